What follows belongs to an exercise in optimizing a design on an open flow for small area and a short achievable clock period; a production flow would make more cautious choices.
At most, simulation tests tie the RTL to the original design; equivalence was not proved.
The runs stand in the order in which they began. Some may have run side by side, so a run need not build on the results above it, and the first need not be the original design.
Some runs may be left out. An edit can pass the tests and still lose a function that they never use.
The RTL of runs 17, 24, 29, 30, 33, 34 and 38 was laid out without a check of its function.
No activity file was given, so power comes from the tool's default toggle rates.

[design.v]
module fp32_mul (
    input wire          clk         ,
    input wire          rst_n       ,
    input wire [31:0]   a           ,        
    input wire [31:0]   b           ,        
    input wire          in_valid    ,        
    output reg          out_valid   ,        
    output reg [31:0]   result               
);
    localparam TOT_BITS = 32;
    localparam EXP_BITS = 8;
    localparam MAN_BITS = 23;
    localparam MAN_STT = 0;
    localparam MAN_END = MAN_BITS-1;
    localparam EXP_STT = MAN_BITS;
    localparam EXP_END = TOT_BITS - 2;
    localparam SGN_BIT = TOT_BITS -1;
    localparam FP_BIAS = 127;
    localparam [EXP_BITS-1:0] EXP_ZERO    = {EXP_BITS{1'b0}};  
    localparam [EXP_BITS-1:0] EXP_INF_NAN = {EXP_BITS{1'b1}};  
    localparam [MAN_BITS-1:0] MAN_ZERO    = {MAN_BITS{1'b0}};
    wire a_sign, b_sign;
    wire [EXP_BITS-1:0] a_exp, b_exp;
    wire [MAN_BITS-1:0] a_mant, b_mant;
    wire a_is_zero, b_is_zero;
    wire a_is_inf, b_is_inf;
    wire a_is_nan, b_is_nan;    
    assign a_sign = a[SGN_BIT];
    assign b_sign = b[SGN_BIT];
    assign a_exp  = a[EXP_END:EXP_STT];
    assign b_exp  = b[EXP_END:EXP_STT];
    assign a_mant = a[MAN_END:MAN_STT];
    assign b_mant = b[MAN_END:MAN_STT];
    assign a_is_zero = (a_exp == 8'h00) && (a_mant == 23'h000000);   
    assign b_is_zero = (b_exp == 8'h00) && (b_mant == 23'h000000);   
    assign a_is_inf  = (a_exp == 8'hff && a_mant == 23'h0);          
    assign b_is_inf  = (b_exp == 8'hff && b_mant == 23'h0);          
    assign a_is_nan  = (a_exp == 8'hff && a_mant != 23'h0);          
    assign b_is_nan  = (b_exp == 8'hff && b_mant != 23'h0);          
    wire a_is_subnormal, b_is_subnormal;
    assign a_is_subnormal = (a_exp == 8'h00 && a_mant != 23'h0);  
    assign b_is_subnormal = (b_exp == 8'h00 && b_mant != 23'h0);  
    wire [23:0] a_mant_std, b_mant_std;
    wire a_std_leading_bit, b_std_leading_bit;
    assign a_std_leading_bit = (a_exp == 8'h00) ? 1'b0 : 1'b1;
    assign b_std_leading_bit = (b_exp == 8'h00) ? 1'b0 : 1'b1;
    assign a_mant_std = {a_std_leading_bit, a_mant};
    assign b_mant_std = {b_std_leading_bit, b_mant};
    reg s1_in_valid_reg;
    reg s1_a_sign_reg, s1_b_sign_reg;
    reg [EXP_BITS-1:0] s1_a_exp_reg, s1_b_exp_reg;
    reg [MAN_BITS:0] s1_a_mant_std_reg, s1_b_mant_std_reg;  
    reg s1_a_is_zero_reg, s1_b_is_zero_reg;
    reg s1_a_is_inf_reg,  s1_b_is_inf_reg;
    reg s1_a_is_nan_reg,  s1_b_is_nan_reg;
    reg s1_a_is_subnormal_reg, s1_b_is_subnormal_reg;
    reg s2_in_valid_reg;
    reg s2_res_sign_reg;
    reg signed [EXP_BITS+3:0] s2_res_exp_provisional_reg;   
    reg [2*MAN_BITS+1:0] s2_prod_mant_reg;
    reg s2_is_special_case_reg;
    reg [TOT_BITS-1:0] s2_special_result_word_reg;
    always @(posedge clk or negedge rst_n) begin
        if (!rst_n) begin
            s1_in_valid_reg <= 1'b0;
            s1_a_sign_reg <= 1'b0; s1_b_sign_reg <= 1'b0;
            s1_a_exp_reg <= {EXP_BITS{1'b0}}; s1_b_exp_reg <= {EXP_BITS{1'b0}};
            s1_a_mant_std_reg <= {(MAN_BITS+1){1'b0}}; s1_b_mant_std_reg <= {(MAN_BITS+1){1'b0}};
            s1_a_is_zero_reg <= 1'b0; s1_b_is_zero_reg <= 1'b0;
            s1_a_is_inf_reg <= 1'b0;  s1_b_is_inf_reg <= 1'b0;
            s1_a_is_nan_reg <= 1'b0;  s1_b_is_nan_reg <= 1'b0;
            s1_a_is_subnormal_reg <= 1'b0; s1_b_is_subnormal_reg <= 1'b0;
        end else begin
            s1_in_valid_reg <= in_valid;
            if (in_valid) begin
                s1_a_sign_reg <= a_sign; s1_b_sign_reg <= b_sign;
                s1_a_exp_reg <= a_exp; s1_b_exp_reg <= b_exp;
                s1_a_mant_std_reg <= a_mant_std; s1_b_mant_std_reg <= b_mant_std;
                s1_a_is_zero_reg <= a_is_zero; s1_b_is_zero_reg <= b_is_zero;
                s1_a_is_inf_reg <= a_is_inf;  s1_b_is_inf_reg <= b_is_inf;
                s1_a_is_nan_reg <= a_is_nan;  s1_b_is_nan_reg <= b_is_nan;
                s1_a_is_subnormal_reg <= a_is_subnormal; s1_b_is_subnormal_reg <= b_is_subnormal;
            end
        end
    end
    wire s2_res_sign_comb;
    wire signed [EXP_BITS+3:0] s2_res_exp_provisional_comb;   
    wire [2*MAN_BITS+1:0] s2_prod_mant_comb;
    wire s2_is_special_case_comb;
    wire [TOT_BITS-1:0] s2_special_result_word_comb;
    wire [EXP_BITS-1:0] eff_a_exp_s1, eff_b_exp_s1;
    assign eff_a_exp_s1 = s1_a_is_subnormal_reg ? 8'd1 : s1_a_exp_reg;
    assign eff_b_exp_s1 = s1_b_is_subnormal_reg ? 8'd1 : s1_b_exp_reg;
    assign s2_res_sign_comb = s1_a_sign_reg ^ s1_b_sign_reg;
    assign s2_res_exp_provisional_comb = $signed({3'b000, eff_a_exp_s1}) + $signed({3'b000, eff_b_exp_s1}) - $signed({3'b000, FP_BIAS});
    assign s2_prod_mant_comb = s1_a_mant_std_reg * s1_b_mant_std_reg;  
    wire s2_res_is_nan, s2_res_is_inf, s2_res_is_zero;
    wire s2_res_is_overflow;
    wire s2_res_is_underflow;
    assign s2_res_is_overflow = (s2_res_exp_provisional_comb > $signed({3'b000, EXP_INF_NAN}));
    assign s2_res_is_underflow = (s2_res_exp_provisional_comb <= -126) || 
                                ((s2_res_exp_provisional_comb == -125) && 
                                 (s1_a_exp_reg == 8'd1) && (s1_b_exp_reg == 8'd1));
    assign s2_res_is_zero = (s1_a_is_zero_reg || s1_b_is_zero_reg || 
                            (s1_a_is_subnormal_reg && s1_b_is_subnormal_reg)) && 
                            !s2_res_is_nan && !s2_res_is_inf;
    assign s2_res_is_nan = s1_a_is_nan_reg || s1_b_is_nan_reg ||
                           (s1_a_is_inf_reg && s1_b_is_zero_reg) ||
                           (s1_b_is_inf_reg && s1_a_is_zero_reg);
    assign s2_res_is_inf = ((s1_a_is_inf_reg || s1_b_is_inf_reg) && !s2_res_is_nan) || s2_res_is_overflow;
    assign s2_is_special_case_comb = s2_res_is_nan || s2_res_is_inf || s2_res_is_zero || s2_res_is_underflow;
    localparam [MAN_END:MAN_STT] QNAN_MANTISSA = (1'b1 << (MAN_BITS-1));
    assign s2_special_result_word_comb =
        s2_res_is_nan  ? {1'b0, EXP_INF_NAN, QNAN_MANTISSA} :  
        s2_res_is_inf  ? {s2_res_sign_comb, EXP_INF_NAN, MAN_ZERO} :
        (s2_res_is_zero || s2_res_is_underflow) ? {s2_res_sign_comb, EXP_ZERO, MAN_ZERO} :
                         32'b0;  
    always @(posedge clk or negedge rst_n) begin
        if (!rst_n) begin
            s2_in_valid_reg <= 1'b0;
            s2_res_sign_reg <= 1'b0;
            s2_res_exp_provisional_reg <= {(EXP_BITS+4){1'b0}};
            s2_prod_mant_reg <= {(2*MAN_BITS+2){1'b0}};
            s2_is_special_case_reg <= 1'b0;
            s2_special_result_word_reg <= {TOT_BITS{1'b0}};
        end else begin
            s2_in_valid_reg <= s1_in_valid_reg;
            if (s1_in_valid_reg) begin
                s2_res_sign_reg <= s2_res_sign_comb;
                s2_res_exp_provisional_reg <= s2_res_exp_provisional_comb;
                s2_prod_mant_reg <= s2_prod_mant_comb;
                s2_is_special_case_reg <= s2_is_special_case_comb;
                s2_special_result_word_reg <= s2_special_result_word_comb;
            end
        end
    end
    wire [TOT_BITS-1:0] result_comb;
    reg signed [EXP_BITS+3:0] norm_exp;  
    reg [2*MAN_BITS+1:0]      norm_mant_shifted;  
    reg [MAN_BITS-1:0]        final_mant;
    reg [EXP_BITS-1:0]        final_exp;
    reg                       norm_prod_is_zero;
    reg signed [EXP_BITS+3:0] exp_after_norm_shift;  
    reg [2*MAN_BITS+1:0]      mant_after_norm_shift;
    reg [5:0]                 left_shift_amount;  
    always @(*) begin
        {exp_after_norm_shift, mant_after_norm_shift, left_shift_amount} = '0;
        norm_exp = s2_res_exp_provisional_reg;
        norm_mant_shifted = s2_prod_mant_reg;
        norm_prod_is_zero = (s2_prod_mant_reg == 0);  
        if (norm_mant_shifted[2*MAN_BITS+1]) begin  
            exp_after_norm_shift = norm_exp + 1;
            mant_after_norm_shift = norm_mant_shifted >> 1;
        end else begin
            exp_after_norm_shift = norm_exp;
            mant_after_norm_shift = norm_mant_shifted;
        end
        if (!norm_prod_is_zero) begin  
            if (mant_after_norm_shift[2*MAN_BITS]) begin  
                left_shift_amount = 6'd0;
            end else if (mant_after_norm_shift[2*MAN_BITS-1]) begin  
                left_shift_amount = 6'd1;
            end else if (mant_after_norm_shift[2*MAN_BITS-2]) begin  
                left_shift_amount = 6'd2;
            end else if (mant_after_norm_shift[2*MAN_BITS-3]) begin  
                left_shift_amount = 6'd3;
            end else if (mant_after_norm_shift[2*MAN_BITS-4]) begin  
                left_shift_amount = 6'd4;
            end else if (mant_after_norm_shift[2*MAN_BITS-5]) begin  
                left_shift_amount = 6'd5;
            end else if (mant_after_norm_shift[2*MAN_BITS-6]) begin  
                left_shift_amount = 6'd6;
            end else if (mant_after_norm_shift[2*MAN_BITS-7]) begin  
                left_shift_amount = 6'd7;
            end else if (mant_after_norm_shift[2*MAN_BITS-8]) begin  
                left_shift_amount = 6'd8;
            end else if (mant_after_norm_shift[2*MAN_BITS-9]) begin  
                left_shift_amount = 6'd9;
            end else if (mant_after_norm_shift[2*MAN_BITS-10]) begin  
                left_shift_amount = 6'd10;
            end else if (mant_after_norm_shift[2*MAN_BITS-11]) begin  
                left_shift_amount = 6'd11;
            end else if (mant_after_norm_shift[2*MAN_BITS-12]) begin  
                left_shift_amount = 6'd12;
            end else if (mant_after_norm_shift[2*MAN_BITS-13]) begin  
                left_shift_amount = 6'd13;
            end else if (mant_after_norm_shift[2*MAN_BITS-14]) begin  
                left_shift_amount = 6'd14;
            end else if (mant_after_norm_shift[2*MAN_BITS-15]) begin  
                left_shift_amount = 6'd15;
            end else if (mant_after_norm_shift[2*MAN_BITS-16]) begin  
                left_shift_amount = 6'd16;
            end else if (mant_after_norm_shift[2*MAN_BITS-17]) begin  
                left_shift_amount = 6'd17;
            end else if (mant_after_norm_shift[2*MAN_BITS-18]) begin  
                left_shift_amount = 6'd18;
            end else if (mant_after_norm_shift[2*MAN_BITS-19]) begin  
                left_shift_amount = 6'd19;
            end else if (mant_after_norm_shift[2*MAN_BITS-20]) begin  
                left_shift_amount = 6'd20;
            end else if (mant_after_norm_shift[2*MAN_BITS-21]) begin  
                left_shift_amount = 6'd21;
            end else if (mant_after_norm_shift[2*MAN_BITS-22]) begin  
                left_shift_amount = 6'd22;
            end else if (mant_after_norm_shift[2*MAN_BITS-23]) begin  
                left_shift_amount = 6'd23;
            end else if (mant_after_norm_shift[2*MAN_BITS-24]) begin  
                left_shift_amount = 6'd24;
            end else if (mant_after_norm_shift[2*MAN_BITS-25]) begin  
                left_shift_amount = 6'd25;
            end else if (mant_after_norm_shift[2*MAN_BITS-26]) begin  
                left_shift_amount = 6'd26;
            end else if (mant_after_norm_shift[2*MAN_BITS-27]) begin  
                left_shift_amount = 6'd27;
            end else if (mant_after_norm_shift[2*MAN_BITS-28]) begin  
                left_shift_amount = 6'd28;
            end else if (mant_after_norm_shift[2*MAN_BITS-29]) begin  
                left_shift_amount = 6'd29;
            end else if (mant_after_norm_shift[2*MAN_BITS-30]) begin  
                left_shift_amount = 6'd30;
            end else if (mant_after_norm_shift[2*MAN_BITS-31]) begin  
                left_shift_amount = 6'd31;
            end else if (mant_after_norm_shift[2*MAN_BITS-32]) begin  
                left_shift_amount = 6'd32;
            end else if (mant_after_norm_shift[2*MAN_BITS-33]) begin  
                left_shift_amount = 6'd33;
            end else if (mant_after_norm_shift[2*MAN_BITS-34]) begin  
                left_shift_amount = 6'd34;
            end else if (mant_after_norm_shift[2*MAN_BITS-35]) begin  
                left_shift_amount = 6'd35;
            end else if (mant_after_norm_shift[2*MAN_BITS-36]) begin  
                left_shift_amount = 6'd36;
            end else if (mant_after_norm_shift[2*MAN_BITS-37]) begin  
                left_shift_amount = 6'd37;
            end else if (mant_after_norm_shift[2*MAN_BITS-38]) begin  
                left_shift_amount = 6'd38;
            end else if (mant_after_norm_shift[2*MAN_BITS-39]) begin  
                left_shift_amount = 6'd39;
            end else if (mant_after_norm_shift[2*MAN_BITS-40]) begin  
                left_shift_amount = 6'd40;
            end else if (mant_after_norm_shift[2*MAN_BITS-41]) begin  
                left_shift_amount = 6'd41;
            end else if (mant_after_norm_shift[2*MAN_BITS-42]) begin  
                left_shift_amount = 6'd42;
            end else if (mant_after_norm_shift[2*MAN_BITS-43]) begin  
                left_shift_amount = 6'd43;
            end else if (mant_after_norm_shift[2*MAN_BITS-44]) begin  
                left_shift_amount = 6'd44;
            end else if (mant_after_norm_shift[2*MAN_BITS-45]) begin  
                left_shift_amount = 6'd45;
            end else if (mant_after_norm_shift[2*MAN_BITS-46]) begin  
                left_shift_amount = 6'd46;
            end else begin  
                left_shift_amount = (2*MAN_BITS)+1;  
            end
        end
        if (left_shift_amount > 0 && left_shift_amount <= (2*MAN_BITS)+1) begin
            exp_after_norm_shift = exp_after_norm_shift - left_shift_amount;
            mant_after_norm_shift = mant_after_norm_shift << left_shift_amount;
        end
    end
    wire [MAN_BITS-1:0] unrounded_fraction = mant_after_norm_shift[(2*MAN_BITS)-1 : (2*MAN_BITS)-MAN_BITS];  
    wire guard_bit  = mant_after_norm_shift[(2*MAN_BITS)-MAN_BITS-1];  
    wire round_bit  = mant_after_norm_shift[(2*MAN_BITS)-MAN_BITS-2];  
    wire sticky_bit = |(mant_after_norm_shift[(2*MAN_BITS)-MAN_BITS-3 : 0]);  
    wire lsb_of_unrounded = unrounded_fraction[0];
    wire round_increment = guard_bit && ( (round_bit || sticky_bit) || (!(round_bit || sticky_bit) && lsb_of_unrounded) );
    wire [MAN_BITS:0] rounded_fraction_sum = {1'b0, unrounded_fraction} + round_increment;
    always @(*) begin
        final_exp = exp_after_norm_shift[EXP_BITS-1:0];  
        final_mant = rounded_fraction_sum[MAN_BITS-1:0];  
        if (exp_after_norm_shift <= 0) begin  
            final_exp = EXP_ZERO;
            final_mant = MAN_ZERO;
        end
        else if (norm_prod_is_zero || (left_shift_amount > (2*MAN_BITS))) begin
            final_exp = EXP_ZERO;
            final_mant = MAN_ZERO;
        end
        else if (exp_after_norm_shift >= $signed({4'b0000, EXP_INF_NAN})) begin  
            final_exp = EXP_INF_NAN;
            final_mant = MAN_ZERO;
        end
        else begin
            if (rounded_fraction_sum[MAN_BITS]) begin  
                final_exp = final_exp + 1;
                if (final_exp >= EXP_INF_NAN) begin
                    final_exp = EXP_INF_NAN;
                    final_mant = MAN_ZERO;
                end
            end
        end
    end
    assign result_comb = s2_is_special_case_reg ? s2_special_result_word_reg :
                         {s2_res_sign_reg, final_exp, final_mant};
    always @(posedge clk or negedge rst_n) begin
        if (!rst_n) begin
            out_valid <= 1'b0;
            result <= {TOT_BITS{1'b0}};
        end else begin
            out_valid <= s2_in_valid_reg;  
            if (s2_in_valid_reg) begin
                result <= result_comb;
            end
        end
    end
endmodule
[run.sh]
#!/bin/bash
# synth_recipe.tcl (not shown) runs the flow's synth.tcl, then flattens the netlist and writes it again
# the make line also repeats each setting of config.mk as NAME=value (left out here)
make -C /OpenROAD-flow-scripts/flow DESIGN_CONFIG=/design/flow/config.mk WORK_HOME=/design/flow/orfs CLKGATE_MAP_FILE= SYNTH_SCRIPT=/design/flow/synth_recipe.tcl finish
[config.mk]
export PLATFORM = sky130hd
export DESIGN_NAME = fp32_mul
export DESIGN_NICKNAME = fp32_mul
export VERILOG_FILES = /design/flow/design.v
export SDC_FILE = /design/flow/constraint.sdc
export NUM_CORES = 4
export LEC_CHECK = 0
export CAP_MARGIN = 20
export CORE_MARGIN = 2
export CORE_UTILIZATION = 40
export SLEW_MARGIN = 20
[constraint.sdc]
create_clock -name core_clock -period 10.0 [get_ports {clk}]
set_input_delay 2.0000 -clock core_clock [delete_from_list [all_inputs] [get_ports {clk}]]
set_output_delay 2.0000 -clock core_clock [all_outputs]
set_load 0.01 [all_outputs]
==> flow_summary.toml, run 1 <==
[synthesis]
synth_cells = 3760
synth_ff_type = "dfrtp_1"
ys_seq_elements = 172
yosysWarnings = 1
async_flop_share = 1.00
ys_seq_area_frac = 0.131
synth_cell_types = 109
synth-edff-count = 0
synthesis.area_sq_um = 32900
avgSynthCellArea_sq_um = 8.75

[timing]
grt_setup_unrepaired = "false"
fin_crit_ns = 9.05
hold_violations = 0
skew_ns = 0.0133
fin_tns_setup_ns = 0
slew_headroom = 0.241
fmax_mhz = 111
setup_violations = 0
finalCritPeriodShare = 0.905
slew_violations = 0
tightest_slew_ns = 1.14

[global_routing]
antenna_found_initial = 2
grt_pass1_vias = 27500
grt-ovfl-total = 0
grt_max_degree = 143
grtUsageTotal = 0.247
grt_pass1_wl_microns = 164000

[setup_path]
cp_slowest_stage_delay_ns = 0.98
reg2reg_depth = 29
required_ns = 10.37
crit_fanout = 25
cp_top_family = "adder cells"
r2r_start = "s1_b_mant_std_reg[9]"
critPathBufInv = 5
timing.rr.end = "s2_prod_mant_reg[47]"
cp_slowest_cell = "dfrtp_1"
worst_path_most_repeated_cell = "fa_1"
worstPathArrival_ns = 9.41
startpoint_type = "flip-flop"
reg2reg_slack_ns = 0.95
critical_path_class = "flip-flop to flip-flop"
critPathCaptureType = "flip-flop"

[place]
placed_area_sq_um = 34700
hpwlAfterDp_microns = 80400
io_buffer_count = 99
routabilityCongestion = 0.971

[clocking]
cts_made_buffers = 17
post_cts_buffers = 0
cts_max_level = 4
cts_buffer_depth = 2
cts_sinks = 172
root_buffer = "clkbuf_16"
cts_resized = 0
clkTransAtPathRegs_ns = 0.08
cts_tree = "done"
holdBufCountCts = 0
clk_latency_ns = 0.49

[detailed_routing]
drtIter0Drc = 2547
wl_per_cell_microns = 21.3
via_per_inst = 5.64
ant_nets = 0
wl_microns = 102000
drc_errors = 0
first_pass_iters = 6
vias = 27100

[layout]
drive_above_1_share = 0.0825
largest_reg_flops = 48
layout_commonest_cell = "inv_1"
fin_nets = 4470
final_cell_mix = "566 x inv_1, 539 x nand2_1, 484 x fa_1"
fin_area_sq_um = 35300
diodes = 0
nFillCells = 8105
synthToLayoutAreaGrowth_pct = 7.46

[floorplanning]
num_rows = 105
pin_count = 100
die-height_microns = 291
coreArea_sq_um = 81700
die_area_sq_um = 84500
die_w_microns = 291
start_util = 0.402

[hold_path]
worstHoldPathCells = 2
holdCritStartpoint = "s2_special_result_word_reg[31]"
hold_end = "s2_special_result_word_reg[31]"
hold_path_class = "flip-flop to flip-flop"

[run]
drv_cap = 0

[outcome]
outcome = "finished clean"
[layout make-up]
| type | count | area, sq um | share of cell area |
|---|---|---|---|
| multi-input combinational | 2792 | 25400 | 0.719 |
| sequential | 172 | 4310 | 0.122 |
| inverter | 568 | 2140 | 0.0605 |
| timing repair buffer | 168 | 1520 | 0.0431 |
| tap | 1070 | 1340 | 0.0379 |
| clock buffer | 17 | 425 | 0.0120 |
| clock inverter | 15 | 196 | 0.00556 |
[worst reg2reg max path, delay by kind of cell, from the launching register on]
kind | cells | cell delay [ns]
mux | 1 | 0.26
compound gates | 10 | 2.32
flops | 1 | 0.98
buf+inv | 5 | 0.26
simple gates | 4 | 1.12
fa+ha+maj | 8 | 3.87
xor+xnor | 1 | 0.12
[cell usage after synthesis, drive strengths merged, types with 89 or more instances]
cell    count  area share
inv       568       0.065
nand2     541       0.062
fa        484        0.29
and2      202       0.038
ha        200       0.076
dfrtp     172        0.13
clkbuf    162       0.018
nor2      150       0.017
mux2      134       0.046
a21oi     127       0.020
mux2i      92       0.028
nor3       89       0.015
[logic make-up (layout without fill, tap and decap cells)]
| family | after synthesis | count (layout) | synth area share |
|---|---|---|---|
| buffers and inverters | 796 | 768 | 0.0974 |
| AO/OA/AOI/OAI | 556 | 556 | 0.118 |
| multiplexers | 227 | 227 | 0.0756 |
| flip-flops | 172 | 172 | 0.131 |
| adder cells (fa/ha/maj) | 684 | 684 | 0.371 |
| XOR/XNOR | 84 | 84 | 0.0224 |
| AND/OR/NAND/NOR | 1241 | 1241 | 0.185 |
[stage by stage]
step | hold slack (ns) | utilization | setup WS [ns] | cells
after floorplan | 0.365 | - | 2.03 | 3760
final | 0.488 | 0.432 | 0.953 | 4802
after global placement | 0.473 | 0.425 | 1.17 | 4770
after CTS | 0.496 | 0.432 | 1.00 | 4802
after detailed placement | 0.477 | 0.425 | 1.03 | 4770
after global routing | 0.533 | 0.432 | 0.522 | 4802
[per-layer routing]
layer / global-route usage / routed length, microns / vias to the layer above
li1: - / - / 12300
met1: 0.354 / 47300 / 13700
met2: 0.388 / 45800 / 1032
met3: 0.0361 / 6800 / 143
met4: 0.0689 / 2440 / 0
met5: 0 / 0 / -
[how the worst max path moves through the flow]
stage	startpoint	depth (start not counted)	to	slack, ns
after floorplan	s1_b_mant_std_reg[9]	30	s2_prod_mant_reg[47]	2.03
after global placement	s1_b_mant_std_reg[9]	29	s2_prod_mant_reg[47]	1.17
after detailed placement	s1_b_mant_std_reg[9]	29	s2_prod_mant_reg[47]	1.03
after CTS	s1_b_mant_std_reg[9]	29	s2_prod_mant_reg[47]	1.00
after global routing	s1_b_mant_std_reg[12]	29	s2_prod_mant_reg[47]	0.52
final	s1_b_mant_std_reg[9]	29	s2_prod_mant_reg[47]	0.95
Power of run 1 is not shown: default switching activity piles up to over one toggle a cycle in this logic, so the estimate is an artifact.
==> inputs of run 2 (changes only) <==
==> design.v (replaced) <==
module fp32_mul (
    input wire          clk         ,
    input wire          rst_n       ,
    input wire [31:0]   a           ,        
    input wire [31:0]   b           ,        
    input wire          in_valid    ,        
    output reg          out_valid   ,        
    output reg [31:0]   result               
);
    wire [7:0]  ea = a[30:23];
    wire [7:0]  eb = b[30:23];
    wire [22:0] fa = a[22:0];
    wire [22:0] fb = b[22:0];
    wire a_e0 = (ea == 8'h00);
    wire b_e0 = (eb == 8'h00);
    wire a_e1 = (ea == 8'hff);
    wire b_e1 = (eb == 8'hff);
    wire a_f0 = (fa == 23'h0);
    wire b_f0 = (fb == 23'h0);
    wire a_zero = a_e0 & a_f0;
    wire b_zero = b_e0 & b_f0;
    wire a_inf  = a_e1 & a_f0;
    wire b_inf  = b_e1 & b_f0;
    wire a_nan  = a_e1 & ~a_f0;
    wire b_nan  = b_e1 & ~b_f0;
    wire c_nan  = a_nan | b_nan | (a_inf & b_zero) | (b_inf & a_zero);
    wire c_inf  = a_inf | b_inf;
    wire c_zero = a_zero | b_zero | (a_e0 & b_e0);
    function [4:0] lzc24;
        input [23:0] v;
        integer k;
        begin
            lzc24 = 5'd0;
            for (k = 0; k < 24; k = k + 1)
                if (v[k]) lzc24 = 5'd23 - k[4:0];
        end
    endfunction
    wire        swap = b_e0;
    wire [22:0] xf   = swap ? fb : fa;
    wire [22:0] yf   = swap ? fa : fb;
    wire [4:0]  lza  = lzc24({~a_e0, fa});
    wire [4:0]  lzb  = lzc24({~b_e0, fb});
    wire [4:0]  xsh  = swap ? lzb : lza;
    wire [8:0]  esum = {1'b0, ea[7:1], ea[0] | a_e0} + {1'b0, eb[7:1], eb[0] | b_e0};
    reg         s1_valid;
    reg [22:0]  s1_xf, s1_yf;
    reg [4:0]   s1_xsh;
    reg [8:0]   s1_esum;
    reg         s1_sign, s1_nan, s1_inf, s1_zero;
    always @(posedge clk or negedge rst_n) begin
        if (!rst_n) s1_valid <= 1'b0;
        else        s1_valid <= in_valid;
    end
    always @(posedge clk) begin
        s1_xf   <= xf;
        s1_yf   <= yf;
        s1_xsh  <= xsh;
        s1_esum <= esum;
        s1_sign <= a[31] ^ b[31];
        s1_nan  <= c_nan;
        s1_inf  <= c_inf;
        s1_zero <= c_zero;
    end
    wire [22:0] xsf = s1_xf << s1_xsh;
    wire [23:0] xn  = {1'b1, xsf};
    wire [23:0] yn  = {1'b1, s1_yf};
    wire [9:0]  e1 = {1'b0, s1_esum} - 10'd127 - {5'd0, s1_xsh};
    wire [24:0] yx = {yn, 1'b0};
    wire [11:0] one, two, neg;
    genvar gi;
    generate
        for (gi = 0; gi < 12; gi = gi + 1) begin : g_booth
            assign one[gi] = yx[2*gi+1] ^ yx[2*gi];
            assign two[gi] = (yx[2*gi+2] & ~yx[2*gi+1] & ~yx[2*gi]) |
                             (~yx[2*gi+2] & yx[2*gi+1] & yx[2*gi]);
            assign neg[gi] = yx[2*gi+2];
        end
    endgenerate
    wire [24:0] pp0 = (({25{one[0]}} & {1'b0, xn}) | ({25{two[0]}} & {xn, 1'b0})) ^ {25{neg[0]}};
    wire [24:0] pp1 = (({25{one[1]}} & {1'b0, xn}) | ({25{two[1]}} & {xn, 1'b0})) ^ {25{neg[1]}};
    wire [24:0] pp2 = (({25{one[2]}} & {1'b0, xn}) | ({25{two[2]}} & {xn, 1'b0})) ^ {25{neg[2]}};
    wire [24:0] pp3 = (({25{one[3]}} & {1'b0, xn}) | ({25{two[3]}} & {xn, 1'b0})) ^ {25{neg[3]}};
    wire [24:0] pp4 = (({25{one[4]}} & {1'b0, xn}) | ({25{two[4]}} & {xn, 1'b0})) ^ {25{neg[4]}};
    wire [24:0] pp5 = (({25{one[5]}} & {1'b0, xn}) | ({25{two[5]}} & {xn, 1'b0})) ^ {25{neg[5]}};
    wire [24:0] pp6 = (({25{one[6]}} & {1'b0, xn}) | ({25{two[6]}} & {xn, 1'b0})) ^ {25{neg[6]}};
    wire [24:0] pp7 = (({25{one[7]}} & {1'b0, xn}) | ({25{two[7]}} & {xn, 1'b0})) ^ {25{neg[7]}};
    wire [24:0] pp8 = (({25{one[8]}} & {1'b0, xn}) | ({25{two[8]}} & {xn, 1'b0})) ^ {25{neg[8]}};
    wire [24:0] pp9 = (({25{one[9]}} & {1'b0, xn}) | ({25{two[9]}} & {xn, 1'b0})) ^ {25{neg[9]}};
    wire [24:0] pp10 = (({25{one[10]}} & {1'b0, xn}) | ({25{two[10]}} & {xn, 1'b0})) ^ {25{neg[10]}};
    wire [24:0] pp11 = (({25{one[11]}} & {1'b0, xn}) | ({25{two[11]}} & {xn, 1'b0})) ^ {25{neg[11]}};
    wire hs0, hc0;
    assign hs0 = neg[8] ^ pp0[16];
    assign hc0 = neg[8] & pp0[16];
    wire hs1, hc1;
    assign hs1 = pp0[17] ^ pp1[15];
    assign hc1 = pp0[17] & pp1[15];
    wire fs0, fc0;
    assign fs0 = neg[9] ^ pp0[18] ^ pp1[16];
    assign fc0 = (neg[9] & pp0[18]) | (neg[9] & pp1[16]) | (pp0[18] & pp1[16]);
    wire hs2, hc2;
    assign hs2 = pp2[14] ^ pp3[12];
    assign hc2 = pp2[14] & pp3[12];
    wire fs1, fc1;
    assign fs1 = pp0[19] ^ pp1[17] ^ pp2[15];
    assign fc1 = (pp0[19] & pp1[17]) | (pp0[19] & pp2[15]) | (pp1[17] & pp2[15]);
    wire hs3, hc3;
    assign hs3 = pp3[13] ^ pp4[11];
    assign hc3 = pp3[13] & pp4[11];
    wire fs2, fc2;
    assign fs2 = neg[10] ^ pp0[20] ^ pp10[0];
    assign fc2 = (neg[10] & pp0[20]) | (neg[10] & pp10[0]) | (pp0[20] & pp10[0]);
    wire fs3, fc3;
    assign fs3 = pp1[18] ^ pp2[16] ^ pp3[14];
    assign fc3 = (pp1[18] & pp2[16]) | (pp1[18] & pp3[14]) | (pp2[16] & pp3[14]);
    wire hs4, hc4;
    assign hs4 = pp4[12] ^ pp5[10];
    assign hc4 = pp4[12] & pp5[10];
    wire fs4, fc4;
    assign fs4 = pp0[21] ^ pp10[1] ^ pp1[19];
    assign fc4 = (pp0[21] & pp10[1]) | (pp0[21] & pp1[19]) | (pp10[1] & pp1[19]);
    wire fs5, fc5;
    assign fs5 = pp2[17] ^ pp3[15] ^ pp4[13];
    assign fc5 = (pp2[17] & pp3[15]) | (pp2[17] & pp4[13]) | (pp3[15] & pp4[13]);
    wire hs5, hc5;
    assign hs5 = pp5[11] ^ pp6[9];
    assign hc5 = pp5[11] & pp6[9];
    wire fs6, fc6;
    assign fs6 = neg[11] ^ pp0[22] ^ pp10[2];
    assign fc6 = (neg[11] & pp0[22]) | (neg[11] & pp10[2]) | (pp0[22] & pp10[2]);
    wire fs7, fc7;
    assign fs7 = pp11[0] ^ pp1[20] ^ pp2[18];
    assign fc7 = (pp11[0] & pp1[20]) | (pp11[0] & pp2[18]) | (pp1[20] & pp2[18]);
    wire fs8, fc8;
    assign fs8 = pp3[16] ^ pp4[14] ^ pp5[12];
    assign fc8 = (pp3[16] & pp4[14]) | (pp3[16] & pp5[12]) | (pp4[14] & pp5[12]);
    wire hs6, hc6;
    assign hs6 = pp6[10] ^ pp7[8];
    assign hc6 = pp6[10] & pp7[8];
    wire fs9, fc9;
    assign fs9 = pp0[23] ^ pp10[3] ^ pp11[1];
    assign fc9 = (pp0[23] & pp10[3]) | (pp0[23] & pp11[1]) | (pp10[3] & pp11[1]);
    wire fs10, fc10;
    assign fs10 = pp1[21] ^ pp2[19] ^ pp3[17];
    assign fc10 = (pp1[21] & pp2[19]) | (pp1[21] & pp3[17]) | (pp2[19] & pp3[17]);
    wire fs11, fc11;
    assign fs11 = pp4[15] ^ pp5[13] ^ pp6[11];
    assign fc11 = (pp4[15] & pp5[13]) | (pp4[15] & pp6[11]) | (pp5[13] & pp6[11]);
    wire hs7, hc7;
    assign hs7 = pp7[9] ^ pp8[7];
    assign hc7 = pp7[9] & pp8[7];
    wire fs12, fc12;
    assign fs12 = xn[0] ^ pp0[24] ^ pp10[4];
    assign fc12 = (xn[0] & pp0[24]) | (xn[0] & pp10[4]) | (pp0[24] & pp10[4]);
    wire fs13, fc13;
    assign fs13 = pp11[2] ^ pp1[22] ^ pp2[20];
    assign fc13 = (pp11[2] & pp1[22]) | (pp11[2] & pp2[20]) | (pp1[22] & pp2[20]);
    wire fs14, fc14;
    assign fs14 = pp3[18] ^ pp4[16] ^ pp5[14];
    assign fc14 = (pp3[18] & pp4[16]) | (pp3[18] & pp5[14]) | (pp4[16] & pp5[14]);
    wire fs15, fc15;
    assign fs15 = pp6[12] ^ pp7[10] ^ pp8[8];
    assign fc15 = (pp6[12] & pp7[10]) | (pp6[12] & pp8[8]) | (pp7[10] & pp8[8]);
    wire fs16, fc16;
    assign fs16 = xn[1] ^ neg[0] ^ pp10[5];
    assign fc16 = (xn[1] & neg[0]) | (xn[1] & pp10[5]) | (neg[0] & pp10[5]);
    wire fs17, fc17;
    assign fs17 = pp11[3] ^ pp1[23] ^ pp2[21];
    assign fc17 = (pp11[3] & pp1[23]) | (pp11[3] & pp2[21]) | (pp1[23] & pp2[21]);
    wire fs18, fc18;
    assign fs18 = pp3[19] ^ pp4[17] ^ pp5[15];
    assign fc18 = (pp3[19] & pp4[17]) | (pp3[19] & pp5[15]) | (pp4[17] & pp5[15]);
    wire fs19, fc19;
    assign fs19 = pp6[13] ^ pp7[11] ^ pp8[9];
    assign fc19 = (pp6[13] & pp7[11]) | (pp6[13] & pp8[9]) | (pp7[11] & pp8[9]);
    wire fs20, fc20;
    assign fs20 = xn[2] ^ neg[0] ^ pp10[6];
    assign fc20 = (xn[2] & neg[0]) | (xn[2] & pp10[6]) | (neg[0] & pp10[6]);
    wire fs21, fc21;
    assign fs21 = pp11[4] ^ pp1[24] ^ pp2[22];
    assign fc21 = (pp11[4] & pp1[24]) | (pp11[4] & pp2[22]) | (pp1[24] & pp2[22]);
    wire fs22, fc22;
    assign fs22 = pp3[20] ^ pp4[18] ^ pp5[16];
    assign fc22 = (pp3[20] & pp4[18]) | (pp3[20] & pp5[16]) | (pp4[18] & pp5[16]);
    wire fs23, fc23;
    assign fs23 = pp6[14] ^ pp7[12] ^ pp8[10];
    assign fc23 = (pp6[14] & pp7[12]) | (pp6[14] & pp8[10]) | (pp7[12] & pp8[10]);
    wire fs24, fc24;
    assign fs24 = xn[3] ^ ~neg[0] ^ ~neg[1];
    assign fc24 = (xn[3] & ~neg[0]) | (xn[3] & ~neg[1]) | (~neg[0] & ~neg[1]);
    wire fs25, fc25;
    assign fs25 = pp10[7] ^ pp11[5] ^ pp2[23];
    assign fc25 = (pp10[7] & pp11[5]) | (pp10[7] & pp2[23]) | (pp11[5] & pp2[23]);
    wire fs26, fc26;
    assign fs26 = pp3[21] ^ pp4[19] ^ pp5[17];
    assign fc26 = (pp3[21] & pp4[19]) | (pp3[21] & pp5[17]) | (pp4[19] & pp5[17]);
    wire fs27, fc27;
    assign fs27 = pp6[15] ^ pp7[13] ^ pp8[11];
    assign fc27 = (pp6[15] & pp7[13]) | (pp6[15] & pp8[11]) | (pp7[13] & pp8[11]);
    wire fs28, fc28;
    assign fs28 = 1'b1 ^ xn[4] ^ pp10[8];
    assign fc28 = (1'b1 & xn[4]) | (1'b1 & pp10[8]) | (xn[4] & pp10[8]);
    wire fs29, fc29;
    assign fs29 = pp11[6] ^ pp2[24] ^ pp3[22];
    assign fc29 = (pp11[6] & pp2[24]) | (pp11[6] & pp3[22]) | (pp2[24] & pp3[22]);
    wire fs30, fc30;
    assign fs30 = pp4[20] ^ pp5[18] ^ pp6[16];
    assign fc30 = (pp4[20] & pp5[18]) | (pp4[20] & pp6[16]) | (pp5[18] & pp6[16]);
    wire hs8, hc8;
    assign hs8 = pp7[14] ^ pp8[12];
    assign hc8 = pp7[14] & pp8[12];
    wire fs31, fc31;
    assign fs31 = xn[5] ^ ~neg[2] ^ pp10[9];
    assign fc31 = (xn[5] & ~neg[2]) | (xn[5] & pp10[9]) | (~neg[2] & pp10[9]);
    wire fs32, fc32;
    assign fs32 = pp11[7] ^ pp3[23] ^ pp4[21];
    assign fc32 = (pp11[7] & pp3[23]) | (pp11[7] & pp4[21]) | (pp3[23] & pp4[21]);
    wire fs33, fc33;
    assign fs33 = pp5[19] ^ pp6[17] ^ pp7[15];
    assign fc33 = (pp5[19] & pp6[17]) | (pp5[19] & pp7[15]) | (pp6[17] & pp7[15]);
    wire fs34, fc34;
    assign fs34 = 1'b1 ^ xn[6] ^ pp10[10];
    assign fc34 = (1'b1 & xn[6]) | (1'b1 & pp10[10]) | (xn[6] & pp10[10]);
    wire fs35, fc35;
    assign fs35 = pp11[8] ^ pp3[24] ^ pp4[22];
    assign fc35 = (pp11[8] & pp3[24]) | (pp11[8] & pp4[22]) | (pp3[24] & pp4[22]);
    wire hs9, hc9;
    assign hs9 = pp5[20] ^ pp6[18];
    assign hc9 = pp5[20] & pp6[18];
    wire fs36, fc36;
    assign fs36 = xn[7] ^ ~neg[3] ^ pp10[11];
    assign fc36 = (xn[7] & ~neg[3]) | (xn[7] & pp10[11]) | (~neg[3] & pp10[11]);
    wire fs37, fc37;
    assign fs37 = pp11[9] ^ pp4[23] ^ pp5[21];
    assign fc37 = (pp11[9] & pp4[23]) | (pp11[9] & pp5[21]) | (pp4[23] & pp5[21]);
    wire fs38, fc38;
    assign fs38 = 1'b1 ^ xn[8] ^ pp10[12];
    assign fc38 = (1'b1 & xn[8]) | (1'b1 & pp10[12]) | (xn[8] & pp10[12]);
    wire hs10, hc10;
    assign hs10 = pp11[10] ^ pp4[24];
    assign hc10 = pp11[10] & pp4[24];
    wire fs39, fc39;
    assign fs39 = xn[9] ^ ~neg[4] ^ pp10[13];
    assign fc39 = (xn[9] & ~neg[4]) | (xn[9] & pp10[13]) | (~neg[4] & pp10[13]);
    wire hs11, hc11;
    assign hs11 = 1'b1 ^ xn[10];
    assign hc11 = 1'b1 & xn[10];
    wire hs12, hc12;
    assign hs12 = neg[5] ^ pp0[10];
    assign hc12 = neg[5] & pp0[10];
    wire hs13, hc13;
    assign hs13 = pp0[11] ^ pp1[9];
    assign hc13 = pp0[11] & pp1[9];
    wire fs40, fc40;
    assign fs40 = neg[6] ^ pp0[12] ^ pp1[10];
    assign fc40 = (neg[6] & pp0[12]) | (neg[6] & pp1[10]) | (pp0[12] & pp1[10]);
    wire hs14, hc14;
    assign hs14 = pp2[8] ^ pp3[6];
    assign hc14 = pp2[8] & pp3[6];
    wire fs41, fc41;
    assign fs41 = pp0[13] ^ pp1[11] ^ pp2[9];
    assign fc41 = (pp0[13] & pp1[11]) | (pp0[13] & pp2[9]) | (pp1[11] & pp2[9]);
    wire hs15, hc15;
    assign hs15 = pp3[7] ^ pp4[5];
    assign hc15 = pp3[7] & pp4[5];
    wire fs42, fc42;
    assign fs42 = neg[7] ^ pp0[14] ^ pp1[12];
    assign fc42 = (neg[7] & pp0[14]) | (neg[7] & pp1[12]) | (pp0[14] & pp1[12]);
    wire fs43, fc43;
    assign fs43 = pp2[10] ^ pp3[8] ^ pp4[6];
    assign fc43 = (pp2[10] & pp3[8]) | (pp2[10] & pp4[6]) | (pp3[8] & pp4[6]);
    wire hs16, hc16;
    assign hs16 = pp5[4] ^ pp6[2];
    assign hc16 = pp5[4] & pp6[2];
    wire fs44, fc44;
    assign fs44 = pp0[15] ^ pp1[13] ^ pp2[11];
    assign fc44 = (pp0[15] & pp1[13]) | (pp0[15] & pp2[11]) | (pp1[13] & pp2[11]);
    wire fs45, fc45;
    assign fs45 = pp3[9] ^ pp4[7] ^ pp5[5];
    assign fc45 = (pp3[9] & pp4[7]) | (pp3[9] & pp5[5]) | (pp4[7] & pp5[5]);
    wire hs17, hc17;
    assign hs17 = pp6[3] ^ pp7[1];
    assign hc17 = pp6[3] & pp7[1];
    wire fs46, fc46;
    assign fs46 = pp1[14] ^ pp2[12] ^ pp3[10];
    assign fc46 = (pp1[14] & pp2[12]) | (pp1[14] & pp3[10]) | (pp2[12] & pp3[10]);
    wire fs47, fc47;
    assign fs47 = pp4[8] ^ pp5[6] ^ pp6[4];
    assign fc47 = (pp4[8] & pp5[6]) | (pp4[8] & pp6[4]) | (pp5[6] & pp6[4]);
    wire fs48, fc48;
    assign fs48 = pp7[2] ^ pp8[0] ^ hs0;
    assign fc48 = (pp7[2] & pp8[0]) | (pp7[2] & hs0) | (pp8[0] & hs0);
    wire fs49, fc49;
    assign fs49 = pp2[13] ^ pp3[11] ^ pp4[9];
    assign fc49 = (pp2[13] & pp3[11]) | (pp2[13] & pp4[9]) | (pp3[11] & pp4[9]);
    wire fs50, fc50;
    assign fs50 = pp5[7] ^ pp6[5] ^ pp7[3];
    assign fc50 = (pp5[7] & pp6[5]) | (pp5[7] & pp7[3]) | (pp6[5] & pp7[3]);
    wire fs51, fc51;
    assign fs51 = pp8[1] ^ hc0 ^ hs1;
    assign fc51 = (pp8[1] & hc0) | (pp8[1] & hs1) | (hc0 & hs1);
    wire fs52, fc52;
    assign fs52 = pp4[10] ^ pp5[8] ^ pp6[6];
    assign fc52 = (pp4[10] & pp5[8]) | (pp4[10] & pp6[6]) | (pp5[8] & pp6[6]);
    wire fs53, fc53;
    assign fs53 = pp7[4] ^ pp8[2] ^ pp9[0];
    assign fc53 = (pp7[4] & pp8[2]) | (pp7[4] & pp9[0]) | (pp8[2] & pp9[0]);
    wire fs54, fc54;
    assign fs54 = hc1 ^ hs2 ^ fs0;
    assign fc54 = (hc1 & hs2) | (hc1 & fs0) | (hs2 & fs0);
    wire fs55, fc55;
    assign fs55 = pp5[9] ^ pp6[7] ^ pp7[5];
    assign fc55 = (pp5[9] & pp6[7]) | (pp5[9] & pp7[5]) | (pp6[7] & pp7[5]);
    wire fs56, fc56;
    assign fs56 = pp8[3] ^ pp9[1] ^ hc2;
    assign fc56 = (pp8[3] & pp9[1]) | (pp8[3] & hc2) | (pp9[1] & hc2);
    wire fs57, fc57;
    assign fs57 = hs3 ^ fc0 ^ fs1;
    assign fc57 = (hs3 & fc0) | (hs3 & fs1) | (fc0 & fs1);
    wire fs58, fc58;
    assign fs58 = pp6[8] ^ pp7[6] ^ pp8[4];
    assign fc58 = (pp6[8] & pp7[6]) | (pp6[8] & pp8[4]) | (pp7[6] & pp8[4]);
    wire fs59, fc59;
    assign fs59 = pp9[2] ^ hc3 ^ hs4;
    assign fc59 = (pp9[2] & hc3) | (pp9[2] & hs4) | (hc3 & hs4);
    wire fs60, fc60;
    assign fs60 = fc1 ^ fs2 ^ fs3;
    assign fc60 = (fc1 & fs2) | (fc1 & fs3) | (fs2 & fs3);
    wire fs61, fc61;
    assign fs61 = pp7[7] ^ pp8[5] ^ pp9[3];
    assign fc61 = (pp7[7] & pp8[5]) | (pp7[7] & pp9[3]) | (pp8[5] & pp9[3]);
    wire fs62, fc62;
    assign fs62 = hc4 ^ hs5 ^ fc2;
    assign fc62 = (hc4 & hs5) | (hc4 & fc2) | (hs5 & fc2);
    wire fs63, fc63;
    assign fs63 = fc3 ^ fs4 ^ fs5;
    assign fc63 = (fc3 & fs4) | (fc3 & fs5) | (fs4 & fs5);
    wire fs64, fc64;
    assign fs64 = pp8[6] ^ pp9[4] ^ hc5;
    assign fc64 = (pp8[6] & pp9[4]) | (pp8[6] & hc5) | (pp9[4] & hc5);
    wire fs65, fc65;
    assign fs65 = hs6 ^ fc4 ^ fc5;
    assign fc65 = (hs6 & fc4) | (hs6 & fc5) | (fc4 & fc5);
    wire fs66, fc66;
    assign fs66 = fs6 ^ fs7 ^ fs8;
    assign fc66 = (fs6 & fs7) | (fs6 & fs8) | (fs7 & fs8);
    wire fs67, fc67;
    assign fs67 = pp9[5] ^ hc6 ^ hs7;
    assign fc67 = (pp9[5] & hc6) | (pp9[5] & hs7) | (hc6 & hs7);
    wire fs68, fc68;
    assign fs68 = fc6 ^ fc7 ^ fc8;
    assign fc68 = (fc6 & fc7) | (fc6 & fc8) | (fc7 & fc8);
    wire fs69, fc69;
    assign fs69 = fs10 ^ fs11 ^ fs9;
    assign fc69 = (fs10 & fs11) | (fs10 & fs9) | (fs11 & fs9);
    wire fs70, fc70;
    assign fs70 = pp9[6] ^ hc7 ^ fc10;
    assign fc70 = (pp9[6] & hc7) | (pp9[6] & fc10) | (hc7 & fc10);
    wire fs71, fc71;
    assign fs71 = fc11 ^ fc9 ^ fs12;
    assign fc71 = (fc11 & fc9) | (fc11 & fs12) | (fc9 & fs12);
    wire fs72, fc72;
    assign fs72 = fs13 ^ fs14 ^ fs15;
    assign fc72 = (fs13 & fs14) | (fs13 & fs15) | (fs14 & fs15);
    wire fs73, fc73;
    assign fs73 = pp9[7] ^ fc12 ^ fc13;
    assign fc73 = (pp9[7] & fc12) | (pp9[7] & fc13) | (fc12 & fc13);
    wire fs74, fc74;
    assign fs74 = fc14 ^ fc15 ^ fs16;
    assign fc74 = (fc14 & fc15) | (fc14 & fs16) | (fc15 & fs16);
    wire fs75, fc75;
    assign fs75 = fs17 ^ fs18 ^ fs19;
    assign fc75 = (fs17 & fs18) | (fs17 & fs19) | (fs18 & fs19);
    wire fs76, fc76;
    assign fs76 = pp9[8] ^ fc16 ^ fc17;
    assign fc76 = (pp9[8] & fc16) | (pp9[8] & fc17) | (fc16 & fc17);
    wire fs77, fc77;
    assign fs77 = fc18 ^ fc19 ^ fs20;
    assign fc77 = (fc18 & fc19) | (fc18 & fs20) | (fc19 & fs20);
    wire fs78, fc78;
    assign fs78 = fs21 ^ fs22 ^ fs23;
    assign fc78 = (fs21 & fs22) | (fs21 & fs23) | (fs22 & fs23);
    wire fs79, fc79;
    assign fs79 = pp9[9] ^ fs24 ^ fc20;
    assign fc79 = (pp9[9] & fs24) | (pp9[9] & fc20) | (fs24 & fc20);
    wire fs80, fc80;
    assign fs80 = fc21 ^ fc22 ^ fc23;
    assign fc80 = (fc21 & fc22) | (fc21 & fc23) | (fc22 & fc23);
    wire fs81, fc81;
    assign fs81 = fs25 ^ fs26 ^ fs27;
    assign fc81 = (fs25 & fs26) | (fs25 & fs27) | (fs26 & fs27);
    wire fs82, fc82;
    assign fs82 = pp9[10] ^ fc24 ^ hs8;
    assign fc82 = (pp9[10] & fc24) | (pp9[10] & hs8) | (fc24 & hs8);
    wire fs83, fc83;
    assign fs83 = fc25 ^ fc26 ^ fc27;
    assign fc83 = (fc25 & fc26) | (fc25 & fc27) | (fc26 & fc27);
    wire fs84, fc84;
    assign fs84 = fs28 ^ fs29 ^ fs30;
    assign fc84 = (fs28 & fs29) | (fs28 & fs30) | (fs29 & fs30);
    wire fs85, fc85;
    assign fs85 = pp8[13] ^ pp9[11] ^ hc8;
    assign fc85 = (pp8[13] & pp9[11]) | (pp8[13] & hc8) | (pp9[11] & hc8);
    wire fs86, fc86;
    assign fs86 = fc28 ^ fc29 ^ fc30;
    assign fc86 = (fc28 & fc29) | (fc28 & fc30) | (fc29 & fc30);
    wire fs87, fc87;
    assign fs87 = fs31 ^ fs32 ^ fs33;
    assign fc87 = (fs31 & fs32) | (fs31 & fs33) | (fs32 & fs33);
    wire fs88, fc88;
    assign fs88 = pp7[16] ^ pp8[14] ^ pp9[12];
    assign fc88 = (pp7[16] & pp8[14]) | (pp7[16] & pp9[12]) | (pp8[14] & pp9[12]);
    wire fs89, fc89;
    assign fs89 = hs9 ^ fc31 ^ fc32;
    assign fc89 = (hs9 & fc31) | (hs9 & fc32) | (fc31 & fc32);
    wire fs90, fc90;
    assign fs90 = fc33 ^ fs34 ^ fs35;
    assign fc90 = (fc33 & fs34) | (fc33 & fs35) | (fs34 & fs35);
    wire fs91, fc91;
    assign fs91 = pp6[19] ^ pp7[17] ^ pp8[15];
    assign fc91 = (pp6[19] & pp7[17]) | (pp6[19] & pp8[15]) | (pp7[17] & pp8[15]);
    wire fs92, fc92;
    assign fs92 = pp9[13] ^ hc9 ^ fc34;
    assign fc92 = (pp9[13] & hc9) | (pp9[13] & fc34) | (hc9 & fc34);
    wire fs93, fc93;
    assign fs93 = fc35 ^ fs36 ^ fs37;
    assign fc93 = (fc35 & fs36) | (fc35 & fs37) | (fs36 & fs37);
    wire fs94, fc94;
    assign fs94 = pp5[22] ^ pp6[20] ^ pp7[18];
    assign fc94 = (pp5[22] & pp6[20]) | (pp5[22] & pp7[18]) | (pp6[20] & pp7[18]);
    wire fs95, fc95;
    assign fs95 = pp8[16] ^ pp9[14] ^ hs10;
    assign fc95 = (pp8[16] & pp9[14]) | (pp8[16] & hs10) | (pp9[14] & hs10);
    wire fs96, fc96;
    assign fs96 = fc36 ^ fc37 ^ fs38;
    assign fc96 = (fc36 & fc37) | (fc36 & fs38) | (fc37 & fs38);
    wire fs97, fc97;
    assign fs97 = pp11[11] ^ pp5[23] ^ pp6[21];
    assign fc97 = (pp11[11] & pp5[23]) | (pp11[11] & pp6[21]) | (pp5[23] & pp6[21]);
    wire fs98, fc98;
    assign fs98 = pp7[19] ^ pp8[17] ^ pp9[15];
    assign fc98 = (pp7[19] & pp8[17]) | (pp7[19] & pp9[15]) | (pp8[17] & pp9[15]);
    wire fs99, fc99;
    assign fs99 = hc10 ^ fc38 ^ fs39;
    assign fc99 = (hc10 & fc38) | (hc10 & fs39) | (fc38 & fs39);
    wire fs100, fc100;
    assign fs100 = hs11 ^ pp10[14] ^ pp11[12];
    assign fc100 = (hs11 & pp10[14]) | (hs11 & pp11[12]) | (pp10[14] & pp11[12]);
    wire fs101, fc101;
    assign fs101 = pp5[24] ^ pp6[22] ^ pp7[20];
    assign fc101 = (pp5[24] & pp6[22]) | (pp5[24] & pp7[20]) | (pp6[22] & pp7[20]);
    wire fs102, fc102;
    assign fs102 = pp8[18] ^ pp9[16] ^ fc39;
    assign fc102 = (pp8[18] & pp9[16]) | (pp8[18] & fc39) | (pp9[16] & fc39);
    wire fs103, fc103;
    assign fs103 = xn[11] ^ ~neg[5] ^ hc11;
    assign fc103 = (xn[11] & ~neg[5]) | (xn[11] & hc11) | (~neg[5] & hc11);
    wire fs104, fc104;
    assign fs104 = pp10[15] ^ pp11[13] ^ pp6[23];
    assign fc104 = (pp10[15] & pp11[13]) | (pp10[15] & pp6[23]) | (pp11[13] & pp6[23]);
    wire fs105, fc105;
    assign fs105 = pp7[21] ^ pp8[19] ^ pp9[17];
    assign fc105 = (pp7[21] & pp8[19]) | (pp7[21] & pp9[17]) | (pp8[19] & pp9[17]);
    wire fs106, fc106;
    assign fs106 = 1'b1 ^ xn[12] ^ pp10[16];
    assign fc106 = (1'b1 & xn[12]) | (1'b1 & pp10[16]) | (xn[12] & pp10[16]);
    wire fs107, fc107;
    assign fs107 = pp11[14] ^ pp6[24] ^ pp7[22];
    assign fc107 = (pp11[14] & pp6[24]) | (pp11[14] & pp7[22]) | (pp6[24] & pp7[22]);
    wire hs18, hc18;
    assign hs18 = pp8[20] ^ pp9[18];
    assign hc18 = pp8[20] & pp9[18];
    wire fs108, fc108;
    assign fs108 = xn[13] ^ ~neg[6] ^ pp10[17];
    assign fc108 = (xn[13] & ~neg[6]) | (xn[13] & pp10[17]) | (~neg[6] & pp10[17]);
    wire fs109, fc109;
    assign fs109 = pp11[15] ^ pp7[23] ^ pp8[21];
    assign fc109 = (pp11[15] & pp7[23]) | (pp11[15] & pp8[21]) | (pp7[23] & pp8[21]);
    wire fs110, fc110;
    assign fs110 = 1'b1 ^ xn[14] ^ pp10[18];
    assign fc110 = (1'b1 & xn[14]) | (1'b1 & pp10[18]) | (xn[14] & pp10[18]);
    wire hs19, hc19;
    assign hs19 = pp11[16] ^ pp7[24];
    assign hc19 = pp11[16] & pp7[24];
    wire fs111, fc111;
    assign fs111 = xn[15] ^ ~neg[7] ^ pp10[19];
    assign fc111 = (xn[15] & ~neg[7]) | (xn[15] & pp10[19]) | (~neg[7] & pp10[19]);
    wire hs20, hc20;
    assign hs20 = 1'b1 ^ xn[16];
    assign hc20 = 1'b1 & xn[16];
    wire hs21, hc21;
    assign hs21 = neg[3] ^ pp0[6];
    assign hc21 = neg[3] & pp0[6];
    wire hs22, hc22;
    assign hs22 = pp0[7] ^ pp1[5];
    assign hc22 = pp0[7] & pp1[5];
    wire fs112, fc112;
    assign fs112 = neg[4] ^ pp0[8] ^ pp1[6];
    assign fc112 = (neg[4] & pp0[8]) | (neg[4] & pp1[6]) | (pp0[8] & pp1[6]);
    wire hs23, hc23;
    assign hs23 = pp2[4] ^ pp3[2];
    assign hc23 = pp2[4] & pp3[2];
    wire fs113, fc113;
    assign fs113 = pp0[9] ^ pp1[7] ^ pp2[5];
    assign fc113 = (pp0[9] & pp1[7]) | (pp0[9] & pp2[5]) | (pp1[7] & pp2[5]);
    wire hs24, hc24;
    assign hs24 = pp3[3] ^ pp4[1];
    assign hc24 = pp3[3] & pp4[1];
    wire fs114, fc114;
    assign fs114 = pp1[8] ^ pp2[6] ^ pp3[4];
    assign fc114 = (pp1[8] & pp2[6]) | (pp1[8] & pp3[4]) | (pp2[6] & pp3[4]);
    wire fs115, fc115;
    assign fs115 = pp4[2] ^ pp5[0] ^ hs12;
    assign fc115 = (pp4[2] & pp5[0]) | (pp4[2] & hs12) | (pp5[0] & hs12);
    wire fs116, fc116;
    assign fs116 = pp2[7] ^ pp3[5] ^ pp4[3];
    assign fc116 = (pp2[7] & pp3[5]) | (pp2[7] & pp4[3]) | (pp3[5] & pp4[3]);
    wire fs117, fc117;
    assign fs117 = pp5[1] ^ hc12 ^ hs13;
    assign fc117 = (pp5[1] & hc12) | (pp5[1] & hs13) | (hc12 & hs13);
    wire fs118, fc118;
    assign fs118 = pp4[4] ^ pp5[2] ^ pp6[0];
    assign fc118 = (pp4[4] & pp5[2]) | (pp4[4] & pp6[0]) | (pp5[2] & pp6[0]);
    wire fs119, fc119;
    assign fs119 = hc13 ^ hs14 ^ fs40;
    assign fc119 = (hc13 & hs14) | (hc13 & fs40) | (hs14 & fs40);
    wire fs120, fc120;
    assign fs120 = pp5[3] ^ pp6[1] ^ hc14;
    assign fc120 = (pp5[3] & pp6[1]) | (pp5[3] & hc14) | (pp6[1] & hc14);
    wire fs121, fc121;
    assign fs121 = hs15 ^ fc40 ^ fs41;
    assign fc121 = (hs15 & fc40) | (hs15 & fs41) | (fc40 & fs41);
    wire fs122, fc122;
    assign fs122 = pp7[0] ^ hc15 ^ hs16;
    assign fc122 = (pp7[0] & hc15) | (pp7[0] & hs16) | (hc15 & hs16);
    wire fs123, fc123;
    assign fs123 = fc41 ^ fs42 ^ fs43;
    assign fc123 = (fc41 & fs42) | (fc41 & fs43) | (fs42 & fs43);
    wire fs124, fc124;
    assign fs124 = hc16 ^ hs17 ^ fc42;
    assign fc124 = (hc16 & hs17) | (hc16 & fc42) | (hs17 & fc42);
    wire fs125, fc125;
    assign fs125 = fc43 ^ fs44 ^ fs45;
    assign fc125 = (fc43 & fs44) | (fc43 & fs45) | (fs44 & fs45);
    wire fs126, fc126;
    assign fs126 = hc17 ^ fc44 ^ fc45;
    assign fc126 = (hc17 & fc44) | (hc17 & fc45) | (fc44 & fc45);
    wire fs127, fc127;
    assign fs127 = fs46 ^ fs47 ^ fs48;
    assign fc127 = (fs46 & fs47) | (fs46 & fs48) | (fs47 & fs48);
    wire fs128, fc128;
    assign fs128 = fc46 ^ fc47 ^ fs49;
    assign fc128 = (fc46 & fc47) | (fc46 & fs49) | (fc47 & fs49);
    wire fs129, fc129;
    assign fs129 = fs50 ^ fc48 ^ fs51;
    assign fc129 = (fs50 & fc48) | (fs50 & fs51) | (fc48 & fs51);
    wire fs130, fc130;
    assign fs130 = fc49 ^ fc50 ^ fs52;
    assign fc130 = (fc49 & fc50) | (fc49 & fs52) | (fc50 & fs52);
    wire fs131, fc131;
    assign fs131 = fs53 ^ fc51 ^ fs54;
    assign fc131 = (fs53 & fc51) | (fs53 & fs54) | (fc51 & fs54);
    wire fs132, fc132;
    assign fs132 = fc52 ^ fc53 ^ fs55;
    assign fc132 = (fc52 & fc53) | (fc52 & fs55) | (fc53 & fs55);
    wire fs133, fc133;
    assign fs133 = fs56 ^ fc54 ^ fs57;
    assign fc133 = (fs56 & fc54) | (fs56 & fs57) | (fc54 & fs57);
    wire fs134, fc134;
    assign fs134 = fc55 ^ fs58 ^ fc56;
    assign fc134 = (fc55 & fs58) | (fc55 & fc56) | (fs58 & fc56);
    wire fs135, fc135;
    assign fs135 = fs59 ^ fc57 ^ fs60;
    assign fc135 = (fs59 & fc57) | (fs59 & fs60) | (fc57 & fs60);
    wire fs136, fc136;
    assign fs136 = fc58 ^ fs61 ^ fc59;
    assign fc136 = (fc58 & fs61) | (fc58 & fc59) | (fs61 & fc59);
    wire fs137, fc137;
    assign fs137 = fc60 ^ fs62 ^ fs63;
    assign fc137 = (fc60 & fs62) | (fc60 & fs63) | (fs62 & fs63);
    wire fs138, fc138;
    assign fs138 = fc61 ^ fs64 ^ fc62;
    assign fc138 = (fc61 & fs64) | (fc61 & fc62) | (fs64 & fc62);
    wire fs139, fc139;
    assign fs139 = fc63 ^ fs65 ^ fs66;
    assign fc139 = (fc63 & fs65) | (fc63 & fs66) | (fs65 & fs66);
    wire fs140, fc140;
    assign fs140 = fc64 ^ fc65 ^ fs67;
    assign fc140 = (fc64 & fc65) | (fc64 & fs67) | (fc65 & fs67);
    wire fs141, fc141;
    assign fs141 = fc66 ^ fs68 ^ fs69;
    assign fc141 = (fc66 & fs68) | (fc66 & fs69) | (fs68 & fs69);
    wire fs142, fc142;
    assign fs142 = fc67 ^ fc68 ^ fc69;
    assign fc142 = (fc67 & fc68) | (fc67 & fc69) | (fc68 & fc69);
    wire fs143, fc143;
    assign fs143 = fs70 ^ fs71 ^ fs72;
    assign fc143 = (fs70 & fs71) | (fs70 & fs72) | (fs71 & fs72);
    wire fs144, fc144;
    assign fs144 = fc70 ^ fc71 ^ fc72;
    assign fc144 = (fc70 & fc71) | (fc70 & fc72) | (fc71 & fc72);
    wire fs145, fc145;
    assign fs145 = fs73 ^ fs74 ^ fs75;
    assign fc145 = (fs73 & fs74) | (fs73 & fs75) | (fs74 & fs75);
    wire fs146, fc146;
    assign fs146 = fc73 ^ fc74 ^ fc75;
    assign fc146 = (fc73 & fc74) | (fc73 & fc75) | (fc74 & fc75);
    wire fs147, fc147;
    assign fs147 = fs76 ^ fs77 ^ fs78;
    assign fc147 = (fs76 & fs77) | (fs76 & fs78) | (fs77 & fs78);
    wire fs148, fc148;
    assign fs148 = fc76 ^ fc77 ^ fc78;
    assign fc148 = (fc76 & fc77) | (fc76 & fc78) | (fc77 & fc78);
    wire fs149, fc149;
    assign fs149 = fs79 ^ fs80 ^ fs81;
    assign fc149 = (fs79 & fs80) | (fs79 & fs81) | (fs80 & fs81);
    wire fs150, fc150;
    assign fs150 = fc79 ^ fc80 ^ fs82;
    assign fc150 = (fc79 & fc80) | (fc79 & fs82) | (fc80 & fs82);
    wire fs151, fc151;
    assign fs151 = fc81 ^ fs83 ^ fs84;
    assign fc151 = (fc81 & fs83) | (fc81 & fs84) | (fs83 & fs84);
    wire fs152, fc152;
    assign fs152 = fc82 ^ fs85 ^ fc83;
    assign fc152 = (fc82 & fs85) | (fc82 & fc83) | (fs85 & fc83);
    wire fs153, fc153;
    assign fs153 = fc84 ^ fs86 ^ fs87;
    assign fc153 = (fc84 & fs86) | (fc84 & fs87) | (fs86 & fs87);
    wire fs154, fc154;
    assign fs154 = fs88 ^ fc85 ^ fc86;
    assign fc154 = (fs88 & fc85) | (fs88 & fc86) | (fc85 & fc86);
    wire fs155, fc155;
    assign fs155 = fc87 ^ fs89 ^ fs90;
    assign fc155 = (fc87 & fs89) | (fc87 & fs90) | (fs89 & fs90);
    wire fs156, fc156;
    assign fs156 = fc88 ^ fs91 ^ fc89;
    assign fc156 = (fc88 & fs91) | (fc88 & fc89) | (fs91 & fc89);
    wire fs157, fc157;
    assign fs157 = fc90 ^ fs92 ^ fs93;
    assign fc157 = (fc90 & fs92) | (fc90 & fs93) | (fs92 & fs93);
    wire fs158, fc158;
    assign fs158 = fc91 ^ fs94 ^ fc92;
    assign fc158 = (fc91 & fs94) | (fc91 & fc92) | (fs94 & fc92);
    wire fs159, fc159;
    assign fs159 = fs95 ^ fc93 ^ fs96;
    assign fc159 = (fs95 & fc93) | (fs95 & fs96) | (fc93 & fs96);
    wire fs160, fc160;
    assign fs160 = fc94 ^ fs97 ^ fs98;
    assign fc160 = (fc94 & fs97) | (fc94 & fs98) | (fs97 & fs98);
    wire fs161, fc161;
    assign fs161 = fc95 ^ fc96 ^ fs99;
    assign fc161 = (fc95 & fc96) | (fc95 & fs99) | (fc96 & fs99);
    wire fs162, fc162;
    assign fs162 = fc97 ^ fc98 ^ fs100;
    assign fc162 = (fc97 & fc98) | (fc97 & fs100) | (fc98 & fs100);
    wire fs163, fc163;
    assign fs163 = fs101 ^ fc99 ^ fs102;
    assign fc163 = (fs101 & fc99) | (fs101 & fs102) | (fc99 & fs102);
    wire fs164, fc164;
    assign fs164 = fs103 ^ fc100 ^ fc101;
    assign fc164 = (fs103 & fc100) | (fs103 & fc101) | (fc100 & fc101);
    wire fs165, fc165;
    assign fs165 = fs104 ^ fs105 ^ fc102;
    assign fc165 = (fs104 & fs105) | (fs104 & fc102) | (fs105 & fc102);
    wire fs166, fc166;
    assign fs166 = fc103 ^ hs18 ^ fc104;
    assign fc166 = (fc103 & hs18) | (fc103 & fc104) | (hs18 & fc104);
    wire fs167, fc167;
    assign fs167 = fc105 ^ fs106 ^ fs107;
    assign fc167 = (fc105 & fs106) | (fc105 & fs107) | (fs106 & fs107);
    wire fs168, fc168;
    assign fs168 = pp9[19] ^ hc18 ^ fc106;
    assign fc168 = (pp9[19] & hc18) | (pp9[19] & fc106) | (hc18 & fc106);
    wire fs169, fc169;
    assign fs169 = fc107 ^ fs108 ^ fs109;
    assign fc169 = (fc107 & fs108) | (fc107 & fs109) | (fs108 & fs109);
    wire fs170, fc170;
    assign fs170 = pp8[22] ^ pp9[20] ^ hs19;
    assign fc170 = (pp8[22] & pp9[20]) | (pp8[22] & hs19) | (pp9[20] & hs19);
    wire fs171, fc171;
    assign fs171 = fc108 ^ fc109 ^ fs110;
    assign fc171 = (fc108 & fc109) | (fc108 & fs110) | (fc109 & fs110);
    wire fs172, fc172;
    assign fs172 = pp11[17] ^ pp8[23] ^ pp9[21];
    assign fc172 = (pp11[17] & pp8[23]) | (pp11[17] & pp9[21]) | (pp8[23] & pp9[21]);
    wire fs173, fc173;
    assign fs173 = hc19 ^ fc110 ^ fs111;
    assign fc173 = (hc19 & fc110) | (hc19 & fs111) | (fc110 & fs111);
    wire fs174, fc174;
    assign fs174 = hs20 ^ pp10[20] ^ pp11[18];
    assign fc174 = (hs20 & pp10[20]) | (hs20 & pp11[18]) | (pp10[20] & pp11[18]);
    wire fs175, fc175;
    assign fs175 = pp8[24] ^ pp9[22] ^ fc111;
    assign fc175 = (pp8[24] & pp9[22]) | (pp8[24] & fc111) | (pp9[22] & fc111);
    wire fs176, fc176;
    assign fs176 = xn[17] ^ ~neg[8] ^ hc20;
    assign fc176 = (xn[17] & ~neg[8]) | (xn[17] & hc20) | (~neg[8] & hc20);
    wire fs177, fc177;
    assign fs177 = pp10[21] ^ pp11[19] ^ pp9[23];
    assign fc177 = (pp10[21] & pp11[19]) | (pp10[21] & pp9[23]) | (pp11[19] & pp9[23]);
    wire fs178, fc178;
    assign fs178 = 1'b1 ^ xn[18] ^ pp10[22];
    assign fc178 = (1'b1 & xn[18]) | (1'b1 & pp10[22]) | (xn[18] & pp10[22]);
    wire hs25, hc25;
    assign hs25 = pp11[20] ^ pp9[24];
    assign hc25 = pp11[20] & pp9[24];
    wire fs179, fc179;
    assign fs179 = xn[19] ^ ~neg[9] ^ pp10[23];
    assign fc179 = (xn[19] & ~neg[9]) | (xn[19] & pp10[23]) | (~neg[9] & pp10[23]);
    wire hs26, hc26;
    assign hs26 = 1'b1 ^ xn[20];
    assign hc26 = 1'b1 & xn[20];
    wire hs27, hc27;
    assign hs27 = neg[2] ^ pp0[4];
    assign hc27 = neg[2] & pp0[4];
    wire hs28, hc28;
    assign hs28 = pp0[5] ^ pp1[3];
    assign hc28 = pp0[5] & pp1[3];
    wire fs180, fc180;
    assign fs180 = pp1[4] ^ pp2[2] ^ pp3[0];
    assign fc180 = (pp1[4] & pp2[2]) | (pp1[4] & pp3[0]) | (pp2[2] & pp3[0]);
    wire fs181, fc181;
    assign fs181 = pp2[3] ^ pp3[1] ^ hc21;
    assign fc181 = (pp2[3] & pp3[1]) | (pp2[3] & hc21) | (pp3[1] & hc21);
    wire fs182, fc182;
    assign fs182 = pp4[0] ^ hc22 ^ hs23;
    assign fc182 = (pp4[0] & hc22) | (pp4[0] & hs23) | (hc22 & hs23);
    wire fs183, fc183;
    assign fs183 = hc23 ^ hs24 ^ fc112;
    assign fc183 = (hc23 & hs24) | (hc23 & fc112) | (hs24 & fc112);
    wire fs184, fc184;
    assign fs184 = hc24 ^ fc113 ^ fs114;
    assign fc184 = (hc24 & fc113) | (hc24 & fs114) | (fc113 & fs114);
    wire fs185, fc185;
    assign fs185 = fc114 ^ fs116 ^ fc115;
    assign fc185 = (fc114 & fs116) | (fc114 & fc115) | (fs116 & fc115);
    wire fs186, fc186;
    assign fs186 = fc116 ^ fs118 ^ fc117;
    assign fc186 = (fc116 & fs118) | (fc116 & fc117) | (fs118 & fc117);
    wire fs187, fc187;
    assign fs187 = fc118 ^ fs120 ^ fc119;
    assign fc187 = (fc118 & fs120) | (fc118 & fc119) | (fs120 & fc119);
    wire fs188, fc188;
    assign fs188 = fc120 ^ fs122 ^ fc121;
    assign fc188 = (fc120 & fs122) | (fc120 & fc121) | (fs122 & fc121);
    wire fs189, fc189;
    assign fs189 = fc122 ^ fc123 ^ fs124;
    assign fc189 = (fc122 & fc123) | (fc122 & fs124) | (fc123 & fs124);
    wire fs190, fc190;
    assign fs190 = fc124 ^ fc125 ^ fs126;
    assign fc190 = (fc124 & fc125) | (fc124 & fs126) | (fc125 & fs126);
    wire fs191, fc191;
    assign fs191 = fc126 ^ fs128 ^ fc127;
    assign fc191 = (fc126 & fs128) | (fc126 & fc127) | (fs128 & fc127);
    wire fs192, fc192;
    assign fs192 = fc128 ^ fs130 ^ fc129;
    assign fc192 = (fc128 & fs130) | (fc128 & fc129) | (fs130 & fc129);
    wire fs193, fc193;
    assign fs193 = fc130 ^ fs132 ^ fc131;
    assign fc193 = (fc130 & fs132) | (fc130 & fc131) | (fs132 & fc131);
    wire fs194, fc194;
    assign fs194 = fc132 ^ fs134 ^ fc133;
    assign fc194 = (fc132 & fs134) | (fc132 & fc133) | (fs134 & fc133);
    wire fs195, fc195;
    assign fs195 = fc134 ^ fs136 ^ fc135;
    assign fc195 = (fc134 & fs136) | (fc134 & fc135) | (fs136 & fc135);
    wire fs196, fc196;
    assign fs196 = fc136 ^ fs138 ^ fc137;
    assign fc196 = (fc136 & fs138) | (fc136 & fc137) | (fs138 & fc137);
    wire fs197, fc197;
    assign fs197 = fc138 ^ fs140 ^ fc139;
    assign fc197 = (fc138 & fs140) | (fc138 & fc139) | (fs140 & fc139);
    wire fs198, fc198;
    assign fs198 = fc140 ^ fs142 ^ fc141;
    assign fc198 = (fc140 & fs142) | (fc140 & fc141) | (fs142 & fc141);
    wire fs199, fc199;
    assign fs199 = fc142 ^ fs144 ^ fc143;
    assign fc199 = (fc142 & fs144) | (fc142 & fc143) | (fs144 & fc143);
    wire fs200, fc200;
    assign fs200 = fc144 ^ fs146 ^ fc145;
    assign fc200 = (fc144 & fs146) | (fc144 & fc145) | (fs146 & fc145);
    wire fs201, fc201;
    assign fs201 = fc146 ^ fs148 ^ fc147;
    assign fc201 = (fc146 & fs148) | (fc146 & fc147) | (fs148 & fc147);
    wire fs202, fc202;
    assign fs202 = fc148 ^ fs150 ^ fc149;
    assign fc202 = (fc148 & fs150) | (fc148 & fc149) | (fs150 & fc149);
    wire fs203, fc203;
    assign fs203 = fc150 ^ fs152 ^ fc151;
    assign fc203 = (fc150 & fs152) | (fc150 & fc151) | (fs152 & fc151);
    wire fs204, fc204;
    assign fs204 = fc152 ^ fs154 ^ fc153;
    assign fc204 = (fc152 & fs154) | (fc152 & fc153) | (fs154 & fc153);
    wire fs205, fc205;
    assign fs205 = fc154 ^ fs156 ^ fc155;
    assign fc205 = (fc154 & fs156) | (fc154 & fc155) | (fs156 & fc155);
    wire fs206, fc206;
    assign fs206 = fc156 ^ fs158 ^ fc157;
    assign fc206 = (fc156 & fs158) | (fc156 & fc157) | (fs158 & fc157);
    wire fs207, fc207;
    assign fs207 = fs160 ^ fc158 ^ fc159;
    assign fc207 = (fs160 & fc158) | (fs160 & fc159) | (fc158 & fc159);
    wire fs208, fc208;
    assign fs208 = fc160 ^ fs162 ^ fs163;
    assign fc208 = (fc160 & fs162) | (fc160 & fs163) | (fs162 & fs163);
    wire fs209, fc209;
    assign fs209 = fc162 ^ fs164 ^ fs165;
    assign fc209 = (fc162 & fs164) | (fc162 & fs165) | (fs164 & fs165);
    wire fs210, fc210;
    assign fs210 = fc164 ^ fs166 ^ fs167;
    assign fc210 = (fc164 & fs166) | (fc164 & fs167) | (fs166 & fs167);
    wire fs211, fc211;
    assign fs211 = fc166 ^ fc167 ^ fs168;
    assign fc211 = (fc166 & fc167) | (fc166 & fs168) | (fc167 & fs168);
    wire fs212, fc212;
    assign fs212 = fc168 ^ fs170 ^ fc169;
    assign fc212 = (fc168 & fs170) | (fc168 & fc169) | (fs170 & fc169);
    wire fs213, fc213;
    assign fs213 = fs172 ^ fc170 ^ fc171;
    assign fc213 = (fs172 & fc170) | (fs172 & fc171) | (fc170 & fc171);
    wire fs214, fc214;
    assign fs214 = fc172 ^ fs174 ^ fc173;
    assign fc214 = (fc172 & fs174) | (fc172 & fc173) | (fs174 & fc173);
    wire fs215, fc215;
    assign fs215 = fs176 ^ fc174 ^ fs177;
    assign fc215 = (fs176 & fc174) | (fs176 & fs177) | (fc174 & fs177);
    wire fs216, fc216;
    assign fs216 = fc176 ^ hs25 ^ fc177;
    assign fc216 = (fc176 & hs25) | (fc176 & fc177) | (hs25 & fc177);
    wire fs217, fc217;
    assign fs217 = pp11[21] ^ hc25 ^ fc178;
    assign fc217 = (pp11[21] & hc25) | (pp11[21] & fc178) | (hc25 & fc178);
    wire fs218, fc218;
    assign fs218 = hs26 ^ pp10[24] ^ pp11[22];
    assign fc218 = (hs26 & pp10[24]) | (hs26 & pp11[22]) | (pp10[24] & pp11[22]);
    wire fs219, fc219;
    assign fs219 = xn[21] ^ ~neg[10] ^ hc26;
    assign fc219 = (xn[21] & ~neg[10]) | (xn[21] & hc26) | (~neg[10] & hc26);
    wire hs29, hc29;
    assign hs29 = 1'b1 ^ xn[22];
    assign hc29 = 1'b1 & xn[22];
    wire hs30, hc30;
    assign hs30 = neg[1] ^ pp0[2];
    assign hc30 = neg[1] & pp0[2];
    wire hs31, hc31;
    assign hs31 = pp0[3] ^ pp1[1];
    assign hc31 = pp0[3] & pp1[1];
    wire fs220, fc220;
    assign fs220 = pp1[2] ^ pp2[0] ^ hs27;
    assign fc220 = (pp1[2] & pp2[0]) | (pp1[2] & hs27) | (pp2[0] & hs27);
    wire fs221, fc221;
    assign fs221 = pp2[1] ^ hc27 ^ hs28;
    assign fc221 = (pp2[1] & hc27) | (pp2[1] & hs28) | (hc27 & hs28);
    wire fs222, fc222;
    assign fs222 = hc28 ^ hs21 ^ fs180;
    assign fc222 = (hc28 & hs21) | (hc28 & fs180) | (hs21 & fs180);
    wire fs223, fc223;
    assign fs223 = hs22 ^ fc180 ^ fs181;
    assign fc223 = (hs22 & fc180) | (hs22 & fs181) | (fc180 & fs181);
    wire fs224, fc224;
    assign fs224 = fs112 ^ fc181 ^ fs182;
    assign fc224 = (fs112 & fc181) | (fs112 & fs182) | (fc181 & fs182);
    wire fs225, fc225;
    assign fs225 = fs113 ^ fc182 ^ fs183;
    assign fc225 = (fs113 & fc182) | (fs113 & fs183) | (fc182 & fs183);
    wire fs226, fc226;
    assign fs226 = fc183 ^ fs115 ^ fs184;
    assign fc226 = (fc183 & fs115) | (fc183 & fs184) | (fs115 & fs184);
    wire fs227, fc227;
    assign fs227 = fs117 ^ fc184 ^ fs185;
    assign fc227 = (fs117 & fc184) | (fs117 & fs185) | (fc184 & fs185);
    wire fs228, fc228;
    assign fs228 = fs119 ^ fc185 ^ fs186;
    assign fc228 = (fs119 & fc185) | (fs119 & fs186) | (fc185 & fs186);
    wire fs229, fc229;
    assign fs229 = fs121 ^ fc186 ^ fs187;
    assign fc229 = (fs121 & fc186) | (fs121 & fs187) | (fc186 & fs187);
    wire fs230, fc230;
    assign fs230 = fs123 ^ fc187 ^ fs188;
    assign fc230 = (fs123 & fc187) | (fs123 & fs188) | (fc187 & fs188);
    wire fs231, fc231;
    assign fs231 = fs125 ^ fc188 ^ fs189;
    assign fc231 = (fs125 & fc188) | (fs125 & fs189) | (fc188 & fs189);
    wire fs232, fc232;
    assign fs232 = fc189 ^ fs127 ^ fs190;
    assign fc232 = (fc189 & fs127) | (fc189 & fs190) | (fs127 & fs190);
    wire fs233, fc233;
    assign fs233 = fc190 ^ fs129 ^ fs191;
    assign fc233 = (fc190 & fs129) | (fc190 & fs191) | (fs129 & fs191);
    wire fs234, fc234;
    assign fs234 = fs131 ^ fc191 ^ fs192;
    assign fc234 = (fs131 & fc191) | (fs131 & fs192) | (fc191 & fs192);
    wire fs235, fc235;
    assign fs235 = fs133 ^ fc192 ^ fs193;
    assign fc235 = (fs133 & fc192) | (fs133 & fs193) | (fc192 & fs193);
    wire fs236, fc236;
    assign fs236 = fs135 ^ fc193 ^ fs194;
    assign fc236 = (fs135 & fc193) | (fs135 & fs194) | (fc193 & fs194);
    wire fs237, fc237;
    assign fs237 = fs137 ^ fc194 ^ fs195;
    assign fc237 = (fs137 & fc194) | (fs137 & fs195) | (fc194 & fs195);
    wire fs238, fc238;
    assign fs238 = fs139 ^ fc195 ^ fs196;
    assign fc238 = (fs139 & fc195) | (fs139 & fs196) | (fc195 & fs196);
    wire fs239, fc239;
    assign fs239 = fs141 ^ fc196 ^ fs197;
    assign fc239 = (fs141 & fc196) | (fs141 & fs197) | (fc196 & fs197);
    wire fs240, fc240;
    assign fs240 = fs143 ^ fc197 ^ fs198;
    assign fc240 = (fs143 & fc197) | (fs143 & fs198) | (fc197 & fs198);
    wire fs241, fc241;
    assign fs241 = fs145 ^ fc198 ^ fs199;
    assign fc241 = (fs145 & fc198) | (fs145 & fs199) | (fc198 & fs199);
    wire fs242, fc242;
    assign fs242 = fs147 ^ fc199 ^ fs200;
    assign fc242 = (fs147 & fc199) | (fs147 & fs200) | (fc199 & fs200);
    wire fs243, fc243;
    assign fs243 = fs149 ^ fc200 ^ fs201;
    assign fc243 = (fs149 & fc200) | (fs149 & fs201) | (fc200 & fs201);
    wire fs244, fc244;
    assign fs244 = fs151 ^ fc201 ^ fs202;
    assign fc244 = (fs151 & fc201) | (fs151 & fs202) | (fc201 & fs202);
    wire fs245, fc245;
    assign fs245 = fs153 ^ fc202 ^ fs203;
    assign fc245 = (fs153 & fc202) | (fs153 & fs203) | (fc202 & fs203);
    wire fs246, fc246;
    assign fs246 = fs155 ^ fc203 ^ fs204;
    assign fc246 = (fs155 & fc203) | (fs155 & fs204) | (fc203 & fs204);
    wire fs247, fc247;
    assign fs247 = fs157 ^ fc204 ^ fs205;
    assign fc247 = (fs157 & fc204) | (fs157 & fs205) | (fc204 & fs205);
    wire fs248, fc248;
    assign fs248 = fs159 ^ fc205 ^ fs206;
    assign fc248 = (fs159 & fc205) | (fs159 & fs206) | (fc205 & fs206);
    wire fs249, fc249;
    assign fs249 = fs161 ^ fc206 ^ fs207;
    assign fc249 = (fs161 & fc206) | (fs161 & fs207) | (fc206 & fs207);
    wire fs250, fc250;
    assign fs250 = fc161 ^ fc207 ^ fs208;
    assign fc250 = (fc161 & fc207) | (fc161 & fs208) | (fc207 & fs208);
    wire fs251, fc251;
    assign fs251 = fc163 ^ fc208 ^ fs209;
    assign fc251 = (fc163 & fc208) | (fc163 & fs209) | (fc208 & fs209);
    wire fs252, fc252;
    assign fs252 = fc165 ^ fs210 ^ fc209;
    assign fc252 = (fc165 & fs210) | (fc165 & fc209) | (fs210 & fc209);
    wire fs253, fc253;
    assign fs253 = fs169 ^ fs211 ^ fc210;
    assign fc253 = (fs169 & fs211) | (fs169 & fc210) | (fs211 & fc210);
    wire fs254, fc254;
    assign fs254 = fs171 ^ fc211 ^ fs212;
    assign fc254 = (fs171 & fc211) | (fs171 & fs212) | (fc211 & fs212);
    wire fs255, fc255;
    assign fs255 = fs173 ^ fc212 ^ fs213;
    assign fc255 = (fs173 & fc212) | (fs173 & fs213) | (fc212 & fs213);
    wire fs256, fc256;
    assign fs256 = fs175 ^ fc213 ^ fs214;
    assign fc256 = (fs175 & fc213) | (fs175 & fs214) | (fc213 & fs214);
    wire fs257, fc257;
    assign fs257 = fc175 ^ fs215 ^ fc214;
    assign fc257 = (fc175 & fs215) | (fc175 & fc214) | (fs215 & fc214);
    wire fs258, fc258;
    assign fs258 = fs178 ^ fc215 ^ fs216;
    assign fc258 = (fs178 & fc215) | (fs178 & fs216) | (fc215 & fs216);
    wire fs259, fc259;
    assign fs259 = fs179 ^ fc216 ^ fs217;
    assign fc259 = (fs179 & fc216) | (fs179 & fs217) | (fc216 & fs217);
    wire fs260, fc260;
    assign fs260 = fc179 ^ fs218 ^ fc217;
    assign fc260 = (fc179 & fs218) | (fc179 & fc217) | (fs218 & fc217);
    wire fs261, fc261;
    assign fs261 = pp11[23] ^ fs219 ^ fc218;
    assign fc261 = (pp11[23] & fs219) | (pp11[23] & fc218) | (fs219 & fc218);
    wire fs262, fc262;
    assign fs262 = hs29 ^ pp11[24] ^ fc219;
    assign fc262 = (hs29 & pp11[24]) | (hs29 & fc219) | (pp11[24] & fc219);
    wire fs263, fc263;
    assign fs263 = xn[23] ^ ~neg[11] ^ hc29;
    assign fc263 = (xn[23] & ~neg[11]) | (xn[23] & hc29) | (~neg[11] & hc29);
    wire [47:0] rs, rc;
    assign rs[0] = neg[0];
    assign rc[0] = pp0[0];
    assign rs[1] = pp0[1];
    assign rc[1] = 1'b0;
    assign rs[2] = pp1[0];
    assign rc[2] = hs30;
    assign rs[3] = hc30;
    assign rc[3] = hs31;
    assign rs[4] = hc31;
    assign rc[4] = fs220;
    assign rs[5] = fc220;
    assign rc[5] = fs221;
    assign rs[6] = fc221;
    assign rc[6] = fs222;
    assign rs[7] = fc222;
    assign rc[7] = fs223;
    assign rs[8] = fc223;
    assign rc[8] = fs224;
    assign rs[9] = fc224;
    assign rc[9] = fs225;
    assign rs[10] = fc225;
    assign rc[10] = fs226;
    assign rs[11] = fc226;
    assign rc[11] = fs227;
    assign rs[12] = fc227;
    assign rc[12] = fs228;
    assign rs[13] = fc228;
    assign rc[13] = fs229;
    assign rs[14] = fc229;
    assign rc[14] = fs230;
    assign rs[15] = fc230;
    assign rc[15] = fs231;
    assign rs[16] = fc231;
    assign rc[16] = fs232;
    assign rs[17] = fc232;
    assign rc[17] = fs233;
    assign rs[18] = fc233;
    assign rc[18] = fs234;
    assign rs[19] = fc234;
    assign rc[19] = fs235;
    assign rs[20] = fc235;
    assign rc[20] = fs236;
    assign rs[21] = fc236;
    assign rc[21] = fs237;
    assign rs[22] = fc237;
    assign rc[22] = fs238;
    assign rs[23] = fc238;
    assign rc[23] = fs239;
    assign rs[24] = fc239;
    assign rc[24] = fs240;
    assign rs[25] = fc240;
    assign rc[25] = fs241;
    assign rs[26] = fc241;
    assign rc[26] = fs242;
    assign rs[27] = fc242;
    assign rc[27] = fs243;
    assign rs[28] = fc243;
    assign rc[28] = fs244;
    assign rs[29] = fc244;
    assign rc[29] = fs245;
    assign rs[30] = fc245;
    assign rc[30] = fs246;
    assign rs[31] = fc246;
    assign rc[31] = fs247;
    assign rs[32] = fc247;
    assign rc[32] = fs248;
    assign rs[33] = fc248;
    assign rc[33] = fs249;
    assign rs[34] = fc249;
    assign rc[34] = fs250;
    assign rs[35] = fc250;
    assign rc[35] = fs251;
    assign rs[36] = fc251;
    assign rc[36] = fs252;
    assign rs[37] = fs253;
    assign rc[37] = fc252;
    assign rs[38] = fc253;
    assign rc[38] = fs254;
    assign rs[39] = fc254;
    assign rc[39] = fs255;
    assign rs[40] = fc255;
    assign rc[40] = fs256;
    assign rs[41] = fc256;
    assign rc[41] = fs257;
    assign rs[42] = fs258;
    assign rc[42] = fc257;
    assign rs[43] = fc258;
    assign rc[43] = fs259;
    assign rs[44] = fs260;
    assign rc[44] = fc259;
    assign rs[45] = fs261;
    assign rc[45] = fc260;
    assign rs[46] = fs262;
    assign rc[46] = fc261;
    assign rs[47] = fs263;
    assign rc[47] = fc262;
    wire [22:0] lo = {1'b0, rs[21:0]} + {1'b0, rc[21:0]};
    reg         s2_valid;
    reg [25:0]  s2_hs, s2_hc;
    reg         s2_cin, s2_sticky;
    reg [9:0]   s2_e;
    reg         s2_sign, s2_nan, s2_inf, s2_zero;
    always @(posedge clk or negedge rst_n) begin
        if (!rst_n) s2_valid <= 1'b0;
        else        s2_valid <= s1_valid;
    end
    always @(posedge clk) begin
        s2_hs     <= rs[47:22];
        s2_hc     <= rc[47:22];
        s2_cin    <= lo[22];
        s2_sticky <= |lo[21:0];
        s2_e      <= e1;
        s2_sign   <= s1_sign;
        s2_nan    <= s1_nan;
        s2_inf    <= s1_inf;
        s2_zero   <= s1_zero;
    end
    wire [25:0] ph = s2_hs + s2_hc + {25'd0, s2_cin};
    wire        h  = ph[25];                        
    wire [22:0] mant = h ? ph[24:2] : ph[23:1];
    wire        gbit = h ? ph[1] : ph[0];
    wire        sbit = (h & ph[0]) | s2_sticky;
    wire        rinc = gbit & (sbit | mant[0]);
    wire [23:0] mr   = {1'b0, mant} + {23'd0, rinc};
    wire        rco  = mr[23];
    wire signed [9:0] ep = s2_e + {9'd0, h};
    wire signed [9:0] ef = ep + {9'd0, rco};
    wire        unf = (ep <= 0);
    wire        ovf = (ef >= 255);
    wire [31:0] res =
        s2_nan            ? 32'h7fc00000 :
        s2_inf            ? {s2_sign, 8'hff, 23'd0} :
        (s2_zero | unf)   ? {s2_sign, 8'h00, 23'd0} :
        ovf               ? {s2_sign, 8'hff, 23'd0} :
                            {s2_sign, ef[7:0], mr[22:0]};
    always @(posedge clk or negedge rst_n) begin
        if (!rst_n) out_valid <= 1'b0;
        else        out_valid <= s2_valid;
    end
    always @(posedge clk) begin
        result <= res;
    end
endmodule
--- a/config.mk
+++ b/config.mk
@@ -6,4 +6,5 @@
 export NUM_CORES = 4
 export LEC_CHECK = 0
+export ABC_AREA = 1
 export CAP_MARGIN = 20
 export CORE_MARGIN = 2
==> run 2 against run 1 <==
Compared with the run above:
- critical path depth decreased by 5
- sequential share of layout area rose by 1.4 points
- setup slack gained 1.6 ns
- highest routed layer unchanged
- synthesized cell count shrank 20%
- hold slack worse by 0.16 ns
- first-iteration DRC count down 23%
- global-route usage up 1.4 points
- area after synthesis is 32% lower
- critical endpoint is now s2_sticky
- fmax rose by 22%
==> flow_summary.toml, run 2 <==
[outcome]
outcome = "finished clean"

[timing]
hold_violations = 0
fmax_mhz = 135
slew_headroom = 0.241
tightest_slew_ns = 1.14
grt_setup_unrepaired = "false"
skew_ns = 0.0282
fin_crit_ns = 7.43
slew_violations = 0
setup_violations = 0
finalCritPeriodShare = 0.743
fin_tns_setup_ns = 0

[layout]
seq_area_sq_um = 3360
utilization = 0.446
final_cell_mix = "525 x inv_1, 515 x nand2_1, 282 x xor2_1"
diodes = 0
final_cells = 3774
multi_input_area_sq_um = 16400
synthToLayoutAreaGrowth_pct = 9.72
fin_nets = 3445
layout_commonest_cell = "inv_1"
drive_above_1_share = 0.0549
largest_reg_flops = 32
nFillCells = 5553

[synthesis]
synthTopCellsByCount = "525 x inv_1, 515 x nand2_1, 282 x xor2_1, 256 x fa_1, 251 x o22ai_1"
synth_cells = 3005
yosys.area.top_type = "fa_1"
synth_most_common_cell = "inv_1"
async_flop_share = 0.0180
avgSynthCellArea_sq_um = 7.49
synth_ff_type = "dfxtp_1"
ys_seq_area_frac = 0.149
yosys.area.top_type_share = 0.228
ys_seq_elements = 167
synth-edff-count = 0
netlist_top_cells_area = "fa_1 23%, dfxtp_1 15%, xor2_1 11%"
yosysWarnings = 1
synthesis.area_sq_um = 22500
synth_cell_types = 67

[setup_path]
critical_path_class = "flip-flop to flip-flop"
critPathCaptureType = "flip-flop"
cp_slowest_cell = "dfxtp_1"
startpoint_type = "flip-flop"
cp_cell_sequence = "clkinv_1 -> nand2_1 -> o21ai_0 -> a32o_1 -> inv_1 -> o22ai_1 -> xor2_1 -> fa_1 -> inv_1 -> fa_1 -> fa_1 -> inv_1 -> fa_1 -> fa_1 -> ha_1 -> inv_1 -> nor3_1 -> a21oi_1 -> nand2_1 -> a31oi_1 -> nand3_1 -> nand3b_1 -> nor2_1 -> nand4_1"
worstPathArrival_ns = 7.80
worst_path_most_repeated_cell = "fa_1"
cp_slowest_stage_delay_ns = 0.90
crit_fanout = 25
required_ns = 10.37

[clocking]
cts_sinks = 167
clk_latency_ns = 0.50
cts_max_level = 4
clkTransAtPathRegs_ns = 0.07
cts_resized = 0
cts_made_buffers = 17
root_buffer = "clkbuf_16"
holdBufCountCts = 0
cts_tree = "done"
post_cts_buffers = 0
cts_buffer_depth = 2

[place]
dp.cells = 3742
hpwlAfterDp_microns = 56000
routabilityCongestion = 0.964
io_buffer_count = 99

[floorplanning]
die_area_sq_um = 58200
coreArea_sq_um = 55400
die-height_microns = 241
die_w_microns = 241
num_rows = 86
start_util = 0.406
pin_count = 100

[global_routing]
grt-ovfl-total = 0
grt_max_degree = 89
grt_pass1_wl_microns = 115000
grtUsageTotal = 0.261
antenna_found_initial = 1
grt_pass1_vias = 20500

[detailed_routing]
wl_microns = 73600
drtIter0Drc = 1954
drc_errors = 0
wl_per_cell_microns = 19.5
via_per_inst = 5.45
first_pass_iters = 6
ant_nets = 0
vias = 20600

[run]
drv_cap = 0

[hold_path]
hold_path_class = "flip-flop to flip-flop"
==> run 2: path summary, 6_finish.rpt <==
| path | startpoint | endpoint | slack [ns] | cells after the start |
|---|---|---|---|---|
| setup / recovery | s1_xsh[2] | s2_sticky | 2.57 | 24 |
| hold / removal | s1_inf | s2_inf | 0.33 | 0 |
| setup reg to reg | s1_xsh[2] | s2_sticky | 2.57 | 24 |
| hold reg to reg | s1_inf | s2_inf | 0.33 | 0 |
| max in group asynchronous | rst_n | s2_valid | 8.17 | 1 |
| min in group asynchronous | rst_n | out_valid | 1.69 | 1 |
==> run 2: cell families (layout without fill, tap and decap cells) <==
| logic type | count (synthesis) | after routing | share of synthesized area |
|---|---|---|---|
| adders and majority gates | 365 | 365 | 0.288 |
| and+or+nand+nor | 895 | 895 | 0.171 |
| muxes | 2 | 2 | 0.000889 |
| xor gates and xnor gates | 307 | 307 | 0.120 |
| buffers and inverters | 707 | 728 | 0.121 |
| DFF | 167 | 167 | 0.149 |
| AOI/OAI and AO/OA | 562 | 562 | 0.149 |
==> run 2: layer usage <==
layer | wire length [microns] | global-route usage
met5 | 0 | 0
met2 | 32300 | 0.402
met1 | 31800 | 0.353
met4 | 2970 | 0.108
met3 | 6570 | 0.0582
==> run 2: through the flow <==
step / worst slack, ns / area (sq um) / hold WS (ns)
6_report: 2.57 / 24700 / 0.330
5_1_grt: 2.08 / 24700 / 0.342
4_1_cts: 2.68 / 24700 / 0.333
3_5_place_dp: 2.66 / 24100 / 0.318
3_3_place_gp: 2.74 / 24100 / 0.314
2_1_floorplan: 4.28 / 22500 / 0.310
==> run 2: critical path, delay by kind of cell, from the launching register on <==
family / cells / cell delay, ns
flip-flops: 1 / 0.90
AND/OR/NAND/NOR: 7 / 0.96
adder cells (fa/ha/maj): 6 / 2.74
buffers and inverters: 5 / 1.74
AO/OA/AOI/OAI: 5 / 0.75
XOR/XNOR: 1 / 0.21
==> run 2: final cells by class <==
class,count,share of cell area
Timing Repair Buffer,144,0.0538
Multi-Input combinational cell,2131,0.665
Inverter,552,0.0839
Sequential cell,167,0.136
Clock inverter,10,0.00380
Clock buffer,22,0.0192
Tap cell,748,0.0379
Power of run 2 is not shown: the default activity estimate is doubtful for this run.
==> inputs of run 3 (changes only) <==
--- a/design.v
+++ b/design.v
@@ -36,4 +36,13 @@
         end
     endfunction
+    function [4:0] tzc24;
+        input [23:0] v;
+        integer k;
+        begin
+            tzc24 = 5'd23;
+            for (k = 22; k >= 0; k = k - 1)
+                if (v[k]) tzc24 = k[4:0];
+        end
+    endfunction
     wire        swap = b_e0;
     wire [22:0] xf   = swap ? fb : fa;
@@ -42,9 +51,12 @@
     wire [4:0]  lzb  = lzc24({~b_e0, fb});
     wire [4:0]  xsh  = swap ? lzb : lza;
-    wire [8:0]  esum = {1'b0, ea[7:1], ea[0] | a_e0} + {1'b0, eb[7:1], eb[0] | b_e0};
+    wire [3:0]  xsh_r = 4'b0001 << xsh[1:0];
+    wire [5:0]  xsh_q = 6'b000001 << xsh[4:2];
     reg         s1_valid;
     reg [22:0]  s1_xf, s1_yf;
     reg [4:0]   s1_xsh;
-    reg [8:0]   s1_esum;
+    reg [3:0]   s1_xsh_r;
+    reg [5:0]   s1_xsh_q;
+    reg [7:0]   s1_ea, s1_eb;
     reg         s1_sign, s1_nan, s1_inf, s1_zero;
     always @(posedge clk or negedge rst_n) begin
@@ -53,17 +65,68 @@
     end
     always @(posedge clk) begin
-        s1_xf   <= xf;
-        s1_yf   <= yf;
-        s1_xsh  <= xsh;
-        s1_esum <= esum;
-        s1_sign <= a[31] ^ b[31];
-        s1_nan  <= c_nan;
-        s1_inf  <= c_inf;
-        s1_zero <= c_zero;
+        s1_xf    <= xf;
+        s1_yf    <= yf;
+        s1_xsh   <= xsh;
+        s1_xsh_r <= xsh_r;
+        s1_xsh_q <= xsh_q;
+        s1_ea    <= {ea[7:1], ea[0] | a_e0};
+        s1_eb    <= {eb[7:1], eb[0] | b_e0};
+        s1_sign  <= a[31] ^ b[31];
+        s1_nan   <= c_nan;
+        s1_inf   <= c_inf;
+        s1_zero  <= c_zero;
     end
-    wire [22:0] xsf = s1_xf << s1_xsh;
+    wire [22:0] xs4, xsf;
+    assign xs4[0] = (s1_xsh_r[0] & s1_xf[0]);
+    assign xs4[1] = (s1_xsh_r[0] & s1_xf[1]) | (s1_xsh_r[1] & s1_xf[0]);
+    assign xs4[2] = (s1_xsh_r[0] & s1_xf[2]) | (s1_xsh_r[1] & s1_xf[1]) | (s1_xsh_r[2] & s1_xf[0]);
+    assign xs4[3] = (s1_xsh_r[0] & s1_xf[3]) | (s1_xsh_r[1] & s1_xf[2]) | (s1_xsh_r[2] & s1_xf[1]) | (s1_xsh_r[3] & s1_xf[0]);
+    assign xs4[4] = (s1_xsh_r[0] & s1_xf[4]) | (s1_xsh_r[1] & s1_xf[3]) | (s1_xsh_r[2] & s1_xf[2]) | (s1_xsh_r[3] & s1_xf[1]);
+    assign xs4[5] = (s1_xsh_r[0] & s1_xf[5]) | (s1_xsh_r[1] & s1_xf[4]) | (s1_xsh_r[2] & s1_xf[3]) | (s1_xsh_r[3] & s1_xf[2]);
+    assign xs4[6] = (s1_xsh_r[0] & s1_xf[6]) | (s1_xsh_r[1] & s1_xf[5]) | (s1_xsh_r[2] & s1_xf[4]) | (s1_xsh_r[3] & s1_xf[3]);
+    assign xs4[7] = (s1_xsh_r[0] & s1_xf[7]) | (s1_xsh_r[1] & s1_xf[6]) | (s1_xsh_r[2] & s1_xf[5]) | (s1_xsh_r[3] & s1_xf[4]);
+    assign xs4[8] = (s1_xsh_r[0] & s1_xf[8]) | (s1_xsh_r[1] & s1_xf[7]) | (s1_xsh_r[2] & s1_xf[6]) | (s1_xsh_r[3] & s1_xf[5]);
+    assign xs4[9] = (s1_xsh_r[0] & s1_xf[9]) | (s1_xsh_r[1] & s1_xf[8]) | (s1_xsh_r[2] & s1_xf[7]) | (s1_xsh_r[3] & s1_xf[6]);
+    assign xs4[10] = (s1_xsh_r[0] & s1_xf[10]) | (s1_xsh_r[1] & s1_xf[9]) | (s1_xsh_r[2] & s1_xf[8]) | (s1_xsh_r[3] & s1_xf[7]);
+    assign xs4[11] = (s1_xsh_r[0] & s1_xf[11]) | (s1_xsh_r[1] & s1_xf[10]) | (s1_xsh_r[2] & s1_xf[9]) | (s1_xsh_r[3] & s1_xf[8]);
+    assign xs4[12] = (s1_xsh_r[0] & s1_xf[12]) | (s1_xsh_r[1] & s1_xf[11]) | (s1_xsh_r[2] & s1_xf[10]) | (s1_xsh_r[3] & s1_xf[9]);
+    assign xs4[13] = (s1_xsh_r[0] & s1_xf[13]) | (s1_xsh_r[1] & s1_xf[12]) | (s1_xsh_r[2] & s1_xf[11]) | (s1_xsh_r[3] & s1_xf[10]);
+    assign xs4[14] = (s1_xsh_r[0] & s1_xf[14]) | (s1_xsh_r[1] & s1_xf[13]) | (s1_xsh_r[2] & s1_xf[12]) | (s1_xsh_r[3] & s1_xf[11]);
+    assign xs4[15] = (s1_xsh_r[0] & s1_xf[15]) | (s1_xsh_r[1] & s1_xf[14]) | (s1_xsh_r[2] & s1_xf[13]) | (s1_xsh_r[3] & s1_xf[12]);
+    assign xs4[16] = (s1_xsh_r[0] & s1_xf[16]) | (s1_xsh_r[1] & s1_xf[15]) | (s1_xsh_r[2] & s1_xf[14]) | (s1_xsh_r[3] & s1_xf[13]);
+    assign xs4[17] = (s1_xsh_r[0] & s1_xf[17]) | (s1_xsh_r[1] & s1_xf[16]) | (s1_xsh_r[2] & s1_xf[15]) | (s1_xsh_r[3] & s1_xf[14]);
+    assign xs4[18] = (s1_xsh_r[0] & s1_xf[18]) | (s1_xsh_r[1] & s1_xf[17]) | (s1_xsh_r[2] & s1_xf[16]) | (s1_xsh_r[3] & s1_xf[15]);
+    assign xs4[19] = (s1_xsh_r[0] & s1_xf[19]) | (s1_xsh_r[1] & s1_xf[18]) | (s1_xsh_r[2] & s1_xf[17]) | (s1_xsh_r[3] & s1_xf[16]);
+    assign xs4[20] = (s1_xsh_r[0] & s1_xf[20]) | (s1_xsh_r[1] & s1_xf[19]) | (s1_xsh_r[2] & s1_xf[18]) | (s1_xsh_r[3] & s1_xf[17]);
+    assign xs4[21] = (s1_xsh_r[0] & s1_xf[21]) | (s1_xsh_r[1] & s1_xf[20]) | (s1_xsh_r[2] & s1_xf[19]) | (s1_xsh_r[3] & s1_xf[18]);
+    assign xs4[22] = (s1_xsh_r[0] & s1_xf[22]) | (s1_xsh_r[1] & s1_xf[21]) | (s1_xsh_r[2] & s1_xf[20]) | (s1_xsh_r[3] & s1_xf[19]);
+    assign xsf[0] = (s1_xsh_q[0] & xs4[0]);
+    assign xsf[1] = (s1_xsh_q[0] & xs4[1]);
+    assign xsf[2] = (s1_xsh_q[0] & xs4[2]);
+    assign xsf[3] = (s1_xsh_q[0] & xs4[3]);
+    assign xsf[4] = (s1_xsh_q[0] & xs4[4]) | (s1_xsh_q[1] & xs4[0]);
+    assign xsf[5] = (s1_xsh_q[0] & xs4[5]) | (s1_xsh_q[1] & xs4[1]);
+    assign xsf[6] = (s1_xsh_q[0] & xs4[6]) | (s1_xsh_q[1] & xs4[2]);
+    assign xsf[7] = (s1_xsh_q[0] & xs4[7]) | (s1_xsh_q[1] & xs4[3]);
+    assign xsf[8] = (s1_xsh_q[0] & xs4[8]) | (s1_xsh_q[1] & xs4[4]) | (s1_xsh_q[2] & xs4[0]);
+    assign xsf[9] = (s1_xsh_q[0] & xs4[9]) | (s1_xsh_q[1] & xs4[5]) | (s1_xsh_q[2] & xs4[1]);
+    assign xsf[10] = (s1_xsh_q[0] & xs4[10]) | (s1_xsh_q[1] & xs4[6]) | (s1_xsh_q[2] & xs4[2]);
+    assign xsf[11] = (s1_xsh_q[0] & xs4[11]) | (s1_xsh_q[1] & xs4[7]) | (s1_xsh_q[2] & xs4[3]);
+    assign xsf[12] = (s1_xsh_q[0] & xs4[12]) | (s1_xsh_q[1] & xs4[8]) | (s1_xsh_q[2] & xs4[4]) | (s1_xsh_q[3] & xs4[0]);
+    assign xsf[13] = (s1_xsh_q[0] & xs4[13]) | (s1_xsh_q[1] & xs4[9]) | (s1_xsh_q[2] & xs4[5]) | (s1_xsh_q[3] & xs4[1]);
+    assign xsf[14] = (s1_xsh_q[0] & xs4[14]) | (s1_xsh_q[1] & xs4[10]) | (s1_xsh_q[2] & xs4[6]) | (s1_xsh_q[3] & xs4[2]);
+    assign xsf[15] = (s1_xsh_q[0] & xs4[15]) | (s1_xsh_q[1] & xs4[11]) | (s1_xsh_q[2] & xs4[7]) | (s1_xsh_q[3] & xs4[3]);
+    assign xsf[16] = (s1_xsh_q[0] & xs4[16]) | (s1_xsh_q[1] & xs4[12]) | (s1_xsh_q[2] & xs4[8]) | (s1_xsh_q[3] & xs4[4]) | (s1_xsh_q[4] & xs4[0]);
+    assign xsf[17] = (s1_xsh_q[0] & xs4[17]) | (s1_xsh_q[1] & xs4[13]) | (s1_xsh_q[2] & xs4[9]) | (s1_xsh_q[3] & xs4[5]) | (s1_xsh_q[4] & xs4[1]);
+    assign xsf[18] = (s1_xsh_q[0] & xs4[18]) | (s1_xsh_q[1] & xs4[14]) | (s1_xsh_q[2] & xs4[10]) | (s1_xsh_q[3] & xs4[6]) | (s1_xsh_q[4] & xs4[2]);
+    assign xsf[19] = (s1_xsh_q[0] & xs4[19]) | (s1_xsh_q[1] & xs4[15]) | (s1_xsh_q[2] & xs4[11]) | (s1_xsh_q[3] & xs4[7]) | (s1_xsh_q[4] & xs4[3]);
+    assign xsf[20] = (s1_xsh_q[0] & xs4[20]) | (s1_xsh_q[1] & xs4[16]) | (s1_xsh_q[2] & xs4[12]) | (s1_xsh_q[3] & xs4[8]) | (s1_xsh_q[4] & xs4[4]) | (s1_xsh_q[5] & xs4[0]);
+    assign xsf[21] = (s1_xsh_q[0] & xs4[21]) | (s1_xsh_q[1] & xs4[17]) | (s1_xsh_q[2] & xs4[13]) | (s1_xsh_q[3] & xs4[9]) | (s1_xsh_q[4] & xs4[5]) | (s1_xsh_q[5] & xs4[1]);
+    assign xsf[22] = (s1_xsh_q[0] & xs4[22]) | (s1_xsh_q[1] & xs4[18]) | (s1_xsh_q[2] & xs4[14]) | (s1_xsh_q[3] & xs4[10]) | (s1_xsh_q[4] & xs4[6]) | (s1_xsh_q[5] & xs4[2]);
     wire [23:0] xn  = {1'b1, xsf};
     wire [23:0] yn  = {1'b1, s1_yf};
-    wire [9:0]  e1 = {1'b0, s1_esum} - 10'd127 - {5'd0, s1_xsh};
+    wire [9:0]  e1 = {2'b0, s1_ea} + {2'b0, s1_eb} - 10'd127 - {5'd0, s1_xsh};
+    wire [5:0]  tzs = {1'b0, tzc24(xn)} + {1'b0, tzc24(yn)};
+    wire        sticky = (tzs < 6'd22);
     wire [24:0] yx = {yn, 1'b0};
     wire [11:0] one, two, neg;
@@ -1074,8 +1137,27 @@
     assign rs[47] = fs263;
     assign rc[47] = fc262;
-    wire [22:0] lo = {1'b0, rs[21:0]} + {1'b0, rc[21:0]};
+    wire [6-1:0] lg, lp;
+    wire [4:0] lb0 = {1'b0, rs[3:0]} + {1'b0, rc[3:0]};
+    assign lg[0] = lb0[4];
+    assign lp[0] = &(rs[3:0] ^ rc[3:0]);
+    wire [4:0] lb1 = {1'b0, rs[7:4]} + {1'b0, rc[7:4]};
+    assign lg[1] = lb1[4];
+    assign lp[1] = &(rs[7:4] ^ rc[7:4]);
+    wire [4:0] lb2 = {1'b0, rs[11:8]} + {1'b0, rc[11:8]};
+    assign lg[2] = lb2[4];
+    assign lp[2] = &(rs[11:8] ^ rc[11:8]);
+    wire [4:0] lb3 = {1'b0, rs[15:12]} + {1'b0, rc[15:12]};
+    assign lg[3] = lb3[4];
+    assign lp[3] = &(rs[15:12] ^ rc[15:12]);
+    wire [4:0] lb4 = {1'b0, rs[19:16]} + {1'b0, rc[19:16]};
+    assign lg[4] = lb4[4];
+    assign lp[4] = &(rs[19:16] ^ rc[19:16]);
+    wire [2:0] lb5 = {1'b0, rs[21:20]} + {1'b0, rc[21:20]};
+    assign lg[5] = lb5[2];
+    assign lp[5] = &(rs[21:20] ^ rc[21:20]);
     reg         s2_valid;
     reg [25:0]  s2_hs, s2_hc;
-    reg         s2_cin, s2_sticky;
+    reg [6-1:0] s2_lg, s2_lp;
+    reg         s2_sticky;
     reg [9:0]   s2_e;
     reg         s2_sign, s2_nan, s2_inf, s2_zero;
@@ -1087,6 +1169,7 @@
         s2_hs     <= rs[47:22];
         s2_hc     <= rc[47:22];
-        s2_cin    <= lo[22];
-        s2_sticky <= |lo[21:0];
+        s2_lg     <= lg;
+        s2_lp     <= lp;
+        s2_sticky <= sticky;
         s2_e      <= e1;
         s2_sign   <= s1_sign;
@@ -1095,4 +1178,11 @@
         s2_zero   <= s1_zero;
     end
+    reg s2_cin;
+    integer kb;
+    always @(*) begin
+        s2_cin = 1'b0;
+        for (kb = 0; kb < 6; kb = kb + 1)
+            s2_cin = s2_lg[kb] | (s2_lp[kb] & s2_cin);
+    end
     wire [25:0] ph = s2_hs + s2_hc + {25'd0, s2_cin};
     wire        h  = ph[25];                        
--- a/config.mk
+++ b/config.mk
@@ -10,3 +10,4 @@
 export CORE_MARGIN = 2
 export CORE_UTILIZATION = 40
+export SETUP_SLACK_MARGIN = 5
 export SLEW_MARGIN = 20
==> run 3 against run 2 <==
Compared with the run above:
- cell area rose by 5.7%
- fmax up 31%
- still clean on timing, DRC and antenna
- hold slack got worse by 0.0048 ns
- register-to-register slack gained 1.8 ns
- synthesized cell count shrank 6.9%
- non-clock buffer count up 118
==> flow_summary.toml, run 3 <==
[outcome]
outcome = "finished clean"

[global_routing]
grtUsageTotal = 0.253
grt_max_degree = 76
grt_pass1_vias = 19700
grt_pass1_wl_microns = 112000
antenna_found_initial = 1
grt-ovfl-total = 0

[setup_path]
worstPathArrival_ns = 6.08
critPathCaptureType = "flip-flop"
critical_path_class = "flip-flop to flip-flop"
cp_slowest_stage_delay_ns = 0.40
startpoint_type = "flip-flop"
crit_fanout = 5
cp_slowest_cell = "fa_2"
required_ns = 10.42

[synthesis]
synth_ff_type = "dfxtp_1"
ys_seq_elements = 194
synthesis.area_sq_um = 22100
synth_most_common_cell = "inv_1"
avgSynthCellArea_sq_um = 7.90
synthTopCellsByCount = "511 x inv_1, 379 x nand2_1, 268 x xor2_1, 265 x fa_1, 246 x o22ai_1"
async_flop_share = 0.0155
yosys.area.top_type = "fa_1"
yosysWarnings = 1
synth-edff-count = 0
synth_cells = 2797
ys_seq_area_frac = 0.177
yosys.area.top_type_share = 0.240
synth_cell_types = 62
netlist_top_cells_area = "fa_1 24%, dfxtp_1 17%, xor2_1 11%"

[floorplanning]
die-height_microns = 239
num_rows = 86
die_w_microns = 239
coreArea_sq_um = 54900
pin_count = 100
die_area_sq_um = 57100
start_util = 0.402

[clocking]
holdBufCountCts = 0
cts_tree = "done"
cts_buffer_depth = 2
cts_made_buffers = 17
cts_sinks = 194
cts_max_level = 4
clkTransAtPathRegs_ns = 0.08
root_buffer = "clkbuf_16"
clk_latency_ns = 0.50

[place]
dp_slack_ns = 3.27
hpwlAfterDp_microns = 50500
routabilityCongestion = 0.904
io_buffer_count = 99
dp.cells = 3493

[power]
switching_share = 0.498
power.leakage_nw = 12.1
combPwrFrac = 0.771
p_int_mw = 4.01
seqPwrFrac = 0.143
power_frac_clock = 0.086
powerDensity_nw_per_um2 = 306
p_sw_mw = 3.98
max-vdd-ir-drop_uv = 205

[timing]
fin_tns_setup_ns = 0
worst_slack_ns = 4.34
hold_violations = 0
slew_headroom = 0.421
finalCritPeriodShare = 0.566
fin_crit_ns = 5.66
fmax_mhz = 177
grt_setup_unrepaired = "true"
setup_violations = 0
tightest_slew_ns = 0.868
slew_violations = 0
skew_ns = 0.0170

[detailed_routing]
drtIter0Drc = 2145
via_per_inst = 5.50
ant_nets = 0
wl_per_cell_microns = 19.9
first_pass_iters = 6
drc_errors = 0
wl_microns = 72700
vias = 20100

[layout]
synthToLayoutAreaGrowth_pct = 18.2
largest_reg_flops = 32
drive_above_1_share = 0.144
fin_nets = 3375
final_cells = 3656
final_cell_mix = "488 x inv_1, 365 x nand2_1, 266 x xor2_1"
layout_commonest_cell = "inv_1"

[run]
drv_cap = 0

[hold_path]
hold_path_class = "flip-flop to flip-flop"
## run 3: final timing paths
check,startpoint,end,slack (ns),cells after the start
max,s2_lp[1],result[11],4.34,34
min,s1_nan,s2_nan,0.33,0
max reg2reg,s2_lp[1],result[11],4.34,34
min reg2reg,s1_nan,s2_nan,0.33,0
max in group asynchronous,rst_n,s2_valid,8.16,1
min in group asynchronous,rst_n,out_valid,1.69,1
## run 3: layout make-up
cell class / instances / area [sq um]
Sequential cell: 194 / 3920
Timing Repair inverter: 5 / 30.0
Inverter: 531 / 2080
Multi-Input combinational cell: 1927 / 16200
Fill cell: 5259 / 28800
Antenna cell: 1 / 2.50
Tap cell: 704 / 881
Timing Repair Buffer: 262 / 2420
Clock buffer: 18 / 429
Clock inverter: 14 / 151
## run 3: timing repair
action	CTS	global route
cloned	12	5
setup endpoints to repair	75	66
buffers inserted	54	59
resized for setup	98	134
pin swaps	49	76
## run 3: worst max-delay path: cells and delay by family, from the launching register on
| kind | cells | cell delay [ns] |
|---|---|---|
| multiplexers | 1 | 0.22 |
| AND/OR/NAND/NOR | 12 | 1.73 |
| flip-flops | 1 | 0.32 |
| AO/OA/AOI/OAI | 13 | 1.54 |
| adder cells (fa/ha/maj) | 4 | 1.12 |
| buffers and inverters | 2 | 0.32 |
| XOR/XNOR | 2 | 0.32 |
## run 3: stage by stage
| stage | hold WS, ns | area [sq um] | power [mW] | util |
|---|---|---|---|---|
| after global routing | 0.335 | 26100 | 8.94 | 0.476 |
| after CTS | 0.322 | 25100 | 7.56 | 0.458 |
| final | 0.325 | 26100 | 7.99 | 0.476 |
| after detailed placement | 0.316 | 23700 | 6.42 | 0.433 |
| after global placement | 0.312 | 23700 | 6.32 | 0.433 |
| after floorplan | 0.310 | 22100 | 5.08 | - |
## run 3: kinds of logic after synthesis
| logic type | Yosys count | share of synthesized area |
|---|---|---|
| muxes | 5 | 0.00244 |
| buffers and inverters | 683 | 0.119 |
| xor gates and xnor gates | 284 | 0.113 |
| and+or+nand+nor | 692 | 0.136 |
| DFF | 194 | 0.177 |
| adders and majority gates | 370 | 0.300 |
| AOI/OAI and AO/OA | 569 | 0.154 |
## run 3: metal layers
layer | share of wire | vias up | routed length, microns | track usage
met2 | 0.44 | 1086 | 32300 | 0.393
met5 | 0 | - | 0 | 0
met1 | 0.42 | 9586 | 30700 | 0.345
li1 | - | 9203 | - | -
met4 | 0.043 | 0 | 3130 | 0.104
met3 | 0.091 | 222 | 6630 | 0.0477
## run 3: power by group through the flow
stage                     sequential (mW)  clock (mW)  combinational, mW
after floorplan                      1.16           0               3.92
final                                1.14       0.689               6.16
after global routing                 1.17       0.737               7.04
after CTS                            1.15       0.708               5.70
after detailed placement             1.16           0               5.26
after global placement               1.16           0               5.17
==> inputs of run 4 (changes only) <==
--- a/config.mk
+++ b/config.mk
@@ -9,5 +9,5 @@
 export CAP_MARGIN = 20
 export CORE_MARGIN = 2
-export CORE_UTILIZATION = 40
+export CORE_UTILIZATION = 55
 export SETUP_SLACK_MARGIN = 5
 export SLEW_MARGIN = 20
==> run 4 against run 3 <==
Compared with the run above:
- core utilization is 19 points higher
- clock power up 0.7%
- largest power group unchanged
- hold slack lost 0.0016 ns
- still clean
- area after synthesis unchanged
==> flow_summary.toml, run 4 <==
[synthesis]
async_flop_share = 0.0155
yosys.area.top_type_share = 0.240
yosysWarnings = 1
ys_seq_elements = 194
synthTopCellsByCount = "511 x inv_1, 379 x nand2_1, 268 x xor2_1, 265 x fa_1, 246 x o22ai_1"
synth-edff-count = 0
synthesis.area_sq_um = 22100
ys_seq_area_frac = 0.177
synth_cell_types = 62
synth_cells = 2797
synth_ff_type = "dfxtp_1"
synth_most_common_cell = "inv_1"
netlist_top_cells_area = "fa_1 24%, dfxtp_1 17%, xor2_1 11%"
avgSynthCellArea_sq_um = 7.90
yosys.area.top_type = "fa_1"

[timing]
skew_ns = 0.0156
hold_violations = 0
holdWs_ns = 0.324
tightest_slew_ns = 0.788
slew_headroom = 0.474
fmax_mhz = 167
grt_setup_unrepaired = "true"
setup_violations = 0
finalCritPeriodShare = 0.600
slew_violations = 0
fin_tns_setup_ns = 0
fin_crit_ns = 6.00

[place]
routabilityCongestion = 0.921
placed_area_sq_um = 23500
hpwlAfterDp_microns = 48600
io_buffer_count = 99
dp.cells = 3310

[layout]
largest_reg_flops = 32
fin_area_sq_um = 26200
fin_nets = 3396
synthToLayoutAreaGrowth_pct = 18.7
final_cell_mix = "483 x inv_1, 359 x nand2_1, 265 x xor2_1"
drive_above_1_share = 0.152
final_cells = 3497
diodes = 0
layout_commonest_cell = "inv_1"

[clocking]
holdBufCountCts = 0
cts_max_level = 4
cts_tree = "done"
cts_sinks = 194
clkTransAtPathRegs_ns = 0.08
cts_buffer_depth = 2
clk_latency_ns = 0.48
root_buffer = "clkbuf_16"
cts_made_buffers = 17

[global_routing]
grtUsageMet2 = 0.546
antenna_found_initial = 1
global_route.usage.met1 = 0.448
grt_pass1_vias = 20300
busiest_layer = "met2"
grt-ovfl-total = 0
grt_util_met3 = 0.0842
grt_pass1_wl_microns = 112000
grtUsageTotal = 0.349
grt_max_degree = 76

[detailed_routing]
ant_nets = 0
via_per_inst = 5.87
drc_errors = 0
wl_microns = 73500
first_pass_iters = 6
vias = 20500
wl_per_cell_microns = 21.0
drtIter0Drc = 2223

[power]
power.leakage_nw = 12.2
max-vdd-ir-drop_uv = 267
powerDensity_nw_per_um2 = 309

[setup_path]
startpoint_type = "flip-flop"
crit_fanout = 5
required_ns = 10.39
cp_slowest_cell = "fa_2"
worst_path_most_repeated_cell = "nand2_2"
cp_top_family = "simple AND/OR/NAND/NOR gates"
cp_slowest_stage_delay_ns = 0.39
critical_path_class = "flip-flop to flip-flop"
critPathBufInv = 4
critPathCaptureType = "flip-flop"
worstPathArrival_ns = 6.39

[floorplanning]
coreArea_sq_um = 39600
die-height_microns = 204
num_rows = 73
die_w_microns = 204
pin_count = 100
start_util = 0.557
die_area_sq_um = 41800

[run]
drv_cap = 0

[outcome]
outcome = "finished clean"

[hold_path]
hold_path_class = "flip-flop to flip-flop"
run 4: metrics by stage:
step	total power, mW	setup slack, ns	utilization
global placement	6.37	3.31	0.593
detailed placement	6.51	3.19	0.593
global route	8.97	3.67	0.661
floorplan	5.08	5.03	-
CTS	7.69	4.19	0.635
finish	8.09	4.00	0.661
run 4: report_power, final:
part | total, mW | internal, mW | switching, mW
registers | 1.14 | 1.06 | 0.0755
logic | 6.26 | 2.65 | 3.62
clock network | 0.694 | 0.342 | 0.352
total | 8.09 | 4.05 | 4.05
run 4: timing repair:
item	in CTS	in global routing
gates cloned	16	6
endpoints found under the setup margin	71	61
setup buffers	75	58
pin swaps	51	79
resized for setup	117	142
run 4: worst paths after layout:
path                                from   endpoint  slack (ns)  cells after the start
worst max-delay path            s2_lg[0]  result[4]        4.00                     36
worst min-delay path             s1_sign    s2_sign        0.32                      0
worst max register to register  s2_lg[0]  result[4]        4.00                     36
worst min register to register   s1_sign    s2_sign        0.32                      0
max in group asynchronous          rst_n   s2_valid        8.16                      1
min in group asynchronous          rst_n  out_valid        1.70                      1
run 4: layer usage:
layer	up-vias	routed length, microns
met5	-	55
met4	2	3990
met3	309	8050
met2	1240	32500
met1	9715	28900
li1	9249	-
run 4: final cells by class:
class / instances / area, sq um
well taps: 525 / 657
repair inverters: 9 / 57.6
flip-flops and latches: 194 / 3920
fillers: 3448 / 13400
clock inverters: 12 / 114
repair buffers: 279 / 2650
clock buffers: 20 / 457
inverters: 531 / 2090
multi-input cells: 1927 / 16300
run 4: logic make-up (layout without fill, tap and decap cells):
family                   count (synthesis)  after routing  share of synthesized area
flip-flops                             194            194                      0.177
AO/OA/AOI/OAI                          569            569                      0.154
adder cells (fa/ha/maj)                370            370                      0.300
AND/OR/NAND/NOR                        692            699                      0.136
multiplexers                             5              5                    0.00244
XOR/XNOR                               284            284                      0.113
buffers and inverters                  683            851                      0.119
## Run 5: large edit since run 4, in outline
design.v: 1212 -> 1568 lines; modules unchanged: 0
  fp32_mul: edited, 1212 -> 1568 lines, not shown
--- a/config.mk
+++ b/config.mk
@@ -9,5 +9,5 @@
 export CAP_MARGIN = 20
 export CORE_MARGIN = 2
-export CORE_UTILIZATION = 55
+export CORE_UTILIZATION = 40
 export SETUP_SLACK_MARGIN = 5
 export SLEW_MARGIN = 20
==> run 5 against run 4 <==
Compared with the run above:
- routed wire length fell by 3.6%
- register-to-register slack better by 1.1 ns
- cell count is 6.7% higher
- flip-flop and latch count did not move
- non-clock buffer count decreased by 46
- global-route usage fell by 11 points
- critical path depth fell by 17
- area after synthesis rose by 1.5%
- sequential share of layout area is essentially flat
- fmax rose by 22%
- critical endpoint is now s2_lg[5]
- highest routed layer is now met4
==> flow_summary.toml, run 5 <==
[timing]
fin_tns_setup_ns = 0
finalCritPeriodShare = 0.490
slew_headroom = 0.413
setup_violations = 0
tightest_slew_ns = 0.879
fin_crit_ns = 4.90
grt_setup_unrepaired = "true"
skew_ns = 0.0143
worst_slack_ns = 5.10
hold_violations = 0
slew_violations = 0
fmax_mhz = 204

[global_routing]
grt-ovfl-total = 0
grt_pass1_wl_microns = 108000
grt_max_degree = 75
grt_pass1_vias = 19800
grtUsageTotal = 0.242
antenna_found_initial = 1

[power]
max-vdd-ir-drop_uv = 258
total_power_mw = 7.81
power.leakage_nw = 12.1
powerDensity_nw_per_um2 = 298

[clocking]
clk_latency_ns = 0.50
holdBufCountCts = 0
cts_made_buffers = 17
root_buffer = "clkbuf_16"
cts_max_level = 4
cts_tree = "done"
cts_sinks = 194
cts_buffer_depth = 2
clkTransAtPathRegs_ns = 0.09

[detailed_routing]
ant_nets = 0
route.met2.wl_microns = 32100
vias = 20300
drc_errors = 0
dr.max_layer_used = "met4"
wl_met1_microns = 29100
route.met3.wl_microns = 6630
wl_per_cell_microns = 19.0
first_pass_iters = 8
wl_microns = 70800
drtIter0Drc = 1977
via_per_inst = 5.45

[floorplanning]
die_area_sq_um = 57900
coreArea_sq_um = 55200
num_rows = 86
start_util = 0.406
die-height_microns = 241
die_w_microns = 241
pin_count = 100

[synthesis]
synth_most_common_cell = "inv_1"
synthesis.area_sq_um = 22400
synth_ff_type = "dfxtp_1"
avgSynthCellArea_sq_um = 7.83
synth_cell_types = 69
ys_seq_elements = 194
yosys.area.top_type = "fa_1"
netlist_top_cells_area = "fa_1 24%, dfxtp_1 17%, xor2_1 10%"
yosys.area.top_type_share = 0.236
ys_seq_area_frac = 0.174
synthTopCellsByCount = "501 x inv_1, 403 x nand2_1, 264 x fa_1, 260 x xor2_1, 250 x o22ai_1"
async_flop_share = 0.0155
yosysWarnings = 1
synth_cells = 2864
synth-edff-count = 0

[layout]
layout_commonest_cell = "inv_1"
nFillCells = 5412
largest_reg_flops = 52
final_cell_mix = "475 x inv_1, 387 x nand2_1, 259 x fa_1"
drive_above_1_share = 0.124
synthToLayoutAreaGrowth_pct = 16.9
fin_nets = 3411

[setup_path]
timing.rr.end = "s2_lg[5]"
worstPathArrival_ns = 5.30
cp_top_family = "adder cells"
reg2reg_slack_ns = 5.10
cp_slowest_stage_delay_ns = 0.55
critical_path_class = "flip-flop to flip-flop"
reg2reg_depth = 19
critPathCaptureType = "flip-flop"
worst_path_most_repeated_cell = "fa_1"
crit_fanout = 7
cp_cell_sequence = "buf_4 -> inv_2 -> o22ai_1 -> o21a_1 -> nor4_4 -> buf_12 -> buf_4 -> o22ai_1 -> xor2_1 -> fa_1 -> fa_1 -> inv_1 -> fa_1 -> inv_2 -> fa_1 -> inv_1 -> fa_1 -> ha_4 -> a21o_1"
startpoint_type = "flip-flop"
required_ns = 10.40
critPathBufInv = 7
cp_slowest_cell = "fa_1"
r2r_start = "s1_xsh_r[2]"

[hold_path]
worstHoldPathCells = 0
holdCritStartpoint = "s1_zero"
hold_path_class = "flip-flop to flip-flop"
hold_end = "s2_zero"

[place]
routabilityCongestion = 0.958
hpwlAfterDp_microns = 51000
dp_slack_ns = 4.29
io_buffer_count = 99

[outcome]
outcome = "finished clean"

[run]
drv_cap = 0
[run 5: repair_timing]
action                                  4_1_cts  5_1_grt
gates cloned                                  5        6
gates resized for setup                      66      127
pin swaps                                    13       55
endpoints found under the setup margin       64       62
setup buffers                                27       60
[run 5: layout make-up]
type | instances | area, sq um | share of cell area
Timing Repair Buffer | 233 | 2190 | 0.0837
Multi-Input combinational cell | 1987 | 16400 | 0.624
Clock inverter | 15 | 225 | 0.00860
Timing Repair inverter | 6 | 41.3 | 0.00158
Inverter | 531 | 2090 | 0.0799
Tap cell | 748 | 936 | 0.0357
Antenna cell | 1 | 2.50 | 0.0000955
Sequential cell | 194 | 3920 | 0.150
Clock buffer | 17 | 425 | 0.0162
[run 5: layer usage]
layer | GRT usage | vias up
li1 | - | 9359
met1 | 0.316 | 9713
met2 | 0.382 | 1064
met3 | 0.0495 | 194
met4 | 0.115 | 0
met5 | 0.00168 | -
[run 5: worst max-delay path by stage]
stage | from | endpoint | slack (ns) | cells past startpoint
floorplan | s1_xsh_q[0] | s2_lg[5] | 5.04 | 18
global placement | s1_xsh_r[0] | s2_lg[4] | 4.35 | 18
detailed placement | s1_xsh_r[0] | s2_lg[4] | 4.29 | 18
CTS | s1_xsh_r[0] | s2_lg[4] | 4.97 | 19
global route | s1_xsh_r[0] | s2_lg[4] | 4.93 | 22
finish | s1_xsh_r[2] | s2_lg[5] | 5.10 | 19
[run 5: power by group]
group          switching (mW)  internal (mW)
sequential             0.0890           1.06
combinational            3.55           2.37
clock                   0.374          0.369
total                    4.01           3.81
[run 5: cells by family (layout without fill, tap and decap cells)]
| kind of cell | Yosys count | count (layout) | share of synthesized area |
|---|---|---|---|
| AND/OR/NAND/NOR | 790 | 791 | 0.154 |
| buffers and inverters | 684 | 802 | 0.118 |
| AO/OA/AOI/OAI | 549 | 549 | 0.149 |
| adder cells (fa/ha/maj) | 374 | 374 | 0.297 |
| XOR/XNOR | 272 | 272 | 0.107 |
| flip-flops | 194 | 194 | 0.174 |
| multiplexers | 1 | 1 | 0.000502 |
| other | 0 | 1 | 0 |
[run 5: through the flow]
step | cell area, sq um | hold WS (ns) | util | instances
final | 26200 | 0.332 | 0.474 | 3732
after global routing | 26200 | 0.340 | 0.474 | 3731
after CTS | 25200 | 0.334 | 0.457 | 3665
after detailed placement | 24100 | 0.318 | 0.436 | 3601
after global placement | 24100 | 0.314 | 0.436 | 3601
after floorplan | 22400 | 0.310 | - | 2864
## Run 6: large edit since run 5, in outline
design.v: 1568 -> 1674 lines; modules unchanged: 0
  fp32_mul: edited, 1568 -> 1674 lines, shown in part
==> module fp32_mul, changes in run 6, first 29 of 641 lines <==
@@ -938,107 +938,5 @@
     assign fs229 = fs121 ^ fc186 ^ fs187;
     assign fc229 = (fs121 & fc186) | (fs121 & fs187) | (fc186 & fs187);
-    wire fs230, fc230;
-    assign fs230 = fs123 ^ fc187 ^ fs188;
-    assign fc230 = (fs123 & fc187) | (fs123 & fs188) | (fc187 & fs188);
-    wire fs231, fc231;
-    assign fs231 = fs125 ^ fc188 ^ fs189;
-    assign fc231 = (fs125 & fc188) | (fs125 & fs189) | (fc188 & fs189);
-    wire fs232, fc232;
-    assign fs232 = fs127 ^ fc189 ^ fs190;
-    assign fc232 = (fs127 & fc189) | (fs127 & fs190) | (fc189 & fs190);
-    wire fs233, fc233;
-    assign fs233 = fs129 ^ fc190 ^ fs191;
-    assign fc233 = (fs129 & fc190) | (fs129 & fs191) | (fc190 & fs191);
-    wire fs234, fc234;
-    assign fs234 = fs131 ^ fc191 ^ fs192;
-    assign fc234 = (fs131 & fc191) | (fs131 & fs192) | (fc191 & fs192);
-    wire fs235, fc235;
-    assign fs235 = fs133 ^ fc192 ^ fs193;
-    assign fc235 = (fs133 & fc192) | (fs133 & fs193) | (fc192 & fs193);
-    wire fs236, fc236;
-    assign fs236 = fs135 ^ fc193 ^ fs194;
-    assign fc236 = (fs135 & fc193) | (fs135 & fs194) | (fc193 & fs194);
-    wire fs237, fc237;
-    assign fs237 = fs137 ^ fc194 ^ fs195;
-    assign fc237 = (fs137 & fc194) | (fs137 & fs195) | (fc194 & fs195);
-    wire fs238, fc238;
-    assign fs238 = fs139 ^ fc195 ^ fs196;
==> run 6 against run 5 <==
Compared with the run above:
- still clean
- cell count is 0.67% higher
- clock skew up 0.033 ns
- area after synthesis grew 3.0%
- setup slack got worse by 0.48 ns
- cell area up 2.1%
- critical path type unchanged
- largest cell class unchanged
==> flow_summary.toml, run 6 <==
[detailed_routing]
first_pass_iters = 5
drc_errors = 0
drtIter0Drc = 1737
wl_per_cell_microns = 19.3
route.met3.wl_microns = 6150
vias = 20200
dr.max_layer_used = "met4"
route.met2.wl_microns = 31800
wl_met1_microns = 30900
ant_nets = 0
wl_microns = 72500
via_per_inst = 5.39

[setup_path]
required_ns = 10.50
cp_top_family = "buffers and inverters"
cp_slowest_stage_delay_ns = 0.59
crit_fanout = 4
reg2reg_slack_ns = 4.63
cp_slowest_cell = "fa_1"
worst_path_most_repeated_cell = "buf_4"
critPathCaptureType = "flip-flop"
worstPathArrival_ns = 5.87
critical_path_class = "flip-flop to flip-flop"
critPathBufInv = 24
startpoint_type = "flip-flop"

[timing]
slew_headroom = 0.289
slew_violations = 0
fin_crit_ns = 5.37
finalCritPeriodShare = 0.537
setup_violations = 0
fin_tns_setup_ns = 0
fmax_mhz = 186
worst_slack_ns = 4.63
tightest_slew_ns = 1.06
hold_violations = 0
grt_setup_unrepaired = "true"
skew_ns = 0.0474

[clocking]
cts_max_level = 1
cts_sinks = 239
cts_tree = "done"
clkTransAtPathRegs_ns = 0.07
clk_latency_ns = 0.61
cts_made_buffers = 26
root_buffer = "clkbuf_16"
holdBufCountCts = 0
cts_buffer_depth = 3

[synthesis]
synth-edff-count = 0
yosysWarnings = 1
synth_most_common_cell = "inv_1"
yosys.area.top_type_share = 0.228
synthesis.area_sq_um = 23100
synth_ff_type = "dfxtp_1"
async_flop_share = 0.0126
avgSynthCellArea_sq_um = 8.04
synth_cell_types = 66
ys_seq_elements = 239
yosys.area.top_type = "fa_1"
synthTopCellsByCount = "458 x inv_1, 410 x nand2_1, 277 x xor2_1, 263 x fa_1, 251 x o22ai_1"
netlist_top_cells_area = "fa_1 23%, dfxtp_1 20%, xor2_1 11%"
synth_cells = 2874
ys_seq_area_frac = 0.208

[global_routing]
grt-ovfl-total = 0
grtUsageTotal = 0.238
grt_pass1_vias = 20200
grt_pass1_wl_microns = 112000
antenna_found_initial = 0
grt_max_degree = 76

[hold_path]
hold_path_class = "flip-flop to flip-flop"

[layout]
fin_nets = 3411
largest_reg_flops = 101
final_cell_mix = "448 x inv_1, 399 x nand2_1, 275 x xor2_1"
diodes = 0
drive_above_1_share = 0.106
final_cells = 3757
layout_commonest_cell = "inv_1"
synthToLayoutAreaGrowth_pct = 15.8

[floorplanning]
start_util = 0.403
die_area_sq_um = 59700
die-height_microns = 244
pin_count = 100
die_w_microns = 244
coreArea_sq_um = 57400
num_rows = 88

[place]
io_buffer_count = 99
routabilityCongestion = 0.928
hpwlAfterDp_microns = 51600
dp.cells = 3630
dp_slack_ns = 2.77

[outcome]
outcome = "finished clean"

[run]
drv_cap = 0
run 6: metrics by stage:
stage	area, sq um	hold WS (ns)	util
2_1_floorplan	23100	0.310	-
3_3_place_gp	24800	0.311	0.433
3_5_place_dp	24800	0.312	0.433
4_1_cts	26400	0.326	0.460
5_1_grt	26700	0.333	0.466
6_report	26700	0.325	0.466
run 6: what timing repair did:
action                     CTS  global route
cloned                       3             1
setup buffers               57            18
pin swaps                   38            33
gates resized for setup     50            45
setup endpoints to repair   59            61
run 6: path summary, 6_finish.rpt:
path,startpoint,to,depth (start not counted)
max,s2_hb[16],result[3],40
min,s1_nan,s2_nan,0
max reg2reg,s2_hb[16],result[3],40
min reg2reg,s1_nan,s2_nan,0
max in group asynchronous,rst_n,out_valid,1
min in group asynchronous,rst_n,s1_valid,1
run 6: cells by family (layout without fill, tap and decap cells):
kind of cell,after synthesis,count (layout),share of synthesized area
xor gates and xnor gates,285,286,0.109
buffers and inverters,633,750,0.104
muxes,1,1,0.000488
DFF,239,239,0.208
AOI/OAI and AO/OA,536,536,0.140
adders and majority gates,372,372,0.287
and+or+nand+nor,808,808,0.152
run 6: layout make-up:
class                      count  area [sq um]
multi-input combinational   2003         16300
timing repair inverter         2          10.0
clock inverter                12           118
tap                          765           957
inverter                     480          1830
fill                        5524         30600
sequential                   239          4810
timing repair buffer         220          1960
clock buffer                  36           748
run 6: routing by layer:
| layer | vias to the layer above | track usage |
|---|---|---|
| met2 | 994 | 0.380 |
| li1 | 9401 | - |
| met3 | 227 | 0.0369 |
| met5 | - | 0 |
| met4 | 0 | 0.108 |
| met1 | 9623 | 0.317 |
Power of run 6 is not shown: the default activity estimate is doubtful for this run.
==> run 7: too many edits to list; what changed since run 6 <==
design.v: 1674 -> 1287 lines; modules unchanged: 0
  fp32_mul: edited, 1674 -> 1273 lines, shown in part
  fp32_mul_fa: new, 7 lines
  fp32_mul_ha: new, 7 lines
==> module fp32_mul, changes in run 7, first 24 of 1686 lines <==
@@ -55,8 +55,7 @@
     reg         s1_valid;
     reg [22:0]  s1_xf, s1_yf;
-    reg [4:0]   s1_xsh;
     reg [3:0]   s1_xsh_r;
     reg [5:0]   s1_xsh_q;
-    reg [7:0]   s1_ea, s1_eb;
+    reg [8:0]   s1_esum;
     reg         s1_sign, s1_nan, s1_inf, s1_zero;
     always @(posedge clk or negedge rst_n) begin
@@ -67,9 +66,7 @@
         s1_xf    <= xf;
         s1_yf    <= yf;
-        s1_xsh   <= xsh;
         s1_xsh_r <= xsh_r;
         s1_xsh_q <= xsh_q;
-        s1_ea    <= {ea[7:1], ea[0] | a_e0};
-        s1_eb    <= {eb[7:1], eb[0] | b_e0};
+        s1_esum  <= {1'b0, ea[7:1], ea[0] | a_e0} + {1'b0, eb[7:1], eb[0] | b_e0};
         s1_sign  <= a[31] ^ b[31];
         s1_nan   <= c_nan;
@@ -126,5 +123,8 @@
     wire [23:0] xn  = {1'b1, xsf};
     wire [23:0] yn  = {1'b1, s1_yf};
==> module fp32_mul_fa as of run 7 <==
module fp32_mul_fa (
    input wire a, b, c,
    output wire s, co
);
    assign s  = a ^ b ^ c;
    assign co = (a & b) | (a & c) | (b & c);
endmodule
==> module fp32_mul_ha as of run 7 <==
module fp32_mul_ha (
    input wire a, b,
    output wire s, co
);
    assign s  = a ^ b;
    assign co = a & b;
endmodule
--- a/config.mk
+++ b/config.mk
@@ -12,2 +12,4 @@
 export SETUP_SLACK_MARGIN = 5
 export SLEW_MARGIN = 20
+export SYNTH_HIERARCHICAL = 1
+export SYNTH_MINIMUM_KEEP_SIZE = 0
==> run 7 against run 6 <==
Compared with the run above:
- still clean
- sequential share of layout area decreased by 3.2 points
- routed wire length shrank 2.5%
- critical path depth is 30 lower
- critical endpoint is now s2_lg[4]
==> flow_summary.toml, run 7 <==
[run]
drv_cap = 0

[setup_path]
worstPathArrival_ns = 5.31
r2r_start = "s1_yf[1]"
cp_cell_sequence = "nand2_1 -> o221ai_1 -> fa_1 -> fa_1 -> fa_1 -> fa_1 -> fa_1 -> ha_1 -> a21oi_1 -> o21ai_0"
reg2reg_slack_ns = 5.06
critPathCaptureType = "flip-flop"
worst_path_most_repeated_cell = "fa_1"
startpoint_type = "flip-flop"
cp-endpoint = "s2_lg[4]"
required_ns = 10.37
critPathBufInv = 0
worst-path-stages = 10
timing.rr.end = "s2_lg[4]"
reg2reg_depth = 10
critPathLaunch = "s1_yf[1]"
critical_path_class = "flip-flop to flip-flop"
crit_fanout = 22
cp_slowest_stage_delay_ns = 0.72
cp_slowest_cell = "dfxtp_1"
cp_top_family = "adder cells"

[global_routing]
grt_max_degree = 78
grtUsageTotal = 0.256
grt-ovfl-total = 0
grt_pass1_wl_microns = 108000
antenna_found_initial = 2
grt_pass1_vias = 19400

[timing]
fin_crit_ns = 4.94
skew_ns = 0.0134
setup_violations = 0
slew_headroom = 0.366
finalCritPeriodShare = 0.494
fmax_mhz = 202
slew_violations = 0
hold_violations = 0
fin_tns_setup_ns = 0
grt_setup_unrepaired = "true"
tightest_slew_ns = 0.949

[layout]
largest_reg_flops = 52
final_cell_mix = "418 x nand2_1, 266 x xor2_1, 266 x fa_1"
layout_commonest_cell = "nand2_1"
nFillCells = 5079
fin_nets = 3186
drive_above_1_share = 0.115
diodes = 0
synthToLayoutAreaGrowth_pct = 17.2

[detailed_routing]
wl_microns = 70600
drc_errors = 0
vias = 19600
first_pass_iters = 6
via_per_inst = 5.69
drtIter0Drc = 1642
ant_nets = 0
wl_per_cell_microns = 20.5

[floorplanning]
die_w_microns = 235
coreArea_sq_um = 52600
pin_count = 100
die-height_microns = 235
start_util = 0.405
num_rows = 84
die_area_sq_um = 55000

[synthesis]
synth_top_family_by_area = "adder cells"
synth_ff_type = "dfxtp_1"
synth_xor_area_frac = 0.118
synth-edff-count = 0
ys_seq_elements = 182
synth-simple-area-share = 0.157
synth_cell_types = 57
synthTopCellsByCount = "420 x nand2_1, 268 x fa_1, 268 x xor2_1, 259 x inv_1, 239 x o22ai_1"
synth_cells = 2624
yosys.area.top_type = "fa_1"
async_flop_share = 0.0165
avgSynthCellArea_sq_um = 8.10
yosys.area.top_type_share = 0.252
ys_seq_area_frac = 0.172
netlist_top_cells_area = "fa_1 25%, dfxtp_1 17%, xor2_1 11%"
synth_most_common_cell = "nand2_1"
synthesis.area_sq_um = 21300
synth-compound-area-share = 0.158
synth_fa_ha_area_frac = 0.318
yosysWarnings = 7
synthMuxAreaShare = 0

[place]
hpwlAfterDp_microns = 49500
io_buffer_count = 99
routabilityCongestion = 0.909

[power]
power.leakage_nw = 10.7
total_power_mw = 7.75
powerDensity_nw_per_um2 = 311
max-vdd-ir-drop_uv = 155

[clocking]
clk_latency_ns = 0.48
cts_sinks = 182
root_buffer = "clkbuf_16"
clkTransAtPathRegs_ns = 0.08
cts_max_level = 4
cts_tree = "done"
cts_buffer_depth = 2
cts_made_buffers = 17
holdBufCountCts = 0

[outcome]
outcome = "finished clean"

[hold_path]
hold_path_class = "flip-flop to flip-flop"
run 7: worst min-delay path by stage:
stage | startpoint | end | slack (ns) | cells past startpoint
3_3_place_gp | s1_sign | s2_sign | 0.31 | 0
5_1_grt | s1_zero | s2_zero | 0.33 | 0
6_report | s1_sign | s2_sign | 0.33 | 0
2_1_floorplan | s1_inf | s2_inf | 0.31 | 0
4_1_cts | s1_sign | s2_sign | 0.33 | 0
3_5_place_dp | s1_sign | s2_sign | 0.31 | 0
run 7: power breakdown:
part	switching (mW)	leakage [nW]	internal [mW]	total [mW]
clock network	0.311	0.301	0.401	0.713
logic	3.48	8.86	2.44	5.92
registers	0.0943	1.54	1.02	1.12
total	3.89	10.7	3.87	7.75
run 7: final cells by class:
class	count	area, sq um	area share
sequential	182	3680	0.148
clock buffer	18	439	0.0176
tap	688	861	0.0346
clock inverter	12	166	0.00668
multi-input combinational	2020	16400	0.659
timing repair inverter	14	95.1	0.00382
timing repair buffer	229	2090	0.0839
inverter	275	1150	0.0463
run 7: cells by family after synthesis:
| group | Yosys count |
|---|---|
| and+or+nand+nor | 788 |
| AOI/OAI and AO/OA | 556 |
| buffers and inverters | 434 |
| adders and majority gates | 380 |
| xor gates and xnor gates | 282 |
| DFF | 182 |
| other | 2 |
run 7: repair_timing:
| action | CTS | global route |
|---|---|---|
| resized for setup | 67 | 91 |
| setup buffers | 31 | 52 |
| endpoints found under the hold margin | 0 | 0 |
| pin swaps | 6 | 31 |
| cloned | 12 | 8 |
| setup endpoints to repair | 64 | 69 |
run 7: layer usage:
metal  wire, microns  vias up  global-route usage  part of all wire
met5              28        -                   0           0.00040
li1                -     8912                   -                 -
met2           31600     1057               0.405              0.45
met3            6760      251              0.0607             0.096
met1           28400     9355               0.325              0.40
met4            3850        4               0.133             0.055
run 7: per-stage QoR:
step,util,area [sq um],cells,worst slack [ns],hold WS [ns]
after floorplan,-,21300,2635,5.27,0.310
after global placement,0.436,22900,3305,4.14,0.311
after detailed placement,0.436,22900,3305,4.09,0.315
after CTS,0.458,24100,3378,5.00,0.331
after global routing,0.474,24900,3438,4.91,0.333
final,0.474,24900,3438,5.06,0.328
run 7: modules after synthesis (local to each module, per instance):
module	flip-flops and latches	cells	cell area, sq um	copies in the design
fp32_mul	182	2328	15600	1
fp32_mul_fa	0	1	20.0	264
fp32_mul_ha	0	1	12.5	32
==> run 8: too many edits to list; what changed since run 7 <==
design.v: 1287 -> 1459 lines; modules unchanged: 2
  fp32_mul: edited, 1273 -> 1445 lines, shown in part
==> module fp32_mul, changes in run 8, first 39 of 362 lines <==
@@ -27,35 +27,132 @@
     wire c_inf  = a_inf | b_inf;
     wire c_zero = a_zero | b_zero | (a_e0 & b_e0);
-    function [4:0] lzc24;
-        input [23:0] v;
-        integer k;
-        begin
-            lzc24 = 5'd0;
-            for (k = 0; k < 24; k = k + 1)
-                if (v[k]) lzc24 = 5'd23 - k[4:0];
-        end
-    endfunction
-    function [4:0] tzc24;
-        input [23:0] v;
-        integer k;
-        begin
-            tzc24 = 5'd23;
-            for (k = 22; k >= 0; k = k - 1)
-                if (v[k]) tzc24 = k[4:0];
-        end
-    endfunction
-    wire        swap = b_e0;
-    wire [22:0] xf   = swap ? fb : fa;
-    wire [22:0] yf   = swap ? fa : fb;
-    wire [4:0]  lza  = lzc24({~a_e0, fa});
-    wire [4:0]  lzb  = lzc24({~b_e0, fb});
-    wire [4:0]  xsh  = swap ? lzb : lza;
-    wire [3:0]  xsh_r = 4'b0001 << xsh[1:0];
-    wire [5:0]  xsh_q = 6'b000001 << xsh[4:2];
+    wire [23:0] ma = {~a_e0, fa};
+    wire [23:0] mb = {~b_e0, fb};
+    wire [5:0]  qsa, qsb;
+    wire [3:0]  rsa, rsb;
+    wire [23:0] ca, cb;
+    wire [22:0] asf, bsf;
+    assign qsa[0] = (|ma[23:20]);
+    assign qsa[1] = (|ma[19:16]) & ~(|ma[23:20]);
+    assign qsa[2] = (|ma[15:12]) & ~(|ma[23:20]) & ~(|ma[19:16]);
+    assign qsa[3] = (|ma[11:8]) & ~(|ma[23:20]) & ~(|ma[19:16]) & ~(|ma[15:12]);
==> run 8 against run 7 <==
Compared with the run above:
- still clean
- non-clock buffer count down 93
- die area up 3.4%
- global-route usage down 0.72 points
- power down 0.82%
- sequential share of layout area down 0.13 points
- hold slack about the same
- first-iteration DRC count up 27%
- register-to-register slack better by 0.09 ns
- combinational power down 0.7%
- critical path type is now primary input to flip-flop
- largest power group unchanged
==> flow_summary.toml, run 8 <==
[global_routing]
grt_pass1_wl_microns = 110000
grtUsageTotal = 0.249
grt-ovfl-total = 0
antenna_found_initial = 3
grt_max_degree = 32
grt_pass1_vias = 20100

[floorplanning]
die_area_sq_um = 56900
num_rows = 85
start_util = 0.406
coreArea_sq_um = 54100
pin_count = 100
die-height_microns = 238
die_w_microns = 238

[detailed_routing]
wl_per_cell_microns = 20.1
vias = 20100
drtIter0Drc = 2093
ant_nets = 0
drc_errors = 0
wl_microns = 70000
first_pass_iters = 6
via_per_inst = 5.78

[setup_path]
timing.rr.end = "s2_lg[5]"
required_ns = 10.37
critical_path_class = "primary input to flip-flop"
reg2reg_slack_ns = 5.15
reg2reg_depth = 14
critPathCaptureType = "flip-flop"
startpoint_type = "primary input"
critPathLaunch = "b[30]"
worstPathArrival_ns = 5.22
crit_fanout = 23
r2r_start = "s1_yf[5]"

[clocking]
cts_sinks = 177
cts_tree = "done"
clk_latency_ns = 0.51
holdBufCountCts = 0
clkTransAtPathRegs_ns = 0.08
root_buffer = "clkbuf_16"
cts_max_level = 4
cts_made_buffers = 17
cts_buffer_depth = 2

[layout]
diodes = 0
synthToLayoutAreaGrowth_pct = 10.5
drive_above_1_share = 0.0680
nFillCells = 5296
fin_area_sq_um = 24300
largest_reg_flops = 52
layout_commonest_cell = "nand2_1"
final_cell_mix = "496 x nand2_1, 288 x o22ai_1, 281 x xor2_1"
fin_nets = 3210

[power]
max-vdd-ir-drop_uv = 228
powerDensity_nw_per_um2 = 316
power.leakage_nw = 10.5

[place]
io_buffer_count = 99
placed_area_sq_um = 23500
hpwlAfterDp_microns = 50000
routabilityCongestion = 0.945

[hold_path]
hold_path_class = "flip-flop to flip-flop"
hold_end = "s2_zero"
holdCritStartpoint = "s1_zero"
worstHoldPathCells = 0

[timing]
finalCritPeriodShare = 0.485
setup_violations = 0
fmax_mhz = 206
skew_ns = 0.0305
fin_crit_ns = 4.85
slew_violations = 0
tightest_slew_ns = 1.18
fin_tns_setup_ns = 0
hold_violations = 0
grt_setup_unrepaired = "true"
holdWs_ns = 0.328
slew_headroom = 0.212

[synthesis]
synth_cells = 2756
synthesis.area_sq_um = 22000
synth_most_common_cell = "nand2_1"
yosys.area.top_type_share = 0.244
netlist_top_cells_area = "fa_1 24%, dfxtp_1 16%, xor2_1 11%"
synthTopCellsByCount = "506 x nand2_1, 288 x o22ai_1, 281 x xor2_1, 271 x inv_1, 268 x fa_1"
synth_cell_types = 51
ys_seq_elements = 177
avgSynthCellArea_sq_um = 7.98
yosysWarnings = 7
yosys.area.top_type = "fa_1"
async_flop_share = 0.0169
synth_ff_type = "dfxtp_1"
ys_seq_area_frac = 0.162
synth-edff-count = 0

[run]
drv_cap = 0

[outcome]
outcome = "finished clean"
==> run 8: Yosys stat by module, one instance, submodules excluded <==
module	cells	flops+latches	area [sq um]
fp32_mul_fa	1	0	20.0
fp32_mul_ha	1	0	12.5
fp32_mul	2460	177	16300
==> run 8: per-layer routing <==
layer  GRT usage  up-vias  part of all wire  wire length, microns
li1            -     9210                 -                     -
met1       0.316     9567              0.41                 28700
met2       0.396     1073              0.45                 31200
met3      0.0765      212              0.11                  7530
met4      0.0958        4             0.036                  2520
met5           0        -           0.00030                    21
==> run 8: worst max-delay path by stage <==
stage,end,slack (ns),depth (start not counted)
after floorplan,s2_lg[5],5.56,15
after global placement,s1_yf[1],3.81,14
after detailed placement,s1_yf[1],4.13,14
after CTS,s2_lg[5],4.92,14
after global routing,s1_lz[0],4.94,16
final,s1_yf[14],5.15,16
==> run 8: kinds of logic after synthesis <==
| kind of cell | share of synthesized area |
|---|---|
| compound gates | 0.144 |
| fa+ha+maj | 0.307 |
| simple gates | 0.193 |
| xor+xnor | 0.115 |
| flops | 0.162 |
| buf+inv | 0.0792 |
| other cells | 0.000342 |
==> run 8: timing repair <==
item                       in CTS  in global routing
setup buffers                   0                  4
cloned                          1                  1
setup endpoints to repair      61                 59
gates resized for setup        11                 18
pin swaps                       0                  1
==> run 8: through the flow <==
stage | power (mW) | instances | util | setup slack [ns]
after floorplan | 5.31 | 2767 | - | 5.56
after global placement | 6.81 | 3436 | 0.434 | 3.81
after detailed placement | 6.94 | 3436 | 0.434 | 4.13
after CTS | 7.70 | 3469 | 0.447 | 4.92
after global routing | 8.59 | 3474 | 0.449 | 4.94
final | 7.69 | 3474 | 0.449 | 5.15
==> run 8: worst max-delay path: stages <==
cell and delay, ns:
clkdlybuf4s50_1 0.47, nor2_1 0.11, nand2_1 0.07, nor2_1 0.24
inv_1 0.20, nor2_4 0.32, inv_1 0.20, nor2_1 0.30
nand3_1 0.22, o21ai_1 0.18, buf_4 0.29, inv_1 0.12
nand2_1 0.14, nor2_4 0.12, nand2_1 0.13, nand4_1 0.10
==> run 8: layout make-up <==
type	count	area, sq um	area share
Clock buffer	17	425	0.0175
Tap cell	696	871	0.0358
Multi-Input combinational cell	2136	16800	0.693
Sequential cell	177	3560	0.146
Timing Repair Buffer	136	1280	0.0527
Timing Repair inverter	1	5.00	0.000206
Clock inverter	15	213	0.00875
Inverter	296	1120	0.0460
==> run 8: power by group <==
part           total, mW  switching (mW)  leakage, nW  internal [mW]
Clock              0.721           0.356        0.305          0.365
Sequential          1.09          0.0952         1.49          0.992
Combinational       5.88            3.53         8.69           2.35
==> inputs of run 9 (changes only) <==
--- a/config.mk
+++ b/config.mk
@@ -9,5 +9,5 @@
 export CAP_MARGIN = 20
 export CORE_MARGIN = 2
-export CORE_UTILIZATION = 40
+export CORE_UTILIZATION = 60
 export SETUP_SLACK_MARGIN = 5
 export SLEW_MARGIN = 20
==> run 9 against run 8 <==
Compared with the run above:
- still clean
- setup slack worse by 0.025 ns
- die area is 33% lower
- cell count decreased by 6.2%
- hold slack better by 0.0018 ns
- critical path depth shrank 5
- critical path type is now flip-flop to flip-flop
==> flow_summary.toml, run 9 <==
[outcome]
outcome = "finished clean"

[floorplanning]
die_w_microns = 195
coreArea_sq_um = 36300
die-height_microns = 195
num_rows = 70
die_area_sq_um = 38200
start_util = 0.605
pin_count = 100

[clocking]
cts_max_level = 4
clk_latency_ns = 0.47
holdBufCountCts = 0
cts_made_buffers = 17
cts_buffer_depth = 2
clkTransAtPathRegs_ns = 0.08
root_buffer = "clkbuf_16"
cts_tree = "done"
cts_sinks = 177

[setup_path]
cp_slowest_stage_delay_ns = 0.64
worstPathArrival_ns = 5.22
timing.rr.end = "s2_hb[17]"
crit_fanout = 28
reg2reg_depth = 11
critPathLaunch = "s1_yf[21]"
reg2reg_slack_ns = 5.12
critical_path_class = "flip-flop to flip-flop"
cp_cell_sequence = "buf_4 -> inv_1 -> ha_1 -> inv_1 -> o22ai_1 -> inv_1 -> fa_1 -> fa_1 -> fa_1 -> fa_1 -> fa_1"
startpoint_type = "flip-flop"
critPathCaptureType = "flip-flop"
required_ns = 10.34
worst_path_most_repeated_cell = "fa_1"
cp_slowest_cell = "inv_1"
r2r_start = "s1_yf[21]"

[timing]
fin_crit_ns = 4.88
tightest_slew_ns = 1.11
setup_violations = 0
slew_headroom = 0.261
fmax_mhz = 205
grt_setup_unrepaired = "false"
fin_tns_setup_ns = 0
hold_violations = 0
slew_violations = 0
holdWs_ns = 0.330
finalCritPeriodShare = 0.488
worst_slack_ns = 5.12
skew_ns = 0.00804

[power]
power.leakage_nw = 10.5
powerDensity_nw_per_um2 = 308
max-vdd-ir-drop_uv = 165
total_power_mw = 7.42

[global_routing]
antenna_found_initial = 0
grtUsageTotal = 0.364
grt-ovfl-total = 0
grt_pass1_wl_microns = 109000
grt_pass1_vias = 20600
grt_max_degree = 32

[synthesis]
synth_cell_types = 51
synth_ff_type = "dfxtp_1"
synthTopCellsByCount = "506 x nand2_1, 288 x o22ai_1, 281 x xor2_1, 271 x inv_1, 268 x fa_1"
synth_cells = 2756
async_flop_share = 0.0169
synth_top_family_by_area = "adder cells"
ys_seq_elements = 177
synth-compound-area-share = 0.144
yosys.area.top_type_share = 0.244
synth-simple-area-share = 0.193
ys_seq_area_frac = 0.162
synthMuxAreaShare = 0
synth_most_common_cell = "nand2_1"
synthesis.area_sq_um = 22000
yosys.area.top_type = "fa_1"
synth-edff-count = 0
netlist_top_cells_area = "fa_1 24%, dfxtp_1 16%, xor2_1 11%"
yosysWarnings = 7
synth_xor_area_frac = 0.115
avgSynthCellArea_sq_um = 7.98
synth_fa_ha_area_frac = 0.307

[layout]
layout_commonest_cell = "nand2_1"
drive_above_1_share = 0.0731
synthToLayoutAreaGrowth_pct = 9.51
multi_input_area_sq_um = 16800
utilization = 0.662
diodes = 0
fin_area_sq_um = 24100
seq_area_sq_um = 3560
fin_nets = 3222
final_cell_mix = "497 x nand2_1, 288 x o22ai_1, 281 x xor2_1"
final_cells = 3258
largest_reg_flops = 52
nFillCells = 3049

[detailed_routing]
route.met3.wl_microns = 7100
drc_errors = 0
vias = 20500
route.met2.wl_microns = 32600
via_per_inst = 6.30
first_pass_iters = 6
wl_microns = 69000
dr.max_layer_used = "met4"
ant_nets = 0
drtIter0Drc = 2112
wl_per_cell_microns = 21.2
wl_met1_microns = 26200

[place]
hpwlAfterDp_microns = 50400
dp.cells = 3215
dp_slack_ns = 3.62
routabilityCongestion = 1.00
io_buffer_count = 99
placed_area_sq_um = 23300

[hold_path]
hold_path_class = "flip-flop to flip-flop"
holdCritStartpoint = "s1_inf"
hold_end = "s2_inf"
worstHoldPathCells = 0

[run]
drv_cap = 0
## run 9: changes by cell type in the layout (fill, tap and decap cells not counted), sizes merged
cell    change
buf        +13
clkinv      -4
inv         +3
bufinv      -1
clkbuf      +1
## run 9: how the worst max path moves through the flow
stage / end / depth (start not counted)
after floorplan: s2_lg[5] / 15
after global placement: s1_yf[1] / 14
after detailed placement: s1_yf[4] / 17
after CTS: s2_lg[5] / 13
after global routing: s2_lp[4] / 14
final: s2_hb[17] / 11
## run 9: cells by family after synthesis
group,after synthesis
xor+xnor,289
flops,177
simple gates,942
compound gates,513
other cells,2
buf+inv,455
fa+ha+maj,378
## run 9: modules after synthesis, one instance, submodules excluded
module,cells,flip-flops and latches
fp32_mul,2460,177
fp32_mul_fa,1,0
fp32_mul_ha,1,0
## run 9: critical path, delay by kind of cell (launching register included)
kind,cells,cell delay (ns)
flops,1,0.31
compound gates,1,0.15
buf+inv,4,1.51
fa+ha+maj,6,2.75
## run 9: report_power, final
group	switching [mW]	total, mW	internal [mW]
registers	0.0917	1.08	0.992
logic	3.41	5.67	2.25
clock network	0.330	0.672	0.343
total	3.83	7.42	3.59
## run 9: layer usage
layer  vias up  GRT usage
met3       251     0.0846
li1       9224          -
met2      1253      0.614
met1      9790      0.440
met4         0      0.177
met5         -          0
## run 9: cell type report
cell class,count,area share
sequential,177,0.148
multi-input combinational,2136,0.700
timing repair buffer,149,0.0571
clock buffer,18,0.0182
clock inverter,14,0.00665
tap,468,0.0243
inverter,296,0.0465
## run 9: timing repair
action,4_1_cts,5_1_grt
setup buffers,3,7
resized for setup,16,15
endpoints found under the setup margin,51,50
pin swaps,1,2
endpoints found under the hold margin,0,0
gates cloned,1,0
==> inputs of run 10 (changes only) <==
==> flow/run.sh (new file) <==
#!/bin/bash
# The standard layout (standard.sh), with the ports buffered by buf_2 cells
# instead of the default delay buffers. Synthesis is unchanged.
set -euo pipefail
bash standard.sh BUFFER_PORTS_ARGS="-buffer_cell sky130_fd_sc_hd__buf_2" finish > flow_make.log 2>&1
==> standard.sh (new file) <==
#!/bin/bash
# synth_recipe.tcl (not shown) runs the flow's synth.tcl, then flattens the netlist and writes it again
# the make line also repeats each setting of config.mk as NAME=value (left out here)
make -C /OpenROAD-flow-scripts/flow DESIGN_CONFIG=/design/flow/config.mk WORK_HOME=/design/flow/orfs CLKGATE_MAP_FILE= SYNTH_SCRIPT=/design/flow/synth_recipe.tcl "${@:-finish}"
--- a/config.mk
+++ b/config.mk
@@ -9,5 +9,5 @@
 export CAP_MARGIN = 20
 export CORE_MARGIN = 2
-export CORE_UTILIZATION = 60
+export CORE_UTILIZATION = 40
 export SETUP_SLACK_MARGIN = 5
 export SLEW_MARGIN = 20
removed: run.sh
==> run 10 against run 9 <==
Compared with the run above:
- area after synthesis stayed put
- cell count is 6.7% higher
- critical path depth is 4 higher
- combinational power is 3% higher
- sequential share of layout area is 0.24 points higher
- core utilization is 22 points lower
- via count is 1.8% lower
- cell area is 1.6% lower
- clock skew is 0.012 ns higher
==> flow_summary.toml, run 10 <==
[outcome]
outcome = "finished clean"

[hold_path]
hold_path_class = "flip-flop to flip-flop"

[layout]
fin_area_sq_um = 23700
synthToLayoutAreaGrowth_pct = 7.78
diodes = 0
final_cell_mix = "499 x nand2_1, 288 x o22ai_1, 281 x xor2_1"
largest_reg_flops = 52
fin_nets = 3211
final_cells = 3475
utilization = 0.438
drive_above_1_share = 0.101
layout_commonest_cell = "nand2_1"
nFillCells = 5316

[detailed_routing]
drc_errors = 0
wl_per_cell_microns = 20.3
ant_nets = 0
drtIter0Drc = 2117
first_pass_iters = 6
wl_microns = 70400
vias = 20100
via_per_inst = 5.80

[power]
total_power_mw = 7.61
power.leakage_nw = 10.5
max-vdd-ir-drop_uv = 218
powerDensity_nw_per_um2 = 321

[setup_path]
critPathBufInv = 3
crit_fanout = 29
worstPathArrival_ns = 5.30
cp_cell_sequence = "buf_4 -> inv_1 -> nand2_1 -> nand2_1 -> nand2_1 -> buf_4 -> o22ai_1 -> xor2_1 -> fa_1 -> fa_1 -> fa_1 -> fa_1 -> fa_1 -> ha_1 -> a21o_1"
critical_path_class = "flip-flop to flip-flop"
worst_path_most_repeated_cell = "fa_1"
cp_slowest_cell = "fa_1"
startpoint_type = "flip-flop"
critPathCaptureType = "flip-flop"
cp_top_family = "adder cells"
cp_slowest_stage_delay_ns = 0.52
required_ns = 10.40

[floorplanning]
coreArea_sq_um = 54100
pin_count = 100
die_area_sq_um = 56900
die_w_microns = 238
num_rows = 85
start_util = 0.406
die-height_microns = 238

[timing]
holdWs_ns = 0.330
tightest_slew_ns = 1.17
worst_slack_ns = 5.10
skew_ns = 0.0202
slew_headroom = 0.218
fin_crit_ns = 4.90
grt_setup_unrepaired = "true"
fin_tns_setup_ns = 0
hold_violations = 0
slew_violations = 0
fmax_mhz = 204
setup_violations = 0
finalCritPeriodShare = 0.490

[place]
io_buffer_count = 99
routabilityCongestion = 0.935
placed_area_sq_um = 23100
dp.cells = 3442
hpwlAfterDp_microns = 50400
dp_slack_ns = 4.81

[clocking]
cts_made_buffers = 17
cts_tree = "done"
cts_buffer_depth = 2
holdBufCountCts = 0
cts_sinks = 177
cts_max_level = 4
clk_latency_ns = 0.50
clkTransAtPathRegs_ns = 0.08
root_buffer = "clkbuf_16"

[synthesis]
synth-edff-count = 0
async_flop_share = 0.0169
synth_most_common_cell = "nand2_1"
synthesis.area_sq_um = 22000
synth_ff_type = "dfxtp_1"
yosys.area.top_type = "fa_1"
synth_cell_types = 51
netlist_top_cells_area = "fa_1 24%, dfxtp_1 16%, xor2_1 11%"
synthTopCellsByCount = "506 x nand2_1, 288 x o22ai_1, 281 x xor2_1, 271 x inv_1, 268 x fa_1"
ys_seq_area_frac = 0.162
synth_cells = 2756
ys_seq_elements = 177
yosysWarnings = 7
avgSynthCellArea_sq_um = 7.98
yosys.area.top_type_share = 0.244

[global_routing]
grt_max_degree = 32
global_route.usage.met1 = 0.329
busiest_layer = "met2"
grt_pass1_vias = 19700
grtUsageTotal = 0.248
grt_util_met3 = 0.0559
antenna_found_initial = 1
grt-ovfl-total = 0
grtUsageMet2 = 0.390
grt_pass1_wl_microns = 110000

[run]
drv_cap = 0
-- run 10: final cells by class --
class / instances / area (sq um) / area share
clock buffers: 18 / 429 / 0.0181
repair inverters: 1 / 5.00 / 0.000211
multi-input cells: 2135 / 16800 / 0.707
flip-flops and latches: 177 / 3560 / 0.150
repair buffers: 138 / 792 / 0.0334
inverters: 296 / 1110 / 0.0470
well taps: 696 / 871 / 0.0367
clock inverters: 14 / 163 / 0.00686
-- run 10: worst reg2reg max path: stages (launching register included) --
cell     delay (ns)
dfxtp_1        0.31
buf_4          0.42
inv_1          0.24
nand2_1        0.18
nand2_1        0.08
nand2_1        0.08
buf_4          0.33
o22ai_1        0.15
xor2_1         0.19
fa_1           0.52
fa_1           0.45
fa_1           0.40
fa_1           0.50
fa_1           0.45
ha_1           0.32
a21o_1         0.18
-- run 10: cell families (layout without fill, tap and decap cells) --
kind of cell / count (synthesis) / count (layout) / synth area share
simple gates: 942 / 942 / 0.193
compound gates: 513 / 513 / 0.144
buf+inv: 455 / 467 / 0.0792
fa+ha+maj: 378 / 378 / 0.307
xor+xnor: 289 / 289 / 0.115
flops: 177 / 177 / 0.162
other cells: 2 / 13 / 0.000342
-- run 10: modules after synthesis (local to each module, per instance) --
module | cells inside | times used | area, sq um | flops+latches
fp32_mul | 2460 | 1 | 16300 | 177
fp32_mul_fa | 1 | 264 | 20.0 | 0
fp32_mul_ha | 1 | 32 | 12.5 | 0
-- run 10: final timing paths --
kind / from / endpoint / slack [ns] / depth (start not counted)
setup / recovery: s1_yf[5] / s2_lg[5] / 5.10 / 15
hold / removal: s1_nan / s2_nan / 0.33 / 0
setup reg to reg: s1_yf[5] / s2_lg[5] / 5.10 / 15
hold reg to reg: s1_nan / s2_nan / 0.33 / 0
max in group asynchronous: rst_n / s1_valid / 8.62 / 1
min in group asynchronous: rst_n / out_valid / 1.28 / 1
-- run 10: what timing repair did --
item / in CTS / in global routing
buffers inserted: 0 / 0
gates resized for setup: 6 / 5
endpoints found under the setup margin: 3 / 5
gates cloned: 1 / 0
-- run 10: report_power, final --
group          internal (mW)  total (mW)  switching (mW)  leakage [nW]
registers              0.992        1.09          0.0956          1.49
logic                   2.28        5.83            3.55          8.72
clock network          0.335       0.688           0.353         0.282
total                   3.61        7.61            4.00          10.5
-- run 10: metal layers --
| layer | wire length [microns] | vias up |
|---|---|---|
| met5 | 0 | - |
| met4 | 2710 | 0 |
| met3 | 6440 | 239 |
| met2 | 31200 | 1100 |
| met1 | 30000 | 9596 |
| li1 | - | 9210 |
==> inputs of run 11 (changes only) <==
--- a/design.v
+++ b/design.v
@@ -33,10 +33,10 @@
     wire [23:0] ca, cb;
     wire [22:0] asf, bsf;
-    assign qsa[0] = (|ma[23:20]);
-    assign qsa[1] = (|ma[19:16]) & ~(|ma[23:20]);
-    assign qsa[2] = (|ma[15:12]) & ~(|ma[23:20]) & ~(|ma[19:16]);
-    assign qsa[3] = (|ma[11:8]) & ~(|ma[23:20]) & ~(|ma[19:16]) & ~(|ma[15:12]);
-    assign qsa[4] = (|ma[7:4]) & ~(|ma[23:20]) & ~(|ma[19:16]) & ~(|ma[15:12]) & ~(|ma[11:8]);
-    assign qsa[5] = (|ma[3:0]) & ~(|ma[23:20]) & ~(|ma[19:16]) & ~(|ma[15:12]) & ~(|ma[11:8]) & ~(|ma[7:4]);
+    assign qsa[0] = ~a_e0 | ((|ma[22:20]));
+    assign qsa[1] = a_e0 & (|ma[19:16]) & ~(|ma[22:20]);
+    assign qsa[2] = a_e0 & (|ma[15:12]) & ~(|ma[22:20]) & ~(|ma[19:16]);
+    assign qsa[3] = a_e0 & (|ma[11:8]) & ~(|ma[22:20]) & ~(|ma[19:16]) & ~(|ma[15:12]);
+    assign qsa[4] = a_e0 & (|ma[7:4]) & ~(|ma[22:20]) & ~(|ma[19:16]) & ~(|ma[15:12]) & ~(|ma[11:8]);
+    assign qsa[5] = a_e0 & (|ma[3:0]) & ~(|ma[22:20]) & ~(|ma[19:16]) & ~(|ma[15:12]) & ~(|ma[11:8]) & ~(|ma[7:4]);
     assign ca[0] = (qsa[0] & ma[0]);
     assign ca[1] = (qsa[0] & ma[1]);
@@ -90,10 +90,10 @@
     assign asf[21] = (rsa[0] & ca[21]) | (rsa[1] & ca[20]) | (rsa[2] & ca[19]) | (rsa[3] & ca[18]);
     assign asf[22] = (rsa[0] & ca[22]) | (rsa[1] & ca[21]) | (rsa[2] & ca[20]) | (rsa[3] & ca[19]);
-    assign qsb[0] = (|mb[23:20]);
-    assign qsb[1] = (|mb[19:16]) & ~(|mb[23:20]);
-    assign qsb[2] = (|mb[15:12]) & ~(|mb[23:20]) & ~(|mb[19:16]);
-    assign qsb[3] = (|mb[11:8]) & ~(|mb[23:20]) & ~(|mb[19:16]) & ~(|mb[15:12]);
-    assign qsb[4] = (|mb[7:4]) & ~(|mb[23:20]) & ~(|mb[19:16]) & ~(|mb[15:12]) & ~(|mb[11:8]);
-    assign qsb[5] = (|mb[3:0]) & ~(|mb[23:20]) & ~(|mb[19:16]) & ~(|mb[15:12]) & ~(|mb[11:8]) & ~(|mb[7:4]);
+    assign qsb[0] = ~b_e0 | ((|mb[22:20]));
+    assign qsb[1] = b_e0 & (|mb[19:16]) & ~(|mb[22:20]);
+    assign qsb[2] = b_e0 & (|mb[15:12]) & ~(|mb[22:20]) & ~(|mb[19:16]);
+    assign qsb[3] = b_e0 & (|mb[11:8]) & ~(|mb[22:20]) & ~(|mb[19:16]) & ~(|mb[15:12]);
+    assign qsb[4] = b_e0 & (|mb[7:4]) & ~(|mb[22:20]) & ~(|mb[19:16]) & ~(|mb[15:12]) & ~(|mb[11:8]);
+    assign qsb[5] = b_e0 & (|mb[3:0]) & ~(|mb[22:20]) & ~(|mb[19:16]) & ~(|mb[15:12]) & ~(|mb[11:8]) & ~(|mb[7:4]);
     assign cb[0] = (qsb[0] & mb[0]);
     assign cb[1] = (qsb[0] & mb[1]);
@@ -153,5 +153,5 @@
     reg         s1_valid;
     reg [22:0]  s1_xf, s1_yf;
-    reg [8:0]   s1_esum;
+    reg [7:0]   s1_ea, s1_eb;
     reg [4:0]   s1_lz;
     reg         s1_sign, s1_nan, s1_inf, s1_zero;
@@ -163,5 +163,6 @@
         s1_xf    <= asf;
         s1_yf    <= bsf;
-        s1_esum  <= {1'b0, ea[7:1], ea[0] | a_e0} + {1'b0, eb[7:1], eb[0] | b_e0};
+        s1_ea    <= {ea[7:1], ea[0] | a_e0};
+        s1_eb    <= {eb[7:1], eb[0] | b_e0};
         s1_lz    <= lza | lzb;
         s1_sign  <= a[31] ^ b[31];
@@ -172,5 +173,5 @@
     wire [23:0] xn  = {1'b1, s1_xf};
     wire [23:0] yn  = {1'b1, s1_yf};
-    wire [9:0]  e1  = {1'b0, s1_esum} - 10'd127 - {5'd0, s1_lz};
+    wire [9:0]  e1  = {2'b0, s1_ea} + {2'b0, s1_eb} - 10'd127 - {5'd0, s1_lz};
     wire [31:0] tzx_v = {8'hff, xn};
     wire tzx_a0_0 = tzx_v[0] | tzx_v[1];
@@ -916,5 +917,5 @@
     wire fs263, fc263;
     fp32_mul_fa u_fa263 (.a(~neg[11]), .b(xn[23]), .c(hc29), .s(fs263), .co(fc263));
-    wire [21:0] ls, lc;
+    wire [17:0] ls, lc;
     assign ls[0] = neg[0];
     assign lc[0] = pp0[0];
@@ -953,13 +954,5 @@
     assign ls[17] = fc232;
     assign lc[17] = fs233;
-    assign ls[18] = fc233;
-    assign lc[18] = fs234;
-    assign ls[19] = fc234;
-    assign lc[19] = fs235;
-    assign ls[20] = fc235;
-    assign lc[20] = fs236;
-    assign ls[21] = fc236;
-    assign lc[21] = fs237;
-    wire [5:0] lg, lp;
+    wire [4:0] lg, lp;
     wire [4:0] lb0 = {1'b0, ls[3:0]} + {1'b0, lc[3:0]};
     assign lg[0] = lb0[4];
@@ -974,66 +967,71 @@
     assign lg[3] = lb3[4];
     assign lp[3] = &(ls[15:12] ^ lc[15:12]);
-    wire [4:0] lb4 = {1'b0, ls[19:16]} + {1'b0, lc[19:16]};
-    assign lg[4] = lb4[4];
-    assign lp[4] = &(ls[19:16] ^ lc[19:16]);
-    wire [2:0] lb5 = {1'b0, ls[21:20]} + {1'b0, lc[21:20]};
-    assign lg[5] = lb5[2];
-    assign lp[5] = &(ls[21:20] ^ lc[21:20]);
-    wire [51:0] hb;
-    assign hb[0] = fc237;
-    assign hb[1] = fs238;
-    assign hb[2] = fc238;
-    assign hb[3] = fs239;
-    assign hb[4] = fc239;
-    assign hb[5] = fs240;
-    assign hb[6] = fc240;
-    assign hb[7] = fs241;
-    assign hb[8] = fc241;
-    assign hb[9] = fs242;
-    assign hb[10] = fc242;
-    assign hb[11] = fs243;
-    assign hb[12] = fc243;
-    assign hb[13] = fs244;
-    assign hb[14] = fc244;
-    assign hb[15] = fs245;
-    assign hb[16] = fc245;
-    assign hb[17] = fs246;
-    assign hb[18] = fc246;
-    assign hb[19] = fs247;
-    assign hb[20] = fc247;
-    assign hb[21] = fs248;
-    assign hb[22] = fc248;
-    assign hb[23] = fs249;
-    assign hb[24] = fc249;
-    assign hb[25] = fs250;
-    assign hb[26] = fc250;
-    assign hb[27] = fs251;
-    assign hb[28] = fc251;
-    assign hb[29] = fs252;
-    assign hb[30] = fc252;
-    assign hb[31] = fs253;
-    assign hb[32] = fc253;
-    assign hb[33] = fs254;
-    assign hb[34] = fc254;
-    assign hb[35] = fs255;
-    assign hb[36] = fc255;
-    assign hb[37] = fs256;
-    assign hb[38] = fc256;
-    assign hb[39] = fs257;
-    assign hb[40] = fc257;
-    assign hb[41] = fs258;
-    assign hb[42] = fc258;
-    assign hb[43] = fs259;
-    assign hb[44] = fc259;
-    assign hb[45] = fs260;
-    assign hb[46] = fc260;
-    assign hb[47] = fs261;
-    assign hb[48] = fc261;
-    assign hb[49] = fs262;
-    assign hb[50] = fc262;
-    assign hb[51] = fs263;
+    wire [2:0] lb4 = {1'b0, ls[17:16]} + {1'b0, lc[17:16]};
+    assign lg[4] = lb4[2];
+    assign lp[4] = &(ls[17:16] ^ lc[17:16]);
+    wire [59:0] hb;
+    assign hb[0] = fc233;
+    assign hb[1] = fs234;
+    assign hb[2] = fc234;
+    assign hb[3] = fs235;
+    assign hb[4] = fc235;
+    assign hb[5] = fs236;
+    assign hb[6] = fc236;
+    assign hb[7] = fs237;
+    assign hb[8] = fc237;
+    assign hb[9] = fs238;
+    assign hb[10] = fc238;
+    assign hb[11] = fs239;
+    assign hb[12] = fc239;
+    assign hb[13] = fs240;
+    assign hb[14] = fc240;
+    assign hb[15] = fs241;
+    assign hb[16] = fc241;
+    assign hb[17] = fs242;
+    assign hb[18] = fc242;
+    assign hb[19] = fs243;
+    assign hb[20] = fc243;
+    assign hb[21] = fs244;
+    assign hb[22] = fc244;
+    assign hb[23] = fs245;
+    assign hb[24] = fc245;
+    assign hb[25] = fs246;
+    assign hb[26] = fc246;
+    assign hb[27] = fs247;
+    assign hb[28] = fc247;
+    assign hb[29] = fs248;
+    assign hb[30] = fc248;
+    assign hb[31] = fs249;
+    assign hb[32] = fc249;
+    assign hb[33] = fs250;
+    assign hb[34] = fc250;
+    assign hb[35] = fs251;
+    assign hb[36] = fc251;
+    assign hb[37] = fs252;
+    assign hb[38] = fc252;
+    assign hb[39] = fs253;
+    assign hb[40] = fc253;
+    assign hb[41] = fs254;
+    assign hb[42] = fc254;
+    assign hb[43] = fs255;
+    assign hb[44] = fc255;
+    assign hb[45] = fs256;
+    assign hb[46] = fc256;
+    assign hb[47] = fs257;
+    assign hb[48] = fc257;
+    assign hb[49] = fs258;
+    assign hb[50] = fc258;
+    assign hb[51] = fs259;
+    assign hb[52] = fc259;
+    assign hb[53] = fs260;
+    assign hb[54] = fc260;
+    assign hb[55] = fs261;
+    assign hb[56] = fc261;
+    assign hb[57] = fs262;
+    assign hb[58] = fc262;
+    assign hb[59] = fs263;
     reg         s2_valid;
-    reg [51:0] s2_hb;
-    reg [5:0]  s2_lg, s2_lp;
+    reg [59:0] s2_hb;
+    reg [4:0]  s2_lg, s2_lp;
     reg         s2_sticky;
     reg [9:0]   s2_e;
@@ -1054,5 +1052,5 @@
         s2_zero   <= s1_zero;
     end
-    wire [25:0] ha_, hc_;
+    wire [29:0] ha_, hc_;
     assign ha_[0] = s2_hb[0];
     assign hc_[0] = s2_hb[1];
@@ -1107,7 +1105,15 @@
     assign ha_[25] = s2_hb[50];
     assign hc_[25] = s2_hb[51];
-    wire cin = ((s2_lg[5] | (s2_lp[5] & s2_lg[4])) | ((s2_lp[5] & s2_lp[4]) & ((s2_lg[3] | (s2_lp[3] & s2_lg[2])) | ((s2_lp[3] & s2_lp[2]) & (s2_lg[1] | (s2_lp[1] & s2_lg[0]))))));
-    wire [25:0] pg = ha_ & hc_;
-    wire [25:0] pp = ha_ ^ hc_;
+    assign ha_[26] = s2_hb[52];
+    assign hc_[26] = s2_hb[53];
+    assign ha_[27] = s2_hb[54];
+    assign hc_[27] = s2_hb[55];
+    assign ha_[28] = s2_hb[56];
+    assign hc_[28] = s2_hb[57];
+    assign ha_[29] = s2_hb[58];
+    assign hc_[29] = s2_hb[59];
+    wire cin = (s2_lg[4] | (s2_lp[4] & ((s2_lg[3] | (s2_lp[3] & s2_lg[2])) | ((s2_lp[3] & s2_lp[2]) & (s2_lg[1] | (s2_lp[1] & s2_lg[0]))))));
+    wire [29:0] pg = ha_ & hc_;
+    wire [29:0] pp = ha_ ^ hc_;
     wire sg0_1 = pg[1] | (pp[1] & pg[0]);
     wire sp0_1 = pp[1] & pp[0];
@@ -1136,4 +1142,8 @@
     wire sg0_25 = pg[25] | (pp[25] & pg[24]);
     wire sp0_25 = pp[25] & pp[24];
+    wire sg0_27 = pg[27] | (pp[27] & pg[26]);
+    wire sp0_27 = pp[27] & pp[26];
+    wire sg0_29 = pg[29] | (pp[29] & pg[28]);
+    wire sp0_29 = pp[29] & pp[28];
     wire sg1_2 = pg[2] | (pp[2] & sg0_1);
     wire sp1_2 = pp[2] & sp0_1;
@@ -1160,4 +1170,8 @@
     wire sg1_23 = sg0_23 | (sp0_23 & sg0_21);
     wire sp1_23 = sp0_23 & sp0_21;
+    wire sg1_26 = pg[26] | (pp[26] & sg0_25);
+    wire sp1_26 = pp[26] & sp0_25;
+    wire sg1_27 = sg0_27 | (sp0_27 & sg0_25);
+    wire sp1_27 = sp0_27 & sp0_25;
     wire sg2_4 = pg[4] | (pp[4] & sg1_3);
     wire sp2_4 = pp[4] & sp1_3;
@@ -1184,4 +1198,8 @@
     wire sg2_23 = sg1_23 | (sp1_23 & sg1_19);
     wire sp2_23 = sp1_23 & sp1_19;
+    wire sg2_28 = pg[28] | (pp[28] & sg1_27);
+    wire sp2_28 = pp[28] & sp1_27;
+    wire sg2_29 = sg0_29 | (sp0_29 & sg1_27);
+    wire sp2_29 = sp0_29 & sp1_27;
     wire sg3_8 = pg[8] | (pp[8] & sg2_7);
     wire sp3_8 = pp[8] & sp2_7;
@@ -1204,4 +1222,12 @@
     wire sg3_25 = sg0_25 | (sp0_25 & sg2_23);
     wire sp3_25 = sp0_25 & sp2_23;
+    wire sg3_26 = sg1_26 | (sp1_26 & sg2_23);
+    wire sp3_26 = sp1_26 & sp2_23;
+    wire sg3_27 = sg1_27 | (sp1_27 & sg2_23);
+    wire sp3_27 = sp1_27 & sp2_23;
+    wire sg3_28 = sg2_28 | (sp2_28 & sg2_23);
+    wire sp3_28 = sp2_28 & sp2_23;
+    wire sg3_29 = sg2_29 | (sp2_29 & sg2_23);
+    wire sp3_29 = sp2_29 & sp2_23;
     wire sg4_16 = pg[16] | (pp[16] & sg3_15);
     wire sp4_16 = pp[16] & sp3_15;
@@ -1224,5 +1250,13 @@
     wire sg4_25 = sg3_25 | (sp3_25 & sg3_15);
     wire sp4_25 = sp3_25 & sp3_15;
-    wire [26:0] cc;
+    wire sg4_26 = sg3_26 | (sp3_26 & sg3_15);
+    wire sp4_26 = sp3_26 & sp3_15;
+    wire sg4_27 = sg3_27 | (sp3_27 & sg3_15);
+    wire sp4_27 = sp3_27 & sp3_15;
+    wire sg4_28 = sg3_28 | (sp3_28 & sg3_15);
+    wire sp4_28 = sp3_28 & sp3_15;
+    wire sg4_29 = sg3_29 | (sp3_29 & sg3_15);
+    wire sp4_29 = sp3_29 & sp3_15;
+    wire [30:0] cc;
     assign cc[0] = cin;
     assign cc[1] = pg[0] | (pp[0] & cin);
@@ -1252,6 +1286,10 @@
     assign cc[25] = sg4_24 | (sp4_24 & cin);
     assign cc[26] = sg4_25 | (sp4_25 & cin);
-    wire [25:0] qa = pp ^ cc[25:0];
-    wire [25:0] q = qa[25:0];        
+    assign cc[27] = sg4_26 | (sp4_26 & cin);
+    assign cc[28] = sg4_27 | (sp4_27 & cin);
+    assign cc[29] = sg4_28 | (sp4_28 & cin);
+    assign cc[30] = sg4_29 | (sp4_29 & cin);
+    wire [29:0] qa = pp ^ cc[29:0];
+    wire [25:0] q = qa[29:4];        
     wire        h    = q[25];
     wire        inc0 = q[0] & (s2_sticky | q[1]);
==> flow/run.sh (replaced) <==
#!/bin/bash
# The standard layout (standard.sh) with two changes: the ports are buffered
# by buf_2 cells instead of the default delay buffers, and the setup repair
# aims for a slack of 5 ns. Synthesis is unchanged.
set -euo pipefail
sed "s/SETUP_SLACK_MARGIN=[0-9.]*/SETUP_SLACK_MARGIN=5/" standard.sh > standard_margin.sh
bash standard_margin.sh BUFFER_PORTS_ARGS="-buffer_cell sky130_fd_sc_hd__buf_2" finish > flow_make.log 2>&1
==> run 11 against run 10 <==
Compared with the run above:
- still clean on timing, DRC and antenna
- non-clock buffer count is 5 lower
- register-to-register slack gained 0.10 ns
- largest cell class unchanged
- count of clock-buffer cells in the layout is 1 lower
- cell count grew 1.6%
- first-iteration DRC count shrank 5.9%
- routed wire length grew 0.12%
==> flow_summary.toml, run 11 <==
[synthesis]
netlist_top_cells_area = "fa_1 24%, dfxtp_1 17%, xor2_1 11%"
synth_ff_type = "dfxtp_1"
yosys.area.top_type = "fa_1"
avgSynthCellArea_sq_um = 8.03
synth-edff-count = 0
async_flop_share = 0.0158
synthTopCellsByCount = "501 x nand2_1, 286 x o22ai_1, 277 x inv_1, 277 x xor2_1, 272 x fa_1"
yosysWarnings = 7
ys_seq_elements = 190
synth_cell_types = 55
synth_most_common_cell = "nand2_1"
synthesis.area_sq_um = 22200
ys_seq_area_frac = 0.172
yosys.area.top_type_share = 0.245
synth_cells = 2768

[layout]
fin_nets = 3214
fin_area_sq_um = 24000
final_cell_mix = "494 x nand2_1, 286 x o22ai_1, 277 x xor2_1"
synthToLayoutAreaGrowth_pct = 7.89
diodes = 0
utilization = 0.436
layout_commonest_cell = "nand2_1"
drive_above_1_share = 0.0973
multi_input_area_sq_um = 16700
nFillCells = 5481
final_cells = 3532
largest_reg_flops = 60
seq_area_sq_um = 3820

[global_routing]
grtUsageTotal = 0.250
grt_max_degree = 32
grt_pass1_vias = 20500
antenna_found_initial = 0
grt-ovfl-total = 0
grt_pass1_wl_microns = 112000

[detailed_routing]
ant_nets = 0
drc_errors = 0
wl_per_cell_microns = 20.0
drtIter0Drc = 1993
via_per_inst = 5.75
wl_microns = 70500
vias = 20300
first_pass_iters = 6

[setup_path]
critical_path_class = "flip-flop to flip-flop"
startpoint_type = "flip-flop"
worstPathArrival_ns = 5.18
critPathCaptureType = "flip-flop"
required_ns = 10.38
crit_fanout = 28

[timing]
slew_headroom = 0.256
finalCritPeriodShare = 0.480
hold_violations = 0
holdWs_ns = 0.318
fmax_mhz = 209
tightest_slew_ns = 1.11
slew_violations = 0
fin_tns_setup_ns = 0
skew_ns = 0.0230
setup_violations = 0
fin_crit_ns = 4.80
grt_setup_unrepaired = "false"

[place]
hpwlAfterDp_microns = 52000
placed_area_sq_um = 23300
dp.cells = 3499
io_buffer_count = 99
routabilityCongestion = 0.919

[floorplanning]
num_rows = 86
pin_count = 100
die_w_microns = 240
coreArea_sq_um = 55000
start_util = 0.404
die-height_microns = 240
die_area_sq_um = 57500

[outcome]
outcome = "finished clean"

[clocking]
root_buffer = "clkbuf_16"
clkTransAtPathRegs_ns = 0.09
cts_made_buffers = 17
cts_sinks = 190
cts_tree = "done"
cts_buffer_depth = 2
post_cts_buffers = 0
cts_max_level = 4
clk_latency_ns = 0.51

[power]
power.leakage_nw = 10.6
max-vdd-ir-drop_uv = 155
powerDensity_nw_per_um2 = 302

[hold_path]
hold_path_class = "flip-flop to flip-flop"

[run]
drv_cap = 0
[run 11: where the power goes]
group	internal, mW	switching, mW
combinational	2.07	3.33
clock	0.343	0.365
sequential	1.06	0.0835
total	3.48	3.78
[run 11: worst paths after layout]
| check | start | endpoint | slack, ns | cells after the start |
|---|---|---|---|---|
| worst min register to register | s1_zero | s2_zero | 0.32 | 0 |
| worst max register to register | s1_yf[21] | s2_hb[25] | 5.20 | 11 |
| worst max-delay path | s1_yf[21] | s2_hb[25] | 5.20 | 11 |
| worst min-delay path | s1_zero | s2_zero | 0.32 | 0 |
| min in group asynchronous | rst_n | s1_valid | 1.28 | 1 |
| max in group asynchronous | rst_n | out_valid | 8.62 | 1 |
[run 11: what timing repair did]
action | in CTS | in global routing
setup endpoints to repair | 0 | 55
resized for setup | 0 | 11
hold buffers | 0 | 0
[run 11: stage by stage]
| stage | setup slack, ns | power [mW] |
|---|---|---|
| global route | 5.02 | 8.11 |
| detailed placement | 4.51 | 6.56 |
| finish | 5.20 | 7.25 |
| floorplan | 5.91 | 5.17 |
| CTS | 5.06 | 7.30 |
| global placement | 4.45 | 6.41 |
[run 11: kinds of logic (layout without fill, tap and decap cells)]
| logic type | after synthesis | count (layout) | synth area share |
|---|---|---|---|
| AOI/OAI and AO/OA | 503 | 503 | 0.142 |
| xor gates and xnor gates | 283 | 283 | 0.111 |
| buffers and inverters | 460 | 465 | 0.0800 |
| adders and majority gates | 376 | 376 | 0.303 |
| and+or+nand+nor | 954 | 954 | 0.191 |
| other | 2 | 13 | 0.000338 |
| DFF | 190 | 190 | 0.172 |
[run 11: cell type report]
cell class | count | share of cell area
clock buffer | 17 | 0.0177
clock inverter | 15 | 0.00850
timing repair inverter | 1 | 0.000209
tap | 748 | 0.0390
sequential | 190 | 0.159
timing repair buffer | 133 | 0.0313
multi-input combinational | 2129 | 0.697
inverter | 299 | 0.0469
[run 11: metal layers]
layer	wire length [microns]	part of all wire	track usage	vias to the layer above
li1	-	-	-	9232
met1	29100	0.41	0.315	9842
met2	32200	0.46	0.403	1035
met3	6010	0.085	0.0519	193
met4	3210	0.045	0.134	0
met5	0	0	0	-
[run 11: per-module statistics from Yosys, one instance, submodules excluded]
module,cell area [sq um],cells
fp32_mul,16500,2472
fp32_mul_fa,20.0,1
fp32_mul_ha,12.5,1
[run 11: worst max-delay path, cell delays in order (launching register included)]
cell and delay [ns]:
dfxtp_1 0.33, buf_4 0.43, inv_1 0.23, ha_1 0.53, clkinvlp_4 0.36, o22ai_1 0.26
inv_1 0.10, fa_1 0.47, fa_1 0.51, fa_1 0.52, fa_1 0.53, fa_1 0.40
==> inputs of run 12 (changes only) <==
==> flow/run.sh (replaced) <==
#!/bin/bash
# The standard layout (standard.sh) with two changes: the ports are buffered
# by buf_2 cells instead of the default delay buffers, and the setup repair
# aims for a slack of 6.5 ns. Synthesis is unchanged.
set -euo pipefail
sed "s/SETUP_SLACK_MARGIN=[0-9.]*/SETUP_SLACK_MARGIN=6.5/" standard.sh > standard_margin.sh
bash standard_margin.sh BUFFER_PORTS_ARGS="-buffer_cell sky130_fd_sc_hd__buf_2" finish > flow_make.log 2>&1
==> run 12 against run 11 <==
Compared with the run above:
- synthesized cell count unchanged
- via count increased by 11%
- area after synthesis unchanged
- die area unchanged
- cell count increased by 6.4%
- non-clock buffer count increased by 189
- routed wire length increased by 20%
- critical path depth increased by 1
- count of clock-buffer cells in the layout unchanged
- first-iteration DRC count increased by 22%
- global-route usage increased by 3.5 points
==> flow_summary.toml, run 12 <==
[outcome]
outcome = "finished clean"

[layout]
drive_above_1_share = 0.315
seq_area_sq_um = 3900
final_cells = 3759
synthToLayoutAreaGrowth_pct = 32.0
largest_reg_flops = 60
nFillCells = 4827
fin_nets = 3440
final_cell_mix = "403 x nand2_1, 256 x xor2_1, 231 x inv_1"
multi_input_area_sq_um = 19500
fin_area_sq_um = 29300
layout_commonest_cell = "nand2_1"

[global_routing]
grt_max_degree = 30
grt_pass1_vias = 22100
grtUsageTotal = 0.285
grt-ovfl-total = 0
grt_util_met3 = 0.0725
grtUsageMet2 = 0.447
global_route.usage.met1 = 0.359
grt_pass1_wl_microns = 126000
antenna_found_initial = 1
busiest_layer = "met2"

[place]
placed_area_sq_um = 23700
io_buffer_count = 99
hpwlAfterDp_microns = 50400
dp_slack_ns = 4.65
routabilityCongestion = 0.902
dp.cells = 3494

[power]
power.leakage_nw = 12.4
switching_share = 0.517
combPwrFrac = 0.773
p_sw_mw = 4.22
p_int_mw = 3.94
seqPwrFrac = 0.141
powerDensity_nw_per_um2 = 278
power_frac_clock = 0.086
max-vdd-ir-drop_uv = 202

[synthesis]
avgSynthCellArea_sq_um = 8.03
synthTopCellsByCount = "501 x nand2_1, 286 x o22ai_1, 277 x inv_1, 277 x xor2_1, 272 x fa_1"
yosysWarnings = 7
synth-edff-count = 0
yosys.area.top_type_share = 0.245
synth_ff_type = "dfxtp_1"
yosys.area.top_type = "fa_1"
ys_seq_elements = 190
synth_cell_types = 55
synth_most_common_cell = "nand2_1"
synth_cells = 2768
async_flop_share = 0.0158
ys_seq_area_frac = 0.172
synthesis.area_sq_um = 22200
netlist_top_cells_area = "fa_1 24%, dfxtp_1 17%, xor2_1 11%"

[detailed_routing]
wl_microns = 84500
wl_per_cell_microns = 22.5
first_pass_iters = 12
vias = 22500
drtIter0Drc = 2435
via_per_inst = 5.97
drc_errors = 0
ant_nets = 0

[setup_path]
required_ns = 10.36
cp_slowest_cell = "fa_1"
critPathCaptureType = "flip-flop"
cp_cell_sequence = "buf_12 -> nor2_4 -> clkinv_4 -> nand2_8 -> nand2_8 -> o22ai_1 -> xor2_1 -> fa_1 -> fa_1 -> fa_2 -> fa_1 -> fa_2"
cp_slowest_stage_delay_ns = 0.51
critPathBufInv = 2
crit_fanout = 6
worstPathArrival_ns = 4.37
worst_path_most_repeated_cell = "fa_1"
cp_top_family = "adder cells"
startpoint_type = "flip-flop"
critical_path_class = "flip-flop to flip-flop"

[timing]
hold_violations = 0
grt_setup_unrepaired = "true"
holdWs_ns = 0.333
fin_tns_setup_ns = 0
setup_violations = 0
worst_slack_ns = 5.99
finalCritPeriodShare = 0.401
fmax_mhz = 250
fin_crit_ns = 4.01
tightest_slew_ns = 0.889
slew_headroom = 0.407
skew_ns = 0.0188
slew_violations = 0

[clocking]
cts_buffer_depth = 2
root_buffer = "clkbuf_16"
cts_max_level = 4
clk_latency_ns = 0.50
clkTransAtPathRegs_ns = 0.08
holdBufCountCts = 0
cts_made_buffers = 17
cts_tree = "done"
cts_sinks = 190

[floorplanning]
die-height_microns = 240
num_rows = 86
start_util = 0.404
pin_count = 100
die_area_sq_um = 57500
coreArea_sq_um = 55000
die_w_microns = 240

[hold_path]
hold_path_class = "flip-flop to flip-flop"

[run]
drv_cap = 0
-- run 12: what timing repair did --
action	4_1_cts	5_1_grt
resized for setup	354	321
buffers inserted	123	52
pin swaps	98	141
setup endpoints to repair	145	127
cloned	47	10
-- run 12: per-stage QoR --
step                power, mW  utilization
floorplan                5.30            -
global placement         6.52        0.431
detailed placement       6.66        0.431
CTS                      7.65        0.498
global route             9.02        0.534
finish                   8.15        0.534
-- run 12: per-layer routing --
metal,up-vias,part of all wire,wire (microns)
li1,9757,-,-
met1,10900,0.38,32500
met2,1447,0.45,38000
met3,384,0.11,9030
met4,0,0.059,4990
met5,-,0,0
-- run 12: worst paths after layout --
check	from	endpoint	slack [ns]	cells past startpoint
max	s1_yf[5]	s2_hb[15]	5.99	12
min	s1_zero	s2_zero	0.33	0
max reg2reg	s1_yf[5]	s2_hb[15]	5.99	12
min reg2reg	s1_zero	s2_zero	0.33	0
max in group asynchronous	rst_n	s2_valid	8.62	1
min in group asynchronous	rst_n	s1_valid	1.28	1
-- run 12: logic make-up (layout without fill, tap and decap cells) --
group,after synthesis,after routing,synth area share
XOR/XNOR,283,283,0.111
flip-flops,190,190,0.172
AO/OA/AOI/OAI,503,504,0.142
other,2,14,0.000338
AND/OR/NAND/NOR,954,984,0.191
buffers and inverters,460,660,0.0800
adder cells (fa/ha/maj),376,376,0.303
-- run 12: modules after synthesis (local to each module, per instance) --
module / flip-flops and latches / times used / cells inside / area, sq um
fp32_mul_ha: 0 / 32 / 1 / 12.5
fp32_mul_fa: 0 / 264 / 1 / 20.0
fp32_mul: 190 / 1 / 2472 / 16500
-- run 12: area by class of cell --
cell class / instances / area share
clock inverters: 15 / 0.00657
clock buffers: 17 / 0.0145
repair inverters: 7 / 0.00179
repair buffers: 322 / 0.106
multi-input cells: 2160 / 0.664
diodes: 1 / 0.0000853
inverters: 299 / 0.0417
well taps: 748 / 0.0319
flip-flops and latches: 190 / 0.133
-- run 12: power by group through the flow --
stage / clock, mW / sequential (mW) / combinational, mW
floorplan: 0 / 1.16 / 4.14
global placement: 0 / 1.17 / 5.35
detailed placement: 0 / 1.17 / 5.49
CTS: 0.726 / 1.15 / 5.77
global route: 0.755 / 1.17 / 7.10
finish: 0.705 / 1.15 / 6.30
==> inputs of run 13 (changes only) <==
==> flow/run.sh (replaced) <==
#!/bin/bash
# The standard layout (standard.sh) with two changes: the ports are buffered
# by buf_2 cells instead of the default delay buffers, and the setup repair
# aims for a slack of 7 ns. Synthesis is unchanged.
set -euo pipefail
sed "s/SETUP_SLACK_MARGIN=[0-9.]*/SETUP_SLACK_MARGIN=7/" standard.sh > standard_margin.sh
bash standard_margin.sh BUFFER_PORTS_ARGS="-buffer_cell sky130_fd_sc_hd__buf_2" finish > flow_make.log 2>&1
==> run 13 against run 12 <==
Compared with the run above:
- cell area rose by 8.3%
- critical path depth did not move
- first-iteration DRC count rose by 8.9%
- non-clock buffer count rose by 100
- power rose by 19%
- routed wire length rose by 7.4%
- sequential share of layout area fell by 0.92 points
- largest power group unchanged
==> flow_summary.toml, run 13 <==
[layout]
diodes = 0
synthToLayoutAreaGrowth_pct = 43.0
largest_reg_flops = 60
fin_nets = 3544
final_cells = 3862
drive_above_1_share = 0.408
fin_area_sq_um = 31800
final_cell_mix = "337 x nand2_1, 255 x xor2_1, 211 x inv_1"
nFillCells = 4581
layout_commonest_cell = "nand2_1"

[detailed_routing]
wl_microns = 90700
vias = 23400
drtIter0Drc = 2651
wl_per_cell_microns = 23.5
via_per_inst = 6.05
ant_nets = 0
first_pass_iters = 8
drc_errors = 0

[synthesis]
synth_top_family_by_area = "adder cells"
netlist_top_cells_area = "fa_1 24%, dfxtp_1 17%, xor2_1 11%"
synth_most_common_cell = "nand2_1"
synth_xor_area_frac = 0.111
synth-compound-area-share = 0.142
ys_seq_elements = 190
synth_cells = 2768
synth-edff-count = 0
ys_seq_area_frac = 0.172
async_flop_share = 0.0158
synthesis.area_sq_um = 22200
yosysWarnings = 7
yosys.area.top_type_share = 0.245
synthTopCellsByCount = "501 x nand2_1, 286 x o22ai_1, 277 x inv_1, 277 x xor2_1, 272 x fa_1"
synth_cell_types = 55
avgSynthCellArea_sq_um = 8.03
synthMuxAreaShare = 0
yosys.area.top_type = "fa_1"
synth-simple-area-share = 0.191
synth_ff_type = "dfxtp_1"
synth_fa_ha_area_frac = 0.303

[clocking]
clkTransAtPathRegs_ns = 0.09
cts_made_buffers = 17
clk_latency_ns = 0.51
cts_buffer_depth = 2
cts_tree = "done"
cts_sinks = 190
holdBufCountCts = 0
cts_max_level = 4
root_buffer = "clkbuf_16"

[setup_path]
critPathBufInv = 3
cp_slowest_cell = "fa_2"
cp_cell_sequence = "clkinvlp_4 -> buf_4 -> nand2_4 -> o21ai_4 -> buf_12 -> o22ai_1 -> xor2_1 -> fa_2 -> fa_2 -> fa_2 -> fa_2 -> fa_2"
crit_fanout = 12
critical_path_class = "flip-flop to flip-flop"
worstPathArrival_ns = 4.38
cp_slowest_stage_delay_ns = 0.58
worst_path_most_repeated_cell = "fa_2"
required_ns = 10.44
critPathCaptureType = "flip-flop"
startpoint_type = "flip-flop"
cp_top_family = "adder cells"

[timing]
slew_violations = 0
skew_ns = 0.0201
hold_violations = 0
setup_violations = 0
finalCritPeriodShare = 0.394
slew_headroom = 0.500
grt_setup_unrepaired = "true"
fmax_mhz = 254
tightest_slew_ns = 0.743
fin_tns_setup_ns = 0
worst_slack_ns = 6.06
fin_crit_ns = 3.94

[place]
dp_slack_ns = 4.72
placed_area_sq_um = 23800
routabilityCongestion = 0.901
io_buffer_count = 99
dp.cells = 3494
hpwlAfterDp_microns = 50900

[hold_path]
hold_path_class = "flip-flop to flip-flop"

[floorplanning]
die_area_sq_um = 57500
start_util = 0.404
coreArea_sq_um = 55000
num_rows = 86
pin_count = 100
die-height_microns = 240
die_w_microns = 240

[global_routing]
grt-ovfl-total = 0
grt_pass1_wl_microns = 134000
grt_pass1_vias = 23400
grt_max_degree = 30
antenna_found_initial = 1
grtUsageTotal = 0.306

[outcome]
outcome = "finished clean"

[power]
total_power_mw = 9.72
max-vdd-ir-drop_uv = 238
power.leakage_nw = 13.2
powerDensity_nw_per_um2 = 306

[run]
drv_cap = 0
-- run 13: changes by cell type in the layout (fill, tap and decap cells not counted), moves of 17 or more --
cell / delta
ha_4: +18
dfxtp_1: -18
nand3_2: +17
nand2_2: +34
ha_1: -21
nor2_1: -18
nand2_4: +28
fa_1: -24
nand3_1: -22
inv_1: -20
buf_4: +48
fa_2: +24
nand2_1: -66
buf_6: +47
-- run 13: power breakdown --
group / leakage (nW) / internal, mW / total (mW) / switching (mW)
clock: 0.315 / 0.355 / 0.757 / 0.402
combinational: 11.3 / 3.34 / 7.76 / 4.42
sequential: 1.61 / 1.07 / 1.20 / 0.131
total: 13.2 / 4.77 / 9.72 / 4.95
-- run 13: stage by stage --
| stage | hold slack (ns) | util |
|---|---|---|
| final | 0.335 | 0.578 |
| after floorplan | 0.310 | - |
| after global placement | 0.310 | 0.433 |
| after CTS | 0.336 | 0.535 |
| after detailed placement | 0.314 | 0.434 |
| after global routing | 0.344 | 0.578 |
-- run 13: logic make-up after synthesis --
| group | count (synthesis) |
|---|---|
| other cells | 2 |
| simple gates | 954 |
| flops | 190 |
| xor+xnor | 283 |
| fa+ha+maj | 376 |
| buf+inv | 460 |
| compound gates | 503 |
-- run 13: repair_timing --
item / 4_1_cts / 5_1_grt
gates resized for setup: 645 / 353
cloned: 55 / 6
pin swaps: 209 / 235
setup endpoints to repair: 153 / 150
setup buffers: 192 / 82
-- run 13: routing by layer --
layer / track usage / wire length (microns) / vias to the layer above
met4: 0.172 / 6020 / 2
met2: 0.469 / 40300 / 1631
met5: 0 / 13 / -
met3: 0.106 / 10600 / 465
met1: 0.373 / 33800 / 11300
li1: - / - / 9963
-- run 13: final timing paths --
check,from,slack [ns],depth (start not counted),to
worst max-delay path,s1_yf[21],6.06,12,s2_hb[17]
worst min-delay path,s1_sign,0.34,0,s2_sign
worst max register to register,s1_yf[21],6.06,12,s2_hb[17]
worst min register to register,s1_sign,0.34,0,s2_sign
max in group asynchronous,rst_n,8.61,1,out_valid
min in group asynchronous,rst_n,1.27,1,s2_valid
-- run 13: modules after synthesis, one instance, submodules excluded --
module / times used / cells / cell area (sq um)
fp32_mul: 1 / 2472 / 16500
fp32_mul_fa: 264 / 1 / 20.0
fp32_mul_ha: 32 / 1 / 12.5
-- run 13: final cells by class --
| type | count | area (sq um) | share of cell area |
|---|---|---|---|
| multi-input cells | 2163 | 20800 | 0.654 |
| repair buffers | 422 | 4180 | 0.131 |
| flip-flops and latches | 190 | 3930 | 0.124 |
| inverters | 299 | 1250 | 0.0392 |
| well taps | 748 | 936 | 0.0294 |
| clock buffers | 17 | 425 | 0.0134 |
| clock inverters | 15 | 229 | 0.00720 |
| repair inverters | 8 | 53.8 | 0.00169 |
==> inputs of run 14 (changes only) <==
==> flow/run.sh (replaced) <==
#!/bin/bash
# The standard layout (standard.sh) with two changes: the ports are buffered
# by buf_2 cells instead of the default delay buffers, and the setup repair
# aims for a slack of 6 ns. Synthesis is unchanged.
set -euo pipefail
sed "s/SETUP_SLACK_MARGIN=[0-9.]*/SETUP_SLACK_MARGIN=6/" standard.sh > standard_margin.sh
bash standard_margin.sh BUFFER_PORTS_ARGS="-buffer_cell sky130_fd_sc_hd__buf_2" finish > flow_make.log 2>&1
==> run 14 against run 13 <==
Compared with the run above:
- via count fell by 8.8%
- non-clock buffer count fell by 200
- combinational power fell by 28%
- synthesized cell count did not move
- largest cell class unchanged
==> flow_summary.toml, run 14 <==
[setup_path]
cp_slowest_cell = "fa_1"
timing.rr.end = "s2_hb[31]"
cp_slowest_stage_delay_ns = 0.53
crit_fanout = 6
critPathBufInv = 3
worstPathArrival_ns = 4.35
startpoint_type = "flip-flop"
worst_path_most_repeated_cell = "fa_1"
reg2reg_slack_ns = 6.01
cp_top_family = "adder cells"
r2r_start = "s1_yf[21]"
critPathCaptureType = "flip-flop"
critPathLaunch = "s1_yf[21]"
cp_cell_sequence = "buf_12 -> clkinvlp_4 -> o21ai_4 -> clkbuf_4 -> o22ai_1 -> xor2_1 -> fa_1 -> fa_1 -> fa_1 -> fa_1 -> fa_1"
reg2reg_depth = 11
critical_path_class = "flip-flop to flip-flop"
required_ns = 10.36

[synthesis]
async_flop_share = 0.0158
synthesis.area_sq_um = 22200
yosysWarnings = 7
netlist_top_cells_area = "fa_1 24%, dfxtp_1 17%, xor2_1 11%"
synth-edff-count = 0
synth_cell_types = 55
ys_seq_area_frac = 0.172
yosys.area.top_type_share = 0.245
synth_cells = 2768
ys_seq_elements = 190
synth_most_common_cell = "nand2_1"
avgSynthCellArea_sq_um = 8.03
synth_ff_type = "dfxtp_1"
yosys.area.top_type = "fa_1"
synthTopCellsByCount = "501 x nand2_1, 286 x o22ai_1, 277 x inv_1, 277 x xor2_1, 272 x fa_1"

[clocking]
clk_latency_ns = 0.49
cts_sinks = 190
clkTransAtPathRegs_ns = 0.09
cts_max_level = 4
cts_made_buffers = 17
cts_buffer_depth = 2
cts_tree = "done"
root_buffer = "clkbuf_16"
holdBufCountCts = 0

[place]
io_buffer_count = 99
dp.cells = 3501
routabilityCongestion = 0.925
hpwlAfterDp_microns = 52300
placed_area_sq_um = 23300

[outcome]
outcome = "finished clean"

[hold_path]
hold_end = "s2_sign"
holdCritStartpoint = "s1_sign"
worstHoldPathCells = 0
hold_path_class = "flip-flop to flip-flop"

[floorplanning]
pin_count = 100
num_rows = 86
coreArea_sq_um = 55000
die-height_microns = 240
die_w_microns = 240
start_util = 0.404
die_area_sq_um = 57500

[power]
powerDensity_nw_per_um2 = 287
max-vdd-ir-drop_uv = 162
total_power_mw = 7.47
power.leakage_nw = 11.4

[timing]
fmax_mhz = 251
tightest_slew_ns = 1.39
slew_headroom = 0.0729
grt_setup_unrepaired = "true"
setup_violations = 0
skew_ns = 0.0157
slew_violations = 0
hold_violations = 0
fin_tns_setup_ns = 0
finalCritPeriodShare = 0.399
fin_crit_ns = 3.99

[global_routing]
grt_util_met3 = 0.0554
grtUsageMet2 = 0.438
antenna_found_initial = 0
grt-ovfl-total = 0
global_route.usage.met1 = 0.335
busiest_layer = "met2"
grt_pass1_wl_microns = 119000
grtUsageTotal = 0.269
grt_max_degree = 31
grt_pass1_vias = 21100

[run]
drv_cap = 0

[detailed_routing]
via_per_inst = 5.84
ant_nets = 0
first_pass_iters = 5
drc_errors = 0
wl_microns = 79700
vias = 21300
drtIter0Drc = 2438
wl_per_cell_microns = 21.9

[layout]
diodes = 0
layout_commonest_cell = "nand2_1"
drive_above_1_share = 0.172
fin_area_sq_um = 26000
synthToLayoutAreaGrowth_pct = 17.1
fin_nets = 3330
final_cells = 3648
final_cell_mix = "471 x nand2_1, 279 x o22ai_1, 276 x xor2_1"
largest_reg_flops = 60
[run 14: cell counts after synthesis]
No cell type changed its count.
[run 14: stage by stage]
| step | utilization | hold WS (ns) | worst slack (ns) |
|---|---|---|---|
| after floorplan | - | 0.310 | 5.99 |
| after global placement | 0.424 | 0.314 | 4.22 |
| after detailed placement | 0.424 | 0.315 | 4.20 |
| after CTS | 0.456 | 0.342 | 6.00 |
| after global routing | 0.473 | 0.352 | 5.96 |
| final | 0.473 | 0.340 | 6.01 |
[run 14: cells by family (layout without fill, tap and decap cells)]
group	Yosys count	in the layout	synth area share
AND/OR/NAND/NOR	954	971	0.191
AO/OA/AOI/OAI	503	503	0.142
buffers and inverters	460	564	0.0800
adder cells (fa/ha/maj)	376	376	0.303
XOR/XNOR	283	283	0.111
flip-flops	190	190	0.172
other	2	13	0.000338
[run 14: area by class of cell]
| cell class | count | area (sq um) |
|---|---|---|
| tap | 748 | 936 |
| clock inverter | 15 | 201 |
| timing repair buffer | 222 | 1900 |
| timing repair inverter | 11 | 70.1 |
| clock buffer | 17 | 425 |
| multi-input combinational | 2146 | 17500 |
| fill | 5251 | 29000 |
| inverter | 299 | 1180 |
| sequential | 190 | 3850 |
[run 14: modules after synthesis, one instance, submodules excluded]
module	cells inside	flip-flops and latches
fp32_mul_fa	1	0
fp32_mul_ha	1	0
fp32_mul	2472	190
[run 14: timing repair]
action,4_1_cts,5_1_grt
resized for setup,140,122
gates cloned,24,18
pin swaps,11,48
buffers inserted,26,47
endpoints found under the setup margin,105,116
[run 14: how the worst max path moves through the flow]
stage / slack, ns / cells past startpoint / endpoint
final: 6.01 / 11 / s2_hb[31]
after CTS: 6.00 / 14 / s1_xf[16]
after detailed placement: 4.20 / 13 / s1_xf[2]
after floorplan: 5.99 / 11 / s2_hb[23]
after global placement: 4.22 / 12 / s1_xf[21]
after global routing: 5.96 / 12 / s2_hb[21]
[run 14: worst reg2reg max path: cells and delay by family, from the launching register on]
| family | cells | cell delay (ns) |
|---|---|---|
| buf+inv | 3 | 0.51 |
| fa+ha+maj | 5 | 2.39 |
| flops | 1 | 0.37 |
| xor+xnor | 1 | 0.23 |
| compound gates | 2 | 0.36 |
[run 14: power by group]
group | leakage, nW | switching (mW) | internal, mW
sequential | 1.60 | 0.0929 | 1.06
combinational | 9.46 | 3.42 | 2.19
clock | 0.301 | 0.368 | 0.343
total | 11.4 | 3.88 | 3.59
[run 14: layer usage]
metal  part of all wire  routed length, microns  vias up
li1                   -                       -     9504
met1               0.39                   31200    10200
met4              0.058                    4610        0
met3              0.098                    7810      302
met2               0.45                   36100     1313
met5                  0                       0        -
==> inputs of run 15 (changes only) <==
--- a/config.mk
+++ b/config.mk
@@ -9,5 +9,5 @@
 export CAP_MARGIN = 20
 export CORE_MARGIN = 2
-export CORE_UTILIZATION = 40
+export CORE_UTILIZATION = 60
 export SETUP_SLACK_MARGIN = 5
 export SLEW_MARGIN = 20
==> run 15 against run 14 <==
Compared with the run above:
- fmax fell by 2.3%
- flip-flop and latch count did not move
- area after synthesis unchanged
- cell count decreased by 7.1%
- highest routed layer is now met5
==> flow_summary.toml, run 15 <==
[clocking]
root_buffer = "clkbuf_16"
cts_buffer_depth = 2
holdBufCountCts = 0
cts_sinks = 190
cts_tree = "done"
clkTransAtPathRegs_ns = 0.08
cts_made_buffers = 17
cts_max_level = 4
clk_latency_ns = 0.48

[timing]
tightest_slew_ns = 0.708
skew_ns = 0.0116
holdWs_ns = 0.336
grt_setup_unrepaired = "true"
slew_headroom = 0.524
slew_violations = 0
fin_tns_setup_ns = 0
setup_violations = 0
fin_crit_ns = 4.08
finalCritPeriodShare = 0.408
fmax_mhz = 245
hold_violations = 0

[setup_path]
r2r_start = "s1_yf[5]"
critical_path_class = "flip-flop to flip-flop"
cp_top_family = "adder cells"
startpoint_type = "flip-flop"
crit_fanout = 15
timing.rr.end = "s2_hb[13]"
critPathCaptureType = "flip-flop"
worst_path_most_repeated_cell = "fa_1"
reg2reg_depth = 12
required_ns = 10.35
cp-endpoint = "s2_hb[13]"
critPathBufInv = 2
worstPathArrival_ns = 4.43
worst-path-stages = 12
critPathLaunch = "s1_yf[5]"
cp_cell_sequence = "buf_12 -> nor2_1 -> inv_2 -> nand2_4 -> nand2_8 -> o22ai_1 -> xor2_1 -> fa_1 -> fa_1 -> fa_1 -> fa_1 -> fa_1"
cp_slowest_cell = "fa_1"
cp_slowest_stage_delay_ns = 0.57
reg2reg_slack_ns = 5.92

[layout]
final_cell_mix = "470 x nand2_1, 276 x xor2_1, 273 x o22ai_1"
multi_input_area_sq_um = 17400
synthToLayoutAreaGrowth_pct = 16.2
largest_reg_flops = 60
seq_area_sq_um = 3850
layout_commonest_cell = "nand2_1"
final_cells = 3390
diodes = 0
fin_nets = 3352
nFillCells = 2830
drive_above_1_share = 0.176

[global_routing]
antenna_found_initial = 3
grt_pass1_wl_microns = 115000
busiest_layer = "met2"
grt_max_degree = 31
grt-ovfl-total = 0
global_route.usage.met1 = 0.473
grt_util_met3 = 0.0972
grtUsageMet2 = 0.615
grtUsageTotal = 0.384
grt_pass1_vias = 21500

[power]
power.leakage_nw = 11.5
powerDensity_nw_per_um2 = 292
max-vdd-ir-drop_uv = 255

[synthesis]
ys_seq_elements = 190
synth_cell_types = 55
synth_ff_type = "dfxtp_1"
synth-edff-count = 0
synthesis.area_sq_um = 22200
avgSynthCellArea_sq_um = 8.03
netlist_top_cells_area = "fa_1 24%, dfxtp_1 17%, xor2_1 11%"
synth_cells = 2768
yosys.area.top_type = "fa_1"
ys_seq_area_frac = 0.172
synth_most_common_cell = "nand2_1"
async_flop_share = 0.0158
yosysWarnings = 7
yosys.area.top_type_share = 0.245
synthTopCellsByCount = "501 x nand2_1, 286 x o22ai_1, 277 x inv_1, 277 x xor2_1, 272 x fa_1"

[detailed_routing]
first_pass_iters = 7
drc_errors = 0
vias = 22200
wl_microns = 78800
wl_per_cell_microns = 23.2
drtIter0Drc = 3156
ant_nets = 0
via_per_inst = 6.55

[floorplanning]
die-height_microns = 196
start_util = 0.609
coreArea_sq_um = 36500
pin_count = 100
die_area_sq_um = 38600
num_rows = 70
die_w_microns = 196

[place]
dp.cells = 3221
hpwlAfterDp_microns = 50200
routabilityCongestion = 0.970
io_buffer_count = 99

[run]
drv_cap = 0

[hold_path]
hold_path_class = "flip-flop to flip-flop"

[outcome]
outcome = "finished clean"
## run 15: cell counts after synthesis
Identical to the previous run, type by type.
## run 15: metal layers
| metal | part of all wire | vias to the layer above |
|---|---|---|
| li1 | - | 9555 |
| met1 | 0.36 | 10500 |
| met2 | 0.44 | 1720 |
| met3 | 0.13 | 484 |
| met4 | 0.071 | 2 |
| met5 | 0.00017 | - |
## run 15: cells by family (layout without fill, tap and decap cells)
logic type | after synthesis | count (layout) | synth area share
simple gates | 954 | 969 | 0.191
compound gates | 503 | 503 | 0.142
buf+inv | 460 | 588 | 0.0800
fa+ha+maj | 376 | 376 | 0.303
xor+xnor | 283 | 283 | 0.111
flops | 190 | 190 | 0.172
other cells | 2 | 13 | 0.000338
## run 15: modules after synthesis (local to each module, per instance)
module	area, sq um	cells inside
fp32_mul	16500	2472
fp32_mul_ha	12.5	1
fp32_mul_fa	20.0	1
## run 15: stage by stage
| step | util | instance area (sq um) | setup WS (ns) | power [mW] |
|---|---|---|---|---|
| finish | 0.707 | 25800 | 5.92 | 7.55 |
| global placement | 0.629 | 23000 | 4.38 | 6.34 |
| detailed placement | 0.629 | 23000 | 4.34 | 6.56 |
| CTS | 0.672 | 24500 | 5.92 | 7.35 |
| floorplan | - | 22300 | 5.99 | 5.17 |
| global route | 0.707 | 25800 | 5.88 | 8.29 |
## run 15: worst min-delay path by stage
stage / end / slack, ns / depth (start not counted) / start
after floorplan: s2_inf / 0.31 / 0 / s1_inf
after global placement: s2_nan / 0.32 / 0 / s1_nan
after detailed placement: s2_nan / 0.31 / 0 / s1_nan
after CTS: s2_nan / 0.34 / 0 / s1_nan
after global routing: s2_nan / 0.35 / 0 / s1_nan
final: s2_nan / 0.34 / 0 / s1_nan
## run 15: area by class of cell
type	count	share of cell area
clock buffers	17	0.0165
clock inverters	15	0.00789
inverters	299	0.0454
multi-input cells	2144	0.675
flip-flops and latches	190	0.149
well taps	468	0.0227
repair buffers	247	0.0809
repair inverters	10	0.00252
## run 15: what timing repair did
action	4_1_cts	5_1_grt
hold endpoints to repair	0	0
setup endpoints to repair	101	109
buffers inserted	29	69
gates cloned	18	21
pin swaps	9	50
resized for setup	113	137
## run 15: power by group
group          total [mW]  switching, mW  internal [mW]
clock network       0.718          0.374          0.344
logic                5.68           3.49           2.19
registers            1.15         0.0896           1.06
total                7.55           3.95           3.59
==> inputs of run 16 (changes only) <==
==> flow/run.sh (replaced) <==
#!/bin/bash
# The standard layout (standard.sh) with two changes: the ports are buffered
# by buf_2 cells instead of the default delay buffers, and the setup repair
# aims for a slack of 6.25 ns. Synthesis is unchanged.
set -euo pipefail
sed "s/SETUP_SLACK_MARGIN=[0-9.]*/SETUP_SLACK_MARGIN=6.25/" standard.sh > standard_margin.sh
bash standard_margin.sh BUFFER_PORTS_ARGS="-buffer_cell sky130_fd_sc_hd__buf_2" finish > flow_make.log 2>&1
--- a/config.mk
+++ b/config.mk
@@ -9,5 +9,5 @@
 export CAP_MARGIN = 20
 export CORE_MARGIN = 2
-export CORE_UTILIZATION = 60
+export CORE_UTILIZATION = 40
 export SETUP_SLACK_MARGIN = 5
 export SLEW_MARGIN = 20
==> run 16 against run 15 <==
Compared with the run above:
- power rose by 2.3%
- sequential power barely moved
- synthesized cell count did not move
- first-iteration DRC count fell by 17%
- routed wire length rose by 5.6%
- via count rose by 0.41%
- critical path depth rose by 1
- clock power rose by 4.5%
- register-to-register slack improved by 0.10 ns
- hold slack got worse by 0.0024 ns
- non-clock buffer count rose by 40
- clock skew rose by 0.0097 ns
- highest routed layer is now met4
==> flow_summary.toml, run 16 <==
[outcome]
outcome = "finished clean"

[timing]
fin_crit_ns = 3.98
skew_ns = 0.0214
fmax_mhz = 252
fin_tns_setup_ns = 0
grt_setup_unrepaired = "true"
slew_violations = 0
hold_violations = 0
slew_headroom = 0.402
tightest_slew_ns = 0.896
setup_violations = 0
finalCritPeriodShare = 0.398

[setup_path]
reg2reg_slack_ns = 6.02
cp_top_family = "adder cells"
startpoint_type = "flip-flop"
critPathBufInv = 3
timing.rr.end = "s2_hb[29]"
critPathLaunch = "s1_yf[9]"
required_ns = 10.38
critPathCaptureType = "flip-flop"
reg2reg_depth = 13
worst_path_most_repeated_cell = "fa_1"
r2r_start = "s1_yf[9]"
crit_fanout = 12
critical_path_class = "flip-flop to flip-flop"
worstPathArrival_ns = 4.36
cp_slowest_cell = "fa_2"
cp_cell_sequence = "buf_12 -> nor2_1 -> inv_1 -> nand2_2 -> nand2_4 -> buf_12 -> o22ai_1 -> xor2_1 -> fa_1 -> fa_1 -> fa_2 -> fa_2 -> fa_1"
cp_slowest_stage_delay_ns = 0.55

[power]
powerDensity_nw_per_um2 = 277
max-vdd-ir-drop_uv = 157
total_power_mw = 7.72
power.leakage_nw = 12.0

[layout]
layout_commonest_cell = "nand2_1"
final_cell_mix = "444 x nand2_1, 269 x xor2_1, 244 x inv_1"
largest_reg_flops = 60
fin_nets = 3409
drive_above_1_share = 0.251
utilization = 0.508
synthToLayoutAreaGrowth_pct = 25.6
final_cells = 3728
nFillCells = 4989

[synthesis]
synthesis.area_sq_um = 22200
synth_most_common_cell = "nand2_1"
avgSynthCellArea_sq_um = 8.03
ys_seq_area_frac = 0.172
netlist_top_cells_area = "fa_1 24%, dfxtp_1 17%, xor2_1 11%"
synth_cell_types = 55
synth_cells = 2768
async_flop_share = 0.0158
synth_ff_type = "dfxtp_1"
ys_seq_elements = 190
yosys.area.top_type = "fa_1"
synth-edff-count = 0
yosys.area.top_type_share = 0.245
yosysWarnings = 7
synthTopCellsByCount = "501 x nand2_1, 286 x o22ai_1, 277 x inv_1, 277 x xor2_1, 272 x fa_1"

[clocking]
clk_latency_ns = 0.52
holdBufCountCts = 0
cts_max_level = 4
cts_tree = "done"
cts_buffer_depth = 2
cts_sinks = 190
cts_made_buffers = 17
clkTransAtPathRegs_ns = 0.09
root_buffer = "clkbuf_16"

[detailed_routing]
wl_per_cell_microns = 22.3
drc_errors = 0
first_pass_iters = 7
wl_microns = 83200
drtIter0Drc = 2631
vias = 22300
ant_nets = 0
via_per_inst = 5.98

[hold_path]
worstHoldPathCells = 0
holdCritStartpoint = "s1_nan"
hold_path_class = "flip-flop to flip-flop"
hold_end = "s2_nan"

[global_routing]
grtUsageTotal = 0.282
grt_max_degree = 27
antenna_found_initial = 2
grt_pass1_wl_microns = 124000
grt-ovfl-total = 0
grt_pass1_vias = 21800

[place]
dp.cells = 3497
routabilityCongestion = 0.897
hpwlAfterDp_microns = 50400
io_buffer_count = 99

[floorplanning]
die_w_microns = 240
die_area_sq_um = 57500
num_rows = 86
start_util = 0.404
pin_count = 100
die-height_microns = 240
coreArea_sq_um = 55000

[run]
drv_cap = 0
==> run 16: changes by cell type in the layout (fill, tap and decap cells not counted), sizes merged <==
cell      delta
bufbuf       +6
clkbuf       -5
clkinvlp     +9
o21ai        +1
clkinv       -5
diode        +1
buf         +39
inv          -2
nand2       +10
nand3        +1
nor2         +3
==> run 16: per-layer routing <==
metal  part of all wire  vias up  track usage
met4              0.060        0        0.166
met3               0.12      361       0.0761
met2               0.44     1507        0.434
met1               0.38    10800        0.354
li1                   -     9671            -
met5                  0        -            0
==> run 16: per-module statistics from Yosys (local to each module, per instance) <==
| module | cells inside | area, sq um | copies in the design |
|---|---|---|---|
| fp32_mul_ha | 1 | 12.5 | 32 |
| fp32_mul_fa | 1 | 20.0 | 264 |
| fp32_mul | 2472 | 16500 | 1 |
==> run 16: cell families after synthesis <==
| kind of cell | after synthesis | synth area share |
|---|---|---|
| buffers and inverters | 460 | 0.0800 |
| other | 2 | 0.000338 |
| flip-flops | 190 | 0.172 |
| AND/OR/NAND/NOR | 954 | 0.191 |
| AO/OA/AOI/OAI | 503 | 0.142 |
| XOR/XNOR | 283 | 0.111 |
| adder cells (fa/ha/maj) | 376 | 0.303 |
==> run 16: repair_timing <==
action | 4_1_cts | 5_1_grt
gates resized for setup | 260 | 226
endpoints found under the setup margin | 135 | 119
setup buffers | 84 | 57
pin swaps | 67 | 127
cloned | 45 | 12
==> run 16: worst register-to-register path, cell delays in order (launching register included) <==
cell and delay [ns]:
dfxtp_4 0.38, buf_12 0.14, nor2_1 0.11, inv_1 0.08
nand2_2 0.09, nand2_4 0.11, buf_12 0.18, o22ai_1 0.16
xor2_1 0.28, fa_1 0.49, fa_1 0.49, fa_2 0.40
fa_2 0.55, fa_1 0.39
==> run 16: where the power goes <==
group	switching, mW	internal (mW)
clock	0.395	0.355
combinational	3.52	2.31
sequential	0.0923	1.06
total	4.00	3.72
==> run 16: area by class of cell <==
| cell class | count | area, sq um | area share |
|---|---|---|---|
| diodes | 1 | 2.50 | 0.0000896 |
| clock buffers | 17 | 425 | 0.0152 |
| clock inverters | 15 | 223 | 0.00797 |
| inverters | 299 | 1210 | 0.0435 |
| multi-input cells | 2159 | 18600 | 0.664 |
| flip-flops and latches | 190 | 3880 | 0.139 |
| well taps | 748 | 936 | 0.0335 |
| repair buffers | 287 | 2620 | 0.0937 |
| repair inverters | 12 | 82.6 | 0.00296 |
==> run 16: worst max-delay path by stage <==
stage,to,cells after the start
2_1_floorplan,s1_yf[22],15
3_3_place_gp,s1_yf[8],12
3_5_place_dp,s1_yf[13],14
4_1_cts,s2_hb[17],12
5_1_grt,s2_hb[29],13
6_report,s2_hb[29],13
==> run 16: per-stage QoR <==
stage	cell area (sq um)	hold WS, ns	worst slack [ns]
6_report	27900	0.334	6.02
5_1_grt	27900	0.339	5.96
4_1_cts	26300	0.336	6.17
3_5_place_dp	23400	0.313	4.64
3_3_place_gp	23400	0.311	4.40
2_1_floorplan	22500	0.310	6.03
==> inputs of run 17 (changes only) <==
--- a/design.v
+++ b/design.v
@@ -849,73 +849,5 @@
     wire fs229, fc229;
     fp32_mul_fa u_fa229 (.a(fs121), .b(fc186), .c(fs187), .s(fs229), .co(fc229));
-    wire fs230, fc230;
-    fp32_mul_fa u_fa230 (.a(fs123), .b(fc187), .c(fs188), .s(fs230), .co(fc230));
-    wire fs231, fc231;
-    fp32_mul_fa u_fa231 (.a(fs125), .b(fc188), .c(fs189), .s(fs231), .co(fc231));
-    wire fs232, fc232;
-    fp32_mul_fa u_fa232 (.a(fs127), .b(fc189), .c(fs190), .s(fs232), .co(fc232));
-    wire fs233, fc233;
-    fp32_mul_fa u_fa233 (.a(fs129), .b(fc190), .c(fs191), .s(fs233), .co(fc233));
-    wire fs234, fc234;
-    fp32_mul_fa u_fa234 (.a(fs131), .b(fc191), .c(fs192), .s(fs234), .co(fc234));
-    wire fs235, fc235;
-    fp32_mul_fa u_fa235 (.a(fs133), .b(fc192), .c(fs193), .s(fs235), .co(fc235));
-    wire fs236, fc236;
-    fp32_mul_fa u_fa236 (.a(fs135), .b(fc193), .c(fs194), .s(fs236), .co(fc236));
-    wire fs237, fc237;
-    fp32_mul_fa u_fa237 (.a(fs137), .b(fc194), .c(fs195), .s(fs237), .co(fc237));
-    wire fs238, fc238;
-    fp32_mul_fa u_fa238 (.a(fs139), .b(fc195), .c(fs196), .s(fs238), .co(fc238));
-    wire fs239, fc239;
-    fp32_mul_fa u_fa239 (.a(fs141), .b(fc196), .c(fs197), .s(fs239), .co(fc239));
-    wire fs240, fc240;
-    fp32_mul_fa u_fa240 (.a(fs143), .b(fc197), .c(fs198), .s(fs240), .co(fc240));
-    wire fs241, fc241;
-    fp32_mul_fa u_fa241 (.a(fs145), .b(fc198), .c(fs199), .s(fs241), .co(fc241));
-    wire fs242, fc242;
-    fp32_mul_fa u_fa242 (.a(fs147), .b(fc199), .c(fs200), .s(fs242), .co(fc242));
-    wire fs243, fc243;
-    fp32_mul_fa u_fa243 (.a(fs149), .b(fc200), .c(fs201), .s(fs243), .co(fc243));
-    wire fs244, fc244;
-    fp32_mul_fa u_fa244 (.a(fs151), .b(fc201), .c(fs202), .s(fs244), .co(fc244));
-    wire fs245, fc245;
-    fp32_mul_fa u_fa245 (.a(fs153), .b(fc202), .c(fs203), .s(fs245), .co(fc245));
-    wire fs246, fc246;
-    fp32_mul_fa u_fa246 (.a(fs155), .b(fc203), .c(fs204), .s(fs246), .co(fc246));
-    wire fs247, fc247;
-    fp32_mul_fa u_fa247 (.a(fs157), .b(fc204), .c(fs205), .s(fs247), .co(fc247));
-    wire fs248, fc248;
-    fp32_mul_fa u_fa248 (.a(fs159), .b(fc205), .c(fs206), .s(fs248), .co(fc248));
-    wire fs249, fc249;
-    fp32_mul_fa u_fa249 (.a(fs161), .b(fc206), .c(fs207), .s(fs249), .co(fc249));
-    wire fs250, fc250;
-    fp32_mul_fa u_fa250 (.a(fs163), .b(fc207), .c(fs208), .s(fs250), .co(fc250));
-    wire fs251, fc251;
-    fp32_mul_fa u_fa251 (.a(fs165), .b(fc208), .c(fs209), .s(fs251), .co(fc251));
-    wire fs252, fc252;
-    fp32_mul_fa u_fa252 (.a(fc165), .b(fs210), .c(fc209), .s(fs252), .co(fc252));
-    wire fs253, fc253;
-    fp32_mul_fa u_fa253 (.a(fs169), .b(fc210), .c(fs211), .s(fs253), .co(fc253));
-    wire fs254, fc254;
-    fp32_mul_fa u_fa254 (.a(fs171), .b(fc211), .c(fs212), .s(fs254), .co(fc254));
-    wire fs255, fc255;
-    fp32_mul_fa u_fa255 (.a(fs173), .b(fc212), .c(fs213), .s(fs255), .co(fc255));
-    wire fs256, fc256;
-    fp32_mul_fa u_fa256 (.a(fc173), .b(fc213), .c(fs214), .s(fs256), .co(fc256));
-    wire fs257, fc257;
-    fp32_mul_fa u_fa257 (.a(fc175), .b(fs215), .c(fc214), .s(fs257), .co(fc257));
-    wire fs258, fc258;
-    fp32_mul_fa u_fa258 (.a(fs178), .b(fs216), .c(fc215), .s(fs258), .co(fc258));
-    wire fs259, fc259;
-    fp32_mul_fa u_fa259 (.a(fs179), .b(fc216), .c(fs217), .s(fs259), .co(fc259));
-    wire fs260, fc260;
-    fp32_mul_fa u_fa260 (.a(fc179), .b(fs218), .c(fc217), .s(fs260), .co(fc260));
-    wire fs261, fc261;
-    fp32_mul_fa u_fa261 (.a(pp11[23]), .b(fs219), .c(fc218), .s(fs261), .co(fc261));
-    wire fs262, fc262;
-    fp32_mul_fa u_fa262 (.a(hs29), .b(pp11[24]), .c(fc219), .s(fs262), .co(fc262));
-    wire fs263, fc263;
-    fp32_mul_fa u_fa263 (.a(~neg[11]), .b(xn[23]), .c(hc29), .s(fs263), .co(fc263));
-    wire [17:0] ls, lc;
+    wire [13:0] ls, lc;
     assign ls[0] = neg[0];
     assign lc[0] = pp0[0];
@@ -946,13 +878,5 @@
     assign ls[13] = fc228;
     assign lc[13] = fs229;
-    assign ls[14] = fc229;
-    assign lc[14] = fs230;
-    assign ls[15] = fc230;
-    assign lc[15] = fs231;
-    assign ls[16] = fc231;
-    assign lc[16] = fs232;
-    assign ls[17] = fc232;
-    assign lc[17] = fs233;
-    wire [4:0] lg, lp;
+    wire [3:0] lg, lp;
     wire [4:0] lb0 = {1'b0, ls[3:0]} + {1'b0, lc[3:0]};
     assign lg[0] = lb0[4];
@@ -964,74 +888,114 @@
     assign lg[2] = lb2[4];
     assign lp[2] = &(ls[11:8] ^ lc[11:8]);
-    wire [4:0] lb3 = {1'b0, ls[15:12]} + {1'b0, lc[15:12]};
-    assign lg[3] = lb3[4];
-    assign lp[3] = &(ls[15:12] ^ lc[15:12]);
-    wire [2:0] lb4 = {1'b0, ls[17:16]} + {1'b0, lc[17:16]};
-    assign lg[4] = lb4[2];
-    assign lp[4] = &(ls[17:16] ^ lc[17:16]);
-    wire [59:0] hb;
-    assign hb[0] = fc233;
-    assign hb[1] = fs234;
-    assign hb[2] = fc234;
-    assign hb[3] = fs235;
-    assign hb[4] = fc235;
-    assign hb[5] = fs236;
-    assign hb[6] = fc236;
-    assign hb[7] = fs237;
-    assign hb[8] = fc237;
-    assign hb[9] = fs238;
-    assign hb[10] = fc238;
-    assign hb[11] = fs239;
-    assign hb[12] = fc239;
-    assign hb[13] = fs240;
-    assign hb[14] = fc240;
-    assign hb[15] = fs241;
-    assign hb[16] = fc241;
-    assign hb[17] = fs242;
-    assign hb[18] = fc242;
-    assign hb[19] = fs243;
-    assign hb[20] = fc243;
-    assign hb[21] = fs244;
-    assign hb[22] = fc244;
-    assign hb[23] = fs245;
-    assign hb[24] = fc245;
-    assign hb[25] = fs246;
-    assign hb[26] = fc246;
-    assign hb[27] = fs247;
-    assign hb[28] = fc247;
-    assign hb[29] = fs248;
-    assign hb[30] = fc248;
-    assign hb[31] = fs249;
-    assign hb[32] = fc249;
-    assign hb[33] = fs250;
-    assign hb[34] = fc250;
-    assign hb[35] = fs251;
-    assign hb[36] = fc251;
-    assign hb[37] = fs252;
-    assign hb[38] = fc252;
-    assign hb[39] = fs253;
-    assign hb[40] = fc253;
-    assign hb[41] = fs254;
-    assign hb[42] = fc254;
-    assign hb[43] = fs255;
-    assign hb[44] = fc255;
-    assign hb[45] = fs256;
-    assign hb[46] = fc256;
-    assign hb[47] = fs257;
-    assign hb[48] = fc257;
-    assign hb[49] = fs258;
-    assign hb[50] = fc258;
-    assign hb[51] = fs259;
-    assign hb[52] = fc259;
-    assign hb[53] = fs260;
-    assign hb[54] = fc260;
-    assign hb[55] = fs261;
-    assign hb[56] = fc261;
-    assign hb[57] = fs262;
-    assign hb[58] = fc262;
-    assign hb[59] = fs263;
+    wire [2:0] lb3 = {1'b0, ls[13:12]} + {1'b0, lc[13:12]};
+    assign lg[3] = lb3[2];
+    assign lp[3] = &(ls[13:12] ^ lc[13:12]);
+    wire [102:0] hb;
+    assign hb[0] = fc187;
+    assign hb[1] = fs188;
+    assign hb[2] = fs123;
+    assign hb[3] = fc229;
+    assign hb[4] = fc188;
+    assign hb[5] = fs189;
+    assign hb[6] = fs125;
+    assign hb[7] = fc189;
+    assign hb[8] = fs190;
+    assign hb[9] = fs127;
+    assign hb[10] = fc190;
+    assign hb[11] = fs191;
+    assign hb[12] = fs129;
+    assign hb[13] = fc191;
+    assign hb[14] = fs192;
+    assign hb[15] = fs131;
+    assign hb[16] = fc192;
+    assign hb[17] = fs193;
+    assign hb[18] = fs133;
+    assign hb[19] = fc193;
+    assign hb[20] = fs194;
+    assign hb[21] = fs135;
+    assign hb[22] = fc194;
+    assign hb[23] = fs195;
+    assign hb[24] = fs137;
+    assign hb[25] = fc195;
+    assign hb[26] = fs196;
+    assign hb[27] = fs139;
+    assign hb[28] = fc196;
+    assign hb[29] = fs197;
+    assign hb[30] = fs141;
+    assign hb[31] = fc197;
+    assign hb[32] = fs198;
+    assign hb[33] = fs143;
+    assign hb[34] = fc198;
+    assign hb[35] = fs199;
+    assign hb[36] = fs145;
+    assign hb[37] = fc199;
+    assign hb[38] = fs200;
+    assign hb[39] = fs147;
+    assign hb[40] = fc200;
+    assign hb[41] = fs201;
+    assign hb[42] = fs149;
+    assign hb[43] = fc201;
+    assign hb[44] = fs202;
+    assign hb[45] = fs151;
+    assign hb[46] = fc202;
+    assign hb[47] = fs203;
+    assign hb[48] = fs153;
+    assign hb[49] = fc203;
+    assign hb[50] = fs204;
+    assign hb[51] = fs155;
+    assign hb[52] = fc204;
+    assign hb[53] = fs205;
+    assign hb[54] = fs157;
+    assign hb[55] = fc205;
+    assign hb[56] = fs206;
+    assign hb[57] = fs159;
+    assign hb[58] = fc206;
+    assign hb[59] = fs207;
+    assign hb[60] = fs161;
+    assign hb[61] = fc207;
+    assign hb[62] = fs208;
+    assign hb[63] = fs163;
+    assign hb[64] = fc208;
+    assign hb[65] = fs209;
+    assign hb[66] = fs165;
+    assign hb[67] = fc209;
+    assign hb[68] = fs210;
+    assign hb[69] = fc165;
+    assign hb[70] = fc210;
+    assign hb[71] = fs211;
+    assign hb[72] = fs169;
+    assign hb[73] = fc211;
+    assign hb[74] = fs212;
+    assign hb[75] = fs171;
+    assign hb[76] = fc212;
+    assign hb[77] = fs213;
+    assign hb[78] = fs173;
+    assign hb[79] = fc213;
+    assign hb[80] = fs214;
+    assign hb[81] = fc173;
+    assign hb[82] = fc214;
+    assign hb[83] = fs215;
+    assign hb[84] = fc175;
+    assign hb[85] = fc215;
+    assign hb[86] = fs216;
+    assign hb[87] = fs178;
+    assign hb[88] = fc216;
+    assign hb[89] = fs217;
+    assign hb[90] = fs179;
+    assign hb[91] = fc217;
+    assign hb[92] = fs218;
+    assign hb[93] = fc179;
+    assign hb[94] = fc218;
+    assign hb[95] = fs219;
+    assign hb[96] = pp11[23];
+    assign hb[97] = fc219;
+    assign hb[98] = hs29;
+    assign hb[99] = pp11[24];
+    assign hb[100] = hc29;
+    assign hb[101] = ~neg[11];
+    assign hb[102] = xn[23];
     reg         s2_valid;
-    reg [59:0] s2_hb;
-    reg [4:0]  s2_lg, s2_lp;
+    reg [102:0] s2_hb;
+    reg [3:0]  s2_lg, s2_lp;
     reg         s2_sticky;
     reg [9:0]   s2_e;
@@ -1052,68 +1016,144 @@
         s2_zero   <= s1_zero;
     end
-    wire [29:0] ha_, hc_;
-    assign ha_[0] = s2_hb[0];
-    assign hc_[0] = s2_hb[1];
-    assign ha_[1] = s2_hb[2];
-    assign hc_[1] = s2_hb[3];
-    assign ha_[2] = s2_hb[4];
-    assign hc_[2] = s2_hb[5];
-    assign ha_[3] = s2_hb[6];
-    assign hc_[3] = s2_hb[7];
-    assign ha_[4] = s2_hb[8];
-    assign hc_[4] = s2_hb[9];
-    assign ha_[5] = s2_hb[10];
-    assign hc_[5] = s2_hb[11];
-    assign ha_[6] = s2_hb[12];
-    assign hc_[6] = s2_hb[13];
-    assign ha_[7] = s2_hb[14];
-    assign hc_[7] = s2_hb[15];
-    assign ha_[8] = s2_hb[16];
-    assign hc_[8] = s2_hb[17];
-    assign ha_[9] = s2_hb[18];
-    assign hc_[9] = s2_hb[19];
-    assign ha_[10] = s2_hb[20];
-    assign hc_[10] = s2_hb[21];
-    assign ha_[11] = s2_hb[22];
-    assign hc_[11] = s2_hb[23];
-    assign ha_[12] = s2_hb[24];
-    assign hc_[12] = s2_hb[25];
-    assign ha_[13] = s2_hb[26];
-    assign hc_[13] = s2_hb[27];
-    assign ha_[14] = s2_hb[28];
-    assign hc_[14] = s2_hb[29];
-    assign ha_[15] = s2_hb[30];
-    assign hc_[15] = s2_hb[31];
-    assign ha_[16] = s2_hb[32];
-    assign hc_[16] = s2_hb[33];
-    assign ha_[17] = s2_hb[34];
-    assign hc_[17] = s2_hb[35];
-    assign ha_[18] = s2_hb[36];
-    assign hc_[18] = s2_hb[37];
-    assign ha_[19] = s2_hb[38];
-    assign hc_[19] = s2_hb[39];
-    assign ha_[20] = s2_hb[40];
-    assign hc_[20] = s2_hb[41];
-    assign ha_[21] = s2_hb[42];
-    assign hc_[21] = s2_hb[43];
-    assign ha_[22] = s2_hb[44];
-    assign hc_[22] = s2_hb[45];
-    assign ha_[23] = s2_hb[46];
-    assign hc_[23] = s2_hb[47];
-    assign ha_[24] = s2_hb[48];
-    assign hc_[24] = s2_hb[49];
-    assign ha_[25] = s2_hb[50];
-    assign hc_[25] = s2_hb[51];
-    assign ha_[26] = s2_hb[52];
-    assign hc_[26] = s2_hb[53];
-    assign ha_[27] = s2_hb[54];
-    assign hc_[27] = s2_hb[55];
-    assign ha_[28] = s2_hb[56];
-    assign hc_[28] = s2_hb[57];
-    assign ha_[29] = s2_hb[58];
-    assign hc_[29] = s2_hb[59];
-    wire cin = (s2_lg[4] | (s2_lp[4] & ((s2_lg[3] | (s2_lp[3] & s2_lg[2])) | ((s2_lp[3] & s2_lp[2]) & (s2_lg[1] | (s2_lp[1] & s2_lg[0]))))));
-    wire [29:0] pg = ha_ & hc_;
-    wire [29:0] pp = ha_ ^ hc_;
+    wire fs230, fc230;
+    fp32_mul_fa u_fa230 (.a(s2_hb[0]), .b(s2_hb[1]), .c(s2_hb[2]), .s(fs230), .co(fc230));
+    wire fs231, fc231;
+    fp32_mul_fa u_fa231 (.a(s2_hb[4]), .b(s2_hb[5]), .c(s2_hb[6]), .s(fs231), .co(fc231));
+    wire fs232, fc232;
+    fp32_mul_fa u_fa232 (.a(s2_hb[7]), .b(s2_hb[8]), .c(s2_hb[9]), .s(fs232), .co(fc232));
+    wire fs233, fc233;
+    fp32_mul_fa u_fa233 (.a(s2_hb[10]), .b(s2_hb[11]), .c(s2_hb[12]), .s(fs233), .co(fc233));
+    wire fs234, fc234;
+    fp32_mul_fa u_fa234 (.a(s2_hb[13]), .b(s2_hb[14]), .c(s2_hb[15]), .s(fs234), .co(fc234));
+    wire fs235, fc235;
+    fp32_mul_fa u_fa235 (.a(s2_hb[16]), .b(s2_hb[17]), .c(s2_hb[18]), .s(fs235), .co(fc235));
+    wire fs236, fc236;
+    fp32_mul_fa u_fa236 (.a(s2_hb[19]), .b(s2_hb[20]), .c(s2_hb[21]), .s(fs236), .co(fc236));
+    wire fs237, fc237;
+    fp32_mul_fa u_fa237 (.a(s2_hb[22]), .b(s2_hb[23]), .c(s2_hb[24]), .s(fs237), .co(fc237));
+    wire fs238, fc238;
+    fp32_mul_fa u_fa238 (.a(s2_hb[25]), .b(s2_hb[26]), .c(s2_hb[27]), .s(fs238), .co(fc238));
+    wire fs239, fc239;
+    fp32_mul_fa u_fa239 (.a(s2_hb[28]), .b(s2_hb[29]), .c(s2_hb[30]), .s(fs239), .co(fc239));
+    wire fs240, fc240;
+    fp32_mul_fa u_fa240 (.a(s2_hb[31]), .b(s2_hb[32]), .c(s2_hb[33]), .s(fs240), .co(fc240));
+    wire fs241, fc241;
+    fp32_mul_fa u_fa241 (.a(s2_hb[34]), .b(s2_hb[35]), .c(s2_hb[36]), .s(fs241), .co(fc241));
+    wire fs242, fc242;
+    fp32_mul_fa u_fa242 (.a(s2_hb[37]), .b(s2_hb[38]), .c(s2_hb[39]), .s(fs242), .co(fc242));
+    wire fs243, fc243;
+    fp32_mul_fa u_fa243 (.a(s2_hb[40]), .b(s2_hb[41]), .c(s2_hb[42]), .s(fs243), .co(fc243));
+    wire fs244, fc244;
+    fp32_mul_fa u_fa244 (.a(s2_hb[43]), .b(s2_hb[44]), .c(s2_hb[45]), .s(fs244), .co(fc244));
+    wire fs245, fc245;
+    fp32_mul_fa u_fa245 (.a(s2_hb[46]), .b(s2_hb[47]), .c(s2_hb[48]), .s(fs245), .co(fc245));
+    wire fs246, fc246;
+    fp32_mul_fa u_fa246 (.a(s2_hb[49]), .b(s2_hb[50]), .c(s2_hb[51]), .s(fs246), .co(fc246));
+    wire fs247, fc247;
+    fp32_mul_fa u_fa247 (.a(s2_hb[52]), .b(s2_hb[53]), .c(s2_hb[54]), .s(fs247), .co(fc247));
+    wire fs248, fc248;
+    fp32_mul_fa u_fa248 (.a(s2_hb[55]), .b(s2_hb[56]), .c(s2_hb[57]), .s(fs248), .co(fc248));
+    wire fs249, fc249;
+    fp32_mul_fa u_fa249 (.a(s2_hb[58]), .b(s2_hb[59]), .c(s2_hb[60]), .s(fs249), .co(fc249));
+    wire fs250, fc250;
+    fp32_mul_fa u_fa250 (.a(s2_hb[61]), .b(s2_hb[62]), .c(s2_hb[63]), .s(fs250), .co(fc250));
+    wire fs251, fc251;
+    fp32_mul_fa u_fa251 (.a(s2_hb[64]), .b(s2_hb[65]), .c(s2_hb[66]), .s(fs251), .co(fc251));
+    wire fs252, fc252;
+    fp32_mul_fa u_fa252 (.a(s2_hb[67]), .b(s2_hb[68]), .c(s2_hb[69]), .s(fs252), .co(fc252));
+    wire fs253, fc253;
+    fp32_mul_fa u_fa253 (.a(s2_hb[70]), .b(s2_hb[71]), .c(s2_hb[72]), .s(fs253), .co(fc253));
+    wire fs254, fc254;
+    fp32_mul_fa u_fa254 (.a(s2_hb[73]), .b(s2_hb[74]), .c(s2_hb[75]), .s(fs254), .co(fc254));
+    wire fs255, fc255;
+    fp32_mul_fa u_fa255 (.a(s2_hb[76]), .b(s2_hb[77]), .c(s2_hb[78]), .s(fs255), .co(fc255));
+    wire fs256, fc256;
+    fp32_mul_fa u_fa256 (.a(s2_hb[79]), .b(s2_hb[80]), .c(s2_hb[81]), .s(fs256), .co(fc256));
+    wire fs257, fc257;
+    fp32_mul_fa u_fa257 (.a(s2_hb[82]), .b(s2_hb[83]), .c(s2_hb[84]), .s(fs257), .co(fc257));
+    wire fs258, fc258;
+    fp32_mul_fa u_fa258 (.a(s2_hb[85]), .b(s2_hb[86]), .c(s2_hb[87]), .s(fs258), .co(fc258));
+    wire fs259, fc259;
+    fp32_mul_fa u_fa259 (.a(s2_hb[88]), .b(s2_hb[89]), .c(s2_hb[90]), .s(fs259), .co(fc259));
+    wire fs260, fc260;
+    fp32_mul_fa u_fa260 (.a(s2_hb[91]), .b(s2_hb[92]), .c(s2_hb[93]), .s(fs260), .co(fc260));
+    wire fs261, fc261;
+    fp32_mul_fa u_fa261 (.a(s2_hb[94]), .b(s2_hb[95]), .c(s2_hb[96]), .s(fs261), .co(fc261));
+    wire fs262, fc262;
+    fp32_mul_fa u_fa262 (.a(s2_hb[97]), .b(s2_hb[98]), .c(s2_hb[99]), .s(fs262), .co(fc262));
+    wire fs263, fc263;
+    fp32_mul_fa u_fa263 (.a(s2_hb[100]), .b(s2_hb[101]), .c(s2_hb[102]), .s(fs263), .co(fc263));
+    wire [33:0] ha_, hc_;
+    assign ha_[0] = fs230;
+    assign hc_[0] = s2_hb[3];
+    assign ha_[1] = fc230;
+    assign hc_[1] = fs231;
+    assign ha_[2] = fc231;
+    assign hc_[2] = fs232;
+    assign ha_[3] = fc232;
+    assign hc_[3] = fs233;
+    assign ha_[4] = fc233;
+    assign hc_[4] = fs234;
+    assign ha_[5] = fc234;
+    assign hc_[5] = fs235;
+    assign ha_[6] = fc235;
+    assign hc_[6] = fs236;
+    assign ha_[7] = fc236;
+    assign hc_[7] = fs237;
+    assign ha_[8] = fc237;
+    assign hc_[8] = fs238;
+    assign ha_[9] = fc238;
+    assign hc_[9] = fs239;
+    assign ha_[10] = fc239;
+    assign hc_[10] = fs240;
+    assign ha_[11] = fc240;
+    assign hc_[11] = fs241;
+    assign ha_[12] = fc241;
+    assign hc_[12] = fs242;
+    assign ha_[13] = fc242;
+    assign hc_[13] = fs243;
+    assign ha_[14] = fc243;
+    assign hc_[14] = fs244;
+    assign ha_[15] = fc244;
+    assign hc_[15] = fs245;
+    assign ha_[16] = fc245;
+    assign hc_[16] = fs246;
+    assign ha_[17] = fc246;
+    assign hc_[17] = fs247;
+    assign ha_[18] = fc247;
+    assign hc_[18] = fs248;
+    assign ha_[19] = fc248;
+    assign hc_[19] = fs249;
+    assign ha_[20] = fc249;
+    assign hc_[20] = fs250;
+    assign ha_[21] = fc250;
+    assign hc_[21] = fs251;
+    assign ha_[22] = fc251;
+    assign hc_[22] = fs252;
+    assign ha_[23] = fc252;
+    assign hc_[23] = fs253;
+    assign ha_[24] = fc253;
+    assign hc_[24] = fs254;
+    assign ha_[25] = fc254;
+    assign hc_[25] = fs255;
+    assign ha_[26] = fc255;
+    assign hc_[26] = fs256;
+    assign ha_[27] = fc256;
+    assign hc_[27] = fs257;
+    assign ha_[28] = fc257;
+    assign hc_[28] = fs258;
+    assign ha_[29] = fc258;
+    assign hc_[29] = fs259;
+    assign ha_[30] = fc259;
+    assign hc_[30] = fs260;
+    assign ha_[31] = fc260;
+    assign hc_[31] = fs261;
+    assign ha_[32] = fc261;
+    assign hc_[32] = fs262;
+    assign ha_[33] = fc262;
+    assign hc_[33] = fs263;
+    wire cin = ((s2_lg[3] | (s2_lp[3] & s2_lg[2])) | ((s2_lp[3] & s2_lp[2]) & (s2_lg[1] | (s2_lp[1] & s2_lg[0]))));
+    wire [33:0] pg = ha_ & hc_;
+    wire [33:0] pp = ha_ ^ hc_;
     wire sg0_1 = pg[1] | (pp[1] & pg[0]);
     wire sp0_1 = pp[1] & pp[0];
@@ -1146,4 +1186,8 @@
     wire sg0_29 = pg[29] | (pp[29] & pg[28]);
     wire sp0_29 = pp[29] & pp[28];
+    wire sg0_31 = pg[31] | (pp[31] & pg[30]);
+    wire sp0_31 = pp[31] & pp[30];
+    wire sg0_33 = pg[33] | (pp[33] & pg[32]);
+    wire sp0_33 = pp[33] & pp[32];
     wire sg1_2 = pg[2] | (pp[2] & sg0_1);
     wire sp1_2 = pp[2] & sp0_1;
@@ -1174,4 +1218,8 @@
     wire sg1_27 = sg0_27 | (sp0_27 & sg0_25);
     wire sp1_27 = sp0_27 & sp0_25;
+    wire sg1_30 = pg[30] | (pp[30] & sg0_29);
+    wire sp1_30 = pp[30] & sp0_29;
+    wire sg1_31 = sg0_31 | (sp0_31 & sg0_29);
+    wire sp1_31 = sp0_31 & sp0_29;
     wire sg2_4 = pg[4] | (pp[4] & sg1_3);
     wire sp2_4 = pp[4] & sp1_3;
@@ -1202,4 +1250,8 @@
     wire sg2_29 = sg0_29 | (sp0_29 & sg1_27);
     wire sp2_29 = sp0_29 & sp1_27;
+    wire sg2_30 = sg1_30 | (sp1_30 & sg1_27);
+    wire sp2_30 = sp1_30 & sp1_27;
+    wire sg2_31 = sg1_31 | (sp1_31 & sg1_27);
+    wire sp2_31 = sp1_31 & sp1_27;
     wire sg3_8 = pg[8] | (pp[8] & sg2_7);
     wire sp3_8 = pp[8] & sp2_7;
@@ -1230,4 +1282,8 @@
     wire sg3_29 = sg2_29 | (sp2_29 & sg2_23);
     wire sp3_29 = sp2_29 & sp2_23;
+    wire sg3_30 = sg2_30 | (sp2_30 & sg2_23);
+    wire sp3_30 = sp2_30 & sp2_23;
+    wire sg3_31 = sg2_31 | (sp2_31 & sg2_23);
+    wire sp3_31 = sp2_31 & sp2_23;
     wire sg4_16 = pg[16] | (pp[16] & sg3_15);
     wire sp4_16 = pp[16] & sp3_15;
@@ -1258,5 +1314,13 @@
     wire sg4_29 = sg3_29 | (sp3_29 & sg3_15);
     wire sp4_29 = sp3_29 & sp3_15;
-    wire [30:0] cc;
+    wire sg4_30 = sg3_30 | (sp3_30 & sg3_15);
+    wire sp4_30 = sp3_30 & sp3_15;
+    wire sg4_31 = sg3_31 | (sp3_31 & sg3_15);
+    wire sp4_31 = sp3_31 & sp3_15;
+    wire sg5_32 = pg[32] | (pp[32] & sg4_31);
+    wire sp5_32 = pp[32] & sp4_31;
+    wire sg5_33 = sg0_33 | (sp0_33 & sg4_31);
+    wire sp5_33 = sp0_33 & sp4_31;
+    wire [34:0] cc;
     assign cc[0] = cin;
     assign cc[1] = pg[0] | (pp[0] & cin);
@@ -1290,6 +1354,10 @@
     assign cc[29] = sg4_28 | (sp4_28 & cin);
     assign cc[30] = sg4_29 | (sp4_29 & cin);
-    wire [29:0] qa = pp ^ cc[29:0];
-    wire [25:0] q = qa[29:4];        
+    assign cc[31] = sg4_30 | (sp4_30 & cin);
+    assign cc[32] = sg4_31 | (sp4_31 & cin);
+    assign cc[33] = sg5_32 | (sp5_32 & cin);
+    assign cc[34] = sg5_33 | (sp5_33 & cin);
+    wire [33:0] qa = pp ^ cc[33:0];
+    wire [25:0] q = qa[33:8];        
     wire        h    = q[25];
     wire        inc0 = q[0] & (s2_sticky | q[1]);
==> flow/run.sh (replaced) <==
#!/bin/bash
# The standard layout (standard.sh) with two changes: the ports are buffered
# by buf_2 cells instead of the default delay buffers, and the setup repair
# aims for a slack of 6 ns. Synthesis is unchanged.
set -euo pipefail
sed "s/SETUP_SLACK_MARGIN=[0-9.]*/SETUP_SLACK_MARGIN=6/" standard.sh > standard_margin.sh
bash standard_margin.sh BUFFER_PORTS_ARGS="-buffer_cell sky130_fd_sc_hd__buf_2" finish > flow_make.log 2>&1
==> run 17 against run 16 <==
Compared with the run above:
- largest cell class unchanged
- core utilization fell by 2.3 points
- setup slack improved by 0.014 ns
- flip-flop and latch count rose by 39
==> flow_summary.toml, run 17 <==
[clocking]
holdBufCountCts = 0
cts_tree = "done"
root_buffer = "clkbuf_16"
cts_buffer_depth = 3
cts_made_buffers = 28
clk_latency_ns = 0.59
cts_max_level = 1
cts_sinks = 229
clkTransAtPathRegs_ns = 0.06

[synthesis]
avgSynthCellArea_sq_um = 8.21
synthMuxAreaShare = 0.000872
synth-edff-count = 0
synth_most_common_cell = "nand2_1"
ys_seq_area_frac = 0.200
ys_seq_elements = 229
synthTopCellsByCount = "486 x nand2_1, 288 x xor2_1, 285 x o22ai_1, 283 x inv_1, 272 x fa_1"
synth_cell_types = 53
yosys.area.top_type_share = 0.237
yosysWarnings = 7
synth_xor_area_frac = 0.114
yosys.area.top_type = "fa_1"
async_flop_share = 0.0131
synth_top_family_by_area = "adder cells"
synthesis.area_sq_um = 23000
synth-simple-area-share = 0.177
synth_fa_ha_area_frac = 0.294
synth-compound-area-share = 0.136
synth_ff_type = "dfxtp_1"
synth_cells = 2795
netlist_top_cells_area = "fa_1 24%, dfxtp_1 20%, xor2_1 11%"

[setup_path]
required_ns = 10.48
critPathBufInv = 3
cp_cell_sequence = "buf_2 -> nor2_1 -> nand4_1 -> buf_4 -> a21oi_1 -> o21ai_1 -> a221oi_2 -> o21ai_4 -> inv_1 -> nand2_4 -> nor2_4 -> nand2_1 -> o2111ai_1"
cp_top_family = "compound AO/OA/AOI/OAI gates"
critical_path_class = "primary input to flip-flop"
cp_slowest_cell = "a221oi_2"
cp_slowest_stage_delay_ns = 0.44
critPathCaptureType = "flip-flop"
crit_fanout = 10
startpoint_type = "primary input"
worstPathArrival_ns = 4.44

[outcome]
outcome = "finished clean"

[run]
drv_cap = 0

[timing]
finalCritPeriodShare = 0.396
tightest_slew_ns = 1.05
fin_tns_setup_ns = 0
slew_violations = 0
grt_setup_unrepaired = "true"
slew_headroom = 0.301
setup_violations = 0
fmax_mhz = 252
skew_ns = 0.0349
hold_violations = 0
fin_crit_ns = 3.96

[global_routing]
grt-ovfl-total = 0
grt_pass1_vias = 21200
grt_pass1_wl_microns = 119000
antenna_found_initial = 0
grt_max_degree = 31
grtUsageTotal = 0.252

[place]
io_buffer_count = 99
hpwlAfterDp_microns = 52400
routabilityCongestion = 0.939

[detailed_routing]
vias = 21200
wl_per_cell_microns = 20.9
ant_nets = 0
route.met3.wl_microns = 6310
wl_met1_microns = 31700
wl_microns = 77200
drc_errors = 0
route.met2.wl_microns = 35500
first_pass_iters = 8
via_per_inst = 5.74
dr.max_layer_used = "met4"
drtIter0Drc = 2195

[hold_path]
hold_path_class = "flip-flop to flip-flop"

[floorplanning]
die-height_microns = 244
start_util = 0.406
pin_count = 100
die_w_microns = 244
num_rows = 87
die_area_sq_um = 59300
coreArea_sq_um = 56600

[layout]
layout_commonest_cell = "nand2_1"
diodes = 0
nFillCells = 5487
drive_above_1_share = 0.182
largest_reg_flops = 101
fin_nets = 3364
synthToLayoutAreaGrowth_pct = 19.6
final_cell_mix = "419 x nand2_1, 287 x xor2_1, 285 x o22ai_1"
-- run 17: area by class of cell --
type	count	area [sq um]	area share
clock buffer	40	827	0.0301
clock inverter	10	134	0.00488
inverter	299	1150	0.0419
multi-input combinational	2134	18000	0.656
sequential	229	4600	0.168
tap	756	946	0.0345
timing repair buffer	226	1780	0.0647
timing repair inverter	3	17.5	0.000638
-- run 17: logic make-up (layout without fill, tap and decap cells) --
group           Yosys count  in the layout
fa+ha+maj               376            376
flops                   229            229
simple gates            919            937
buf+inv                 462            578
compound gates          507            508
other cells               2             13
xor+xnor                298            298
mux                       2              2
-- run 17: final timing paths --
| path | from | to | slack [ns] | cells past startpoint |
|---|---|---|---|---|
| hold / removal | s1_sign | s2_sign | 0.33 | 0 |
| setup reg to reg | s2_hb[24] | result[10] | 6.04 | 22 |
| hold reg to reg | s1_sign | s2_sign | 0.33 | 0 |
| setup / recovery | b[30] | s1_yf[8] | 6.04 | 13 |
| min in group asynchronous | rst_n | out_valid | 1.20 | 1 |
| max in group asynchronous | rst_n | s2_valid | 8.70 | 1 |
-- run 17: layer usage --
layer | track usage | up-vias
li1 | - | 9582
met1 | 0.332 | 10400
met2 | 0.400 | 1090
met3 | 0.0400 | 198
met4 | 0.129 | 0
met5 | 0 | -
-- run 17: repair_timing --
item	in CTS	in global routing
gates resized for setup	152	148
cloned	16	10
setup buffers	42	51
setup endpoints to repair	123	98
pin swaps	41	66
-- run 17: modules after synthesis, one instance, submodules excluded --
module / flops+latches / times used
fp32_mul: 229 / 1
fp32_mul_fa: 0 / 264
fp32_mul_ha: 0 / 32
-- run 17: stage by stage --
| step | std cells | setup slack, ns | cell area, sq um | hold WS (ns) | utilization |
|---|---|---|---|---|---|
| after global routing | 3697 | 5.85 | 27500 | 0.345 | 0.485 |
| after CTS | 3636 | 6.00 | 26300 | 0.340 | 0.464 |
| after global placement | 3528 | 4.20 | 24100 | 0.311 | 0.425 |
| final | 3697 | 6.04 | 27500 | 0.333 | 0.485 |
| after detailed placement | 3528 | 4.01 | 24100 | 0.323 | 0.425 |
| after floorplan | 2806 | 5.99 | 23000 | 0.310 | - |
Power of run 17 is not shown: the default activity estimate is doubtful for this run.
==> inputs of run 18 (changes only) <==
==> design.v: back to that of run 11 <==
--- a/config.mk
+++ b/config.mk
@@ -14,2 +14,3 @@
 export SYNTH_HIERARCHICAL = 1
 export SYNTH_MINIMUM_KEEP_SIZE = 0
+export TNS_END_PERCENT = 10
==> run 18 against run 17 <==
Compared with the run above:
- area after synthesis shrank 3.2%
- largest cell class unchanged
- register-to-register slack lost 0.13 ns
- cell count shrank 2.5%
- flip-flop and latch count shrank 39
- critical path depth shrank 5
- die area shrank 3.1%
- global-route usage grew 1.1 points
- via count shrank 1.2%
==> flow_summary.toml, run 18 <==
[layout]
final_cells = 3606
largest_reg_flops = 60
nFillCells = 5312
synthToLayoutAreaGrowth_pct = 13.9
utilization = 0.461
layout_commonest_cell = "nand2_1"
final_cell_mix = "478 x nand2_1, 282 x o22ai_1, 277 x xor2_1"
drive_above_1_share = 0.141
fin_nets = 3287

[global_routing]
grt_max_degree = 32
grt-ovfl-total = 0
antenna_found_initial = 1
grtUsageTotal = 0.262
grt_pass1_wl_microns = 117000
grt_pass1_vias = 21000

[setup_path]
critical_path_class = "flip-flop to flip-flop"
critPathCaptureType = "flip-flop"
worstPathArrival_ns = 4.45
startpoint_type = "flip-flop"
reg2reg_slack_ns = 5.91
crit_fanout = 12
required_ns = 10.36

[synthesis]
yosys.area.top_type_share = 0.245
async_flop_share = 0.0158
synth_cells = 2768
synth_most_common_cell = "nand2_1"
synthesis.area_sq_um = 22200
synth-edff-count = 0
yosysWarnings = 7
ys_seq_elements = 190
netlist_top_cells_area = "fa_1 24%, dfxtp_1 17%, xor2_1 11%"
ys_seq_area_frac = 0.172
avgSynthCellArea_sq_um = 8.03
yosys.area.top_type = "fa_1"
synthTopCellsByCount = "501 x nand2_1, 286 x o22ai_1, 277 x inv_1, 277 x xor2_1, 272 x fa_1"
synth_ff_type = "dfxtp_1"
synth_cell_types = 55

[detailed_routing]
drc_errors = 0
wl_microns = 76100
first_pass_iters = 6
drtIter0Drc = 2182
wl_per_cell_microns = 21.1
ant_nets = 0
vias = 21000
via_per_inst = 5.82

[place]
routabilityCongestion = 0.917
dp.cells = 3503
io_buffer_count = 99
hpwlAfterDp_microns = 52200

[floorplanning]
die-height_microns = 240
die_area_sq_um = 57500
num_rows = 86
start_util = 0.404
pin_count = 100
coreArea_sq_um = 55000
die_w_microns = 240

[timing]
skew_ns = 0.0169
finalCritPeriodShare = 0.409
fin_tns_setup_ns = 0
fmax_mhz = 244
slew_violations = 0
grt_setup_unrepaired = "true"
holdWs_ns = 0.331
tightest_slew_ns = 1.09
slew_headroom = 0.269
fin_crit_ns = 4.09
setup_violations = 0
hold_violations = 0

[run]
drv_cap = 0

[hold_path]
hold_path_class = "flip-flop to flip-flop"

[power]
powerDensity_nw_per_um2 = 290
max-vdd-ir-drop_uv = 133
total_power_mw = 7.34
power.leakage_nw = 11.1

[outcome]
outcome = "finished clean"

[clocking]
holdBufCountCts = 0
cts_max_level = 4
cts_sinks = 190
clkTransAtPathRegs_ns = 0.09
cts_buffer_depth = 2
cts_tree = "done"
root_buffer = "clkbuf_16"
clk_latency_ns = 0.49
cts_made_buffers = 17
## run 18: changes by cell type after synthesis, sizes merged, moves of 10 or more
cell	delta
clkbuf	-10
nor2	-19
dfxtp	-39
nand2	+16
xor2	-11
a21oi	+11
nand3	+35
## run 18: cell type report
class | instances | area (sq um) | area share
antenna | 1 | 2.50 | 0.0000988
clock buffer | 17 | 425 | 0.0168
clock inverter | 15 | 201 | 0.00795
inverter | 299 | 1170 | 0.0462
multi-input combinational | 2135 | 17100 | 0.676
sequential | 190 | 3830 | 0.151
tap | 748 | 936 | 0.0370
timing repair buffer | 191 | 1570 | 0.0620
timing repair inverter | 10 | 62.6 | 0.00247
## run 18: cells by family after synthesis
group,after synthesis,share of synthesized area
AO/OA/AOI/OAI,503,0.142
buffers and inverters,460,0.0800
AND/OR/NAND/NOR,954,0.191
adder cells (fa/ha/maj),376,0.303
flip-flops,190,0.172
other,2,0.000338
XOR/XNOR,283,0.111
## run 18: per-layer routing
metal,share of wire,GRT usage,vias to the layer above,wire (microns)
met1,0.39,0.324,10100,29600
met4,0.057,0.143,0,4360
met2,0.46,0.427,1197,34700
met5,0,0,-,0
met3,0.096,0.0546,263,7340
li1,-,-,9409,-
## run 18: repair_timing
action                     4_1_cts  5_1_grt
resized for setup              110       54
buffers inserted                29       14
setup endpoints to repair      104      118
pin swaps                        7       10
cloned                          17       10
## run 18: power breakdown
part / switching, mW / internal (mW)
clock: 0.365 / 0.343
sequential: 0.0927 / 1.06
combinational: 3.36 / 2.12
total: 3.82 / 3.52
## run 18: path summary, 6_finish.rpt
check                          start        end  cells past startpoint
max reg2reg                s1_xf[13]   s2_hb[7]                      8
min                          s1_sign    s2_sign                      0
min in group asynchronous      rst_n   s2_valid                      1
max in group asynchronous      rst_n  out_valid                      1
max                        s1_xf[13]   s2_hb[7]                      8
min reg2reg                  s1_sign    s2_sign                      0
## run 18: worst max-delay path, stage by stage (launching register included)
cell,delay (ns)
dfxtp_1,0.65
clkinvlp_4,0.51
o22ai_1,0.27
xor2_1,0.22
fa_1,0.46
fa_1,0.53
fa_1,0.42
fa_1,0.51
fa_1,0.40
## run 18: modules after synthesis (local to each module, per instance)
module | cells inside | flip-flops and latches | area, sq um | times used
fp32_mul | 2472 | 190 | 16500 | 1
fp32_mul_fa | 1 | 0 | 20.0 | 264
fp32_mul_ha | 1 | 0 | 12.5 | 32
## run 18: metrics by stage
step	setup slack [ns]	instance area, sq um
floorplan	5.96	22300
global placement	4.68	23300
detailed placement	4.77	23400
CTS	5.96	24800
global route	5.86	25300
finish	5.91	25300
==> inputs of run 19 (changes only) <==
==> flow/run.sh (replaced) <==
#!/bin/bash
# The standard layout (standard.sh) with two changes: the ports are buffered
# by buf_2 cells instead of the default delay buffers, and the setup repair
# aims for a slack of 6.5 ns. Synthesis is unchanged.
set -euo pipefail
sed "s/SETUP_SLACK_MARGIN=[0-9.]*/SETUP_SLACK_MARGIN=6.5/" standard.sh > standard_margin.sh
bash standard_margin.sh BUFFER_PORTS_ARGS="-buffer_cell sky130_fd_sc_hd__buf_2" finish > flow_make.log 2>&1
==> run 19 against run 18 <==
Compared with the run above:
- still clean on timing, DRC and antenna
- critical path depth rose by 5
- clock power increased by 4.9%
- non-clock buffer count increased by 68
- combinational power rose by 5.1%
- clock skew increased by 0.0043 ns
- core utilization increased by 2.9 points
- register-to-register slack better by 0.18 ns
- critical path type unchanged
- largest cell class unchanged
==> flow_summary.toml, run 19 <==
[outcome]
outcome = "finished clean"

[setup_path]
critPathCaptureType = "flip-flop"
crit_fanout = 8
worstPathArrival_ns = 4.27
cp_top_family = "adder cells"
worst_path_most_repeated_cell = "fa_1"
cp_slowest_stage_delay_ns = 0.56
startpoint_type = "flip-flop"
worst-path-stages = 13
reg2reg_slack_ns = 6.09
timing.rr.end = "s2_hb[11]"
required_ns = 10.36
cp_slowest_cell = "fa_1"
r2r_start = "s1_yf[21]"
cp_cell_sequence = "buf_12 -> clkinvlp_4 -> nand2_2 -> o21ai_4 -> buf_8 -> buf_6 -> o22ai_1 -> xor2_1 -> fa_1 -> fa_1 -> fa_2 -> fa_1 -> fa_1"
critical_path_class = "flip-flop to flip-flop"
reg2reg_depth = 13
critPathBufInv = 4

[detailed_routing]
vias = 21900
first_pass_iters = 8
drc_errors = 0
wl_microns = 83200
wl_per_cell_microns = 22.5
via_per_inst = 5.92
drtIter0Drc = 2616
ant_nets = 0

[global_routing]
grt_pass1_vias = 21600
grt-ovfl-total = 0
antenna_found_initial = 1
grtUsageTotal = 0.284
grt_pass1_wl_microns = 125000
grt_max_degree = 30

[layout]
layout_commonest_cell = "nand2_1"
largest_reg_flops = 60
synthToLayoutAreaGrowth_pct = 21.2
final_cell_mix = "454 x nand2_1, 276 x xor2_1, 269 x o22ai_1"
fin_nets = 3374
diodes = 0
drive_above_1_share = 0.207

[clocking]
cts_max_level = 4
cts_made_buffers = 17
cts_tree = "done"
clk_latency_ns = 0.49
cts_buffer_depth = 2
holdBufCountCts = 0
cts_sinks = 190
clkTransAtPathRegs_ns = 0.08
root_buffer = "clkbuf_16"

[timing]
fin_crit_ns = 3.91
fmax_mhz = 256
setup_violations = 0
finalCritPeriodShare = 0.391
skew_ns = 0.0212
grt_setup_unrepaired = "true"
slew_headroom = 0.387
slew_violations = 0
hold_violations = 0
fin_tns_setup_ns = 0
tightest_slew_ns = 0.918
worst_slack_ns = 6.09

[hold_path]
hold_path_class = "flip-flop to flip-flop"
worstHoldPathCells = 0
hold_end = "s2_zero"
holdCritStartpoint = "s1_zero"

[floorplanning]
die_area_sq_um = 57500
pin_count = 100
num_rows = 86
start_util = 0.404
coreArea_sq_um = 55000
die_w_microns = 240
die-height_microns = 240

[power]
power_frac_clock = 0.097
max-vdd-ir-drop_uv = 153
powerDensity_nw_per_um2 = 284
switching_share = 0.520
power.leakage_nw = 11.7
p_int_mw = 3.67
combPwrFrac = 0.753
p_sw_mw = 3.98
seqPwrFrac = 0.150

[synthesis]
synthTopCellsByCount = "501 x nand2_1, 286 x o22ai_1, 277 x inv_1, 277 x xor2_1, 272 x fa_1"
avgSynthCellArea_sq_um = 8.03
yosysWarnings = 7
ys_seq_area_frac = 0.172
ys_seq_elements = 190
synth_cell_types = 55
yosys.area.top_type_share = 0.245
synth_ff_type = "dfxtp_1"
synth_most_common_cell = "nand2_1"
synth-edff-count = 0
synth_cells = 2768
yosys.area.top_type = "fa_1"
netlist_top_cells_area = "fa_1 24%, dfxtp_1 17%, xor2_1 11%"
async_flop_share = 0.0158
synthesis.area_sq_um = 22200

[place]
hpwlAfterDp_microns = 52700
io_buffer_count = 99
dp_slack_ns = 4.48
routabilityCongestion = 0.940

[run]
drv_cap = 0
[run 19: modules after synthesis, one instance, submodules excluded]
module       cell area (sq um)  flip-flops and latches  cells inside
fp32_mul                 16500                     190          2472
fp32_mul_ha               12.5                       0             1
fp32_mul_fa               20.0                       0             1
[run 19: logic make-up (layout without fill, tap and decap cells)]
group | count (synthesis) | count (layout) | share of synthesized area
buffers and inverters | 460 | 598 | 0.0800
DFF | 190 | 190 | 0.172
adders and majority gates | 376 | 376 | 0.303
AOI/OAI and AO/OA | 503 | 503 | 0.142
and+or+nand+nor | 954 | 981 | 0.191
xor gates and xnor gates | 283 | 283 | 0.111
other | 2 | 13 | 0.000338
[run 19: area by class of cell]
cell class | instances | area, sq um
clock inverter | 15 | 214
sequential | 190 | 3870
timing repair inverter | 8 | 52.6
multi-input combinational | 2156 | 17900
clock buffer | 17 | 425
inverter | 299 | 1210
fill | 5132 | 28000
timing repair buffer | 259 | 2320
tap | 748 | 936
[run 19: worst max path at each step]
stage               from         to  slack (ns)
2_1_floorplan      b[27]  s1_yf[22]        6.02
3_3_place_gp       b[27]  s1_yf[22]        4.35
3_5_place_dp        a[1]  s1_xf[19]        4.48
4_1_cts        s1_yf[21]  s2_hb[25]        6.17
5_1_grt         s1_yf[3]  s2_hb[19]        5.94
6_report       s1_yf[21]  s2_hb[11]        6.09
[run 19: timing repair]
item / CTS / global route
gates cloned: 41 / 12
setup buffers: 72 / 34
pin swaps: 51 / 60
endpoints found under the setup margin: 146 / 133
resized for setup: 254 / 120
endpoints found under the hold margin: 0 / 0
[run 19: layer usage]
metal,vias to the layer above,GRT usage,wire (microns)
met3,359,0.0641,8550
li1,9617,-,-
met4,2,0.166,5240
met1,10500,0.345,31000
met5,-,0,8
met2,1438,0.463,38400
[run 19: metrics by stage]
step	hold WS [ns]	instances	instance area (sq um)	utilization	total power, mW
6_report	0.336	3692	26900	0.490	7.65
5_1_grt	0.352	3692	26900	0.490	8.50
4_1_cts	0.336	3646	26000	0.474	7.55
3_5_place_dp	0.319	3501	23400	0.425	6.62
3_3_place_gp	0.313	3501	23400	0.425	6.47
2_1_floorplan	0.310	2779	22300	-	5.17
[run 19: power groups by stage]
stage	clock (mW)	sequential (mW)	combinational (mW)
floorplan	0	1.16	4.01
global placement	0	1.16	5.32
detailed placement	0	1.16	5.46
CTS	0.759	1.15	5.64
global route	0.787	1.17	6.54
finish	0.743	1.15	5.76
==> inputs of run 20 (changes only) <==
--- a/design.v
+++ b/design.v
@@ -153,5 +153,5 @@
     reg         s1_valid;
     reg [22:0]  s1_xf, s1_yf;
-    reg [7:0]   s1_ea, s1_eb;
+    reg [8:0]   s1_esum;
     reg [4:0]   s1_lz;
     reg         s1_sign, s1_nan, s1_inf, s1_zero;
@@ -163,6 +163,5 @@
         s1_xf    <= asf;
         s1_yf    <= bsf;
-        s1_ea    <= {ea[7:1], ea[0] | a_e0};
-        s1_eb    <= {eb[7:1], eb[0] | b_e0};
+        s1_esum  <= {1'b0, ea[7:1], ea[0] | a_e0} + {1'b0, eb[7:1], eb[0] | b_e0};
         s1_lz    <= lza | lzb;
         s1_sign  <= a[31] ^ b[31];
@@ -173,5 +172,5 @@
     wire [23:0] xn  = {1'b1, s1_xf};
     wire [23:0] yn  = {1'b1, s1_yf};
-    wire [9:0]  e1  = {2'b0, s1_ea} + {2'b0, s1_eb} - 10'd127 - {5'd0, s1_lz};
+    wire [9:0]  e1  = {1'b0, s1_esum} - 10'd127 - {5'd0, s1_lz};
     wire [31:0] tzx_v = {8'hff, xn};
     wire tzx_a0_0 = tzx_v[0] | tzx_v[1];
==> flow/run.sh (replaced) <==
#!/bin/bash
# The standard layout (standard.sh) with two changes: the ports are buffered
# by buf_2 cells instead of the default delay buffers, and the setup repair
# aims for a slack of 6 ns. Synthesis is unchanged.
set -euo pipefail
sed "s/SETUP_SLACK_MARGIN=[0-9.]*/SETUP_SLACK_MARGIN=6/" standard.sh > standard_margin.sh
bash standard_margin.sh BUFFER_PORTS_ARGS="-buffer_cell sky130_fd_sc_hd__buf_2" finish > flow_make.log 2>&1
--- a/config.mk
+++ b/config.mk
@@ -14,3 +14,2 @@
 export SYNTH_HIERARCHICAL = 1
 export SYNTH_MINIMUM_KEEP_SIZE = 0
-export TNS_END_PERCENT = 10
==> run 20 against run 19 <==
Compared with the run above:
- still clean
- combinational power fell by 3%
- hold slack worse by 0.0024 ns
- setup slack got worse by 0.11 ns
- sequential power about the same
- routed wire length decreased by 7.2%
- cell area decreased by 3.7%
- critical path type unchanged
- largest power group unchanged
- highest routed layer unchanged
==> flow_summary.toml, run 20 <==
[outcome]
outcome = "finished clean"

[detailed_routing]
drc_errors = 0
wl_per_cell_microns = 21.7
drtIter0Drc = 2377
wl_microns = 77200
ant_nets = 0
vias = 21200
first_pass_iters = 7
via_per_inst = 5.94

[timing]
skew_ns = 0.0145
slew_headroom = 0.253
grt_setup_unrepaired = "true"
setup_violations = 0
tightest_slew_ns = 1.12
worst_slack_ns = 5.98
slew_violations = 0
finalCritPeriodShare = 0.402
fin_tns_setup_ns = 0
fin_crit_ns = 4.02
fmax_mhz = 249
hold_violations = 0

[layout]
largest_reg_flops = 60
diodes = 0
synthToLayoutAreaGrowth_pct = 17.3
seq_area_sq_um = 3710
fin_nets = 3292
final_cell_mix = "459 x nand2_1, 287 x xor2_1, 264 x o22ai_1"
nFillCells = 5252
multi_input_area_sq_um = 17700
drive_above_1_share = 0.173
layout_commonest_cell = "nand2_1"

[clocking]
cts_tree = "done"
cts_made_buffers = 17
clkTransAtPathRegs_ns = 0.09
cts_buffer_depth = 2
cts_max_level = 4
root_buffer = "clkbuf_16"
clk_latency_ns = 0.51
cts_sinks = 183

[power]
total_power_mw = 7.46
powerDensity_nw_per_um2 = 288
power.leakage_nw = 11.2
max-vdd-ir-drop_uv = 157

[synthesis]
yosysWarnings = 7
ys_seq_elements = 183
synth_most_common_cell = "nand2_1"
synthMuxAreaShare = 0
synth_cell_types = 53
synth_fa_ha_area_frac = 0.304
async_flop_share = 0.0164
netlist_top_cells_area = "fa_1 24%, dfxtp_1 16%, xor2_1 11%"
synth_cells = 2749
synthTopCellsByCount = "491 x nand2_1, 287 x xor2_1, 285 x o22ai_1, 267 x fa_1, 254 x inv_1"
synth-compound-area-share = 0.146
ys_seq_area_frac = 0.166
synth_ff_type = "dfxtp_1"
synthesis.area_sq_um = 22100
synth_top_family_by_area = "adder cells"
avgSynthCellArea_sq_um = 8.04
synth-simple-area-share = 0.190
yosys.area.top_type = "fa_1"
synth-edff-count = 0
synth_xor_area_frac = 0.117
yosys.area.top_type_share = 0.242

[hold_path]
hold_end = "s2_sign"
worstHoldPathCells = 0
hold_path_class = "flip-flop to flip-flop"
holdCritStartpoint = "s1_sign"

[setup_path]
reg2reg_slack_ns = 5.98
critPathCaptureType = "flip-flop"
required_ns = 10.38
crit_fanout = 12
timing.rr.end = "s2_hb[23]"
r2r_start = "s1_yf[21]"
critical_path_class = "flip-flop to flip-flop"
critPathLaunch = "s1_yf[21]"
reg2reg_depth = 12
worstPathArrival_ns = 4.40
startpoint_type = "flip-flop"

[run]
drv_cap = 0

[place]
hpwlAfterDp_microns = 50300
dp_slack_ns = 4.28
io_buffer_count = 99
routabilityCongestion = 0.930

[global_routing]
grtUsageTotal = 0.259
grt_max_degree = 31
grt-ovfl-total = 0
grt_pass1_wl_microns = 115000
grt_pass1_vias = 20700
antenna_found_initial = 1

[floorplanning]
die_area_sq_um = 57100
die_w_microns = 239
num_rows = 86
die-height_microns = 239
start_util = 0.403
pin_count = 100
coreArea_sq_um = 54900
[run 20: cell families after synthesis]
logic type | Yosys count
buffers and inverters | 442
AOI/OAI and AO/OA | 517
other | 2
and+or+nand+nor | 933
DFF | 183
adders and majority gates | 377
xor gates and xnor gates | 295
[run 20: area by class of cell]
class / instances / area share
Clock buffer: 17 / 0.0164
Clock inverter: 15 / 0.00772
Inverter: 281 / 0.0426
Multi-Input combinational cell: 2154 / 0.684
Sequential cell: 183 / 0.143
Tap cell: 704 / 0.0340
Timing Repair Buffer: 203 / 0.0698
Timing Repair inverter: 8 / 0.00193
[run 20: worst max-delay path, stage by stage, from the launching register on]
cell	delay (ns)
dfxtp_4	0.37
buf_12	0.11
clkinvlp_4	0.11
buf_4	0.16
o21ai_2	0.18
buf_6	0.21
o22ai_1	0.10
xor2_1	0.25
fa_1	0.50
fa_2	0.53
fa_2	0.44
fa_1	0.53
fa_1	0.41
[run 20: Yosys stat by module, one instance, submodules excluded]
module | times used | area (sq um)
fp32_mul | 1 | 16400
fp32_mul_ha | 32 | 12.5
fp32_mul_fa | 264 | 20.0
[run 20: what timing repair did]
action,CTS,global route
gates resized for setup,123,153
hold buffers,0,0
endpoints found under the setup margin,124,115
pin swaps,10,43
cloned,22,19
setup buffers,20,38
[run 20: metal layers]
layer | share of wire | global-route usage | wire length, microns | vias to the layer above
li1 | - | - | - | 9457
met1 | 0.41 | 0.333 | 31500 | 10200
met2 | 0.45 | 0.409 | 34800 | 1223
met3 | 0.098 | 0.0627 | 7560 | 271
met4 | 0.044 | 0.125 | 3380 | 2
met5 | 0.00017 | 0 | 13 | -
[run 20: worst max path at each step]
| stage | endpoint | cells past startpoint | slack [ns] |
|---|---|---|---|
| after CTS | s2_lg[3] | 13 | 5.98 |
| after global placement | s1_yf[1] | 14 | 4.11 |
| after global routing | s2_lg[3] | 14 | 5.93 |
| final | s2_hb[23] | 12 | 5.98 |
| after detailed placement | s1_yf[22] | 16 | 4.28 |
| after floorplan | s2_lg[4] | 12 | 6.01 |
[run 20: per-stage QoR]
step / cells / util / hold WS, ns / area (sq um)
after global routing: 3565 / 0.473 / 0.339 / 25900
after floorplan: 2760 / - / 0.310 / 22200
after CTS: 3508 / 0.451 / 0.336 / 24700
final: 3565 / 0.473 / 0.333 / 25900
after global placement: 3433 / 0.421 / 0.310 / 23100
after detailed placement: 3434 / 0.422 / 0.315 / 23100
[run 20: report_power, final]
part,leakage [nW],total [mW],internal (mW),switching (mW)
Sequential,1.55,1.14,1.04,0.101
Clock,0.300,0.731,0.347,0.383
Combinational,9.36,5.59,2.22,3.38
==> inputs of run 21 (changes only) <==
--- a/design.v
+++ b/design.v
@@ -153,5 +153,5 @@
     reg         s1_valid;
     reg [22:0]  s1_xf, s1_yf;
-    reg [8:0]   s1_esum;
+    reg [7:0]   s1_ea, s1_eb;
     reg [4:0]   s1_lz;
     reg         s1_sign, s1_nan, s1_inf, s1_zero;
@@ -163,5 +163,6 @@
         s1_xf    <= asf;
         s1_yf    <= bsf;
-        s1_esum  <= {1'b0, ea[7:1], ea[0] | a_e0} + {1'b0, eb[7:1], eb[0] | b_e0};
+        s1_ea    <= {ea[7:1], ea[0] | a_e0};
+        s1_eb    <= {eb[7:1], eb[0] | b_e0};
         s1_lz    <= lza | lzb;
         s1_sign  <= a[31] ^ b[31];
@@ -172,5 +173,5 @@
     wire [23:0] xn  = {1'b1, s1_xf};
     wire [23:0] yn  = {1'b1, s1_yf};
-    wire [9:0]  e1  = {1'b0, s1_esum} - 10'd127 - {5'd0, s1_lz};
+    wire [9:0]  e1  = {2'b0, s1_ea} + {2'b0, s1_eb} - 10'd127 - {5'd0, s1_lz};
     wire [31:0] tzx_v = {8'hff, xn};
     wire tzx_a0_0 = tzx_v[0] | tzx_v[1];
--- a/config.mk
+++ b/config.mk
@@ -10,4 +10,5 @@
 export CORE_MARGIN = 2
 export CORE_UTILIZATION = 40
+export CTS_BUF_LIST = sky130_fd_sc_hd__clkbuf_8
 export SETUP_SLACK_MARGIN = 5
 export SLEW_MARGIN = 20
==> run 21 against run 20 <==
Compared with the run above:
- sequential share of layout area increased by 0.55 points
- flip-flop and latch count is 7 higher
- power fell by 1.9%
- cell area increased by 0.21%
- hold slack gained 0.016 ns
- cell count is 2.3% higher
- still clean on timing, DRC and antenna
- first-iteration DRC count rose by 6.2%
==> flow_summary.toml, run 21 <==
[timing]
finalCritPeriodShare = 0.404
fin_crit_ns = 4.04
grt_setup_unrepaired = "true"
worst_slack_ns = 5.96
skew_ns = 0.0254
slew_violations = 0
fmax_mhz = 247
holdWs_ns = 0.349
setup_violations = 0
slew_headroom = 0.132
tightest_slew_ns = 1.30
hold_violations = 0
fin_tns_setup_ns = 0

[synthesis]
synthesis.area_sq_um = 22200
yosysWarnings = 7
synthTopCellsByCount = "501 x nand2_1, 286 x o22ai_1, 277 x inv_1, 277 x xor2_1, 272 x fa_1"
synth_ff_type = "dfxtp_1"
synth-edff-count = 0
synth_most_common_cell = "nand2_1"
synth_cell_types = 55
yosys.area.top_type_share = 0.245
ys_seq_area_frac = 0.172
avgSynthCellArea_sq_um = 8.03
synth_cells = 2768
netlist_top_cells_area = "fa_1 24%, dfxtp_1 17%, xor2_1 11%"
async_flop_share = 0.0158
yosys.area.top_type = "fa_1"
ys_seq_elements = 190

[setup_path]
reg2reg_slack_ns = 5.96
reg2reg_depth = 11
cp_cell_sequence = "buf_12 -> clkinvlp_4 -> o21ai_4 -> buf_6 -> o22ai_1 -> xor2_1 -> fa_1 -> fa_1 -> fa_1 -> fa_1 -> fa_1"
critical_path_class = "flip-flop to flip-flop"
cp_slowest_cell = "fa_1"
cp_slowest_stage_delay_ns = 0.56
required_ns = 10.42
startpoint_type = "flip-flop"
critPathCaptureType = "flip-flop"
cp_top_family = "adder cells"
crit_fanout = 6
worst_path_most_repeated_cell = "fa_1"
r2r_start = "s1_yf[21]"
critPathBufInv = 3
worstPathArrival_ns = 4.46
timing.rr.end = "s2_hb[11]"

[layout]
synthToLayoutAreaGrowth_pct = 16.9
diodes = 0
layout_commonest_cell = "nand2_1"
fin_nets = 3329
utilization = 0.473
drive_above_1_share = 0.174
largest_reg_flops = 60
final_cell_mix = "470 x nand2_1, 276 x xor2_1, 274 x o22ai_1"

[power]
total_power_mw = 7.32
max-vdd-ir-drop_uv = 159
power.leakage_nw = 11.3
powerDensity_nw_per_um2 = 282

[detailed_routing]
ant_nets = 0
wl_per_cell_microns = 22.2
vias = 21500
via_per_inst = 5.88
first_pass_iters = 6
drtIter0Drc = 2525
wl_microns = 81000
drc_errors = 0

[clocking]
cts_buffer_depth = 2
cts_tree = "done"
clkTransAtPathRegs_ns = 0.12
cts_max_level = 4
cts_made_buffers = 17
clk_latency_ns = 0.55
cts_sinks = 190
holdBufCountCts = 0
root_buffer = "clkbuf_8"

[floorplanning]
die-height_microns = 240
die_w_microns = 240
start_util = 0.404
coreArea_sq_um = 55000
pin_count = 100
num_rows = 86
die_area_sq_um = 57500

[place]
hpwlAfterDp_microns = 52300
routabilityCongestion = 0.925
io_buffer_count = 99
dp_slack_ns = 4.20

[outcome]
outcome = "finished clean"

[global_routing]
grt-ovfl-total = 0
grt_pass1_wl_microns = 119000
grt_max_degree = 31
antenna_found_initial = 0
grtUsageTotal = 0.268
grt_pass1_vias = 21300

[hold_path]
worstHoldPathCells = 0
hold_end = "s2_sign"
holdCritStartpoint = "s1_sign"
hold_path_class = "flip-flop to flip-flop"

[run]
drv_cap = 0
## run 21: area by class of cell
class	count	area, sq um
Clock inverter	15	201
Tap cell	748	936
Fill cell	5266	29000
Sequential cell	190	3860
Timing Repair Buffer	222	2000
Multi-Input combinational cell	2145	17500
Inverter	299	1180
Clock buffer	17	234
Timing Repair inverter	11	70.1
## run 21: Yosys stat by module, one instance, submodules excluded
module,copies in the design,cells
fp32_mul_ha,32,1
fp32_mul_fa,264,1
fp32_mul,1,2472
## run 21: power breakdown
group	switching, mW	internal [mW]	total, mW
Combinational	3.43	2.19	5.63
Clock	0.343	0.197	0.540
Sequential	0.0946	1.06	1.15
## run 21: cell families (layout without fill, tap and decap cells)
| logic type | after synthesis | in the layout | synth area share |
|---|---|---|---|
| AOI/OAI and AO/OA | 503 | 503 | 0.142 |
| xor gates and xnor gates | 283 | 283 | 0.111 |
| adders and majority gates | 376 | 376 | 0.303 |
| buffers and inverters | 460 | 564 | 0.0800 |
| DFF | 190 | 190 | 0.172 |
| other | 2 | 13 | 0.000338 |
| and+or+nand+nor | 954 | 970 | 0.191 |
## run 21: through the flow
step | instance area [sq um] | instances
2_1_floorplan | 22300 | 2779
3_3_place_gp | 23300 | 3501
3_5_place_dp | 23300 | 3501
4_1_cts | 24800 | 3584
5_1_grt | 26000 | 3647
6_report | 26000 | 3647
## run 21: worst max path at each step
stage | slack, ns | startpoint | endpoint | cells after the start
6_report | 5.96 | s1_yf[21] | s2_hb[11] | 11
5_1_grt | 5.91 | s1_yf[7] | s2_hb[11] | 11
4_1_cts | 5.99 | s1_yf[5] | s2_hb[13] | 12
3_5_place_dp | 4.20 | a[25] | s1_xf[2] | 13
3_3_place_gp | 4.22 | a[21] | s1_xf[21] | 12
2_1_floorplan | 5.99 | s1_yf[19] | s2_hb[23] | 11
## run 21: what timing repair did
action	CTS	global route
pin swaps	9	48
endpoints found under the hold margin	0	0
gates cloned	24	19
setup buffers	27	44
endpoints found under the setup margin	103	116
gates resized for setup	131	141
## run 21: routing by layer
metal | global-route usage | up-vias | wire length (microns)
met2 | 0.436 | 1397 | 36600
met3 | 0.0552 | 345 | 8400
met1 | 0.332 | 10200 | 31200
li1 | - | 9507 | -
met5 | 0 | - | 0
met4 | 0.147 | 0 | 4880
==> inputs of run 22 (changes only) <==
--- a/config.mk
+++ b/config.mk
@@ -10,5 +10,5 @@
 export CORE_MARGIN = 2
 export CORE_UTILIZATION = 40
-export CTS_BUF_LIST = sky130_fd_sc_hd__clkbuf_8
+export GPL_ROUTABILITY_DRIVEN = 0
 export SETUP_SLACK_MARGIN = 5
 export SLEW_MARGIN = 20
==> run 22 against run 21 <==
Compared with the run above:
- fmax hardly changed
- power up 1.7%
- still clean on timing, DRC and antenna
- first-iteration DRC count increased by 5.7%
- flip-flop and latch count did not move
- critical endpoint is now s2_hb[27]
- critical path depth grew 1
- sequential share of layout area down 0.17 points
- cell area grew 1.1%
==> flow_summary.toml, run 22 <==
[outcome]
outcome = "finished clean"

[synthesis]
avgSynthCellArea_sq_um = 8.03
synth-edff-count = 0
async_flop_share = 0.0158
synthesis.area_sq_um = 22200
synth_cell_types = 55
ys_seq_elements = 190
netlist_top_cells_area = "fa_1 24%, dfxtp_1 17%, xor2_1 11%"
synth_ff_type = "dfxtp_1"
yosys.area.top_type = "fa_1"
synthTopCellsByCount = "501 x nand2_1, 286 x o22ai_1, 277 x inv_1, 277 x xor2_1, 272 x fa_1"
synth_cells = 2768
yosys.area.top_type_share = 0.245
ys_seq_area_frac = 0.172
yosysWarnings = 7
synth_most_common_cell = "nand2_1"

[layout]
largest_reg_flops = 60
fin_nets = 3358
synthToLayoutAreaGrowth_pct = 18.2
final_cells = 3675
layout_commonest_cell = "nand2_1"
diodes = 0
final_cell_mix = "470 x nand2_1, 276 x o22ai_1, 276 x xor2_1"
drive_above_1_share = 0.182

[clocking]
cts_sinks = 190
root_buffer = "clkbuf_16"
cts_buffer_depth = 2
cts_tree = "done"
cts_made_buffers = 17
clkTransAtPathRegs_ns = 0.08
clk_latency_ns = 0.51
cts_max_level = 4

[power]
combPwrFrac = 0.755
power.leakage_nw = 11.5
max-vdd-ir-drop_uv = 161
p_sw_mw = 3.86
p_int_mw = 3.58
power_frac_clock = 0.090
powerDensity_nw_per_um2 = 283
switching_share = 0.518
seqPwrFrac = 0.154

[timing]
finalCritPeriodShare = 0.404
fin_crit_ns = 4.04
slew_violations = 0
skew_ns = 0.0163
setup_violations = 0
tightest_slew_ns = 1.17
fin_tns_setup_ns = 0
hold_violations = 0
holdWs_ns = 0.324
fmax_mhz = 247
grt_setup_unrepaired = "true"
slew_headroom = 0.214

[global_routing]
grt_max_degree = 31
antenna_found_initial = 0
grtUsageTotal = 0.259
grt_pass1_wl_microns = 114000
grt_pass1_vias = 20600
grt-ovfl-total = 0

[setup_path]
cp_top_family = "adder cells"
cp_cell_sequence = "buf_12 -> clkinvlp_4 -> ha_4 -> buf_12 -> clkinvlp_4 -> o22ai_2 -> inv_2 -> fa_1 -> fa_1 -> fa_2 -> fa_2 -> fa_1"
critPathCaptureType = "flip-flop"
cp_slowest_stage_delay_ns = 0.58
critical_path_class = "flip-flop to flip-flop"
startpoint_type = "flip-flop"
worstPathArrival_ns = 4.43
required_ns = 10.38
worst_path_most_repeated_cell = "fa_1"
critPathBufInv = 5
cp_slowest_cell = "fa_1"
crit_fanout = 5

[hold_path]
hold_path_class = "flip-flop to flip-flop"

[floorplanning]
start_util = 0.404
die_w_microns = 240
die-height_microns = 240
num_rows = 86
coreArea_sq_um = 55000
die_area_sq_um = 57500
pin_count = 100

[detailed_routing]
ant_nets = 0
vias = 21600
wl_per_cell_microns = 21.3
first_pass_iters = 6
drc_errors = 0
via_per_inst = 5.87
drtIter0Drc = 2669
wl_microns = 78200

[place]
hpwlAfterDp_microns = 51000
io_buffer_count = 99
dp.cells = 3501

[run]
drv_cap = 0
## run 22: worst paths after layout
path / from / to / slack [ns] / cells after the start
setup / recovery: s1_yf[21] / s2_hb[27] / 5.96 / 12
hold / removal: s1_zero / s2_zero / 0.32 / 0
setup reg to reg: s1_yf[21] / s2_hb[27] / 5.96 / 12
hold reg to reg: s1_zero / s2_zero / 0.32 / 0
max in group asynchronous: rst_n / s1_valid / 8.62 / 1
min in group asynchronous: rst_n / out_valid / 1.27 / 1
## run 22: area by class of cell
class	instances	area, sq um
Clock buffer	17	425
Clock inverter	14	145
Tap cell	748	936
Multi-Input combinational cell	2143	17500
Timing Repair inverter	10	62.6
Timing Repair Buffer	254	2210
Sequential cell	190	3860
Fill cell	5198	28700
Inverter	299	1180
## run 22: power by group through the flow
stage	Clock (mW)	Sequential [mW]	Combinational, mW
after floorplan	0	1.16	4.01
after global placement	0	1.16	5.27
after detailed placement	0	1.16	5.41
after CTS	0.694	1.15	5.49
after global routing	0.715	1.17	6.39
final	0.670	1.15	5.62
## run 22: per-stage QoR
step                      power [mW]  area (sq um)  utilization  setup WS, ns
after detailed placement        6.57         23300        0.424          4.49
after CTS                       7.34         24900        0.453          5.99
after global routing            8.28         26300        0.478          5.92
after floorplan                 5.17         22300            -          5.99
final                           7.44         26300        0.478          5.96
after global placement          6.43         23300        0.424          4.37
## run 22: cell families (layout without fill, tap and decap cells)
| family | after synthesis | in the layout | synth area share |
|---|---|---|---|
| AO/OA/AOI/OAI | 503 | 503 | 0.142 |
| XOR/XNOR | 283 | 283 | 0.111 |
| adder cells (fa/ha/maj) | 376 | 376 | 0.303 |
| buffers and inverters | 460 | 594 | 0.0800 |
| flip-flops | 190 | 190 | 0.172 |
| other | 2 | 13 | 0.000338 |
| AND/OR/NAND/NOR | 954 | 968 | 0.191 |
## run 22: layer usage
metal  vias to the layer above  wire, microns  track usage
li1                       9538              -            -
met1                     10200          29800        0.328
met2                      1507          34300        0.404
met3                       337           9230       0.0644
met4                         0           4850        0.144
met5                         -              0            0
## run 22: per-module statistics from Yosys (local to each module, per instance)
module       cells inside  flops+latches
fp32_mul             2472            190
fp32_mul_ha             1              0
fp32_mul_fa             1              0
## run 22: worst register-to-register path, delay by kind of cell (launching register included)
kind	cells	cell delay, ns
flops	1	0.37
compound gates	1	0.20
fa+ha+maj	6	2.77
buf+inv	5	0.58
## run 22: what timing repair did
item / 4_1_cts / 5_1_grt
pin swaps: 8 / 33
hold endpoints to repair: 0 / 0
gates cloned: 21 / 19
setup endpoints to repair: 104 / 108
hold buffers: 0 / 0
setup buffers: 28 / 75
gates resized for setup: 125 / 135
==> inputs of run 23 (changes only) <==
--- a/config.mk
+++ b/config.mk
@@ -10,5 +10,5 @@
 export CORE_MARGIN = 2
 export CORE_UTILIZATION = 40
-export GPL_ROUTABILITY_DRIVEN = 0
+export PLACE_DENSITY = 0.7
 export SETUP_SLACK_MARGIN = 5
 export SLEW_MARGIN = 20
==> run 23 against run 22 <==
Compared with the run above:
- register-to-register slack is essentially flat
- synthesized cell count is the same
- combinational power is essentially flat
- flip-flop and latch count is the same
- die area is the same
- core utilization shrank 0.54 points
- sequential power is essentially flat
- first-iteration DRC count grew 9.8%
- largest power group unchanged
==> flow_summary.toml, run 23 <==
[power]
max-vdd-ir-drop_uv = 149
power.leakage_nw = 11.4
powerDensity_nw_per_um2 = 289
p_sw_mw = 3.86
combPwrFrac = 0.746
seqPwrFrac = 0.153
switching_share = 0.514
p_int_mw = 3.65
power_frac_clock = 0.100

[floorplanning]
num_rows = 86
die_w_microns = 240
die_area_sq_um = 57500
die-height_microns = 240
coreArea_sq_um = 55000
pin_count = 100
start_util = 0.404

[clocking]
clkTransAtPathRegs_ns = 0.08
root_buffer = "clkbuf_16"
clk_latency_ns = 0.51
cts_made_buffers = 17
cts_buffer_depth = 2
cts_tree = "done"
holdBufCountCts = 0
cts_sinks = 190
cts_max_level = 4

[setup_path]
startpoint_type = "flip-flop"
worstPathArrival_ns = 4.43
critical_path_class = "flip-flop to flip-flop"
critPathCaptureType = "flip-flop"
crit_fanout = 16
required_ns = 10.38

[timing]
fmax_mhz = 247
slew_violations = 0
tightest_slew_ns = 0.830
setup_violations = 0
finalCritPeriodShare = 0.405
slew_headroom = 0.442
skew_ns = 0.0203
holdWs_ns = 0.335
fin_crit_ns = 4.05
fin_tns_setup_ns = 0
grt_setup_unrepaired = "true"
hold_violations = 0

[synthesis]
yosysWarnings = 7
synth_cell_types = 55
synth_cells = 2768
synth_most_common_cell = "nand2_1"
synthesis.area_sq_um = 22200
netlist_top_cells_area = "fa_1 24%, dfxtp_1 17%, xor2_1 11%"
synth-edff-count = 0
ys_seq_area_frac = 0.172
synth_ff_type = "dfxtp_1"
yosys.area.top_type = "fa_1"
async_flop_share = 0.0158
avgSynthCellArea_sq_um = 8.03
yosys.area.top_type_share = 0.245
synthTopCellsByCount = "501 x nand2_1, 286 x o22ai_1, 277 x inv_1, 277 x xor2_1, 272 x fa_1"
ys_seq_elements = 190

[hold_path]
hold_path_class = "flip-flop to flip-flop"

[global_routing]
antenna_found_initial = 1
grt_pass1_vias = 19900
grt_pass1_wl_microns = 111000
grt_max_degree = 31
grt-ovfl-total = 0
grtUsageTotal = 0.249

[detailed_routing]
ant_nets = 0
wl_microns = 75500
drtIter0Drc = 2931
vias = 21200
wl_per_cell_microns = 20.7
via_per_inst = 5.84
drc_errors = 0
first_pass_iters = 8

[layout]
layout_commonest_cell = "nand2_1"
fin_nets = 3319
largest_reg_flops = 60
utilization = 0.472
synthToLayoutAreaGrowth_pct = 16.8
drive_above_1_share = 0.166
final_cell_mix = "466 x nand2_1, 277 x xor2_1, 276 x o22ai_1"

[place]
io_buffer_count = 99
hpwlAfterDp_microns = 48200
routabilityCongestion = 0.926

[run]
drv_cap = 0

[outcome]
outcome = "finished clean"
-- run 23: cell counts after synthesis --
No cell type changed its count.
-- run 23: cell families after synthesis --
family,share of synthesized area
fa+ha+maj,0.303
xor+xnor,0.111
flops,0.172
other cells,0.000338
simple gates,0.191
compound gates,0.142
buf+inv,0.0800
-- run 23: Yosys stat by module (local to each module, per instance) --
| module | cells inside | copies in the design | flops+latches | cell area [sq um] |
|---|---|---|---|---|
| fp32_mul_fa | 1 | 264 | 0 | 20.0 |
| fp32_mul | 2472 | 1 | 190 | 16500 |
| fp32_mul_ha | 1 | 32 | 0 | 12.5 |
-- run 23: cell type report --
| class | instances | area (sq um) |
|---|---|---|
| diodes | 1 | 2.50 |
| clock buffers | 18 | 439 |
| clock inverters | 14 | 218 |
| fillers | 5143 | 29000 |
| inverters | 299 | 1170 |
| multi-input cells | 2144 | 17500 |
| flip-flops and latches | 190 | 3860 |
| well taps | 748 | 936 |
| repair buffers | 216 | 1840 |
| repair inverters | 8 | 50.0 |
-- run 23: worst max-delay path: stages (launching register included) --
cell     delay, ns
dfxtp_4       0.37
buf_12        0.16
nor2_1        0.12
inv_2         0.10
nand2_4       0.14
nand2_8       0.12
o21ai_0       0.25
xor2_1        0.28
fa_2          0.54
fa_2          0.49
fa_1          0.41
fa_1          0.55
fa_1          0.41
-- run 23: worst paths after layout --
check / startpoint / end / slack [ns] / depth (start not counted)
worst max-delay path: s1_yf[1] / s2_hb[17] / 5.95 / 12
worst min-delay path: s1_zero / s2_zero / 0.34 / 0
worst max register to register: s1_yf[1] / s2_hb[17] / 5.95 / 12
worst min register to register: s1_zero / s2_zero / 0.34 / 0
max in group asynchronous: rst_n / s1_valid / 8.62 / 1
min in group asynchronous: rst_n / out_valid / 1.27 / 1
-- run 23: metal layers --
layer / share of wire / global-route usage
met1: 0.38 / 0.311
met2: 0.43 / 0.378
met3: 0.13 / 0.0832
met4: 0.066 / 0.138
met5: 0.00021 / 0
-- run 23: what timing repair did --
action | in CTS | in global routing
cloned | 19 | 18
gates resized for setup | 114 | 140
setup endpoints to repair | 100 | 102
pin swaps | 8 | 46
setup buffers | 20 | 42
-- run 23: power by group through the flow --
stage	Sequential, mW	Combinational (mW)	Clock [mW]
after floorplan	1.16	4.01	0
after global placement	1.15	5.22	0
after detailed placement	1.16	5.35	0
after CTS	1.15	5.46	0.773
after global routing	1.17	6.35	0.801
final	1.15	5.60	0.754
-- run 23: metrics by stage --
step | worst slack (ns) | cell area [sq um] | instances | total power, mW
after floorplan | 5.99 | 22300 | 2779 | 5.17
after global placement | 4.37 | 23400 | 3506 | 6.37
after detailed placement | 4.58 | 23400 | 3506 | 6.51
after CTS | 5.98 | 24900 | 3577 | 7.38
after global routing | 5.90 | 26000 | 3637 | 8.32
final | 5.95 | 26000 | 3638 | 7.50
## Run 24: large edit since run 23, in outline
design.v: 1497 -> 1502 lines; modules unchanged: 2
  fp32_mul: edited, 1483 -> 1488 lines, not shown
--- a/config.mk
+++ b/config.mk
@@ -10,5 +10,4 @@
 export CORE_MARGIN = 2
 export CORE_UTILIZATION = 40
-export PLACE_DENSITY = 0.7
 export SETUP_SLACK_MARGIN = 5
 export SLEW_MARGIN = 20
==> run 24 against run 23 <==
Compared with the run above:
- still clean
- synthesized cell count increased by 0.87%
- non-clock buffer count increased by 5
- die area increased by 2.3%
- flip-flop and latch count increased by 11
- count of clock-buffer cells in the layout increased by 12
- setup slack improved by 0.044 ns
- routed wire length decreased by 0.84%
- core utilization decreased by 0.79 points
- cell count increased by 1.5%
- hold slack got worse by 0.0098 ns
- first-iteration DRC count decreased by 24%
- via count decreased by 0.73%
- critical endpoint is now s2_hb[27]
- largest power group unchanged
==> flow_summary.toml, run 24 <==
[floorplanning]
die_w_microns = 242
coreArea_sq_um = 56300
die_area_sq_um = 58800
pin_count = 100
num_rows = 87
start_util = 0.404
die-height_microns = 242

[global_routing]
busiest_layer = "met2"
grt-ovfl-total = 0
grtUsageTotal = 0.237
grtUsageMet2 = 0.382
grt_util_met3 = 0.0395
global_route.usage.met1 = 0.316
grt_pass1_vias = 20500
grt_pass1_wl_microns = 113000
antenna_found_initial = 0
grt_max_degree = 27

[layout]
drive_above_1_share = 0.164
final_cell_mix = "378 x nand2_1, 308 x xor2_1, 298 x o22ai_1"
seq_area_sq_um = 4050
layout_commonest_cell = "nand2_1"
diodes = 0
nFillCells = 5441
synthToLayoutAreaGrowth_pct = 14.9
multi_input_area_sq_um = 17300
fin_nets = 3370
largest_reg_flops = 60

[detailed_routing]
wl_microns = 74800
via_per_inst = 5.71
wl_per_cell_microns = 20.3
drc_errors = 0
first_pass_iters = 8
vias = 21100
ant_nets = 0
drtIter0Drc = 2220

[clocking]
clk_latency_ns = 0.57
cts_made_buffers = 24
cts_tree = "done"
cts_sinks = 201
holdBufCountCts = 0
cts_max_level = 1
cts_buffer_depth = 3
root_buffer = "clkbuf_16"
clkTransAtPathRegs_ns = 0.06

[setup_path]
startpoint_type = "flip-flop"
cp_slowest_stage_delay_ns = 0.56
critPathBufInv = 1
critPathCaptureType = "flip-flop"
crit_fanout = 11
cp_slowest_cell = "dfxtp_1"
required_ns = 10.45
worstPathArrival_ns = 4.46
cp_cell_sequence = "clkinvlp_4 -> o22ai_1 -> xor2_1 -> fa_1 -> fa_1 -> fa_1 -> fa_1 -> fa_1"
critical_path_class = "flip-flop to flip-flop"
reg2reg_slack_ns = 5.99
cp_top_family = "adder cells"
worst_path_most_repeated_cell = "fa_1"

[timing]
tightest_slew_ns = 1.01
skew_ns = 0.0146
worst_slack_ns = 5.99
fin_crit_ns = 4.01
setup_violations = 0
slew_headroom = 0.323
hold_violations = 0
fmax_mhz = 250
grt_setup_unrepaired = "true"
fin_tns_setup_ns = 0
slew_violations = 0
finalCritPeriodShare = 0.401

[synthesis]
ys_seq_area_frac = 0.178
yosys.area.top_type = "fa_1"
synth_cell_types = 58
yosysWarnings = 7
synthTopCellsByCount = "389 x nand2_1, 330 x inv_1, 308 x xor2_1, 299 x o22ai_1, 268 x fa_1"
synth_ff_type = "dfxtp_1"
yosys.area.top_type_share = 0.236
async_flop_share = 0.0149
synth_cells = 2792
synthesis.area_sq_um = 22700
avgSynthCellArea_sq_um = 8.15
netlist_top_cells_area = "fa_1 24%, dfxtp_1 17%, xor2_1 12%"
synth_most_common_cell = "nand2_1"
synth-edff-count = 0
ys_seq_elements = 201

[power]
max-vdd-ir-drop_uv = 159
power.leakage_nw = 11.5
powerDensity_nw_per_um2 = 293
total_power_mw = 7.67

[run]
drv_cap = 0

[place]
hpwlAfterDp_microns = 51400
dp_slack_ns = 3.95
io_buffer_count = 99
routabilityCongestion = 0.895

[outcome]
outcome = "finished clean"

[hold_path]
hold_path_class = "flip-flop to flip-flop"
==> run 24: cell types whose count changed in the layout (fill, tap and decap cells not counted), moves of 14 or more <==
cell,delta
nand2_1,-88
a21oi_1,+40
fa_1,+14
dfxtp_1,+22
nand2_4,-18
fa_2,-18
clkinvlp_4,+32
inv_1,+31
o22ai_1,+22
buf_4,+33
xor2_1,+31
nand4_1,-36
==> run 24: where the power goes <==
part / internal, mW / switching [mW] / total, mW
combinational: 2.18 / 3.41 / 5.59
sequential: 1.12 / 0.118 / 1.24
clock: 0.473 / 0.363 / 0.837
==> run 24: layer usage <==
layer / wire (microns) / up-vias
met5: 0 / -
met4: 3860 / 0
met3: 7270 / 232
met2: 33300 / 1196
met1: 30400 / 10100
li1: - / 9542
==> run 24: worst reg2reg max path: stages (launching register included) <==
cell	delay, ns
dfxtp_1	0.56
clkinvlp_4	0.45
o22ai_1	0.31
xor2_1	0.25
fa_1	0.50
fa_1	0.47
fa_1	0.45
fa_1	0.52
fa_1	0.40
==> run 24: repair_timing <==
action | CTS | global route
resized for setup | 48 | 106
endpoints found under the setup margin | 94 | 113
pin swaps | 9 | 27
setup buffers | 31 | 67
gates cloned | 10 | 18
==> run 24: modules after synthesis (local to each module, per instance) <==
module	times used	area [sq um]
fp32_mul_fa	264	20.0
fp32_mul_ha	32	12.5
fp32_mul	1	17100
==> run 24: worst paths after layout <==
check                           cells past startpoint      start   endpoint
worst min register to register                      0     s1_inf     s2_inf
worst max-delay path                                8  s1_one[4]  s2_hb[27]
worst min-delay path                                0     s1_inf     s2_inf
max in group asynchronous                           1      rst_n   s1_valid
min in group asynchronous                           1      rst_n  out_valid
worst max register to register                      8  s1_one[4]  s2_hb[27]
==> run 24: metrics by stage <==
stage | util | hold WS [ns] | std cells | area [sq um]
after global placement | 0.424 | 0.309 | 3524 | 23900
after floorplan | - | 0.310 | 2803 | 22900
after detailed placement | 0.424 | 0.312 | 3524 | 23900
final | 0.464 | 0.325 | 3691 | 26100
after CTS | 0.447 | 0.325 | 3606 | 25200
after global routing | 0.464 | 0.341 | 3691 | 26100
==> run 24: cell type report <==
| type | instances | area share |
|---|---|---|
| Timing Repair Buffer | 221 | 0.0587 |
| Clock inverter | 11 | 0.00378 |
| Multi-Input combinational cell | 2109 | 0.661 |
| Sequential cell | 201 | 0.155 |
| Inverter | 339 | 0.0534 |
| Timing Repair inverter | 24 | 0.00608 |
| Tap cell | 756 | 0.0362 |
| Clock buffer | 30 | 0.0254 |
==> run 24: kinds of logic (layout without fill, tap and decap cells) <==
family / Yosys count / in the layout / share of synthesized area
AO/OA/AOI/OAI: 583 / 583 / 0.158
XOR/XNOR: 320 / 320 / 0.123
adder cells (fa/ha/maj): 383 / 383 / 0.299
buffers and inverters: 496 / 625 / 0.0838
flip-flops: 201 / 201 / 0.178
other: 2 / 13 / 0.000330
AND/OR/NAND/NOR: 807 / 810 / 0.158
==> inputs of run 25 (changes only) <==
==> design.v: back to that of run 20 <==
--- a/config.mk
+++ b/config.mk
@@ -14,2 +14,3 @@
 export SYNTH_HIERARCHICAL = 1
 export SYNTH_MINIMUM_KEEP_SIZE = 0
+export TNS_END_PERCENT = 10
==> run 25 against run 24 <==
Compared with the run above:
- sequential power down 8%
- flip-flop and latch count down 18
- critical path type unchanged
- register-to-register slack worse by 0.03 ns
- power down 3.8%
- area after synthesis down 2.8%
- die area down 2.8%
- routed wire length down 0.47%
- still clean
- clock power down 12%
- critical endpoint is now s2_hb[21]
- synthesized cell count down 1.5%
==> flow_summary.toml, run 25 <==
[clocking]
cts_max_level = 4
cts_made_buffers = 17
clkTransAtPathRegs_ns = 0.09
cts_sinks = 183
root_buffer = "clkbuf_16"
clk_latency_ns = 0.52
cts_tree = "done"
cts_buffer_depth = 2
holdBufCountCts = 0

[timing]
slew_headroom = 0.258
fmax_mhz = 248
finalCritPeriodShare = 0.404
fin_crit_ns = 4.04
skew_ns = 0.0231
setup_violations = 0
fin_tns_setup_ns = 0
grt_setup_unrepaired = "true"
slew_violations = 0
tightest_slew_ns = 1.11
hold_violations = 0

[layout]
layout_commonest_cell = "nand2_1"
drive_above_1_share = 0.146
final_cells = 3539
diodes = 0
largest_reg_flops = 60
fin_nets = 3266
utilization = 0.461
final_cell_mix = "463 x nand2_1, 287 x xor2_1, 283 x o22ai_1"
synthToLayoutAreaGrowth_pct = 14.4

[synthesis]
async_flop_share = 0.0164
synth_cells = 2749
synthMuxAreaShare = 0
synth-compound-area-share = 0.146
yosys.area.top_type_share = 0.242
synth_cell_types = 53
synth_ff_type = "dfxtp_1"
synth_most_common_cell = "nand2_1"
synth_xor_area_frac = 0.117
netlist_top_cells_area = "fa_1 24%, dfxtp_1 16%, xor2_1 11%"
synthesis.area_sq_um = 22100
ys_seq_elements = 183
yosysWarnings = 7
synth_fa_ha_area_frac = 0.304
synth_top_family_by_area = "adder cells"
synth-edff-count = 0
synthTopCellsByCount = "491 x nand2_1, 287 x xor2_1, 285 x o22ai_1, 267 x fa_1, 254 x inv_1"
synth-simple-area-share = 0.190
avgSynthCellArea_sq_um = 8.04
yosys.area.top_type = "fa_1"
ys_seq_area_frac = 0.166

[floorplanning]
start_util = 0.403
pin_count = 100
die_w_microns = 239
die-height_microns = 239
num_rows = 86
die_area_sq_um = 57100
coreArea_sq_um = 54900

[detailed_routing]
drtIter0Drc = 2160
ant_nets = 0
via_per_inst = 5.89
drc_errors = 0
first_pass_iters = 6
wl_microns = 74500
vias = 20900
wl_per_cell_microns = 21.0

[setup_path]
critPathCaptureType = "flip-flop"
worst_path_most_repeated_cell = "fa_1"
cp_cell_sequence = "buf_12 -> inv_1 -> nand2_1 -> nand2_1 -> buf_12 -> o22ai_1 -> xor2_1 -> fa_1 -> fa_1 -> fa_1 -> fa_1 -> fa_1"
crit_fanout = 23
critical_path_class = "flip-flop to flip-flop"
cp_slowest_cell = "fa_1"
startpoint_type = "flip-flop"
cp_top_family = "adder cells"
critPathBufInv = 3
required_ns = 10.38
worstPathArrival_ns = 4.42
cp_slowest_stage_delay_ns = 0.51

[outcome]
outcome = "finished clean"

[global_routing]
grtUsageTotal = 0.253
grt_pass1_wl_microns = 113000
grt_max_degree = 31
antenna_found_initial = 0
grt_pass1_vias = 20400
grt-ovfl-total = 0

[run]
drv_cap = 0

[power]
max-vdd-ir-drop_uv = 166
power.leakage_nw = 11.0
powerDensity_nw_per_um2 = 292

[hold_path]
hold_path_class = "flip-flop to flip-flop"

[place]
dp.cells = 3436
hpwlAfterDp_microns = 50400
io_buffer_count = 99
routabilityCongestion = 0.924
## run 25: cell types whose count changed after synthesis, sizes merged, moves of 18 or more
cell,before,now
nand2,407,515
inv,337,273
nand4,45,79
a21oi,125,93
nor2,205,173
xor2,308,287
dfxtp,198,180
## run 25: worst paths after layout
kind                            slack, ns         to  startpoint  depth (start not counted)
worst max-delay path                 5.96  s2_hb[21]   s1_yf[13]                         12
worst min-delay path                 0.33    s2_sign     s1_sign                          0
worst max register to register       5.96  s2_hb[21]   s1_yf[13]                         12
worst min register to register       0.33    s2_sign     s1_sign                          0
max in group asynchronous            8.62   s1_valid       rst_n                          1
min in group asynchronous            1.28  out_valid       rst_n                          1
## run 25: logic make-up after synthesis
kind of cell,Yosys count
other,2
XOR/XNOR,295
flip-flops,183
buffers and inverters,442
AO/OA/AOI/OAI,517
AND/OR/NAND/NOR,933
adder cells (fa/ha/maj),377
## run 25: metal layers
layer  vias to the layer above  track usage  share of wire
met1                     10100        0.328           0.41
met5                         -            0              0
met2                      1148        0.405           0.46
met4                         0        0.111          0.042
li1                       9388            -              -
met3                       222       0.0558          0.092
## run 25: final cells by class
type                            count  area, sq um
Fill cell                        5317        29600
Multi-Input combinational cell   2151        17400
Sequential cell                   183         3700
Timing Repair Buffer              181         1550
Inverter                          281         1090
Tap cell                          704          881
Clock buffer                       17          425
Clock inverter                     15          201
Timing Repair inverter              7         42.5
## run 25: worst register-to-register path, cell delays in order, from the launching register on
cell	delay, ns
dfxtp_2	0.43
buf_12	0.22
inv_1	0.15
nand2_1	0.10
nand2_1	0.10
buf_12	0.18
o22ai_1	0.17
xor2_1	0.28
fa_1	0.45
fa_1	0.49
fa_1	0.41
fa_1	0.51
fa_1	0.40
## run 25: what timing repair did
item / CTS / global route
pin swaps: 12 / 20
endpoints found under the setup margin: 126 / 129
setup buffers: 18 / 19
gates resized for setup: 111 / 90
endpoints found under the hold margin: 0 / 0
gates cloned: 19 / 15
## run 25: power by group
part           switching, mW  internal, mW  total (mW)
clock                  0.374         0.363       0.737
sequential            0.0993          1.04        1.14
combinational           3.33          2.17        5.50
total                   3.81          3.57        7.37
## run 25: per-module statistics from Yosys (local to each module, per instance)
module / flops+latches / area [sq um] / cells
fp32_mul_ha: 0 / 12.5 / 1
fp32_mul: 183 / 16400 / 2453
fp32_mul_fa: 0 / 20.0 / 1
## run 25: through the flow
stage                     hold slack [ns]  power [mW]  worst slack [ns]  instance area, sq um
after floorplan                     0.310        5.21              5.94                 22200
after global placement              0.311        6.39              4.14                 23100
after detailed placement            0.312        6.53              4.13                 23200
after CTS                           0.332        7.35              5.93                 24600
after global routing                0.342        8.24              5.87                 25300
final                               0.331        7.37              5.96                 25300
==> inputs of run 26 (changes only) <==
--- a/config.mk
+++ b/config.mk
@@ -14,3 +14,3 @@
 export SYNTH_HIERARCHICAL = 1
 export SYNTH_MINIMUM_KEEP_SIZE = 0
-export TNS_END_PERCENT = 10
+export TNS_END_PERCENT = 5
==> run 26 against run 25 <==
Compared with the run above:
- critical path depth unchanged
- still clean on timing, DRC and antenna
- sequential power about the same
- via count unchanged
- routed wire length unchanged
- clock power about the same
- largest power group unchanged
- area after synthesis unchanged
==> flow_summary.toml, run 26 <==
[synthesis]
synthTopCellsByCount = "491 x nand2_1, 287 x xor2_1, 285 x o22ai_1, 267 x fa_1, 254 x inv_1"
synth_most_common_cell = "nand2_1"
yosys.area.top_type = "fa_1"
async_flop_share = 0.0164
ys_seq_area_frac = 0.166
synth-edff-count = 0
ys_seq_elements = 183
yosys.area.top_type_share = 0.242
synth_cells = 2749
synth_ff_type = "dfxtp_1"
yosysWarnings = 7
netlist_top_cells_area = "fa_1 24%, dfxtp_1 16%, xor2_1 11%"
synth_cell_types = 53
avgSynthCellArea_sq_um = 8.04
synthesis.area_sq_um = 22100

[timing]
skew_ns = 0.0231
holdWs_ns = 0.331
fin_crit_ns = 4.04
tightest_slew_ns = 1.11
hold_violations = 0
grt_setup_unrepaired = "true"
slew_violations = 0
setup_violations = 0
fmax_mhz = 248
finalCritPeriodShare = 0.404
worst_slack_ns = 5.96
slew_headroom = 0.258
fin_tns_setup_ns = 0

[setup_path]
reg2reg_slack_ns = 5.96
r2r_start = "s1_yf[13]"
critPathCaptureType = "flip-flop"
reg2reg_depth = 12
worst_path_most_repeated_cell = "fa_1"
cp_cell_sequence = "buf_12 -> inv_1 -> nand2_1 -> nand2_1 -> buf_12 -> o22ai_1 -> xor2_1 -> fa_1 -> fa_1 -> fa_1 -> fa_1 -> fa_1"
required_ns = 10.38
timing.rr.end = "s2_hb[21]"
worstPathArrival_ns = 4.42
cp_slowest_cell = "fa_1"
critical_path_class = "flip-flop to flip-flop"
startpoint_type = "flip-flop"
cp_slowest_stage_delay_ns = 0.51
crit_fanout = 23

[floorplanning]
num_rows = 86
pin_count = 100
start_util = 0.403
die_w_microns = 239
die_area_sq_um = 57100
die-height_microns = 239
coreArea_sq_um = 54900

[hold_path]
hold_path_class = "flip-flop to flip-flop"
hold_end = "s2_sign"
worstHoldPathCells = 0
holdCritStartpoint = "s1_sign"

[power]
powerDensity_nw_per_um2 = 292
power.leakage_nw = 11.0
max-vdd-ir-drop_uv = 166

[clocking]
cts_sinks = 183
clkTransAtPathRegs_ns = 0.09
holdBufCountCts = 0
cts_made_buffers = 17
clk_latency_ns = 0.52
cts_buffer_depth = 2
cts_max_level = 4
root_buffer = "clkbuf_16"
cts_tree = "done"

[detailed_routing]
wl_microns = 74500
via_per_inst = 5.89
wl_per_cell_microns = 21.0
drc_errors = 0
ant_nets = 0
vias = 20900
drtIter0Drc = 2160
first_pass_iters = 6

[layout]
layout_commonest_cell = "nand2_1"
final_cell_mix = "463 x nand2_1, 287 x xor2_1, 283 x o22ai_1"
nFillCells = 5317
fin_area_sq_um = 25300
largest_reg_flops = 60
fin_nets = 3266
synthToLayoutAreaGrowth_pct = 14.4
seq_area_sq_um = 3700
diodes = 0
drive_above_1_share = 0.146
multi_input_area_sq_um = 17400

[global_routing]
grtUsageTotal = 0.253
grt-ovfl-total = 0
grt_pass1_vias = 20400
antenna_found_initial = 0
grt_max_degree = 31
grt_pass1_wl_microns = 113000

[place]
dp_slack_ns = 4.13
routabilityCongestion = 0.924
io_buffer_count = 99
placed_area_sq_um = 23200
hpwlAfterDp_microns = 50400

[run]
drv_cap = 0

[outcome]
outcome = "finished clean"
==> run 26: cell counts after synthesis <==
No cell type changed its count.
==> run 26: metrics by stage <==
step / total power, mW / util / instances
global route: 8.24 / 0.461 / 3539
finish: 7.37 / 0.461 / 3539
CTS: 7.35 / 0.448 / 3505
floorplan: 5.21 / - / 2760
detailed placement: 6.53 / 0.422 / 3436
global placement: 6.39 / 0.422 / 3436
==> run 26: how the worst max path moves through the flow <==
stage                          from        end  cells past startpoint
final                     s1_yf[13]  s2_hb[21]                     12
after CTS                     a[24]  s1_xf[10]                     15
after detailed placement      b[24]   s1_yf[5]                     13
after global routing      s1_yf[21]  s2_hb[27]                     11
after global placement        b[28]   s1_yf[1]                     14
after floorplan            s1_yf[1]   s2_lg[4]                     14
==> run 26: logic make-up after synthesis <==
| logic type | share of synthesized area |
|---|---|
| AND/OR/NAND/NOR | 0.190 |
| AO/OA/AOI/OAI | 0.146 |
| buffers and inverters | 0.0769 |
| adder cells (fa/ha/maj) | 0.304 |
| flip-flops | 0.166 |
| other | 0.000340 |
| XOR/XNOR | 0.117 |
==> run 26: layout make-up <==
| class | instances | area share |
|---|---|---|
| Sequential cell | 183 | 0.146 |
| Clock buffer | 17 | 0.0168 |
| Timing Repair Buffer | 181 | 0.0611 |
| Inverter | 281 | 0.0432 |
| Timing Repair inverter | 7 | 0.00168 |
| Multi-Input combinational cell | 2151 | 0.688 |
| Tap cell | 704 | 0.0348 |
| Clock inverter | 15 | 0.00796 |
==> run 26: report_power, final <==
| group | internal [mW] | switching, mW | leakage (nW) |
|---|---|---|---|
| sequential | 1.04 | 0.0993 | 1.55 |
| combinational | 2.17 | 3.33 | 9.14 |
| clock | 0.363 | 0.374 | 0.305 |
| total | 3.57 | 3.81 | 11.0 |
==> run 26: repair_timing <==
item | in CTS | in global routing
endpoints found under the setup margin | 126 | 129
gates cloned | 19 | 15
buffers inserted | 18 | 19
pin swaps | 12 | 20
resized for setup | 111 | 90
==> run 26: modules after synthesis (local to each module, per instance) <==
module,flops+latches,area [sq um],times used
fp32_mul_fa,0,20.0,264
fp32_mul,183,16400,1
fp32_mul_ha,0,12.5,32
==> run 26: per-layer routing <==
layer | up-vias | GRT usage | share of wire
met5 | - | 0 | 0
met2 | 1148 | 0.405 | 0.46
li1 | 9388 | - | -
met4 | 0 | 0.111 | 0.042
met3 | 222 | 0.0558 | 0.092
met1 | 10100 | 0.328 | 0.41
==> run 26: critical path, delay by kind of cell (launching register included) <==
kind            cells  cell delay (ns)
simple gates        2             0.20
buf+inv             3             0.54
xor+xnor            1             0.28
fa+ha+maj           5             2.26
flops               1             0.43
compound gates      1             0.16
==> inputs of run 27 (changes only) <==
==> flow/run.sh (replaced) <==
#!/bin/bash
# The standard layout (standard.sh) with two changes: the ports are buffered
# by buf_2 cells instead of the default delay buffers, and the setup repair
# aims for a slack of 5.85 ns. Synthesis is unchanged.
set -euo pipefail
sed "s/SETUP_SLACK_MARGIN=[0-9.]*/SETUP_SLACK_MARGIN=5.85/" standard.sh > standard_margin.sh
bash standard_margin.sh BUFFER_PORTS_ARGS="-buffer_cell sky130_fd_sc_hd__buf_2" finish > flow_make.log 2>&1
--- a/config.mk
+++ b/config.mk
@@ -14,3 +14,3 @@
 export SYNTH_HIERARCHICAL = 1
 export SYNTH_MINIMUM_KEEP_SIZE = 0
-export TNS_END_PERCENT = 5
+export TNS_END_PERCENT = 10
==> run 27 against run 26 <==
Compared with the run above:
- setup slack lost 0.18 ns
- non-clock buffer count shrank 6
- largest cell class unchanged
- critical path depth is the same
- die area is the same
- combinational power shrank 0.7%
- count of clock-buffer cells in the layout is the same
- fmax shrank 4.2%
- via count shrank 0.95%
- core utilization shrank 0.53 points
- hold slack lost 0.0031 ns
- flip-flop and latch count is the same
==> flow_summary.toml, run 27 <==
[floorplanning]
coreArea_sq_um = 54900
die_w_microns = 239
num_rows = 86
die_area_sq_um = 57100
start_util = 0.403
pin_count = 100
die-height_microns = 239

[outcome]
outcome = "finished clean"

[synthesis]
ys_seq_elements = 183
synth_most_common_cell = "nand2_1"
async_flop_share = 0.0164
synth_ff_type = "dfxtp_1"
yosys.area.top_type_share = 0.242
yosys.area.top_type = "fa_1"
synthesis.area_sq_um = 22100
avgSynthCellArea_sq_um = 8.04
synth_cells = 2749
netlist_top_cells_area = "fa_1 24%, dfxtp_1 16%, xor2_1 11%"
synth-edff-count = 0
synth_cell_types = 53
synthTopCellsByCount = "491 x nand2_1, 287 x xor2_1, 285 x o22ai_1, 267 x fa_1, 254 x inv_1"
yosysWarnings = 7
ys_seq_area_frac = 0.166

[global_routing]
grt_pass1_wl_microns = 111000
grtUsageTotal = 0.245
grt-ovfl-total = 0
grt_pass1_vias = 20100
grt_max_degree = 32
antenna_found_initial = 0

[setup_path]
cp_slowest_cell = "fa_1"
cp_cell_sequence = "buf_12 -> nand2_1 -> nand2_1 -> o21ai_1 -> buf_4 -> o22ai_1 -> xor2_1 -> fa_1 -> fa_1 -> fa_1 -> fa_1 -> fa_1"
critical_path_class = "flip-flop to flip-flop"
worstPathArrival_ns = 4.56
critPathLaunch = "s1_yf[19]"
startpoint_type = "flip-flop"
r2r_start = "s1_yf[19]"
critPathBufInv = 2
worst_path_most_repeated_cell = "fa_1"
critPathCaptureType = "flip-flop"
cp_slowest_stage_delay_ns = 0.55
required_ns = 10.34
crit_fanout = 30
cp_top_family = "adder cells"

[timing]
fin_tns_setup_ns = 0
fmax_mhz = 237
slew_headroom = 0.396
hold_violations = 0
skew_ns = 0.0186
tightest_slew_ns = 0.906
grt_setup_unrepaired = "true"
worst_slack_ns = 5.79
finalCritPeriodShare = 0.421
slew_violations = 0
setup_violations = 0
fin_crit_ns = 4.21

[layout]
final_cells = 3529
layout_commonest_cell = "nand2_1"
drive_above_1_share = 0.135
final_cell_mix = "473 x nand2_1, 287 x xor2_1, 284 x o22ai_1"
diodes = 0
largest_reg_flops = 60
fin_nets = 3256
nFillCells = 5378
synthToLayoutAreaGrowth_pct = 13.1

[power]
p_int_mw = 3.52
max-vdd-ir-drop_uv = 176
seqPwrFrac = 0.155
p_sw_mw = 3.79
power_frac_clock = 0.098
combPwrFrac = 0.746
switching_share = 0.518
power.leakage_nw = 10.9
powerDensity_nw_per_um2 = 293

[run]
drv_cap = 0

[clocking]
clk_latency_ns = 0.47
clkTransAtPathRegs_ns = 0.08
holdBufCountCts = 0
cts_buffer_depth = 2
cts_sinks = 183
cts_max_level = 4
cts_made_buffers = 17
root_buffer = "clkbuf_16"
cts_tree = "done"

[place]
dp.cells = 3434
dp_slack_ns = 4.02
hpwlAfterDp_microns = 50100
routabilityCongestion = 0.912
io_buffer_count = 99

[detailed_routing]
first_pass_iters = 6
drtIter0Drc = 2148
wl_per_cell_microns = 20.5
wl_microns = 72300
via_per_inst = 5.85
ant_nets = 0
vias = 20700
drc_errors = 0

[hold_path]
hold_path_class = "flip-flop to flip-flop"
holdCritStartpoint = "s1_nan"
==> run 27: power groups by stage <==
stage          Clock, mW  Combinational (mW)  Sequential [mW]
6_report           0.720                5.46             1.14
5_1_grt            0.765                6.25             1.16
4_1_cts            0.739                5.44             1.13
3_5_place_dp           0                5.39             1.15
3_3_place_gp           0                5.27             1.15
2_1_floorplan          0                4.06             1.14
==> run 27: kinds of logic (layout without fill, tap and decap cells) <==
| logic type | count (synthesis) | after routing | share of synthesized area |
|---|---|---|---|
| other cells | 2 | 13 | 0.000340 |
| xor+xnor | 295 | 295 | 0.117 |
| flops | 183 | 183 | 0.166 |
| fa+ha+maj | 377 | 377 | 0.304 |
| compound gates | 517 | 518 | 0.146 |
| buf+inv | 442 | 494 | 0.0769 |
| simple gates | 933 | 945 | 0.190 |
==> run 27: per-stage QoR <==
step                      total power [mW]  utilization  cell area (sq um)  hold WS [ns]
after detailed placement              6.54        0.421              23100         0.314
after global routing                  8.18        0.456              25000         0.338
final                                 7.31        0.456              25000         0.327
after global placement                6.42        0.421              23100         0.310
after floorplan                       5.20            -              22100         0.310
after CTS                             7.31        0.441              24200         0.330
==> run 27: repair_timing <==
action	CTS	global route
resized for setup	77	87
endpoints found under the setup margin	96	113
pin swaps	8	13
gates cloned	9	18
buffers inserted	3	33
==> run 27: layout make-up <==
| type | instances | area, sq um | area share |
|---|---|---|---|
| multi-input combinational | 2148 | 17300 | 0.692 |
| sequential | 183 | 3690 | 0.147 |
| timing repair buffer | 175 | 1370 | 0.0548 |
| inverter | 281 | 1090 | 0.0436 |
| tap | 704 | 881 | 0.0352 |
| clock buffer | 17 | 425 | 0.0170 |
| clock inverter | 15 | 201 | 0.00806 |
| timing repair inverter | 6 | 35.0 | 0.00140 |
==> run 27: worst paths after layout <==
kind,to,slack [ns],depth (start not counted)
min in group asynchronous,s1_valid,1.31,1
max,s2_hb[13],5.79,12
max reg2reg,s2_hb[13],5.79,12
max in group asynchronous,out_valid,8.59,1
min,s2_nan,0.33,0
min reg2reg,s2_nan,0.33,0
==> run 27: per-layer routing <==
metal | share of wire | global-route usage | wire length (microns)
met4 | 0.039 | 0.109 | 2800
met3 | 0.091 | 0.0465 | 6600
met2 | 0.46 | 0.396 | 33000
met1 | 0.41 | 0.320 | 29900
met5 | 0 | 0 | 0
==> run 27: per-module statistics from Yosys (local to each module, per instance) <==
module / cells / times used / area (sq um)
fp32_mul: 2453 / 1 / 16400
fp32_mul_ha: 1 / 32 / 12.5
fp32_mul_fa: 1 / 264 / 20.0
==> inputs of run 28 (changes only) <==
==> flow/run.sh (replaced) <==
#!/bin/bash
# The standard layout (standard.sh) with two changes: the ports are buffered
# by buf_2 cells instead of the default delay buffers, and the setup repair
# aims for a slack of 6.15 ns. Synthesis is unchanged.
set -euo pipefail
sed "s/SETUP_SLACK_MARGIN=[0-9.]*/SETUP_SLACK_MARGIN=6.15/" standard.sh > standard_margin.sh
bash standard_margin.sh BUFFER_PORTS_ARGS="-buffer_cell sky130_fd_sc_hd__buf_2" finish > flow_make.log 2>&1
==> run 28 against run 27 <==
Compared with the run above:
- hold slack gained 0.0059 ns
- sequential power barely moved
- power increased by 1.8%
- flip-flop and latch count stayed put
- non-clock buffer count increased by 33
- count of clock-buffer cells in the layout stayed put
- die area unchanged
==> flow_summary.toml, run 28 <==
[synthesis]
synth_fa_ha_area_frac = 0.304
synth_cells = 2749
synthesis.area_sq_um = 22100
netlist_top_cells_area = "fa_1 24%, dfxtp_1 16%, xor2_1 11%"
synth_xor_area_frac = 0.117
ys_seq_area_frac = 0.166
synth_cell_types = 53
synth_most_common_cell = "nand2_1"
synth_top_family_by_area = "adder cells"
synthTopCellsByCount = "491 x nand2_1, 287 x xor2_1, 285 x o22ai_1, 267 x fa_1, 254 x inv_1"
synth-edff-count = 0
synthMuxAreaShare = 0
synth-simple-area-share = 0.190
yosys.area.top_type = "fa_1"
avgSynthCellArea_sq_um = 8.04
async_flop_share = 0.0164
synth-compound-area-share = 0.146
synth_ff_type = "dfxtp_1"
yosysWarnings = 7
yosys.area.top_type_share = 0.242
ys_seq_elements = 183

[power]
power.leakage_nw = 11.3
powerDensity_nw_per_um2 = 287
power_frac_clock = 0.096
max-vdd-ir-drop_uv = 154
seqPwrFrac = 0.153
switching_share = 0.517
p_int_mw = 3.60
p_sw_mw = 3.85
combPwrFrac = 0.752

[place]
routabilityCongestion = 0.935
io_buffer_count = 99
dp_slack_ns = 4.11
hpwlAfterDp_microns = 49900
dp.cells = 3435

[detailed_routing]
vias = 21000
first_pass_iters = 6
ant_nets = 0
wl_per_cell_microns = 21.2
via_per_inst = 5.89
drtIter0Drc = 2247
drc_errors = 0
wl_microns = 75600

[layout]
final_cell_mix = "457 x nand2_1, 287 x xor2_1, 278 x o22ai_1"
final_cells = 3571
fin_nets = 3297
largest_reg_flops = 60
utilization = 0.472
layout_commonest_cell = "nand2_1"
synthToLayoutAreaGrowth_pct = 17.3
drive_above_1_share = 0.167

[setup_path]
required_ns = 10.37
crit_fanout = 15
critPathCaptureType = "flip-flop"
worstPathArrival_ns = 4.36
critical_path_class = "flip-flop to flip-flop"
startpoint_type = "flip-flop"

[global_routing]
grt_pass1_wl_microns = 116000
grt-ovfl-total = 0
grt_max_degree = 31
antenna_found_initial = 1
grtUsageTotal = 0.259
grt_pass1_vias = 20900

[run]
drv_cap = 0

[timing]
slew_headroom = 0.159
fmax_mhz = 251
hold_violations = 0
grt_setup_unrepaired = "true"
finalCritPeriodShare = 0.399
fin_crit_ns = 3.99
setup_violations = 0
worst_slack_ns = 6.01
slew_violations = 0
fin_tns_setup_ns = 0
skew_ns = 0.0193
tightest_slew_ns = 1.26

[clocking]
holdBufCountCts = 0
cts_max_level = 4
cts_sinks = 183
clk_latency_ns = 0.50
cts_made_buffers = 17
cts_buffer_depth = 2
cts_tree = "done"
root_buffer = "clkbuf_16"
clkTransAtPathRegs_ns = 0.08

[floorplanning]
num_rows = 86
coreArea_sq_um = 54900
start_util = 0.403
die_w_microns = 239
pin_count = 100
die-height_microns = 239
die_area_sq_um = 57100

[outcome]
outcome = "finished clean"

[hold_path]
hold_path_class = "flip-flop to flip-flop"
==> run 28: cell counts after synthesis <==
No cell type changed its count.
==> run 28: logic make-up (layout without fill, tap and decap cells) <==
family | after synthesis | count (layout)
and+or+nand+nor | 933 | 953
AOI/OAI and AO/OA | 517 | 519
buffers and inverters | 442 | 526
adders and majority gates | 377 | 377
xor gates and xnor gates | 295 | 295
DFF | 183 | 183
other | 2 | 14
==> run 28: critical path, stage by stage (launching register included) <==
cell and delay (ns):
dfxtp_2 0.38, buf_12 0.18, nor2_1 0.08, inv_2 0.13
buf_12 0.12, nand2_8 0.09, o22ai_1 0.26, xor2_1 0.23
fa_2 0.52, fa_1 0.51, fa_1 0.40, fa_1 0.53
fa_1 0.40
==> run 28: per-layer routing <==
| metal | global-route usage | vias to the layer above | routed length (microns) |
|---|---|---|---|
| li1 | - | 9488 | - |
| met3 | 0.0551 | 241 | 7300 |
| met5 | 0 | - | 10 |
| met2 | 0.414 | 1198 | 34400 |
| met1 | 0.332 | 10100 | 30400 |
| met4 | 0.129 | 2 | 3510 |
==> run 28: layout make-up <==
cell class | count | area, sq um
Fill cell | 5290 | 29000
Timing Repair inverter | 5 | 30.0
Inverter | 281 | 1090
Timing Repair Buffer | 208 | 1850
Multi-Input combinational cell | 2157 | 17700
Antenna cell | 1 | 2.50
Clock buffer | 17 | 425
Tap cell | 704 | 881
Clock inverter | 15 | 221
Sequential cell | 183 | 3710
==> run 28: worst paths after layout <==
path | from | to | slack [ns] | depth (start not counted)
worst max-delay path | s1_yf[3] | s2_hb[17] | 6.01 | 12
worst min-delay path | s1_nan | s2_nan | 0.33 | 0
worst max register to register | s1_yf[3] | s2_hb[17] | 6.01 | 12
worst min register to register | s1_nan | s2_nan | 0.33 | 0
max in group asynchronous | rst_n | s1_valid | 8.62 | 1
min in group asynchronous | rst_n | out_valid | 1.28 | 1
==> run 28: per-stage QoR <==
step / power, mW / area (sq um) / hold WS, ns
after CTS: 7.33 / 25200 / 0.334
after detailed placement: 6.50 / 23200 / 0.313
after global routing: 8.31 / 25900 / 0.336
after floorplan: 5.21 / 22200 / 0.310
after global placement: 6.38 / 23200 / 0.312
final: 7.44 / 25900 / 0.333
==> run 28: modules after synthesis, one instance, submodules excluded <==
module | flops+latches | copies in the design | cell area [sq um]
fp32_mul | 183 | 1 | 16400
fp32_mul_fa | 0 | 264 | 20.0
fp32_mul_ha | 0 | 32 | 12.5
==> run 28: timing repair <==
action,in CTS,in global routing
resized for setup,171,73
gates cloned,28,11
buffers inserted,28,36
pin swaps,20,39
endpoints found under the setup margin,136,127
==> run 28: power groups by stage <==
stage	logic (mW)	registers (mW)	clock network (mW)
finish	5.60	1.14	0.712
global route	6.39	1.16	0.762
CTS	5.46	1.14	0.735
detailed placement	5.35	1.15	0
global placement	5.23	1.14	0
floorplan	4.06	1.14	0
==> inputs of run 29 (changes only) <==
--- a/design.v
+++ b/design.v
@@ -1292,44 +1292,46 @@
     wire [25:0] q = qa[29:4];        
     wire        h    = q[25];
-    wire        inc0 = q[0] & (s2_sticky | q[1]);
-    wire        inc1 = q[1] & (q[0] | s2_sticky | q[2]);
-    wire [24:0] t0, t1;            
-    wire ta0_1 = q[2] & q[1];
-    wire ta0_3 = q[4] & q[3];
-    wire ta0_5 = q[6] & q[5];
-    wire ta0_7 = q[8] & q[7];
-    wire ta0_9 = q[10] & q[9];
-    wire ta0_11 = q[12] & q[11];
-    wire ta0_13 = q[14] & q[13];
-    wire ta0_15 = q[16] & q[15];
-    wire ta0_17 = q[18] & q[17];
-    wire ta0_19 = q[20] & q[19];
-    wire ta0_21 = q[22] & q[21];
-    wire ta0_23 = q[24] & q[23];
-    wire ta1_2 = q[3] & ta0_1;
+    wire [23:0] sg   = h ? q[25:2] : q[24:1];
+    wire        gbit = h ? q[1] : q[0];
+    wire        sbit = (h & q[0]) | s2_sticky;
+    wire        rinc = gbit & (sbit | sg[0]);
+    wire [24:0] t0;                
+    wire ta0_1 = sg[1] & sg[0];
+    wire ta0_3 = sg[3] & sg[2];
+    wire ta0_5 = sg[5] & sg[4];
+    wire ta0_7 = sg[7] & sg[6];
+    wire ta0_9 = sg[9] & sg[8];
+    wire ta0_11 = sg[11] & sg[10];
+    wire ta0_13 = sg[13] & sg[12];
+    wire ta0_15 = sg[15] & sg[14];
+    wire ta0_17 = sg[17] & sg[16];
+    wire ta0_19 = sg[19] & sg[18];
+    wire ta0_21 = sg[21] & sg[20];
+    wire ta0_23 = sg[23] & sg[22];
+    wire ta1_2 = sg[2] & ta0_1;
     wire ta1_3 = ta0_3 & ta0_1;
-    wire ta1_6 = q[7] & ta0_5;
+    wire ta1_6 = sg[6] & ta0_5;
     wire ta1_7 = ta0_7 & ta0_5;
-    wire ta1_10 = q[11] & ta0_9;
+    wire ta1_10 = sg[10] & ta0_9;
     wire ta1_11 = ta0_11 & ta0_9;
-    wire ta1_14 = q[15] & ta0_13;
+    wire ta1_14 = sg[14] & ta0_13;
     wire ta1_15 = ta0_15 & ta0_13;
-    wire ta1_18 = q[19] & ta0_17;
+    wire ta1_18 = sg[18] & ta0_17;
     wire ta1_19 = ta0_19 & ta0_17;
-    wire ta1_22 = q[23] & ta0_21;
+    wire ta1_22 = sg[22] & ta0_21;
     wire ta1_23 = ta0_23 & ta0_21;
-    wire ta2_4 = q[5] & ta1_3;
+    wire ta2_4 = sg[4] & ta1_3;
     wire ta2_5 = ta0_5 & ta1_3;
     wire ta2_6 = ta1_6 & ta1_3;
     wire ta2_7 = ta1_7 & ta1_3;
-    wire ta2_12 = q[13] & ta1_11;
+    wire ta2_12 = sg[12] & ta1_11;
     wire ta2_13 = ta0_13 & ta1_11;
     wire ta2_14 = ta1_14 & ta1_11;
     wire ta2_15 = ta1_15 & ta1_11;
-    wire ta2_20 = q[21] & ta1_19;
+    wire ta2_20 = sg[20] & ta1_19;
     wire ta2_21 = ta0_21 & ta1_19;
     wire ta2_22 = ta1_22 & ta1_19;
     wire ta2_23 = ta1_23 & ta1_19;
-    wire ta3_8 = q[9] & ta2_7;
+    wire ta3_8 = sg[8] & ta2_7;
     wire ta3_9 = ta0_9 & ta2_7;
     wire ta3_10 = ta1_10 & ta2_7;
@@ -1339,5 +1341,5 @@
     wire ta3_14 = ta2_14 & ta2_7;
     wire ta3_15 = ta2_15 & ta2_7;
-    wire ta4_16 = q[17] & ta3_15;
+    wire ta4_16 = sg[16] & ta3_15;
     wire ta4_17 = ta0_17 & ta3_15;
     wire ta4_18 = ta1_18 & ta3_15;
@@ -1347,112 +1349,31 @@
     wire ta4_22 = ta2_22 & ta3_15;
     wire ta4_23 = ta2_23 & ta3_15;
-    wire tb0_1 = q[3] & q[2];
-    wire tb0_3 = q[5] & q[4];
-    wire tb0_5 = q[7] & q[6];
-    wire tb0_7 = q[9] & q[8];
-    wire tb0_9 = q[11] & q[10];
-    wire tb0_11 = q[13] & q[12];
-    wire tb0_13 = q[15] & q[14];
-    wire tb0_15 = q[17] & q[16];
-    wire tb0_17 = q[19] & q[18];
-    wire tb0_19 = q[21] & q[20];
-    wire tb0_21 = q[23] & q[22];
-    wire tb0_23 = q[25] & q[24];
-    wire tb1_2 = q[4] & tb0_1;
-    wire tb1_3 = tb0_3 & tb0_1;
-    wire tb1_6 = q[8] & tb0_5;
-    wire tb1_7 = tb0_7 & tb0_5;
-    wire tb1_10 = q[12] & tb0_9;
-    wire tb1_11 = tb0_11 & tb0_9;
-    wire tb1_14 = q[16] & tb0_13;
-    wire tb1_15 = tb0_15 & tb0_13;
-    wire tb1_18 = q[20] & tb0_17;
-    wire tb1_19 = tb0_19 & tb0_17;
-    wire tb1_22 = q[24] & tb0_21;
-    wire tb1_23 = tb0_23 & tb0_21;
-    wire tb2_4 = q[6] & tb1_3;
-    wire tb2_5 = tb0_5 & tb1_3;
-    wire tb2_6 = tb1_6 & tb1_3;
-    wire tb2_7 = tb1_7 & tb1_3;
-    wire tb2_12 = q[14] & tb1_11;
-    wire tb2_13 = tb0_13 & tb1_11;
-    wire tb2_14 = tb1_14 & tb1_11;
-    wire tb2_15 = tb1_15 & tb1_11;
-    wire tb2_20 = q[22] & tb1_19;
-    wire tb2_21 = tb0_21 & tb1_19;
-    wire tb2_22 = tb1_22 & tb1_19;
-    wire tb2_23 = tb1_23 & tb1_19;
-    wire tb3_8 = q[10] & tb2_7;
-    wire tb3_9 = tb0_9 & tb2_7;
-    wire tb3_10 = tb1_10 & tb2_7;
-    wire tb3_11 = tb1_11 & tb2_7;
-    wire tb3_12 = tb2_12 & tb2_7;
-    wire tb3_13 = tb2_13 & tb2_7;
-    wire tb3_14 = tb2_14 & tb2_7;
-    wire tb3_15 = tb2_15 & tb2_7;
-    wire tb4_16 = q[18] & tb3_15;
-    wire tb4_17 = tb0_17 & tb3_15;
-    wire tb4_18 = tb1_18 & tb3_15;
-    wire tb4_19 = tb1_19 & tb3_15;
-    wire tb4_20 = tb2_20 & tb3_15;
-    wire tb4_21 = tb2_21 & tb3_15;
-    wire tb4_22 = tb2_22 & tb3_15;
-    wire tb4_23 = tb2_23 & tb3_15;
     assign t0[0] = 1'b1;
-    assign t1[0] = 1'b1;
-    assign t0[1] = q[1];
-    assign t1[1] = q[2];
+    assign t0[1] = sg[0];
     assign t0[2] = ta0_1;
-    assign t1[2] = tb0_1;
     assign t0[3] = ta1_2;
-    assign t1[3] = tb1_2;
     assign t0[4] = ta1_3;
-    assign t1[4] = tb1_3;
     assign t0[5] = ta2_4;
-    assign t1[5] = tb2_4;
     assign t0[6] = ta2_5;
-    assign t1[6] = tb2_5;
     assign t0[7] = ta2_6;
-    assign t1[7] = tb2_6;
     assign t0[8] = ta2_7;
-    assign t1[8] = tb2_7;
     assign t0[9] = ta3_8;
-    assign t1[9] = tb3_8;
     assign t0[10] = ta3_9;
-    assign t1[10] = tb3_9;
     assign t0[11] = ta3_10;
-    assign t1[11] = tb3_10;
     assign t0[12] = ta3_11;
-    assign t1[12] = tb3_11;
     assign t0[13] = ta3_12;
-    assign t1[13] = tb3_12;
     assign t0[14] = ta3_13;
-    assign t1[14] = tb3_13;
     assign t0[15] = ta3_14;
-    assign t1[15] = tb3_14;
     assign t0[16] = ta3_15;
-    assign t1[16] = tb3_15;
     assign t0[17] = ta4_16;
-    assign t1[17] = tb4_16;
     assign t0[18] = ta4_17;
-    assign t1[18] = tb4_17;
     assign t0[19] = ta4_18;
-    assign t1[19] = tb4_18;
     assign t0[20] = ta4_19;
-    assign t1[20] = tb4_19;
     assign t0[21] = ta4_20;
-    assign t1[21] = tb4_20;
     assign t0[22] = ta4_21;
-    assign t1[22] = tb4_21;
     assign t0[23] = ta4_22;
-    assign t1[23] = tb4_22;
     assign t0[24] = ta4_23;
-    assign t1[24] = tb4_23;
-    wire [22:0] m0 = q[23:1] ^ ({23{inc0}} & t0[22:0]);
-    wire [22:0] m1 = q[24:2] ^ ({23{inc1}} & t1[22:0]);
-    wire        co0 = inc0 & t0[24];
-    wire        co1 = inc1 & t1[24];
-    wire [22:0] mant = h ? m1 : m0;
-    wire        rco  = h ? co1 : co0;
+    wire [22:0] mant = sg[22:0] ^ ({23{rinc}} & t0[22:0]);
+    wire        rco  = rinc & t0[24];
     wire [9:0]  e_p1 = s2_e + 10'd1;
     wire [9:0]  e_p2 = s2_e + 10'd2;
==> flow/run.sh (replaced) <==
#!/bin/bash
# The standard layout (standard.sh) with two changes: the ports are buffered
# by buf_2 cells instead of the default delay buffers, and the setup repair
# aims for a slack of 6 ns. Synthesis is unchanged.
set -euo pipefail
sed "s/SETUP_SLACK_MARGIN=[0-9.]*/SETUP_SLACK_MARGIN=6/" standard.sh > standard_margin.sh
bash standard_margin.sh BUFFER_PORTS_ARGS="-buffer_cell sky130_fd_sc_hd__buf_2" finish > flow_make.log 2>&1
==> run 29 against run 28 <==
Compared with the run above:
- still clean
- die area fell by 2.6%
- flip-flop and latch count is the same
- synthesized cell count is 3.9% lower
- clock skew shrank 0.0011 ns
- cell area decreased by 1.6%
- area after synthesis decreased by 2.7%
- critical path type unchanged
- critical endpoint is now s2_hb[15]
==> flow_summary.toml, run 29 <==
[outcome]
outcome = "finished clean"

[place]
hpwlAfterDp_microns = 47500
dp_slack_ns = 4.49
io_buffer_count = 99
routabilityCongestion = 0.880

[synthesis]
ys_seq_elements = 183
async_flop_share = 0.0164
synthesis.area_sq_um = 21500
yosysWarnings = 7
synthTopCellsByCount = "464 x nand2_1, 287 x o22ai_1, 279 x xor2_1, 267 x fa_1, 265 x inv_1"
synth-edff-count = 0
ys_seq_area_frac = 0.171
synth_ff_type = "dfxtp_1"
yosys.area.top_type_share = 0.248
synth_most_common_cell = "nand2_1"
netlist_top_cells_area = "fa_1 25%, dfxtp_1 17%, xor2_1 11%"
synth_cell_types = 57
synth_cells = 2641
avgSynthCellArea_sq_um = 8.15
yosys.area.top_type = "fa_1"

[hold_path]
hold_end = "s2_sign"
hold_path_class = "flip-flop to flip-flop"
worstHoldPathCells = 0
holdCritStartpoint = "s1_sign"

[setup_path]
timing.rr.end = "s2_hb[15]"
critPathBufInv = 1
cp_slowest_cell = "inv_1"
critPathCaptureType = "flip-flop"
cp_slowest_stage_delay_ns = 0.74
crit_fanout = 23
reg2reg_depth = 8
startpoint_type = "flip-flop"
required_ns = 10.33
worstPathArrival_ns = 4.56
cp_top_family = "adder cells"
worst-path-stages = 8
cp_cell_sequence = "inv_1 -> o22ai_1 -> xor2_1 -> fa_1 -> fa_1 -> fa_1 -> fa_1 -> fa_1"
r2r_start = "s1_xf[21]"
worst_path_most_repeated_cell = "fa_1"
critical_path_class = "flip-flop to flip-flop"
reg2reg_slack_ns = 5.77

[layout]
drive_above_1_share = 0.190
largest_reg_flops = 60
utilization = 0.482
layout_commonest_cell = "nand2_1"
diodes = 0
synthToLayoutAreaGrowth_pct = 18.5
fin_nets = 3206
final_cell_mix = "396 x nand2_1, 287 x o22ai_1, 279 x xor2_1"

[detailed_routing]
ant_nets = 0
drc_errors = 0
drtIter0Drc = 1925
wl_per_cell_microns = 20.4
wl_microns = 70700
via_per_inst = 5.78
vias = 20000
first_pass_iters = 6

[global_routing]
grt-ovfl-total = 0
antenna_found_initial = 0
grt_max_degree = 32
grtUsageMet2 = 0.391
grt_pass1_vias = 19900
grt_util_met3 = 0.0398
global_route.usage.met1 = 0.328
grtUsageTotal = 0.246
busiest_layer = "met2"
grt_pass1_wl_microns = 109000

[timing]
grt_setup_unrepaired = "true"
hold_violations = 0
skew_ns = 0.0182
setup_violations = 0
finalCritPeriodShare = 0.423
holdWs_ns = 0.331
slew_headroom = 0.343
fin_tns_setup_ns = 0
fin_crit_ns = 4.23
slew_violations = 0
tightest_slew_ns = 0.979
worst_slack_ns = 5.77
fmax_mhz = 237

[floorplanning]
die_w_microns = 236
die-height_microns = 236
die_area_sq_um = 55700
start_util = 0.407
pin_count = 100
coreArea_sq_um = 52900
num_rows = 84

[clocking]
clk_latency_ns = 0.47
root_buffer = "clkbuf_16"
cts_sinks = 183
clkTransAtPathRegs_ns = 0.07
holdBufCountCts = 0
cts_made_buffers = 17
cts_buffer_depth = 2
cts_tree = "done"
cts_max_level = 4

[power]
max-vdd-ir-drop_uv = 181
power.leakage_nw = 11.2
total_power_mw = 8.15
powerDensity_nw_per_um2 = 319

[run]
drv_cap = 0
[run 29: cell count changes in the layout (fill, tap and decap cells not counted), moves of 17 or more]
cell     change
buf_4       +27
fa_1        +18
fa_2        -18
ha_1        -24
ha_4        +23
nand2_1     -61
nand2_2     +31
nand3_1     -42
nand4_1     -17
[run 29: cell type report]
| class | instances | area [sq um] |
|---|---|---|
| clock buffers | 20 | 457 |
| clock inverters | 11 | 131 |
| fillers | 4912 | 27400 |
| inverters | 282 | 1110 |
| multi-input cells | 2043 | 17400 |
| flip-flops and latches | 183 | 3710 |
| well taps | 688 | 861 |
| repair buffers | 225 | 1730 |
| repair inverters | 10 | 62.6 |
[run 29: layer usage]
layer  wire, microns  vias to the layer above
met5               0                        -
met4            3170                        0
met3            5400                      203
met2           32200                      991
met1           29900                     9758
li1                -                     9072
[run 29: how the worst max path moves through the flow]
stage	start	end	slack, ns
2_1_floorplan	s2_hb[14]	result[22]	5.95
5_1_grt	s2_hb[51]	result[3]	5.66
3_5_place_dp	b[28]	s1_yf[20]	4.49
3_3_place_gp	b[29]	s1_yf[20]	4.55
6_report	s1_xf[21]	s2_hb[15]	5.77
4_1_cts	s1_xf[10]	s2_lg[3]	5.81
[run 29: per-stage QoR]
step	instance area [sq um]	cells
2_1_floorplan	21600	2652
4_1_cts	24800	3425
3_3_place_gp	22600	3319
3_5_place_dp	22600	3319
6_report	25500	3462
5_1_grt	25500	3462
[run 29: power by group]
| part | switching (mW) | internal [mW] |
|---|---|---|
| registers | 0.137 | 1.06 |
| logic | 3.58 | 2.70 |
| clock network | 0.313 | 0.365 |
[run 29: cell families after synthesis]
logic type | Yosys count | synth area share
fa+ha+maj | 377 | 0.312
other cells | 2 | 0.000349
flops | 183 | 0.171
buf+inv | 436 | 0.0775
simple gates | 838 | 0.175
xor+xnor | 288 | 0.117
compound gates | 517 | 0.147
[run 29: modules after synthesis (local to each module, per instance)]
module	copies in the design	cells
fp32_mul	1	2345
fp32_mul_fa	264	1
fp32_mul_ha	32	1
[run 29: repair_timing]
item	in CTS	in global routing
setup endpoints to repair	131	124
cloned	15	10
pin swaps	56	44
gates resized for setup	214	107
setup buffers	60	27
==> inputs of run 30 (changes only) <==
==> flow/run.sh (replaced) <==
#!/bin/bash
# The standard layout (standard.sh) with two changes: the ports are buffered
# by buf_2 cells instead of the default delay buffers, and the setup repair
# aims for a slack of 6.15 ns. Synthesis is unchanged.
set -euo pipefail
sed "s/SETUP_SLACK_MARGIN=[0-9.]*/SETUP_SLACK_MARGIN=6.15/" standard.sh > standard_margin.sh
bash standard_margin.sh BUFFER_PORTS_ARGS="-buffer_cell sky130_fd_sc_hd__buf_2" finish > flow_make.log 2>&1
==> run 30 against run 29 <==
Compared with the run above:
- fmax rose by 0.92%
- highest routed layer unchanged
- largest cell class unchanged
- setup slack improved by 0.039 ns
- routed wire length rose by 5.5%
- register-to-register slack improved by 0.04 ns
- global-route usage rose by 1.9 points
- core utilization rose by 1.6 points
- via count rose by 2.4%
==> flow_summary.toml, run 30 <==
[global_routing]
grt-ovfl-total = 0
grt_pass1_vias = 20500
grt_max_degree = 28
grt_pass1_wl_microns = 115000
antenna_found_initial = 0
grtUsageTotal = 0.265

[setup_path]
required_ns = 10.38
reg2reg_slack_ns = 5.81
critPathCaptureType = "flip-flop"
reg2reg_depth = 32
worst_path_most_repeated_cell = "buf_4"
r2r_start = "s2_hb[34]"
cp_slowest_cell = "dfxtp_2"
startpoint_type = "flip-flop"
timing.rr.end = "result[3]"
crit_fanout = 7
worstPathArrival_ns = 4.57
cp_slowest_stage_delay_ns = 0.34
critical_path_class = "flip-flop to flip-flop"

[clocking]
cts_max_level = 4
clkTransAtPathRegs_ns = 0.09
clk_latency_ns = 0.51
cts_made_buffers = 17
cts_tree = "done"
root_buffer = "clkbuf_16"
cts_sinks = 183
cts_buffer_depth = 2

[synthesis]
synthTopCellsByCount = "464 x nand2_1, 287 x o22ai_1, 279 x xor2_1, 267 x fa_1, 265 x inv_1"
synth-edff-count = 0
synth-simple-area-share = 0.175
ys_seq_elements = 183
synth_most_common_cell = "nand2_1"
async_flop_share = 0.0164
synth_ff_type = "dfxtp_1"
avgSynthCellArea_sq_um = 8.15
synthesis.area_sq_um = 21500
ys_seq_area_frac = 0.171
synth_cell_types = 57
synth-compound-area-share = 0.147
synth_top_family_by_area = "adder cells"
yosys.area.top_type_share = 0.248
yosysWarnings = 7
synth_xor_area_frac = 0.117
synth_fa_ha_area_frac = 0.312
synth_cells = 2641
netlist_top_cells_area = "fa_1 25%, dfxtp_1 17%, xor2_1 11%"
yosys.area.top_type = "fa_1"
synthMuxAreaShare = 0

[layout]
fin_nets = 3241
layout_commonest_cell = "nand2_1"
synthToLayoutAreaGrowth_pct = 22.4
fin_area_sq_um = 26300
largest_reg_flops = 60
diodes = 0
final_cell_mix = "394 x nand2_1, 280 x o22ai_1, 279 x xor2_1"
drive_above_1_share = 0.220

[power]
powerDensity_nw_per_um2 = 312
power.leakage_nw = 11.6
total_power_mw = 8.22
max-vdd-ir-drop_uv = 193

[timing]
fin_tns_setup_ns = 0
slew_headroom = 0.306
finalCritPeriodShare = 0.419
setup_violations = 0
hold_violations = 0
fmax_mhz = 239
fin_crit_ns = 4.19
holdWs_ns = 0.332
skew_ns = 0.0169
slew_violations = 0
worst_slack_ns = 5.81
grt_setup_unrepaired = "true"
tightest_slew_ns = 1.03

[place]
routabilityCongestion = 0.870
dp_slack_ns = 4.73
placed_area_sq_um = 22600
io_buffer_count = 99
hpwlAfterDp_microns = 47500

[floorplanning]
die_area_sq_um = 55700
die-height_microns = 236
num_rows = 84
coreArea_sq_um = 52900
pin_count = 100
start_util = 0.407
die_w_microns = 236

[detailed_routing]
vias = 20500
drtIter0Drc = 1957
wl_per_cell_microns = 21.3
ant_nets = 0
wl_microns = 74600
first_pass_iters = 5
drc_errors = 0
via_per_inst = 5.86

[hold_path]
worstHoldPathCells = 0
hold_end = "s2_sign"
holdCritStartpoint = "s1_sign"
hold_path_class = "flip-flop to flip-flop"

[outcome]
outcome = "finished clean"

[run]
drv_cap = 0
## run 30: cell counts after synthesis
No cell type changed its count.
## run 30: worst max path at each step
stage,endpoint,startpoint,depth (start not counted)
6_report,result[3],s2_hb[34],32
5_1_grt,result[19],s2_hb[42],26
4_1_cts,result[4],s2_hb[34],27
3_5_place_dp,s1_yf[19],b[24],13
3_3_place_gp,s1_yf[20],b[24],16
2_1_floorplan,result[22],s2_hb[22],31
## run 30: per-stage QoR
stage	utilization	instances
detailed placement	0.427	3319
CTS	0.488	3475
finish	0.498	3498
global placement	0.427	3319
floorplan	-	2652
global route	0.498	3498
## run 30: layout make-up
cell class / instances / area [sq um]
repair buffers: 253 / 2180
clock inverters: 15 / 220
multi-input cells: 2048 / 17700
fillers: 4893 / 26500
repair inverters: 12 / 75.1
clock buffers: 17 / 425
flip-flops and latches: 183 / 3730
well taps: 688 / 861
inverters: 282 / 1130
## run 30: logic make-up after synthesis
family,count (synthesis)
compound gates,517
xor+xnor,288
fa+ha+maj,377
buf+inv,436
flops,183
other cells,2
simple gates,838
## run 30: per-layer routing
metal | wire, microns | GRT usage
met5 | 0 | 0
met4 | 4250 | 0.149
met3 | 6990 | 0.0652
met2 | 33700 | 0.413
met1 | 29700 | 0.336
## run 30: report_power, final
part           internal (mW)  leakage [nW]  switching [mW]
Clock                  0.350         0.309           0.369
Sequential              1.06          1.55           0.142
Combinational           2.74          9.70            3.56
## run 30: critical path: cells and delay by family, from the launching register on
kind / cells / cell delay [ns]
compound gates: 3 / 0.46
fa+ha+maj: 1 / 0.25
buf+inv: 17 / 2.00
flops: 1 / 0.34
simple gates: 11 / 1.02
## run 30: Yosys stat by module (local to each module, per instance)
module       area, sq um  cells  flops+latches  copies in the design
fp32_mul           15800   2345            183                     1
fp32_mul_fa         20.0      1              0                   264
fp32_mul_ha         12.5      1              0                    32
## run 30: timing repair
item	CTS	global route
hold buffers	0	0
cloned	35	4
gates resized for setup	307	83
setup buffers	89	19
pin swaps	75	67
endpoints found under the setup margin	136	125
==> inputs of run 31 (changes only) <==
==> design.v: back to that of run 20 <==
==> flow/run.sh (replaced) <==
#!/bin/bash
# The standard layout (standard.sh) with two changes: the ports are buffered
# by buf_2 cells instead of the default delay buffers, and the setup repair
# aims for a slack of 6 ns. Synthesis is unchanged.
set -euo pipefail
sed "s/SETUP_SLACK_MARGIN=[0-9.]*/SETUP_SLACK_MARGIN=6/" standard.sh > standard_margin.sh
bash standard_margin.sh BUFFER_PORTS_ARGS="-buffer_cell sky130_fd_sc_hd__buf_2" finish > flow_make.log 2>&1
--- a/config.mk
+++ b/config.mk
@@ -9,5 +9,5 @@
 export CAP_MARGIN = 20
 export CORE_MARGIN = 2
-export CORE_UTILIZATION = 40
+export CORE_UTILIZATION = 35
 export SETUP_SLACK_MARGIN = 5
 export SLEW_MARGIN = 20
==> run 31 against run 30 <==
Compared with the run above:
- global-route usage decreased by 4.3 points
- hold slack improved by 0.0025 ns
- combinational power decreased by about 10%
- via count about the same
- critical endpoint is now s2_hb[17]
- cell count increased by 5.7%
==> flow_summary.toml, run 31 <==
[synthesis]
yosysWarnings = 7
synth_cell_types = 53
async_flop_share = 0.0164
yosys.area.top_type_share = 0.242
yosys.area.top_type = "fa_1"
synth_ff_type = "dfxtp_1"
synth_cells = 2749
synthesis.area_sq_um = 22100
avgSynthCellArea_sq_um = 8.04
ys_seq_area_frac = 0.166
synth-edff-count = 0
synth_most_common_cell = "nand2_1"
synthTopCellsByCount = "491 x nand2_1, 287 x xor2_1, 285 x o22ai_1, 267 x fa_1, 254 x inv_1"
netlist_top_cells_area = "fa_1 24%, dfxtp_1 16%, xor2_1 11%"
ys_seq_elements = 183

[timing]
fmax_mhz = 248
tightest_slew_ns = 1.08
holdWs_ns = 0.335
skew_ns = 0.0158
fin_tns_setup_ns = 0
finalCritPeriodShare = 0.404
hold_violations = 0
fin_crit_ns = 4.04
slew_headroom = 0.277
slew_violations = 0
setup_violations = 0
grt_setup_unrepaired = "true"
worst_slack_ns = 5.96

[setup_path]
cp_slowest_stage_delay_ns = 0.57
cp_slowest_cell = "fa_1"
reg2reg_slack_ns = 5.96
cp-endpoint = "s2_hb[17]"
cp_cell_sequence = "buf_12 -> nor2_2 -> o21ai_2 -> buf_6 -> o22ai_1 -> xor2_1 -> fa_1 -> fa_1 -> fa_1 -> fa_1 -> fa_1"
worstPathArrival_ns = 4.37
timing.rr.end = "s2_hb[17]"
required_ns = 10.33
startpoint_type = "flip-flop"
critical_path_class = "flip-flop to flip-flop"
worst-path-stages = 11
worst_path_most_repeated_cell = "fa_1"
cp_top_family = "adder cells"
reg2reg_depth = 11
crit_fanout = 15
critPathLaunch = "s1_yf[19]"
r2r_start = "s1_yf[19]"
critPathBufInv = 2
critPathCaptureType = "flip-flop"

[global_routing]
grt_max_degree = 32
antenna_found_initial = 0
grtUsageTotal = 0.222
grt-ovfl-total = 0
grt_pass1_wl_microns = 112000
grt_pass1_vias = 19600

[floorplanning]
coreArea_sq_um = 62700
start_util = 0.352
die-height_microns = 255
num_rows = 92
die_area_sq_um = 65200
pin_count = 100
die_w_microns = 255

[clocking]
cts_made_buffers = 17
clk_latency_ns = 0.48
cts_tree = "done"
cts_buffer_depth = 2
root_buffer = "clkbuf_16"
clkTransAtPathRegs_ns = 0.08
cts_max_level = 4
cts_sinks = 183

[detailed_routing]
vias = 20500
drc_errors = 0
wl_microns = 75600
ant_nets = 0
drtIter0Drc = 2064
via_per_inst = 5.55
wl_per_cell_microns = 20.4
first_pass_iters = 6

[layout]
final_cell_mix = "471 x nand2_1, 287 x xor2_1, 282 x o22ai_1"
synthToLayoutAreaGrowth_pct = 16.2
largest_reg_flops = 60
drive_above_1_share = 0.153
diodes = 0
final_cells = 3699
layout_commonest_cell = "nand2_1"
fin_nets = 3284

[run]
drv_cap = 0

[power]
powerDensity_nw_per_um2 = 295
power.leakage_nw = 11.1
total_power_mw = 7.58
max-vdd-ir-drop_uv = 147

[place]
dp_slack_ns = 4.36
hpwlAfterDp_microns = 49600
dp.cells = 3589
routabilityCongestion = 0.938
io_buffer_count = 99

[hold_path]
holdCritStartpoint = "s1_inf"
hold_path_class = "flip-flop to flip-flop"

[outcome]
outcome = "finished clean"
[run 31: cell families (layout without fill, tap and decap cells)]
kind of cell,after synthesis,in the layout,share of synthesized area
flip-flops,183,183,0.166
XOR/XNOR,295,295,0.117
AO/OA/AOI/OAI,517,518,0.146
adder cells (fa/ha/maj),377,377,0.304
AND/OR/NAND/NOR,933,941,0.190
buffers and inverters,442,526,0.0769
other,2,13,0.000340
[run 31: repair_timing]
item | in CTS | in global routing
cloned | 12 | 16
endpoints found under the setup margin | 114 | 117
pin swaps | 6 | 30
hold buffers | 0 | 0
resized for setup | 93 | 113
buffers inserted | 19 | 31
[run 31: how the worst min path moves through the flow]
stage          slack [ns]  depth (start not counted)  endpoint
2_1_floorplan        0.31                          0    s2_inf
3_3_place_gp         0.31                          0   s2_sign
3_5_place_dp         0.31                          0    s2_inf
4_1_cts              0.33                          0    s2_inf
5_1_grt              0.35                          0   s2_zero
6_report             0.33                          0    s2_inf
[run 31: through the flow]
stage          area (sq um)   util
4_1_cts               24700  0.394
6_report              25700  0.409
3_3_place_gp          23400  0.373
2_1_floorplan         22200      -
5_1_grt               25700  0.409
3_5_place_dp          23400  0.373
[run 31: metal layers]
metal  share of wire  vias to the layer above  wire length (microns)  global-route usage
met1            0.40                     9733                  30500               0.288
met4           0.051                        0                   3870              0.0951
met3           0.095                      232                   7190              0.0417
met5               0                        -                      0                   0
li1                -                     9446                      -                   -
met2            0.45                     1105                  34000               0.362
[run 31: Yosys stat by module (local to each module, per instance)]
module / times used / flip-flops and latches / cells / area (sq um)
fp32_mul_ha: 32 / 0 / 1 / 12.5
fp32_mul: 1 / 183 / 2453 / 16400
fp32_mul_fa: 264 / 0 / 1 / 20.0
[run 31: power by group]
group | leakage [nW] | switching (mW) | total (mW) | internal (mW)
clock network | 0.315 | 0.381 | 0.755 | 0.374
registers | 1.55 | 0.119 | 1.15 | 1.04
logic | 9.25 | 3.41 | 5.67 | 2.26
[run 31: final cells by class]
cell class,count,area (sq um)
fill,6209,37000
multi-input combinational,2144,17300
sequential,183,3720
timing repair buffer,208,1830
inverter,281,1100
tap,846,1060
clock buffer,17,425
clock inverter,15,233
timing repair inverter,5,27.5
==> inputs of run 32 (changes only) <==
--- a/config.mk
+++ b/config.mk
@@ -9,5 +9,5 @@
 export CAP_MARGIN = 20
 export CORE_MARGIN = 2
-export CORE_UTILIZATION = 35
+export CORE_UTILIZATION = 45
 export SETUP_SLACK_MARGIN = 5
 export SLEW_MARGIN = 20
==> run 32 against run 31 <==
Compared with the run above:
- power is 3.3% lower
- area after synthesis unchanged
- non-clock buffer count is 37 lower
- largest cell class unchanged
==> flow_summary.toml, run 32 <==
[outcome]
outcome = "finished clean"

[setup_path]
reg2reg_slack_ns = 5.93
worst_path_most_repeated_cell = "fa_1"
reg2reg_depth = 8
cp_cell_sequence = "clkinvlp_4 -> o22ai_1 -> xor2_1 -> fa_1 -> fa_1 -> fa_1 -> fa_1 -> fa_1"
worstPathArrival_ns = 4.44
timing.rr.end = "s2_hb[17]"
critPathCaptureType = "flip-flop"
required_ns = 10.37
startpoint_type = "flip-flop"
cp_slowest_cell = "dfxtp_1"
cp_slowest_stage_delay_ns = 0.65
r2r_start = "s1_xf[11]"
critical_path_class = "flip-flop to flip-flop"
crit_fanout = 12

[timing]
hold_violations = 0
slew_headroom = 0.275
grt_setup_unrepaired = "true"
skew_ns = 0.0168
holdWs_ns = 0.327
fmax_mhz = 246
tightest_slew_ns = 1.08
finalCritPeriodShare = 0.407
setup_violations = 0
fin_tns_setup_ns = 0
slew_violations = 0
fin_crit_ns = 4.07
worst_slack_ns = 5.93

[clocking]
cts_sinks = 183
cts_max_level = 4
clkTransAtPathRegs_ns = 0.08
root_buffer = "clkbuf_16"
clk_latency_ns = 0.50
cts_made_buffers = 17
cts_tree = "done"
cts_buffer_depth = 2

[floorplanning]
die_w_microns = 226
die-height_microns = 226
num_rows = 81
die_area_sq_um = 50900
coreArea_sq_um = 48700
pin_count = 100
start_util = 0.453

[synthesis]
synthTopCellsByCount = "491 x nand2_1, 287 x xor2_1, 285 x o22ai_1, 267 x fa_1, 254 x inv_1"
synth_cells = 2749
synthesis.area_sq_um = 22100
ys_seq_area_frac = 0.166
netlist_top_cells_area = "fa_1 24%, dfxtp_1 16%, xor2_1 11%"
synth_cell_types = 53
ys_seq_elements = 183
synth-edff-count = 0
yosysWarnings = 7
synth_ff_type = "dfxtp_1"
synth_most_common_cell = "nand2_1"
avgSynthCellArea_sq_um = 8.04
yosys.area.top_type_share = 0.242
yosys.area.top_type = "fa_1"
async_flop_share = 0.0164

[detailed_routing]
wl_per_cell_microns = 21.0
drtIter0Drc = 2085
first_pass_iters = 5
wl_microns = 73100
ant_nets = 0
drc_errors = 0
via_per_inst = 5.96
vias = 20800

[place]
hpwlAfterDp_microns = 49800
io_buffer_count = 99
placed_area_sq_um = 23100
routabilityCongestion = 0.900
dp_slack_ns = 4.15

[hold_path]
holdCritStartpoint = "s1_sign"
hold_path_class = "flip-flop to flip-flop"
hold_end = "s2_sign"
worstHoldPathCells = 0

[layout]
largest_reg_flops = 60
nFillCells = 4645
fin_nets = 3255
final_cell_mix = "460 x nand2_1, 287 x xor2_1, 281 x o22ai_1"
drive_above_1_share = 0.144
fin_area_sq_um = 25100
diodes = 0
synthToLayoutAreaGrowth_pct = 13.6
utilization = 0.515
layout_commonest_cell = "nand2_1"

[power]
power.leakage_nw = 10.9
p_sw_mw = 3.77
max-vdd-ir-drop_uv = 161
seqPwrFrac = 0.156
p_int_mw = 3.56
power_frac_clock = 0.095
powerDensity_nw_per_um2 = 292
combPwrFrac = 0.749
switching_share = 0.515

[global_routing]
grtUsageTotal = 0.278
antenna_found_initial = 0
grt_max_degree = 32
grt_pass1_wl_microns = 110000
grt-ovfl-total = 0
grt_pass1_vias = 20200

[run]
drv_cap = 0
==> run 32: cell type report <==
type                            count  area [sq um]  share of cell area
Multi-Input combinational cell   2149         17400               0.694
Sequential cell                   183          3690               0.147
Timing Repair Buffer              171          1410              0.0561
Inverter                          281          1090              0.0435
Tap cell                          664           831              0.0331
Clock buffer                       18           429              0.0171
Clock inverter                     14           178             0.00708
Timing Repair inverter              8          47.5             0.00189
==> run 32: power by group through the flow <==
stage	registers (mW)	clock network, mW	logic (mW)
after floorplan	1.14	0	4.06
after global placement	1.15	0	5.23
after detailed placement	1.15	0	5.39
after CTS	1.14	0.721	5.44
after global routing	1.16	0.747	6.25
final	1.14	0.698	5.49
==> run 32: cell families after synthesis <==
group,Yosys count,synth area share
other,2,0.000340
flip-flops,183,0.166
XOR/XNOR,295,0.117
AO/OA/AOI/OAI,517,0.146
adder cells (fa/ha/maj),377,0.304
AND/OR/NAND/NOR,933,0.190
buffers and inverters,442,0.0769
==> run 32: worst max-delay path: cells and delay by family, from the launching register on <==
family | cells | cell delay, ns
flops | 1 | 0.65
fa+ha+maj | 5 | 2.38
buf+inv | 1 | 0.50
xor+xnor | 1 | 0.14
compound gates | 1 | 0.28
==> run 32: metrics by stage <==
step	std cells	power, mW
finish	3488	7.33
global route	3488	8.16
detailed placement	3393	6.54
CTS	3453	7.30
global placement	3393	6.38
floorplan	2760	5.21
==> run 32: timing repair <==
action,CTS,global route
buffers inserted,14,17
hold buffers,0,0
pin swaps,7,18
gates cloned,14,18
endpoints found under the setup margin,122,114
resized for setup,99,92
==> run 32: how the worst max path moves through the flow <==
| stage | startpoint | end | slack [ns] |
|---|---|---|---|
| after floorplan | s1_yf[1] | s2_lg[4] | 5.94 |
| after CTS | s1_yf[19] | s2_hb[11] | 5.88 |
| final | s1_xf[11] | s2_hb[17] | 5.93 |
| after detailed placement | b[24] | s1_yf[9] | 4.15 |
| after global placement | b[29] | s1_yf[1] | 4.11 |
| after global routing | s1_yf[19] | s2_hb[23] | 5.87 |
==> run 32: modules after synthesis, one instance, submodules excluded <==
| module | flip-flops and latches | cells | cell area (sq um) |
|---|---|---|---|
| fp32_mul_ha | 0 | 1 | 12.5 |
| fp32_mul_fa | 0 | 1 | 20.0 |
| fp32_mul | 183 | 2453 | 16400 |
==> run 32: metal layers <==
layer  share of wire  track usage  vias to the layer above  routed length [microns]
met5               0            0                        -                        0
met4           0.045        0.114                        0                     3290
met3           0.091       0.0546                      231                     6640
met2            0.45        0.439                     1134                    32700
met1            0.42        0.372                    10100                    30500
li1                -            -                     9363                        -
==> inputs of run 33 (changes only) <==
--- a/design.v
+++ b/design.v
@@ -173,132 +173,96 @@
     wire [23:0] yn  = {1'b1, s1_yf};
     wire [9:0]  e1  = {1'b0, s1_esum} - 10'd127 - {5'd0, s1_lz};
-    wire [31:0] tzx_v = {8'hff, xn};
-    wire tzx_a0_0 = tzx_v[0] | tzx_v[1];
-    wire [0:0] tzx_z0_0 = ~tzx_v[0];
-    wire tzx_a0_1 = tzx_v[2] | tzx_v[3];
-    wire [0:0] tzx_z0_1 = ~tzx_v[2];
-    wire tzx_a0_2 = tzx_v[4] | tzx_v[5];
-    wire [0:0] tzx_z0_2 = ~tzx_v[4];
-    wire tzx_a0_3 = tzx_v[6] | tzx_v[7];
-    wire [0:0] tzx_z0_3 = ~tzx_v[6];
-    wire tzx_a0_4 = tzx_v[8] | tzx_v[9];
-    wire [0:0] tzx_z0_4 = ~tzx_v[8];
-    wire tzx_a0_5 = tzx_v[10] | tzx_v[11];
-    wire [0:0] tzx_z0_5 = ~tzx_v[10];
-    wire tzx_a0_6 = tzx_v[12] | tzx_v[13];
-    wire [0:0] tzx_z0_6 = ~tzx_v[12];
-    wire tzx_a0_7 = tzx_v[14] | tzx_v[15];
-    wire [0:0] tzx_z0_7 = ~tzx_v[14];
-    wire tzx_a0_8 = tzx_v[16] | tzx_v[17];
-    wire [0:0] tzx_z0_8 = ~tzx_v[16];
-    wire tzx_a0_9 = tzx_v[18] | tzx_v[19];
-    wire [0:0] tzx_z0_9 = ~tzx_v[18];
-    wire tzx_a0_10 = tzx_v[20] | tzx_v[21];
-    wire [0:0] tzx_z0_10 = ~tzx_v[20];
-    wire tzx_a0_11 = tzx_v[22] | tzx_v[23];
-    wire [0:0] tzx_z0_11 = ~tzx_v[22];
-    wire tzx_a0_12 = tzx_v[24] | tzx_v[25];
-    wire [0:0] tzx_z0_12 = ~tzx_v[24];
-    wire tzx_a0_13 = tzx_v[26] | tzx_v[27];
-    wire [0:0] tzx_z0_13 = ~tzx_v[26];
-    wire tzx_a0_14 = tzx_v[28] | tzx_v[29];
-    wire [0:0] tzx_z0_14 = ~tzx_v[28];
-    wire tzx_a0_15 = tzx_v[30] | tzx_v[31];
-    wire [0:0] tzx_z0_15 = ~tzx_v[30];
-    wire tzx_a1_0 = tzx_a0_0 | tzx_a0_1;
-    wire [1:0] tzx_z1_0 = tzx_a0_0 ? {1'b0, tzx_z0_0} : {1'b1, tzx_z0_1};
-    wire tzx_a1_1 = tzx_a0_2 | tzx_a0_3;
-    wire [1:0] tzx_z1_1 = tzx_a0_2 ? {1'b0, tzx_z0_2} : {1'b1, tzx_z0_3};
-    wire tzx_a1_2 = tzx_a0_4 | tzx_a0_5;
-    wire [1:0] tzx_z1_2 = tzx_a0_4 ? {1'b0, tzx_z0_4} : {1'b1, tzx_z0_5};
-    wire tzx_a1_3 = tzx_a0_6 | tzx_a0_7;
-    wire [1:0] tzx_z1_3 = tzx_a0_6 ? {1'b0, tzx_z0_6} : {1'b1, tzx_z0_7};
-    wire tzx_a1_4 = tzx_a0_8 | tzx_a0_9;
-    wire [1:0] tzx_z1_4 = tzx_a0_8 ? {1'b0, tzx_z0_8} : {1'b1, tzx_z0_9};
-    wire tzx_a1_5 = tzx_a0_10 | tzx_a0_11;
-    wire [1:0] tzx_z1_5 = tzx_a0_10 ? {1'b0, tzx_z0_10} : {1'b1, tzx_z0_11};
-    wire tzx_a1_6 = tzx_a0_12 | tzx_a0_13;
-    wire [1:0] tzx_z1_6 = tzx_a0_12 ? {1'b0, tzx_z0_12} : {1'b1, tzx_z0_13};
-    wire tzx_a1_7 = tzx_a0_14 | tzx_a0_15;
-    wire [1:0] tzx_z1_7 = tzx_a0_14 ? {1'b0, tzx_z0_14} : {1'b1, tzx_z0_15};
-    wire tzx_a2_0 = tzx_a1_0 | tzx_a1_1;
-    wire [2:0] tzx_z2_0 = tzx_a1_0 ? {1'b0, tzx_z1_0} : {1'b1, tzx_z1_1};
-    wire tzx_a2_1 = tzx_a1_2 | tzx_a1_3;
-    wire [2:0] tzx_z2_1 = tzx_a1_2 ? {1'b0, tzx_z1_2} : {1'b1, tzx_z1_3};
-    wire tzx_a2_2 = tzx_a1_4 | tzx_a1_5;
-    wire [2:0] tzx_z2_2 = tzx_a1_4 ? {1'b0, tzx_z1_4} : {1'b1, tzx_z1_5};
-    wire tzx_a2_3 = tzx_a1_6 | tzx_a1_7;
-    wire [2:0] tzx_z2_3 = tzx_a1_6 ? {1'b0, tzx_z1_6} : {1'b1, tzx_z1_7};
-    wire tzx_a3_0 = tzx_a2_0 | tzx_a2_1;
-    wire [3:0] tzx_z3_0 = tzx_a2_0 ? {1'b0, tzx_z2_0} : {1'b1, tzx_z2_1};
-    wire tzx_a3_1 = tzx_a2_2 | tzx_a2_3;
-    wire [3:0] tzx_z3_1 = tzx_a2_2 ? {1'b0, tzx_z2_2} : {1'b1, tzx_z2_3};
-    wire tzx_a4_0 = tzx_a3_0 | tzx_a3_1;
-    wire [4:0] tzx_z4_0 = tzx_a3_0 ? {1'b0, tzx_z3_0} : {1'b1, tzx_z3_1};
-    wire [31:0] tzy_v = {8'hff, yn};
-    wire tzy_a0_0 = tzy_v[0] | tzy_v[1];
-    wire [0:0] tzy_z0_0 = ~tzy_v[0];
-    wire tzy_a0_1 = tzy_v[2] | tzy_v[3];
-    wire [0:0] tzy_z0_1 = ~tzy_v[2];
-    wire tzy_a0_2 = tzy_v[4] | tzy_v[5];
-    wire [0:0] tzy_z0_2 = ~tzy_v[4];
-    wire tzy_a0_3 = tzy_v[6] | tzy_v[7];
-    wire [0:0] tzy_z0_3 = ~tzy_v[6];
-    wire tzy_a0_4 = tzy_v[8] | tzy_v[9];
-    wire [0:0] tzy_z0_4 = ~tzy_v[8];
-    wire tzy_a0_5 = tzy_v[10] | tzy_v[11];
-    wire [0:0] tzy_z0_5 = ~tzy_v[10];
-    wire tzy_a0_6 = tzy_v[12] | tzy_v[13];
-    wire [0:0] tzy_z0_6 = ~tzy_v[12];
-    wire tzy_a0_7 = tzy_v[14] | tzy_v[15];
-    wire [0:0] tzy_z0_7 = ~tzy_v[14];
-    wire tzy_a0_8 = tzy_v[16] | tzy_v[17];
-    wire [0:0] tzy_z0_8 = ~tzy_v[16];
-    wire tzy_a0_9 = tzy_v[18] | tzy_v[19];
-    wire [0:0] tzy_z0_9 = ~tzy_v[18];
-    wire tzy_a0_10 = tzy_v[20] | tzy_v[21];
-    wire [0:0] tzy_z0_10 = ~tzy_v[20];
-    wire tzy_a0_11 = tzy_v[22] | tzy_v[23];
-    wire [0:0] tzy_z0_11 = ~tzy_v[22];
-    wire tzy_a0_12 = tzy_v[24] | tzy_v[25];
-    wire [0:0] tzy_z0_12 = ~tzy_v[24];
-    wire tzy_a0_13 = tzy_v[26] | tzy_v[27];
-    wire [0:0] tzy_z0_13 = ~tzy_v[26];
-    wire tzy_a0_14 = tzy_v[28] | tzy_v[29];
-    wire [0:0] tzy_z0_14 = ~tzy_v[28];
-    wire tzy_a0_15 = tzy_v[30] | tzy_v[31];
-    wire [0:0] tzy_z0_15 = ~tzy_v[30];
-    wire tzy_a1_0 = tzy_a0_0 | tzy_a0_1;
-    wire [1:0] tzy_z1_0 = tzy_a0_0 ? {1'b0, tzy_z0_0} : {1'b1, tzy_z0_1};
-    wire tzy_a1_1 = tzy_a0_2 | tzy_a0_3;
-    wire [1:0] tzy_z1_1 = tzy_a0_2 ? {1'b0, tzy_z0_2} : {1'b1, tzy_z0_3};
-    wire tzy_a1_2 = tzy_a0_4 | tzy_a0_5;
-    wire [1:0] tzy_z1_2 = tzy_a0_4 ? {1'b0, tzy_z0_4} : {1'b1, tzy_z0_5};
-    wire tzy_a1_3 = tzy_a0_6 | tzy_a0_7;
-    wire [1:0] tzy_z1_3 = tzy_a0_6 ? {1'b0, tzy_z0_6} : {1'b1, tzy_z0_7};
-    wire tzy_a1_4 = tzy_a0_8 | tzy_a0_9;
-    wire [1:0] tzy_z1_4 = tzy_a0_8 ? {1'b0, tzy_z0_8} : {1'b1, tzy_z0_9};
-    wire tzy_a1_5 = tzy_a0_10 | tzy_a0_11;
-    wire [1:0] tzy_z1_5 = tzy_a0_10 ? {1'b0, tzy_z0_10} : {1'b1, tzy_z0_11};
-    wire tzy_a1_6 = tzy_a0_12 | tzy_a0_13;
-    wire [1:0] tzy_z1_6 = tzy_a0_12 ? {1'b0, tzy_z0_12} : {1'b1, tzy_z0_13};
-    wire tzy_a1_7 = tzy_a0_14 | tzy_a0_15;
-    wire [1:0] tzy_z1_7 = tzy_a0_14 ? {1'b0, tzy_z0_14} : {1'b1, tzy_z0_15};
-    wire tzy_a2_0 = tzy_a1_0 | tzy_a1_1;
-    wire [2:0] tzy_z2_0 = tzy_a1_0 ? {1'b0, tzy_z1_0} : {1'b1, tzy_z1_1};
-    wire tzy_a2_1 = tzy_a1_2 | tzy_a1_3;
-    wire [2:0] tzy_z2_1 = tzy_a1_2 ? {1'b0, tzy_z1_2} : {1'b1, tzy_z1_3};
-    wire tzy_a2_2 = tzy_a1_4 | tzy_a1_5;
-    wire [2:0] tzy_z2_2 = tzy_a1_4 ? {1'b0, tzy_z1_4} : {1'b1, tzy_z1_5};
-    wire tzy_a2_3 = tzy_a1_6 | tzy_a1_7;
-    wire [2:0] tzy_z2_3 = tzy_a1_6 ? {1'b0, tzy_z1_6} : {1'b1, tzy_z1_7};
-    wire tzy_a3_0 = tzy_a2_0 | tzy_a2_1;
-    wire [3:0] tzy_z3_0 = tzy_a2_0 ? {1'b0, tzy_z2_0} : {1'b1, tzy_z2_1};
-    wire tzy_a3_1 = tzy_a2_2 | tzy_a2_3;
-    wire [3:0] tzy_z3_1 = tzy_a2_2 ? {1'b0, tzy_z2_2} : {1'b1, tzy_z2_3};
-    wire tzy_a4_0 = tzy_a3_0 | tzy_a3_1;
-    wire [4:0] tzy_z4_0 = tzy_a3_0 ? {1'b0, tzy_z3_0} : {1'b1, tzy_z3_1};
-    wire [5:0]  tzs = {1'b0, tzx_z4_0[4:0]} + {1'b0, tzy_z4_0[4:0]};
-    wire        sticky = (tzs < 6'd22);
+    wire [21:0] ylo;            
+    wire yo0_1 = yn[1] | yn[0];
+    wire yo0_3 = yn[3] | yn[2];
+    wire yo0_5 = yn[5] | yn[4];
+    wire yo0_7 = yn[7] | yn[6];
+    wire yo0_9 = yn[9] | yn[8];
+    wire yo0_11 = yn[11] | yn[10];
+    wire yo0_13 = yn[13] | yn[12];
+    wire yo0_15 = yn[15] | yn[14];
+    wire yo0_17 = yn[17] | yn[16];
+    wire yo0_19 = yn[19] | yn[18];
+    wire yo0_21 = yn[21] | yn[20];
+    wire yo1_2 = yn[2] | yo0_1;
+    wire yo1_3 = yo0_3 | yo0_1;
+    wire yo1_6 = yn[6] | yo0_5;
+    wire yo1_7 = yo0_7 | yo0_5;
+    wire yo1_10 = yn[10] | yo0_9;
+    wire yo1_11 = yo0_11 | yo0_9;
+    wire yo1_14 = yn[14] | yo0_13;
+    wire yo1_15 = yo0_15 | yo0_13;
+    wire yo1_18 = yn[18] | yo0_17;
+    wire yo1_19 = yo0_19 | yo0_17;
+    wire yo2_4 = yn[4] | yo1_3;
+    wire yo2_5 = yo0_5 | yo1_3;
+    wire yo2_6 = yo1_6 | yo1_3;
+    wire yo2_7 = yo1_7 | yo1_3;
+    wire yo2_12 = yn[12] | yo1_11;
+    wire yo2_13 = yo0_13 | yo1_11;
+    wire yo2_14 = yo1_14 | yo1_11;
+    wire yo2_15 = yo1_15 | yo1_11;
+    wire yo2_20 = yn[20] | yo1_19;
+    wire yo2_21 = yo0_21 | yo1_19;
+    wire yo3_8 = yn[8] | yo2_7;
+    wire yo3_9 = yo0_9 | yo2_7;
+    wire yo3_10 = yo1_10 | yo2_7;
+    wire yo3_11 = yo1_11 | yo2_7;
+    wire yo3_12 = yo2_12 | yo2_7;
+    wire yo3_13 = yo2_13 | yo2_7;
+    wire yo3_14 = yo2_14 | yo2_7;
+    wire yo3_15 = yo2_15 | yo2_7;
+    wire yo4_16 = yn[16] | yo3_15;
+    wire yo4_17 = yo0_17 | yo3_15;
+    wire yo4_18 = yo1_18 | yo3_15;
+    wire yo4_19 = yo1_19 | yo3_15;
+    wire yo4_20 = yo2_20 | yo3_15;
+    wire yo4_21 = yo2_21 | yo3_15;
+    assign ylo[0] = yn[0];
+    assign ylo[1] = yo0_1;
+    assign ylo[2] = yo1_2;
+    assign ylo[3] = yo1_3;
+    assign ylo[4] = yo2_4;
+    assign ylo[5] = yo2_5;
+    assign ylo[6] = yo2_6;
+    assign ylo[7] = yo2_7;
+    assign ylo[8] = yo3_8;
+    assign ylo[9] = yo3_9;
+    assign ylo[10] = yo3_10;
+    assign ylo[11] = yo3_11;
+    assign ylo[12] = yo3_12;
+    assign ylo[13] = yo3_13;
+    assign ylo[14] = yo3_14;
+    assign ylo[15] = yo3_15;
+    assign ylo[16] = yo4_16;
+    assign ylo[17] = yo4_17;
+    assign ylo[18] = yo4_18;
+    assign ylo[19] = yo4_19;
+    assign ylo[20] = yo4_20;
+    assign ylo[21] = yo4_21;
+    wire [21:0] stk;
+    assign stk[0] = xn[0] & ylo[21];
+    assign stk[1] = xn[1] & ylo[20];
+    assign stk[2] = xn[2] & ylo[19];
+    assign stk[3] = xn[3] & ylo[18];
+    assign stk[4] = xn[4] & ylo[17];
+    assign stk[5] = xn[5] & ylo[16];
+    assign stk[6] = xn[6] & ylo[15];
+    assign stk[7] = xn[7] & ylo[14];
+    assign stk[8] = xn[8] & ylo[13];
+    assign stk[9] = xn[9] & ylo[12];
+    assign stk[10] = xn[10] & ylo[11];
+    assign stk[11] = xn[11] & ylo[10];
+    assign stk[12] = xn[12] & ylo[9];
+    assign stk[13] = xn[13] & ylo[8];
+    assign stk[14] = xn[14] & ylo[7];
+    assign stk[15] = xn[15] & ylo[6];
+    assign stk[16] = xn[16] & ylo[5];
+    assign stk[17] = xn[17] & ylo[4];
+    assign stk[18] = xn[18] & ylo[3];
+    assign stk[19] = xn[19] & ylo[2];
+    assign stk[20] = xn[20] & ylo[1];
+    assign stk[21] = xn[21] & ylo[0];
+    wire        sticky = |stk;
     wire [24:0] yx = {yn, 1'b0};
     wire [11:0] one, two, neg;
--- a/config.mk
+++ b/config.mk
@@ -9,5 +9,5 @@
 export CAP_MARGIN = 20
 export CORE_MARGIN = 2
-export CORE_UTILIZATION = 45
+export CORE_UTILIZATION = 40
 export SETUP_SLACK_MARGIN = 5
 export SLEW_MARGIN = 20
==> run 33 against run 32 <==
Compared with the run above:
- combinational power grew 2%
- register-to-register slack is essentially flat
- first-iteration DRC count grew 10%
- die area grew 12%
- sequential power is essentially flat
- fmax is essentially flat
- global-route usage shrank 2.3 points
- critical path type unchanged
- hold slack gained 0.015 ns
- core utilization shrank 4.5 points
- critical endpoint is now s2_hb[31]
- synthesized cell count shrank 0.91%
- cell count grew 1.0%
==> flow_summary.toml, run 33 <==
[outcome]
outcome = "finished clean"

[layout]
fin_nets = 3254
fin_area_sq_um = 25400
final_cell_mix = "463 x nand2_1, 281 x xor2_1, 273 x o22ai_1"
seq_area_sq_um = 3700
final_cells = 3524
multi_input_area_sq_um = 17300
layout_commonest_cell = "nand2_1"
diodes = 0
drive_above_1_share = 0.171
largest_reg_flops = 60
synthToLayoutAreaGrowth_pct = 15.5
nFillCells = 5171

[detailed_routing]
wl_microns = 74200
drc_errors = 0
drtIter0Drc = 2298
ant_nets = 0
vias = 20700
first_pass_iters = 8
via_per_inst = 5.86
wl_per_cell_microns = 21.1

[synthesis]
synthTopCellsByCount = "498 x nand2_1, 282 x xor2_1, 278 x o22ai_1, 266 x fa_1, 250 x inv_1"
avgSynthCellArea_sq_um = 8.06
synthesis.area_sq_um = 22000
ys_seq_elements = 183
synth_ff_type = "dfxtp_1"
yosys.area.top_type_share = 0.242
synth-edff-count = 0
synth_most_common_cell = "nand2_1"
yosys.area.top_type = "fa_1"
yosysWarnings = 7
async_flop_share = 0.0164
synth_cells = 2724
ys_seq_area_frac = 0.168
netlist_top_cells_area = "fa_1 24%, dfxtp_1 16%, xor2_1 11%"
synth_cell_types = 53

[timing]
hold_violations = 0
tightest_slew_ns = 0.902
grt_setup_unrepaired = "true"
worst_slack_ns = 5.93
skew_ns = 0.0176
fin_crit_ns = 4.07
slew_violations = 0
fin_tns_setup_ns = 0
slew_headroom = 0.398
setup_violations = 0
fmax_mhz = 246
finalCritPeriodShare = 0.407

[clocking]
cts_buffer_depth = 2
holdBufCountCts = 0
cts_max_level = 4
cts_sinks = 183
clk_latency_ns = 0.47
cts_tree = "done"
root_buffer = "clkbuf_16"
cts_made_buffers = 17
clkTransAtPathRegs_ns = 0.08

[floorplanning]
start_util = 0.406
die_area_sq_um = 56800
pin_count = 100
coreArea_sq_um = 54000
die-height_microns = 238
num_rows = 85
die_w_microns = 238

[place]
placed_area_sq_um = 22900
io_buffer_count = 99
hpwlAfterDp_microns = 48800
dp.cells = 3395
routabilityCongestion = 0.930
dp_slack_ns = 4.44

[run]
drv_cap = 0

[setup_path]
required_ns = 10.35
cp_slowest_cell = "dfxtp_1"
startpoint_type = "flip-flop"
worstPathArrival_ns = 4.42
crit_fanout = 12
critPathBufInv = 1
cp_slowest_stage_delay_ns = 0.61
worst_path_most_repeated_cell = "fa_1"
critical_path_class = "flip-flop to flip-flop"
critPathCaptureType = "flip-flop"
cp_cell_sequence = "clkinvlp_4 -> o22ai_1 -> xor2_1 -> fa_1 -> fa_1 -> fa_1 -> fa_1 -> fa_1"
cp_top_family = "adder cells"

[power]
max-vdd-ir-drop_uv = 159
powerDensity_nw_per_um2 = 292
power.leakage_nw = 11.0
total_power_mw = 7.41

[global_routing]
grt-ovfl-total = 0
grt_pass1_wl_microns = 114000
grt_pass1_vias = 20600
grt_max_degree = 32
antenna_found_initial = 0
grtUsageTotal = 0.254

[hold_path]
hold_path_class = "flip-flop to flip-flop"
[run 33: changes by cell type in the layout (fill, tap and decap cells not counted), moves of 7 or more]
cell,previous run,this run
nand3_1,110,99
o22ai_1,281,273
inv_1,241,226
fa_1,262,255
buf_4,43,65
nor4_1,14,7
nand2_2,29,36
a21oi_1,76,65
clkinvlp_4,13,26
[run 33: final timing paths]
| check | startpoint | to | slack (ns) | depth (start not counted) |
|---|---|---|---|---|
| min in group asynchronous | rst_n | s2_valid | 1.30 | 1 |
| worst max register to register | s1_xf[11] | s2_hb[31] | 5.93 | 8 |
| max in group asynchronous | rst_n | s1_valid | 8.59 | 1 |
| worst min register to register | s1_sign | s2_sign | 0.34 | 0 |
| worst min-delay path | s1_sign | s2_sign | 0.34 | 0 |
| worst max-delay path | s1_xf[11] | s2_hb[31] | 5.93 | 8 |
[run 33: logic make-up after synthesis]
logic type,synth area share
fa+ha+maj,0.303
buf+inv,0.0762
flops,0.168
compound gates,0.140
xor+xnor,0.115
simple gates,0.198
other cells,0.000342
[run 33: layout make-up]
cell class	count	share of cell area
clock buffer	17	0.0168
clock inverter	15	0.00705
inverter	275	0.0435
multi-input combinational	2122	0.683
sequential	183	0.146
tap	696	0.0343
timing repair buffer	201	0.0660
timing repair inverter	15	0.00365
[run 33: through the flow]
| step | hold WS [ns] | utilization |
|---|---|---|
| 2_1_floorplan | 0.310 | - |
| 5_1_grt | 0.356 | 0.470 |
| 4_1_cts | 0.345 | 0.456 |
| 3_5_place_dp | 0.325 | 0.425 |
| 3_3_place_gp | 0.311 | 0.425 |
| 6_report | 0.342 | 0.470 |
[run 33: modules after synthesis, one instance, submodules excluded]
module       flip-flops and latches  cells  area [sq um]
fp32_mul                        183   2428         16300
fp32_mul_fa                       0      1          20.0
fp32_mul_ha                       0      1          12.5
[run 33: repair_timing]
action,CTS,global route
endpoints found under the hold margin,0,0
setup buffers,36,24
gates cloned,24,13
pin swaps,9,23
resized for setup,136,102
endpoints found under the setup margin,102,117
[run 33: metal layers]
layer	GRT usage	up-vias	wire (microns)
met5	0	-	0
met4	0.103	0	3080
met3	0.0570	225	7890
met2	0.410	1248	33300
met1	0.331	9914	29900
li1	-	9279	-
[run 33: report_power, final]
part,leakage (nW),switching [mW],total (mW),internal [mW]
Sequential,1.55,0.103,1.14,1.04
Clock,0.291,0.348,0.686,0.338
Combinational,9.15,3.40,5.58,2.18
==> inputs of run 34 (changes only) <==
--- a/config.mk
+++ b/config.mk
@@ -9,5 +9,5 @@
 export CAP_MARGIN = 20
 export CORE_MARGIN = 2
-export CORE_UTILIZATION = 40
+export CORE_UTILIZATION = 45
 export SETUP_SLACK_MARGIN = 5
 export SLEW_MARGIN = 20
==> run 34 against run 33 <==
Compared with the run above:
- clock power increased by 5.1%
- flip-flop and latch count did not move
- register-to-register slack worse by 0.03 ns
- non-clock buffer count fell by 18
- area after synthesis stayed put
- via count down 0.19%
- power is 0.76% higher
- critical endpoint is now s2_hb[11]
- clock skew shrank 0.0033 ns
- still clean
- synthesized cell count is the same
- core utilization is 5.2 points higher
- largest power group unchanged
- critical path type unchanged
- setup slack lost 0.032 ns
==> flow_summary.toml, run 34 <==
[global_routing]
grt_max_degree = 31
grt_pass1_vias = 20400
antenna_found_initial = 0
grtUsageTotal = 0.294
grt-ovfl-total = 0
grt_pass1_wl_microns = 115000

[hold_path]
holdCritStartpoint = "s1_nan"
hold_path_class = "flip-flop to flip-flop"
hold_end = "s2_nan"
worstHoldPathCells = 0

[timing]
tightest_slew_ns = 0.970
slew_violations = 0
fmax_mhz = 244
fin_crit_ns = 4.10
slew_headroom = 0.351
grt_setup_unrepaired = "true"
skew_ns = 0.0143
setup_violations = 0
finalCritPeriodShare = 0.410
hold_violations = 0
fin_tns_setup_ns = 0

[detailed_routing]
via_per_inst = 6.02
ant_nets = 0
drc_errors = 0
first_pass_iters = 6
wl_microns = 73600
wl_per_cell_microns = 21.5
vias = 20600
drtIter0Drc = 2318

[synthesis]
synth_cells = 2724
synth_cell_types = 53
synth-edff-count = 0
netlist_top_cells_area = "fa_1 24%, dfxtp_1 16%, xor2_1 11%"
async_flop_share = 0.0164
yosys.area.top_type = "fa_1"
ys_seq_area_frac = 0.168
synthTopCellsByCount = "498 x nand2_1, 282 x xor2_1, 278 x o22ai_1, 266 x fa_1, 250 x inv_1"
avgSynthCellArea_sq_um = 8.06
yosys.area.top_type_share = 0.242
synth_most_common_cell = "nand2_1"
ys_seq_elements = 183
yosysWarnings = 7
synthesis.area_sq_um = 22000
synth_ff_type = "dfxtp_1"

[setup_path]
cp_cell_sequence = "clkinvlp_4 -> o22ai_1 -> xor2_1 -> fa_1 -> fa_1 -> fa_1 -> fa_1 -> fa_1"
worst_path_most_repeated_cell = "fa_1"
critPathCaptureType = "flip-flop"
reg2reg_slack_ns = 5.90
startpoint_type = "flip-flop"
cp_slowest_cell = "dfxtp_1"
worstPathArrival_ns = 4.48
crit_fanout = 12
r2r_start = "s1_xf[20]"
critical_path_class = "flip-flop to flip-flop"
timing.rr.end = "s2_hb[11]"
cp_top_family = "adder cells"
reg2reg_depth = 8
cp_slowest_stage_delay_ns = 0.57
critPathLaunch = "s1_xf[20]"
critPathBufInv = 1
required_ns = 10.38

[run]
drv_cap = 0

[floorplanning]
start_util = 0.458
die_w_microns = 225
num_rows = 80
pin_count = 100
coreArea_sq_um = 47900
die_area_sq_um = 50600
die-height_microns = 225

[layout]
diodes = 0
final_cells = 3428
utilization = 0.522
drive_above_1_share = 0.161
synthToLayoutAreaGrowth_pct = 13.9
nFillCells = 4474
largest_reg_flops = 60
fin_nets = 3239
final_cell_mix = "467 x nand2_1, 282 x xor2_1, 278 x o22ai_1"
layout_commonest_cell = "nand2_1"

[clocking]
root_buffer = "clkbuf_16"
holdBufCountCts = 0
clkTransAtPathRegs_ns = 0.08
cts_tree = "done"
cts_max_level = 4
cts_sinks = 183
clk_latency_ns = 0.51
cts_made_buffers = 17
cts_buffer_depth = 2

[power]
max-vdd-ir-drop_uv = 168
power.leakage_nw = 10.9
power_frac_clock = 0.097
seqPwrFrac = 0.153
p_sw_mw = 3.88
combPwrFrac = 0.750
powerDensity_nw_per_um2 = 298
p_int_mw = 3.58
switching_share = 0.520
total_power_mw = 7.46

[place]
hpwlAfterDp_microns = 49300
dp.cells = 3312
routabilityCongestion = 0.917
io_buffer_count = 99

[outcome]
outcome = "finished clean"
run 34: cell counts after synthesis:
No cell type changed its count.
run 34: final cells by class:
cell class / instances / area, sq um / share of cell area
Multi-Input combinational cell: 2123 / 17300 / 0.690
Sequential cell: 183 / 3700 / 0.148
Timing Repair Buffer: 183 / 1460 / 0.0584
Inverter: 275 / 1110 / 0.0444
Tap cell: 615 / 769 / 0.0308
Clock buffer: 17 / 425 / 0.0170
Clock inverter: 15 / 196 / 0.00785
Timing Repair inverter: 17 / 103 / 0.00410
run 34: worst max path at each step:
stage / to / slack, ns / cells after the start
CTS: s1_lz[0] / 5.94 / 16
floorplan: s1_lz[0] / 5.96 / 13
global route: s2_hb[19] / 5.83 / 11
detailed placement: s1_yf[5] / 4.77 / 13
finish: s2_hb[11] / 5.90 / 8
global placement: s1_xf[1] / 4.52 / 13
run 34: repair_timing:
action	4_1_cts	5_1_grt
buffers inserted	32	19
pin swaps	8	17
endpoints found under the setup margin	102	117
gates cloned	28	5
gates resized for setup	145	57
run 34: cells by family after synthesis:
group                    after synthesis  synth area share
buffers and inverters                436            0.0762
adder cells (fa/ha/maj)              372             0.303
flip-flops                           183             0.168
XOR/XNOR                             288             0.115
AO/OA/AOI/OAI                        492             0.140
AND/OR/NAND/NOR                      951             0.198
other                                  2          0.000342
run 34: through the flow:
step	hold slack [ns]	worst slack (ns)	area, sq um
4_1_cts	0.333	5.94	24600
2_1_floorplan	0.310	5.96	22000
6_report	0.331	5.90	25000
3_5_place_dp	0.314	4.77	22800
5_1_grt	0.333	5.83	25000
3_3_place_gp	0.312	4.52	22800
run 34: modules after synthesis (local to each module, per instance):
module       cell area (sq um)  flip-flops and latches  cells inside  copies in the design
fp32_mul                 16300                     183          2428                     1
fp32_mul_fa               20.0                       0             1                   264
fp32_mul_ha               12.5                       0             1                    32
run 34: power by group through the flow:
stage	logic [mW]	registers [mW]	clock network [mW]
final	5.60	1.14	0.721
after global routing	6.40	1.16	0.774
after CTS	5.58	1.14	0.744
after detailed placement	5.46	1.15	0
after global placement	5.30	1.15	0
after floorplan	4.10	1.14	0
run 34: metal layers:
layer | global-route usage | up-vias | share of wire
met5 | 0 | - | 0
met4 | 0.128 | 0 | 0.040
met3 | 0.0698 | 197 | 0.10
met2 | 0.454 | 1165 | 0.44
met1 | 0.394 | 10000 | 0.42
li1 | - | 9254 | -
==> inputs of run 35 (changes only) <==
==> design.v: back to that of run 20 <==
--- a/config.mk
+++ b/config.mk
@@ -7,9 +7,9 @@
 export LEC_CHECK = 0
 export ABC_AREA = 1
-export CAP_MARGIN = 20
+export CAP_MARGIN = 10
 export CORE_MARGIN = 2
-export CORE_UTILIZATION = 45
+export CORE_UTILIZATION = 40
 export SETUP_SLACK_MARGIN = 5
-export SLEW_MARGIN = 20
+export SLEW_MARGIN = 10
 export SYNTH_HIERARCHICAL = 1
 export SYNTH_MINIMUM_KEEP_SIZE = 0
==> run 35 against run 34 <==
Compared with the run above:
- still clean on timing, DRC and antenna
- via count shrank 0.40%
- register-to-register slack worse by 0.07 ns
- combinational power shrank 2%
- hold slack about the same
- count of clock-buffer cells in the layout up 1
- non-clock buffer count down 20
- critical path depth up 4
- flip-flop and latch count did not move
- clock skew increased by 0.0070 ns
- largest cell class unchanged
- largest power group unchanged
==> flow_summary.toml, run 35 <==
[setup_path]
cp_cell_sequence = "buf_12 -> inv_1 -> nand2_1 -> nand2_1 -> buf_6 -> o22ai_1 -> xor2_1 -> fa_1 -> fa_1 -> fa_1 -> fa_1 -> fa_1"
crit_fanout = 30
worst-path-stages = 12
critPathBufInv = 3
reg2reg_depth = 12
reg2reg_slack_ns = 5.83
cp-endpoint = "s2_hb[13]"
worstPathArrival_ns = 4.54
r2r_start = "s1_yf[13]"
cp_top_family = "adder cells"
critPathLaunch = "s1_yf[13]"
timing.rr.end = "s2_hb[13]"
cp_slowest_cell = "fa_1"
cp_slowest_stage_delay_ns = 0.55
worst_path_most_repeated_cell = "fa_1"
critPathCaptureType = "flip-flop"
critical_path_class = "flip-flop to flip-flop"
startpoint_type = "flip-flop"
required_ns = 10.37

[synthesis]
yosysWarnings = 7
synth_most_common_cell = "nand2_1"
synthTopCellsByCount = "491 x nand2_1, 287 x xor2_1, 285 x o22ai_1, 267 x fa_1, 254 x inv_1"
synth_cell_types = 53
synth_cells = 2749
synth-edff-count = 0
synth_ff_type = "dfxtp_1"
avgSynthCellArea_sq_um = 8.04
yosys.area.top_type = "fa_1"
async_flop_share = 0.0164
ys_seq_area_frac = 0.166
ys_seq_elements = 183
synthesis.area_sq_um = 22100
netlist_top_cells_area = "fa_1 24%, dfxtp_1 16%, xor2_1 11%"
yosys.area.top_type_share = 0.242

[clocking]
cts_max_level = 4
cts_tree = "done"
holdBufCountCts = 0
cts_sinks = 183
clkTransAtPathRegs_ns = 0.10
clk_latency_ns = 0.51
cts_buffer_depth = 2
root_buffer = "clkbuf_16"
cts_made_buffers = 17

[detailed_routing]
drtIter0Drc = 1935
via_per_inst = 5.85
wl_per_cell_microns = 20.5
wl_microns = 72100
ant_nets = 0
vias = 20500
first_pass_iters = 5
drc_errors = 0

[floorplanning]
die_area_sq_um = 57100
die_w_microns = 239
start_util = 0.403
coreArea_sq_um = 54900
die-height_microns = 239
pin_count = 100
num_rows = 86

[power]
power_frac_clock = 0.101
seqPwrFrac = 0.154
switching_share = 0.516
p_sw_mw = 3.79
powerDensity_nw_per_um2 = 297
p_int_mw = 3.56
max-vdd-ir-drop_uv = 159
power.leakage_nw = 10.8
combPwrFrac = 0.745

[global_routing]
grt_pass1_vias = 20300
grt-ovfl-total = 0
grtUsageTotal = 0.251
antenna_found_initial = 0
grt_max_degree = 31
grt_pass1_wl_microns = 112000

[timing]
hold_violations = 0
fmax_mhz = 240
fin_tns_setup_ns = 0
slew_violations = 0
fin_crit_ns = 4.17
grt_setup_unrepaired = "true"
finalCritPeriodShare = 0.417
skew_ns = 0.0214
setup_violations = 0
slew_headroom = 0.305
tightest_slew_ns = 1.04

[layout]
synthToLayoutAreaGrowth_pct = 11.8
drive_above_1_share = 0.125
layout_commonest_cell = "nand2_1"
utilization = 0.450
diodes = 0
final_cell_mix = "476 x nand2_1, 287 x xor2_1, 285 x o22ai_1"
largest_reg_flops = 60
fin_nets = 3241

[place]
routabilityCongestion = 0.924
hpwlAfterDp_microns = 50300
io_buffer_count = 99

[run]
drv_cap = 0

[hold_path]
hold_path_class = "flip-flop to flip-flop"

[outcome]
outcome = "finished clean"
## run 35: Yosys stat by module (local to each module, per instance)
module       cells inside  cell area, sq um  flip-flops and latches
fp32_mul_ha             1              12.5                       0
fp32_mul             2453             16400                     183
fp32_mul_fa             1              20.0                       0
## run 35: stage by stage
stage	hold slack (ns)	instances	total power [mW]	instance area [sq um]	worst slack (ns)
floorplan	0.310	2760	5.21	22200	5.94
global placement	0.311	3436	6.39	23100	4.14
detailed placement	0.312	3436	6.51	23100	3.99
CTS	0.331	3502	7.33	24500	5.92
global route	0.350	3514	8.21	24700	5.70
finish	0.331	3514	7.34	24700	5.83
## run 35: cells by family after synthesis
group / Yosys count / synth area share
fa+ha+maj: 377 / 0.304
other cells: 2 / 0.000340
flops: 183 / 0.166
compound gates: 517 / 0.146
simple gates: 933 / 0.190
buf+inv: 442 / 0.0769
xor+xnor: 295 / 0.117
## run 35: cell type report
type / count / area [sq um]
multi-input combinational: 2145 / 17200
tap: 704 / 881
timing repair inverter: 6 / 37.5
sequential: 183 / 3680
clock buffer: 18 / 439
fill: 5372 / 30200
inverter: 281 / 1080
timing repair buffer: 163 / 1220
clock inverter: 14 / 196
## run 35: worst min-delay path by stage
stage          startpoint      end  slack [ns]  cells past startpoint
3_3_place_gp      s1_sign  s2_sign        0.31                      0
5_1_grt            s1_inf   s2_inf        0.35                      0
3_5_place_dp      s1_sign  s2_sign        0.31                      0
4_1_cts           s1_sign  s2_sign        0.33                      0
6_report          s1_sign  s2_sign        0.33                      0
2_1_floorplan      s1_inf   s2_inf        0.31                      0
## run 35: worst register-to-register path: cells and delay by family (launching register included)
family / cells / cell delay [ns]
compound gates: 1 / 0.19
xor+xnor: 1 / 0.22
fa+ha+maj: 5 / 2.43
buf+inv: 3 / 0.65
flops: 1 / 0.37
simple gates: 2 / 0.17
## run 35: per-layer routing
layer	track usage	vias to the layer above	wire length (microns)
met5	0	-	0
met4	0.111	0	2820
met3	0.0543	189	6280
met2	0.400	1027	33100
met1	0.329	9997	29900
li1	-	9332	-
## run 35: power by group through the flow
stage / Combinational (mW) / Sequential (mW) / Clock (mW)
after floorplan: 4.06 / 1.14 / 0
after CTS: 5.43 / 1.14 / 0.761
after detailed placement: 5.36 / 1.15 / 0
final: 5.47 / 1.13 / 0.741
after global routing: 6.26 / 1.15 / 0.788
after global placement: 5.24 / 1.15 / 0
## run 35: repair_timing
item / CTS / global route
endpoints found under the hold margin: 0 / 0
buffers inserted: 17 / 10
setup endpoints to repair: 121 / 126
gates cloned: 17 / 2
resized for setup: 108 / 14
pin swaps: 10 / 5
==> inputs of run 36 (changes only) <==
--- a/config.mk
+++ b/config.mk
@@ -7,9 +7,10 @@
 export LEC_CHECK = 0
 export ABC_AREA = 1
-export CAP_MARGIN = 10
+export CAP_MARGIN = 20
 export CORE_MARGIN = 2
 export CORE_UTILIZATION = 40
+export GPL_TIMING_DRIVEN = 0
 export SETUP_SLACK_MARGIN = 5
-export SLEW_MARGIN = 10
+export SLEW_MARGIN = 20
 export SYNTH_HIERARCHICAL = 1
 export SYNTH_MINIMUM_KEEP_SIZE = 0
==> run 36 against run 35 <==
Compared with the run above:
- combinational power increased by 3%
- core utilization up 1.4 points
- largest power group unchanged
- cell count rose by 2.9%
- critical endpoint is now s2_hb[19]
- via count is 2.6% higher
- sequential share of layout area is 0.30 points lower
- area after synthesis unchanged
- die area did not move
- synthesized cell count is the same
- flip-flop and latch count stayed put
- critical path type unchanged
==> flow_summary.toml, run 36 <==
[floorplanning]
start_util = 0.403
coreArea_sq_um = 54900
die-height_microns = 239
die_area_sq_um = 57100
die_w_microns = 239
pin_count = 100
num_rows = 86

[power]
max-vdd-ir-drop_uv = 156
powerDensity_nw_per_um2 = 295
total_power_mw = 7.50
power.leakage_nw = 11.2

[global_routing]
antenna_found_initial = 0
grtUsageTotal = 0.280
grt_pass1_wl_microns = 121000
busiest_layer = "met2"
grt_pass1_vias = 20900
grt_max_degree = 24
global_route.usage.met1 = 0.368
grtUsageMet2 = 0.440
grt_util_met3 = 0.0583
grt-ovfl-total = 0

[setup_path]
cp_cell_sequence = "clkbuf_16 -> nand2_1 -> nand2_2 -> buf_2 -> o22ai_1 -> xor2_1 -> fa_2 -> fa_1 -> fa_2 -> fa_1 -> fa_1"
required_ns = 10.38
crit_fanout = 10
cp_slowest_stage_delay_ns = 0.59
critPathCaptureType = "flip-flop"
critical_path_class = "flip-flop to flip-flop"
worstPathArrival_ns = 4.43
cp_slowest_cell = "fa_1"
startpoint_type = "flip-flop"
worst_path_most_repeated_cell = "fa_1"

[place]
dp_slack_ns = 4.88
io_buffer_count = 99
routabilityCongestion = 1.02
hpwlAfterDp_microns = 63800
dp.cells = 3563
placed_area_sq_um = 23500

[synthesis]
synth_ff_type = "dfxtp_1"
yosys.area.top_type_share = 0.242
avgSynthCellArea_sq_um = 8.04
synthTopCellsByCount = "491 x nand2_1, 287 x xor2_1, 285 x o22ai_1, 267 x fa_1, 254 x inv_1"
ys_seq_elements = 183
synth_cells = 2749
yosysWarnings = 7
async_flop_share = 0.0164
synth_most_common_cell = "nand2_1"
synth-edff-count = 0
netlist_top_cells_area = "fa_1 24%, dfxtp_1 16%, xor2_1 11%"
yosys.area.top_type = "fa_1"
ys_seq_area_frac = 0.166
synth_cell_types = 53
synthesis.area_sq_um = 22100

[clocking]
root_buffer = "clkbuf_16"
cts_sinks = 183
clk_latency_ns = 0.51
holdBufCountCts = 0
cts_tree = "done"
cts_buffer_depth = 2
clkTransAtPathRegs_ns = 0.09
cts_max_level = 4
cts_made_buffers = 17

[timing]
skew_ns = 0.0175
tightest_slew_ns = 0.879
fin_crit_ns = 4.05
fmax_mhz = 247
holdWs_ns = 0.334
slew_violations = 0
hold_violations = 0
setup_violations = 0
fin_tns_setup_ns = 0
grt_setup_unrepaired = "true"
finalCritPeriodShare = 0.405
worst_slack_ns = 5.95
slew_headroom = 0.414

[detailed_routing]
first_pass_iters = 6
via_per_inst = 5.83
ant_nets = 0
vias = 21100
wl_microns = 79900
drtIter0Drc = 2356
drc_errors = 0
wl_per_cell_microns = 22.1

[layout]
drive_above_1_share = 0.169
synthToLayoutAreaGrowth_pct = 15.2
final_cell_mix = "468 x nand2_1, 283 x xor2_1, 265 x o22ai_1"
final_cells = 3616
layout_commonest_cell = "nand2_1"
utilization = 0.464
diodes = 0
largest_reg_flops = 60
fin_nets = 3343
nFillCells = 5411
fin_area_sq_um = 25500

[outcome]
outcome = "finished clean"

[hold_path]
hold_path_class = "flip-flop to flip-flop"

[run]
drv_cap = 0
==> run 36: logic make-up after synthesis <==
logic type                 share of synthesized area
other                                       0.000340
xor gates and xnor gates                       0.117
buffers and inverters                         0.0769
and+or+nand+nor                                0.190
DFF                                            0.166
AOI/OAI and AO/OA                              0.146
adders and majority gates                      0.304
==> run 36: layout make-up <==
type | instances | area, sq um | share of cell area
timing repair buffer | 120 | 671 | 0.0263
clock buffer | 17 | 425 | 0.0167
buffer | 161 | 1130 | 0.0444
sequential | 183 | 3720 | 0.146
inverter | 281 | 1090 | 0.0427
tap | 704 | 881 | 0.0346
multi-input combinational | 2135 | 17300 | 0.681
clock inverter | 15 | 224 | 0.00880
==> run 36: path summary, 6_finish.rpt <==
kind	from	cells past startpoint	to	slack (ns)
worst max-delay path	s1_yf[13]	11	s2_hb[19]	5.95
worst min-delay path	s1_inf	0	s2_inf	0.33
min in group asynchronous	rst_n	1	out_valid	1.27
worst max register to register	s1_yf[13]	11	s2_hb[19]	5.95
worst min register to register	s1_inf	0	s2_inf	0.33
max in group asynchronous	rst_n	1	s1_valid	8.63
==> run 36: timing repair <==
action,CTS,global route
setup buffers,4,16
gates resized for setup,247,153
pin swaps,9,41
cloned,0,1
setup endpoints to repair,104,80
==> run 36: power breakdown <==
group | total, mW | internal, mW | switching [mW] | leakage [nW]
Sequential | 1.13 | 1.04 | 0.0972 | 1.55
Clock | 0.731 | 0.354 | 0.377 | 0.315
Combinational | 5.64 | 2.23 | 3.41 | 9.32
==> run 36: Yosys stat by module, one instance, submodules excluded <==
module	cell area [sq um]	flops+latches
fp32_mul	16400	183
fp32_mul_fa	20.0	0
fp32_mul_ha	12.5	0
==> run 36: critical path, delay by kind of cell, from the launching register on <==
family          cells  cell delay (ns)
buf+inv             2             0.49
fa+ha+maj           5             2.37
compound gates      1             0.13
flops               1             0.40
simple gates        2             0.34
xor+xnor            1             0.19
==> run 36: routing by layer <==
layer / vias to the layer above / routed length (microns)
met5: - / 0
met4: 0 / 3750
met3: 233 / 7260
met2: 1192 / 35900
met1: 10100 / 33000
li1: 9518 / -
==> inputs of run 37 (changes only) <==
==> flow/run.sh (replaced) <==
#!/bin/bash
# The standard layout (standard.sh) with two changes: the ports are buffered
# by buf_2 cells instead of the default delay buffers, and the setup repair
# aims for a slack of 6.15 ns. Synthesis is unchanged.
set -euo pipefail
sed "s/SETUP_SLACK_MARGIN=[0-9.]*/SETUP_SLACK_MARGIN=6.15/" standard.sh > standard_margin.sh
bash standard_margin.sh BUFFER_PORTS_ARGS="-buffer_cell sky130_fd_sc_hd__buf_2" finish > flow_make.log 2>&1
--- a/config.mk
+++ b/config.mk
@@ -7,10 +7,9 @@
 export LEC_CHECK = 0
 export ABC_AREA = 1
-export CAP_MARGIN = 20
+export CAP_MARGIN = 10
 export CORE_MARGIN = 2
 export CORE_UTILIZATION = 40
-export GPL_TIMING_DRIVEN = 0
 export SETUP_SLACK_MARGIN = 5
-export SLEW_MARGIN = 20
+export SLEW_MARGIN = 10
 export SYNTH_HIERARCHICAL = 1
 export SYNTH_MINIMUM_KEEP_SIZE = 0
==> run 37 against run 36 <==
Compared with the run above:
- still clean on timing, DRC and antenna
- critical path depth grew 1
- clock power down about 10%
- power down 1.9%
- via count down 0.11%
- area after synthesis stayed put
- combinational power down 1%
- non-clock buffer count down 86
- cell area rose by 0.72%
- synthesized cell count is the same
- register-to-register slack improved by 0.03 ns
- cell count down 1.7%
==> flow_summary.toml, run 37 <==
[synthesis]
synth_cells = 2749
synth-edff-count = 0
avgSynthCellArea_sq_um = 8.04
synthTopCellsByCount = "491 x nand2_1, 287 x xor2_1, 285 x o22ai_1, 267 x fa_1, 254 x inv_1"
synthesis.area_sq_um = 22100
synth-simple-area-share = 0.190
synth_ff_type = "dfxtp_1"
synth-compound-area-share = 0.146
yosysWarnings = 7
netlist_top_cells_area = "fa_1 24%, dfxtp_1 16%, xor2_1 11%"
synth_cell_types = 53
ys_seq_elements = 183
synth_xor_area_frac = 0.117
yosys.area.top_type = "fa_1"
synthMuxAreaShare = 0
async_flop_share = 0.0164
synth_fa_ha_area_frac = 0.304
ys_seq_area_frac = 0.166
synth_most_common_cell = "nand2_1"
synth_top_family_by_area = "adder cells"
yosys.area.top_type_share = 0.242

[global_routing]
grtUsageTotal = 0.257
grt_pass1_wl_microns = 115000
grt_max_degree = 31
antenna_found_initial = 1
grt_pass1_vias = 20800
grt-ovfl-total = 0

[place]
dp_slack_ns = 4.01
hpwlAfterDp_microns = 49900
io_buffer_count = 99
routabilityCongestion = 0.935

[setup_path]
critical_path_class = "flip-flop to flip-flop"
cp-endpoint = "s2_hb[23]"
timing.rr.end = "s2_hb[23]"
critPathCaptureType = "flip-flop"
cp_slowest_cell = "fa_1"
reg2reg_slack_ns = 5.98
worst-path-stages = 12
r2r_start = "s1_yf[21]"
critPathBufInv = 5
worst_path_most_repeated_cell = "fa_1"
cp_cell_sequence = "buf_12 -> clkinvlp_4 -> ha_4 -> clkinvlp_4 -> buf_4 -> o22ai_1 -> inv_1 -> fa_1 -> fa_1 -> fa_1 -> fa_1 -> fa_1"
worstPathArrival_ns = 4.37
crit_fanout = 8
startpoint_type = "flip-flop"
critPathLaunch = "s1_yf[21]"
cp_slowest_stage_delay_ns = 0.57
required_ns = 10.35
reg2reg_depth = 12
cp_top_family = "adder cells"

[layout]
multi_input_area_sq_um = 17700
fin_nets = 3283
nFillCells = 5263
drive_above_1_share = 0.161
final_cell_mix = "456 x nand2_1, 287 x xor2_1, 280 x o22ai_1"
seq_area_sq_um = 3700
layout_commonest_cell = "nand2_1"
largest_reg_flops = 60
diodes = 0
synthToLayoutAreaGrowth_pct = 16.0

[detailed_routing]
vias = 21100
ant_nets = 0
wl_per_cell_microns = 21.2
wl_microns = 75200
drtIter0Drc = 2465
first_pass_iters = 6
via_per_inst = 5.92
drc_errors = 0

[hold_path]
worstHoldPathCells = 0
hold_path_class = "flip-flop to flip-flop"
holdCritStartpoint = "s1_zero"

[floorplanning]
die_w_microns = 239
die-height_microns = 239
start_util = 0.403
pin_count = 100
coreArea_sq_um = 54900
num_rows = 86
die_area_sq_um = 57100

[timing]
worst_slack_ns = 5.98
slew_headroom = 0.133
hold_violations = 0
finalCritPeriodShare = 0.402
tightest_slew_ns = 1.30
fin_tns_setup_ns = 0
fmax_mhz = 249
slew_violations = 0
grt_setup_unrepaired = "true"
setup_violations = 0
skew_ns = 0.0203
fin_crit_ns = 4.02

[power]
powerDensity_nw_per_um2 = 287
max-vdd-ir-drop_uv = 144
seqPwrFrac = 0.154
power_frac_clock = 0.089
switching_share = 0.516
combPwrFrac = 0.757
p_sw_mw = 3.80
power.leakage_nw = 11.1
p_int_mw = 3.56

[clocking]
root_buffer = "clkbuf_16"
clk_latency_ns = 0.50
cts_tree = "done"
cts_buffer_depth = 2
clkTransAtPathRegs_ns = 0.08
cts_max_level = 4
cts_sinks = 183
cts_made_buffers = 17

[run]
drv_cap = 0

[outcome]
outcome = "finished clean"
==> run 37: cell types whose count changed in the layout (fill, tap and decap cells not counted), sizes merged <==
| cell | delta |
|---|---|
| nor2 | +8 |
| buf | -2 |
| clkdlybuf4s15 | -1 |
| clkbuf | -91 |
| inv | -5 |
| nand3 | +2 |
| clkinv | +3 |
| o21ai | +2 |
| bufbuf | +9 |
| nand2 | +9 |
| clkinvlp | +5 |
==> run 37: how the worst min path moves through the flow <==
stage,to
after detailed placement,s2_zero
after global placement,s2_sign
after global routing,s2_inf
after floorplan,s2_inf
after CTS,s2_zero
final,s2_zero
==> run 37: cell type report <==
class	instances	area share
multi-input cells	2156	0.688
flip-flops and latches	183	0.144
repair buffers	195	0.0673
inverters	281	0.0425
well taps	704	0.0344
clock buffers	18	0.0167
clock inverters	13	0.00527
repair inverters	5	0.00117
==> run 37: per-module statistics from Yosys (local to each module, per instance) <==
module       area, sq um  copies in the design  flops+latches  cells
fp32_mul           16400                     1            183   2453
fp32_mul_fa         20.0                   264              0      1
fp32_mul_ha         12.5                    32              0      1
==> run 37: logic make-up after synthesis <==
| logic type | count (synthesis) |
|---|---|
| AOI/OAI and AO/OA | 517 |
| xor gates and xnor gates | 295 |
| adders and majority gates | 377 |
| buffers and inverters | 442 |
| DFF | 183 |
| other | 2 |
| and+or+nand+nor | 933 |
==> run 37: power by group through the flow <==
| stage | Clock, mW | Combinational [mW] | Sequential, mW |
|---|---|---|---|
| 2_1_floorplan | 0 | 4.06 | 1.14 |
| 3_3_place_gp | 0 | 5.23 | 1.14 |
| 3_5_place_dp | 0 | 5.35 | 1.15 |
| 4_1_cts | 0.681 | 5.47 | 1.14 |
| 5_1_grt | 0.704 | 6.38 | 1.16 |
| 6_report | 0.655 | 5.57 | 1.14 |
==> run 37: routing by layer <==
layer / wire length [microns] / track usage / share of wire
met4: 3190 / 0.123 / 0.042
met3: 7100 / 0.0522 / 0.094
met5: 12 / 0 / 0.00016
met2: 34400 / 0.414 / 0.46
met1: 30500 / 0.331 / 0.41
==> run 37: metrics by stage <==
| step | std cells | total power [mW] | area (sq um) | util | hold slack, ns |
|---|---|---|---|---|---|
| finish | 3555 | 7.36 | 25600 | 0.467 | 0.332 |
| global route | 3555 | 8.24 | 25600 | 0.467 | 0.339 |
| CTS | 3523 | 7.28 | 25100 | 0.457 | 0.333 |
| detailed placement | 3435 | 6.50 | 23200 | 0.422 | 0.313 |
| global placement | 3435 | 6.38 | 23200 | 0.422 | 0.312 |
| floorplan | 2760 | 5.21 | 22200 | - | 0.310 |
==> run 37: worst reg2reg max path, cell delays in order (launching register included) <==
cell	delay, ns
dfxtp_4	0.39
buf_12	0.12
clkinvlp_4	0.14
ha_4	0.34
clkinvlp_4	0.09
buf_4	0.18
o22ai_1	0.16
inv_1	0.09
fa_1	0.57
fa_1	0.48
fa_1	0.42
fa_1	0.51
fa_1	0.40
==> run 37: repair_timing <==
item                                   CTS  global route
resized for setup                      173            60
cloned                                  28            10
pin swaps                               22            28
hold buffers                             0             0
setup buffers                           29            22
endpoints found under the hold margin    0             0
setup endpoints to repair              132           128
==> inputs of run 38 (changes only) <==
==> design.v: back to that of run 33 <==
==> flow/run.sh (replaced) <==
#!/bin/bash
# The standard layout (standard.sh) with two changes: the ports are buffered
# by buf_2 cells instead of the default delay buffers, and the setup repair
# aims for a slack of 6 ns. Synthesis is unchanged.
set -euo pipefail
sed "s/SETUP_SLACK_MARGIN=[0-9.]*/SETUP_SLACK_MARGIN=6/" standard.sh > standard_margin.sh
bash standard_margin.sh BUFFER_PORTS_ARGS="-buffer_cell sky130_fd_sc_hd__buf_2" finish > flow_make.log 2>&1
==> run 38 against run 37 <==
Compared with the run above:
- via count fell by 2.0%
- largest cell class unchanged
- flip-flop and latch count did not move
- count of clock-buffer cells in the layout did not move
- first-iteration DRC count rose by 0.69%
- setup slack got worse by 0.13 ns
- clock skew fell by 0.0052 ns
- combinational power barely moved
==> flow_summary.toml, run 38 <==
[global_routing]
grtUsageTotal = 0.254
grt_pass1_wl_microns = 113000
grt-ovfl-total = 0
antenna_found_initial = 0
grt_max_degree = 32
grt_pass1_vias = 20400

[clocking]
holdBufCountCts = 0
cts_tree = "done"
cts_sinks = 183
cts_max_level = 4
clkTransAtPathRegs_ns = 0.08
clk_latency_ns = 0.47
root_buffer = "clkbuf_16"
cts_buffer_depth = 2
cts_made_buffers = 17

[timing]
tightest_slew_ns = 0.711
hold_violations = 0
fin_crit_ns = 4.15
slew_headroom = 0.523
skew_ns = 0.0151
worst_slack_ns = 5.85
slew_violations = 0
finalCritPeriodShare = 0.415
grt_setup_unrepaired = "true"
fin_tns_setup_ns = 0
setup_violations = 0
fmax_mhz = 241

[place]
io_buffer_count = 99
hpwlAfterDp_microns = 48900
routabilityCongestion = 0.930
dp_slack_ns = 4.41

[layout]
largest_reg_flops = 60
drive_above_1_share = 0.169
final_cell_mix = "463 x nand2_1, 282 x xor2_1, 270 x o22ai_1"
fin_nets = 3255
layout_commonest_cell = "nand2_1"
utilization = 0.469
diodes = 0
nFillCells = 5155
synthToLayoutAreaGrowth_pct = 15.3

[synthesis]
netlist_top_cells_area = "fa_1 24%, dfxtp_1 16%, xor2_1 11%"
ys_seq_area_frac = 0.168
synthesis.area_sq_um = 22000
synth_most_common_cell = "nand2_1"
synth_ff_type = "dfxtp_1"
synth-edff-count = 0
yosysWarnings = 7
synth_cell_types = 53
yosys.area.top_type_share = 0.242
synthTopCellsByCount = "498 x nand2_1, 282 x xor2_1, 278 x o22ai_1, 266 x fa_1, 250 x inv_1"
synth_cells = 2724
yosys.area.top_type = "fa_1"
ys_seq_elements = 183
avgSynthCellArea_sq_um = 8.06
async_flop_share = 0.0164

[floorplanning]
start_util = 0.406
die_w_microns = 238
die-height_microns = 238
num_rows = 85
pin_count = 100
coreArea_sq_um = 54000
die_area_sq_um = 56800

[outcome]
outcome = "finished clean"

[hold_path]
hold_path_class = "flip-flop to flip-flop"
worstHoldPathCells = 0
hold_end = "s2_sign"
holdCritStartpoint = "s1_sign"

[setup_path]
worstPathArrival_ns = 4.53
crit_fanout = 12
critPathCaptureType = "flip-flop"
critical_path_class = "flip-flop to flip-flop"
reg2reg_slack_ns = 5.85
timing.rr.end = "s2_lg[4]"
reg2reg_depth = 8
startpoint_type = "flip-flop"
r2r_start = "s1_xf[7]"
required_ns = 10.38

[detailed_routing]
first_pass_iters = 8
wl_microns = 74300
vias = 20600
ant_nets = 0
wl_per_cell_microns = 21.1
drc_errors = 0
drtIter0Drc = 2482
via_per_inst = 5.85

[power]
max-vdd-ir-drop_uv = 145
total_power_mw = 7.38
power.leakage_nw = 11.0
powerDensity_nw_per_um2 = 291

[run]
drv_cap = 0
[run 38: how the worst max path moves through the flow]
stage                          from         to  cells past startpoint
after floorplan               a[21]   s1_lz[0]                     13
after global placement        a[24]  s1_xf[22]                     12
after detailed placement      b[24]  s1_yf[18]                     13
after CTS                 s1_xf[10]   s2_lg[3]                     10
after global routing       s1_xf[7]   s2_lg[4]                      8
final                      s1_xf[7]   s2_lg[4]                      8
[run 38: cell families after synthesis]
group                    Yosys count  synth area share
AND/OR/NAND/NOR                  951             0.198
XOR/XNOR                         288             0.115
flip-flops                       183             0.168
AO/OA/AOI/OAI                    492             0.140
buffers and inverters            436            0.0762
other                              2          0.000342
adder cells (fa/ha/maj)          372             0.303
[run 38: layer usage]
layer	vias to the layer above	wire length, microns	track usage
li1	9290	-	-
met1	9915	29900	0.336
met2	1211	32900	0.402
met3	221	8200	0.0571
met4	0	3260	0.103
met5	-	0	0
[run 38: per-stage QoR]
stage                     hold slack (ns)  cell area [sq um]  cells
after global routing                0.349              25300   3525
after CTS                           0.338              24500   3479
after global placement              0.311              22900   3395
after floorplan                     0.310              22000   2735
final                               0.336              25300   3525
after detailed placement            0.319              22900   3395
[run 38: final cells by class]
cell class / count / area (sq um) / area share
Multi-Input combinational cell: 2126 / 17400 / 0.685
Sequential cell: 183 / 3690 / 0.146
Timing Repair Buffer: 196 / 1610 / 0.0634
Inverter: 275 / 1110 / 0.0438
Tap cell: 696 / 871 / 0.0344
Clock buffer: 18 / 429 / 0.0169
Clock inverter: 14 / 154 / 0.00608
Timing Repair inverter: 17 / 100 / 0.00395
[run 38: per-module statistics from Yosys (local to each module, per instance)]
module | times used | flip-flops and latches
fp32_mul | 1 | 183
fp32_mul_fa | 264 | 0
fp32_mul_ha | 32 | 0
[run 38: worst max-delay path, cell delays in order (launching register included)]
cell and delay (ns):
dfxtp_1 0.64, clkinvlp_2 0.76, o22ai_1 0.42, xor2_1 0.24, fa_1 0.47, fa_1 0.52, fa_1 0.53, ha_1 0.32
a21o_1 0.17
[run 38: repair_timing]
action,in CTS,in global routing
cloned,23,16
hold endpoints to repair,0,0
setup endpoints to repair,103,120
pin swaps,8,26
gates resized for setup,135,93
buffers inserted,29,30
[run 38: where the power goes]
| part | internal [mW] | switching, mW |
|---|---|---|
| combinational | 2.17 | 3.39 |
| sequential | 1.04 | 0.104 |
| clock | 0.334 | 0.337 |
| total | 3.54 | 3.84 |

-- port drivers added, routing unchanged --
How much do the figures lean on ideal ports? The routed layouts below were timed once more, with nothing changed but the port constraints.
Step 1: set_driving_cell puts a clkbuf_16 on clk and a buf_2 on each other input, an assumption about the parent block.
Step 2 also shifts input and output timing later by t, the mid clock arrival at the registers, as if the neighbouring blocks saw the same clock.
Three values: no drivers, after step 1, after step 2; two values: the first two.
run | t (ns) | setup slack, ns | hold WS [ns]
run 1 | 0.548 | 0.953 / 0.953 / 0.953 | 0.488 / 0.488 / 0.488
run 2 | 0.540 | 2.572 / 2.572 / 2.572 | 0.330 / 0.330 / 0.330
run 3 | 0.544 | 4.344 / 4.344 / 4.344 | 0.325 / 0.325 / 0.325
run 4 | 0.530 | 4.002 / 4.002 / 4.002 | 0.324 / 0.324 / 0.324
run 5 | 0.548 | 5.102 / 5.102 / 4.912 | 0.332 / 0.332 / 0.332
run 6 | 0.643 | 4.627 / 4.627 / 4.627 | 0.325 / 0.325 / 0.325
run 7 | 0.535 | 5.059 / 5.059 / 4.824 | 0.328 / 0.328 / 0.328
run 8 | 0.551 | 5.146 / 5.151 / 4.630 | 0.328 / 0.328 / 0.328
run 9 | 0.519 | 5.121 / 5.121 / 4.695 | 0.330 / 0.330 / 0.330
run 10 | 0.550 | 5.104 / 5.104 / 4.781 | 0.330 / 0.330 / 0.330
run 11 | 0.560 | 5.204 / 5.204 / 4.743 | 0.318 / 0.318 / 0.318
run 12 | 0.541 | 5.995 / 5.995 / 5.783 | 0.333 / 0.333 / 0.333
run 13 | 0.559 | 6.061 / 6.061 / 5.707 | 0.335 / 0.335 / 0.335
run 14 | 0.540 | 6.015 / 6.015 / 5.626 | 0.340 / 0.340 / 0.340
run 15 | 0.530 | 5.921 / 5.920 / 5.602 | 0.336 / 0.336 / 0.336
run 16 | 0.566 | 6.024 / 6.024 / 5.759 | 0.334 / 0.334 / 0.334
run 17 | 0.625 | 6.038 / 6.043 / 5.445 | 0.333 / 0.333 / 0.333
run 18 | 0.547 | 5.910 / 5.910 / 5.540 | 0.331 / 0.331 / 0.331
run 19 | 0.550 | 6.089 / 6.089 / 5.777 | 0.336 / 0.336 / 0.336
run 20 | 0.557 | 5.979 / 5.979 / 5.585 | 0.333 / 0.333 / 0.333
run 21 | 0.591 | 5.957 / 5.957 / 5.514 | 0.349 / 0.349 / 0.349
run 22 | 0.556 | 5.957 / 5.957 / 5.490 | 0.324 / 0.324 / 0.324
run 23 | 0.564 | 5.950 / 5.950 / 5.564 | 0.335 / 0.335 / 0.335
run 24 | 0.623 | 5.994 / 5.994 / 5.510 | 0.325 / 0.325 / 0.325
run 25 | 0.566 | 5.964 / 5.964 / 5.520 | 0.331 / 0.331 / 0.331
run 26 | 0.566 | 5.964 / 5.964 / 5.520 | 0.331 / 0.331 / 0.331
run 27 | 0.516 | 5.786 / 5.786 / 5.441 | 0.327 / 0.327 / 0.327
run 28 | 0.548 | 6.012 / 6.012 / 5.652 | 0.333 / 0.333 / 0.333
run 29 | 0.518 | 5.774 / 5.774 / 5.471 | 0.331 / 0.331 / 0.331
run 30 | 0.554 | 5.813 / 5.813 / 5.395 | 0.332 / 0.332 / 0.332
run 31 | 0.526 | 5.960 / 5.960 / 5.603 | 0.335 / 0.335 / 0.335
run 32 | 0.547 | 5.929 / 5.929 / 5.528 | 0.327 / 0.327 / 0.327
run 33 | 0.522 | 5.929 / 5.929 / 5.570 | 0.342 / 0.342 / 0.342
run 34 | 0.555 | 5.897 / 5.897 / 5.589 | 0.331 / 0.331 / 0.331
run 35 | 0.557 | 5.829 / 5.829 / 5.355 | 0.330 / 0.331 / 0.331
run 36 | 0.558 | 5.949 / 5.949 / 5.534 | 0.334 / 0.334 / 0.334
run 37 | 0.546 | 5.984 / 5.984 / 5.606 | 0.332 / 0.332 / 0.332
run 38 | 0.525 | 5.851 / 5.851 / 5.552 | 0.336 / 0.336 / 0.336
After both steps every run listed still meets setup and hold. For run 17, which loses most, drivers alone change the setup slack by +0.005 ns; drivers and shift together by -0.593 ns.
